This is an optimization exercise on Yosys and OpenROAD, whose aim is small area, a short achievable clock period and few clock cycles per item, not a production implementation. Where RTL was checked, it was by simulation tests only, not by an equivalence proof against the original. The runs stand in the order in which they began. Some may have run side by side, so a run need not build on the results above it, and the first need not be the original design. Not every run is shown, and edits may drop behaviour that the tests do not exercise. Function not checked in runs 3, 4, 8 to 11, 15, 16, 20, 21, 28, 35 and 36: the RTL went through the layout flow alone. Power and IR drop assume default switching activity.

$ cat flow/run.sh
#!/bin/bash
# synth_recipe.tcl (not shown) runs the flow's synth.tcl, then flattens the netlist and writes it again
# the make line also repeats each setting of config.mk as NAME=value (left out here)
make -C /OpenROAD-flow-scripts/flow DESIGN_CONFIG=/design/flow/config.mk WORK_HOME=/design/flow/orfs CLKGATE_MAP_FILE= SYNTH_SCRIPT=/design/flow/synth_recipe.tcl finish
$ cat flow/config.mk
export PLATFORM = sky130hd
export DESIGN_NAME = MyDesign
export DESIGN_NICKNAME = MyDesign
export VERILOG_FILES = /design/flow/design.v
export SDC_FILE = /design/flow/constraint.sdc
export NUM_CORES = 4
export LEC_CHECK = 0
export CAP_MARGIN = 20
export CORE_MARGIN = 2
export CORE_UTILIZATION = 40
export SLEW_MARGIN = 20
$ cat flow/constraint.sdc
create_clock -name core_clock -period 10.0 [get_ports {clk}]
set_input_delay 2.0000 -clock core_clock [delete_from_list [all_inputs] [get_ports {clk}]]
set_output_delay 2.0000 -clock core_clock [all_outputs]
set_load 0.01 [all_outputs]
$ cat flow/design.v
module MyDesign #(parameter OUTPUT_LENGTH       = 8,
                  parameter MAX_MESSAGE_LENGTH  = 55,
                  parameter NUMBER_OF_Ks        = 64,
                  parameter NUMBER_OF_Hs        = 8 ,
                  parameter SYMBOL_WIDTH        = 8  )
            (
            output reg                                      dut__xxx__finish     ,
            input  wire                                     xxx__dut__go         ,
            input  wire  [ $clog2(MAX_MESSAGE_LENGTH):0]    xxx__dut__msg_length ,
            output reg  [ $clog2(MAX_MESSAGE_LENGTH)-1:0]   dut__msg__address  ,
            output wire                                     dut__msg__enable   ,
            output wire                                     dut__msg__write    ,
            input  wire [7:0]                               msg__dut__data     ,
            output wire [ $clog2(NUMBER_OF_Ks)-1:0]         dut__kmem__address  ,
            output wire                                     dut__kmem__enable   ,
            output wire                                     dut__kmem__write    ,
            input  wire [31:0]                              kmem__dut__data     ,
            output reg  [ $clog2(NUMBER_OF_Hs)-1:0]         dut__hmem__address  ,
            output wire                                     dut__hmem__enable   ,
            output wire                                     dut__hmem__write    ,
            input  wire [31:0]                              hmem__dut__data     ,
            output reg  [ $clog2(OUTPUT_LENGTH)-1:0]        dut__dom__address  ,
            output reg  [31:0]                              dut__dom__data     ,
            output wire                                     dut__dom__enable   ,
            output wire                                     dut__dom__write    ,
            input  wire                 clk             ,
            input  wire                 reset
            );
assign dut__msg__enable  = 1'b1;
assign dut__msg__write   = 1'b0;
assign dut__kmem__enable = 1'b1;
assign dut__kmem__write  = 1'b0;
assign dut__hmem__enable = 1'b1;
assign dut__hmem__write  = 1'b0;
reg        busy;
reg  [6:0] r, p;
reg  [3:0] hcnt;
reg        dom_en;
wire [6:0] len   = xxx__dut__msg_length;
wire       start = xxx__dut__go & ~busy;
wire       act   = busy | xxx__dut__go;
wire       kwf   = p[0] ^ r[0];              
wire       hdone = hcnt[3];
wire       last  = (r == 7'd69);
assign dut__kmem__address = p[5:0];
assign dut__dom__enable   = dom_en;
assign dut__dom__write    = dom_en;
wire [5:0] maddr = dut__msg__address;
wire       mdone = ({1'b0, maddr} == len);
wire       wavail = (p[6:4] != 3'd0) | mdone | (maddr[5:2] == p[3:0] + 4'd1);
wire rstep = kwf & hdone & ~r[6];
wire pstep = busy & ~p[6] & wavail & (~kwf | rstep);
wire rd    = act & ~mdone & ((maddr[5:2] == p[3:0]) | pstep);
wire hload = act & ~hdone;
wire drain = busy & (r >= 7'd65) & (r <= 7'd67);
wire owr   = busy & (r >= 7'd61) & (r <= 7'd68);
wire [6:0] r_n    = last ? 7'd0 : ((rstep | (busy & r[6])) ? r + 7'd1 : r);
wire [3:0] hcnt_n = last ? 4'd0 : (hload ? hcnt + 4'd1 : hcnt);
wire [2:0] haddr_n = hcnt_n[3] ? (3'd0 - r_n[2:0]) : ~hcnt_n[2:0];
always @(posedge clk or posedge reset) begin
    if (reset) begin
        busy              <= 1'b0;
        r                 <= 7'd0;
        p                 <= 7'd0;
        hcnt              <= 4'd0;
        dut__msg__address <= 6'd0;
        dut__hmem__address<= 3'd7;
        dut__xxx__finish  <= 1'b0;
        dom_en            <= 1'b0;
    end else begin
        busy               <= start | (busy & ~last);
        r                  <= r_n;
        p                  <= last ? 7'd0 : (pstep ? p + 7'd1 : p);
        hcnt               <= hcnt_n;
        dut__msg__address  <= last ? 6'd0 : (rd ? maddr + 6'd1 : maddr);
        dut__hmem__address <= haddr_n;
        dut__xxx__finish   <= busy & last;
        dom_en             <= owr;
    end
end
reg  [31:0] wr [0:15];
reg  [31:0] kw;
function [31:0] rotr(input [31:0] x, input integer n);
    rotr = (x >> n) | (x << (32 - n));
endfunction
wire [3:0]  q     = start ? 4'd0 : p[3:0] + 4'd1;
wire        qlen  = (len[5:2] == q);
wire [31:0] padw  = {qlen & (len[1:0] == 2'd0), 7'd0,
                     qlen & (len[1:0] == 2'd1), 7'd0,
                     qlen & (len[1:0] == 2'd2), 7'd0,
                     qlen & (len[1:0] == 2'd3), 7'd0}
                  | ((q == 4'd15) ? {23'd0, len[5:0], 3'd0} : 32'd0);
wire        p_lt15 = (p[6:4] == 3'd0) & (p[3:0] != 4'd15);
wire [31:0] ss0 = rotr(wr[1], 7) ^ rotr(wr[1], 18) ^ (wr[1] >> 3);
wire [31:0] ss1 = rotr(wr[14], 17) ^ rotr(wr[14], 19) ^ (wr[14] >> 10);
wire [31:0] u0  = wr[0] ^ wr[9] ^ ss0;
wire [31:0] u1  = ((wr[0] & wr[9]) | (wr[0] & ss0) | (wr[9] & ss0)) << 1;
wire [31:0] v0  = u0 ^ u1 ^ ss1;
wire [31:0] v1  = ((u0 & u1) | (u0 & ss1) | (u1 & ss1)) << 1;
wire [31:0] sched = v0 + v1;
reg [31:0] w15n;
always @(*) begin
    w15n = wr[15];
    if (pstep)      w15n = p_lt15 ? padw : sched;
    else if (start) w15n = padw;
    if (rd) begin
        case (maddr[1:0])
            2'd0: w15n[31:24] = msg__dut__data;
            2'd1: w15n[23:16] = msg__dut__data;
            2'd2: w15n[15: 8] = msg__dut__data;
            2'd3: w15n[ 7: 0] = msg__dut__data;
        endcase
    end
end
integer i;
always @(posedge clk) begin
    if (pstep) begin
        for (i = 0; i < 15; i = i + 1) wr[i] <= wr[i+1];
        kw <= kmem__dut__data + wr[15];
    end
    wr[15] <= w15n;
end
reg [31:0] a, b, c, d, e, f, g, h;
wire [31:0] S0  = rotr(a, 2) ^ rotr(a, 13) ^ rotr(a, 22);
wire [31:0] S1  = rotr(e, 6) ^ rotr(e, 11) ^ rotr(e, 25);
wire [31:0] ch  = g ^ (e & (f ^ g));
wire [31:0] maj = (a & b) | (c & (a | b));
wire [31:0] x0 = h ^ kw ^ ch;
wire [31:0] x1 = ((h & kw) | (h & ch) | (kw & ch)) << 1;
wire [31:0] m0 = S0 ^ maj ^ S1;
wire [31:0] m1 = ((S0 & maj) | (S0 & S1) | (maj & S1)) << 1;
wire [31:0] n0 = x0 ^ x1 ^ m0;
wire [31:0] n1 = ((x0 & x1) | (x0 & m0) | (x1 & m0)) << 1;
wire [31:0] y0 = x0 ^ x1 ^ S1;
wire [31:0] y1 = ((x0 & x1) | (x0 & S1) | (x1 & S1)) << 1;
wire [31:0] z0 = y0 ^ y1 ^ d;
wire [31:0] z1 = ((y0 & y1) | (y0 & d) | (y1 & d)) << 1;
wire [31:0] o0 = n0 ^ n1 ^ m1;
wire [31:0] o1 = ((n0 & n1) | (n0 & m1) | (n1 & m1)) << 1;
wire [31:0] anew = o0 + o1;
wire [31:0] enew = z0 + z1;
always @(posedge clk) begin
    if (rstep) begin
        a <= anew; b <= a; c <= b; d <= c;
        e <= enew; f <= e; g <= f; h <= g;
    end else if (hload | drain) begin
        a <= hmem__dut__data; b <= a; c <= b; d <= c;
        e <= d;               f <= e; g <= f; h <= g;
    end
end
wire [31:0] tap = (r[6] & (r[2:0] != 3'd0)) ? h : a;
always @(posedge clk) begin
    if (owr) begin
        dut__dom__data    <= tap + hmem__dut__data;
        dut__dom__address <= dut__hmem__address;
    end
end
endmodule
==> reports/results.tsv, run 1 <==
metric	value	unit
cts_htree_levels	3	
die_y	337.1	µm
synth_cell_type_count	84	
die_x	337.1	µm
grt_max_degree	172	
synthArstFlopShare	3.468	%
start_util	40.20	%
hold_viol	0	
first_pass_iters	5	
final_net_count	3800	
tightest_slew	1.091	ns
dp_cells	4700	
ff_latch_area	25510	µm²
path_clk_slew	0.07	ns
cts-root-buf	clkbuf_16	
cp-end-kind	register	
wl_per_cell	21.77	µm
grt_pass1_wl	156.9	mm
port_buffers	134	
first_iter_violations	2344	
vias_per_cell	5.127	
globalRouteOverflowTotal	0	
antenna_found_initial	9	
use_met3	4.199	%
clock_sinks	865	
synth_seq_area_share	57.49	%
crit_type	register to register	
via_count	24960	
gp_congestion	0.8846	
clk-insertion-delay-late	0.67	ns
status	no timing/DRC/antenna violations	
io_pins	141	
area_delta_synth_final	13.70	%
n_fill_cell	9768	
setup_viol	0	
gr-usage-met1	27.89	%
hold_buffers	0	
final_layout_size_suffix_gt1_share	6.955	%
rows	122	
multi_input_area	17620	µm²
drc	0	
syn_area_per_cell	14.05	µm²
clockBufferDepth	3	
cts_tree	yes	
drv_slew	0	
synth_area_leader_cell	edfxtp_1	
cts.repair.resized	0	
yosys-top-cells-area	edfxtp_1 54%, fa_1 11%, xnor2_1 6.7%, ha_1 4.7%, inv_1 1.9%	
instances_no_fill	4868	
min_period	5.895	ns
syn-cell-area	44370	µm²
wirelength	106.0	mm
ys.flop_type	edfxtp_1	
rsz0062_at_grt	no	
crit_required	10.38	ns
period_share	58.95	%
worstPathArrival	6.27	ns
first_global_vias	24786	
synth_edf_count	803	
max_cap_violations	0	
tns	0	ns
track_usage	18.81	%
netlist.area_leader.share	54.34	%
slew_headroom	27.24	%
start_kind	register	
fin_skew	0.01993	ns
synth_seq_cells	865	
dp_hpwl	79.68	mm
top_usage_layer	met1	
cts_setup_buffers	0	
syn_inst	3158	
ant_nets	0	
grtUsageMet2	27.47	%
timing.fmax	169.6	MHz
numCtsBuffers	91	
hold_class	register to register	
die-area	113600	µm²
yosys_warnings	2	
crit_fanout	5	
core	110400	µm²
[final cells by class]
cell class / instances / area share [%]
flip-flops and latches: 865 / 50.56
multi-input cells: 1966 / 34.93
clock buffers: 119 / 4.923
well taps: 1488 / 3.690
repair buffers: 151 / 2.986
inverters: 230 / 1.711
clock inverters: 48 / 1.195
diodes: 1 / 0.004960
[through the flow]
stage | setup slack [ns] | util, % | area, µm² | hold WS, ns
2_1_floorplan | 0.04156 | - | 44410 | 0.4003
3_3_place_gp | 4.240 | 42.91 | 47350 | 0.4002
4_1_cts | 4.162 | 45.71 | 50440 | 0.4115
5_1_grt | 3.798 | 45.71 | 50450 | 0.4151
3_5_place_dp | 4.192 | 42.91 | 47360 | 0.4045
6_report | 4.105 | 45.71 | 50450 | 0.4112
[cells in the final DEF (no fill, tap or decap), drive strengths merged, types with 21 or more instances in the layout]
cell type,n
mux2,59
a22oi,21
nor2b,21
a21oi,154
maj3,29
o21a,24
nand3,35
o21ai,136
a21o,86
clkinv,29
clkbuf,119
nor2,130
clkdlybuf4s50,134
dfrtp,27
xor2,84
xnor2,340
ha,165
edfxtp,803
nand2b,25
fa,248
a31oi,21
nand2,168
inv,236
dfxtp,32
[cell families (layout without fill, tap and decap cells)]
| family | Yosys count | in the layout | synth area share (%) |
|---|---|---|---|
| simple gates | 469 | 469 | 4.926 |
| buf+inv | 331 | 548 | 2.952 |
| compound gates | 554 | 554 | 7.938 |
| other cells | 2 | 7 | 0.01693 |
| xor+xnor | 424 | 424 | 8.386 |
| mux | 71 | 71 | 1.796 |
| fa+ha+maj | 442 | 442 | 16.50 |
| flops | 865 | 865 | 57.49 |
[final timing paths]
kind / start / to / slack, ns / depth (start not counted)
setup / recovery: e[26] / a[30] / 4.11 / 19
hold / removal: wr[5][23] / wr[4][23] / 0.41 / 0
setup reg to reg: e[26] / a[30] / 4.11 / 19
hold reg to reg: wr[5][23] / wr[4][23] / 0.41 / 0
max in group asynchronous: reset / dut__hmem__address[2] / 7.94 / 3
min in group asynchronous: reset / dut__msg__address[5] / 1.71 / 3
[flip-flops by register name, summed over array words and instances, names as in the netlist]
register / flops
h: 32
dut__dom__data: 32
d: 32
a: 32
r: 7
b: 32
wr: 512
dom_en: 1
f: 32
g: 32
e: 32
busy: 1
dut__dom__address: 3
kw: 32
dut__xxx__finish: 1
hcnt: 4
p: 7
dut__msg__address: 6
dut__hmem__address: 3
c: 32
[cells in the mapped netlist, drive strengths merged, types with 11 or more instances]
cell type	instances
a211oi	14
a21o	86
a21oi	154
a22oi	21
a31oi	21
and3	14
buf	20
clkbuf	81
dfrtp	27
dfxtp	32
edfxtp	803
fa	248
ha	165
inv	230
maj3	29
mux2	59
mux2i	11
nand2	168
nand2b	25
nand3	35
nand4	20
nor2	130
nor2b	21
nor3	16
o211ai	11
o21a	24
o21ai	136
o21bai	18
xnor2	340
xor2	84
[critical path, stage by stage, from the launching register on]
cell,delay [ns]
edfxtp_1,0.54
xnor2_1,0.46
xnor2_1,0.24
fa_1,0.57
inv_1,0.06
fa_1,0.41
inv_1,0.08
fa_1,0.42
ha_1,0.27
fa_1,0.48
a21o_1,0.20
a21oi_1,0.28
o21ai_0,0.19
nand3_1,0.10
nand2_1,0.17
o21a_1,0.29
a41o_1,0.26
o41ai_1,0.30
xor2_1,0.18
o21ai_0,0.09
[layer usage]
metal  vias to the layer above  routed length [µm]
met4                        10                2769
met3                       139                7739
met2                       773               46230
met1                     12487               49180
met5                         -                  71
li1                      11551                   -
Testbench counts, summed over its fixed seeds: cycles 17,711, hashes 192.
Power of run 1 is not shown: default switching activity piles up to over one toggle a cycle in this logic, so the estimate is an artifact.
==> inputs of run 2 (changes only) <==
--- a/flow/config.mk
+++ b/flow/config.mk
@@ -10,2 +10,3 @@
 export CORE_UTILIZATION = 40
+export SETUP_SLACK_MARGIN = 5
 export SLEW_MARGIN = 20
==> run 2 against run 1 <==
  * Non-clock buffer count increased by 143
  * Critical path depth decreased by 1
  * Still clean
  * Wire length grew 4.2%
  * First-iteration DRC count decreased by 1.2%
  * Register-to-register slack better by 0.74 ns
  * Area after synthesis did not move
  * Sequential cell count unchanged
  * Hold slack worse by 0.0031 ns
  * Critical path type unchanged
  * Via count grew 3.6%
  * Synthesized cell count unchanged
  * Die area did not move
  * Fmax grew 14%
==> reports/results.tsv, run 2 <==
metric	value	unit	change
status	no timing/DRC/antenna violations		
wirelength	110.4	mm	+4.2%
hold_class	register to register		
drc	0		unchanged
cts-root-buf	clkbuf_16		
core	110400	µm²	unchanged
worstReg2RegEnd	a[31]		
wl_per_cell	22.02	µm	+1.1%
vias_per_cell	5.159		+0.62%
r2r-start	e[27]		
min_period	5.159	ns	-0.7364 ns
cts_tree	yes		
syn_inst	3158		unchanged
multi_input_area	18790	µm²	+6.6%
crit_chain	buf_6 -> xnor2_4 -> xnor2_2 -> fa_1 -> fa_1 -> fa_1 -> ha_4 -> buf_4 -> a211oi_4 -> o21ai_2 -> a21oi_4 -> nor3_4 -> o2111ai_4 -> a31oi_4 -> or4_4 -> a31oi_4 -> xnor2_1 -> o21ai_0		
reg2reg_depth	18		-1
synthArstFlopShare	3.468	%	unchanged
track_usage	19.24	%	+0.44 points
yosys-top-cells-area	edfxtp_1 54%, fa_1 11%, xnor2_1 6.7%, ha_1 4.7%, inv_1 1.9%		
final_layout_size_suffix_gt1_share	14.89	%	+7.9 points
path_clk_slew	0.06	ns	about the same
via_count	25868		+3.6%
numCtsBuffers	92		+1.1%
port_buffers	134		unchanged
holdWs	0.4081	ns	-0.003140 ns
synth_top_cells_by_count	803 x edfxtp_1, 339 x xnor2_1, 248 x fa_1		
hold_viol	0		unchanged
rows	122		unchanged
instances_no_fill	5014		+3.0%
crit_type	register to register		
synth_seq_area_share	57.49	%	unchanged
worstSetupStartpoint	e[27]		
largest_register_ffs	512		unchanged
first_pass_iters	6		+1
worstPathArrival	5.53	ns	-0.74 ns
yosys_warnings	2		unchanged
clock_sinks	865		unchanged
slew_headroom	31.22	%	+4.0 points
gp_congestion	0.8770		-0.86%
fin_skew	0.03640	ns	+0.01647 ns
path_common_cell	fa_1		
largest-register	wr		
die-area	113600	µm²	unchanged
reg2reg_setup_slack	4.84	ns	+0.74 ns
synth_edf_count	803		unchanged
area_delta_synth_final	18.80	%	
tightest_slew	1.032	ns	-0.05965 ns
ant_nets	0		unchanged
final_cell_mix	803 x edfxtp_1, 281 x xnor2_1, 237 x fa_1, 228 x inv_1, 166 x nand2_1		
grt_pass1_wl	160.6	mm	+2.3%
dp_cells	4698		-0.043%
cts_htree_levels	3		unchanged
die_y	337.1	µm	unchanged
preCtsSetupSlack	4.219	ns	+0.02680 ns
die_x	337.1	µm	unchanged
hold_buffers	0		unchanged
synth_seq_cells	865		unchanged
drv_slew	0		unchanged
syn-cell-area	44370	µm²	unchanged
slowest_stage	edfxtp_1		
synth_cell_type_count	84		unchanged
synth_area_leader_cell	edfxtp_1		
start_kind	register		
cp-end-kind	register		
final_common_cell	edfxtp_1		
endpoint	a[31]		
timing.fmax	193.9	MHz	+14%
final_net_count	3944		+3.8%
max_cap_violations	0		unchanged
timing.final.ws_setup	4.841	ns	+0.7364 ns
first_global_vias	25563		+3.1%
clk-insertion-delay-late	0.68	ns	about the same
syn_area_per_cell	14.05	µm²	unchanged
grt_max_degree	192		+12%
tns	0	ns	unchanged
period_share	51.59	%	-7.4 points
io_pins	141		unchanged
globalRouteOverflowTotal	0		unchanged
post-synth-top-count-cell	edfxtp_1		
ff_latch_area	25510	µm²	unchanged
setup_viol	0		unchanged
dp_hpwl	79.58	mm	-0.12%
ys.flop_type	edfxtp_1		
netlist.area_leader.share	54.34	%	unchanged
clockBufferDepth	3		unchanged
rsz0062_at_grt	yes		
crit_required	10.37	ns	about the same
antenna_found_initial	8		-1
start_util	40.20	%	unchanged
crit_fanout	3		-2
n_fill_cell	9586		-1.9%
first_iter_violations	2317		-1.2%
cpPeakStageDelay	0.54	ns	-0.03 ns
[run 2: cell types whose count changed in the layout (fill, tap and decap cells not counted), sizes merged]
cell           before  now
buf                17  157
clkinv             29   39
inv               236  234
bufinv             11    9
clkdlybuf4s50     134  133
dlygate4sd2         0    1
clkinvlp            2    5
clkbuf            119  116
[run 2: layout make-up]
class	instances	area share, %
multi-input cells	1966	35.65
repair buffers	294	5.077
diodes	1	0.004747
clock inverters	57	1.170
well taps	1488	3.532
inverters	230	1.638
clock buffers	113	4.536
flip-flops and latches	865	48.39
[run 2: metal layers]
layer | global-route usage (%) | wire length [µm]
met1 | 27.93 | 50230
met5 | 0 | 82
met2 | 28.51 | 49080
met4 | 5.452 | 2668
met3 | 4.894 | 8333
[run 2: kinds of logic after synthesis]
family,count (synthesis),synth area share (%)
AOI/OAI and AO/OA,554,7.938
xor gates and xnor gates,424,8.386
adders and majority gates,442,16.50
buffers and inverters,331,2.952
DFF,865,57.49
muxes,71,1.796
other,2,0.01693
and+or+nand+nor,469,4.926
[run 2: per-stage QoR]
stage / utilization (%) / instance area [µm²]
final: 47.76 / 52710
after global routing: 47.76 / 52710
after CTS: 46.66 / 51500
after detailed placement: 42.90 / 47340
after global placement: 42.89 / 47340
after floorplan: - / 44430
[run 2: how the worst min path moves through the flow]
stage            endpoint  startpoint  slack, ns  cells past startpoint
3_5_place_dp    wr[10][0]   wr[11][0]       0.40                      0
4_1_cts          wr[7][8]    wr[8][8]       0.41                      0
2_1_floorplan   wr[10][0]   wr[11][0]       0.40                      0
3_3_place_gp    wr[3][13]   wr[4][13]       0.40                      0
5_1_grt         wr[12][7]   wr[13][7]       0.42                      0
6_report       wr[11][21]  wr[12][21]       0.41                      0
[run 2: critical path, delay by kind of cell (launching register included)]
| kind | cells | cell delay (ns) |
|---|---|---|
| buffers and inverters | 2 | 0.34 |
| flip-flops | 1 | 0.54 |
| XOR/XNOR | 3 | 0.50 |
| AND/OR/NAND/NOR | 2 | 0.55 |
| adder cells (fa/ha/maj) | 4 | 1.65 |
| AO/OA/AOI/OAI | 7 | 1.28 |
[run 2: timing repair]
item / 4_1_cts / 5_1_grt
hold endpoints to repair: 0 / 0
pin swaps: 40 / 79
resized for setup: 89 / 124
gates cloned: 0 / 3
setup endpoints to repair: 35 / 443
buffers inserted: 80 / 62
Power of run 2 is left out for the same reason.
==> inputs of run 3 (changes only) <==
--- a/flow/design.v
+++ b/flow/design.v
@@ -129,14 +129,15 @@
 wire [31:0] x1 = ((h & kw) | (h & ch) | (kw & ch)) << 1;
-wire [31:0] m0 = S0 ^ maj ^ S1;
-wire [31:0] m1 = ((S0 & maj) | (S0 & S1) | (maj & S1)) << 1;
-wire [31:0] n0 = x0 ^ x1 ^ m0;
-wire [31:0] n1 = ((x0 & x1) | (x0 & m0) | (x1 & m0)) << 1;
-wire [31:0] y0 = x0 ^ x1 ^ S1;
-wire [31:0] y1 = ((x0 & x1) | (x0 & S1) | (x1 & S1)) << 1;
-wire [31:0] z0 = y0 ^ y1 ^ d;
-wire [31:0] z1 = ((y0 & y1) | (y0 & d) | (y1 & d)) << 1;
-wire [31:0] o0 = n0 ^ n1 ^ m1;
-wire [31:0] o1 = ((n0 & n1) | (n0 & m1) | (n1 & m1)) << 1;
-wire [31:0] anew = o0 + o1;
-wire [31:0] enew = z0 + z1;
+wire [31:0] m0 = x0 ^ x1 ^ maj;
+wire [31:0] m1 = ((x0 & x1) | (x0 & maj) | (x1 & maj)) << 1;
+wire [31:0] n0 = m0 ^ m1 ^ S0;
+wire [31:0] n1 = ((m0 & m1) | (m0 & S0) | (m1 & S0)) << 1;
+wire [31:0] o0 = n0 ^ n1 ^ S1;
+wire [31:0] o1 = ((n0 & n1) | (n0 & S1) | (n1 & S1)) << 1;
+wire [31:0] y0 = x0 ^ x1 ^ d;
+wire [31:0] y1 = ((x0 & x1) | (x0 & d) | (x1 & d)) << 1;
+wire [31:0] z0 = y0 ^ y1 ^ S1;
+wire [31:0] z1 = ((y0 & y1) | (y0 & S1) | (y1 & S1)) << 1;
+wire [31:0] anew, enew;
+ksadd32 adda (.x(o0), .y(o1), .s(anew));
+ksadd32 adde (.x(z0), .y(z1), .s(enew));
 always @(posedge clk) begin
@@ -158 +159,10 @@
 endmodule
+module ksadd32 (input wire [31:0] x, input wire [31:0] y, output wire [31:0] s);
+    wire [31:0] g0 = x & y, p0 = x ^ y;
+    wire [31:0] g1 = g0 | (p0 & {g0[30:0], 1'b0}),  p1 = p0 & {p0[30:0], 1'b0};
+    wire [31:0] g2 = g1 | (p1 & {g1[29:0], 2'b0}),  p2 = p1 & {p1[29:0], 2'b0};
+    wire [31:0] g3 = g2 | (p2 & {g2[27:0], 4'b0}),  p3 = p2 & {p2[27:0], 4'b0};
+    wire [31:0] g4 = g3 | (p3 & {g3[23:0], 8'b0}),  p4 = p3 & {p3[23:0], 8'b0};
+    wire [31:0] g5 = g4 | (p4 & {g4[15:0], 16'b0});
+    assign s = p0 ^ {g5[30:0], 1'b0};
+endmodule
==> run 3 against run 2 <==
  * Core utilization decreased by 1.2 points
  * Critical endpoint unchanged
  * Design area decreased by 2.3%
  * Sequential cell count is the same
  * Worst setup slack got worse by 0.22 ns
  * Still clean on timing, DRC and antenna
  * Critical path depth grew 4
  * Largest cell class unchanged
  * First-iteration DRC count shrank 4.7%
  * Non-clock buffer count fell by 83
  * Hold slack better by 0.0043 ns
  * Synthesized cell count rose by 0.79%
==> reports/results.tsv, run 3 <==
metric	value	unit	change
crit_type	register to register		
synth_cell_type_count	93		+11%
yosys_warnings	2		unchanged
netlist.area_leader.share	54.12	%	-0.23 points
first_iter_violations	2208		-4.7%
antenna_found_initial	12		+4
track_usage	18.85	%	-0.39 points
wl_per_cell	21.67	µm	-1.6%
timing.fmax	185.8	MHz	-4.2%
period_share	53.83	%	+2.2 points
slew_headroom	26.59	%	-4.6 points
synthArstFlopShare	3.468	%	unchanged
start_kind	register		
wirelength	107.6	mm	-2.5%
holdWs	0.4124	ns	+0.004339 ns
core	110500	µm²	+0.14%
ant_nets	0		unchanged
drv_slew	0		unchanged
crit_fanout	3		unchanged
cp-end-kind	register		
gp_congestion	0.8914		+1.6%
hold_class	register to register		
grt_max_degree	272		+42%
cts-root-buf	clkbuf_16		
tightest_slew	1.101	ns	+0.06949 ns
min_period	5.383	ns	+0.2247 ns
hold_viol	0		unchanged
cts_tree	yes		
area_delta_synth_final	15.56	%	
worstPathArrival	5.77	ns	+0.24 ns
vias_per_cell	5.126		-0.65%
path_clk_slew	0.06	ns	about the same
globalRouteOverflowTotal	0		unchanged
crit_required	10.38	ns	about the same
io_pins	141		unchanged
synth_seq_area_share	57.25	%	-0.24 points
rsz0062_at_grt	yes		
syn_area_per_cell	14.00	µm²	-0.37%
final_cell_mix	803 x edfxtp_1, 310 x xnor2_1, 278 x inv_1, 238 x fa_1, 159 x ha_1		
numCtsBuffers	90		-2.2%
final_net_count	3901		-1.1%
synth_top_cells_by_count	803 x edfxtp_1, 314 x xnor2_1, 282 x inv_1		
synth_edf_count	803		unchanged
fin_skew	0.03507	ns	-0.001330 ns
max_cap_violations	0		unchanged
start_util	40.32	%	+0.11 points
synth_area_leader_cell	edfxtp_1		
port_buffers	134		unchanged
clockBufferDepth	3		unchanged
fin_util	46.59	%	-1.2 points
setup_viol	0		unchanged
die_y	337.8	µm	+0.21%
grt_pass1_wl	156.9	mm	-2.3%
drc	0		unchanged
ys.flop_type	edfxtp_1		
preCtsSetupSlack	4.140	ns	-0.07841 ns
final_common_cell	edfxtp_1		
clock_sinks	865		unchanged
synth_seq_cells	865		unchanged
final_layout_size_suffix_gt1_share	10.98	%	-3.9 points
clk-insertion-delay-late	0.67	ns	about the same
largest_register_ffs	512		unchanged
timing.final.ws_setup	4.617	ns	-0.2247 ns
die-area	114100	µm²	+0.42%
yosys-top-cells-area	edfxtp_1 54%, fa_1 11%, xnor2_1 6.2%, ha_1 4.7%, inv_1 2.4%		
first_global_vias	24507		-4.1%
cts_htree_levels	3		unchanged
syn_inst	3183		+0.79%
largest-register	wr		
syn-cell-area	44560	µm²	+0.42%
rows	122		unchanged
post-synth-top-count-cell	edfxtp_1		
status	no timing/DRC/antenna violations		
via_count	25459		-1.6%
die_x	337.8	µm	+0.21%
first_pass_iters	6		unchanged
dp_hpwl	79.37	mm	-0.27%
## run 3: cell types whose count changed after synthesis, sizes merged, moves of 7 or more
cell / previous run / this run
nand2: 168 / 147
buf: 20 / 31
mux2: 59 / 67
nor2: 130 / 146
xor2: 84 / 109
xnor2: 340 / 315
clkbuf: 81 / 56
nand3: 35 / 28
inv: 230 / 283
## run 3: cell families after synthesis
logic type	share of synthesized area, %
flops	57.25
compound gates	8.036
other cells	0.01685
buf+inv	3.291
simple gates	4.723
mux	1.806
xor+xnor	8.393
fa+ha+maj	16.49
## run 3: metal layers
layer	share of wire, %	global-route usage (%)	vias up
met5	0.12	0	-
li1	-	-	11741
met3	7.5	4.262	160
met2	43	27.22	731
met1	46	28.02	12807
met4	2.8	6.109	20
## run 3: timing repair
action	4_1_cts	5_1_grt
hold buffers	0	0
endpoints found under the setup margin	36	118
pin swaps	43	45
gates resized for setup	48	47
buffers inserted	35	28
gates cloned	0	1
endpoints found under the hold margin	0	0
## run 3: worst max-delay path, cell delays in order, from the launching register on
cell	delay, ns
edfxtp_1	0.40
mux2_4	0.32
fa_1	0.50
inv_1	0.05
fa_1	0.45
fa_1	0.49
inv_1	0.05
fa_1	0.44
ha_2	0.20
inv_2	0.06
fa_2	0.21
nor2b_1	0.05
o21a_1	0.19
o21ai_2	0.22
a21oi_4	0.10
a311oi_4	0.31
buf_6	0.16
o41ai_4	0.06
buf_4	0.17
a211o_1	0.26
a31o_2	0.21
xnor2_1	0.15
o21ai_1	0.07
## run 3: final timing paths
kind / end / cells past startpoint / slack (ns) / startpoint
max reg2reg: a[31] / 22 / 4.62 / e[1]
min reg2reg: wr[12][27] / 0 / 0.41 / wr[13][27]
min: wr[12][27] / 0 / 0.41 / wr[13][27]
max in group asynchronous: dut__hmem__address[1] / 3 / 7.95 / reset
max: a[31] / 22 / 4.62 / e[1]
min in group asynchronous: p[1] / 3 / 1.71 / reset
## run 3: area by class of cell
cell class / count / area [µm²]
Fill cell: 9924 / 59020
Sequential cell: 865 / 25510
Multi-Input combinational cell: 1953 / 18060
Clock buffer: 107 / 2359
Timing Repair Buffer: 211 / 1982
Tap cell: 1488 / 1862
Inverter: 283 / 1089
Clock inverter: 59 / 631.9
Antenna cell: 1 / 2.502
## run 3: metrics by stage
step	setup TNS (ns)	area, µm²	instances
2_1_floorplan	-1267.61	44650	3187
4_1_cts	0	51040	4937
3_3_place_gp	0	47600	4736
6_report	0	51490	4967
3_5_place_dp	0	47600	4736
5_1_grt	0	51490	4966
Power of run 3 is left out for the same reason.
==> inputs of run 4 (changes only) <==
--- a/flow/design.v
+++ b/flow/design.v
@@ -38,3 +38,6 @@
 reg        dom_en;
-wire [6:0] len   = xxx__dut__msg_length;
+reg  [5:0] lenr;                             
+reg  [5:0] kaddr;                            
+reg  [31:0] kreg;                            
+reg  [31:0] hreg;                            
 wire       start = xxx__dut__go & ~busy;
@@ -44,3 +47,3 @@
 wire       last  = (r == 7'd69);
-assign dut__kmem__address = p[5:0];
+assign dut__kmem__address = kaddr;
 assign dut__dom__enable   = dom_en;
@@ -48,3 +51,3 @@
 wire [5:0] maddr = dut__msg__address;
-wire       mdone = ({1'b0, maddr} == len);
+wire       mdone = (maddr == lenr);
 wire       wavail = (p[6:4] != 3'd0) | mdone | (maddr[5:2] == p[3:0] + 4'd1);
@@ -52,3 +55,3 @@
 wire pstep = busy & ~p[6] & wavail & (~kwf | rstep);
-wire rd    = act & ~mdone & ((maddr[5:2] == p[3:0]) | pstep);
+wire rd    = start | (busy & ~mdone & ((maddr[5:2] == p[3:0]) | pstep));
 wire hload = act & ~hdone;
@@ -58,3 +61,3 @@
 wire [3:0] hcnt_n = last ? 4'd0 : (hload ? hcnt + 4'd1 : hcnt);
-wire [2:0] haddr_n = hcnt_n[3] ? (3'd0 - r_n[2:0]) : ~hcnt_n[2:0];
+wire [2:0] haddr_n = ~(hcnt_n[3] ? r_n[2:0] : hcnt_n[2:0]);
 always @(posedge clk or posedge reset) begin
@@ -66,2 +69,3 @@
         dut__msg__address <= 6'd0;
+        kaddr             <= 6'd0;
         dut__hmem__address<= 3'd7;
@@ -75,2 +79,3 @@
         dut__msg__address  <= last ? 6'd0 : (rd ? maddr + 6'd1 : maddr);
+        kaddr              <= last ? 6'd0 : ((start | pstep) ? kaddr + 6'd1 : kaddr);
         dut__hmem__address <= haddr_n;
@@ -85,2 +90,8 @@
 endfunction
+always @(posedge clk) begin
+    if (start) lenr <= xxx__dut__msg_length[5:0];
+    if (start | pstep) kreg <= kmem__dut__data;
+    hreg <= hmem__dut__data;
+end
+wire [5:0]  len   = start ? xxx__dut__msg_length[5:0] : lenr;
 wire [3:0]  q     = start ? 4'd0 : p[3:0] + 4'd1;
@@ -100,13 +111,12 @@
 wire [31:0] sched = v0 + v1;
-reg [31:0] w15n;
+wire selS = pstep & ~p_lt15;
+reg [31:0] wrest;
 always @(*) begin
-    w15n = wr[15];
-    if (pstep)      w15n = p_lt15 ? padw : sched;
-    else if (start) w15n = padw;
+    wrest = ((pstep & p_lt15) | start) ? padw : wr[15];
     if (rd) begin
         case (maddr[1:0])
-            2'd0: w15n[31:24] = msg__dut__data;
-            2'd1: w15n[23:16] = msg__dut__data;
-            2'd2: w15n[15: 8] = msg__dut__data;
-            2'd3: w15n[ 7: 0] = msg__dut__data;
+            2'd0: wrest[31:24] = msg__dut__data;
+            2'd1: wrest[23:16] = msg__dut__data;
+            2'd2: wrest[15: 8] = msg__dut__data;
+            2'd3: wrest[ 7: 0] = msg__dut__data;
         endcase
@@ -114,2 +124,3 @@
 end
+wire [31:0] w15n = selS ? sched : wrest;
 integer i;
@@ -118,3 +129,3 @@
         for (i = 0; i < 15; i = i + 1) wr[i] <= wr[i+1];
-        kw <= kmem__dut__data + wr[15];
+        kw <= kreg + wr[15];
     end
@@ -129,15 +140,14 @@
 wire [31:0] x1 = ((h & kw) | (h & ch) | (kw & ch)) << 1;
-wire [31:0] m0 = x0 ^ x1 ^ maj;
-wire [31:0] m1 = ((x0 & x1) | (x0 & maj) | (x1 & maj)) << 1;
-wire [31:0] n0 = m0 ^ m1 ^ S0;
-wire [31:0] n1 = ((m0 & m1) | (m0 & S0) | (m1 & S0)) << 1;
-wire [31:0] o0 = n0 ^ n1 ^ S1;
-wire [31:0] o1 = ((n0 & n1) | (n0 & S1) | (n1 & S1)) << 1;
-wire [31:0] y0 = x0 ^ x1 ^ d;
-wire [31:0] y1 = ((x0 & x1) | (x0 & d) | (x1 & d)) << 1;
-wire [31:0] z0 = y0 ^ y1 ^ S1;
-wire [31:0] z1 = ((y0 & y1) | (y0 & S1) | (y1 & S1)) << 1;
-wire [31:0] anew, enew;
-ksadd32 adda (.x(o0), .y(o1), .s(anew));
-ksadd32 adde (.x(z0), .y(z1), .s(enew));
+wire [31:0] m0 = S0 ^ maj ^ S1;
+wire [31:0] m1 = ((S0 & maj) | (S0 & S1) | (maj & S1)) << 1;
+wire [31:0] n0 = x0 ^ x1 ^ m0;
+wire [31:0] n1 = ((x0 & x1) | (x0 & m0) | (x1 & m0)) << 1;
+wire [31:0] y0 = x0 ^ x1 ^ S1;
+wire [31:0] y1 = ((x0 & x1) | (x0 & S1) | (x1 & S1)) << 1;
+wire [31:0] z0 = y0 ^ y1 ^ d;
+wire [31:0] z1 = ((y0 & y1) | (y0 & d) | (y1 & d)) << 1;
+wire [31:0] o0 = n0 ^ n1 ^ m1;
+wire [31:0] o1 = ((n0 & n1) | (n0 & m1) | (n1 & m1)) << 1;
+wire [31:0] anew = o0 + o1;
+wire [31:0] enew = z0 + z1;
 always @(posedge clk) begin
@@ -154,4 +164,4 @@
     if (owr) begin
-        dut__dom__data    <= tap + hmem__dut__data;
-        dut__dom__address <= dut__hmem__address;
+        dut__dom__data    <= tap + hreg;
+        dut__dom__address <= 3'd0 - r[2:0];
     end
@@ -159,10 +169 @@
 endmodule
-module ksadd32 (input wire [31:0] x, input wire [31:0] y, output wire [31:0] s);
-    wire [31:0] g0 = x & y, p0 = x ^ y;
-    wire [31:0] g1 = g0 | (p0 & {g0[30:0], 1'b0}),  p1 = p0 & {p0[30:0], 1'b0};
-    wire [31:0] g2 = g1 | (p1 & {g1[29:0], 2'b0}),  p2 = p1 & {p1[29:0], 2'b0};
-    wire [31:0] g3 = g2 | (p2 & {g2[27:0], 4'b0}),  p3 = p2 & {p2[27:0], 4'b0};
-    wire [31:0] g4 = g3 | (p3 & {g3[23:0], 8'b0}),  p4 = p3 & {p3[23:0], 8'b0};
-    wire [31:0] g5 = g4 | (p4 & {g4[15:0], 16'b0});
-    assign s = p0 ^ {g5[30:0], 1'b0};
-endmodule
==> run 4 against run 3 <==
  * Worst setup slack worse by 0.0026 ns
  * Global-route usage up 0.50 points
  * Largest cell class unchanged
  * Sequential share of layout area up 0.19 points
  * Synthesized cell count up 3.7%
  * Area after synthesis up 4.7%
  * Hold slack worse by 0.0081 ns
==> reports/results.tsv, run 4 <==
metric	value	unit	change
drv_slew	0		unchanged
yosys-top-cells-area	edfxtp_1 54%, fa_1 11%, xnor2_1 6.2%, ha_1 4.5%, dfxtp_1 3.0%		
yosys_warnings	2		unchanged
path_clk_slew	0.07	ns	about the same
timing.fmax	185.7	MHz	about the same
instances_no_fill	5189		+4.5%
vias_per_cell	5.173		+0.92%
cts_tree	yes		
track_usage	19.34	%	+0.50 points
dp_cells	4887		+3.2%
globalRouteOverflowTotal	0		unchanged
setup_viol	0		unchanged
wl_per_cell	22.44	µm	+3.6%
status	no timing/DRC/antenna violations		
syn_inst	3302		+3.7%
synthArstFlopShare	3.826	%	+0.36 points
crit_required	10.43	ns	+0.05 ns
tightest_slew	1.102	ns	+0.0007136 ns
dp_hpwl	85.05	mm	+7.2%
clk-insertion-delay-late	0.70	ns	+0.03 ns
cp-end-kind	register		
core	115900	µm²	+4.9%
via_count	26842		+5.4%
area_delta_synth_final	18.07	%	
die-area	119300	µm²	+4.6%
io_pins	141		unchanged
largest-register	wr		
final_common_cell	edfxtp_1		
die_x	345.5	µm	+2.3%
synth_seq_area_share	58.71	%	+1.5 points
timing.final.ws_setup	4.614	ns	-0.002590 ns
hold_viol	0		unchanged
final_net_count	4078		+4.5%
port_buffers	133		-0.75%
wirelength	116.4	mm	+8.2%
clock_sinks	941		+8.8%
max_cap_violations	0		unchanged
crit_type	register to register		
min_period	5.386	ns	+0.002590 ns
final_cell_mix	835 x edfxtp_1, 284 x xnor2_1, 238 x fa_1, 227 x inv_1, 200 x nand2_1		
final_layout_size_suffix_gt1_share	14.82	%	+3.8 points
first_global_vias	26343		+7.5%
synth_edf_count	835		+4.0%
largest_register_ffs	512		unchanged
synth_cell_type_count	79		-15%
syn-cell-area	46640	µm²	+4.7%
antenna_found_initial	11		-1
worstSetupStartpoint	a[16]		
numCtsBuffers	96		+6.7%
drc	0		unchanged
start_util	40.24	%	-0.078 points
grt_max_degree	174		-36%
fin_skew	0.02686	ns	-0.008217 ns
rows	125		+2.5%
hold_buffers	0		unchanged
grt_pass1_wl	170.3	mm	+8.6%
period_share	53.86	%	about the same
rsz0062_at_grt	yes		
n_fill_cell	10050		+1.3%
post-synth-top-count-cell	edfxtp_1		
crit_fanout	3		unchanged
holdWs	0.4043	ns	-0.008050 ns
die_y	345.5	µm	+2.3%
ant_nets	0		unchanged
ys.flop_type	edfxtp_1		
slew_headroom	26.54	%	-0.048 points
syn_area_per_cell	14.12	µm²	+0.89%
multi_input_area	18910	µm²	+4.7%
netlist.area_leader.share	53.77	%	-0.35 points
clockBufferDepth	3		unchanged
start_kind	register		
cts-root-buf	clkbuf_16		
first_iter_violations	2558		+16%
r2r-start	a[16]		
cts_htree_levels	3		unchanged
first_pass_iters	5		-1
preCtsSetupSlack	3.881	ns	-0.2594 ns
tns	0	ns	unchanged
synth_top_cells_by_count	835 x edfxtp_1, 330 x xnor2_1, 248 x fa_1		
ff_latch_area	27380	µm²	+7.3%
synth_seq_cells	941		+8.8%
hold_class	register to register		
worstPathArrival	5.81	ns	+0.04 ns
gp_congestion	0.8987		+0.82%
hp-start	wr[13][0]		
synth_area_leader_cell	edfxtp_1		
-- run 4: cell count changes after synthesis, moves of 19 or more --
cell / previous run / this run
a21o_1: 90 / 60
dfxtp_1: 32 / 70
edfxtp_1: 803 / 835
inv_1: 282 / 234
nand2_1: 146 / 203
nand3_1: 27 / 58
xor2_1: 108 / 89
-- run 4: area by class of cell --
type / count / area share [%]
Clock buffer: 125 / 4.783
Inverter: 234 / 1.595
Sequential cell: 941 / 49.73
Antenna cell: 1 / 0.004545
Timing Repair Buffer: 276 / 4.642
Clock inverter: 55 / 1.441
Tap cell: 1524 / 3.463
Multi-Input combinational cell: 2033 / 34.35
-- run 4: cells by family after synthesis --
family / after synthesis / share of synthesized area [%]
xor+xnor: 420 / 7.904
buf+inv: 332 / 2.855
simple gates: 548 / 5.500
flops: 941 / 58.71
compound gates: 537 / 7.418
fa+ha+maj: 443 / 15.72
other cells: 2 / 0.01610
mux: 79 / 1.875
-- run 4: through the flow --
stage,util [%],cell area (µm²)
finish,47.51,55060
floorplan,-,46670
global route,47.51,55060
CTS,46.83,54280
global placement,42.85,49660
detailed placement,42.85,49660
-- run 4: repair_timing --
| action | 4_1_cts | 5_1_grt |
|---|---|---|
| pin swaps | 51 | 62 |
| endpoints found under the hold margin | 0 | 0 |
| setup endpoints to repair | 42 | 36 |
| resized for setup | 110 | 82 |
| buffers inserted | 73 | 48 |
-- run 4: worst max-delay path, cell delays in order, from the launching register on --
cell and delay [ns]:
edfxtp_1 0.57, xnor2_2 0.22, xnor2_2 0.16, fa_1 0.52, fa_1 0.49, inv_1 0.05, fa_1 0.56, inv_2 0.08
fa_2 0.40, a211o_1 0.26, o211ai_1 0.19, o31ai_4 0.16, o41ai_2 0.21, buf_4 0.18, o211a_4 0.21, buf_12 0.12
o22ai_4 0.09, o41ai_4 0.26, buf_4 0.17, xor2_1 0.14, o21ai_0 0.08
-- run 4: metal layers --
metal	track usage, %	vias up	share of wire, %
met4	6.042	12	2.8
li1	-	12347	-
met3	4.405	158	7.8
met5	0	-	0.061
met2	27.45	808	42
met1	29.31	13517	47
-- run 4: final timing paths --
check                       endpoint  slack [ns]  cells after the start
setup / recovery               a[28]        4.61                     20
hold / removal             wr[12][0]        0.40                      0
setup reg to reg               a[28]        4.61                     20
hold reg to reg            wr[12][0]        0.40                      0
max in group asynchronous       r[0]        7.92                      3
min in group asynchronous     dom_en        1.72                      3
Power of run 4 is left out for the same reason.
==> inputs of run 5 (changes only) <==
--- a/flow/design.v
+++ b/flow/design.v
@@ -45,3 +45,3 @@
 wire       kwf   = p[0] ^ r[0];              
-wire       hdone = hcnt[3];
+wire       hdone = hcnt[3] | (hcnt[2:0] == 3'd7);
 wire       last  = (r == 7'd69);
@@ -57,7 +57,20 @@
 wire hload = act & ~hdone;
+wire h0ld  = rstep & (r == 7'd0);
 wire drain = busy & (r >= 7'd65) & (r <= 7'd67);
 wire owr   = busy & (r >= 7'd61) & (r <= 7'd68);
+function [2:0] wordof(input [2:0] km1);
+    case (km1)
+        3'd4: wordof = 3'd7;
+        3'd5: wordof = 3'd3;
+        3'd6: wordof = 3'd2;
+        3'd7: wordof = 3'd1;
+        3'd0: wordof = 3'd0;
+        3'd1: wordof = 3'd6;
+        3'd2: wordof = 3'd5;
+        default: wordof = 3'd4;
+    endcase
+endfunction
 wire [6:0] r_n    = last ? 7'd0 : ((rstep | (busy & r[6])) ? r + 7'd1 : r);
-wire [3:0] hcnt_n = last ? 4'd0 : (hload ? hcnt + 4'd1 : hcnt);
-wire [2:0] haddr_n = ~(hcnt_n[3] ? r_n[2:0] : hcnt_n[2:0]);
+wire [3:0] hcnt_n = last ? 4'd0 : ((hload | h0ld) ? hcnt + 4'd1 : hcnt);
+wire [2:0] haddr_n = hcnt_n[3] ? wordof(r_n[2:0]) : ~hcnt_n[2:0];
 always @(posedge clk or posedge reset) begin
@@ -133,35 +146,40 @@
 end
-reg [31:0] a, b, c, d, e, f, g, h;
-wire [31:0] S0  = rotr(a, 2) ^ rotr(a, 13) ^ rotr(a, 22);
+reg [31:0] A1, A2, A3, A4, e, f, g, h;
+wire [31:0] S0  = rotr(A1, 2) ^ rotr(A1, 13) ^ rotr(A1, 22);
 wire [31:0] S1  = rotr(e, 6) ^ rotr(e, 11) ^ rotr(e, 25);
 wire [31:0] ch  = g ^ (e & (f ^ g));
-wire [31:0] maj = (a & b) | (c & (a | b));
-wire [31:0] x0 = h ^ kw ^ ch;
-wire [31:0] x1 = ((h & kw) | (h & ch) | (kw & ch)) << 1;
-wire [31:0] m0 = S0 ^ maj ^ S1;
-wire [31:0] m1 = ((S0 & maj) | (S0 & S1) | (maj & S1)) << 1;
-wire [31:0] n0 = x0 ^ x1 ^ m0;
-wire [31:0] n1 = ((x0 & x1) | (x0 & m0) | (x1 & m0)) << 1;
-wire [31:0] y0 = x0 ^ x1 ^ S1;
-wire [31:0] y1 = ((x0 & x1) | (x0 & S1) | (x1 & S1)) << 1;
-wire [31:0] z0 = y0 ^ y1 ^ d;
-wire [31:0] z1 = ((y0 & y1) | (y0 & d) | (y1 & d)) << 1;
-wire [31:0] o0 = n0 ^ n1 ^ m1;
-wire [31:0] o1 = ((n0 & n1) | (n0 & m1) | (n1 & m1)) << 1;
-wire [31:0] anew = o0 + o1;
+wire [31:0] maj = (A1 & A2) | (A3 & (A1 | A2));
+wire [31:0] nA4 = ~A4;
+wire [31:0] x0 = A3 ^ h ^ kw;
+wire [31:0] x1 = ((A3 & h) | (A3 & kw) | (h & kw)) << 1;
+wire [31:0] y0 = x0 ^ x1 ^ ch;
+wire [31:0] y1 = ((x0 & x1) | (x0 & ch) | (x1 & ch)) << 1;
+wire [31:0] z0 = y0 ^ y1 ^ S1;
+wire [31:0] z1 = ((y0 & y1) | (y0 & S1) | (y1 & S1)) << 1;
 wire [31:0] enew = z0 + z1;
+wire [31:0] ua = e ^ nA4 ^ maj;
+wire [31:0] ub = {((e[30:0] & nA4[30:0]) | (e[30:0] & maj[30:0]) | (nA4[30:0] & maj[30:0])), 1'b1};
+wire [31:0] va = ua ^ ub ^ S0;
+wire [31:0] vb = ((ua & ub) | (ua & S0) | (ub & S0)) << 1;
+wire [31:0] anew = va + vb;
+wire r0     = (r == 7'd0);
+wire ashift = hload | rstep | (busy & (r == 7'd64));
+wire eshift = hload | rstep | drain;
 always @(posedge clk) begin
-    if (rstep) begin
-        a <= anew; b <= a; c <= b; d <= c;
-        e <= enew; f <= e; g <= f; h <= g;
-    end else if (hload | drain) begin
-        a <= hmem__dut__data; b <= a; c <= b; d <= c;
-        e <= d;               f <= e; g <= f; h <= g;
+    if (ashift) begin
+        A1 <= (hload | r0) ? hmem__dut__data : anew;
+        A2 <= A1; A3 <= A2; A4 <= A3;
+    end
+    if (eshift) begin
+        e <= hload ? A3 : enew;
+        f <= e; g <= f; h <= g;
     end
 end
-wire [31:0] tap = (r[6] & (r[2:0] != 3'd0)) ? h : a;
+reg  [1:0] tsel;                             
+wire [31:0] tap = tsel[1] ? h : (tsel[0] ? A1 : e);
 always @(posedge clk) begin
+    tsel <= (r_n == 7'd61) ? 2'd0 : ((r_n <= 7'd65) ? 2'd1 : 2'd2);
     if (owr) begin
         dut__dom__data    <= tap + hreg;
-        dut__dom__address <= 3'd0 - r[2:0];
+        dut__dom__address <= wordof(r[2:0] - 3'd1);
     end
==> run 5 against run 4 <==
  * Core utilization shrank 1.9 points
  * Worst setup slack gained 0.53 ns
  * First-iteration DRC count is 7.1% higher
  * Sequential share of layout area increased by 1.4 points
  * Wire length is 3.8% lower
  * Die area rose by 1.3%
  * Hold slack better by 0.0061 ns
  * Design area fell by 2.6%
  * Non-clock buffer count fell by 122
  * Critical path type unchanged
==> reports/results.tsv, run 5 <==
metric	value	unit	change
min_period	4.856	ns	-0.5304 ns
ant_nets	0		unchanged
yosys.area_share.simple	5.817	%	+0.32 points
vias_per_cell	5.199		+0.51%
area_delta_synth_final	13.54	%	
via_count	27519		+2.5%
status	no timing/DRC/antenna violations		
setup_viol	0		unchanged
track_usage	18.43	%	-0.91 points
timing.fmax	206.0	MHz	+11%
first_iter_violations	2739		+7.1%
holdWs	0.4105	ns	+0.006138 ns
reg2reg_setup_slack	5.14	ns	+0.53 ns
clockBufferDepth	3		unchanged
hold_viol	0		unchanged
r2r-start	A1[0]		
final_common_cell	edfxtp_1		
yosys_warnings	2		unchanged
synthXorXnorAreaFrac	7.783	%	-0.12 points
synth_seq_cells	943		+0.21%
syn-cell-area	47230	µm²	+1.3%
whs_endpoint	wr[4][10]		
die-area	120800	µm²	+1.3%
clk-insertion-delay-late	0.70	ns	about the same
numCtsBuffers	100		+4.2%
crit_fanout	6		+3
multi_input_area	18230	µm²	-3.6%
yosys-top-cells-area	edfxtp_1 53%, fa_1 9.2%, xnor2_1 6.2%, ha_1 4.5%, dfxtp_1 3.1%		
synth_top_family_by_area	adder cells		
final_net_count	4146		+1.7%
worstReg2RegEnd	A1[29]		
fin_skew	0.04231	ns	+0.01546 ns
start_kind	register		
tns	0	ns	unchanged
post-synth-top-count-cell	edfxtp_1		
gp_congestion	0.9211		+2.5%
ys.flop_type	edfxtp_1		
io_pins	141		unchanged
path_clk_slew	0.06	ns	about the same
syn_inst	3545		+7.4%
rows	126		+0.80%
grt_max_degree	193		+11%
synthAdderAreaFrac	13.83	%	-1.9 points
wirelength	112.0	mm	-3.8%
cts_htree_levels	3		unchanged
worstPathArrival	5.35	ns	-0.46 ns
hp-start	wr[5][10]		
syn_area_per_cell	13.32	µm²	-5.7%
synth_compound_area_share	9.094	%	+1.7 points
dp_hpwl	82.70	mm	-2.8%
netlist.area_leader.share	53.09	%	-0.68 points
synth_cell_type_count	85		+7.6%
core	117600	µm²	+1.5%
die_y	347.6	µm	+0.63%
crit_type	register to register		
start_util	40.16	%	-0.081 points
slew_headroom	28.07	%	+1.5 points
synthMuxAreaShare	1.770	%	-0.11 points
final_cell_mix	835 x edfxtp_1, 333 x xnor2_1, 313 x inv_1, 218 x fa_1, 202 x nand2_1		
tightest_slew	1.079	ns	-0.02293 ns
rsz0062_at_grt	yes		
crit_required	10.50	ns	+0.07 ns
hold_depth	0		unchanged
hold_class	register to register		
ff_latch_area	27420	µm²	+0.15%
synthArstFlopShare	3.818	%	-0.0081 points
cts_tree	yes		
clock_sinks	943		+0.21%
synth_seq_area_share	58.05	%	-0.66 points
largest-register	wr		
synth_top_cells_by_count	835 x edfxtp_1, 333 x xnor2_1, 313 x inv_1		
drv_slew	0		unchanged
wl_per_cell	21.16	µm	-5.7%
cp-end-kind	register		
first_pass_iters	6		+1
synth_edf_count	835		unchanged
final_layout_size_suffix_gt1_share	5.777	%	-9.0 points
period_share	48.56	%	-5.3 points
n_fill_cell	10584		+5.3%
antenna_found_initial	6		-5
synth_area_leader_cell	edfxtp_1		
grt_pass1_wl	166.4	mm	-2.3%
die_x	347.6	µm	+0.63%
cts-root-buf	clkbuf_16		
first_global_vias	26797		+1.7%
max_cap_violations	0		unchanged
reg2reg_depth	14		-30%
globalRouteOverflowTotal	0		unchanged
drc	0		unchanged
port_buffers	133		unchanged
largest_register_ffs	512		unchanged
run 5: cell count changes after synthesis, moves of 26 or more:
cell	change
clkbuf_1	+33
fa_1	-30
inv_1	+79
maj3_1	-26
mux2_2	-63
mux2i_1	+67
o21ai_0	+58
run 5: final cells by class:
cell class | instances | area share, %
timing repair buffer | 154 | 2.830
multi-input combinational | 2163 | 33.99
sequential | 943 | 51.14
inverter | 313 | 2.191
clock inverter | 57 | 1.279
antenna | 1 | 0.004666
tap | 1536 | 3.584
clock buffer | 126 | 4.984
run 5: per-layer routing:
| layer | track usage, % | part of all wire [%] | vias up |
|---|---|---|---|
| met5 | 0 | 0.057 | - |
| met4 | 5.292 | 2.2 | 10 |
| met3 | 4.280 | 8.0 | 137 |
| met2 | 27.02 | 43 | 831 |
| met1 | 27.26 | 46 | 13681 |
| li1 | - | - | 12860 |
run 5: what timing repair did:
item                       4_1_cts  5_1_grt
buffers inserted                 0        3
hold buffers                     0        0
resized for setup                2        9
setup endpoints to repair        2       22
hold endpoints to repair         0        0
pin swaps                        0        2
run 5: metrics by stage:
step	area [µm²]	utilization (%)	std cells	setup WS, ns
detailed placement	50180	42.66	5106	4.475
floorplan	47260	-	3549	5.352
CTS	53550	45.53	5289	5.093
finish	53630	45.60	5293	5.144
global route	53620	45.60	5292	4.985
global placement	50170	42.66	5106	4.548
run 5: critical path, stage by stage, from the launching register on:
cell,delay (ns)
edfxtp_1,0.57
maj3_1,0.44
fa_1,0.41
fa_1,0.52
ha_1,0.17
inv_1,0.06
fa_1,0.45
nor2b_1,0.18
o31a_1,0.21
o21bai_1,0.27
a2111oi_2,0.56
o31a_1,0.29
o211ai_1,0.16
and3_1,0.22
o31ai_1,0.18
run 5: logic make-up after synthesis:
family,after synthesis
flops,943
compound gates,674
xor+xnor,418
simple gates,590
fa+ha+maj,392
other cells,2
buf+inv,443
mux,83
run 5: worst max-delay path by stage:
stage,start,to,slack [ns]
final,A1[0],A1[29],5.14
after global routing,A3[1],e[29],4.99
after CTS,A3[1],e[29],5.09
after detailed placement,xxx__dut__go,A1[2],4.48
after global placement,xxx__dut__go,A1[2],4.55
after floorplan,dut__msg__address[4],wr[15][23],5.35
Testbench counts for the RTL of run 5, summed over its fixed seeds: cycles 17,686, hashes 192.
Power of run 5 is left out for the same reason.
==> inputs of run 6 (changes only) <==
==> flow/flow/run.sh (new file) <==
#!/bin/bash
bash standard.sh SETUP_SLACK_MARGIN=6 finish > standard.log 2>&1
==> flow/standard.sh (new file) <==
#!/bin/bash
# synth_recipe.tcl (not shown) runs the flow's synth.tcl, then flattens the netlist and writes it again
# the make line also repeats each setting of config.mk as NAME=value (left out here)
make -C /OpenROAD-flow-scripts/flow DESIGN_CONFIG=/design/flow/config.mk WORK_HOME=/design/flow/orfs CLKGATE_MAP_FILE= SYNTH_SCRIPT=/design/flow/synth_recipe.tcl "${@:-finish}"
--- a/flow/config.mk
+++ b/flow/config.mk
@@ -9,3 +9,4 @@
 export CORE_MARGIN = 2
-export CORE_UTILIZATION = 40
+export CORE_UTILIZATION = 55
+export CTS_BUF_LIST = sky130_fd_sc_hd__clkbuf_8
 export SETUP_SLACK_MARGIN = 5
removed: flow/run.sh
==> run 6 against run 5 <==
  * Non-clock buffer count up 154
  * Via count increased by 7.8%
  * Global-route usage increased by 9.2 points
  * Clock skew grew 0.00052 ns
  * Fmax grew 7.4%
==> reports/results.tsv, run 6 <==
metric	value	unit	change
yosys_warnings	2		unchanged
netlist.area_leader.share	53.09	%	unchanged
crit_fanout	4		-2
rsz0062_at_grt	yes		
tightest_slew	1.340	ns	+0.2609 ns
wl_per_cell	23.89	µm	+13%
synth_top_cells_by_count	835 x edfxtp_1, 333 x xnor2_1, 313 x inv_1		
critical_path.top_delay_family	adder cells		
reg2reg_depth	17		+3
die_y	297.0	µm	-15%
io_pins	141		unchanged
clock_sinks	943		unchanged
synth_seq_area_share	58.05	%	unchanged
yosys-top-cells-area	edfxtp_1 53%, fa_1 9.2%, xnor2_1 6.2%, ha_1 4.5%, dfxtp_1 3.1%		
final_layout_size_suffix_gt1_share	15.68	%	+9.9 points
die_x	297.0	µm	-15%
status	no timing/DRC/antenna violations		
cpPeakStageDelay	0.48	ns	-0.09 ns
die-area	88240	µm²	-27%
crit_chain	fa_2 -> inv_1 -> fa_1 -> fa_1 -> inv_1 -> ha_2 -> inv_2 -> fa_2 -> nor2b_2 -> o31a_1 -> o311ai_4 -> a31oi_4 -> a31oi_4 -> buf_12 -> o31ai_4 -> nor3b_2 -> nor3_1		
first_global_vias	29321		+9.4%
hold_depth	0		unchanged
ys.flop_type	edfxtp_1		
preCtsSetupSlack	4.466	ns	-0.009720 ns
path_clk_slew	0.06	ns	about the same
min_period	4.521	ns	-0.3343 ns
syn_area_per_cell	13.32	µm²	unchanged
slowest_stage	edfxtp_1		
cts_htree_levels	4		+1
setup_viol	0		unchanged
via_count	29659		+7.8%
worstPathArrival	5.08	ns	-0.27 ns
synth_area_leader_cell	edfxtp_1		
clk-insertion-delay-late	0.85	ns	+0.15 ns
core	85150	µm²	-28%
globalRouteOverflowTotal	0		unchanged
whs_endpoint	wr[7][0]		
max_cap_violations	0		unchanged
clockBufferDepth	3		unchanged
post-synth-top-count-cell	edfxtp_1		
drc	0		unchanged
fin_util	65.31	%	+20 points
ant_nets	0		unchanged
final_net_count	4361		+5.2%
cts_tree	yes		
hold_buffers	0		unchanged
antenna_found_initial	6		unchanged
port_buffers	133		unchanged
fin_area	55610	µm²	+3.7%
hold_class	register to register		
rows	107		-15%
numCtsBuffers	157		+57%
dp_hpwl	85.85	mm	+3.8%
fin_skew	0.04284	ns	+0.0005220 ns
track_usage	27.63	%	+9.2 points
placed_cell_area	49760	µm²	-0.83%
final_common_cell	edfxtp_1		
tns	0	ns	unchanged
gp_congestion	0.9480		+2.9%
crit_required	10.56	ns	+0.06 ns
first_iter_violations	3035		+11%
reg2reg_setup_slack	5.48	ns	+0.33 ns
worstReg2RegEnd	e[29]		
synth_edf_count	835		unchanged
period_share	45.21	%	-3.3 points
syn-cell-area	47230	µm²	unchanged
grt_pass1_wl	181.1	mm	+8.9%
area_delta_synth_final	17.75	%	
n_fill_cell	6451		-39%
start_kind	register		
synth_seq_cells	943		unchanged
syn_inst	3545		unchanged
final_cell_mix	835 x edfxtp_1, 346 x inv_1, 297 x xnor2_1, 206 x fa_1, 198 x nand2_1		
crit_type	register to register		
grt_max_degree	93		-52%
wirelength	123.4	mm	+10%
drv_slew	0		unchanged
r2r-start	kw[0]		
timing.final.ws_setup	5.479	ns	+0.3343 ns
start_util	55.47	%	+15 points
timing.fmax	221.2	MHz	+7.4%
largest-register	wr		
cp-end-kind	register		
hold_viol	0		unchanged
largest_register_ffs	512		unchanged
first_pass_iters	5		-1
slew_headroom	10.29	%	-18 points
vias_per_cell	5.741		+10%
hp-start	wr[8][0]		
cts-root-buf	clkbuf_8		
synth_cell_type_count	85		unchanged
worst-path-buf-inv	4		+3
synthArstFlopShare	3.818	%	unchanged
run 6: cell counts after synthesis:
No cell type changed its count.
run 6: worst max path at each step:
stage	from	end	slack (ns)	cells after the start
2_1_floorplan	xxx__dut__go	A1[0]	5.44	4
3_3_place_gp	xxx__dut__go	A2[6]	4.60	7
3_5_place_dp	xxx__dut__go	A4[6]	4.47	7
4_1_cts	A3[1]	e[29]	5.58	17
5_1_grt	kw[0]	e[29]	5.31	17
6_report	kw[0]	e[29]	5.48	17
run 6: through the flow:
| stage | cells | hold slack, ns |
|---|---|---|
| 4_1_cts | 5102 | 0.3853 |
| 3_5_place_dp | 4719 | 0.4045 |
| 3_3_place_gp | 4719 | 0.4002 |
| 2_1_floorplan | 3549 | 0.4003 |
| 6_report | 5166 | 0.3965 |
| 5_1_grt | 5164 | 0.3931 |
run 6: cells by family after synthesis:
kind of cell	after synthesis	synth area share, %
mux	83	1.770
fa+ha+maj	392	13.83
simple gates	590	5.817
compound gates	674	9.094
buf+inv	443	3.632
other cells	2	0.01590
flops	943	58.05
xor+xnor	418	7.783
run 6: metal layers:
| layer | vias to the layer above | track usage (%) | share of wire, % |
|---|---|---|---|
| met5 | - | 0 | 0.011 |
| met4 | 2 | 6.914 | 1.9 |
| met3 | 163 | 6.683 | 9.3 |
| met2 | 1200 | 38.59 | 42 |
| met1 | 14951 | 43.42 | 47 |
| li1 | 13343 | - | - |
run 6: repair_timing:
action / 4_1_cts / 5_1_grt
gates resized for setup: 185 / 148
pin swaps: 107 / 91
setup buffers: 92 / 59
setup endpoints to repair: 605 / 352
cloned: 3 / 2
hold endpoints to repair: 0 / 0
run 6: area by class of cell:
| cell class | instances | area (µm²) | share of cell area [%] |
|---|---|---|---|
| Antenna cell | 3 | 7.507 | 0.01350 |
| Multi-Input combinational cell | 2167 | 19640 | 35.31 |
| Clock buffer | 165 | 2271 | 4.083 |
| Clock inverter | 123 | 753.2 | 1.354 |
| Timing Repair Buffer | 308 | 2909 | 5.231 |
| Inverter | 313 | 1175 | 2.113 |
| Tap cell | 1144 | 1431 | 2.574 |
| Sequential cell | 943 | 27430 | 49.32 |
run 6: worst register-to-register path: stages, from the launching register on:
cell	delay [ns]
edfxtp_1	0.48
fa_2	0.43
inv_1	0.10
fa_1	0.44
fa_1	0.44
inv_1	0.07
ha_2	0.19
inv_2	0.05
fa_2	0.38
nor2b_2	0.15
o31a_1	0.25
o311ai_4	0.14
a31oi_4	0.33
a31oi_4	0.15
buf_12	0.17
o31ai_4	0.22
nor3b_2	0.21
nor3_1	0.08
Power of run 6 is left out for the same reason.
==> inputs of run 7 (changes only) <==
==> flow/flow/run.sh (replaced) <==
#!/bin/bash
bash standard.sh SETUP_SLACK_MARGIN=7 finish > standard.log 2>&1
--- a/flow/config.mk
+++ b/flow/config.mk
@@ -9,4 +9,3 @@
 export CORE_MARGIN = 2
-export CORE_UTILIZATION = 55
-export CTS_BUF_LIST = sky130_fd_sc_hd__clkbuf_8
+export CORE_UTILIZATION = 40
 export SETUP_SLACK_MARGIN = 5
==> run 7 against run 6 <==
  * Still clean on timing, DRC and antenna
  * Area after synthesis unchanged
  * Non-clock buffer count rose by 132
  * Via count grew 0.24%
  * Hold slack lost 0.0065 ns
  * Register-to-register slack better by 0.09 ns
  * Synthesized cell count stayed put
  * Core utilization is 15 points lower
  * Sequential cell count stayed put
  * Global-route usage is 7.1 points lower
  * Fmax grew 2.1%
  * Highest routed layer is now met4
==> reports/results.tsv, run 7 <==
metric	value	unit	change
cts-root-buf	clkbuf_16		
max_cap_violations	0		unchanged
final_layout_size_suffix_gt1_share	22.15	%	+6.5 points
clockBufferDepth	3		unchanged
hold_viol	0		unchanged
die-area	120800	µm²	+37%
start_kind	register		
synth_cell_type_count	85		unchanged
slew_headroom	38.79	%	+29 points
gp_congestion	0.8926		-5.8%
final_common_cell	edfxtp_1		
hold_buffers	0		unchanged
synth_top_cells_by_count	835 x edfxtp_1, 333 x xnor2_1, 313 x inv_1		
io_pins	141		unchanged
clock_sinks	943		unchanged
use_met3	3.388	%	-3.3 points
hold_class	register to register		
min_period	4.429	ns	-0.09260 ns
largest-register	wr		
fin_skew	0.04500	ns	+0.002163 ns
synth_seq_cells	943		unchanged
final_net_count	4442		+1.9%
netlist.area_leader.share	53.09	%	unchanged
first_global_vias	28376		-3.2%
wl_per_cell	22.65	µm	-5.2%
crit_fanout	4		unchanged
dp_hpwl	83.83	mm	-2.4%
synth_area_leader_cell	edfxtp_1		
first_pass_iters	5		unchanged
syn_area_per_cell	13.32	µm²	unchanged
gr-usage-met1	31.61	%	-12 points
via_count	29730		+0.24%
status	no timing/DRC/antenna violations		
syn-cell-area	47230	µm²	unchanged
path_clk_slew	0.06	ns	about the same
syn_inst	3545		unchanged
setup_viol	0		unchanged
drv_slew	0		unchanged
tightest_slew	0.9153	ns	-0.4246 ns
grtUsageMet2	30.05	%	-8.5 points
crit_required	10.45	ns	-0.11 ns
worstPathArrival	4.88	ns	-0.20 ns
synth_edf_count	835		unchanged
start_util	40.16	%	-15 points
clk-insertion-delay-late	0.71	ns	-0.14 ns
yosys-top-cells-area	edfxtp_1 53%, fa_1 9.2%, xnor2_1 6.2%, ha_1 4.5%, dfxtp_1 3.1%		
cts_tree	yes		
die_y	347.6	µm	+17%
largest_register_ffs	512		unchanged
synth_seq_area_share	58.05	%	unchanged
cts_htree_levels	3		-1
post-synth-top-count-cell	edfxtp_1		
drc	0		unchanged
grt_pass1_wl	183.4	mm	+1.3%
grt_max_degree	101		+8.6%
preCtsSetupSlack	4.598	ns	+0.1318 ns
timing.final.ws_setup	5.571	ns	+0.09260 ns
rsz0062_at_grt	yes		
final_cell_mix	835 x edfxtp_1, 305 x xnor2_1, 299 x inv_1, 207 x fa_1, 198 x buf_4		
first_iter_violations	2951		-2.8%
port_buffers	133		unchanged
crit_type	register to register		
period_share	44.29	%	-0.93 points
top_usage_layer	met1		
ys.flop_type	edfxtp_1		
globalRouteOverflowTotal	0		unchanged
synthArstFlopShare	3.818	%	unchanged
vias_per_cell	5.317		-7.4%
ant_nets	0		unchanged
tns	0	ns	unchanged
timing.fmax	225.8	MHz	+2.1%
numCtsBuffers	99		-37%
cp-end-kind	register		
rows	126		+18%
antenna_found_initial	5		-1
area_delta_synth_final	24.94	%	
yosys_warnings	2		unchanged
track_usage	20.50	%	-7.1 points
wirelength	126.6	mm	+2.6%
die_x	347.6	µm	+17%
core	117600	µm²	+38%
run 7: cell counts after synthesis:
No cell type changed its count.
run 7: final timing paths:
path,cells past startpoint,endpoint,slack (ns),from
worst min register to register,0,wr[12][29],0.39,wr[13][29]
worst min-delay path,0,wr[12][29],0.39,wr[13][29]
worst max-delay path,16,e[21],5.57,A3[2]
worst max register to register,16,e[21],5.57,A3[2]
max in group asynchronous,3,dut__hmem__address[1],7.90,reset
min in group asynchronous,3,p[1],1.71,reset
run 7: logic make-up after synthesis:
| logic type | share of synthesized area (%) |
|---|---|
| AOI/OAI and AO/OA | 9.094 |
| xor gates and xnor gates | 7.783 |
| adders and majority gates | 13.83 |
| buffers and inverters | 3.632 |
| DFF | 58.05 |
| muxes | 1.770 |
| other | 0.01590 |
| and+or+nand+nor | 5.817 |
run 7: final cells by class:
class | instances | area (µm²)
Fill cell | 10054 | 58600
Sequential cell | 943 | 27450
Multi-Input combinational cell | 2174 | 20570
Timing Repair Buffer | 440 | 4479
Clock buffer | 121 | 2580
Tap cell | 1536 | 1922
Inverter | 313 | 1175
Clock inverter | 63 | 825.8
Antenna cell | 1 | 2.502
run 7: repair_timing:
action / CTS / global route
pin swaps: 139 / 119
setup buffers: 191 / 80
gates resized for setup: 550 / 167
cloned: 28 / 4
setup endpoints to repair: 989 / 723
run 7: critical path, cell delays in order, from the launching register on:
cell      delay (ns)
edfxtp_1        0.40
inv_1           0.08
fa_1            0.44
fa_1            0.52
inv_1           0.05
fa_1            0.43
ha_1            0.36
nor2b_2         0.17
o31a_1          0.29
o311ai_4        0.38
a31oi_4         0.21
buf_4           0.19
buf_6           0.12
nand3_2         0.06
nand2_2         0.05
xor2_1          0.16
mux2_4          0.27
run 7: layer usage:
metal  vias to the layer above  part of all wire [%]
met5                         -                     0
met4                         0                   2.1
met3                       165                   7.6
met2                      1005                    44
met1                     15101                    47
li1                      13459                     -
run 7: through the flow:
| stage | area, µm² | util (%) | hold slack, ns | std cells |
|---|---|---|---|---|
| 3_3_place_gp | 50740 | 43.14 | 0.4001 | 5103 |
| 5_1_grt | 59010 | 50.17 | 0.3877 | 5590 |
| 6_report | 59010 | 50.17 | 0.3900 | 5591 |
| 3_5_place_dp | 50740 | 43.14 | 0.4045 | 5103 |
| 4_1_cts | 57490 | 48.88 | 0.3829 | 5506 |
| 2_1_floorplan | 48160 | - | 0.4003 | 3549 |
Power of run 7 is left out for the same reason.
==> inputs of run 8 (changes only) <==
--- a/flow/design.v
+++ b/flow/design.v
@@ -53,4 +53,6 @@
 wire       wavail = (p[6:4] != 3'd0) | mdone | (maddr[5:2] == p[3:0] + 4'd1);
-wire rstep = kwf & hdone & ~r[6];
-wire pstep = busy & ~p[6] & wavail & (~kwf | rstep);
+wire pr    = busy & kwf & hdone & ~p[6] & wavail;
+wire p0    = busy & (p == 7'd0) & wavail;
+wire rstep = pr | (kwf & p[6]);
+wire pstep = pr | p0;
 wire rd    = start | (busy & ~mdone & ((maddr[5:2] == p[3:0]) | pstep));
@@ -99,3 +101,3 @@
 reg  [31:0] wr [0:15];
-reg  [31:0] kw;
+reg  [31:0] kx;                              
 function [31:0] rotr(input [31:0] x, input integer n);
@@ -142,3 +144,2 @@
         for (i = 0; i < 15; i = i + 1) wr[i] <= wr[i+1];
-        kw <= kreg + wr[15];
     end
@@ -152,8 +153,4 @@
 wire [31:0] nA4 = ~A4;
-wire [31:0] x0 = A3 ^ h ^ kw;
-wire [31:0] x1 = ((A3 & h) | (A3 & kw) | (h & kw)) << 1;
-wire [31:0] y0 = x0 ^ x1 ^ ch;
-wire [31:0] y1 = ((x0 & x1) | (x0 & ch) | (x1 & ch)) << 1;
-wire [31:0] z0 = y0 ^ y1 ^ S1;
-wire [31:0] z1 = ((y0 & y1) | (y0 & S1) | (y1 & S1)) << 1;
+wire [31:0] z0 = kx ^ ch ^ S1;
+wire [31:0] z1 = ((kx & ch) | (kx & S1) | (ch & S1)) << 1;
 wire [31:0] enew = z0 + z1;
@@ -167,2 +164,16 @@
 wire eshift = hload | rstep | drain;
+wire        xfix = hload & (hcnt[2:0] == 3'd6);
+wire        xz   = (p == 7'd0) & ~xfix;
+wire [31:0] q1 = xfix ? kx : kreg;
+wire [31:0] q2 = xfix ? 32'd0 : wr[15];
+wire [31:0] q3 = xz ? 32'd0 : g;
+wire [31:0] q4 = xz ? 32'd0 : A2;
+wire [31:0] c0 = q1 ^ q2 ^ q3;
+wire [31:0] c1 = ((q1 & q2) | (q1 & q3) | (q2 & q3)) << 1;
+wire [31:0] d0 = c0 ^ c1 ^ q4;
+wire [31:0] d1 = ((c0 & c1) | (c0 & q4) | (c1 & q4)) << 1;
+wire [31:0] xnew = d0 + d1;
+always @(posedge clk) begin
+    if (pstep | xfix) kx <= xnew;
+end
 always @(posedge clk) begin
==> flow/flow/run.sh (replaced) <==
#!/bin/bash
bash standard.sh SETUP_SLACK_MARGIN=6 finish > standard.log 2>&1
--- a/flow/config.mk
+++ b/flow/config.mk
@@ -9,3 +9,4 @@
 export CORE_MARGIN = 2
-export CORE_UTILIZATION = 40
+export CORE_UTILIZATION = 50
+export CTS_BUF_LIST = sky130_fd_sc_hd__clkbuf_8
 export SETUP_SLACK_MARGIN = 5
==> run 8 against run 7 <==
  * Register-to-register slack got worse by 1.0 ns
  * Core utilization grew 12 points
  * Via count increased by 4.2%
  * Fmax fell by 23%
  * First-iteration DRC count fell by 4.8%
  * Hold slack better by 0.016 ns
  * Wire length up 8.6%
  * Highest routed layer is now met5
  * Critical path type is now primary input to register
  * Sequential share of layout area about the same
  * Synthesized cell count grew 2.0%
  * Sequential cell count unchanged
==> reports/results.tsv, run 8 <==
metric	value	unit	change
path_clk_slew	0.06	ns	about the same
synth_area_leader_cell	edfxtp_1		
clock_sinks	943		unchanged
port_buffers	133		unchanged
n_fill_cell	7381		-27%
syn_area_per_cell	13.17	µm²	-1.1%
synth_seq_area_share	57.58	%	-0.48 points
netlist.area_leader.share	52.65	%	-0.44 points
largest-register	wr		
setup_viol	0		unchanged
drv_slew	0		unchanged
wl_per_cell	25.00	µm	+10%
cts-root-buf	clkbuf_8		
cts_htree_levels	4		+1
globalRouteOverflowTotal	0		unchanged
first_pass_iters	5		unchanged
cp-end-kind	register		
final_layout_size_suffix_gt1_share	22.56	%	+0.41 points
cpPeakStageDelay	0.52	ns	about the same
first_global_vias	30779		+8.5%
wirelength	137.5	mm	+8.6%
post-synth-top-count-cell	edfxtp_1		
synth_edf_count	835		unchanged
area_delta_synth_final	23.77	%	
slowest_stage	fa_1		
grt_max_degree	173		+71%
track_usage	27.63	%	+7.1 points
antenna_found_initial	7		+2
synth_top_cells_by_count	835 x edfxtp_1, 333 x xnor2_1, 312 x inv_1		
fin_util	62.22	%	+12 points
largest_register_ffs	512		unchanged
tightest_slew	1.125	ns	+0.2094 ns
cts_tree	yes		
synth_seq_cells	943		unchanged
hold_class	register to register		
first_iter_violations	2809		-4.8%
synthArstFlopShare	3.818	%	unchanged
crit_chain	buf_8 -> nor2_4 -> nor3_4 -> buf_12 -> nand3_4 -> nand2b_4 -> buf_12 -> buf_4 -> nand2_4 -> fa_1 -> inv_1 -> fa_1 -> ha_4 -> a21o_1 -> a21o_1 -> a221oi_4 -> o31ai_4 -> a221oi_4 -> o21ai_2 -> or2_4 -> a41oi_4 -> xnor2_1		
die_y	312.6	µm	-10%
max_cap_violations	0		unchanged
vias_per_cell	5.629		+5.9%
rsz0062_at_grt	yes		
gp_congestion	0.9186		+2.9%
syn-cell-area	47620	µm²	+0.83%
instances_no_fill	5502		-1.6%
worst-path-buf-inv	5		+1
core	94730	µm²	-19%
status	no timing/DRC/antenna violations		
rows	113		-10%
dp_cells	4894		-4.1%
ant_nets	0		unchanged
crit_type	primary input to register		
via_count	30971		+4.2%
worstSetupStartpoint	xxx__dut__go		
synth_cell_type_count	92		+8.2%
tns	0	ns	unchanged
die_x	312.6	µm	-10%
ys.flop_type	edfxtp_1		
period_share	57.26	%	+13 points
yosys_warnings	2		unchanged
final_common_cell	edfxtp_1		
final_cell_mix	835 x edfxtp_1, 338 x inv_1, 269 x xnor2_1, 258 x buf_4, 230 x nand2_1		
clockBufferDepth	3		unchanged
drc	0		unchanged
hold_viol	0		unchanged
syn_inst	3615		+2.0%
clk-insertion-delay-late	0.89	ns	+0.18 ns
io_pins	141		unchanged
r2r-start	hcnt[0]		
fin_skew	0.03657	ns	-0.008425 ns
numCtsBuffers	160		+62%
start_util	50.27	%	+10 points
final_net_count	4580		+3.1%
grt_pass1_wl	198.1	mm	+8.0%
timing.fmax	174.6	MHz	-23%
die-area	97730	µm²	-19%
min_period	5.726	ns	+1.298 ns
start_kind	primary input		
crit_required	10.63	ns	+0.18 ns
worstPathArrival	6.35	ns	+1.47 ns
dp_hpwl	93.12	mm	+11%
hp-start	wr[4][26]		
yosys-top-cells-area	edfxtp_1 53%, fa_1 9.2%, xnor2_1 6.1%, ha_1 4.7%, dfxtp_1 3.0%		
crit_fanout	5		+1
slew_headroom	25.02	%	-14 points
critical_path.top_delay_family	compound AO/OA/AOI/OAI gates		
[run 8: cell types whose count changed after synthesis, sizes merged, moves of 12 or more]
cell    delta
and2      +32
a31oi     +12
nand2     +35
o21a      -17
clkbuf    +16
or3       -12
nor2      +28
a21o      +19
nor3      -19
[run 8: kinds of logic (layout without fill, tap and decap cells)]
| group | Yosys count | in the layout | synth area share (%) |
|---|---|---|---|
| other | 2 | 15 | 0.01577 |
| flip-flops | 943 | 943 | 57.58 |
| multiplexers | 85 | 85 | 1.818 |
| buffers and inverters | 457 | 1061 | 3.749 |
| adder cells (fa/ha/maj) | 400 | 400 | 13.95 |
| AND/OR/NAND/NOR | 645 | 649 | 6.256 |
| AO/OA/AOI/OAI | 656 | 657 | 8.715 |
| XOR/XNOR | 427 | 427 | 7.924 |
[run 8: through the flow]
stage	hold slack (ns)	setup WS, ns	instance area, µm²
final	0.4056	4.274	58940
after global routing	0.3997	4.152	58940
after CTS	0.3980	4.406	57150
after detailed placement	0.4045	1.810	50490
after global placement	0.4003	1.865	50490
after floorplan	0.4003	3.887	48050
[run 8: timing repair]
item                                    CTS  global route
endpoints found under the hold margin     0             0
resized for setup                       306           204
endpoints found under the setup margin  444            97
cloned                                   11             3
pin swaps                               156           185
buffers inserted                        201            95
hold buffers                              0             0
[run 8: worst paths after layout]
kind                                        endpoint  slack (ns)  cells past startpoint
worst max-delay path                          kx[30]        4.27                     22
worst min-delay path                       wr[3][26]        0.41                      0
worst max register to register                kx[30]        4.54                     22
worst min register to register             wr[3][26]        0.41                      0
max in group asynchronous       dut__msg__address[3]        8.09                      3
min in group asynchronous           dut__xxx__finish        1.54                      3
[run 8: area by class of cell]
type	instances	area [µm²]	share of cell area [%]
timing repair buffer	460	4373	7.419
multi-input combinational	2224	21160	35.90
sequential	943	27430	46.54
tap	1265	1583	2.685
antenna	9	22.52	0.03821
inverter	312	1182	2.006
clock buffer	171	2354	3.993
clock inverter	118	839.6	1.424
[run 8: per-layer routing]
| metal | track usage (%) | vias to the layer above | routed length, µm |
|---|---|---|---|
| li1 | - | 13713 | - |
| met1 | 42.15 | 15889 | 62810 |
| met2 | 39.79 | 1147 | 59660 |
| met3 | 6.213 | 220 | 11800 |
| met4 | 7.764 | 2 | 3260 |
| met5 | 0 | - | 13 |
Power of run 8 is left out for the same reason.
==> inputs of run 9 (changes only) <==
--- a/flow/config.mk
+++ b/flow/config.mk
@@ -9,4 +9,3 @@
 export CORE_MARGIN = 2
-export CORE_UTILIZATION = 50
-export CTS_BUF_LIST = sky130_fd_sc_hd__clkbuf_8
+export CORE_UTILIZATION = 40
 export SETUP_SLACK_MARGIN = 5
==> run 9 against run 8 <==
  * Fmax hardly changed
  * Highest routed layer unchanged
  * Critical endpoint is now kx[29]
  * Sequential cell count stayed put
  * First-iteration DRC count is 5.0% lower
  * Core utilization is 13 points lower
  * Synthesized cell count stayed put
  * Worst setup slack better by 0.00088 ns
  * Critical path type unchanged
  * Global-route usage is 6.5 points lower
  * Via count is 4.5% lower
  * Design area is 0.93% lower
  * Wire length is 5.0% lower
==> reports/results.tsv, run 9 <==
metric	value	unit	change
rsz0062_at_grt	yes		
period_share	57.26	%	about the same
yosys_warnings	2		unchanged
hold_buffers	0		unchanged
largest_register_ffs	512		unchanged
setup_viol	0		unchanged
timing.fmax	174.7	MHz	about the same
post-synth-top-count-cell	edfxtp_1		
final_layout_size_suffix_gt1_share	19.66	%	-2.9 points
slew_headroom	26.29	%	+1.3 points
placed_cell_area	50810	µm²	+0.63%
crit_fanout	5		unchanged
final_common_cell	edfxtp_1		
cts-root-buf	clkbuf_16		
core	118100	µm²	+25%
yosys-top-cells-area	edfxtp_1 53%, fa_1 9.2%, xnor2_1 6.1%, ha_1 4.7%, dfxtp_1 3.0%		
cts_tree	yes		
largest-register	wr		
status	no timing/DRC/antenna violations		
min_period	5.726	ns	-0.0008800 ns
synth_top_cells_by_count	835 x edfxtp_1, 333 x xnor2_1, 312 x inv_1		
wl_per_cell	23.29	µm	-6.8%
die_x	349.0	µm	+12%
globalRouteOverflowTotal	0		unchanged
clockBufferDepth	3		unchanged
wirelength	130.7	mm	-5.0%
die-area	121800	µm²	+25%
synthArstFlopShare	3.818	%	unchanged
grt_max_degree	97		-44%
worstPathArrival	6.22	ns	-0.13 ns
crit_type	primary input to register		
multi_input_area	20770	µm²	-1.8%
track_usage	21.12	%	-6.5 points
synth_seq_cells	943		unchanged
tns	0	ns	unchanged
numCtsBuffers	102		-36%
cp-end-kind	register		
clock_sinks	943		unchanged
die_y	349.0	µm	+12%
netlist.area_leader.share	52.65	%	unchanged
start_util	40.33	%	-9.9 points
synth_area_leader_cell	edfxtp_1		
reg2reg_setup_slack	4.72	ns	+0.18 ns
start_kind	primary input		
rows	126		+12%
crit_required	10.50	ns	-0.13 ns
ys.flop_type	edfxtp_1		
io_pins	141		unchanged
timing.final.ws_setup	4.274	ns	+0.0008800 ns
gp_congestion	0.9017		-1.8%
path_clk_slew	0.06	ns	about the same
holdWs	0.3806	ns	-0.02495 ns
syn-cell-area	47620	µm²	unchanged
final_cell_mix	835 x edfxtp_1, 292 x inv_1, 278 x xnor2_1, 228 x nand2_1, 215 x buf_4		
fin_skew	0.08047	ns	+0.04390 ns
n_fill_cell	10045		+36%
drv_slew	0		unchanged
tightest_slew	1.103	ns	-0.02128 ns
synth_edf_count	835		unchanged
clk-insertion-delay-late	0.75	ns	-0.14 ns
final_net_count	4470		-2.4%
drc	0		unchanged
grt_pass1_wl	189.2	mm	-4.5%
max_cap_violations	0		unchanged
preCtsSetupSlack	1.798	ns	-0.01227 ns
cts_htree_levels	3		-1
hold_class	register to register		
first_iter_violations	2668		-5.0%
first_global_vias	29173		-5.2%
dp_hpwl	90.15	mm	-3.2%
ant_nets	0		unchanged
syn_inst	3615		unchanged
first_pass_iters	8		+3
synth_seq_area_share	57.58	%	unchanged
synth_cell_type_count	92		unchanged
hold_viol	0		unchanged
area_delta_synth_final	22.61	%	
port_buffers	133		unchanged
vias_per_cell	5.276		-6.3%
antenna_found_initial	8		+1
syn_area_per_cell	13.17	µm²	unchanged
fin_area	58390	µm²	-0.93%
via_count	29592		-4.5%
ff_latch_area	27430	µm²	about the same
-- run 9: changes by cell type in the layout (fill, tap and decap cells not counted), moves of 16 or more --
cell	change
a21oi_2	-16
buf_4	-43
clkbuf_1	+23
clkbuf_16	+101
clkbuf_8	-163
clkinv_1	-19
inv_1	-46
-- run 9: critical path, cell delays in order --
cell	delay, ns
buf_8	0.09
nor2_4	0.04
nor3_4	0.17
nand3_4	0.17
buf_6	0.18
nand2b_4	0.13
nand2_4	0.06
fa_1	0.53
inv_2	0.04
fa_1	0.45
ha_2	0.21
fa_2	0.37
a21oi_2	0.22
nand4b_1	0.22
a31oi_4	0.11
nand4_1	0.10
buf_6	0.13
a41oi_4	0.16
o41ai_4	0.30
nor2b_1	0.10
o21ai_2	0.16
a21oi_2	0.09
xor2_1	0.16
-- run 9: cell type report --
cell class              instances  share of cell area (%)
diodes                          4                 0.01714
clock buffers                 134                   4.750
clock inverters                48                  0.8571
inverters                     312                   2.025
multi-input cells            2225                   35.57
flip-flops and latches        943                   46.97
well taps                    1536                   3.291
repair buffers                407                   6.514
-- run 9: what timing repair did --
item / in CTS / in global routing
endpoints found under the setup margin: 367 / 111
resized for setup: 256 / 206
setup buffers: 166 / 80
pin swaps: 135 / 124
gates cloned: 10 / 1
-- run 9: cell families (layout without fill, tap and decap cells) --
kind of cell / Yosys count / after routing / synth area share, %
flops: 943 / 943 / 57.58
compound gates: 656 / 658 / 8.715
simple gates: 645 / 649 / 6.256
buf+inv: 457 / 901 / 3.749
xor+xnor: 427 / 427 / 7.924
fa+ha+maj: 400 / 400 / 13.95
mux: 85 / 85 / 1.818
other cells: 2 / 10 / 0.01577
-- run 9: final timing paths --
path / endpoint / from / cells past startpoint
max in group asynchronous: dut__msg__address[0] / reset / 3
max: kx[29] / xxx__dut__go / 23
min in group asynchronous: kaddr[5] / reset / 3
min: g[15] / f[15] / 0
max reg2reg: kx[29] / hcnt[0] / 23
min reg2reg: g[15] / f[15] / 0
-- run 9: stage by stage --
stage               std cells  utilization, %
finish                   5609           49.45
global route             5608           49.45
CTS                      5524           48.04
detailed placement       5166           43.03
global placement         5166           43.03
floorplan                3619               -
-- run 9: per-layer routing --
metal  track usage, %  wire length (µm)  vias up  share of wire [%]
met1            30.08             57960    14844                 44
met5                0                 8        -             0.0061
met2            32.36             58730     1053                 45
met4            7.416              4958        2                3.8
li1                 -                 -    13457                  -
met3            3.933              8994      236                6.9
Power of run 9 is left out for the same reason.
==> inputs of run 10 (changes only) <==
--- a/flow/design.v
+++ b/flow/design.v
@@ -119,9 +119,9 @@
 wire        p_lt15 = (p[6:4] == 3'd0) & (p[3:0] != 4'd15);
-wire [31:0] ss0 = rotr(wr[1], 7) ^ rotr(wr[1], 18) ^ (wr[1] >> 3);
+reg  [31:0] sreg;
+wire [31:0] ss0 = rotr(wr[2], 7) ^ rotr(wr[2], 18) ^ (wr[2] >> 3);
 wire [31:0] ss1 = rotr(wr[14], 17) ^ rotr(wr[14], 19) ^ (wr[14] >> 10);
-wire [31:0] u0  = wr[0] ^ wr[9] ^ ss0;
-wire [31:0] u1  = ((wr[0] & wr[9]) | (wr[0] & ss0) | (wr[9] & ss0)) << 1;
-wire [31:0] v0  = u0 ^ u1 ^ ss1;
-wire [31:0] v1  = ((u0 & u1) | (u0 & ss1) | (u1 & ss1)) << 1;
-wire [31:0] sched = v0 + v1;
+wire [31:0] u0  = wr[1] ^ wr[10] ^ ss0;
+wire [31:0] u1  = ((wr[1] & wr[10]) | (wr[1] & ss0) | (wr[10] & ss0)) << 1;
+wire [31:0] snew  = u0 + u1;
+wire [31:0] sched = ss1 + sreg;
 wire selS = pstep & ~p_lt15;
@@ -144,2 +144,3 @@
         for (i = 0; i < 15; i = i + 1) wr[i] <= wr[i+1];
+        sreg <= snew;
     end
@@ -164,3 +165,3 @@
 wire eshift = hload | rstep | drain;
-wire        xfix = hload & (hcnt[2:0] == 3'd6);
+wire        xfix = busy & ~hcnt[3] & (hcnt[2:0] == 3'd6);
 wire        xz   = (p == 7'd0) & ~xfix;
==> run 10 against run 9 <==
  * Design area rose by 1.5%
  * Area after synthesis is 2.2% higher
  * Global-route usage down 0.35 points
  * Register-to-register slack better by 0.21 ns
  * Worst setup slack better by 0.66 ns
  * Core utilization shrank 0.16 points
  * Cell count is 6.0% higher
  * Critical path type is now register to register
==> reports/results.tsv, run 10 <==
metric	value	unit	change
crit_chain	or3_4 -> nor4b_4 -> buf_4 -> nand2_4 -> buf_12 -> buf_16 -> nand2_2 -> fa_1 -> fa_1 -> inv_2 -> fa_2 -> a211oi_2 -> o21ai_2 -> nand2_2 -> a31oi_4 -> o311a_1 -> a21oi_2 -> o21ai_2 -> buf_4 -> nand3_2 -> nand2_2 -> xor2_1		
synthArstFlopShare	3.818	%	unchanged
r2r-start	p[6]		
slowest_stage	fa_1		
track_usage	20.77	%	-0.35 points
vias_per_cell	5.189		-1.7%
dp_hpwl	90.64	mm	+0.54%
multi_input_area	21090	µm²	+1.5%
cpPeakStageDelay	0.53	ns	about the same
syn-cell-area	48680	µm²	+2.2%
path_clk_slew	0.06	ns	about the same
status	no timing/DRC/antenna violations		
synth_area_leader_cell	edfxtp_1		
via_count	30852		+4.3%
n_fill_cell	10396		+3.5%
largest-register	wr		
cts_tree	yes		
worstPathArrival	5.54	ns	-0.68 ns
io_pins	141		unchanged
first_iter_violations	2753		+3.2%
timing.final.ws_setup	4.931	ns	+0.6563 ns
critical_path.top_delay_family	adder cells		
hold_class	register to register		
grt_max_degree	162		+67%
preCtsSetupSlack	3.871	ns	+2.073 ns
wirelength	132.0	mm	+1.0%
cp-end-kind	register		
final_net_count	4716		+5.5%
netlist.area_leader.share	51.51	%	-1.1 points
clockBufferDepth	3		unchanged
area_delta_synth_final	21.79	%	
crit_type	register to register		
final_cell_mix	835 x edfxtp_1, 389 x inv_1, 290 x xnor2_1, 273 x nand2_1, 206 x buf_4		
worst-path-buf-inv	5		+1
rsz0062_at_grt	yes		
crit_fanout	4		-1
setup_viol	0		unchanged
clock_sinks	943		unchanged
hold_viol	0		unchanged
crit_required	10.47	ns	-0.03 ns
drc	0		unchanged
first_global_vias	30474		+4.5%
first_pass_iters	6		-2
start_kind	register		
timing.fmax	197.3	MHz	+13%
gp_congestion	0.8944		-0.81%
numCtsBuffers	99		-2.9%
clk-insertion-delay-late	0.74	ns	about the same
fin_skew	0.03947	ns	-0.04100 ns
synth_edf_count	835		unchanged
yosys_warnings	2		unchanged
globalRouteOverflowTotal	0		unchanged
antenna_found_initial	9		+1
placed_cell_area	52040	µm²	+2.4%
ant_nets	0		unchanged
grt_pass1_wl	193.1	mm	+2.1%
cts-root-buf	clkbuf_16		
synth_cell_type_count	89		-3.3%
die_x	352.9	µm	+1.1%
rows	127		+0.79%
post-synth-top-count-cell	edfxtp_1		
core	120300	µm²	+1.9%
ff_latch_area	27430	µm²	about the same
synth_top_cells_by_count	835 x edfxtp_1, 408 x inv_1, 334 x xnor2_1		
synth_seq_cells	943		unchanged
tightest_slew	1.022	ns	-0.08133 ns
max_cap_violations	0		unchanged
synth_seq_area_share	56.33	%	-1.3 points
die_y	352.9	µm	+1.1%
path_common_cell	nand2_2		
cts_htree_levels	3		unchanged
final_common_cell	edfxtp_1		
fin_area	59290	µm²	+1.5%
hp-start	wr[3][14]		
wl_per_cell	22.19	µm	-4.7%
syn_inst	3884		+7.4%
worstSetupStartpoint	p[6]		
final_layout_size_suffix_gt1_share	17.09	%	-2.6 points
port_buffers	133		unchanged
min_period	5.069	ns	-0.6563 ns
slew_headroom	31.86	%	+5.6 points
drv_slew	0		unchanged
die-area	124500	µm²	+2.2%
syn_area_per_cell	12.53	µm²	-4.9%
period_share	50.69	%	-6.6 points
start_util	40.47	%	+0.14 points
ys.flop_type	edfxtp_1		
yosys-top-cells-area	edfxtp_1 52%, fa_1 7.8%, xnor2_1 6.0%, ha_1 5.1%, inv_1 3.1%		
largest_register_ffs	480		-6.3%
## run 10: changes by cell type in the layout (fill, tap and decap cells not counted), sizes merged, moves of 21 or more
cell / previous run / this run
ha: 178 / 200
a211oi: 24 / 45
o21ai: 193 / 227
a21oi: 161 / 213
nor2b: 10 / 31
inv: 314 / 408
xor2: 92 / 123
fa: 219 / 190
nand2: 239 / 287
## run 10: cells by family (layout without fill, tap and decap cells)
family                   Yosys count  after routing  synth area share [%]
AO/OA/AOI/OAI                    745            745                 9.484
adder cells (fa/ha/maj)          393            393                 13.02
flip-flops                       943            943                 56.33
AND/OR/NAND/NOR                  699            700                 6.610
multiplexers                      91             91                 1.917
XOR/XNOR                         457            457                 8.261
other                              2             11               0.01543
buffers and inverters            554            994                 4.372
## run 10: worst paths after layout
path	end	slack (ns)	cells after the start
min in group asynchronous	kaddr[5]	1.67	3
min	wr[2][14]	0.41	0
min reg2reg	wr[2][14]	0.41	0
max	kx[27]	4.93	22
max in group asynchronous	r[1]	7.94	3
max reg2reg	kx[27]	4.93	22
## run 10: through the flow
stage                     hold WS (ns)  util (%)  TNS [ns]  cells
after floorplan                 0.4003         -    -68.61   3888
after global placement          0.4002     43.26         0   5517
after detailed placement        0.4045     43.26         0   5517
after CTS                       0.4112     48.62         0   5899
after global routing            0.4165     49.28         0   5941
final                           0.4088     49.29         0   5946
## run 10: timing repair
| action | CTS | global route |
|---|---|---|
| resized for setup | 287 | 114 |
| endpoints found under the setup margin | 377 | 224 |
| hold buffers | 0 | 0 |
| pin swaps | 148 | 117 |
| gates cloned | 8 | 2 |
| setup buffers | 188 | 40 |
## run 10: area by class of cell
type,count,share of cell area (%)
antenna,5,0.02110
clock inverter,52,1.047
multi-input combinational,2392,35.58
sequential,943,46.27
inverter,409,2.606
clock buffer,134,4.569
tap,1612,3.402
timing repair buffer,399,6.514
## run 10: metal layers
metal,part of all wire [%],up-vias,track usage (%)
met5,0,-,0
met2,46,1052,33.10
li1,-,14269,-
met3,6.3,276,3.344
met1,43,15255,27.91
met4,4.9,0,9.521
Power of run 10 is left out for the same reason.
==> inputs of run 11 (changes only) <==
--- a/flow/design.v
+++ b/flow/design.v
@@ -119,9 +119,9 @@
 wire        p_lt15 = (p[6:4] == 3'd0) & (p[3:0] != 4'd15);
-reg  [31:0] sreg;
-wire [31:0] ss0 = rotr(wr[2], 7) ^ rotr(wr[2], 18) ^ (wr[2] >> 3);
+wire [31:0] ss0 = rotr(wr[1], 7) ^ rotr(wr[1], 18) ^ (wr[1] >> 3);
 wire [31:0] ss1 = rotr(wr[14], 17) ^ rotr(wr[14], 19) ^ (wr[14] >> 10);
-wire [31:0] u0  = wr[1] ^ wr[10] ^ ss0;
-wire [31:0] u1  = ((wr[1] & wr[10]) | (wr[1] & ss0) | (wr[10] & ss0)) << 1;
-wire [31:0] snew  = u0 + u1;
-wire [31:0] sched = ss1 + sreg;
+wire [31:0] u0  = wr[0] ^ wr[9] ^ ss0;
+wire [31:0] u1  = ((wr[0] & wr[9]) | (wr[0] & ss0) | (wr[9] & ss0)) << 1;
+wire [31:0] v0  = u0 ^ u1 ^ ss1;
+wire [31:0] v1  = ((u0 & u1) | (u0 & ss1) | (u1 & ss1)) << 1;
+wire [31:0] sched = v0 + v1;
 wire selS = pstep & ~p_lt15;
@@ -144,3 +144,2 @@
         for (i = 0; i < 15; i = i + 1) wr[i] <= wr[i+1];
-        sreg <= snew;
     end
==> run 11 against run 10 <==
  * Wire length fell by 2.6%
  * Count of clock-buffer cells in the layout fell by 4
  * Die area fell by 2.3%
  * Critical path depth stayed put
  * Non-clock buffer count rose by 49
  * Area after synthesis is 2.4% lower
  * Clock skew is 0.0028 ns lower
  * Critical path type unchanged
  * Critical endpoint is now kx[31]
==> reports/results.tsv, run 11 <==
metric	value	unit	change
track_usage	20.69	%	-0.077 points
globalRouteOverflowTotal	0		unchanged
cts-root-buf	clkbuf_16		
drc	0		unchanged
synth_top_cells_by_count	835 x edfxtp_1, 332 x xnor2_1, 314 x inv_1		
first_pass_iters	5		-1
dp_hpwl	87.41	mm	-3.6%
die_y	348.7	µm	-1.2%
area_delta_synth_final	23.30	%	
timing.fmax	212.7	MHz	+7.8%
largest-register	wr		
worstPathArrival	5.16	ns	-0.38 ns
instances_no_fill	5656		-4.9%
min_period	4.702	ns	-0.3674 ns
start_util	40.31	%	-0.17 points
placed_cell_area	50540	µm²	-2.9%
clk-insertion-delay-late	0.71	ns	-0.03 ns
yosys_warnings	2		unchanged
synth_edf_count	835		unchanged
wirelength	128.5	mm	-2.6%
syn_area_per_cell	13.12	µm²	+4.7%
rows	126		-0.79%
yosys-top-cells-area	edfxtp_1 53%, fa_1 9.2%, xnor2_1 6.1%, ha_1 4.7%, dfxtp_1 3.0%		
final_net_count	4524		-4.1%
cts_htree_levels	3		unchanged
first_global_vias	29098		-4.5%
fin_area	58610	µm²	-1.2%
status	no timing/DRC/antenna violations		
syn-cell-area	47530	µm²	-2.4%
cts_tree	yes		
port_buffers	133		unchanged
core	117900	µm²	-2.0%
synthArstFlopShare	3.818	%	unchanged
syn_inst	3623		-6.7%
final_common_cell	edfxtp_1		
rsz0062_at_grt	yes		
grt_pass1_wl	187.2	mm	-3.1%
gp_congestion	0.9241		+3.3%
ff_latch_area	27430	µm²	unchanged
largest_register_ffs	512		+6.7%
post-synth-top-count-cell	edfxtp_1		
first_iter_violations	2778		+0.91%
numCtsBuffers	100		+1.0%
slew_headroom	30.53	%	-1.3 points
tightest_slew	1.042	ns	+0.02003 ns
crit_required	10.46	ns	about the same
clockBufferDepth	3		unchanged
die-area	121600	µm²	-2.3%
ys.flop_type	edfxtp_1		
path_clk_slew	0.06	ns	about the same
drv_slew	0		unchanged
hold_buffers	0		unchanged
hold_class	register to register		
via_count	29810		-3.4%
hold_viol	0		unchanged
netlist.area_leader.share	52.75	%	+1.2 points
n_fill_cell	10076		-3.1%
fin_skew	0.03667	ns	-0.002801 ns
synth_seq_area_share	57.69	%	+1.4 points
crit_type	register to register		
synth_area_leader_cell	edfxtp_1		
synth_cell_type_count	88		-1.1%
final_layout_size_suffix_gt1_share	19.83	%	+2.7 points
n_antenna_cell	0		-5
start_kind	register		
synth_seq_cells	943		unchanged
vias_per_cell	5.271		+1.6%
tns	0	ns	unchanged
clock_sinks	943		unchanged
wl_per_cell	22.73	µm	+2.4%
die_x	348.7	µm	-1.2%
final_cell_mix	835 x edfxtp_1, 296 x inv_1, 288 x xnor2_1, 250 x nand2_1, 237 x buf_4		
antenna_found_initial	4		-5
grt_max_degree	140		-14%
period_share	47.02	%	-3.7 points
multi_input_area	20580	µm²	-2.4%
cp-end-kind	register		
io_pins	141		unchanged
dp_cells	5183		-6.1%
ant_nets	0		unchanged
max_cap_violations	0		unchanged
setup_viol	0		unchanged
crit_fanout	6		+2
run 11: cell count changes after synthesis, sizes merged, moves of 22 or more:
cell / change
xor2: -40
fa: +29
inv: -95
nand2: -22
a211oi: -24
ha: -22
o21ai: -34
a21oi: -45
run 11: cell type report:
type,count,area share [%]
clock buffer,130,4.584
sequential,943,46.81
multi-input combinational,2237,35.12
inverter,314,2.041
timing repair buffer,448,7.370
tap,1536,3.279
clock inverter,47,0.7878
timing repair inverter,1,0.008540
run 11: timing repair:
item | in CTS | in global routing
pin swaps | 182 | 154
endpoints found under the hold margin | 0 | 0
cloned | 10 | 3
setup endpoints to repair | 699 | 321
gates resized for setup | 319 | 219
buffers inserted | 207 | 76
run 11: per-layer routing:
layer | up-vias | part of all wire (%) | wire (µm) | GRT usage [%]
met5 | - | 0 | 0 | 0
met1 | 14975 | 45 | 57880 | 29.90
li1 | 13546 | - | - | -
met2 | 1070 | 46 | 58530 | 32.26
met4 | 0 | 3.7 | 4713 | 6.879
met3 | 219 | 5.8 | 7427 | 2.730
run 11: critical path, cell delays in order, from the launching register on:
cell and delay (ns):
dfrtp_1 0.39, inv_1 0.06, ha_1 0.14, nand4b_1 0.19, buf_6 0.20, nand2_8 0.07
buf_12 0.13, nand2_2 0.06, fa_1 0.50, inv_1 0.05, fa_1 0.49, ha_4 0.19
fa_2 0.36, a21o_1 0.20, a21oi_2 0.13, nand2b_4 0.16, a21oi_4 0.07, a21o_4 0.25
a21boi_4 0.21, o31ai_4 0.10, a21oi_2 0.21, nor2_1 0.06, a211o_1 0.22
run 11: worst paths after layout:
path	startpoint	endpoint	slack (ns)	depth (start not counted)
setup / recovery	hcnt[0]	kx[31]	5.30	22
setup reg to reg	hcnt[0]	kx[31]	5.30	22
max in group asynchronous	reset	p[3]	7.89	3
min in group asynchronous	reset	dom_en	1.71	3
hold reg to reg	wr[12][4]	wr[11][4]	0.41	0
hold / removal	wr[12][4]	wr[11][4]	0.41	0
run 11: cells by family (layout without fill, tap and decap cells):
group	count (synthesis)	count (layout)	synth area share [%]
fa+ha+maj	400	400	13.97
flops	943	943	57.69
simple gates	679	680	6.642
buf+inv	448	940	3.620
compound gates	656	656	8.661
mux	79	79	1.693
xor+xnor	416	416	7.705
other cells	2	6	0.01580
run 11: through the flow:
step | setup WS [ns] | hold WS (ns) | utilization [%]
floorplan | 1.046 | 0.4003 | -
global placement | 3.827 | 0.4003 | 42.86
detailed placement | 3.833 | 0.4045 | 42.86
CTS | 5.354 | 0.4159 | 48.32
global route | 5.080 | 0.4207 | 49.70
finish | 5.298 | 0.4132 | 49.70
Power of run 11 is left out for the same reason.
==> inputs of run 12 (changes only) <==
--- a/flow/design.v
+++ b/flow/design.v
@@ -53,6 +53,4 @@
 wire       wavail = (p[6:4] != 3'd0) | mdone | (maddr[5:2] == p[3:0] + 4'd1);
-wire pr    = busy & kwf & hdone & ~p[6] & wavail;
-wire p0    = busy & (p == 7'd0) & wavail;
-wire rstep = pr | (kwf & p[6]);
-wire pstep = pr | p0;
+wire rstep = kwf & hdone & ~r[6];
+wire pstep = busy & ~p[6] & wavail & (~kwf | rstep);
 wire rd    = start | (busy & ~mdone & ((maddr[5:2] == p[3:0]) | pstep));
@@ -101,3 +99,3 @@
 reg  [31:0] wr [0:15];
-reg  [31:0] kx;                              
+reg  [31:0] kw;
 function [31:0] rotr(input [31:0] x, input integer n);
@@ -144,2 +142,3 @@
         for (i = 0; i < 15; i = i + 1) wr[i] <= wr[i+1];
+        kw <= kreg + wr[15];
     end
@@ -153,4 +152,8 @@
 wire [31:0] nA4 = ~A4;
-wire [31:0] z0 = kx ^ ch ^ S1;
-wire [31:0] z1 = ((kx & ch) | (kx & S1) | (ch & S1)) << 1;
+wire [31:0] x0 = A3 ^ h ^ kw;
+wire [31:0] x1 = ((A3 & h) | (A3 & kw) | (h & kw)) << 1;
+wire [31:0] y0 = x0 ^ x1 ^ ch;
+wire [31:0] y1 = ((x0 & x1) | (x0 & ch) | (x1 & ch)) << 1;
+wire [31:0] z0 = y0 ^ y1 ^ S1;
+wire [31:0] z1 = ((y0 & y1) | (y0 & S1) | (y1 & S1)) << 1;
 wire [31:0] enew = z0 + z1;
@@ -164,16 +167,2 @@
 wire eshift = hload | rstep | drain;
-wire        xfix = busy & ~hcnt[3] & (hcnt[2:0] == 3'd6);
-wire        xz   = (p == 7'd0) & ~xfix;
-wire [31:0] q1 = xfix ? kx : kreg;
-wire [31:0] q2 = xfix ? 32'd0 : wr[15];
-wire [31:0] q3 = xz ? 32'd0 : g;
-wire [31:0] q4 = xz ? 32'd0 : A2;
-wire [31:0] c0 = q1 ^ q2 ^ q3;
-wire [31:0] c1 = ((q1 & q2) | (q1 & q3) | (q2 & q3)) << 1;
-wire [31:0] d0 = c0 ^ c1 ^ q4;
-wire [31:0] d1 = ((c0 & c1) | (c0 & q4) | (c1 & q4)) << 1;
-wire [31:0] xnew = d0 + d1;
-always @(posedge clk) begin
-    if (pstep | xfix) kx <= xnew;
-end
 always @(posedge clk) begin
==> run 12 against run 11 <==
  * Fmax rose by 6.8%
  * Cell count fell by 3.6%
  * Register-to-register slack improved by 0.30 ns
  * Sequential cell count did not move
  * Sequential share of layout area rose by 1.8 points
  * Core utilization fell by 1.7 points
  * Synthesized cell count fell by 2.2%
  * Largest cell class unchanged
  * Highest routed layer is now met5
==> reports/results.tsv, run 12 <==
metric	value	unit	change
reg2reg_setup_slack	5.60	ns	+0.30 ns
cts_tree	yes		
slowest_stage	fa_1		
area_delta_synth_final	19.52	%	
instances_no_fill	5455		-3.6%
crit_chain	buf_4 -> inv_1 -> fa_1 -> fa_1 -> inv_1 -> fa_1 -> ha_4 -> a21oi_1 -> o211ai_1 -> a221oi_1 -> nand2_1 -> a31oi_4 -> o31ai_2 -> xnor2_1 -> a21oi_1		
fin_skew	0.05031	ns	+0.01364 ns
timing.fmax	227.2	MHz	+6.8%
numCtsBuffers	100		unchanged
yosys.area_share.simple	5.817	%	-0.82 points
min_period	4.401	ns	-0.3011 ns
synth_seq_area_share	58.05	%	+0.36 points
rsz0062_at_grt	yes		
synth_top_family_by_area	adder cells		
synthMuxAreaShare	1.770	%	+0.077 points
path_clk_slew	0.06	ns	about the same
slew_headroom	29.94	%	-0.59 points
fin_util	48.00	%	-1.7 points
die-area	120800	µm²	-0.62%
globalRouteOverflowTotal	0		unchanged
netlist.area_leader.share	53.09	%	+0.33 points
syn_area_per_cell	13.32	µm²	+1.6%
start_util	40.16	%	-0.15 points
period_share	44.01	%	-3.0 points
synth_top_cells_by_count	835 x edfxtp_1, 333 x xnor2_1, 313 x inv_1		
cpPeakStageDelay	0.50	ns	about the same
grt_max_degree	101		-28%
yosys-top-cells-area	edfxtp_1 53%, fa_1 9.2%, xnor2_1 6.2%, ha_1 4.5%, dfxtp_1 3.1%		
drc	0		unchanged
fin_area	56450	µm²	-3.7%
first_iter_violations	2596		-6.6%
status	no timing/DRC/antenna violations		
largest_register_ffs	512		unchanged
cts-root-buf	clkbuf_16		
grt_pass1_wl	175.4	mm	-6.3%
max_cap_violations	0		unchanged
setup_viol	0		unchanged
tightest_slew	1.051	ns	+0.008862 ns
synth_area_leader_cell	edfxtp_1		
die_x	347.6	µm	-0.31%
ant_nets	0		unchanged
syn_inst	3545		-2.2%
crit_required	10.44	ns	-0.02 ns
first_pass_iters	6		+1
start_kind	register		
tns	0	ns	unchanged
final_cell_mix	835 x edfxtp_1, 308 x xnor2_1, 298 x inv_1, 209 x fa_1, 199 x nand2_1		
critical_path.top_delay_family	adder cells		
cts_htree_levels	3		unchanged
io_pins	141		unchanged
synthAdderAreaFrac	13.83	%	-0.14 points
clk-insertion-delay-late	0.71	ns	about the same
track_usage	19.57	%	-1.1 points
path_common_cell	fa_1		
dp_hpwl	82.94	mm	-5.1%
placed_cell_area	50230	µm²	-0.61%
ys.flop_type	edfxtp_1		
synthXorXnorAreaFrac	7.783	%	+0.078 points
final_net_count	4308		-4.8%
post-synth-top-count-cell	edfxtp_1		
worstPathArrival	4.84	ns	-0.32 ns
rows	126		unchanged
final_layout_size_suffix_gt1_share	14.35	%	-5.5 points
wl_per_cell	22.00	µm	-3.2%
syn-cell-area	47230	µm²	-0.63%
synthArstFlopShare	3.818	%	unchanged
vias_per_cell	5.289		+0.34%
clock_sinks	943		unchanged
synth_seq_cells	943		unchanged
wirelength	120.0	mm	-6.6%
cp-end-kind	register		
crit_type	register to register		
synth_compound_area_share	9.094	%	+0.43 points
hold_buffers	0		unchanged
port_buffers	133		unchanged
crit_fanout	5		-1
clockBufferDepth	3		unchanged
hold_viol	0		unchanged
gp_congestion	0.9067		-1.9%
dp_cells	5105		-1.5%
synth_cell_type_count	85		-3.4%
via_count	28849		-3.2%
worst-path-buf-inv	3		-1
die_y	347.6	µm	-0.31%
first_global_vias	27863		-4.2%
core	117600	µm²	-0.27%
yosys_warnings	2		unchanged
synth_edf_count	835		unchanged
largest-register	wr		
final_common_cell	edfxtp_1		
antenna_found_initial	7		+3
hold_class	register to register		
drv_slew	0		unchanged
==> run 12: cell count changes after synthesis, sizes merged, moves of 10 or more <==
cell / delta
o21a: +15
o31ai: +11
o31a: +10
nor2b: -10
or3: +11
clkbuf: -15
nor2: -19
a21o: -23
nand2: -60
nor3: +18
and2: -34
buf: +11
==> run 12: kinds of logic after synthesis <==
family | Yosys count
AOI/OAI and AO/OA | 674
muxes | 83
other | 2
xor gates and xnor gates | 418
and+or+nand+nor | 590
DFF | 943
buffers and inverters | 443
adders and majority gates | 392
==> run 12: metal layers <==
| metal | part of all wire, % | GRT usage, % | wire length [µm] |
|---|---|---|---|
| met4 | 2.9 | 6.396 | 3431 |
| met3 | 8.3 | 4.349 | 9930 |
| met2 | 44 | 29.17 | 52840 |
| met1 | 45 | 28.33 | 53750 |
| met5 | 0.050 | 0 | 60 |
==> run 12: timing repair <==
action / 4_1_cts / 5_1_grt
cloned: 6 / 2
resized for setup: 175 / 132
setup endpoints to repair: 498 / 500
setup buffers: 113 / 45
pin swaps: 71 / 99
==> run 12: path summary, 6_finish.rpt <==
kind | start | to | cells past startpoint
max in group asynchronous | reset | dut__hmem__address[0] | 3
setup reg to reg | A3[16] | e[25] | 15
min in group asynchronous | reset | dut__xxx__finish | 3
hold / removal | wr[11][5] | wr[10][5] | 0
hold reg to reg | wr[11][5] | wr[10][5] | 0
setup / recovery | A3[16] | e[25] | 15
==> run 12: worst reg2reg max path, cell delays in order, from the launching register on <==
cell,delay [ns]
edfxtp_1,0.41
buf_4,0.17
inv_1,0.06
fa_1,0.50
fa_1,0.50
inv_1,0.06
fa_1,0.48
ha_4,0.28
a21oi_1,0.21
o211ai_1,0.17
a221oi_1,0.38
nand2_1,0.17
a31oi_4,0.35
o31ai_2,0.14
xnor2_1,0.21
a21oi_1,0.10
==> run 12: per-stage QoR <==
step           worst slack (ns)  hold slack (ns)
4_1_cts                   5.652           0.4098
3_3_place_gp              4.531           0.4003
3_5_place_dp              4.465           0.4045
2_1_floorplan             5.441           0.4003
6_report                  5.599           0.4109
5_1_grt                   5.462           0.4073
==> run 12: cell type report <==
cell class,instances,area [µm²]
sequential,943,27420
fill,10372,61160
inverter,313,1175
clock buffer,119,2605
tap,1536,1922
clock inverter,63,845.8
multi-input combinational,2167,19500
timing repair buffer,312,2975
antenna,2,5.005
Testbench counts for the RTL of run 12, summed over its fixed seeds: cycles 17,686, hashes 192.
Power of run 12 is left out for the same reason.
==> inputs of run 13 (changes only) <==
--- a/flow/design.v
+++ b/flow/design.v
@@ -41,3 +41,2 @@
 reg  [31:0] kreg;                            
-reg  [31:0] hreg;                            
 wire       start = xxx__dut__go & ~busy;
@@ -74,3 +73,3 @@
 wire [3:0] hcnt_n = last ? 4'd0 : ((hload | h0ld) ? hcnt + 4'd1 : hcnt);
-wire [2:0] haddr_n = hcnt_n[3] ? wordof(r_n[2:0]) : ~hcnt_n[2:0];
+wire [2:0] haddr_n = hcnt_n[3] ? wordof(r_n[2:0] - 3'd1) : ~hcnt_n[2:0];
 always @(posedge clk or posedge reset) begin
@@ -106,3 +105,2 @@
     if (start | pstep) kreg <= kmem__dut__data;
-    hreg <= hmem__dut__data;
 end
@@ -181,6 +179,4 @@
     tsel <= (r_n == 7'd61) ? 2'd0 : ((r_n <= 7'd65) ? 2'd1 : 2'd2);
-    if (owr) begin
-        dut__dom__data    <= tap + hreg;
-        dut__dom__address <= wordof(r[2:0] - 3'd1);
-    end
+    dut__dom__data    <= tap + hmem__dut__data;
+    dut__dom__address <= dut__hmem__address;
 end
==> run 13 against run 12 <==
  * Clock skew is 0.0031 ns higher
  * First-iteration DRC count is 7.5% lower
  * Critical path depth increased by 2
  * Hold slack got worse by 0.0074 ns
  * Area after synthesis down 2.8%
  * Design area is 1.5% lower
  * Synthesized cell count down 2.8%
  * Sequential cell count shrank 32
  * Via count shrank 3.6%
  * Core utilization is 0.75 points higher
  * Die area down 2.8%
  * Critical path type unchanged
  * Highest routed layer unchanged
==> reports/results.tsv, run 13 <==
metric	value	unit	change
fin_skew	0.05340	ns	+0.003088 ns
crit_chain	xnor2_2 -> xnor2_2 -> fa_1 -> fa_1 -> ha_2 -> inv_2 -> fa_2 -> nor2b_2 -> o31a_1 -> o311a_4 -> o21a_1 -> o31ai_4 -> buf_6 -> o2111ai_2 -> a31o_2 -> xnor2_4 -> o21ai_1		
hold_viol	0		unchanged
core	114000	µm²	-3.0%
netlist.area_leader.share	52.33	%	-0.76 points
port_buffers	133		unchanged
globalRouteOverflowTotal	0		unchanged
clockBufferDepth	3		unchanged
n_antenna_cell	0		-2
wl_met3	8.930	mm	-10%
first_global_vias	27108		-2.7%
synth_seq_cells	911		-3.4%
first_pass_iters	5		-1
synth_area_leader_cell	edfxtp_1		
synthArstFlopShare	3.952	%	+0.13 points
io_pins	141		unchanged
tns	0	ns	unchanged
hold_class	register to register		
slew_headroom	43.34	%	+13 points
tightest_slew	0.8499	ns	-0.2011 ns
vias_per_cell	5.184		-2.0%
final_layout_size_suffix_gt1_share	17.83	%	+3.5 points
synth_seq_area_share	57.57	%	-0.49 points
clk-insertion-delay-late	0.69	ns	-0.02 ns
crit_required	10.55	ns	+0.11 ns
synth_top_cells_by_count	800 x edfxtp_1, 343 x xnor2_1, 314 x inv_1		
rows	124		-1.6%
cts_htree_levels	3		unchanged
clock_sinks	911		-3.4%
yosys_warnings	2		unchanged
rsz0062_at_grt	yes		
period_share	44.72	%	+0.72 points
path_clk_slew	0.06	ns	about the same
synth_edf_count	800		-4.2%
final_common_cell	edfxtp_1		
first_iter_violations	2401		-7.5%
track_usage	19.33	%	-0.24 points
via_count	27809		-3.6%
highest_layer	met5		
post-synth-top-count-cell	edfxtp_1		
slowest_stage	fa_1		
max_cap_violations	0		unchanged
die_x	342.8	µm	-1.4%
crit_fanout	3		-2
ant_nets	0		unchanged
status	no timing/DRC/antenna violations		
syn_inst	3447		-2.8%
cts-root-buf	clkbuf_16		
start_kind	register		
min_period	4.472	ns	+0.07173 ns
largest-register	wr		
crit_type	register to register		
setup_viol	0		unchanged
fin_util	48.75	%	+0.75 points
synth_cell_type_count	90		+5.9%
syn_area_per_cell	13.32	µm²	about the same
wl_per_cell	21.40	µm	-2.7%
syn-cell-area	45910	µm²	-2.8%
cpPeakStageDelay	0.59	ns	+0.09 ns
cts_tree	yes		
largest_register_ffs	512		unchanged
critical_path.top_delay_family	compound AO/OA/AOI/OAI gates		
gp_congestion	0.8970		-1.1%
final_cell_mix	800 x edfxtp_1, 317 x xnor2_1, 296 x inv_1, 205 x fa_1, 196 x nand2_1		
antenna_found_initial	5		-2
grt_pass1_wl	168.6	mm	-3.8%
yosys-top-cells-area	edfxtp_1 52%, fa_1 9.5%, xnor2_1 6.5%, ha_1 4.6%, dfxtp_1 3.3%		
final_net_count	4239		-1.6%
dp_hpwl	80.49	mm	-3.0%
timing.fmax	223.6	MHz	-1.6%
die-area	117500	µm²	-2.8%
holdWs	0.4035	ns	-0.007443 ns
worst-path-buf-inv	2		-1
wl_met1	51.91	mm	-3.4%
drc	0		unchanged
ys.flop_type	edfxtp_1		
dr_wl_met2	50.70	mm	-4.1%
dp_cells	4979		-2.5%
instances_no_fill	5364		-1.7%
start_util	40.26	%	+0.099 points
numCtsBuffers	96		-4.0%
grt_max_degree	85		-16%
drv_slew	0		unchanged
cp-end-kind	register		
die_y	342.8	µm	-1.4%
wirelength	114.8	mm	-4.4%
area_delta_synth_final	21.09	%	
worstPathArrival	5.03	ns	+0.19 ns
[run 13: repair_timing]
action	CTS	global route
resized for setup	266	168
pin swaps	132	143
gates cloned	1	0
buffers inserted	142	64
hold buffers	0	0
setup endpoints to repair	308	385
[run 13: cell type report]
cell class                 count  area [µm²]
fill                        9908       58440
sequential                   911       26430
tap                         1512        1892
clock inverter                57       606.8
inverter                     315        1182
clock buffer                 121        2586
timing repair buffer         357        3271
multi-input combinational   2091       19620
[run 13: final timing paths]
path                                          to  slack, ns  cells past startpoint       from
max                                   wr[15][31]       5.53                     17  wr[1][19]
max in group asynchronous  dut__hmem__address[2]       7.87                      3      reset
min                                    wr[4][17]       0.40                      0  wr[5][17]
max reg2reg                           wr[15][31]       5.53                     17  wr[1][19]
min in group asynchronous   dut__msg__address[4]       1.74                      3      reset
min reg2reg                            wr[4][17]       0.40                      0  wr[5][17]
[run 13: worst reg2reg max path: cells and delay by family (launching register included)]
kind                     cells  cell delay [ns]
AO/OA/AOI/OAI                7             1.50
adder cells (fa/ha/maj)      4             1.45
XOR/XNOR                     3             0.59
flip-flops                   1             0.54
buffers and inverters        2             0.22
AND/OR/NAND/NOR              1             0.05
[run 13: through the flow]
stage / setup WS [ns] / area, µm²
after detailed placement: 4.618 / 48860
final: 5.528 / 55590
after floorplan: -1.366 / 46100
after global routing: 5.395 / 55590
after global placement: 4.697 / 48850
after CTS: 5.548 / 54360
[run 13: logic make-up (layout without fill, tap and decap cells)]
family / Yosys count / in the layout / share of synthesized area, %
compound gates: 653 / 653 / 9.081
xor+xnor: 434 / 434 / 8.329
fa+ha+maj: 388 / 388 / 14.12
buf+inv: 449 / 850 / 3.837
flops: 911 / 911 / 57.57
mux: 75 / 75 / 1.643
other cells: 2 / 6 / 0.01636
simple gates: 535 / 535 / 5.402
[run 13: routing by layer]
metal	GRT usage (%)	up-vias
met2	28.52	889
met1	28.15	13953
met4	6.177	8
met5	0	-
met3	4.505	167
li1	-	12792
Testbench counts for the RTL of run 13, summed over its fixed seeds: cycles 17,686, hashes 192.
Power of run 13 is left out for the same reason.
==> inputs of run 14 (changes only) <==
--- a/flow/config.mk
+++ b/flow/config.mk
@@ -10,2 +10,4 @@
 export CORE_UTILIZATION = 40
+export CTS_CLUSTER_DIAMETER = 100
+export CTS_CLUSTER_SIZE = 24
 export SETUP_SLACK_MARGIN = 5
==> run 14 against run 13 <==
  * Still clean on timing, DRC and antenna
  * Register-to-register slack got worse by 0.04 ns
  * Area after synthesis did not move
  * Hold slack improved by 0.011 ns
  * Count of clock-buffer cells in the layout fell by 61
  * Highest routed layer unchanged
==> reports/results.tsv, run 14 <==
metric	value	unit	change
yosys_warnings	2		unchanged
synthMuxAreaShare	1.643	%	unchanged
via_count	27419		-1.4%
r2r-start	wr[1][19]		
netlist.area_leader.share	52.33	%	unchanged
area_delta_synth_final	16.85	%	
instances_no_fill	5236		-2.4%
reg2reg_depth	17		unchanged
slowest_stage	fa_1		
timing.final.ws_setup	5.489	ns	-0.03872 ns
cts_tree	yes		
worst-path-buf-inv	2		unchanged
wirelength	113.1	mm	-1.4%
largest_register_ffs	512		unchanged
synth_top_family_by_area	adder cells		
preCtsSetupSlack	4.618	ns	unchanged
core	114000	µm²	unchanged
fin_skew	0.04041	ns	-0.01299 ns
worstReg2RegEnd	wr[15][31]		
grt_max_degree	85		unchanged
globalRouteOverflowTotal	0		unchanged
clockBufferDepth	3		unchanged
ff_latch_area	26430	µm²	unchanged
synth_cell_type_count	90		unchanged
port_buffers	133		unchanged
synthAdderAreaFrac	14.12	%	unchanged
setup_viol	0		unchanged
cpPeakStageDelay	0.58	ns	about the same
numCtsBuffers	45		-53%
worstPathArrival	5.03	ns	about the same
n_fill_cell	10081		+1.7%
start_kind	register		
rsz0062_at_grt	yes		
synth_seq_area_share	57.57	%	unchanged
final_layout_size_suffix_gt1_share	15.47	%	-2.4 points
grt_pass1_wl	166.4	mm	-1.3%
crit_fanout	4		+1
drv_slew	0		unchanged
status	no timing/DRC/antenna violations		
post-synth-top-count-cell	edfxtp_1		
syn-cell-area	45910	µm²	unchanged
period_share	45.11	%	+0.39 points
synth_area_leader_cell	edfxtp_1		
vias_per_cell	5.237		+1.0%
cts_htree_levels	2		-1
path_clk_slew	0.10	ns	+0.04 ns
synth_edf_count	800		unchanged
rows	124		unchanged
synthXorXnorAreaFrac	8.329	%	unchanged
ant_nets	0		unchanged
yosys.area_share.simple	5.402	%	unchanged
first_global_vias	26367		-2.7%
antenna_found_initial	3		-2
crit_chain	xnor2_2 -> xnor2_2 -> fa_1 -> fa_1 -> ha_2 -> inv_2 -> fa_2 -> nor2b_2 -> o31a_1 -> o311a_4 -> o21a_1 -> o31ai_4 -> buf_6 -> o2111ai_2 -> a31o_2 -> xnor2_4 -> o21ai_1		
multi_input_area	19710	µm²	+0.44%
synthArstFlopShare	3.952	%	unchanged
synth_top_cells_by_count	800 x edfxtp_1, 343 x xnor2_1, 314 x inv_1		
min_period	4.511	ns	+0.03872 ns
dp_hpwl	80.49	mm	unchanged
tightest_slew	0.8535	ns	+0.003628 ns
largest-register	wr		
worstSetupStartpoint	wr[1][19]		
start_util	40.26	%	unchanged
die-area	117500	µm²	unchanged
cts-root-buf	clkbuf_16		
cp-end-kind	register		
wl_per_cell	21.61	µm	+0.98%
gp_congestion	0.8970		unchanged
die_x	342.8	µm	unchanged
synth_seq_cells	911		unchanged
clock_sinks	911		unchanged
crit_required	10.52	ns	-0.03 ns
critical_path.top_delay_family	compound AO/OA/AOI/OAI gates		
io_pins	141		unchanged
ys.flop_type	edfxtp_1		
final_common_cell	edfxtp_1		
final_net_count	4168		-1.7%
timing.fmax	221.7	MHz	-0.86%
first_iter_violations	2425		+1.0%
syn_area_per_cell	13.32	µm²	unchanged
hold_class	register to register		
hold_viol	0		unchanged
max_cap_violations	0		unchanged
slew_headroom	43.10	%	-0.24 points
dp_cells	4979		unchanged
die_y	342.8	µm	unchanged
n_antenna_cell	0		unchanged
drc	0		unchanged
cp_num_cells	17		unchanged
clk-insertion-delay-late	0.67	ns	-0.02 ns
endpoint	wr[15][31]		
reg2reg_setup_slack	5.49	ns	-0.04 ns
yosys-top-cells-area	edfxtp_1 52%, fa_1 9.5%, xnor2_1 6.5%, ha_1 4.6%, dfxtp_1 3.3%		
crit_type	register to register		
holdWs	0.4146	ns	+0.01114 ns
synth_compound_area_share	9.081	%	unchanged
fin_util	47.04	%	-1.7 points
final_cell_mix	800 x edfxtp_1, 319 x xnor2_1, 293 x inv_1, 202 x fa_1, 194 x nand2_1		
track_usage	18.93	%	-0.39 points
first_pass_iters	5		unchanged
syn_inst	3447		unchanged
==> run 14: cell counts after synthesis <==
Identical to the previous run, type by type.
==> run 14: worst register-to-register path, stage by stage (launching register included) <==
cell       delay (ns)
edfxtp_1         0.56
xnor2_2          0.21
xnor2_2          0.18
fa_1             0.59
fa_1             0.44
ha_2             0.21
inv_2            0.06
fa_2             0.22
nor2b_2          0.05
o31a_1           0.28
o311a_4          0.34
o21a_1           0.21
o31ai_4          0.18
buf_6            0.17
o2111ai_2        0.14
a31o_2           0.27
xnor2_4          0.20
o21ai_1          0.09
==> run 14: cell type report <==
cell class / count / area share, %
clock inverters: 10 / 0.2636
flip-flops and latches: 911 / 49.27
clock buffers: 60 / 2.204
inverters: 315 / 2.204
well taps: 1512 / 3.527
repair buffers: 336 / 5.794
multi-input cells: 2092 / 36.74
==> run 14: routing by layer <==
layer  part of all wire, %  global-route usage [%]  vias to the layer above  wire length [µm]
met5                 0.037                       0                        -                42
met3                   6.7                   2.737                      115              7593
met2                    45                   28.79                      805             50900
li1                      -                       -                    12568                 -
met4                   1.9                   3.673                        6              2204
met1                    46                   28.90                    13925             52400
==> run 14: worst min-delay path by stage <==
stage	cells after the start	start	slack [ns]	endpoint
after global placement	0	wr[8][14]	0.40	wr[7][14]
after detailed placement	0	dut__hmem__address[2]	0.40	dut__dom__address[2]
after CTS	0	wr[8][27]	0.40	wr[7][27]
after global routing	0	wr[8][27]	0.40	wr[7][27]
after floorplan	0	wr[11][0]	0.40	wr[10][0]
final	0	wr[4][10]	0.41	wr[3][10]
==> run 14: what timing repair did <==
action / CTS / global route
setup buffers: 128 / 57
resized for setup: 270 / 181
hold buffers: 0 / 0
endpoints found under the setup margin: 307 / 385
endpoints found under the hold margin: 0 / 0
pin swaps: 126 / 152
gates cloned: 1 / 1
==> run 14: per-stage QoR <==
| stage | cell area [µm²] | setup TNS, ns |
|---|---|---|
| 6_report | 53640 | 0 |
| 5_1_grt | 53640 | 0 |
| 4_1_cts | 52380 | 0 |
| 3_5_place_dp | 48860 | 0 |
| 3_3_place_gp | 48850 | 0 |
| 2_1_floorplan | 46100 | -399.81 |
==> run 14: cells by family (layout without fill, tap and decap cells) <==
| family | after synthesis | in the layout |
|---|---|---|
| DFF | 911 | 911 |
| AOI/OAI and AO/OA | 653 | 653 |
| and+or+nand+nor | 535 | 536 |
| buffers and inverters | 449 | 721 |
| xor gates and xnor gates | 434 | 434 |
| adders and majority gates | 388 | 388 |
| muxes | 75 | 75 |
| other | 2 | 6 |
Power of run 14 is left out for the same reason.
==> inputs of run 15 (changes only) <==
--- a/flow/design.v
+++ b/flow/design.v
@@ -144,3 +144,4 @@
 end
-reg [31:0] A1, A2, A3, A4, e, f, g, h;
+reg [31:0] A1, A2, A3, e, f, g, h;
+reg [31:0] t1, dh;
 wire [31:0] S0  = rotr(A1, 2) ^ rotr(A1, 13) ^ rotr(A1, 22);
@@ -149,15 +150,15 @@
 wire [31:0] maj = (A1 & A2) | (A3 & (A1 | A2));
-wire [31:0] nA4 = ~A4;
-wire [31:0] x0 = A3 ^ h ^ kw;
-wire [31:0] x1 = ((A3 & h) | (A3 & kw) | (h & kw)) << 1;
-wire [31:0] y0 = x0 ^ x1 ^ ch;
-wire [31:0] y1 = ((x0 & x1) | (x0 & ch) | (x1 & ch)) << 1;
-wire [31:0] z0 = y0 ^ y1 ^ S1;
-wire [31:0] z1 = ((y0 & y1) | (y0 & S1) | (y1 & S1)) << 1;
+wire [31:0] x0 = dh ^ kw ^ ch;
+wire [31:0] x1 = ((dh & kw) | (dh & ch) | (kw & ch)) << 1;
+wire [31:0] z0 = x0 ^ x1 ^ S1;
+wire [31:0] z1 = ((x0 & x1) | (x0 & S1) | (x1 & S1)) << 1;
 wire [31:0] enew = z0 + z1;
-wire [31:0] ua = e ^ nA4 ^ maj;
-wire [31:0] ub = {((e[30:0] & nA4[30:0]) | (e[30:0] & maj[30:0]) | (nA4[30:0] & maj[30:0])), 1'b1};
-wire [31:0] va = ua ^ ub ^ S0;
-wire [31:0] vb = ((ua & ub) | (ua & S0) | (ub & S0)) << 1;
-wire [31:0] anew = va + vb;
+wire [31:0] y0 = h ^ kw ^ ch;
+wire [31:0] y1 = ((h & kw) | (h & ch) | (kw & ch)) << 1;
+wire [31:0] w0 = y0 ^ y1 ^ S1;
+wire [31:0] w1 = ((y0 & y1) | (y0 & S1) | (y1 & S1)) << 1;
+wire [31:0] t1new = w0 + w1;
+wire [31:0] ua = t1 ^ maj ^ S0;
+wire [31:0] ub = ((t1 & maj) | (t1 & S0) | (maj & S0)) << 1;
+wire [31:0] anew = ua + ub;
 wire r0     = (r == 7'd0);
@@ -168,3 +169,3 @@
         A1 <= (hload | r0) ? hmem__dut__data : anew;
-        A2 <= A1; A3 <= A2; A4 <= A3;
+        A2 <= A1; A3 <= A2;
     end
@@ -174,2 +175,4 @@
     end
+    if (rstep) t1 <= t1new;
+    if (hload | rstep) dh <= A2 + g;
 end
==> run 15 against run 14 <==
  * Area after synthesis rose by 9.4%
  * Count of clock-buffer cells in the layout is 16 higher
  * Sequential share of layout area decreased by 3.0 points
  * Global-route usage increased by 1.8 points
  * Sequential cell count is 32 higher
  * Wire length grew 20%
  * Synthesized cell count grew 15%
  * Core utilization increased by 0.29 points
  * Hold slack worse by 0.0030 ns
  * Critical endpoint is now t1[30]
  * Highest routed layer unchanged
==> reports/results.tsv, run 15 <==
metric	value	unit	change
crit_chain	mux2_4 -> fa_1 -> inv_1 -> fa_1 -> inv_2 -> ha_4 -> a211oi_4 -> o211ai_1 -> a311oi_4 -> a211oi_4 -> o41ai_2 -> o21ai_1 -> or4_4 -> nand4_1 -> or3b_1		
synthMuxAreaShare	1.559	%	-0.084 points
max_cap_violations	0		unchanged
tightest_slew	1.088	ns	+0.2347 ns
largest_register_ffs	512		unchanged
first_pass_iters	5		unchanged
syn_inst	3975		+15%
synthAdderAreaFrac	14.70	%	+0.58 points
n_fill_cell	10984		+9.0%
first_global_vias	30706		+16%
synth_edf_count	832		+4.0%
rsz0062_at_grt	yes		
period_share	47.01	%	+1.9 points
yosys.area_share.simple	6.919	%	+1.5 points
setup_viol	0		unchanged
globalRouteOverflowTotal	0		unchanged
n_antenna_cell	0		unchanged
tns	0	ns	unchanged
clk-insertion-delay-late	0.68	ns	about the same
post-synth-top-count-cell	edfxtp_1		
port_buffers	133		unchanged
worst-path-buf-inv	2		unchanged
cts_htree_levels	2		unchanged
cp-end-kind	register		
final_common_cell	edfxtp_1		
grt_pass1_wl	197.7	mm	+19%
ant_nets	0		unchanged
clockBufferDepth	3		unchanged
timing.fmax	212.7	MHz	-4.0%
rows	130		+4.8%
synth_top_cells_by_count	832 x edfxtp_1, 334 x inv_1, 324 x xnor2_1		
synth_top_family_by_area	adder cells		
track_usage	20.73	%	+1.8 points
synth_cell_type_count	88		-2.2%
die-area	128400	µm²	+9.3%
dp_hpwl	96.53	mm	+20%
cts-root-buf	clkbuf_16		
synth_area_leader_cell	edfxtp_1		
drv_slew	0		unchanged
wl_per_cell	22.89	µm	+5.9%
worstPathArrival	5.11	ns	+0.08 ns
synth_seq_area_share	54.52	%	-3.0 points
slew_headroom	26.97	%	-16 points
slowest_stage	fa_1		
wirelength	135.9	mm	+20%
synthXorXnorAreaFrac	8.197	%	-0.13 points
vias_per_cell	5.390		+2.9%
netlist.area_leader.share	49.73	%	-2.6 points
largest-register	wr		
cpPeakStageDelay	0.49	ns	-0.09 ns
antenna_found_initial	1		-2
synthArstFlopShare	3.818	%	-0.13 points
syn_area_per_cell	12.64	µm²	-5.1%
crit_required	10.41	ns	-0.11 ns
crit_type	register to register		
die_x	358.4	µm	+4.6%
synth_seq_cells	943		+3.5%
crit_fanout	3		-1
hold_class	register to register		
via_count	32009		+17%
final_cell_mix	832 x edfxtp_1, 319 x inv_1, 265 x xnor2_1, 226 x nand2_1, 204 x fa_1		
path_clk_slew	0.11	ns	about the same
final_layout_size_suffix_gt1_share	16.34	%	+0.88 points
core	125100	µm²	+9.7%
area_delta_synth_final	17.86	%	
min_period	4.701	ns	+0.1899 ns
status	no timing/DRC/antenna violations		
grt_max_degree	182		+110%
drc	0		unchanged
synth_compound_area_share	10.40	%	+1.3 points
syn-cell-area	50240	µm²	+9.4%
start_kind	register		
gp_congestion	0.9229		+2.9%
io_pins	141		unchanged
final_net_count	4783		+15%
clock_sinks	943		+3.5%
yosys-top-cells-area	edfxtp_1 50%, fa_1 8.8%, ha_1 5.8%, xnor2_1 5.6%, dfxtp_1 3.0%		
die_y	358.4	µm	+4.6%
yosys_warnings	2		unchanged
start_util	40.16	%	-0.096 points
ys.flop_type	edfxtp_1		
numCtsBuffers	48		+6.7%
hold_viol	0		unchanged
critical_path.top_delay_family	compound AO/OA/AOI/OAI gates		
cts_tree	yes		
fin_skew	0.04542	ns	+0.005016 ns
first_iter_violations	3217		+33%
==> run 15: metrics by stage <==
| stage | hold WS, ns | worst slack, ns | util (%) | cell area, µm² | std cells |
|---|---|---|---|---|---|
| after floorplan | 0.4003 | 5.700 | - | 50730 | 3979 |
| after global placement | 0.4006 | 3.903 | 42.86 | 53610 | 5638 |
| after detailed placement | 0.4022 | 3.787 | 42.86 | 53610 | 5639 |
| after CTS | 0.4067 | 5.350 | 46.15 | 57720 | 5881 |
| after global routing | 0.4270 | 5.241 | 47.34 | 59210 | 5939 |
| final | 0.4117 | 5.299 | 47.34 | 59210 | 5939 |
==> run 15: metal layers <==
layer	vias to the layer above	part of all wire [%]	global-route usage, %
met5	-	0.012	0
met3	152	6.9	3.122
met2	999	45	31.59
met4	2	2.4	4.912
li1	14661	-	-
met1	16195	46	31.12
==> run 15: cell type report <==
type	count	area (µm²)	area share, %
clock inverters	14	175.2	0.2959
flip-flops and latches	943	27390	46.27
repair buffers	359	3269	5.522
repair inverters	1	7.507	0.01268
well taps	1650	2064	3.487
inverters	334	1257	2.124
multi-input cells	2562	23670	39.98
clock buffers	76	1369	2.312
==> run 15: kinds of logic (layout without fill, tap and decap cells) <==
group,after synthesis,count (layout)
buf+inv,478,784
xor+xnor,468,468
mux,75,75
simple gates,741,741
other cells,2,6
compound gates,809,813
fa+ha+maj,459,459
flops,943,943
==> run 15: final timing paths <==
| check | from | endpoint | slack (ns) | cells past startpoint |
|---|---|---|---|---|
| hold reg to reg | wr[11][31] | wr[10][31] | 0.41 | 0 |
| min in group asynchronous | reset | kaddr[0] | 1.74 | 3 |
| hold / removal | wr[11][31] | wr[10][31] | 0.41 | 0 |
| setup / recovery | e[11] | t1[30] | 5.30 | 15 |
| max in group asynchronous | reset | dut__msg__address[3] | 7.90 | 3 |
| setup reg to reg | e[11] | t1[30] | 5.30 | 15 |
==> run 15: timing repair <==
action | 4_1_cts | 5_1_grt
resized for setup | 270 | 227
hold buffers | 0 | 0
buffers inserted | 147 | 57
setup endpoints to repair | 456 | 250
endpoints found under the hold margin | 0 | 0
cloned | 5 | 1
pin swaps | 143 | 142
Power of run 15 is left out for the same reason.
==> inputs of run 16 (changes only) <==
--- a/flow/design.v
+++ b/flow/design.v
@@ -115,9 +115,9 @@
 wire        p_lt15 = (p[6:4] == 3'd0) & (p[3:0] != 4'd15);
-wire [31:0] ss0 = rotr(wr[1], 7) ^ rotr(wr[1], 18) ^ (wr[1] >> 3);
+reg  [31:0] sreg;
+wire [31:0] ss0 = rotr(wr[2], 7) ^ rotr(wr[2], 18) ^ (wr[2] >> 3);
 wire [31:0] ss1 = rotr(wr[14], 17) ^ rotr(wr[14], 19) ^ (wr[14] >> 10);
-wire [31:0] u0  = wr[0] ^ wr[9] ^ ss0;
-wire [31:0] u1  = ((wr[0] & wr[9]) | (wr[0] & ss0) | (wr[9] & ss0)) << 1;
-wire [31:0] v0  = u0 ^ u1 ^ ss1;
-wire [31:0] v1  = ((u0 & u1) | (u0 & ss1) | (u1 & ss1)) << 1;
-wire [31:0] sched = v0 + v1;
+wire [31:0] u0  = wr[1] ^ wr[10] ^ ss0;
+wire [31:0] u1  = ((wr[1] & wr[10]) | (wr[1] & ss0) | (wr[10] & ss0)) << 1;
+wire [31:0] snew  = u0 + u1;
+wire [31:0] sched = ss1 + sreg;
 wire selS = pstep & ~p_lt15;
@@ -140,2 +140,3 @@
         for (i = 0; i < 15; i = i + 1) wr[i] <= wr[i+1];
+        sreg <= snew;
         kw <= kreg + wr[15];
==> run 16 against run 15 <==
  * Still clean
  * Area after synthesis increased by 2.0%
  * Wire length increased by 3.4%
  * Sequential share of layout area decreased by 0.061 points
  * Hold slack got worse by 0.045 ns
  * Count of clock-buffer cells in the layout decreased by 21
  * Fmax increased by 9.2%
  * Die area increased by 2.0%
  * First-iteration DRC count decreased by 9.4%
  * Cell count increased by 3.9%
  * Worst setup slack improved by 0.40 ns
  * Critical path depth increased by 2
  * Non-clock buffer count decreased by 26
==> reports/results.tsv, run 16 <==
metric	value	unit	change
status	no timing/DRC/antenna violations		
cp-end-kind	register		
gp_congestion	0.9228		about the same
hold_class	register to register		
wirelength	140.6	mm	+3.4%
dp_hpwl	98.25	mm	+1.8%
drc	0		unchanged
ys.flop_type	edfxtp_1		
numCtsBuffers	51		+6.3%
globalRouteOverflowTotal	0		unchanged
min_period	4.303	ns	-0.3979 ns
start_kind	register		
synth_area_leader_cell	edfxtp_1		
synth_seq_area_share	53.43	%	-1.1 points
grt_pass1_wl	205.0	mm	+3.7%
synth_seq_cells	943		unchanged
tns	0	ns	unchanged
fin_area	59280	µm²	+0.13%
largest-register	wr		
antenna_found_initial	1		unchanged
grt_max_degree	189		+3.8%
fin_util	46.55	%	-0.79 points
die_x	362.0	µm	+1.0%
die-area	131000	µm²	+2.0%
syn-cell-area	51260	µm²	+2.0%
yosys-top-cells-area	edfxtp_1 49%, fa_1 7.5%, ha_1 6.3%, xnor2_1 5.6%, inv_1 3.7%		
ant_nets	0		unchanged
rsz0062_at_grt	yes		
synth_top_cells_by_count	832 x edfxtp_1, 503 x inv_1, 326 x xnor2_1		
dp_cells	5907		+4.8%
worst-path-buf-inv	5		+3
hold_viol	0		unchanged
critical_path.top_delay_family	adder cells		
via_count	33013		+3.1%
path_common_cell	buf_4		
slowest_stage	edfxtp_1		
tightest_slew	0.9514	ns	-0.1367 ns
first_global_vias	31778		+3.5%
synth_edf_count	832		unchanged
fin_skew	0.07845	ns	+0.03303 ns
rows	131		+0.77%
final_layout_size_suffix_gt1_share	12.34	%	-4.0 points
final_common_cell	edfxtp_1		
syn_area_per_cell	12.16	µm²	-3.7%
syn_inst	4214		+6.0%
vias_per_cell	5.352		-0.69%
instances_no_fill	6168		+3.9%
area_delta_synth_final	15.65	%	
io_pins	141		unchanged
path_clk_slew	0.10	ns	about the same
slew_headroom	36.57	%	+9.6 points
crit_type	register to register		
setup_viol	0		unchanged
cts_tree	yes		
placed_cell_area	54600	µm²	+1.8%
synth_cell_type_count	82		-6.8%
crit_required	10.45	ns	+0.04 ns
cts_htree_levels	2		unchanged
worstPathArrival	4.75	ns	-0.36 ns
clk-insertion-delay-late	0.72	ns	+0.04 ns
start_util	40.25	%	+0.089 points
max_cap_violations	0		unchanged
clockBufferDepth	3		unchanged
crit_chain	xnor2_2 -> fa_1 -> inv_1 -> ha_2 -> inv_2 -> fa_2 -> nor2b_4 -> o31ai_4 -> a21oi_2 -> a311oi_2 -> buf_4 -> o21a_4 -> a31o_4 -> buf_4 -> buf_6 -> xor2_4 -> a21oi_1		
clock_sinks	943		unchanged
cpPeakStageDelay	0.68	ns	+0.19 ns
final_cell_mix	832 x edfxtp_1, 492 x inv_1, 295 x xnor2_1, 224 x ha_1, 206 x nand2_1		
first_pass_iters	5		unchanged
cts-root-buf	clkbuf_16		
n_fill_cell	11447		+4.2%
crit_fanout	6		+3
netlist.area_leader.share	48.74	%	-1.0 points
die_y	362.0	µm	+1.0%
final_net_count	5012		+4.8%
first_iter_violations	2914		-9.4%
synthArstFlopShare	3.818	%	unchanged
post-synth-top-count-cell	edfxtp_1		
drv_slew	0		unchanged
port_buffers	133		unchanged
wl_per_cell	22.79	µm	-0.41%
hold_buffers	0		unchanged
period_share	43.03	%	-4.0 points
yosys_warnings	2		unchanged
core	127400	µm²	+1.8%
timing.fmax	232.4	MHz	+9.2%
track_usage	21.09	%	+0.36 points
largest_register_ffs	480		-6.3%
run 16: through the flow:
| step | worst slack, ns | hold slack (ns) |
|---|---|---|
| after detailed placement | 4.050 | 0.4039 |
| after CTS | 5.736 | 0.3524 |
| after global routing | 5.592 | 0.3651 |
| final | 5.697 | 0.3662 |
| after floorplan | -2.303 | 0.4003 |
| after global placement | 4.079 | 0.4003 |
run 16: layout make-up:
type	count	area (µm²)	area share (%)
clock buffer	55	1291	2.178
inverter	503	1888	3.185
antenna	1	2.502	0.004221
tap	1662	2079	3.508
clock inverter	22	324.1	0.5466
multi-input combinational	2649	23120	38.99
sequential	943	27390	46.21
timing repair buffer	333	3188	5.378
run 16: final timing paths:
path,from,end,slack [ns],cells past startpoint
max,e[26],e[23],5.70,17
max in group asynchronous,reset,dut__hmem__address[1],7.92,3
min reg2reg,wr[9][7],wr[8][7],0.37,0
min in group asynchronous,reset,r[3],1.71,3
max reg2reg,e[26],e[23],5.70,17
min,wr[9][7],wr[8][7],0.37,0
run 16: worst reg2reg max path: stages, from the launching register on:
cell and delay (ns):
edfxtp_1 0.68, xnor2_2 0.49, fa_1 0.49, inv_1 0.07
ha_2 0.19, inv_2 0.04, fa_2 0.38, nor2b_4 0.16
o31ai_4 0.10, a21oi_2 0.19, a311oi_2 0.12, buf_4 0.17
o21a_4 0.22, a31o_4 0.25, buf_4 0.14, buf_6 0.12
xor2_4 0.15, a21oi_1 0.08
run 16: metal layers:
layer	share of wire, %	wire, µm	up-vias	global-route usage, %
met5	0	0	-	0
met4	3.2	4481	0	6.103
met3	5.6	7900	193	2.863
met2	46	65140	885	33.86
met1	45	63080	16573	29.86
li1	-	-	15362	-
run 16: kinds of logic after synthesis:
kind of cell	count (synthesis)	share of synthesized area [%]
multiplexers	83	1.687
AND/OR/NAND/NOR	704	6.519
flip-flops	943	53.43
XOR/XNOR	509	8.696
other	2	0.01465
adder cells (fa/ha/maj)	452	13.83
buffers and inverters	632	4.733
AO/OA/AOI/OAI	889	11.09
run 16: timing repair:
item	in CTS	in global routing
setup endpoints to repair	419	162
pin swaps	80	71
cloned	10	1
buffers inserted	120	51
resized for setup	175	144
Power of run 16 is left out for the same reason.
==> inputs of run 17 (changes only) <==
==> flow/design.v: back to that of run 13 <==
--- a/flow/config.mk
+++ b/flow/config.mk
@@ -12,2 +12,3 @@
 export CTS_CLUSTER_SIZE = 24
+export PLACE_DENSITY = 0.75
 export SETUP_SLACK_MARGIN = 5
==> run 17 against run 16 <==
  * Wire length down 22%
  * Largest cell class unchanged
  * Register-to-register slack worse by 0.34 ns
  * Via count down 16%
  * First-iteration DRC count down 8.3%
  * Sequential share of layout area up 2.9 points
  * Non-clock buffer count up 16
  * Critical endpoint is now wr[15][31]
  * Hold slack better by 0.050 ns
  * Cell count down 15%
  * Count of clock-buffer cells in the layout up 22
  * Area after synthesis down 10%
  * Die area down 10%
==> reports/results.tsv, run 17 <==
metric	value	unit	change
crit_fanout	4		-2
via_count	27842		-16%
vias_per_cell	5.290		-1.2%
multi_input_area	19700	µm²	-15%
crit_required	10.52	ns	+0.07 ns
yosys_warnings	2		unchanged
hold_buffers	0		unchanged
antenna_found_initial	6		+5
port_buffers	133		unchanged
critical_path.top_delay_family	compound AO/OA/AOI/OAI gates		
holdWs	0.4164	ns	+0.05013 ns
reg2reg_setup_slack	5.35	ns	-0.34 ns
wirelength	110.0	mm	-22%
post-synth-top-count-cell	edfxtp_1		
n_fill_cell	9696		-15%
dp_cells	4979		-16%
ff_latch_area	26430	µm²	-3.5%
ant_nets	0		unchanged
setup_viol	0		unchanged
status	no timing/DRC/antenna violations		
synthArstFlopShare	3.952	%	+0.13 points
r2r-start	wr[1][18]		
area_delta_synth_final	17.28	%	
syn-cell-area	45910	µm²	-10%
whs_endpoint	dut__dom__address[1]		
crit_type	register to register		
die-area	117500	µm²	-10%
final_layout_size_suffix_gt1_share	15.44	%	+3.1 points
max_cap_violations	0		unchanged
cp-end-kind	register		
worst-path-buf-inv	2		-3
hold_viol	0		unchanged
tightest_slew	0.8386	ns	-0.1129 ns
cts-root-buf	clkbuf_16		
clock_sinks	911		-3.4%
instances_no_fill	5263		-15%
cpPeakStageDelay	0.56	ns	-0.12 ns
period_share	46.45	%	+3.4 points
hold_class	register to register		
fin_skew	0.03711	ns	-0.04134 ns
drc	0		unchanged
synth_seq_area_share	57.57	%	+4.1 points
final_net_count	4180		-17%
die_y	342.8	µm	-5.3%
synth_edf_count	800		-3.8%
numCtsBuffers	45		-12%
wl_per_cell	20.91	µm	-8.3%
rows	124		-5.3%
syn_area_per_cell	13.32	µm²	+9.5%
clockBufferDepth	3		unchanged
first_iter_violations	2672		-8.3%
min_period	4.645	ns	+0.3420 ns
globalRouteOverflowTotal	0		unchanged
start_util	40.26	%	about the same
synth_cell_type_count	90		+9.8%
synth_seq_cells	911		-3.4%
timing.fmax	215.3	MHz	-7.4%
gp_congestion	0.9336		+1.2%
largest_register_ffs	512		+6.7%
rsz0062_at_grt	yes		
die_x	342.8	µm	-5.3%
clk-insertion-delay-late	0.66	ns	-0.06 ns
largest-register	wr		
worstPathArrival	5.16	ns	+0.41 ns
synth_top_cells_by_count	800 x edfxtp_1, 343 x xnor2_1, 314 x inv_1		
final_common_cell	edfxtp_1		
slowest_stage	edfxtp_1		
drv_slew	0		unchanged
yosys-top-cells-area	edfxtp_1 52%, fa_1 9.5%, xnor2_1 6.5%, ha_1 4.6%, dfxtp_1 3.3%		
path_common_cell	fa_1		
track_usage	18.07	%	-3.0 points
crit_chain	xor2_1 -> xnor2_1 -> fa_1 -> inv_1 -> fa_1 -> ha_2 -> inv_2 -> fa_2 -> nor2b_2 -> o31a_1 -> o311a_1 -> o21a_1 -> o31ai_4 -> o2111ai_1 -> a31o_2 -> xnor2_4 -> o21ai_1		
hp-start	dut__hmem__address[1]		
netlist.area_leader.share	52.33	%	+3.6 points
dp_hpwl	76.56	mm	-22%
core	114000	µm²	-10%
first_global_vias	26807		-16%
synth_area_leader_cell	edfxtp_1		
path_clk_slew	0.09	ns	about the same
ys.flop_type	edfxtp_1		
cts_htree_levels	2		unchanged
syn_inst	3447		-18%
reg2reg_depth	17		unchanged
grt_max_degree	190		+0.53%
hold_depth	0		unchanged
final_cell_mix	800 x edfxtp_1, 312 x xnor2_1, 296 x inv_1, 204 x fa_1, 195 x nand2_1		
worstReg2RegEnd	wr[15][31]		
grt_pass1_wl	160.6	mm	-22%
cts_tree	yes		
start_kind	register		
io_pins	141		unchanged
first_pass_iters	6		+1
slew_headroom	44.10	%	+7.5 points
run 17: how the worst max path moves through the flow:
stage | start | endpoint | slack, ns | cells past startpoint
final | wr[1][18] | wr[15][31] | 5.35 | 17
after global placement | xxx__dut__go | A1[1] | 4.82 | 7
after detailed placement | xxx__dut__go | A4[0] | 4.74 | 7
after global routing | wr[1][18] | wr[15][31] | 5.29 | 17
after floorplan | dut__msg__address[3] | kaddr[5] | -1.37 | 11
after CTS | wr[1][19] | wr[15][31] | 5.53 | 16
run 17: metal layers:
metal | global-route usage (%) | vias up | routed length (µm)
li1 | - | 12628 | -
met1 | 25.37 | 13925 | 46440
met2 | 28.07 | 1096 | 50410
met3 | 4.156 | 185 | 9966
met4 | 5.181 | 8 | 3162
met5 | 0 | - | 58
run 17: cell type report:
| class | instances | share of cell area [%] |
|---|---|---|
| Inverter | 315 | 2.196 |
| Timing Repair Buffer | 349 | 5.995 |
| Multi-Input combinational cell | 2091 | 36.60 |
| Clock inverter | 7 | 0.2324 |
| Antenna cell | 1 | 0.004648 |
| Clock buffer | 77 | 2.373 |
| Sequential cell | 911 | 49.09 |
| Tap cell | 1512 | 3.514 |
run 17: metrics by stage:
step	instance area, µm²	TNS, ns	utilization (%)	setup slack, ns
final	53840	0	47.22	5.355
after CTS	52400	0	45.95	5.527
after global placement	48850	0	42.84	4.817
after floorplan	46100	-399.81	-	-1.366
after global routing	53840	0	47.21	5.286
after detailed placement	48850	0	42.84	4.737
run 17: worst reg2reg max path, cell delays in order (launching register included):
cell	delay [ns]
edfxtp_1	0.56
xor2_1	0.23
xnor2_1	0.21
fa_1	0.40
inv_1	0.10
fa_1	0.46
ha_2	0.24
inv_2	0.07
fa_2	0.21
nor2b_2	0.05
o31a_1	0.26
o311a_1	0.35
o21a_1	0.22
o31ai_4	0.33
o2111ai_1	0.21
a31o_2	0.31
xnor2_4	0.24
o21ai_1	0.08
run 17: cell families (layout without fill, tap and decap cells):
family                   count (synthesis)  count (layout)  synth area share [%]
XOR/XNOR                               434             434                 8.329
other                                    2               7               0.01636
flip-flops                             911             911                 57.57
multiplexers                            75              75                 1.643
AO/OA/AOI/OAI                          653             653                 9.081
buffers and inverters                  449             748                 3.837
adder cells (fa/ha/maj)                388             388                 14.12
AND/OR/NAND/NOR                        535             535                 5.402
run 17: what timing repair did:
action | in CTS | in global routing
buffers inserted | 131 | 67
pin swaps | 133 | 140
cloned | 0 | 1
resized for setup | 264 | 194
setup endpoints to repair | 383 | 384
Testbench counts for the RTL of run 17, summed over its fixed seeds: cycles 17,686, hashes 192.
Power of run 17 is left out for the same reason.
==> inputs of run 18 (changes only) <==
==> flow/flow/run.sh (replaced) <==
#!/bin/bash
bash standard.sh SETUP_SLACK_MARGIN=5.5 "BUFFER_PORTS_ARGS=-buffer_cell sky130_fd_sc_hd__buf_1" finish > standard.log 2>&1
--- a/flow/config.mk
+++ b/flow/config.mk
@@ -12,3 +12,2 @@
 export CTS_CLUSTER_SIZE = 24
-export PLACE_DENSITY = 0.75
 export SETUP_SLACK_MARGIN = 5
==> run 18 against run 17 <==
  * Design area is 6.6% lower
  * Clock skew is 0.0013 ns lower
  * First-iteration DRC count fell by 6.5%
  * Global-route usage down 0.075 points
  * Register-to-register slack gained 0.06 ns
  * Sequential cell count did not move
  * Count of clock-buffer cells in the layout shrank 14
  * Hold slack worse by 0.00057 ns
  * Critical path depth unchanged
  * Largest cell class unchanged
  * Via count fell by 4.5%
  * Still clean
  * Critical path type unchanged
  * Non-clock buffer count down 119
==> reports/results.tsv, run 18 <==
metric	value	unit	change
wl_per_cell	20.95	µm	+0.19%
cts_tree	yes		
yosys_warnings	2		unchanged
crit_fanout	4		unchanged
first_global_vias	25412		-5.2%
hold_viol	0		unchanged
r2r-start	wr[1][19]		
final_layout_size_suffix_gt1_share	7.350	%	-8.1 points
final_net_count	4061		-2.8%
crit_required	10.55	ns	+0.03 ns
post-synth-top-count-cell	edfxtp_1		
rsz0062_at_grt	yes		
dp_hpwl	79.71	mm	+4.1%
drv_slew	0		unchanged
instances_no_fill	5131		-2.5%
fin_area	50310	µm²	-6.6%
drc	0		unchanged
final_common_cell	edfxtp_1		
grt_max_degree	181		-4.7%
clockBufferDepth	3		unchanged
yosys-top-cells-area	edfxtp_1 52%, fa_1 9.5%, xnor2_1 6.5%, ha_1 4.6%, dfxtp_1 3.3%		
worstSetupStartpoint	wr[1][19]		
rows	124		unchanged
syn_inst	3447		unchanged
synth_top_cells_by_count	800 x edfxtp_1, 343 x xnor2_1, 314 x inv_1		
synth_seq_area_share	57.57	%	unchanged
crit_type	register to register		
fin_skew	0.03583	ns	-0.001277 ns
timing.fmax	218.2	MHz	+1.4%
syn_area_per_cell	13.32	µm²	unchanged
die_x	342.8	µm	unchanged
synth_seq_cells	911		unchanged
hold_class	register to register		
area_delta_synth_final	9.582	%	
setup_viol	0		unchanged
first_pass_iters	5		-1
wirelength	107.5	mm	-2.3%
ys.flop_type	edfxtp_1		
n_antenna_cell	0		-1
track_usage	17.99	%	-0.075 points
syn-cell-area	45910	µm²	unchanged
die_y	342.8	µm	unchanged
synth_edf_count	800		unchanged
cp-end-kind	register		
gp_congestion	0.8951		-4.1%
worstPathArrival	5.14	ns	-0.02 ns
largest_register_ffs	512		unchanged
final_cell_mix	800 x edfxtp_1, 335 x xnor2_1, 310 x inv_1, 216 x fa_1, 199 x nand2_1		
cts_htree_levels	2		unchanged
clock_sinks	911		unchanged
start_util	40.26	%	unchanged
start_kind	register		
path_clk_slew	0.11	ns	+0.02 ns
grt_pass1_wl	158.1	mm	-1.6%
numCtsBuffers	45		unchanged
ant_nets	0		unchanged
vias_per_cell	5.183		-2.0%
port_buffers	133		unchanged
max_cap_violations	0		unchanged
cts-root-buf	clkbuf_16		
synth_cell_type_count	90		unchanged
status	no timing/DRC/antenna violations		
globalRouteOverflowTotal	0		unchanged
dp_cells	4980		+0.020%
via_count	26592		-4.5%
synth_area_leader_cell	edfxtp_1		
placed_cell_area	47920	µm²	-1.9%
tightest_slew	1.042	ns	+0.2034 ns
die-area	117500	µm²	unchanged
first_iter_violations	2499		-6.5%
min_period	4.582	ns	-0.06277 ns
antenna_found_initial	11		+5
core	114000	µm²	unchanged
preCtsSetupSlack	4.805	ns	+0.06723 ns
period_share	45.82	%	-0.63 points
netlist.area_leader.share	52.33	%	unchanged
slew_headroom	30.54	%	-14 points
clk-insertion-delay-late	0.67	ns	about the same
synthArstFlopShare	3.952	%	unchanged
hp-start	wr[3][23]		
largest-register	wr		
timing.final.ws_setup	5.418	ns	+0.06277 ns
io_pins	141		unchanged
## run 18: path summary, 6_finish.rpt
kind	to	slack, ns	cells after the start
worst min register to register	wr[2][23]	0.42	0
worst min-delay path	wr[2][23]	0.42	0
worst max-delay path	wr[15][29]	5.42	17
min in group asynchronous	kaddr[5]	1.42	3
max in group asynchronous	dut__hmem__address[1]	8.19	3
worst max register to register	wr[15][29]	5.42	17
## run 18: timing repair
item | in CTS | in global routing
hold buffers | 0 | 0
pin swaps | 7 | 21
setup buffers | 19 | 60
resized for setup | 32 | 74
endpoints found under the setup margin | 31 | 236
## run 18: logic make-up (layout without fill, tap and decap cells)
family,count (synthesis),in the layout,share of synthesized area (%)
and+or+nand+nor,535,535,5.402
muxes,75,75,1.643
DFF,911,911,57.57
xor gates and xnor gates,434,434,8.329
other,2,6,0.01636
AOI/OAI and AO/OA,653,653,9.081
buffers and inverters,449,617,3.837
adders and majority gates,388,388,14.12
## run 18: layout make-up
class / count / area, µm²
multi-input combinational: 2091 / 18240
clock inverter: 9 / 117.6
timing repair buffer: 230 / 1255
fill: 10442 / 63730
inverter: 315 / 1182
tap: 1512 / 1892
sequential: 911 / 26430
clock buffer: 63 / 1194
## run 18: metal layers
layer  wire length, µm  up-vias  GRT usage, %
li1                  -    12393             -
met1             49930    13379         26.88
met2             47790      682         26.97
met3              7461      120         3.685
met4              2198       18         4.020
met5               113        -             0
## run 18: critical path, stage by stage, from the launching register on
cell and delay [ns]:
edfxtp_1 0.54, xnor2_2 0.21, xnor2_2 0.23, fa_1 0.48, fa_1 0.48, ha_2 0.23
inv_2 0.06, fa_2 0.22, nor2b_2 0.05, o31a_1 0.26, o311a_1 0.35, o21a_1 0.22
o31ai_4 0.32, buf_4 0.18, o21ai_2 0.07, a21boi_2 0.17, xnor2_2 0.12, mux2_4 0.28
## run 18: stage by stage
step,hold WS (ns),utilization (%),TNS [ns]
after floorplan,0.4003,-,-399.81
after global placement,0.4005,42.02,0
after detailed placement,0.4023,42.02,0
after CTS,0.4226,43.43,0
after global routing,0.4160,44.12,0
final,0.4158,44.12,0
Power of run 18 is left out for the same reason.
==> inputs of run 19 (changes only) <==
==> flow/flow/run.sh (replaced) <==
#!/bin/bash
bash standard.sh SETUP_SLACK_MARGIN=5.5 finish > standard.log 2>&1
==> run 19 against run 18 <==
  * Count of clock-buffer cells in the layout increased by 2
  * Via count grew 0.27%
  * Hold slack lost 0.0043 ns
  * Cell count increased by 0.33%
  * Worst setup slack got worse by 0.075 ns
  * Non-clock buffer count up 14
  * Critical endpoint is now wr[15][31]
  * Synthesized cell count is the same
  * Clock skew grew 0.015 ns
  * Core utilization rose by 1.1 points
  * Critical path type unchanged
  * Critical path depth is 3 lower
  * Die area is the same
==> reports/results.tsv, run 19 <==
metric	value	unit	change
status	no timing/DRC/antenna violations		
synth_edf_count	800		unchanged
wl_per_cell	21.22	µm	+1.3%
synthAdderAreaFrac	14.12	%	unchanged
rsz0062_at_grt	yes		
post-synth-top-count-cell	edfxtp_1		
syn_area_per_cell	13.32	µm²	unchanged
ant_nets	0		unchanged
first_pass_iters	5		unchanged
cts-root-buf	clkbuf_16		
start_kind	register		
largest_register_ffs	512		unchanged
clk-insertion-delay-late	0.68	ns	about the same
first_global_vias	25538		+0.50%
gp_congestion	0.8908		-0.48%
cts_tree	yes		
fin_util	45.19	%	+1.1 points
io_pins	141		unchanged
synth_compound_area_share	9.081	%	unchanged
reg2reg_setup_slack	5.34	ns	-0.08 ns
area_delta_synth_final	12.25	%	
tightest_slew	1.138	ns	+0.09658 ns
die_y	342.8	µm	unchanged
min_period	4.658	ns	+0.07528 ns
fin_skew	0.05043	ns	+0.01460 ns
cts_htree_levels	2		unchanged
grt_pass1_wl	160.4	mm	+1.5%
synth_seq_area_share	57.57	%	unchanged
drv_slew	0		unchanged
via_count	26663		+0.27%
ys.flop_type	edfxtp_1		
core	114000	µm²	unchanged
synthMuxAreaShare	1.643	%	unchanged
globalRouteOverflowTotal	0		unchanged
final_cell_mix	800 x edfxtp_1, 330 x xnor2_1, 309 x inv_1, 214 x fa_1, 198 x nand2_1		
yosys.area_share.simple	5.402	%	unchanged
n_antenna_cell	0		unchanged
r2r-start	wr[1][6]		
vias_per_cell	5.179		about the same
wirelength	109.2	mm	+1.6%
timing.final.ws_setup	5.342	ns	-0.07528 ns
port_buffers	133		unchanged
crit_required	10.53	ns	-0.02 ns
drc	0		unchanged
start_util	40.26	%	unchanged
synth_seq_cells	911		unchanged
path_clk_slew	0.11	ns	about the same
syn-cell-area	45910	µm²	unchanged
worstSetupStartpoint	wr[1][6]		
synth_area_leader_cell	edfxtp_1		
final_common_cell	edfxtp_1		
crit_fanout	4		unchanged
yosys_warnings	2		unchanged
largest-register	wr		
final_layout_size_suffix_gt1_share	8.333	%	+0.98 points
clock_sinks	911		unchanged
preCtsSetupSlack	4.392	ns	-0.4122 ns
rows	124		unchanged
setup_viol	0		unchanged
numCtsBuffers	46		+2.2%
final_net_count	4076		+0.37%
hold_class	register to register		
yosys-top-cells-area	edfxtp_1 52%, fa_1 9.5%, xnor2_1 6.5%, ha_1 4.6%, dfxtp_1 3.3%		
slew_headroom	24.10	%	-6.4 points
crit_type	register to register		
reg2reg_depth	14		-3
worstReg2RegEnd	wr[15][31]		
endpoint	wr[15][31]		
hold_viol	0		unchanged
die_x	342.8	µm	unchanged
netlist.area_leader.share	52.33	%	unchanged
synthArstFlopShare	3.952	%	unchanged
grt_max_degree	196		+8.3%
antenna_found_initial	5		-6
dp_hpwl	80.69	mm	+1.2%
syn_inst	3447		unchanged
synth_top_cells_by_count	800 x edfxtp_1, 343 x xnor2_1, 314 x inv_1		
worstPathArrival	5.19	ns	+0.05 ns
synth_top_family_by_area	adder cells		
track_usage	18.30	%	+0.31 points
period_share	46.58	%	+0.75 points
first_iter_violations	2394		-4.2%
timing.fmax	214.7	MHz	-1.6%
die-area	117500	µm²	unchanged
synth_cell_type_count	90		unchanged
n_fill_cell	10230		-2.0%
max_cap_violations	0		unchanged
clockBufferDepth	3		unchanged
synthXorXnorAreaFrac	8.329	%	unchanged
cp-end-kind	register		
-- run 19: kinds of logic (layout without fill, tap and decap cells) --
family          after synthesis  after routing
compound gates              653            653
xor+xnor                    434            434
fa+ha+maj                   388            388
buf+inv                     449            634
flops                       911            911
mux                          75             75
other cells                   2              6
simple gates                535            535
-- run 19: worst min-delay path by stage --
stage	startpoint	end	slack, ns	depth (start not counted)
after CTS	wr[11][17]	wr[10][17]	0.41	0
after floorplan	wr[11][0]	wr[10][0]	0.40	0
after global routing	wr[11][17]	wr[10][17]	0.42	0
after detailed placement	dut__hmem__address[2]	dut__dom__address[2]	0.40	0
final	wr[7][18]	wr[6][18]	0.41	0
after global placement	wr[7][2]	wr[6][2]	0.40	0
-- run 19: worst max-delay path, cell delays in order, from the launching register on --
cell       delay [ns]
edfxtp_1         0.53
xnor2_1          0.19
xnor2_1          0.30
fa_1             0.48
fa_1             0.57
ha_4             0.23
nor2b_2          0.16
o31a_1           0.26
o311a_4          0.38
o21a_1           0.21
o31ai_4          0.37
o2111ai_2        0.15
a31o_2           0.31
xnor2_4          0.27
o21ai_1          0.09
-- run 19: cell type report --
cell class	instances	area, µm²	area share [%]
clock buffers	65	1254	2.433
clock inverters	10	160.2	0.3108
inverters	315	1182	2.294
multi-input cells	2091	18410	35.71
flip-flops and latches	911	26430	51.29
well taps	1512	1892	3.671
repair buffers	244	2210	4.288
-- run 19: per-stage QoR --
stage               TNS [ns]  instances  cell area, µm²  hold slack (ns)
floorplan            -399.81       3451           45960           0.4003
global placement           0       4978           48740           0.4002
detailed placement         0       4978           48750           0.4038
CTS                        0       5072           50530           0.4140
global route               0       5148           51530           0.4187
finish                     0       5148           51530           0.4115
-- run 19: repair_timing --
item                                   in CTS  in global routing
setup endpoints to repair                 157                548
hold buffers                                0                  0
resized for setup                          43                 89
pin swaps                                   8                 50
buffers inserted                           19                 75
endpoints found under the hold margin       0                  0
-- run 19: layer usage --
| metal | GRT usage [%] | vias to the layer above | wire length (µm) |
|---|---|---|---|
| li1 | - | 12369 | - |
| met1 | 27.80 | 13404 | 51510 |
| met2 | 27.18 | 770 | 48110 |
| met3 | 3.286 | 114 | 7217 |
| met4 | 4.267 | 6 | 2347 |
| met5 | 0 | - | 40 |
Power of run 19 is left out for the same reason.
==> inputs of run 20 (changes only) <==
--- a/flow/design.v
+++ b/flow/design.v
@@ -39,4 +39,2 @@
 reg  [5:0] lenr;                             
-reg  [5:0] kaddr;                            
-reg  [31:0] kreg;                            
 wire       start = xxx__dut__go & ~busy;
@@ -46,3 +44,3 @@
 wire       last  = (r == 7'd69);
-assign dut__kmem__address = kaddr;
+assign dut__kmem__address = p[5:0];
 assign dut__dom__enable   = dom_en;
@@ -81,3 +79,2 @@
         dut__msg__address <= 6'd0;
-        kaddr             <= 6'd0;
         dut__hmem__address<= 3'd7;
@@ -91,3 +88,2 @@
         dut__msg__address  <= last ? 6'd0 : (rd ? maddr + 6'd1 : maddr);
-        kaddr              <= last ? 6'd0 : ((start | pstep) ? kaddr + 6'd1 : kaddr);
         dut__hmem__address <= haddr_n;
@@ -104,3 +100,2 @@
     if (start) lenr <= xxx__dut__msg_length[5:0];
-    if (start | pstep) kreg <= kmem__dut__data;
 end
@@ -140,3 +135,3 @@
         for (i = 0; i < 15; i = i + 1) wr[i] <= wr[i+1];
-        kw <= kreg + wr[15];
+        kw <= kmem__dut__data + wr[15];
     end
==> flow/flow/run.sh (replaced) <==
#!/bin/bash
bash standard.sh SETUP_SLACK_MARGIN=5.5 "BUFFER_PORTS_ARGS=-buffer_cell sky130_fd_sc_hd__buf_1" finish > standard.log 2>&1
==> run 20 against run 19 <==
  * Still clean on timing, DRC and antenna
  * Fmax increased by 1.3%
  * Via count decreased by 0.21%
  * Clock skew decreased by 0.019 ns
  * Register-to-register slack improved by 0.06 ns
  * Synthesized cell count decreased by 0.93%
  * Sequential share of layout area decreased by 0.33 points
  * Cell count decreased by 1.2%
  * Design area decreased by 3.6%
  * Critical endpoint is now wr[15][30]
  * Largest cell class unchanged
==> reports/results.tsv, run 20 <==
metric	value	unit	change
globalRouteOverflowTotal	0		unchanged
reg2reg_depth	16		+2
core	111000	µm²	-2.7%
synth_area_leader_cell	edfxtp_1		
port_buffers	133		unchanged
io_pins	141		unchanged
final_cell_mix	768 x edfxtp_1, 329 x xnor2_1, 304 x inv_1, 210 x fa_1, 199 x nand2_1		
wirelength	107.5	mm	-1.6%
start_kind	register		
syn_inst	3415		-0.93%
start_util	40.42	%	+0.16 points
synth_edf_count	768		-4.0%
wl_per_cell	21.12	µm	-0.44%
antenna_found_initial	8		+3
hold_viol	0		unchanged
synthMuxAreaShare	1.869	%	+0.23 points
cp-end-kind	register		
cpPeakStageDelay	0.57	ns	about the same
die_y	338.9	µm	-1.1%
clk-insertion-delay-late	0.66	ns	-0.02 ns
synth_seq_cells	873		-4.2%
status	no timing/DRC/antenna violations		
post-synth-top-count-cell	edfxtp_1		
synth_cell_type_count	90		unchanged
final_layout_size_suffix_gt1_share	9.091	%	+0.76 points
worstSetupStartpoint	wr[1][19]		
cts-root-buf	clkbuf_16		
syn_area_per_cell	13.13	µm²	-1.4%
vias_per_cell	5.230		+0.99%
crit_required	10.58	ns	+0.05 ns
slowest_stage	fa_1		
rsz0062_at_grt	yes		
largest-register	wr		
first_iter_violations	2384		-0.42%
period_share	46.00	%	-0.58 points
clock_sinks	873		-4.2%
hold_class	register to register		
die-area	114800	µm²	-2.3%
synthArstFlopShare	3.436	%	-0.52 points
setup_viol	0		unchanged
cp_num_cells	16		+2
grt_pass1_wl	158.5	mm	-1.2%
yosys.area_share.simple	5.719	%	+0.32 points
synthAdderAreaFrac	14.43	%	+0.31 points
endpoint	wr[15][30]		
crit_type	register to register		
synth_top_cells_by_count	768 x edfxtp_1, 344 x xnor2_1, 312 x inv_1		
largest_register_ffs	512		unchanged
path_clk_slew	0.10	ns	about the same
synth_seq_area_share	56.45	%	-1.1 points
cts_htree_levels	2		unchanged
ys.flop_type	edfxtp_1		
worstPathArrival	5.18	ns	about the same
final_net_count	4040		-0.88%
final_common_cell	edfxtp_1		
netlist.area_leader.share	51.42	%	-0.91 points
syn-cell-area	44850	µm²	-2.3%
crit_fanout	7		+3
max_cap_violations	0		unchanged
first_pass_iters	6		+1
synthXorXnorAreaFrac	8.347	%	+0.018 points
ant_nets	0		unchanged
n_fill_cell	10158		-0.70%
die_x	338.9	µm	-1.1%
drv_slew	0		unchanged
dp_hpwl	78.48	mm	-2.7%
gp_congestion	0.9185		+3.1%
track_usage	18.25	%	-0.051 points
yosys-top-cells-area	edfxtp_1 51%, fa_1 9.7%, xnor2_1 6.7%, ha_1 4.6%, dfxtp_1 3.3%		
via_count	26607		-0.21%
synth_compound_area_share	9.142	%	+0.061 points
slew_headroom	32.77	%	+8.7 points
critical_path.top_delay_family	adder cells		
tightest_slew	1.009	ns	-0.1300 ns
crit_chain	buf_4 -> xnor2_4 -> xnor2_2 -> fa_1 -> fa_1 -> ha_4 -> and4_4 -> and3_4 -> a221o_1 -> a221o_1 -> o311ai_4 -> buf_4 -> a31oi_1 -> xor2_1 -> nand2_1 -> o21ai_0		
grt_max_degree	208		+6.1%
worst-path-buf-inv	2		+2
min_period	4.600	ns	-0.05771 ns
r2r-start	wr[1][19]		
yosys_warnings	2		unchanged
fin_skew	0.03117	ns	-0.01927 ns
first_global_vias	25409		-0.51%
drc	0		unchanged
timing.fmax	217.4	MHz	+1.3%
cts_tree	yes		
tns	0	ns	unchanged
rows	122		-1.6%
worstReg2RegEnd	wr[15][30]		
clockBufferDepth	3		unchanged
synth_top_family_by_area	adder cells		
area_delta_synth_final	10.78	%	
reg2reg_setup_slack	5.40	ns	+0.06 ns
numCtsBuffers	44		-4.3%
run 20: area by class of cell:
class                      instances  area (µm²)  share of cell area [%]
inverter                         312        1171                   2.357
clock buffer                      58        1174                   2.362
tap                             1488        1862                   3.747
antenna                            2       5.005                 0.01007
clock inverter                    11       147.6                  0.2972
timing repair buffer             253        1465                   2.949
sequential                       873       25320                   50.96
multi-input combinational       2090       18540                   37.32
run 20: worst register-to-register path: stages (launching register included):
cell      delay (ns)
edfxtp_1        0.52
buf_4           0.22
xnor2_4         0.14
xnor2_2         0.15
fa_1            0.57
fa_1            0.47
ha_4            0.29
and4_4          0.21
and3_4          0.20
a221o_1         0.30
a221o_1         0.40
o311ai_4        0.28
buf_4           0.17
a31oi_1         0.09
xor2_1          0.33
nand2_1         0.09
o21ai_0         0.10
run 20: worst min-delay path by stage:
stage / startpoint / end / slack [ns] / cells past startpoint
finish: wr[10][29] / wr[9][29] / 0.41 / 0
global route: wr[10][4] / wr[9][4] / 0.41 / 0
CTS: wr[10][4] / wr[9][4] / 0.42 / 0
detailed placement: dut__hmem__address[2] / dut__dom__address[2] / 0.40 / 0
global placement: wr[8][1] / wr[7][1] / 0.40 / 0
floorplan: wr[11][0] / wr[10][0] / 0.40 / 0
run 20: routing by layer:
layer | GRT usage, % | vias to the layer above | wire length [µm]
met5 | 0 | - | 74
met1 | 27.86 | 13467 | 50600
met4 | 3.787 | 10 | 2016
li1 | - | 12280 | -
met2 | 27.34 | 741 | 47210
met3 | 3.039 | 109 | 7552
run 20: stage by stage:
step / hold WS, ns / cell area (µm²) / setup WS [ns] / cells / util [%]
3_3_place_gp: 0.4001 / 46780 / 4.516 / 4911 / 42.16
4_1_cts: 0.4154 / 48800 / 5.411 / 5029 / 43.97
5_1_grt: 0.4107 / 49680 / 5.256 / 5085 / 44.77
3_5_place_dp: 0.3992 / 46780 / 4.415 / 4911 / 42.16
2_1_floorplan: 0.4003 / 44890 / 4.965 / 3419 / -
6_report: 0.4093 / 49690 / 5.400 / 5087 / 44.77
run 20: logic make-up (layout without fill, tap and decap cells):
logic type,after synthesis,count (layout)
mux,83,83
compound gates,646,646
flops,873,873
xor+xnor,425,425
simple gates,543,543
other cells,2,8
buf+inv,456,634
fa+ha+maj,387,387
run 20: repair_timing:
| item | CTS | global route |
|---|---|---|
| setup endpoints to repair | 245 | 332 |
| pin swaps | 35 | 62 |
| gates cloned | 0 | 1 |
| hold buffers | 0 | 0 |
| gates resized for setup | 63 | 93 |
| buffers inserted | 49 | 55 |
Power of run 20 is left out for the same reason.
==> inputs of run 21 (changes only) <==
--- a/flow/design.v
+++ b/flow/design.v
@@ -39,2 +39,4 @@
 reg  [5:0] lenr;                             
+reg  [5:0] kaddr;                            
+reg  [31:0] kreg;                            
 wire       start = xxx__dut__go & ~busy;
@@ -44,3 +46,3 @@
 wire       last  = (r == 7'd69);
-assign dut__kmem__address = p[5:0];
+assign dut__kmem__address = kaddr;
 assign dut__dom__enable   = dom_en;
@@ -79,2 +81,3 @@
         dut__msg__address <= 6'd0;
+        kaddr             <= 6'd0;
         dut__hmem__address<= 3'd7;
@@ -88,2 +91,3 @@
         dut__msg__address  <= last ? 6'd0 : (rd ? maddr + 6'd1 : maddr);
+        kaddr              <= last ? 6'd0 : ((start | pstep) ? kaddr + 6'd1 : kaddr);
         dut__hmem__address <= haddr_n;
@@ -100,2 +104,3 @@
     if (start) lenr <= xxx__dut__msg_length[5:0];
+    if (start | pstep) kreg <= kmem__dut__data;
 end
@@ -110,9 +115,9 @@
 wire        p_lt15 = (p[6:4] == 3'd0) & (p[3:0] != 4'd15);
-wire [31:0] ss0 = rotr(wr[1], 7) ^ rotr(wr[1], 18) ^ (wr[1] >> 3);
+reg  [31:0] sreg;
+wire [31:0] ss0 = rotr(wr[2], 7) ^ rotr(wr[2], 18) ^ (wr[2] >> 3);
 wire [31:0] ss1 = rotr(wr[14], 17) ^ rotr(wr[14], 19) ^ (wr[14] >> 10);
-wire [31:0] u0  = wr[0] ^ wr[9] ^ ss0;
-wire [31:0] u1  = ((wr[0] & wr[9]) | (wr[0] & ss0) | (wr[9] & ss0)) << 1;
-wire [31:0] v0  = u0 ^ u1 ^ ss1;
-wire [31:0] v1  = ((u0 & u1) | (u0 & ss1) | (u1 & ss1)) << 1;
-wire [31:0] sched = v0 + v1;
+wire [31:0] u0  = wr[1] ^ wr[10] ^ ss0;
+wire [31:0] u1  = ((wr[1] & wr[10]) | (wr[1] & ss0) | (wr[10] & ss0)) << 1;
+wire [31:0] snew  = u0 + u1;
+wire [31:0] sched = ss1 + sreg;
 wire selS = pstep & ~p_lt15;
@@ -135,3 +140,4 @@
         for (i = 0; i < 15; i = i + 1) wr[i] <= wr[i+1];
-        kw <= kmem__dut__data + wr[15];
+        sreg <= snew;
+        kw <= kreg + wr[15];
     end
==> run 21 against run 20 <==
  * Critical endpoint is now A1[29]
  * Wire length grew 5.2%
  * Hold slack lost 0.017 ns
  * Critical path depth grew 2
  * Die area grew 5.4%
  * Synthesized cell count grew 11%
  * Highest routed layer unchanged
  * Non-clock buffer count shrank 26
==> reports/results.tsv, run 21 <==
metric	value	unit	change
dp_hpwl	81.96	mm	+4.4%
vias_per_cell	5.217		-0.25%
period_share	45.44	%	-0.56 points
n_antenna_cell	0		-2
n_fill_cell	10844		+6.8%
tns	0	ns	unchanged
status	no timing/DRC/antenna violations		
setup_viol	0		unchanged
die_y	347.9	µm	+2.7%
wirelength	113.0	mm	+5.2%
synth_seq_area_share	55.87	%	-0.58 points
fin_skew	0.03792	ns	+0.006749 ns
first_iter_violations	2523		+5.8%
timing.fmax	220.1	MHz	+1.2%
cts_htree_levels	2		unchanged
final_net_count	4390		+8.7%
final_cell_mix	800 x edfxtp_1, 419 x inv_1, 325 x xnor2_1, 208 x nand2_1, 186 x ha_1		
syn-cell-area	47310	µm²	+5.5%
synthArstFlopShare	3.952	%	+0.52 points
synth_cell_type_count	81		-10%
start_kind	register		
largest_register_ffs	480		-6.3%
instances_no_fill	5485		+7.8%
final_layout_size_suffix_gt1_share	7.268	%	-1.8 points
grt_pass1_wl	168.4	mm	+6.2%
slew_headroom	20.00	%	-13 points
ant_nets	0		unchanged
crit_required	10.41	ns	-0.17 ns
yosys_warnings	2		unchanged
worstPathArrival	4.95	ns	-0.23 ns
via_count	28617		+7.6%
crit_fanout	5		-2
area_delta_synth_final	9.992	%	
cp-end-kind	register		
syn_area_per_cell	12.53	µm²	-4.6%
first_pass_iters	6		unchanged
path_clk_slew	0.10	ns	about the same
clockBufferDepth	3		unchanged
die_x	347.9	µm	+2.7%
numCtsBuffers	48		+9.1%
synth_top_cells_by_count	800 x edfxtp_1, 430 x inv_1, 327 x xnor2_1		
globalRouteOverflowTotal	0		unchanged
first_global_vias	27169		+6.9%
ys.flop_type	edfxtp_1		
tightest_slew	1.200	ns	+0.1915 ns
min_period	4.544	ns	-0.05599 ns
cts-root-buf	clkbuf_16		
antenna_found_initial	3		-5
synth_seq_cells	911		+4.4%
drv_slew	0		unchanged
port_buffers	133		unchanged
syn_inst	3775		+11%
hold_class	register to register		
max_cap_violations	0		unchanged
io_pins	141		unchanged
largest-register	wr		
clock_sinks	911		+4.4%
rsz0062_at_grt	yes		
fin_util	44.24	%	-0.53 points
track_usage	18.33	%	+0.081 points
yosys-top-cells-area	edfxtp_1 51%, fa_1 8.0%, xnor2_1 6.1%, ha_1 5.2%, inv_1 3.4%		
post-synth-top-count-cell	edfxtp_1		
crit_type	register to register		
core	117600	µm²	+6.0%
netlist.area_leader.share	50.78	%	-0.64 points
synth_edf_count	800		+4.2%
rows	126		+3.3%
hold_viol	0		unchanged
clk-insertion-delay-late	0.68	ns	+0.02 ns
synth_area_leader_cell	edfxtp_1		
use_met3	2.388	%	-0.65 points
drc	0		unchanged
ff_latch_area	26430	µm²	+4.4%
grtUsageMet2	28.37	%	+1.0 points
die-area	121000	µm²	+5.4%
gr-usage-met1	27.65	%	-0.20 points
multi_input_area	19280	µm²	+4.0%
wl_per_cell	20.61	µm	-2.4%
cts_tree	yes		
start_util	40.22	%	-0.19 points
final_common_cell	edfxtp_1		
grt_max_degree	200		-3.8%
dp_cells	5329		+8.5%
gp_congestion	0.9262		+0.84%
top_usage_layer	met2		
## run 21: timing repair
action	CTS	global route
hold buffers	0	0
pin swaps	16	58
buffers inserted	32	47
gates resized for setup	28	90
endpoints found under the setup margin	33	37
## run 21: cell families (layout without fill, tap and decap cells)
group | count (synthesis) | in the layout | synth area share [%]
compound gates | 722 | 722 | 9.619
xor+xnor | 446 | 446 | 8.289
fa+ha+maj | 389 | 389 | 13.27
buf+inv | 564 | 734 | 4.594
flops | 911 | 911 | 55.87
mux | 89 | 89 | 1.910
other cells | 2 | 6 | 0.01588
simple gates | 652 | 652 | 6.432
## run 21: metal layers
layer / part of all wire (%) / vias up
met4: 2.0 / 6
met2: 45 / 699
met1: 47 / 14356
li1: - / 13432
met5: 0.037 / -
met3: 5.3 / 124
## run 21: cell type report
cell class | count | share of cell area, %
repair buffers | 227 | 2.414
flip-flops and latches | 911 | 50.80
inverters | 430 | 3.116
multi-input cells | 2304 | 37.06
clock buffers | 61 | 2.503
well taps | 1536 | 3.693
clock inverters | 16 | 0.4136
## run 21: worst paths after layout
path                            from               endpoint  slack (ns)  depth (start not counted)
setup / recovery               A3[2]                 A1[29]        5.46                         18
hold / removal             wr[5][29]              wr[4][29]        0.39                          0
setup reg to reg               A3[2]                 A1[29]        5.46                         18
hold reg to reg            wr[5][29]              wr[4][29]        0.39                          0
max in group asynchronous      reset  dut__hmem__address[0]        8.27                          3
min in group asynchronous      reset                hcnt[2]        1.39                          3
## run 21: critical path: stages, from the launching register on
cell      delay (ns)
edfxtp_1        0.44
buf_4           0.16
buf_6           0.11
a21o_1          0.18
o21ai_2         0.06
fa_1            0.46
inv_2           0.08
fa_2            0.48
inv_2           0.08
fa_2            0.23
nor2b_4         0.06
o31ai_4         0.31
a21oi_2         0.12
a221o_2         0.49
a22oi_2         0.30
a31oi_4         0.17
o211ai_1        0.26
nor3b_2         0.20
o31ai_1         0.08
## run 21: through the flow
stage          instance area (µm²)  setup WS [ns]  hold slack, ns
3_3_place_gp                 49410          4.491          0.4005
5_1_grt                      52030          5.332          0.3946
6_report                     52030          5.456          0.3920
4_1_cts                      51310          5.477          0.3892
2_1_floorplan                47400        0.07786          0.4003
3_5_place_dp                 49410          4.480          0.3978
Power of run 21 is left out for the same reason.
==> inputs of run 22 (changes only) <==
--- a/flow/design.v
+++ b/flow/design.v
@@ -38,5 +38,2 @@
 reg        dom_en;
-reg  [5:0] lenr;                             
-reg  [5:0] kaddr;                            
-reg  [31:0] kreg;                            
 wire       start = xxx__dut__go & ~busy;
@@ -46,3 +43,3 @@
 wire       last  = (r == 7'd69);
-assign dut__kmem__address = kaddr;
+assign dut__kmem__address = p[5:0];
 assign dut__dom__enable   = dom_en;
@@ -50,3 +47,3 @@
 wire [5:0] maddr = dut__msg__address;
-wire       mdone = (maddr == lenr);
+wire       mdone = (maddr == xxx__dut__msg_length[5:0]);    
 wire       wavail = (p[6:4] != 3'd0) | mdone | (maddr[5:2] == p[3:0] + 4'd1);
@@ -81,3 +78,2 @@
         dut__msg__address <= 6'd0;
-        kaddr             <= 6'd0;
         dut__hmem__address<= 3'd7;
@@ -91,3 +87,2 @@
         dut__msg__address  <= last ? 6'd0 : (rd ? maddr + 6'd1 : maddr);
-        kaddr              <= last ? 6'd0 : ((start | pstep) ? kaddr + 6'd1 : kaddr);
         dut__hmem__address <= haddr_n;
@@ -102,7 +97,3 @@
 endfunction
-always @(posedge clk) begin
-    if (start) lenr <= xxx__dut__msg_length[5:0];
-    if (start | pstep) kreg <= kmem__dut__data;
-end
-wire [5:0]  len   = start ? xxx__dut__msg_length[5:0] : lenr;
+wire [5:0]  len   = xxx__dut__msg_length[5:0];
 wire [3:0]  q     = start ? 4'd0 : p[3:0] + 4'd1;
@@ -115,9 +106,9 @@
 wire        p_lt15 = (p[6:4] == 3'd0) & (p[3:0] != 4'd15);
-reg  [31:0] sreg;
-wire [31:0] ss0 = rotr(wr[2], 7) ^ rotr(wr[2], 18) ^ (wr[2] >> 3);
+wire [31:0] ss0 = rotr(wr[1], 7) ^ rotr(wr[1], 18) ^ (wr[1] >> 3);
 wire [31:0] ss1 = rotr(wr[14], 17) ^ rotr(wr[14], 19) ^ (wr[14] >> 10);
-wire [31:0] u0  = wr[1] ^ wr[10] ^ ss0;
-wire [31:0] u1  = ((wr[1] & wr[10]) | (wr[1] & ss0) | (wr[10] & ss0)) << 1;
-wire [31:0] snew  = u0 + u1;
-wire [31:0] sched = ss1 + sreg;
+wire [31:0] u0  = wr[0] ^ wr[9] ^ ss0;
+wire [31:0] u1  = ((wr[0] & wr[9]) | (wr[0] & ss0) | (wr[9] & ss0)) << 1;
+wire [31:0] v0  = u0 ^ u1 ^ ss1;
+wire [31:0] v1  = ((u0 & u1) | (u0 & ss1) | (u1 & ss1)) << 1;
+wire [31:0] sched = v0 + v1;
 wire selS = pstep & ~p_lt15;
@@ -140,4 +131,3 @@
         for (i = 0; i < 15; i = i + 1) wr[i] <= wr[i+1];
-        sreg <= snew;
-        kw <= kreg + wr[15];
+        kw <= kmem__dut__data + wr[15];
     end
==> run 22 against run 21 <==
  * Sequential share of layout area rose by 0.66 points
  * Wire length decreased by 6.2%
  * Synthesized cell count shrank 11%
  * Critical path depth increased by 1
  * Design area decreased by 5.9%
  * Largest cell class unchanged
  * Worst setup slack improved by 0.045 ns
  * Sequential cell count decreased by 44
  * Critical path type unchanged
  * Hold slack improved by 0.020 ns
==> reports/results.tsv, run 22 <==
metric	value	unit	change
synth_cell_type_count	98		+21%
first_pass_iters	5		-1
fin_area	48980	µm²	-5.9%
cts_htree_levels	2		unchanged
crit_type	register to register		
post-synth-top-count-cell	edfxtp_1		
ys.flop_type	edfxtp_1		
slew_headroom	31.28	%	+11 points
drv_slew	0		unchanged
placed_cell_area	46590	µm²	-5.7%
globalRouteOverflowTotal	0		unchanged
cts-root-buf	clkbuf_16		
slowest_stage	fa_1		
clk-insertion-delay-late	0.67	ns	about the same
clockBufferDepth	3		unchanged
crit_fanout	6		+1
final_layout_size_suffix_gt1_share	7.760	%	+0.49 points
path_clk_slew	0.10	ns	about the same
hold_viol	0		unchanged
rows	122		-3.2%
tightest_slew	1.028	ns	-0.1716 ns
final_common_cell	edfxtp_1		
track_usage	18.28	%	-0.049 points
port_buffers	133		unchanged
tns	0	ns	unchanged
gp_congestion	0.8857		-4.4%
wl_per_cell	21.17	µm	+2.7%
synth_seq_cells	867		-4.8%
hold_class	register to register		
clock_sinks	867		-4.8%
timing.fmax	222.3	MHz	+0.99%
final_net_count	3962		-9.7%
cts_tree	yes		
cpPeakStageDelay	0.55	ns	+0.06 ns
synthArstFlopShare	3.460	%	-0.49 points
synth_area_leader_cell	edfxtp_1		
synth_edf_count	768		-4.0%
crit_chain	inv_1 -> fa_1 -> fa_1 -> fa_1 -> inv_2 -> ha_4 -> inv_2 -> fa_2 -> nor2b_2 -> o31a_1 -> o211ai_1 -> buf_4 -> a2111oi_4 -> buf_6 -> o211ai_1 -> nand2_1 -> a21oi_2 -> xor2_1 -> o21ai_1		
path_common_cell	fa_1		
yosys_warnings	2		unchanged
first_global_vias	24833		-8.6%
vias_per_cell	5.181		-0.70%
syn-cell-area	44640	µm²	-5.6%
dp_hpwl	77.92	mm	-4.9%
drc	0		unchanged
holdWs	0.4122	ns	+0.02013 ns
core	110700	µm²	-5.9%
worstPathArrival	4.90	ns	-0.05 ns
worst-path-buf-inv	5		+1
syn_area_per_cell	13.31	µm²	+6.2%
wirelength	106.0	mm	-6.2%
critical_path.top_delay_family	adder cells		
largest-register	wr		
largest_register_ffs	512		+6.7%
setup_viol	0		unchanged
fin_skew	0.05759	ns	+0.01967 ns
netlist.area_leader.share	51.66	%	+0.88 points
io_pins	141		unchanged
final_cell_mix	768 x edfxtp_1, 330 x xnor2_1, 307 x inv_1, 213 x fa_1, 178 x nand2_1		
antenna_found_initial	10		+7
min_period	4.499	ns	-0.04450 ns
via_count	25939		-9.4%
start_kind	register		
die-area	114300	µm²	-5.6%
period_share	44.99	%	-0.45 points
numCtsBuffers	44		-8.3%
area_delta_synth_final	9.718	%	
die_y	338.1	µm	-2.8%
synth_seq_area_share	56.45	%	+0.58 points
max_cap_violations	0		unchanged
crit_required	10.40	ns	about the same
yosys-top-cells-area	edfxtp_1 52%, fa_1 9.8%, xnor2_1 6.7%, ha_1 4.7%, dfxtp_1 3.1%		
first_iter_violations	2070		-18%
syn_inst	3353		-11%
start_util	40.34	%	+0.11 points
synth_top_cells_by_count	768 x edfxtp_1, 340 x xnor2_1, 311 x inv_1		
grt_pass1_wl	154.9	mm	-8.0%
cp-end-kind	register		
status	no timing/DRC/antenna violations		
die_x	338.1	µm	-2.8%
grt_max_degree	176		-12%
rsz0062_at_grt	yes		
ant_nets	0		unchanged
[run 22: cell count changes in the layout (fill, tap and decap cells not counted), sizes merged, moves of 10 or more]
cell / previous run / this run
inv: 435 / 316
nor2: 171 / 117
a21oi: 193 / 152
edfxtp: 800 / 768
xor2: 119 / 87
ha: 197 / 166
fa: 189 / 218
nand2: 212 / 184
nand3: 58 / 30
nor3: 48 / 25
xnor2: 327 / 341
a211oi: 37 / 26
o31ai: 18 / 8
[run 22: cell type report]
type | count | area [µm²]
sequential | 867 | 25200
clock buffer | 58 | 1175
fill | 10058 | 61690
multi-input combinational | 2047 | 18170
inverter | 311 | 1167
tap | 1488 | 1862
timing repair buffer | 225 | 1250
antenna | 1 | 2.502
clock inverter | 10 | 148.9
[run 22: worst paths after layout]
path / from / endpoint / slack [ns] / depth (start not counted)
setup / recovery: A3[1] / e[29] / 5.50 / 19
max in group asynchronous: reset / dut__hmem__address[2] / 8.28 / 3
setup reg to reg: A3[1] / e[29] / 5.50 / 19
min in group asynchronous: reset / dut__msg__address[4] / 1.38 / 3
hold / removal: dut__hmem__address[2] / dut__dom__address[2] / 0.41 / 0
hold reg to reg: dut__hmem__address[2] / dut__dom__address[2] / 0.41 / 0
[run 22: cell families (layout without fill, tap and decap cells)]
logic type               after synthesis  in the layout  share of synthesized area, %
flip-flops                           867            867                         56.45
AO/OA/AOI/OAI                        645            645                         9.387
AND/OR/NAND/NOR                      498            498                         5.342
buffers and inverters                443            604                         3.972
XOR/XNOR                             429            429                         8.482
adder cells (fa/ha/maj)              387            387                         14.50
multiplexers                          82             82                         1.856
other                                  2              7                       0.01682
[run 22: metrics by stage]
step                util [%]  instances  worst slack, ns
global route           44.25       5006            5.244
global placement       42.10       4862            4.632
floorplan                  -       3357           -2.061
detailed placement     42.10       4862            4.582
CTS                    43.62       4952            5.420
finish                 44.26       5007            5.501
[run 22: layer usage]
metal	wire length [µm]	GRT usage, %	share of wire, %
met1	50030	27.67	47
met2	46620	27.32	44
met3	7175	3.301	6.8
met4	2090	4.076	2.0
met5	112	0	0.11
[run 22: worst register-to-register path: stages, from the launching register on]
cell	delay, ns
edfxtp_1	0.44
inv_1	0.10
fa_1	0.43
fa_1	0.55
fa_1	0.44
inv_2	0.08
ha_4	0.13
inv_2	0.04
fa_2	0.40
nor2b_2	0.13
o31a_1	0.17
o211ai_1	0.10
buf_4	0.17
a2111oi_4	0.30
buf_6	0.18
o211ai_1	0.16
nand2_1	0.13
a21oi_2	0.06
xor2_1	0.17
o21ai_1	0.07
[run 22: repair_timing]
item,in CTS,in global routing
hold buffers,0,0
endpoints found under the setup margin,255,283
resized for setup,36,68
pin swaps,24,47
gates cloned,0,2
buffers inserted,22,52
Testbench counts for the RTL of run 22, summed over its fixed seeds: cycles 17,686, hashes 192.
Power of run 22 is left out for the same reason.
==> inputs of run 23 (changes only) <==
--- a/flow/config.mk
+++ b/flow/config.mk
@@ -7,2 +7,3 @@
 export LEC_CHECK = 0
+export ABC_AREA = 1
 export CAP_MARGIN = 20
==> run 23 against run 22 <==
  * Register-to-register slack better by 0.20 ns
  * Design area up 2.5%
  * Via count up 14%
  * Synthesized cell count up 25%
  * Core utilization down 0.48 points
  * Critical path depth down 4
  * Critical endpoint is now e[25]
  * Die area up 3.9%
==> reports/results.tsv, run 23 <==
metric	value	unit	change
hold_class	register to register		
ys.flop_type	edfxtp_1		
yosys-top-cells-area	edfxtp_1 50%, fa_1 9.4%, nand2_1 5.8%, inv_1 5.3%, ha_1 4.5%		
vias_per_cell	5.067		-2.2%
hold_depth	0		unchanged
slew_headroom	29.18	%	-2.1 points
tns	0	ns	unchanged
dp_hpwl	95.01	mm	+22%
tightest_slew	1.061	ns	+0.03270 ns
wirelength	122.2	mm	+15%
dp_cells	5762		+19%
synth_seq_cells	867		unchanged
rows	124		+1.6%
r2r-start	A3[8]		
worstPathArrival	4.72	ns	-0.18 ns
core	114700	µm²	+3.6%
start_util	40.46	%	+0.12 points
yosys_warnings	2		unchanged
hp-start	dut__hmem__address[2]		
fin_area	50190	µm²	+2.5%
final_cell_mix	768 x edfxtp_1, 711 x nand2_1, 650 x inv_1, 238 x a21oi_1, 218 x fa_1		
clk-insertion-delay-late	0.69	ns	+0.02 ns
wl_per_cell	20.89	µm	-1.3%
cts_htree_levels	2		unchanged
drv_slew	0		unchanged
final_layout_size_suffix_gt1_share	3.297	%	-4.5 points
syn_area_per_cell	11.06	µm²	-17%
instances_no_fill	5850		+17%
crit_chain	inv_1 -> fa_1 -> fa_1 -> inv_1 -> fa_1 -> ha_1 -> a21oi_1 -> o21ai_0 -> a21oi_1 -> inv_1 -> nand4_1 -> nand3_1 -> or2_2 -> nand3_1 -> o21ai_0		
largest_register_ffs	512		unchanged
gp_congestion	0.9100		+2.7%
hold_viol	0		unchanged
antenna_found_initial	6		-4
die-area	118700	µm²	+3.9%
synth_top_cells_by_count	768 x edfxtp_1, 713 x nand2_1, 651 x inv_1		
syn-cell-area	46390	µm²	+3.9%
first_global_vias	27570		+11%
timing.fmax	232.5	MHz	+4.6%
syn_inst	4194		+25%
synth_area_leader_cell	edfxtp_1		
reg2reg_depth	15		-4
largest-register	wr		
crit_type	register to register		
worstReg2RegEnd	e[25]		
final_net_count	4780		+21%
port_buffers	133		unchanged
placed_cell_area	48550	µm²	+4.2%
post-synth-top-count-cell	edfxtp_1		
final_common_cell	edfxtp_1		
worst-path-buf-inv	3		-2
numCtsBuffers	47		+6.8%
via_count	29644		+14%
clockBufferDepth	3		unchanged
min_period	4.300	ns	-0.1992 ns
drc	0		unchanged
whs_endpoint	dut__dom__address[2]		
period_share	43.00	%	-2.0 points
area_delta_synth_final	8.191	%	
globalRouteOverflowTotal	0		unchanged
cpPeakStageDelay	0.49	ns	-0.06 ns
max_cap_violations	0		unchanged
hold_buffers	0		unchanged
crit_fanout	5		-1
track_usage	20.45	%	+2.2 points
reg2reg_setup_slack	5.70	ns	+0.20 ns
die_x	344.6	µm	+1.9%
synth_cell_type_count	57		-42%
synthArstFlopShare	3.460	%	unchanged
slowest_stage	fa_1		
crit_required	10.42	ns	+0.02 ns
cp-end-kind	register		
clock_sinks	867		unchanged
fin_skew	0.03612	ns	-0.02146 ns
grt_max_degree	200		+14%
n_fill_cell	10737		+6.8%
io_pins	141		unchanged
status	no timing/DRC/antenna violations		
ant_nets	0		unchanged
grt_pass1_wl	178.5	mm	+15%
die_y	344.6	µm	+1.9%
holdWs	0.4124	ns	+0.0002800 ns
rsz0062_at_grt	no		
setup_viol	0		unchanged
cts-root-buf	clkbuf_16		
synth_edf_count	768		unchanged
critical_path.top_delay_family	adder cells		
path_clk_slew	0.10	ns	about the same
cts_tree	yes		
start_kind	register		
netlist.area_leader.share	49.71	%	-1.9 points
synth_seq_area_share	54.32	%	-2.1 points
first_iter_violations	3046		+47%
first_pass_iters	7		+2
run 23: cell count changes in the layout (fill, tap and decap cells not counted), moves of 80 or more:
cell | before | now
nand2_1 | 178 | 711
xor2_1 | 85 | 217
a21oi_1 | 138 | 238
a21o_1 | 106 | 26
xnor2_1 | 330 | 160
nor2_1 | 113 | 209
nand3_1 | 30 | 184
inv_1 | 307 | 650
run 23: logic make-up (layout without fill, tap and decap cells):
group	Yosys count	in the layout	synth area share [%]
AOI/OAI and AO/OA	569	569	6.821
buffers and inverters	753	892	6.236
and+or+nand+nor	1205	1205	10.80
DFF	867	867	54.32
muxes	32	32	0.6932
xor gates and xnor gates	380	380	7.191
other	2	7	0.01619
adders and majority gates	386	386	13.93
run 23: metrics by stage:
| step | worst slack [ns] | util, % |
|---|---|---|
| after floorplan | -0.6162 | - |
| after global placement | 4.800 | 42.34 |
| after detailed placement | 4.791 | 42.34 |
| after CTS | 5.512 | 43.62 |
| after global routing | 5.495 | 43.77 |
| final | 5.700 | 43.77 |
run 23: cell type report:
class                           instances  area (µm²)  area share (%)
Timing Repair inverter                  1       5.005        0.009972
Multi-Input combinational cell       2578       18390           36.63
Clock inverter                         18       257.7          0.5135
Tap cell                             1512        1892           3.769
Inverter                              654        2459           4.899
Antenna cell                            1       2.502        0.004986
Sequential cell                       867       25200           50.21
Clock buffer                           54        1202           2.396
Timing Repair Buffer                  165       787.0           1.568
run 23: worst max path at each step:
stage	startpoint	end	slack, ns	depth (start not counted)
floorplan	xxx__dut__msg_length[0]	kw[0]	-0.62	6
global placement	xxx__dut__msg_length[3]	wr[1][26]	4.80	11
detailed placement	xxx__dut__msg_length[3]	wr[1][0]	4.79	11
CTS	A3[1]	e[21]	5.51	15
global route	A3[0]	e[27]	5.50	18
finish	A3[8]	e[25]	5.70	15
run 23: worst register-to-register path, delay by kind of cell (launching register included):
kind	cells	cell delay [ns]
and+or+nand+nor	4	0.70
DFF	1	0.45
AOI/OAI and AO/OA	4	0.76
adders and majority gates	4	1.72
buffers and inverters	3	0.44
run 23: layer usage:
metal / global-route usage [%] / vias to the layer above / wire [µm] / part of all wire (%)
li1: - / 14099 / - / -
met4: 4.447 / 10 / 2380 / 1.9
met1: 31.91 / 14549 / 58710 / 48
met5: 0 / - / 69 / 0.056
met2: 29.59 / 877 / 51980 / 43
met3: 3.522 / 109 / 9061 / 7.4
run 23: timing repair:
| action | CTS | global route |
|---|---|---|
| pin swaps | 0 | 2 |
| gates resized for setup | 9 | 13 |
| gates cloned | 0 | 1 |
| endpoints found under the hold margin | 0 | 0 |
| endpoints found under the setup margin | 16 | 226 |
| buffers inserted | 0 | 12 |
Power of run 23 is not shown: the default activity estimate is doubtful for this run.
==> inputs of run 24 (changes only) <==
==> flow/flow/run.sh (replaced) <==
#!/bin/bash
bash standard.sh SETUP_SLACK_MARGIN=5 "BUFFER_PORTS_ARGS=-buffer_cell sky130_fd_sc_hd__buf_1" finish > standard.log 2>&1
==> run 24 against run 23 <==
  * Still clean
  * Critical path type unchanged
  * Critical endpoint is now wr[15][15]
  * Cell count fell by 0.22%
  * Register-to-register slack got worse by 0.38 ns
  * Clock skew decreased by 0.0020 ns
==> reports/results.tsv, run 24 <==
metric	value	unit	change
worstSetupStartpoint	wr[1][19]		
start_util	40.46	%	unchanged
first_global_vias	27570		unchanged
die_x	344.6	µm	unchanged
track_usage	20.45	%	unchanged
synth_top_cells_by_count	768 x edfxtp_1, 713 x nand2_1, 651 x inv_1		
clock_sinks	867		unchanged
fin_area	50040	µm²	-0.29%
cp-end-kind	register		
tightest_slew	1.076	ns	+0.01477 ns
hold_buffers	0		unchanged
io_pins	141		unchanged
globalRouteOverflowTotal	0		unchanged
wirelength	121.7	mm	-0.41%
drc	0		unchanged
hold_viol	0		unchanged
path_clk_slew	0.10	ns	about the same
largest-register	wr		
cpPeakStageDelay	0.54	ns	+0.05 ns
core	114700	µm²	unchanged
path_common_cell	nand2_1		
fin_skew	0.03415	ns	-0.001976 ns
synth_seq_area_share	54.32	%	unchanged
clockBufferDepth	3		unchanged
grt_pass1_wl	178.5	mm	unchanged
numCtsBuffers	47		unchanged
ys.flop_type	edfxtp_1		
final_common_cell	edfxtp_1		
final_cell_mix	768 x edfxtp_1, 711 x nand2_1, 650 x inv_1, 238 x a21oi_1		
crit_type	register to register		
syn_inst	4194		unchanged
synthArstFlopShare	3.460	%	unchanged
vias_per_cell	5.062		-0.11%
rows	124		unchanged
clk-insertion-delay-late	0.69	ns	about the same
crit_required	10.63	ns	+0.21 ns
timing.fmax	213.7	MHz	-8.1%
grt_max_degree	200		unchanged
slowest_stage	fa_1		
hold_class	register to register		
gp_congestion	0.9100		unchanged
reg2reg_setup_slack	5.32	ns	-0.38 ns
cts_htree_levels	2		unchanged
first_pass_iters	6		-1
synth_edf_count	768		unchanged
syn-cell-area	46390	µm²	unchanged
die_y	344.6	µm	unchanged
final_net_count	4767		-0.27%
wl_per_cell	20.85	µm	-0.19%
yosys_warnings	2		unchanged
final_layout_size_suffix_gt1_share	2.798	%	-0.50 points
cts_tree	yes		
syn_area_per_cell	11.06	µm²	unchanged
r2r-start	wr[1][19]		
port_buffers	133		unchanged
start_kind	register		
post-synth-top-count-cell	edfxtp_1		
rsz0062_at_grt	no		
dp_hpwl	95.01	mm	unchanged
yosys-top-cells-area	edfxtp_1 50%, fa_1 9.4%, nand2_1 5.8%, inv_1 5.3%, ha_1 4.5%		
placed_cell_area	48550	µm²	unchanged
ant_nets	0		unchanged
drv_slew	0		unchanged
antenna_found_initial	6		unchanged
hp-start	wr[7][18]		
cts-root-buf	clkbuf_16		
synth_cell_type_count	57		unchanged
die-area	118700	µm²	unchanged
via_count	29545		-0.33%
min_period	4.680	ns	+0.3799 ns
fin_util	43.65	%	-0.13 points
period_share	46.80	%	+3.8 points
synth_area_leader_cell	edfxtp_1		
status	no timing/DRC/antenna violations		
worstPathArrival	5.31	ns	+0.59 ns
synth_seq_cells	867		unchanged
netlist.area_leader.share	49.71	%	unchanged
largest_register_ffs	512		unchanged
slew_headroom	28.27	%	-0.91 points
crit_fanout	4		-1
setup_viol	0		unchanged
area_delta_synth_final	7.876	%	
crit_chain	xnor2_1 -> xor2_1 -> inv_1 -> fa_1 -> fa_1 -> ha_1 -> inv_1 -> fa_1 -> o21ai_0 -> nand2_1 -> nand2_1 -> inv_1 -> o21ai_0 -> nand2_1 -> nand2_1 -> xor2_1 -> nand2_1 -> nand2_1		
first_iter_violations	3192		+4.8%
max_cap_violations	0		unchanged
-- run 24: cell counts after synthesis --
Identical to the previous run, type by type.
-- run 24: cell type report --
| class | instances | area (µm²) |
|---|---|---|
| Tap cell | 1512 | 1892 |
| Sequential cell | 867 | 25200 |
| Fill cell | 10738 | 64610 |
| Clock buffer | 54 | 1202 |
| Antenna cell | 1 | 2.502 |
| Multi-Input combinational cell | 2578 | 18340 |
| Inverter | 654 | 2459 |
| Clock inverter | 18 | 257.7 |
| Timing Repair Buffer | 153 | 689.4 |
-- run 24: worst paths after layout --
path	to	cells after the start
min reg2reg	wr[6][18]	0
max reg2reg	wr[15][15]	18
max in group asynchronous	dut__hmem__address[2]	3
min	wr[6][18]	0
max	wr[15][15]	18
min in group asynchronous	r[4]	3
-- run 24: routing by layer --
layer	track usage, %	part of all wire, %	vias up
met5	0	0.057	-
met4	4.447	2.0	10
met3	3.522	7.2	111
met2	29.59	43	859
met1	31.91	48	14492
li1	-	-	14073
-- run 24: cell families (layout without fill, tap and decap cells) --
kind of cell             count (synthesis)  after routing  share of synthesized area [%]
adder cells (fa/ha/maj)                386            386                          13.93
XOR/XNOR                               380            380                          7.191
other                                    2              7                        0.01619
AND/OR/NAND/NOR                       1205           1205                          10.80
multiplexers                            32             32                         0.6932
buffers and inverters                  753            879                          6.236
AO/OA/AOI/OAI                          569            569                          6.821
flip-flops                             867            867                          54.32
-- run 24: critical path, delay by kind of cell, from the launching register on --
family	cells	cell delay (ns)
AO/OA/AOI/OAI	2	0.72
XOR/XNOR	3	0.73
AND/OR/NAND/NOR	6	0.67
adder cells (fa/ha/maj)	4	1.75
flip-flops	1	0.53
buffers and inverters	3	0.21
-- run 24: what timing repair did --
item	CTS	global route
gates resized for setup	0	5
setup buffers	0	0
endpoints found under the setup margin	0	8
-- run 24: metrics by stage --
| stage | hold WS (ns) | worst slack (ns) | setup TNS [ns] | instances |
|---|---|---|---|---|
| after floorplan | 0.4003 | -0.6162 | -315.49 | 4198 |
| after global placement | 0.4004 | 4.800 | 0 | 5762 |
| after detailed placement | 0.3977 | 4.791 | 0 | 5762 |
| after CTS | 0.4146 | 5.079 | 0 | 5834 |
| after global routing | 0.4100 | 5.009 | 0 | 5836 |
| final | 0.4104 | 5.320 | 0 | 5837 |
Power of run 24 is not shown: the default activity estimate is doubtful for this run.
==> inputs of run 25 (changes only) <==
==> flow/flow/run.sh (replaced) <==
#!/bin/bash
bash standard.sh SETUP_SLACK_MARGIN=6.5 "BUFFER_PORTS_ARGS=-buffer_cell sky130_fd_sc_hd__buf_1" finish > standard.log 2>&1
==> run 25 against run 24 <==
  * Still clean on timing, DRC and antenna
  * Core utilization up 4.5 points
  * Clock skew up 0.0054 ns
  * Area after synthesis unchanged
  * First-iteration DRC count down 1.2%
  * Sequential share of layout area down 4.7 points
  * Wire length up 8.8%
  * Hold slack about the same
  * Critical path depth down 4
  * Global-route usage up 1.1 points
  * Sequential cell count unchanged
  * Die area unchanged
  * Design area up 10%
  * Critical path type unchanged
  * Critical endpoint is now e[21]
==> reports/results.tsv, run 25 <==
metric	value	unit	change
syn_inst	4194		unchanged
hp-start	wr[5][24]		
largest_register_ffs	512		unchanged
antenna_found_initial	7		+1
top_usage_layer	met1		
gp_congestion	0.9309		+2.3%
timing.fmax	251.0	MHz	+17%
status	no timing/DRC/antenna violations		
final_cell_mix	768 x edfxtp_1, 651 x nand2_1, 602 x inv_1, 200 x xor2_1, 200 x fa_1		
synth_edf_count	768		unchanged
crit_type	register to register		
hold_class	register to register		
synth_seq_cells	867		unchanged
slowest_stage	fa_1		
final_common_cell	edfxtp_1		
crit_required	10.43	ns	-0.20 ns
drv_slew	0		unchanged
yosys-top-cells-area	edfxtp_1 50%, fa_1 9.4%, nand2_1 5.8%, inv_1 5.3%, ha_1 4.5%		
grt_max_degree	129		-36%
clock_sinks	867		unchanged
syn-cell-area	46390	µm²	unchanged
synth_top_cells_by_count	768 x edfxtp_1, 713 x nand2_1, 651 x inv_1		
port_buffers	133		unchanged
cp-end-kind	register		
first_iter_violations	3154		-1.2%
dp_hpwl	94.87	mm	-0.15%
tightest_slew	0.8237	ns	-0.2522 ns
synthArstFlopShare	3.460	%	unchanged
cts_htree_levels	2		unchanged
core	114700	µm²	unchanged
cpPeakStageDelay	0.49	ns	-0.05 ns
syn_area_per_cell	11.06	µm²	unchanged
numCtsBuffers	48		+2.1%
area_delta_synth_final	19.04	%	
crit_fanout	5		+1
max_cap_violations	0		unchanged
n_fill_cell	10283		-4.2%
via_count	31482		+6.6%
rows	124		unchanged
clk-insertion-delay-late	0.69	ns	about the same
period_share	39.84	%	-7.0 points
fin_skew	0.03956	ns	+0.005410 ns
netlist.area_leader.share	49.71	%	unchanged
die-area	118700	µm²	unchanged
final_layout_size_suffix_gt1_share	18.21	%	+15 points
worstSetupStartpoint	A3[12]		
wl_per_cell	21.75	µm	+4.3%
synth_seq_area_share	54.32	%	unchanged
drc	0		unchanged
synth_cell_type_count	57		unchanged
slew_headroom	44.93	%	+17 points
crit_chain	inv_2 -> fa_2 -> fa_1 -> inv_1 -> fa_1 -> ha_4 -> nand2_1 -> nor2_1 -> inv_1 -> o21ai_4 -> a21oi_2 -> or2_4 -> nand3_2 -> o21ai_1		
hold_viol	0		unchanged
reg2reg_setup_slack	6.02	ns	+0.70 ns
use_met3	4.244	%	+0.72 points
start_kind	register		
fin_area	55220	µm²	+10%
first_pass_iters	5		-1
hold_buffers	0		unchanged
ant_nets	0		unchanged
rsz0062_at_grt	yes		
path_clk_slew	0.10	ns	about the same
clockBufferDepth	3		unchanged
min_period	3.984	ns	-0.6964 ns
wirelength	132.4	mm	+8.8%
placed_cell_area	48780	µm²	+0.47%
globalRouteOverflowTotal	0		unchanged
worstPathArrival	4.42	ns	-0.89 ns
gr-usage-met1	32.30	%	+0.39 points
final_net_count	5012		+5.1%
io_pins	141		unchanged
synth_area_leader_cell	edfxtp_1		
die_x	344.6	µm	unchanged
r2r-start	A3[12]		
vias_per_cell	5.170		+2.1%
grt_pass1_wl	188.2	mm	+5.4%
grtUsageMet2	31.94	%	+2.4 points
track_usage	21.59	%	+1.1 points
start_util	40.46	%	unchanged
die_y	344.6	µm	unchanged
setup_viol	0		unchanged
largest-register	wr		
first_global_vias	29404		+6.7%
yosys_warnings	2		unchanged
cts-root-buf	clkbuf_16		
post-synth-top-count-cell	edfxtp_1		
cts_tree	yes		
ys.flop_type	edfxtp_1		
==> run 25: cell types whose count changed in the layout (fill, tap and decap cells not counted), moves of 36 or more <==
cell and delta:
buf_4 +177, buf_6 +45, ha_4 +59, inv_1 -48, inv_2 +44, a21oi_1 -85
nand2_1 -60, o21ai_0 -67, nand3_1 -36, ha_1 -70, a21oi_2 +67, nand2_2 +43
==> run 25: layout make-up <==
type | count | area, µm² | share of cell area [%]
sequential | 867 | 25200 | 45.64
multi-input combinational | 2582 | 21230 | 38.44
timing repair buffer | 389 | 2850 | 5.161
inverter | 654 | 2474 | 4.479
tap | 1512 | 1892 | 3.426
clock buffer | 61 | 1250 | 2.264
clock inverter | 18 | 294.0 | 0.5325
timing repair inverter | 4 | 27.53 | 0.04985
antenna | 2 | 5.005 | 0.009063
==> run 25: stage by stage <==
stage / cells / utilization, % / hold WS (ns) / setup TNS, ns / setup WS [ns]
after floorplan: 4198 / - / 0.4003 / -315.49 / -0.6162
after global placement: 5760 / 42.54 / 0.4006 / 0 / 4.863
after detailed placement: 5760 / 42.54 / 0.4045 / 0 / 4.855
after CTS: 6001 / 46.31 / 0.4004 / 0 / 6.070
after global routing: 6087 / 48.16 / 0.4132 / 0 / 5.940
final: 6089 / 48.16 / 0.4102 / 0 / 6.016
==> run 25: final timing paths <==
| path | end | cells after the start |
|---|---|---|
| min reg2reg | wr[4][24] | 0 |
| max reg2reg | e[21] | 14 |
| max | e[21] | 14 |
| min | wr[4][24] | 0 |
| max in group asynchronous | dut__hmem__address[2] | 3 |
| min in group asynchronous | r[6] | 3 |
==> run 25: layer usage <==
| metal | routed length, µm | vias to the layer above |
|---|---|---|
| met4 | 3662 | 10 |
| met1 | 60450 | 15625 |
| met5 | 64 | - |
| met2 | 57870 | 1080 |
| li1 | - | 14588 |
| met3 | 10380 | 179 |
==> run 25: worst max-delay path: cells and delay by family, from the launching register on <==
family,cells,cell delay (ns)
simple gates,4,0.75
buf+inv,3,0.33
compound gates,3,0.45
flops,1,0.45
fa+ha+maj,4,1.75
==> run 25: kinds of logic (layout without fill, tap and decap cells) <==
family | Yosys count | count (layout) | share of synthesized area [%]
xor gates and xnor gates | 380 | 380 | 7.191
AOI/OAI and AO/OA | 569 | 569 | 6.821
muxes | 32 | 32 | 0.6932
adders and majority gates | 386 | 386 | 13.93
buffers and inverters | 753 | 1126 | 6.236
other | 2 | 8 | 0.01619
and+or+nand+nor | 1205 | 1209 | 10.80
DFF | 867 | 867 | 54.32
==> run 25: what timing repair did <==
action / in CTS / in global routing
cloned: 7 / 7
buffers inserted: 155 / 79
pin swaps: 107 / 141
endpoints found under the setup margin: 781 / 634
endpoints found under the hold margin: 0 / 0
gates resized for setup: 357 / 319
Power of run 25 is not shown: the default activity estimate is doubtful for this run.
==> inputs of run 26 (changes only) <==
==> flow/flow/run.sh (replaced) <==
#!/bin/bash
bash standard.sh SETUP_SLACK_MARGIN=7 "BUFFER_PORTS_ARGS=-buffer_cell sky130_fd_sc_hd__buf_1" finish > standard.log 2>&1
==> run 26 against run 25 <==
  * Still clean
  * Worst setup slack improved by 0.10 ns
  * Core utilization increased by 5.7 points
  * Register-to-register slack improved by 0.10 ns
  * Critical path depth increased by 6
  * Wire length increased by 9.7%
  * Via count increased by 4.8%
==> reports/results.tsv, run 26 <==
metric	value	unit	change
status	no timing/DRC/antenna violations		
setup_viol	0		unchanged
n_fill_cell	9484		-7.8%
slew_headroom	36.91	%	-8.0 points
fin_util	53.86	%	+5.7 points
crit_type	register to register		
io_pins	141		unchanged
path_clk_slew	0.10	ns	about the same
placed_cell_area	49380	µm²	+1.2%
n_antenna_cell	0		-2
syn-cell-area	46390	µm²	unchanged
start_kind	register		
first_iter_violations	3094		-1.9%
rows	124		unchanged
grt_pass1_wl	206.6	mm	+9.8%
grt_max_degree	60		-53%
cp-end-kind	register		
fin_area	61750	µm²	+12%
globalRouteOverflowTotal	0		unchanged
first_global_vias	31867		+8.4%
wirelength	145.3	mm	+9.7%
netlist.area_leader.share	49.71	%	unchanged
die-area	118700	µm²	unchanged
clock_sinks	867		unchanged
largest_register_ffs	512		unchanged
drv_slew	0		unchanged
yosys_warnings	2		unchanged
final_layout_size_suffix_gt1_share	31.18	%	+13 points
holdWs	0.3927	ns	-0.01745 ns
dp_cells	5753		-0.12%
crit_required	10.55	ns	+0.12 ns
die_y	344.6	µm	unchanged
synth_cell_type_count	57		unchanged
synth_top_cells_by_count	768 x edfxtp_1, 713 x nand2_1, 651 x inv_1		
hold_class	register to register		
largest-register	wr		
start_util	40.46	%	unchanged
clockBufferDepth	3		unchanged
yosys-top-cells-area	edfxtp_1 50%, fa_1 9.4%, nand2_1 5.8%, inv_1 5.3%, ha_1 4.5%		
worstPathArrival	4.43	ns	about the same
final_cell_mix	768 x edfxtp_1, 606 x nand2_1, 565 x inv_1, 305 x buf_4, 197 x xor2_1		
area_delta_synth_final	33.12	%	
crit_fanout	3		-2
hold_depth	0		unchanged
min_period	3.879	ns	-0.1046 ns
hold_viol	0		unchanged
ys.flop_type	edfxtp_1		
dp_hpwl	96.18	mm	+1.4%
core	114700	µm²	unchanged
final_common_cell	edfxtp_1		
synth_seq_area_share	54.32	%	unchanged
rsz0062_at_grt	yes		
numCtsBuffers	47		-2.1%
post-synth-top-count-cell	edfxtp_1		
fin_skew	0.05311	ns	+0.01355 ns
final_net_count	5289		+5.5%
vias_per_cell	5.187		+0.31%
synthArstFlopShare	3.460	%	unchanged
via_count	33007		+4.8%
ant_nets	0		unchanged
max_cap_violations	0		unchanged
synth_area_leader_cell	edfxtp_1		
timing.fmax	257.8	MHz	+2.7%
port_buffers	133		unchanged
wl_per_cell	22.83	µm	+5.0%
reg2reg_depth	20		+6
reg2reg_setup_slack	6.12	ns	+0.10 ns
synth_seq_cells	867		unchanged
hold_buffers	0		unchanged
cts_htree_levels	2		unchanged
synth_edf_count	768		unchanged
track_usage	23.59	%	+2.0 points
period_share	38.79	%	-1.0 points
syn_area_per_cell	11.06	µm²	unchanged
antenna_found_initial	2		-5
die_x	344.6	µm	unchanged
gp_congestion	0.9566		+2.8%
cts_tree	yes		
syn_inst	4194		unchanged
first_pass_iters	7		+2
drc	0		unchanged
instances_no_fill	6364		+4.5%
clk-insertion-delay-late	0.69	ns	about the same
tightest_slew	0.9436	ns	+0.1199 ns
cts-root-buf	clkbuf_16		
-- run 26: cell count changes in the layout (fill, tap and decap cells not counted), sizes merged --
| cell | delta |
|---|---|
| nand3 | +1 |
| buf | +228 |
| clkinvlp | -2 |
| inv | -1 |
| nand2 | +6 |
| clkbuf | +41 |
| nor2 | +1 |
| diode | -2 |
| bufinv | +1 |
| clkinv | +2 |
-- run 26: path summary, 6_finish.rpt --
path	start	end
max in group asynchronous	reset	p[0]
min in group asynchronous	reset	dom_en
worst max-delay path	wr[1][19]	wr[15][31]
worst max register to register	wr[1][19]	wr[15][31]
worst min register to register	wr[10][23]	wr[9][23]
worst min-delay path	wr[10][23]	wr[9][23]
-- run 26: worst max-delay path: stages, from the launching register on --
cell,delay (ns)
edfxtp_1,0.50
xnor2_2,0.21
xor2_1,0.16
inv_1,0.09
fa_2,0.52
fa_1,0.54
ha_2,0.20
inv_2,0.04
fa_2,0.36
o21ai_4,0.20
nand2_2,0.07
nand2_2,0.08
inv_2,0.05
o21ai_4,0.15
nand2_2,0.09
nand2_4,0.12
nand2_2,0.07
nand2_1,0.07
nand2_1,0.06
nand3_2,0.11
nand2_1,0.06
-- run 26: metrics by stage --
stage	setup TNS, ns	worst slack, ns
3_3_place_gp	0	4.825
6_report	0	6.121
2_1_floorplan	-315.49	-0.6162
5_1_grt	0	5.998
4_1_cts	0	6.138
3_5_place_dp	0	4.795
-- run 26: cell families after synthesis --
family / Yosys count / share of synthesized area (%)
AOI/OAI and AO/OA: 569 / 6.821
xor gates and xnor gates: 380 / 7.191
adders and majority gates: 386 / 13.93
buffers and inverters: 753 / 6.236
DFF: 867 / 54.32
muxes: 32 / 0.6932
other: 2 / 0.01619
and+or+nand+nor: 1205 / 10.80
-- run 26: cell type report --
cell class	instances	area, µm²	share of cell area [%]
Clock buffer	60	1225	1.984
Clock inverter	18	265.3	0.4295
Inverter	654	2496	4.042
Multi-Input combinational cell	2590	23300	37.74
Sequential cell	867	25230	40.86
Tap cell	1512	1892	3.064
Timing Repair Buffer	659	7311	11.84
Timing Repair inverter	4	30.03	0.04863
-- run 26: timing repair --
item	4_1_cts	5_1_grt
endpoints found under the hold margin	0	0
resized for setup	805	461
pin swaps	210	247
buffers inserted	309	121
gates cloned	64	39
endpoints found under the setup margin	972	832
-- run 26: routing by layer --
layer  up-vias  track usage, %  part of all wire [%]
li1      15161               -                     -
met1     16490           34.73                    45
met2      1146           36.73                    46
met4         2           6.567                   3.2
met3       208           2.932                   6.4
met5         -               0                0.0089
Power of run 26 is not shown: the default activity estimate is doubtful for this run.
==> inputs of run 27 (changes only) <==
==> flow/flow/run.sh (replaced) <==
#!/bin/bash
bash standard.sh SETUP_SLACK_MARGIN=6 "BUFFER_PORTS_ARGS=-buffer_cell sky130_fd_sc_hd__buf_1" finish > standard.log 2>&1
==> run 27 against run 26 <==
  * Cell count is 6.4% lower
  * Sequential cell count unchanged
  * Global-route usage fell by 2.8 points
  * Critical endpoint is now e[25]
  * Count of clock-buffer cells in the layout decreased by 7
  * Synthesized cell count did not move
  * Fmax decreased by 2.1%
  * Still clean
  * Design area shrank 16%
  * Critical path depth down 4
  * Worst setup slack got worse by 0.085 ns
  * Critical path type unchanged
==> reports/results.tsv, run 27 <==
metric	value	unit	change
vias_per_cell	5.068		-2.3%
numCtsBuffers	48		+2.1%
antenna_found_initial	3		+1
ant_nets	0		unchanged
final_net_count	4885		-7.6%
grt_pass1_wl	182.6	mm	-12%
drv_slew	0		unchanged
crit_fanout	5		+2
wirelength	125.2	mm	-14%
cpPeakStageDelay	0.50	ns	-0.04 ns
globalRouteOverflowTotal	0		unchanged
status	no timing/DRC/antenna violations		
clockBufferDepth	3		unchanged
synth_seq_cells	867		unchanged
track_usage	20.83	%	-2.8 points
timing.final.ws_setup	6.036	ns	-0.08472 ns
syn_area_per_cell	11.06	µm²	unchanged
slew_headroom	26.78	%	-10 points
synth_edf_count	768		unchanged
synthArstFlopShare	3.460	%	unchanged
synthMuxAreaShare	0.6932	%	unchanged
path_clk_slew	0.10	ns	about the same
clock_sinks	867		unchanged
dp_hpwl	96.12	mm	about the same
synth_top_family_by_area	adder cells		
first_pass_iters	5		-2
rows	124		unchanged
final_layout_size_suffix_gt1_share	8.440	%	-23 points
preCtsSetupSlack	4.963	ns	+0.1683 ns
rsz0062_at_grt	yes		
gp_congestion	0.9229		-3.5%
synth_area_leader_cell	edfxtp_1		
start_util	40.46	%	unchanged
fin_skew	0.05397	ns	+0.0008559 ns
synthXorXnorAreaFrac	7.191	%	unchanged
largest_register_ffs	512		unchanged
largest-register	wr		
io_pins	141		unchanged
area_delta_synth_final	11.49	%	
start_kind	register		
timing.fmax	252.3	MHz	-2.1%
final_common_cell	edfxtp_1		
period_share	39.64	%	+0.85 points
worstPathArrival	4.40	ns	-0.03 ns
final_cell_mix	768 x edfxtp_1, 698 x nand2_1, 638 x inv_1, 214 x xor2_1, 211 x fa_1		
die-area	118700	µm²	unchanged
cts-root-buf	clkbuf_16		
tightest_slew	1.098	ns	+0.1547 ns
max_cap_violations	0		unchanged
yosys_warnings	2		unchanged
crit_chain	inv_1 -> fa_1 -> fa_1 -> inv_1 -> fa_1 -> ha_2 -> a21oi_2 -> o21ai_4 -> a21oi_4 -> inv_2 -> nand4_1 -> nand3_2 -> buf_4 -> or2_4 -> nand3_2 -> o21ai_1		
cts_tree	yes		
yosys-top-cells-area	edfxtp_1 50%, fa_1 9.4%, nand2_1 5.8%, inv_1 5.3%, ha_1 4.5%		
path_common_cell	fa_1		
yosys.area_share.simple	10.80	%	unchanged
synth_cell_type_count	57		unchanged
slowest_stage	fa_1		
min_period	3.964	ns	+0.08472 ns
ys.flop_type	edfxtp_1		
netlist.area_leader.share	49.71	%	unchanged
synth_compound_area_share	6.821	%	unchanged
hold_buffers	0		unchanged
wl_per_cell	21.01	µm	-8.0%
n_fill_cell	10703		+13%
hold_viol	0		unchanged
cp-end-kind	register		
via_count	30185		-8.5%
drc	0		unchanged
clk-insertion-delay-late	0.69	ns	about the same
holdWs	0.3905	ns	-0.002257 ns
first_global_vias	28182		-12%
tns	0	ns	unchanged
die_x	344.6	µm	unchanged
crit_required	10.44	ns	-0.11 ns
syn_inst	4194		unchanged
crit_type	register to register		
setup_viol	0		unchanged
synth_seq_area_share	54.32	%	unchanged
hold_class	register to register		
port_buffers	133		unchanged
syn-cell-area	46390	µm²	unchanged
first_iter_violations	2978		-3.7%
core	114700	µm²	unchanged
cts_htree_levels	2		unchanged
synthAdderAreaFrac	13.93	%	unchanged
die_y	344.6	µm	unchanged
post-synth-top-count-cell	edfxtp_1		
synth_top_cells_by_count	768 x edfxtp_1, 713 x nand2_1, 651 x inv_1		
grt_max_degree	193		+220%
run 27: cell count changes in the layout (fill, tap and decap cells not counted), moves of 63 or more:
| cell | delta |
|---|---|
| ha_4 | -106 |
| inv_1 | +73 |
| inv_2 | -66 |
| buf_4 | -180 |
| ha_1 | +115 |
| buf_6 | -112 |
| nand2_2 | -67 |
| a21oi_2 | -80 |
| buf_1 | +95 |
| a21oi_1 | +107 |
| o21ai_0 | +63 |
| nand2_1 | +92 |
run 27: repair_timing:
item                                    4_1_cts  5_1_grt
buffers inserted                             19       95
gates cloned                                  2        2
endpoints found under the setup margin      296      535
pin swaps                                     7       31
resized for setup                            61      144
run 27: through the flow:
step                      util [%]  cells  cell area (µm²)
after floorplan                  -   4198            46430
after global placement       42.36   5762            48570
after detailed placement     42.36   5762            48570
after CTS                    44.01   5857            50460
after global routing         45.11   5955            51720
final                        45.11   5956            51720
run 27: kinds of logic (layout without fill, tap and decap cells):
kind of cell	count (synthesis)	count (layout)
muxes	32	32
AOI/OAI and AO/OA	569	569
adders and majority gates	386	386
and+or+nand+nor	1205	1205
DFF	867	867
xor gates and xnor gates	380	380
other	2	7
buffers and inverters	753	998
run 27: per-layer routing:
layer	global-route usage (%)	up-vias	routed length, µm
met5	0	-	34
met4	3.424	6	1965
met3	3.037	96	8572
met2	30.21	909	53180
met1	33.25	14855	61400
li1	-	14319	-
run 27: worst max-delay path, delay by kind of cell (launching register included):
kind                       cells  cell delay [ns]
AOI/OAI and AO/OA              4             0.62
adders and majority gates      4             1.76
and+or+nand+nor                4             0.51
DFF                            1             0.38
buffers and inverters          4             0.49
run 27: final cells by class:
cell class	count	area, µm²	area share (%)
clock inverter	21	299.0	0.5782
antenna	1	2.502	0.004838
multi-input combinational	2578	19000	36.73
tap	1512	1892	3.658
sequential	867	25200	48.72
clock buffer	53	1220	2.359
timing repair buffer	268	1634	3.159
inverter	654	2462	4.761
timing repair inverter	2	12.51	0.02419
run 27: final timing paths:
check	start	endpoint	slack, ns	cells past startpoint
hold reg to reg	wr[10][27]	wr[9][27]	0.39	0
hold / removal	wr[10][27]	wr[9][27]	0.39	0
setup reg to reg	h[4]	e[25]	6.04	16
min in group asynchronous	reset	hcnt[1]	1.35	3
setup / recovery	h[4]	e[25]	6.04	16
max in group asynchronous	reset	dut__hmem__address[2]	8.32	3
Power of run 27 is not shown: the default activity estimate is doubtful for this run.
==> inputs of run 28 (changes only) <==
--- a/flow/design.v
+++ b/flow/design.v
@@ -38,2 +38,5 @@
 reg        dom_en;
+reg  [5:0] lenr;                             
+reg  [5:0] kaddr;                            
+reg  [31:0] kreg;                            
 wire       start = xxx__dut__go & ~busy;
@@ -43,3 +46,3 @@
 wire       last  = (r == 7'd69);
-assign dut__kmem__address = p[5:0];
+assign dut__kmem__address = kaddr;
 assign dut__dom__enable   = dom_en;
@@ -47,3 +50,3 @@
 wire [5:0] maddr = dut__msg__address;
-wire       mdone = (maddr == xxx__dut__msg_length[5:0]);    
+wire       mdone = (maddr == lenr);
 wire       wavail = (p[6:4] != 3'd0) | mdone | (maddr[5:2] == p[3:0] + 4'd1);
@@ -78,2 +81,3 @@
         dut__msg__address <= 6'd0;
+        kaddr             <= 6'd0;
         dut__hmem__address<= 3'd7;
@@ -87,2 +91,3 @@
         dut__msg__address  <= last ? 6'd0 : (rd ? maddr + 6'd1 : maddr);
+        kaddr              <= last ? 6'd0 : ((start | pstep) ? kaddr + 6'd1 : kaddr);
         dut__hmem__address <= haddr_n;
@@ -97,3 +102,7 @@
 endfunction
-wire [5:0]  len   = xxx__dut__msg_length[5:0];
+always @(posedge clk) begin
+    if (start) lenr <= xxx__dut__msg_length[5:0];
+    if (start | pstep) kreg <= kmem__dut__data;
+end
+wire [5:0]  len   = start ? xxx__dut__msg_length[5:0] : lenr;
 wire [3:0]  q     = start ? 4'd0 : p[3:0] + 4'd1;
@@ -106,9 +115,9 @@
 wire        p_lt15 = (p[6:4] == 3'd0) & (p[3:0] != 4'd15);
-wire [31:0] ss0 = rotr(wr[1], 7) ^ rotr(wr[1], 18) ^ (wr[1] >> 3);
+reg  [31:0] sreg;
+wire [31:0] ss0 = rotr(wr[2], 7) ^ rotr(wr[2], 18) ^ (wr[2] >> 3);
 wire [31:0] ss1 = rotr(wr[14], 17) ^ rotr(wr[14], 19) ^ (wr[14] >> 10);
-wire [31:0] u0  = wr[0] ^ wr[9] ^ ss0;
-wire [31:0] u1  = ((wr[0] & wr[9]) | (wr[0] & ss0) | (wr[9] & ss0)) << 1;
-wire [31:0] v0  = u0 ^ u1 ^ ss1;
-wire [31:0] v1  = ((u0 & u1) | (u0 & ss1) | (u1 & ss1)) << 1;
-wire [31:0] sched = v0 + v1;
+wire [31:0] u0  = wr[1] ^ wr[10] ^ ss0;
+wire [31:0] u1  = ((wr[1] & wr[10]) | (wr[1] & ss0) | (wr[10] & ss0)) << 1;
+wire [31:0] snew  = u0 + u1;
+wire [31:0] sched = ss1 + sreg;
 wire selS = pstep & ~p_lt15;
@@ -131,3 +140,4 @@
         for (i = 0; i < 15; i = i + 1) wr[i] <= wr[i+1];
-        kw <= kmem__dut__data + wr[15];
+        sreg <= snew;
+        kw <= kreg + wr[15];
     end
==> run 28 against run 27 <==
  * Fmax is 3.4% lower
  * Highest routed layer unchanged
  * Critical endpoint is now e[9]
  * Cell count increased by 8.7%
  * Still clean
  * Wire length grew 5.8%
==> reports/results.tsv, run 28 <==
metric	value	unit	change
cts_tree	yes		
synth_cell_type_count	56		-1.8%
whs_endpoint	wr[11][22]		
grt_pass1_wl	196.4	mm	+7.6%
first_global_vias	31375		+11%
gp_congestion	0.9420		+2.1%
numCtsBuffers	51		+6.3%
hold_depth	0		unchanged
hold_class	register to register		
syn-cell-area	49430	µm²	+6.6%
slew_headroom	30.24	%	+3.5 points
synth_seq_area_share	53.46	%	-0.86 points
rows	128		+3.2%
clock_sinks	911		+5.1%
reg2reg_setup_slack	5.99	ns	-0.05 ns
cp-end-kind	register		
ys.flop_type	edfxtp_1		
die_y	355.6	µm	+3.2%
synth_top_cells_by_count	800 x edfxtp_1, 757 x inv_1, 755 x nand2_1		
wirelength	132.4	mm	+5.8%
max_cap_violations	0		unchanged
drv_slew	0		unchanged
reg2reg_depth	13		-3
clockBufferDepth	3		unchanged
die_x	355.6	µm	+3.2%
r2r-start	A3[12]		
setup_viol	0		unchanged
worstPathArrival	4.62	ns	+0.22 ns
fin_util	44.64	%	-0.47 points
period_share	41.03	%	+1.4 points
grt_max_degree	172		-11%
via_count	32962		+9.2%
final_cell_mix	800 x edfxtp_1, 746 x nand2_1, 746 x inv_1, 270 x a21oi_1, 253 x nor2_1		
first_iter_violations	3342		+12%
clk-insertion-delay-late	0.69	ns	about the same
vias_per_cell	5.089		+0.42%
instances_no_fill	6477		+8.7%
dp_hpwl	101.8	mm	+5.9%
hold_buffers	0		unchanged
globalRouteOverflowTotal	0		unchanged
track_usage	20.69	%	-0.15 points
area_delta_synth_final	10.34	%	
netlist.area_leader.share	48.60	%	-1.1 points
antenna_found_initial	3		unchanged
synth_compound_area_share	7.692	%	+0.87 points
io_pins	141		unchanged
final_net_count	5291		+8.3%
yosys-top-cells-area	edfxtp_1 49%, fa_1 7.7%, inv_1 5.7%, nand2_1 5.7%, ha_1 5.0%		
crit_type	primary input to register		
synth_area_leader_cell	edfxtp_1		
synth_top_family_by_area	adder cells		
tightest_slew	1.040	ns	-0.05827 ns
final_layout_size_suffix_gt1_share	6.430	%	-2.0 points
start_kind	primary input		
synth_seq_cells	911		+5.1%
core	122200	µm²	+6.6%
cts_htree_levels	2		unchanged
syn_area_per_cell	10.66	µm²	-3.6%
hold_viol	0		unchanged
syn_inst	4637		+11%
cp_num_cells	7		-9
rsz0062_at_grt	yes		
synth_edf_count	800		+4.2%
path_common_cell	o21ai_0		
worstReg2RegEnd	e[19]		
dp_cells	6323		+9.7%
tns	0	ns	unchanged
crit_fanout	39		+34
crit_chain	buf_1 -> o21ai_4 -> buf_4 -> clkinv_1 -> a21oi_1 -> o21ai_0 -> o21ai_0		
crit_required	10.52	ns	+0.08 ns
yosys.area_share.simple	11.64	%	+0.85 points
min_period	4.103	ns	+0.1396 ns
port_buffers	133		unchanged
synthArstFlopShare	3.952	%	+0.49 points
post-synth-top-count-cell	edfxtp_1		
holdWs	0.4012	ns	+0.01076 ns
path_clk_slew	0.09	ns	about the same
largest-register	wr		
final_common_cell	edfxtp_1		
critical_path.top_delay_family	buffers and inverters		
die-area	126400	µm²	+6.5%
first_pass_iters	5		unchanged
cts-root-buf	clkbuf_16		
cpPeakStageDelay	1.00	ns	+0.50 ns
fin_skew	0.05256	ns	-0.001407 ns
hp-start	wr[12][22]		
status	no timing/DRC/antenna violations		
yosys_warnings	2		unchanged
slowest_stage	clkinv_1		
synthXorXnorAreaFrac	7.175	%	-0.015 points
largest_register_ffs	480		-6.3%
start_util	40.46	%	about the same
ant_nets	0		unchanged
timing.fmax	243.7	MHz	-3.4%
drc	0		unchanged
synthMuxAreaShare	0.6302	%	-0.063 points
n_antenna_cell	0		-1
worst-path-buf-inv	3		-1
wl_per_cell	20.44	µm	-2.7%
synthAdderAreaFrac	12.68	%	-1.2 points
run 28: cell count changes after synthesis, moves of 15 or more:
cell / before / now
ha_1: 166 / 197
edfxtp_1: 768 / 800
xnor2_1: 161 / 176
o21ai_1: 1 / 25
o21ai_0: 198 / 218
a21oi_1: 238 / 292
nand4_1: 24 / 73
nor2_1: 209 / 262
fa_1: 218 / 189
inv_1: 651 / 757
nand2_1: 713 / 755
run 28: final cells by class:
cell class	instances	area [µm²]
fillers	11481	67650
flip-flops and latches	911	26430
multi-input cells	2865	20230
inverters	770	2920
well taps	1625	2033
clock buffers	59	1328
repair buffers	223	1230
clock inverters	23	369.1
repair inverters	1	7.507
run 28: per-layer routing:
metal,global-route usage [%],share of wire (%),vias up
li1,-,-,15749
met1,31.00,47,16045
met2,30.96,43,1009
met3,3.303,6.8,155
met4,5.754,2.9,4
met5,0,0.014,-
run 28: worst max path at each step:
stage	from	endpoint	slack [ns]
5_1_grt	xxx__dut__go	e[9]	5.80
6_report	xxx__dut__go	e[9]	5.90
3_5_place_dp	xxx__dut__go	h[1]	5.05
4_1_cts	A1[3]	A1[26]	5.97
3_3_place_gp	xxx__dut__go	e[1]	5.11
2_1_floorplan	p[0]	p[1]	6.17
run 28: kinds of logic (layout without fill, tap and decap cells):
logic type | count (synthesis) | count (layout)
AOI/OAI and AO/OA | 685 | 685
xor gates and xnor gates | 405 | 405
adders and majority gates | 388 | 388
buffers and inverters | 865 | 1076
DFF | 911 | 911
muxes | 31 | 31
other | 2 | 6
and+or+nand+nor | 1350 | 1350
run 28: repair_timing:
action | 4_1_cts | 5_1_grt
buffers inserted | 14 | 57
endpoints found under the setup margin | 166 | 244
resized for setup | 47 | 92
pin swaps | 14 | 25
cloned | 1 | 0
run 28: stage by stage:
| stage | instance area [µm²] | worst slack (ns) |
|---|---|---|
| after floorplan | 49480 | 6.172 |
| after global routing | 54550 | 5.804 |
| final | 54550 | 5.897 |
| after global placement | 51780 | 5.113 |
| after CTS | 53730 | 5.969 |
| after detailed placement | 51780 | 5.052 |
Power of run 28 is not shown: default switching activity piles up to over one toggle a cycle in this logic, so the estimate is an artifact.
==> inputs of run 29 (changes only) <==
--- a/flow/design.v
+++ b/flow/design.v
@@ -38,5 +38,2 @@
 reg        dom_en;
-reg  [5:0] lenr;                             
-reg  [5:0] kaddr;                            
-reg  [31:0] kreg;                            
 wire       start = xxx__dut__go & ~busy;
@@ -46,3 +43,3 @@
 wire       last  = (r == 7'd69);
-assign dut__kmem__address = kaddr;
+assign dut__kmem__address = p[5:0];
 assign dut__dom__enable   = dom_en;
@@ -50,3 +47,3 @@
 wire [5:0] maddr = dut__msg__address;
-wire       mdone = (maddr == lenr);
+wire       mdone = (maddr == xxx__dut__msg_length[5:0]);    
 wire       wavail = (p[6:4] != 3'd0) | mdone | (maddr[5:2] == p[3:0] + 4'd1);
@@ -81,3 +78,2 @@
         dut__msg__address <= 6'd0;
-        kaddr             <= 6'd0;
         dut__hmem__address<= 3'd7;
@@ -91,3 +87,2 @@
         dut__msg__address  <= last ? 6'd0 : (rd ? maddr + 6'd1 : maddr);
-        kaddr              <= last ? 6'd0 : ((start | pstep) ? kaddr + 6'd1 : kaddr);
         dut__hmem__address <= haddr_n;
@@ -102,7 +97,3 @@
 endfunction
-always @(posedge clk) begin
-    if (start) lenr <= xxx__dut__msg_length[5:0];
-    if (start | pstep) kreg <= kmem__dut__data;
-end
-wire [5:0]  len   = start ? xxx__dut__msg_length[5:0] : lenr;
+wire [5:0]  len   = xxx__dut__msg_length[5:0];
 wire [3:0]  q     = start ? 4'd0 : p[3:0] + 4'd1;
@@ -115,9 +106,9 @@
 wire        p_lt15 = (p[6:4] == 3'd0) & (p[3:0] != 4'd15);
-reg  [31:0] sreg;
-wire [31:0] ss0 = rotr(wr[2], 7) ^ rotr(wr[2], 18) ^ (wr[2] >> 3);
+wire [31:0] ss0 = rotr(wr[1], 7) ^ rotr(wr[1], 18) ^ (wr[1] >> 3);
 wire [31:0] ss1 = rotr(wr[14], 17) ^ rotr(wr[14], 19) ^ (wr[14] >> 10);
-wire [31:0] u0  = wr[1] ^ wr[10] ^ ss0;
-wire [31:0] u1  = ((wr[1] & wr[10]) | (wr[1] & ss0) | (wr[10] & ss0)) << 1;
-wire [31:0] snew  = u0 + u1;
-wire [31:0] sched = ss1 + sreg;
+wire [31:0] u0  = wr[0] ^ wr[9] ^ ss0;
+wire [31:0] u1  = ((wr[0] & wr[9]) | (wr[0] & ss0) | (wr[9] & ss0)) << 1;
+wire [31:0] v0  = u0 ^ u1 ^ ss1;
+wire [31:0] v1  = ((u0 & u1) | (u0 & ss1) | (u1 & ss1)) << 1;
+wire [31:0] sched = v0 + v1;
 wire selS = pstep & ~p_lt15;
@@ -140,4 +131,3 @@
         for (i = 0; i < 15; i = i + 1) wr[i] <= wr[i+1];
-        sreg <= snew;
-        kw <= kreg + wr[15];
+        kw <= kmem__dut__data + wr[15];
     end
==> flow/flow/run.sh (replaced) <==
#!/bin/bash
bash standard.sh SETUP_SLACK_MARGIN=6.25 "BUFFER_PORTS_ARGS=-buffer_cell sky130_fd_sc_hd__buf_1" finish > standard.log 2>&1
==> run 29 against run 28 <==
  * Still clean
  * Critical path depth grew 8
  * Register-to-register slack gained 0.06 ns
  * Hold slack gained 0.0067 ns
  * Fmax grew 3.8%
  * Sequential cell count shrank 44
  * Critical path type is now register to register
==> reports/results.tsv, run 29 <==
metric	value	unit	change
vias_per_cell	5.094		about the same
setup_viol	0		unchanged
yosys_warnings	2		unchanged
synth_top_cells_by_count	768 x edfxtp_1, 713 x nand2_1, 651 x inv_1		
final_cell_mix	768 x edfxtp_1, 664 x nand2_1, 605 x inv_1, 211 x buf_4, 206 x xor2_1		
via_count	30896		-6.3%
die-area	118700	µm²	-6.1%
cts_tree	yes		
track_usage	21.33	%	+0.64 points
n_antenna_cell	0		unchanged
first_global_vias	29242		-6.8%
crit_type	register to register		
fin_util	47.17	%	+2.5 points
antenna_found_initial	6		+3
timing.final.ws_setup	6.047	ns	+0.1504 ns
grt_pass1_wl	187.3	mm	-4.6%
n_fill_cell	10484		-8.7%
syn-cell-area	46390	µm²	-6.2%
max_cap_violations	0		unchanged
yosys-top-cells-area	edfxtp_1 50%, fa_1 9.4%, nand2_1 5.8%, inv_1 5.3%, ha_1 4.5%		
cts-root-buf	clkbuf_16		
io_pins	141		unchanged
syn_area_per_cell	11.06	µm²	+3.8%
fin_skew	0.03929	ns	-0.01327 ns
area_delta_synth_final	16.58	%	
largest-register	wr		
synth_edf_count	768		-4.0%
core	114700	µm²	-6.2%
ys.flop_type	edfxtp_1		
worstPathArrival	4.37	ns	-0.25 ns
crit_fanout	3		-92%
globalRouteOverflowTotal	0		unchanged
first_pass_iters	5		unchanged
min_period	3.953	ns	-0.1504 ns
synth_area_leader_cell	edfxtp_1		
wl_per_cell	21.27	µm	+4.1%
synth_cell_type_count	57		+1.8%
wirelength	129.0	mm	-2.6%
cts_htree_levels	2		unchanged
die_y	344.6	µm	-3.1%
port_buffers	133		unchanged
first_iter_violations	2776		-17%
preCtsSetupSlack	4.795	ns	-0.2575 ns
drv_slew	0		unchanged
ff_latch_area	25200	µm²	-4.7%
holdWs	0.4079	ns	+0.006657 ns
synthArstFlopShare	3.460	%	-0.49 points
clk-insertion-delay-late	0.68	ns	about the same
synth_seq_area_share	54.32	%	+0.86 points
start_kind	register		
dp_hpwl	96.05	mm	-5.7%
hold_buffers	0		unchanged
rows	124		-3.1%
synth_seq_cells	867		-4.8%
timing.fmax	253.0	MHz	+3.8%
multi_input_area	20450	µm²	+1.1%
placed_cell_area	48530	µm²	-6.3%
numCtsBuffers	47		-7.8%
final_common_cell	edfxtp_1		
slew_headroom	49.56	%	+19 points
ant_nets	0		unchanged
crit_required	10.42	ns	-0.10 ns
clock_sinks	867		-4.8%
gp_congestion	0.9072		-3.7%
syn_inst	4194		-9.6%
status	no timing/DRC/antenna violations		
netlist.area_leader.share	49.71	%	+1.1 points
start_util	40.46	%	about the same
die_x	344.6	µm	-3.1%
final_net_count	4995		-5.6%
fin_area	54080	µm²	-0.86%
drc	0		unchanged
tightest_slew	0.7566	ns	-0.2834 ns
rsz0062_at_grt	yes		
hold_class	register to register		
cp-end-kind	register		
grt_max_degree	94		-45%
post-synth-top-count-cell	edfxtp_1		
path_clk_slew	0.10	ns	about the same
hold_viol	0		unchanged
largest_register_ffs	512		+6.7%
final_layout_size_suffix_gt1_share	15.88	%	+9.4 points
period_share	39.53	%	-1.5 points
clockBufferDepth	3		unchanged
==> run 29: critical path: stages, from the launching register on <==
cell and delay (ns):
edfxtp_1 0.39, inv_2 0.07, fa_1 0.55, fa_1 0.45, fa_1 0.44, inv_1 0.06
ha_2 0.18, inv_2 0.04, fa_2 0.42, o21ai_4 0.27, a21oi_4 0.13, o21ai_4 0.23
a21oi_2 0.10, or2_4 0.25, nand3_2 0.06, o21ai_1 0.06
==> run 29: kinds of logic after synthesis <==
family                     count (synthesis)  share of synthesized area [%]
buffers and inverters                    753                          6.236
adders and majority gates                386                          13.93
other                                      2                        0.01619
xor gates and xnor gates                 380                          7.191
and+or+nand+nor                         1205                          10.80
DFF                                      867                          54.32
muxes                                     32                         0.6932
AOI/OAI and AO/OA                        569                          6.821
==> run 29: metrics by stage <==
step                      cells  setup TNS, ns
after floorplan            4198        -315.49
after global placement     5761              0
after detailed placement   5761              0
after CTS                  5933              0
after global routing       6065              0
final                      6065              0
==> run 29: cell type report <==
cell class              instances  share of cell area [%]
clock buffers                  54                   2.223
clock inverters                19                  0.5553
inverters                     654                   4.565
multi-input cells            2578                   37.81
flip-flops and latches        867                   46.60
well taps                    1512                   3.498
repair buffers                378                   4.715
repair inverters                3                 0.03702
==> run 29: final timing paths <==
kind                                             from                     to  slack [ns]  depth (start not counted)
min in group asynchronous                       reset                   r[4]        1.37                          3
max in group asynchronous                       reset  dut__hmem__address[0]        8.28                          3
worst min-delay path            dut__hmem__address[0]   dut__dom__address[0]        0.41                          0
worst min register to register  dut__hmem__address[0]   dut__dom__address[0]        0.41                          0
worst max register to register                  A3[1]                  e[21]        6.05                         15
worst max-delay path                            A3[1]                  e[21]        6.05                         15
==> run 29: repair_timing <==
item,CTS,global route
setup buffers,96,130
gates cloned,3,1
gates resized for setup,186,376
pin swaps,46,140
endpoints found under the setup margin,413,441
==> run 29: routing by layer <==
layer	routed length (µm)	vias up	global-route usage, %
li1	-	14519	-
met1	60610	15292	32.63
met2	56000	943	31.45
met3	9701	132	3.996
met4	2610	10	4.438
met5	66	-	0
Testbench counts for the RTL of run 29, summed over its fixed seeds: cycles 17,686, hashes 192.
Power of run 29 is not shown: the default activity estimate is doubtful for this run.
==> inputs of run 30 (changes only) <==
==> flow/flow/run.sh (replaced) <==
#!/bin/bash
bash standard.sh SETUP_SLACK_MARGIN=5.75 "BUFFER_PORTS_ARGS=-buffer_cell sky130_fd_sc_hd__buf_1" finish > standard.log 2>&1
==> run 30 against run 29 <==
  * Still clean
  * Sequential cell count is the same
  * Hold slack lost 0.011 ns
  * Cell count shrank 3.4%
  * First-iteration DRC count grew 7.3%
  * Critical path depth shrank 1
  * Wire length shrank 4.2%
  * Register-to-register slack lost 0.21 ns
  * Sequential share of layout area grew 3.3 points
  * Fmax shrank 5.0%
==> reports/results.tsv, run 30 <==
metric	value	unit	change
synth_cell_type_count	57		unchanged
first_iter_violations	2978		+7.3%
core	114700	µm²	unchanged
timing.final.ws_setup	5.837	ns	-0.2096 ns
clock_sinks	867		unchanged
numCtsBuffers	48		+2.1%
port_buffers	133		unchanged
gr-usage-met1	33.04	%	+0.41 points
die_y	344.6	µm	unchanged
use_met3	2.954	%	-1.0 points
first_global_vias	28029		-4.1%
syn_area_per_cell	11.06	µm²	unchanged
clockBufferDepth	3		unchanged
grt_max_degree	193		+110%
reg2reg_setup_slack	5.84	ns	-0.21 ns
vias_per_cell	5.071		-0.45%
timing.fmax	240.2	MHz	-5.0%
status	no timing/DRC/antenna violations		
tns	0	ns	unchanged
final_layout_size_suffix_gt1_share	4.210	%	-12 points
wirelength	123.6	mm	-4.2%
synth_area_leader_cell	edfxtp_1		
cts_htree_levels	2		unchanged
ys.flop_type	edfxtp_1		
slew_headroom	20.56	%	-29 points
dp_cells	5762		+0.017%
largest-register	wr		
grt_pass1_wl	181.4	mm	-3.2%
fin_util	44.03	%	-3.1 points
r2r-start	wr[1][18]		
cp-end-kind	register		
start_util	40.46	%	unchanged
dp_hpwl	96.12	mm	about the same
rsz0062_at_grt	yes		
drc	0		unchanged
worstPathArrival	4.74	ns	+0.37 ns
min_period	4.163	ns	+0.2096 ns
drv_slew	0		unchanged
rows	124		unchanged
die_x	344.6	µm	unchanged
synthArstFlopShare	3.460	%	unchanged
syn_inst	4194		unchanged
hold_viol	0		unchanged
whs_endpoint	wr[9][27]		
crit_type	register to register		
synth_edf_count	768		unchanged
first_pass_iters	6		+1
tightest_slew	1.192	ns	+0.4350 ns
start_kind	register		
instances_no_fill	5860		-3.4%
largest_register_ffs	512		unchanged
hold_depth	0		unchanged
ant_nets	0		unchanged
preCtsSetupSlack	4.963	ns	+0.1680 ns
via_count	29717		-3.8%
synth_top_cells_by_count	768 x edfxtp_1, 713 x nand2_1, 651 x inv_1		
track_usage	20.69	%	-0.63 points
final_net_count	4789		-4.1%
cts-root-buf	clkbuf_16		
crit_fanout	4		+1
globalRouteOverflowTotal	0		unchanged
syn-cell-area	46390	µm²	unchanged
clk-insertion-delay-late	0.69	ns	about the same
final_common_cell	edfxtp_1		
antenna_found_initial	3		-3
die-area	118700	µm²	unchanged
period_share	41.63	%	+2.1 points
crit_required	10.58	ns	+0.16 ns
gp_congestion	0.9229		+1.7%
final_cell_mix	768 x edfxtp_1, 709 x nand2_1, 646 x inv_1, 231 x a21oi_1		
hold_class	register to register		
post-synth-top-count-cell	edfxtp_1		
wl_per_cell	21.09	µm	-0.82%
top_usage_layer	met1		
synth_seq_cells	867		unchanged
reg2reg_depth	14		-1
area_delta_synth_final	8.822	%	
cts_tree	yes		
max_cap_violations	0		unchanged
io_pins	141		unchanged
grtUsageMet2	30.11	%	-1.3 points
synth_seq_area_share	54.32	%	unchanged
fin_skew	0.05375	ns	+0.01446 ns
yosys_warnings	2		unchanged
path_clk_slew	0.09	ns	about the same
worstReg2RegEnd	wr[15][24]		
hp-start	wr[10][27]		
netlist.area_leader.share	49.71	%	unchanged
yosys-top-cells-area	edfxtp_1 50%, fa_1 9.4%, nand2_1 5.8%, inv_1 5.3%, ha_1 4.5%		
setup_viol	0		unchanged
==> run 30: cell counts after synthesis <==
No cell type changed its count.
==> run 30: cells by family (layout without fill, tap and decap cells) <==
family	count (synthesis)	count (layout)	synth area share, %
other	2	7	0.01619
buffers and inverters	753	902	6.236
DFF	867	867	54.32
AOI/OAI and AO/OA	569	569	6.821
xor gates and xnor gates	380	380	7.191
and+or+nand+nor	1205	1205	10.80
muxes	32	32	0.6932
adders and majority gates	386	386	13.93
==> run 30: area by class of cell <==
class	instances	area [µm²]
clock inverter	21	299.0
timing repair inverter	1	7.507
inverter	654	2462
multi-input combinational	2578	18520
tap	1512	1892
clock buffer	53	1220
timing repair buffer	173	877.1
fill	10771	64170
sequential	867	25200
antenna	1	2.502
==> run 30: layer usage <==
layer,share of wire [%],vias to the layer above
li1,-,14116
met1,50,14660
met2,42,854
met3,6.4,81
met4,1.3,6
met5,0.028,-
==> run 30: repair_timing <==
| action | 4_1_cts | 5_1_grt |
|---|---|---|
| hold buffers | 0 | 0 |
| endpoints found under the setup margin | 116 | 290 |
| resized for setup | 22 | 41 |
| setup buffers | 4 | 16 |
| pin swaps | 1 | 4 |
| cloned | 0 | 2 |
==> run 30: critical path, stage by stage, from the launching register on <==
cell	delay [ns]
edfxtp_1	0.57
xnor2_1	0.24
xor2_1	0.17
inv_1	0.07
fa_1	0.55
fa_1	0.45
ha_1	0.42
a21oi_1	0.34
a21boi_0	0.36
o21ai_0	0.18
nand2_1	0.10
nand4_1	0.18
xor2_1	0.21
nand2_1	0.14
nand2_1	0.07
==> run 30: stage by stage <==
step | area (µm²) | hold WS (ns)
floorplan | 46430 | 0.4003
global placement | 48570 | 0.4000
detailed placement | 48570 | 0.3991
CTS | 50160 | 0.3919
global route | 50480 | 0.3876
finish | 50480 | 0.3970
==> run 30: worst max-delay path by stage <==
stage                             from          to  slack, ns  cells past startpoint
2_1_floorplan  xxx__dut__msg_length[0]       kw[0]      -0.62                      6
3_3_place_gp   xxx__dut__msg_length[3]   wr[1][16]       4.99                     11
3_5_place_dp   xxx__dut__msg_length[3]    wr[1][8]       4.96                     11
4_1_cts                          A3[1]       e[31]       5.75                     17
5_1_grt                          A3[0]      A1[29]       5.70                     15
6_report                     wr[1][18]  wr[15][24]       5.84                     14
Power of run 30 is not shown: the default activity estimate is doubtful for this run.
==> inputs of run 31 (changes only) <==
==> flow/flow/run.sh (replaced) <==
#!/bin/bash
bash standard.sh SETUP_SLACK_MARGIN=6 "BUFFER_PORTS_ARGS=-buffer_cell sky130_fd_sc_hd__buf_1" finish > standard.log 2>&1
--- a/flow/config.mk
+++ b/flow/config.mk
@@ -12,3 +12,3 @@
 export CTS_CLUSTER_DIAMETER = 100
-export CTS_CLUSTER_SIZE = 24
+export CTS_CLUSTER_SIZE = 28
 export SETUP_SLACK_MARGIN = 5
==> run 31 against run 30 <==
  * First-iteration DRC count is 1.9% higher
  * Wire length is 2.1% higher
  * Non-clock buffer count is 105 higher
  * Critical path depth is 1 higher
  * Area after synthesis stayed put
  * Count of clock-buffer cells in the layout is 4 lower
  * Global-route usage is 0.17 points higher
  * Critical path type unchanged
==> reports/results.tsv, run 31 <==
metric	value	unit	change
synth_area_leader_cell	edfxtp_1		
max_cap_violations	0		unchanged
largest_register_ffs	512		unchanged
area_delta_synth_final	11.82	%	
clock_sinks	867		unchanged
start_util	40.46	%	unchanged
yosys-top-cells-area	edfxtp_1 50%, fa_1 9.4%, nand2_1 5.8%, inv_1 5.3%, ha_1 4.5%		
synth_seq_cells	867		unchanged
post-synth-top-count-cell	edfxtp_1		
first_global_vias	28147		+0.42%
status	no timing/DRC/antenna violations		
dp_hpwl	96.12	mm	unchanged
reg2reg_depth	15		+1
reg2reg_setup_slack	6.02	ns	+0.18 ns
synth_seq_area_share	54.32	%	unchanged
largest-register	wr		
globalRouteOverflowTotal	0		unchanged
rows	124		unchanged
rsz0062_at_grt	yes		
slew_headroom	26.98	%	+6.4 points
worstReg2RegEnd	e[21]		
ys.flop_type	edfxtp_1		
final_layout_size_suffix_gt1_share	9.173	%	+5.0 points
crit_fanout	3		-1
cp-end-kind	register		
io_pins	141		unchanged
worstPathArrival	4.40	ns	-0.34 ns
synth_cell_type_count	57		unchanged
setup_viol	0		unchanged
holdWs	0.4122	ns	+0.01526 ns
ant_nets	0		unchanged
cts-root-buf	clkbuf_16		
synth_top_cells_by_count	768 x edfxtp_1, 713 x nand2_1, 651 x inv_1		
cts_tree	yes		
synthArstFlopShare	3.460	%	unchanged
syn-cell-area	46390	µm²	unchanged
wl_per_cell	21.16	µm	+0.33%
clk-insertion-delay-late	0.68	ns	about the same
dp_cells	5762		unchanged
tns	0	ns	unchanged
hold_class	register to register		
gp_congestion	0.9229		unchanged
hp-start	wr[10][28]		
instances_no_fill	5961		+1.7%
grt_max_degree	193		unchanged
drc	0		unchanged
die-area	118700	µm²	unchanged
syn_inst	4194		unchanged
cts_htree_levels	2		unchanged
via_count	30335		+2.1%
grt_pass1_wl	182.5	mm	+0.59%
period_share	39.81	%	-1.8 points
drv_slew	0		unchanged
path_clk_slew	0.11	ns	+0.02 ns
tightest_slew	1.095	ns	-0.09639 ns
track_usage	20.86	%	+0.17 points
core	114700	µm²	unchanged
yosys_warnings	2		unchanged
hold_buffers	0		unchanged
start_kind	register		
worstSetupStartpoint	A3[1]		
numCtsBuffers	44		-8.3%
die_y	344.6	µm	unchanged
crit_required	10.42	ns	-0.16 ns
syn_area_per_cell	11.06	µm²	unchanged
first_pass_iters	6		unchanged
r2r-start	A3[1]		
crit_type	register to register		
vias_per_cell	5.089		+0.35%
hold_depth	0		unchanged
clockBufferDepth	3		unchanged
final_cell_mix	768 x edfxtp_1, 690 x nand2_1, 631 x inv_1, 214 x xor2_1, 209 x fa_1		
port_buffers	133		unchanged
fin_skew	0.03550	ns	-0.01824 ns
die_x	344.6	µm	unchanged
wirelength	126.1	mm	+2.1%
synth_edf_count	768		unchanged
first_iter_violations	3036		+1.9%
whs_endpoint	wr[9][28]		
netlist.area_leader.share	49.71	%	unchanged
min_period	3.981	ns	-0.1820 ns
placed_cell_area	48570	µm²	unchanged
final_common_cell	edfxtp_1		
fin_area	51870	µm²	+2.8%
hold_viol	0		unchanged
final_net_count	4891		+2.1%
timing.fmax	251.2	MHz	+4.6%
antenna_found_initial	4		+1
## run 31: how the worst max path moves through the flow
stage	endpoint	slack, ns	cells after the start
floorplan	kw[0]	-0.62	6
global placement	wr[1][16]	4.99	11
detailed placement	wr[1][8]	4.96	11
CTS	e[21]	5.91	15
global route	e[21]	5.88	15
finish	e[21]	6.02	15
## run 31: cell families (layout without fill, tap and decap cells)
logic type	Yosys count	count (layout)	synth area share (%)
AND/OR/NAND/NOR	1205	1205	10.80
flip-flops	867	867	54.32
buffers and inverters	753	1003	6.236
AO/OA/AOI/OAI	569	569	6.821
adder cells (fa/ha/maj)	386	386	13.93
XOR/XNOR	380	380	7.191
multiplexers	32	32	0.6932
other	2	7	0.01619
## run 31: layer usage
metal / GRT usage [%] / vias to the layer above / wire, µm
met3: 2.855 / 116 / 8415
met5: 0 / - / 34
met2: 30.39 / 919 / 53710
li1: - / 14303 / -
met4: 3.614 / 6 / 2188
met1: 33.24 / 14991 / 61800
## run 31: final cells by class
| class | count | area [µm²] |
|---|---|---|
| Timing Repair inverter | 2 | 12.51 |
| Clock inverter | 20 | 365.4 |
| Antenna cell | 1 | 2.502 |
| Fill cell | 10667 | 62780 |
| Clock buffer | 49 | 1120 |
| Tap cell | 1512 | 1892 |
| Inverter | 654 | 2462 |
| Multi-Input combinational cell | 2578 | 19100 |
| Timing Repair Buffer | 278 | 1718 |
| Sequential cell | 867 | 25200 |
## run 31: critical path, cell delays in order, from the launching register on
cell and delay [ns]:
edfxtp_1 0.42, inv_2 0.11, fa_1 0.43, fa_1 0.53, fa_1 0.43, inv_2 0.08, ha_4 0.13, inv_2 0.04
fa_2 0.41, o21ai_4 0.24, a21oi_4 0.12, o21ai_4 0.26, a21oi_2 0.10, or2_2 0.28, nand3_1 0.07, o21ai_0 0.08
## run 31: repair_timing
item | in CTS | in global routing
gates resized for setup | 72 | 159
buffers inserted | 22 | 102
endpoints found under the setup margin | 300 | 520
gates cloned | 2 | 2
pin swaps | 18 | 45
## run 31: through the flow
stage	setup slack, ns	util, %
5_1_grt	5.878	45.24
6_report	6.019	45.24
2_1_floorplan	-0.6162	-
3_3_place_gp	4.987	42.36
3_5_place_dp	4.963	42.36
4_1_cts	5.906	44.01
Power of run 31 is not shown: the default activity estimate is doubtful for this run.
==> inputs of run 32 (changes only) <==
--- a/flow/config.mk
+++ b/flow/config.mk
@@ -10,5 +10,5 @@
 export CORE_MARGIN = 2
-export CORE_UTILIZATION = 40
+export CORE_UTILIZATION = 50
 export CTS_CLUSTER_DIAMETER = 100
-export CTS_CLUSTER_SIZE = 28
+export CTS_CLUSTER_SIZE = 24
 export SETUP_SLACK_MARGIN = 5
==> run 32 against run 31 <==
  * Still clean
  * Clock skew shrank 0.0057 ns
  * Critical endpoint unchanged
  * Non-clock buffer count shrank 3
  * Synthesized cell count is the same
  * First-iteration DRC count grew 11%
  * Critical path depth is the same
  * Die area shrank 20%
  * Cell count shrank 4.4%
  * Wire length shrank 1.4%
  * Design area shrank 0.68%
==> reports/results.tsv, run 32 <==
metric	value	unit	change
crit_required	10.39	ns	-0.03 ns
hold_viol	0		unchanged
min_period	4.119	ns	+0.1385 ns
final_layout_size_suffix_gt1_share	8.915	%	-0.26 points
netlist.area_leader.share	49.71	%	unchanged
fin_util	56.13	%	+11 points
wirelength	124.4	mm	-1.4%
die-area	95230	µm²	-20%
worstPathArrival	4.51	ns	+0.11 ns
start_util	50.53	%	+10 points
wl_per_cell	21.84	µm	+3.2%
vias_per_cell	5.335		+4.8%
max_cap_violations	0		unchanged
dp_hpwl	94.89	mm	-1.3%
synth_top_cells_by_count	768 x edfxtp_1, 713 x nand2_1, 651 x inv_1		
clk-insertion-delay-late	0.67	ns	about the same
slew_headroom	32.50	%	+5.5 points
start_kind	register		
ys.flop_type	edfxtp_1		
clockBufferDepth	3		unchanged
synthArstFlopShare	3.460	%	unchanged
tightest_slew	1.005	ns	-0.09048 ns
synth_cell_type_count	57		unchanged
timing.fmax	242.8	MHz	-3.4%
grt_max_degree	93		-52%
cts_tree	yes		
die_x	308.6	µm	-10%
yosys-top-cells-area	edfxtp_1 50%, fa_1 9.4%, nand2_1 5.8%, inv_1 5.3%, ha_1 4.5%		
final_cell_mix	768 x edfxtp_1, 702 x nand2_1, 631 x inv_1, 208 x fa_1, 206 x xor2_1		
first_pass_iters	5		-1
path_clk_slew	0.10	ns	about the same
area_delta_synth_final	11.07	%	
io_pins	141		unchanged
grt_pass1_wl	180.1	mm	-1.3%
crit_chain	inv_2 -> fa_1 -> fa_1 -> fa_1 -> inv_1 -> ha_2 -> inv_2 -> fa_2 -> o21ai_4 -> a21oi_4 -> o21ai_4 -> a21oi_2 -> or2_4 -> nand3_1 -> o21ai_0		
yosys_warnings	2		unchanged
first_iter_violations	3384		+11%
rows	111		-10%
first_global_vias	27878		-0.96%
die_y	308.6	µm	-10%
drc	0		unchanged
syn-cell-area	46390	µm²	unchanged
synth_seq_area_share	54.32	%	unchanged
hold_class	register to register		
slowest_stage	fa_1		
cp-end-kind	register		
syn_area_per_cell	11.06	µm²	unchanged
gp_congestion	0.9543		+3.4%
cts_htree_levels	2		unchanged
largest-register	wr		
track_usage	26.00	%	+5.1 points
post-synth-top-count-cell	edfxtp_1		
cpPeakStageDelay	0.55	ns	+0.02 ns
crit_type	register to register		
ant_nets	0		unchanged
synth_seq_cells	867		unchanged
final_net_count	4891		unchanged
hold_buffers	0		unchanged
via_count	30392		+0.19%
rsz0062_at_grt	yes		
clock_sinks	867		unchanged
largest_register_ffs	512		unchanged
status	no timing/DRC/antenna violations		
final_common_cell	edfxtp_1		
crit_fanout	4		+1
cts-root-buf	clkbuf_16		
core	91800	µm²	-20%
synth_edf_count	768		unchanged
antenna_found_initial	3		-1
synth_area_leader_cell	edfxtp_1		
drv_slew	0		unchanged
path_common_cell	fa_1		
port_buffers	133		unchanged
period_share	41.19	%	+1.4 points
numCtsBuffers	46		+4.5%
syn_inst	4194		unchanged
setup_viol	0		unchanged
globalRouteOverflowTotal	0		unchanged
fin_skew	0.02985	ns	-0.005652 ns
-- run 32: cell counts after synthesis --
Identical to the previous run, type by type.
-- run 32: kinds of logic (layout without fill, tap and decap cells) --
kind of cell	after synthesis	count (layout)	synth area share (%)
muxes	32	32	0.6932
other	2	7	0.01619
xor gates and xnor gates	380	380	7.191
adders and majority gates	386	386	13.93
and+or+nand+nor	1205	1205	10.80
AOI/OAI and AO/OA	569	569	6.821
buffers and inverters	753	1008	6.236
DFF	867	867	54.32
-- run 32: area by class of cell --
cell class | count | area (µm²)
Timing Repair inverter | 3 | 20.02
Timing Repair Buffer | 275 | 1722
Clock buffer | 61 | 1229
Tap cell | 1243 | 1555
Inverter | 654 | 2466
Fill cell | 7995 | 40280
Clock inverter | 15 | 198.9
Multi-Input combinational cell | 2578 | 19130
Antenna cell | 1 | 2.502
Sequential cell | 867 | 25200
-- run 32: repair_timing --
item	CTS	global route
buffers inserted	33	83
setup endpoints to repair	344	354
gates cloned	4	1
pin swaps	11	31
gates resized for setup	85	141
-- run 32: worst max-delay path, delay by kind of cell, from the launching register on --
| kind | cells | cell delay, ns |
|---|---|---|
| AO/OA/AOI/OAI | 5 | 0.85 |
| adder cells (fa/ha/maj) | 5 | 2.02 |
| buffers and inverters | 3 | 0.23 |
| flip-flops | 1 | 0.42 |
| AND/OR/NAND/NOR | 2 | 0.31 |
-- run 32: stage by stage --
step | instances | hold slack, ns | setup TNS (ns) | setup slack, ns | area (µm²)
4_1_cts | 5611 | 0.3985 | 0 | 5.931 | 50280
3_3_place_gp | 5498 | 0.4004 | 0 | 4.796 | 48260
3_5_place_dp | 5498 | 0.4010 | 0 | 4.783 | 48260
5_1_grt | 5697 | 0.4169 | 0 | 5.743 | 51520
2_1_floorplan | 4198 | 0.4003 | -315.49 | -0.6162 | 46430
6_report | 5697 | 0.4072 | 0 | 5.881 | 51520
-- run 32: per-layer routing --
layer | GRT usage [%] | share of wire (%)
met5 | 0 | 0
met4 | 5.740 | 2.0
met3 | 6.008 | 9.5
met2 | 34.90 | 40
met1 | 42.27 | 48
-- run 32: path summary, 6_finish.rpt --
kind	cells after the start	end	slack (ns)	from
hold reg to reg	0	wr[6][28]	0.41	wr[7][28]
max in group asynchronous	3	dut__hmem__address[0]	8.28	reset
setup reg to reg	15	e[21]	5.88	A3[1]
setup / recovery	15	e[21]	5.88	A3[1]
min in group asynchronous	3	dut__xxx__finish	1.40	reset
hold / removal	0	wr[6][28]	0.41	wr[7][28]
Power of run 32 is not shown: the default activity estimate is doubtful for this run.
==> inputs of run 33 (changes only) <==
--- a/flow/config.mk
+++ b/flow/config.mk
@@ -8,5 +8,5 @@
 export ABC_AREA = 1
-export CAP_MARGIN = 20
+export CAP_MARGIN = 0
 export CORE_MARGIN = 2
-export CORE_UTILIZATION = 50
+export CORE_UTILIZATION = 40
 export CTS_CLUSTER_DIAMETER = 100
@@ -14,2 +14,2 @@
 export SETUP_SLACK_MARGIN = 5
-export SLEW_MARGIN = 20
+export SLEW_MARGIN = 0
==> run 33 against run 32 <==
  * Still clean
  * Clock skew is 0.023 ns higher
  * Hold slack worse by 0.010 ns
  * Sequential share of layout area is 0.17 points lower
  * Design area is 0.35% higher
  * Global-route usage is 5.2 points lower
  * Die area is 25% higher
  * Area after synthesis stayed put
  * Via count is 0.46% lower
  * Largest cell class unchanged
==> reports/results.tsv, run 33 <==
metric	value	unit	change
first_pass_iters	6		+1
max_cap_violations	0		unchanged
clock_sinks	867		unchanged
grt_pass1_wl	182.6	mm	+1.4%
reg2reg_setup_slack	6.01	ns	+0.13 ns
cts-root-buf	clkbuf_16		
final_layout_size_suffix_gt1_share	8.330	%	-0.59 points
clk-insertion-delay-late	0.69	ns	+0.02 ns
cp-end-kind	register		
netlist.area_leader.share	49.71	%	unchanged
drv_slew	0		unchanged
ys.flop_type	edfxtp_1		
n_fill_cell	10702		+34%
ff_latch_area	25200	µm²	unchanged
first_iter_violations	3068		-9.3%
status	no timing/DRC/antenna violations		
path_common_cell	fa_1		
whs_endpoint	wr[9][27]		
via_count	30253		-0.46%
hold_viol	0		unchanged
final_net_count	4884		-0.14%
synth_top_cells_by_count	768 x edfxtp_1, 713 x nand2_1, 651 x inv_1		
final_common_cell	edfxtp_1		
rsz0062_at_grt	yes		
gp_congestion	0.9229		-3.3%
grt_max_degree	193		+110%
hold_class	register to register		
vias_per_cell	5.079		-4.8%
first_global_vias	28182		+1.1%
area_delta_synth_final	11.45	%	
wl_per_cell	21.05	µm	-3.6%
port_buffers	133		unchanged
syn-cell-area	46390	µm²	unchanged
dp_hpwl	96.12	mm	+1.3%
setup_viol	0		unchanged
tightest_slew	1.107	ns	+0.1025 ns
yosys_warnings	2		unchanged
syn_area_per_cell	11.06	µm²	unchanged
holdWs	0.3973	ns	-0.009950 ns
globalRouteOverflowTotal	0		unchanged
crit_fanout	5		+1
synth_area_leader_cell	edfxtp_1		
hp-start	wr[10][27]		
start_util	40.46	%	-10 points
die_x	344.6	µm	+12%
rows	124		+12%
ant_nets	0		unchanged
crit_type	register to register		
clockBufferDepth	3		unchanged
reg2reg_depth	16		+1
r2r-start	h[4]		
core	114700	µm²	+25%
slew_headroom	25.73	%	-6.8 points
tns	0	ns	unchanged
slowest_stage	fa_1		
hold_depth	0		unchanged
cts_tree	yes		
wirelength	125.4	mm	+0.76%
fin_skew	0.05290	ns	+0.02305 ns
post-synth-top-count-cell	edfxtp_1		
worstPathArrival	4.43	ns	-0.08 ns
multi_input_area	18990	µm²	-0.72%
crit_chain	inv_1 -> fa_1 -> fa_1 -> inv_1 -> fa_1 -> ha_2 -> a21oi_2 -> o21ai_4 -> a21oi_4 -> inv_2 -> nand4_1 -> nand3_2 -> buf_4 -> or2_4 -> nand3_2 -> o21ai_1		
yosys-top-cells-area	edfxtp_1 50%, fa_1 9.4%, nand2_1 5.8%, inv_1 5.3%, ha_1 4.5%		
worstReg2RegEnd	e[25]		
numCtsBuffers	48		+4.3%
largest_register_ffs	512		unchanged
drc	0		unchanged
cpPeakStageDelay	0.50	ns	-0.05 ns
final_cell_mix	768 x edfxtp_1, 700 x nand2_1, 638 x inv_1, 214 x xor2_1, 211 x fa_1		
cts_htree_levels	2		unchanged
timing.fmax	250.6	MHz	+3.2%
synth_edf_count	768		unchanged
min_period	3.990	ns	-0.1289 ns
synth_cell_type_count	57		unchanged
io_pins	141		unchanged
synth_seq_area_share	54.32	%	unchanged
period_share	39.90	%	-1.3 points
synthArstFlopShare	3.460	%	unchanged
track_usage	20.83	%	-5.2 points
synth_seq_cells	867		unchanged
antenna_found_initial	3		unchanged
die-area	118700	µm²	+25%
largest-register	wr		
syn_inst	4194		unchanged
start_kind	register		
crit_required	10.44	ns	+0.05 ns
die_y	344.6	µm	+12%
path_clk_slew	0.10	ns	about the same
## run 33: cell types whose count changed in the layout (fill, tap and decap cells not counted), moves of 5 or more
| cell | delta |
|---|---|
| inv_1 | +7 |
| xor2_2 | -9 |
| ha_1 | +5 |
| clkbuf_1 | -9 |
| xor2_1 | +8 |
| inv_2 | -7 |
## run 33: worst max path at each step
stage               depth (start not counted)                     from        end  slack [ns]
floorplan                                   6  xxx__dut__msg_length[0]      kw[0]       -0.62
global placement                           11  xxx__dut__msg_length[3]  wr[1][16]        4.99
detailed placement                         11  xxx__dut__msg_length[3]   wr[1][8]        4.96
CTS                                        17                    A3[9]      e[31]        5.97
global route                               15                    A3[1]      e[21]        5.89
finish                                     16                     h[4]      e[25]        6.01
## run 33: critical path, delay by kind of cell, from the launching register on
| kind | cells | cell delay [ns] |
|---|---|---|
| adders and majority gates | 4 | 1.77 |
| AOI/OAI and AO/OA | 4 | 0.62 |
| and+or+nand+nor | 4 | 0.52 |
| buffers and inverters | 4 | 0.50 |
| DFF | 1 | 0.38 |
## run 33: through the flow
| step | util, % | cells | setup WS [ns] | area [µm²] |
|---|---|---|---|---|
| 2_1_floorplan | - | 4198 | -0.6162 | 46430 |
| 3_3_place_gp | 42.36 | 5762 | 4.987 | 48570 |
| 3_5_place_dp | 42.36 | 5762 | 4.963 | 48570 |
| 4_1_cts | 44.01 | 5857 | 5.969 | 50460 |
| 5_1_grt | 45.09 | 5954 | 5.893 | 51700 |
| 6_report | 45.09 | 5956 | 6.010 | 51700 |
## run 33: metal layers
| layer | vias up | wire length (µm) | track usage [%] |
|---|---|---|---|
| met5 | - | 34 | 0 |
| met4 | 6 | 1903 | 3.424 |
| met3 | 90 | 8405 | 3.037 |
| met2 | 894 | 53400 | 30.21 |
| met1 | 14952 | 61610 | 33.25 |
| li1 | 14311 | - | - |
## run 33: cell families after synthesis
family | Yosys count | share of synthesized area [%]
AOI/OAI and AO/OA | 569 | 6.821
xor gates and xnor gates | 380 | 7.191
adders and majority gates | 386 | 13.93
buffers and inverters | 753 | 6.236
DFF | 867 | 54.32
muxes | 32 | 0.6932
other | 2 | 0.01619
and+or+nand+nor | 1205 | 10.80
## run 33: what timing repair did
item	in CTS	in global routing
setup endpoints to repair	296	535
hold buffers	0	0
gates cloned	2	2
setup buffers	19	95
gates resized for setup	61	139
pin swaps	7	30
## run 33: layout make-up
class,count,area share (%)
Tap cell,1512,3.659
Clock buffer,53,2.359
Antenna cell,2,0.009680
Multi-Input combinational cell,2578,36.74
Timing Repair inverter,2,0.02420
Clock inverter,21,0.5784
Timing Repair Buffer,267,3.131
Inverter,654,4.762
Sequential cell,867,48.74
Power of run 33 is not shown: the default activity estimate is doubtful for this run.
==> inputs of run 34 (changes only) <==
--- a/flow/config.mk
+++ b/flow/config.mk
@@ -8,3 +8,3 @@
 export ABC_AREA = 1
-export CAP_MARGIN = 0
+export CAP_MARGIN = 10
 export CORE_MARGIN = 2
@@ -14,2 +14,2 @@
 export SETUP_SLACK_MARGIN = 5
-export SLEW_MARGIN = 0
+export SLEW_MARGIN = 10
==> run 34 against run 33 <==
  * Clock skew unchanged
  * Worst setup slack unchanged
  * Via count unchanged
  * Critical endpoint unchanged
  * First-iteration DRC count unchanged
  * Global-route usage unchanged
==> reports/results.tsv, run 34 <==
metric	value	unit	change
status	no timing/DRC/antenna violations		
placed_cell_area	48570	µm²	unchanged
tns	0	ns	unchanged
largest-register	wr		
hold_class	register to register		
n_fill_cell	10702		unchanged
yosys_warnings	2		unchanged
cpPeakStageDelay	0.50	ns	about the same
final_common_cell	edfxtp_1		
final_net_count	4884		unchanged
core	114700	µm²	unchanged
drv_slew	0		unchanged
synthArstFlopShare	3.460	%	unchanged
synth_seq_area_share	54.32	%	unchanged
largest_register_ffs	512		unchanged
first_global_vias	28182		unchanged
io_pins	141		unchanged
hold_depth	0		unchanged
rsz0062_at_grt	yes		
fin_skew	0.05290	ns	unchanged
worstPathArrival	4.43	ns	about the same
synth_edf_count	768		unchanged
cts_tree	yes		
area_delta_synth_final	11.45	%	unchanged
clock_sinks	867		unchanged
die_y	344.6	µm	unchanged
cp-end-kind	register		
holdWs	0.3973	ns	unchanged
period_share	39.90	%	unchanged
timing.fmax	250.6	MHz	unchanged
setup_viol	0		unchanged
tightest_slew	1.107	ns	unchanged
syn_area_per_cell	11.06	µm²	unchanged
first_iter_violations	3068		unchanged
synth_top_cells_by_count	768 x edfxtp_1, 713 x nand2_1, 651 x inv_1		
via_count	30253		unchanged
start_util	40.46	%	unchanged
hold_viol	0		unchanged
reg2reg_depth	16		unchanged
synth_seq_cells	867		unchanged
clk-insertion-delay-late	0.69	ns	about the same
final_cell_mix	768 x edfxtp_1, 700 x nand2_1, 638 x inv_1, 214 x xor2_1, 211 x fa_1		
netlist.area_leader.share	49.71	%	unchanged
fin_util	45.09	%	unchanged
antenna_found_initial	3		unchanged
drc	0		unchanged
cts-root-buf	clkbuf_16		
path_common_cell	fa_1		
crit_type	register to register		
syn_inst	4194		unchanged
port_buffers	133		unchanged
fin_area	51700	µm²	unchanged
grt_pass1_wl	182.6	mm	unchanged
gp_congestion	0.9229		unchanged
crit_chain	inv_1 -> fa_1 -> fa_1 -> inv_1 -> fa_1 -> ha_2 -> a21oi_2 -> o21ai_4 -> a21oi_4 -> inv_2 -> nand4_1 -> nand3_2 -> buf_4 -> or2_4 -> nand3_2 -> o21ai_1		
ant_nets	0		unchanged
globalRouteOverflowTotal	0		unchanged
start_kind	register		
wirelength	125.4	mm	unchanged
post-synth-top-count-cell	edfxtp_1		
slowest_stage	fa_1		
die_x	344.6	µm	unchanged
wl_per_cell	21.05	µm	unchanged
ys.flop_type	edfxtp_1		
vias_per_cell	5.079		unchanged
synth_cell_type_count	57		unchanged
synth_area_leader_cell	edfxtp_1		
grt_max_degree	193		unchanged
yosys-top-cells-area	edfxtp_1 50%, fa_1 9.4%, nand2_1 5.8%, inv_1 5.3%, ha_1 4.5%		
cts_htree_levels	2		unchanged
max_cap_violations	0		unchanged
path_clk_slew	0.10	ns	about the same
numCtsBuffers	48		unchanged
final_layout_size_suffix_gt1_share	8.330	%	unchanged
crit_fanout	5		unchanged
clockBufferDepth	3		unchanged
crit_required	10.44	ns	about the same
min_period	3.990	ns	unchanged
rows	124		unchanged
slew_headroom	25.73	%	unchanged
dp_hpwl	96.12	mm	unchanged
syn-cell-area	46390	µm²	unchanged
track_usage	20.83	%	unchanged
hold_buffers	0		unchanged
first_pass_iters	6		unchanged
die-area	118700	µm²	unchanged
## run 34: cell counts after synthesis
Identical to the previous run, type by type.
## run 34: metrics by stage
step	std cells	setup WS (ns)
after floorplan	4198	-0.6162
after global placement	5762	4.987
after detailed placement	5762	4.963
after CTS	5857	5.969
after global routing	5954	5.893
final	5956	6.010
## run 34: what timing repair did
action,4_1_cts,5_1_grt
gates cloned,2,2
gates resized for setup,61,139
endpoints found under the setup margin,296,535
pin swaps,7,30
hold endpoints to repair,0,0
buffers inserted,19,95
## run 34: metal layers
layer | track usage (%) | vias up | wire length (µm)
met3 | 3.037 | 90 | 8405
li1 | - | 14311 | -
met1 | 33.25 | 14952 | 61610
met2 | 30.21 | 894 | 53400
met5 | 0 | - | 34
met4 | 3.424 | 6 | 1903
## run 34: final timing paths
kind	start	to	slack, ns
hold reg to reg	wr[10][27]	wr[9][27]	0.40
max in group asynchronous	reset	dut__hmem__address[2]	8.32
hold / removal	wr[10][27]	wr[9][27]	0.40
setup / recovery	h[4]	e[25]	6.01
setup reg to reg	h[4]	e[25]	6.01
min in group asynchronous	reset	hcnt[1]	1.36
## run 34: final cells by class
| class | instances | area (µm²) | area share, % |
|---|---|---|---|
| timing repair buffer | 267 | 1619 | 3.131 |
| clock inverter | 21 | 299.0 | 0.5784 |
| timing repair inverter | 2 | 12.51 | 0.02420 |
| antenna | 2 | 5.005 | 0.009680 |
| multi-input combinational | 2578 | 18990 | 36.74 |
| tap | 1512 | 1892 | 3.659 |
| inverter | 654 | 2462 | 4.762 |
| clock buffer | 53 | 1220 | 2.359 |
| sequential | 867 | 25200 | 48.74 |
## run 34: cells by family after synthesis
group / count (synthesis) / synth area share [%]
and+or+nand+nor: 1205 / 10.80
DFF: 867 / 54.32
buffers and inverters: 753 / 6.236
AOI/OAI and AO/OA: 569 / 6.821
adders and majority gates: 386 / 13.93
xor gates and xnor gates: 380 / 7.191
muxes: 32 / 0.6932
other: 2 / 0.01619
## run 34: critical path: cells and delay by family, from the launching register on
| family | cells | cell delay (ns) |
|---|---|---|
| buffers and inverters | 4 | 0.50 |
| flip-flops | 1 | 0.38 |
| AND/OR/NAND/NOR | 4 | 0.52 |
| adder cells (fa/ha/maj) | 4 | 1.77 |
| AO/OA/AOI/OAI | 4 | 0.62 |
Power of run 34 is not shown: the default activity estimate is doubtful for this run.
==> inputs of run 35 (changes only) <==
--- a/flow/design.v
+++ b/flow/design.v
@@ -106,9 +106,9 @@
 wire        p_lt15 = (p[6:4] == 3'd0) & (p[3:0] != 4'd15);
-wire [31:0] ss0 = rotr(wr[1], 7) ^ rotr(wr[1], 18) ^ (wr[1] >> 3);
+reg  [31:0] sreg;
+wire [31:0] ss0 = rotr(wr[2], 7) ^ rotr(wr[2], 18) ^ (wr[2] >> 3);
 wire [31:0] ss1 = rotr(wr[14], 17) ^ rotr(wr[14], 19) ^ (wr[14] >> 10);
-wire [31:0] u0  = wr[0] ^ wr[9] ^ ss0;
-wire [31:0] u1  = ((wr[0] & wr[9]) | (wr[0] & ss0) | (wr[9] & ss0)) << 1;
-wire [31:0] v0  = u0 ^ u1 ^ ss1;
-wire [31:0] v1  = ((u0 & u1) | (u0 & ss1) | (u1 & ss1)) << 1;
-wire [31:0] sched = v0 + v1;
+wire [31:0] u0  = wr[1] ^ wr[10] ^ ss0;
+wire [31:0] u1  = ((wr[1] & wr[10]) | (wr[1] & ss0) | (wr[10] & ss0)) << 1;
+wire [31:0] snew  = u0 + u1;
+wire [31:0] sched = ss1 + sreg;
 wire selS = pstep & ~p_lt15;
@@ -131,2 +131,3 @@
         for (i = 0; i < 15; i = i + 1) wr[i] <= wr[i+1];
+        sreg <= snew;
         kw <= kmem__dut__data + wr[15];
--- a/flow/config.mk
+++ b/flow/config.mk
@@ -8,3 +8,3 @@
 export ABC_AREA = 1
-export CAP_MARGIN = 10
+export CAP_MARGIN = 20
 export CORE_MARGIN = 2
@@ -14,2 +14,2 @@
 export SETUP_SLACK_MARGIN = 5
-export SLEW_MARGIN = 10
+export SLEW_MARGIN = 20
==> run 35 against run 34 <==
  * First-iteration DRC count down 3.1%
  * Core utilization decreased by 0.74 points
  * Via count up 5.2%
  * Sequential share of layout area down 0.69 points
  * Critical path depth unchanged
  * Die area rose by 3.0%
==> reports/results.tsv, run 35 <==
metric	value	unit	change
cts_htree_levels	2		unchanged
start_util	40.43	%	about the same
n_fill_cell	11224		+4.9%
crit_required	10.41	ns	-0.03 ns
rows	126		+1.6%
p_per_area	141.8	nW/µm²	
drv_slew	0		unchanged
die_y	349.7	µm	+1.5%
yosys-top-cells-area	edfxtp_1 48%, fa_1 7.9%, nand2_1 6.0%, inv_1 6.0%, ha_1 5.1%		
final_layout_size_suffix_gt1_share	5.968	%	-2.4 points
slew_headroom	34.11	%	+8.4 points
wirelength	126.7	mm	+1.0%
min_period	4.015	ns	+0.02478 ns
post-synth-top-count-cell	edfxtp_1		
preCtsSetupSlack	4.704	ns	-0.2588 ns
status	no timing/DRC/antenna violations		
drc	0		unchanged
die-area	122300	µm²	+3.0%
fin_util	44.36	%	-0.74 points
yosys_warnings	2		unchanged
first_pass_iters	5		-1
max_cap_violations	0		unchanged
cts-root-buf	clkbuf_16		
hold_class	register to register		
largest_register_ffs	480		-6.3%
cts_tree	yes		
crit_fanout	4		-1
first_iter_violations	2973		-3.1%
ys.flop_type	edfxtp_1		
path_common_cell	fa_1		
power	7.437	mW	
synth_top_cells_by_count	768 x edfxtp_1, 763 x nand2_1, 759 x inv_1		
numCtsBuffers	46		-4.2%
die_x	349.7	µm	+1.5%
vias_per_cell	5.082		about the same
worst-path-buf-inv	4		unchanged
io_pins	141		unchanged
netlist.area_leader.share	48.25	%	-1.5 points
fin_skew	0.04285	ns	-0.01005 ns
first_global_vias	29851		+5.9%
ant_nets	0		unchanged
track_usage	20.46	%	-0.37 points
worstPathArrival	4.42	ns	about the same
crit_chain	inv_2 -> fa_1 -> fa_1 -> fa_1 -> inv_1 -> ha_2 -> inv_2 -> fa_2 -> o21ai_4 -> a21oi_4 -> o21ai_2 -> buf_6 -> a21oi_4 -> or2_4 -> nand3_2 -> o21ai_1		
final_common_cell	edfxtp_1		
holdWs	0.4103	ns	+0.01306 ns
port_buffers	133		unchanged
timing.fmax	249.1	MHz	-0.62%
grt_max_degree	196		+1.6%
wl_per_cell	20.23	µm	-3.9%
setup_viol	0		unchanged
ir_drop	0.1282	mV	
synth_area_leader_cell	edfxtp_1		
synth_seq_area_share	52.71	%	-1.6 points
slowest_stage	fa_1		
globalRouteOverflowTotal	0		unchanged
start_kind	register		
antenna_found_initial	2		-1
period_share	40.15	%	+0.25 points
rsz0062_at_grt	yes		
clockBufferDepth	3		unchanged
clk-insertion-delay-late	0.67	ns	-0.02 ns
hold_viol	0		unchanged
cpPeakStageDelay	0.56	ns	+0.06 ns
gp_congestion	0.9616		+4.2%
path_clk_slew	0.10	ns	about the same
tightest_slew	0.9884	ns	-0.1189 ns
syn_inst	4523		+7.8%
syn-cell-area	47800	µm²	+3.0%
timing.final.ws_setup	5.985	ns	-0.02478 ns
crit_type	register to register		
area_delta_synth_final	9.724	%	
synthArstFlopShare	3.460	%	unchanged
core	118200	µm²	+3.1%
clock_sinks	867		unchanged
critical_path.top_delay_family	adder cells		
synth_edf_count	768		unchanged
via_count	31826		+5.2%
leakage	21.50	nW	
largest-register	wr		
final_net_count	5167		+5.8%
syn_area_per_cell	10.57	µm²	-4.5%
final_cell_mix	768 x edfxtp_1, 759 x nand2_1, 741 x inv_1, 257 x a21oi_1, 246 x nor2_1		
synth_cell_type_count	57		unchanged
dp_hpwl	97.93	mm	+1.9%
cp-end-kind	register		
synth_seq_cells	867		unchanged
grt_pass1_wl	187.5	mm	+2.7%
## run 35: changes by cell type after synthesis, moves of 8 or more
cell	delta
o21ai_0	+17
nand2_1	+50
fa_1	-29
nand4_1	+8
a21oi_1	+42
a21o_1	+10
inv_1	+108
nor2_1	+45
xor2_1	+13
clkbuf_1	-11
ha_1	+30
xnor2_1	+8
## run 35: area by class of cell
cell class	instances	area [µm²]	share of cell area, %
diodes	1	2.502	0.004771
clock buffers	56	1199	2.285
clock inverters	17	236.5	0.4509
inverters	762	2869	5.470
multi-input cells	2806	19770	37.68
flip-flops and latches	867	25200	48.05
well taps	1536	1922	3.664
repair buffers	215	1244	2.371
repair inverters	2	12.51	0.02386
## run 35: report_power, final
group	switching [mW]	internal (mW)	total [mW]	leakage [nW]
clock	1.23	0.937	2.16	0.698
combinational	0.690	0.383	1.07	13.0
sequential	0.158	4.04	4.20	7.85
## run 35: through the flow
stage	cell area, µm²	setup TNS (ns)	instances
after floorplan	47850	-314.53	4527
after global placement	50010	0	6121
after detailed placement	50020	0	6122
after CTS	51720	0	6210
after global routing	52450	0	6261
final	52450	0	6262
## run 35: what timing repair did
item / in CTS / in global routing
gates resized for setup: 52 / 85
buffers inserted: 13 / 50
gates cloned: 2 / 1
setup endpoints to repair: 422 / 394
pin swaps: 5 / 20
hold buffers: 0 / 0
## run 35: worst reg2reg max path, cell delays in order, from the launching register on
cell and delay [ns]:
edfxtp_1 0.43, inv_2 0.10, fa_1 0.44, fa_1 0.56
fa_1 0.43, inv_1 0.08, ha_2 0.19, inv_2 0.05
fa_2 0.46, o21ai_4 0.23, a21oi_4 0.09, o21ai_2 0.16
buf_6 0.14, a21oi_4 0.06, or2_4 0.25, nand3_2 0.06
o21ai_1 0.06
## run 35: worst paths after layout
check / cells after the start / slack (ns) / endpoint / from
setup / recovery: 16 / 5.99 / e[21] / kw[1]
hold / removal: 0 / 0.41 / wr[11][18] / wr[12][18]
setup reg to reg: 16 / 5.99 / e[21] / kw[1]
hold reg to reg: 0 / 0.41 / wr[11][18] / wr[12][18]
max in group asynchronous: 3 / 8.29 / dut__hmem__address[2] / reset
min in group asynchronous: 3 / 1.37 / p[2] / reset
## run 35: kinds of logic (layout without fill, tap and decap cells)
| family | Yosys count | after routing | synth area share [%] |
|---|---|---|---|
| AND/OR/NAND/NOR | 1321 | 1321 | 11.56 |
| flip-flops | 867 | 867 | 52.71 |
| buffers and inverters | 854 | 1052 | 6.879 |
| other | 2 | 7 | 0.01571 |
| XOR/XNOR | 401 | 401 | 7.363 |
| multiplexers | 31 | 31 | 0.6518 |
| AO/OA/AOI/OAI | 660 | 660 | 7.727 |
| adder cells (fa/ha/maj) | 387 | 387 | 13.09 |
## run 35: layer usage
layer	up-vias	GRT usage (%)	wire, µm
li1	15286	-	-
met1	15510	32.04	62090
met2	914	30.33	54600
met3	116	2.482	7654
met4	0	4.152	2325
met5	-	0	0
==> inputs of run 36 (changes only) <==
==> flow/flow/run.sh (replaced) <==
#!/bin/bash
bash standard.sh SETUP_SLACK_MARGIN=6.25 "BUFFER_PORTS_ARGS=-buffer_cell sky130_fd_sc_hd__buf_1" finish > standard.log 2>&1
==> run 36 against run 35 <==
  * Global-route usage up 0.12 points
  * Still clean
  * Cell count up 1.7%
  * Sequential share of layout area down 1.6 points
==> reports/results.tsv, run 36 <==
metric	value	unit	change
status	no timing/DRC/antenna violations		
largest-register	wr		
syn-cell-area	47800	µm²	unchanged
gp_congestion	0.9424		-2.0%
crit_type	register to register		
period_share	39.41	%	-0.74 points
synthArstFlopShare	3.460	%	unchanged
post-synth-top-count-cell	edfxtp_1		
die_y	349.7	µm	unchanged
ir_drop	0.1233	mV	-3.8%
first_iter_violations	3183		+7.1%
ant_nets	0		unchanged
synth_top_cells_by_count	768 x edfxtp_1, 763 x nand2_1, 759 x inv_1		
crit_required	10.41	ns	about the same
start_kind	register		
synth_seq_area_share	52.71	%	unchanged
io_pins	141		unchanged
n_antenna_cell	0		-1
grt_max_degree	196		unchanged
cts_tree	yes		
globalRouteOverflowTotal	0		unchanged
via_count	32556		+2.3%
n_fill_cell	11051		-1.5%
vias_per_cell	5.110		+0.54%
yosys-top-cells-area	edfxtp_1 48%, fa_1 7.9%, nand2_1 6.0%, inv_1 6.0%, ha_1 5.1%		
drv_slew	0		unchanged
final_layout_size_suffix_gt1_share	11.19	%	+5.2 points
setup_viol	0		unchanged
wirelength	129.7	mm	+2.4%
start_util	40.43	%	unchanged
crit_fanout	3		-1
cts-root-buf	clkbuf_16		
port_buffers	133		unchanged
placed_cell_area	50010	µm²	about the same
syn_area_per_cell	10.57	µm²	unchanged
netlist.area_leader.share	48.25	%	unchanged
tightest_slew	1.046	ns	+0.05726 ns
area_delta_synth_final	13.54	%	
timing.final.ws_setup	6.060	ns	+0.07442 ns
hold_viol	0		unchanged
path_clk_slew	0.10	ns	about the same
first_pass_iters	6		+1
rsz0062_at_grt	yes		
largest_register_ffs	480		unchanged
fin_skew	0.03368	ns	-0.009166 ns
cp-end-kind	register		
antenna_found_initial	2		unchanged
yosys_warnings	2		unchanged
fin_area	54270	µm²	+3.5%
synth_area_leader_cell	edfxtp_1		
final_common_cell	edfxtp_1		
syn_inst	4523		unchanged
clockBufferDepth	3		unchanged
leakage	22.20	nW	+3.3%
core	118200	µm²	unchanged
synth_seq_cells	867		unchanged
ys.flop_type	edfxtp_1		
worstPathArrival	4.35	ns	-0.07 ns
track_usage	20.58	%	+0.12 points
first_global_vias	30369		+1.7%
clk-insertion-delay-late	0.68	ns	about the same
wl_per_cell	20.35	µm	+0.62%
hold_class	register to register		
p_per_area	137.1	nW/µm²	-3.3%
die-area	122300	µm²	unchanged
numCtsBuffers	47		+2.2%
power	7.443	mW	about the same
ff_latch_area	25200	µm²	unchanged
clock_sinks	867		unchanged
multi_input_area	20640	µm²	+4.4%
synth_edf_count	768		unchanged
min_period	3.941	ns	-0.07442 ns
preCtsSetupSlack	4.980	ns	+0.2764 ns
final_net_count	5280		+2.2%
die_x	349.7	µm	unchanged
dp_hpwl	96.65	mm	-1.3%
drc	0		unchanged
instances_no_fill	6371		+1.7%
grt_pass1_wl	189.2	mm	+0.90%
cts_htree_levels	2		unchanged
dp_cells	6119		-0.049%
rows	126		unchanged
slew_headroom	30.22	%	-3.9 points
final_cell_mix	768 x edfxtp_1, 739 x nand2_1, 721 x inv_1, 239 x nor2_1, 228 x a21oi_1		
hold_buffers	0		unchanged
synth_cell_type_count	57		unchanged
timing.fmax	253.8	MHz	+1.9%
max_cap_violations	0		unchanged
==> run 36: cell types whose count changed in the layout (fill, tap and decap cells not counted), moves of 17 or more <==
cell     previous run  this run
buf_4              70       167
a21oi_1           257       228
o21ai_0           189       163
ha_1              188       166
a21oi_2            21        41
inv_1             741       721
nand2_1           759       739
inv_2              17        34
==> run 36: area by class of cell <==
type	count	area share [%]
Clock buffer	53	2.209
Clock inverter	18	0.4634
Inverter	762	5.312
Multi-Input combinational cell	2806	38.02
Sequential cell	867	46.43
Tap cell	1536	3.541
Timing Repair Buffer	328	4.005
Timing Repair inverter	1	0.01383
==> run 36: per-stage QoR <==
stage          hold slack [ns]  util, %  setup TNS (ns)
6_report                0.3992    45.90               0
5_1_grt                 0.3970    45.90               0
2_1_floorplan           0.4003        -         -314.53
4_1_cts                 0.3962    44.52               0
3_3_place_gp            0.4000    42.28               0
3_5_place_dp            0.4000    42.29               0
==> run 36: kinds of logic after synthesis <==
family          after synthesis  synth area share [%]
other cells                   2               0.01571
simple gates               1321                 11.56
xor+xnor                    401                 7.363
fa+ha+maj                   387                 13.09
compound gates              660                 7.727
buf+inv                     854                 6.879
mux                          31                0.6518
flops                       867                 52.71
==> run 36: final timing paths <==
kind / startpoint / end / slack (ns) / cells past startpoint
setup reg to reg: A3[1] / e[21] / 6.06 / 16
hold / removal: wr[3][27] / wr[2][27] / 0.40 / 0
max in group asynchronous: reset / dut__hmem__address[1] / 8.29 / 3
min in group asynchronous: reset / p[2] / 1.36 / 3
setup / recovery: A3[1] / e[21] / 6.06 / 16
hold reg to reg: wr[3][27] / wr[2][27] / 0.40 / 0
==> run 36: metal layers <==
metal / routed length [µm] / vias up / track usage, % / part of all wire [%]
met4: 3007 / 2 / 4.821 / 2.3
li1: - / 15508 / - / -
met5: 13 / - / 0 / 0.010
met3: 8372 / 145 / 2.886 / 6.5
met2: 56410 / 979 / 30.57 / 44
met1: 61870 / 15922 / 31.68 / 48
==> run 36: report_power, final <==
group	leakage, nW	internal (mW)	switching, mW
Clock	0.694	0.903	1.26
Sequential	7.85	4.04	0.162
Combinational	13.7	0.386	0.691
==> run 36: critical path: stages, from the launching register on <==
cell and delay (ns):
edfxtp_1 0.42, inv_2 0.11, fa_1 0.45, fa_1 0.52, fa_1 0.41, inv_1 0.07
ha_2 0.18, inv_2 0.04, fa_2 0.39, o21ai_4 0.18, a21oi_4 0.09, buf_6 0.13
o21ai_4 0.23, a21oi_2 0.10, or2_4 0.23, nand3_2 0.05, o21ai_1 0.07
==> run 36: what timing repair did <==
action	CTS	global route
resized for setup	176	201
pin swaps	37	80
gates cloned	2	2
endpoints found under the hold margin	0	0
buffers inserted	68	109
endpoints found under the setup margin	693	647

[what the ideal ports hide]
No port has a modelled driver above. Below, the same layouts with a new extraction and two added sets of constraints.
Step 1, drivers: a clkbuf_16 drives clk and a buf_2 each remaining input, both assumed.
Step 2 times the ports against the registers' clock, not the clock port: input delays grow and output delays shrink by t, the midpoint of the rising clock arrivals with the driver on.
Slacks: ideal ports / drivers / drivers and shift; pairs: ideal ports / drivers.
| run | t, ns | slack for setup (ns) | latest minus earliest clock arrival (ns) | worst register clock-pin slew, ns |
|---|---|---|---|---|
| run 1 | 0.732 | 4.105 / 4.105 / 4.105 | 0.023 / 0.023 | 0.07 / 0.07 |
| run 2 | 0.734 | 4.841 / 4.841 / 4.388 | 0.036 / 0.037 | 0.07 / 0.07 |
| run 3 | 0.720 | 4.617 / 4.617 / 4.489 | 0.036 / 0.036 | 0.07 / 0.07 |
| run 4 | 0.754 | 4.614 / 4.614 / 4.614 | 0.027 / 0.027 | 0.07 / 0.07 |
| run 5 | 0.752 | 5.144 / 5.144 / 4.543 | 0.043 / 0.044 | 0.06 / 0.06 |
| run 6 | 0.895 | 5.479 / 5.479 / 5.125 | 0.045 / 0.045 | 0.07 / 0.07 |
| run 7 | 0.764 | 5.571 / 5.571 / 5.571 | 0.049 / 0.049 | 0.07 / 0.07 |
| run 8 | 0.937 | 4.274 / 4.275 / 3.338 | 0.049 / 0.048 | 0.07 / 0.07 |
| run 9 | 0.783 | 4.274 / 4.272 / 3.489 | 0.081 / 0.081 | 0.07 / 0.07 |
| run 10 | 0.797 | 4.931 / 4.931 / 4.931 | 0.040 / 0.040 | 0.07 / 0.07 |
| run 11 | 0.760 | 5.298 / 5.298 / 5.245 | 0.039 / 0.039 | 0.07 / 0.07 |
| run 12 | 0.756 | 5.599 / 5.599 / 5.432 | 0.051 / 0.051 | 0.07 / 0.07 |
| run 13 | 0.736 | 5.528 / 5.528 / 5.360 | 0.058 / 0.058 | 0.07 / 0.07 |
| run 14 | 0.710 | 5.489 / 5.489 / 5.409 | 0.041 / 0.042 | 0.11 / 0.11 |
| run 15 | 0.726 | 5.299 / 5.299 / 5.248 | 0.047 / 0.047 | 0.11 / 0.11 |
| run 16 | 0.756 | 5.697 / 5.697 / 5.337 | 0.079 / 0.079 | 0.11 / 0.11 |
| run 17 | 0.704 | 5.355 / 5.355 / 5.355 | 0.037 / 0.038 | 0.11 / 0.11 |
| run 18 | 0.713 | 5.418 / 5.418 / 5.061 | 0.039 / 0.038 | 0.11 / 0.11 |
| run 19 | 0.716 | 5.342 / 5.342 / 4.903 | 0.051 / 0.051 | 0.11 / 0.11 |
| run 20 | 0.710 | 5.400 / 5.400 / 4.956 | 0.033 / 0.033 | 0.11 / 0.11 |
| run 21 | 0.728 | 5.456 / 5.456 / 4.937 | 0.039 / 0.039 | 0.10 / 0.10 |
| run 22 | 0.709 | 5.501 / 5.501 / 5.048 | 0.058 / 0.058 | 0.11 / 0.11 |
| run 23 | 0.734 | 5.700 / 5.700 / 5.004 | 0.037 / 0.038 | 0.11 / 0.11 |
| run 24 | 0.735 | 5.320 / 5.320 / 4.750 | 0.036 / 0.036 | 0.10 / 0.10 |
| run 25 | 0.745 | 6.016 / 6.016 / 5.822 | 0.040 / 0.040 | 0.11 / 0.11 |
| run 26 | 0.732 | 6.121 / 6.121 / 5.791 | 0.059 / 0.059 | 0.11 / 0.11 |
| run 27 | 0.730 | 6.036 / 6.036 / 5.443 | 0.054 / 0.054 | 0.10 / 0.10 |
| run 28 | 0.741 | 5.897 / 5.923 / 5.182 | 0.053 / 0.054 | 0.10 / 0.10 |
| run 29 | 0.734 | 6.047 / 6.047 / 5.679 | 0.040 / 0.041 | 0.10 / 0.10 |
| run 30 | 0.734 | 5.837 / 5.837 / 5.219 | 0.057 / 0.056 | 0.10 / 0.10 |
| run 31 | 0.732 | 6.019 / 6.019 / 5.404 | 0.036 / 0.036 | 0.12 / 0.12 |
| run 32 | 0.722 | 5.881 / 5.881 / 5.512 | 0.036 / 0.035 | 0.11 / 0.11 |
| run 33 | 0.732 | 6.010 / 6.010 / 5.442 | 0.053 / 0.053 | 0.10 / 0.10 |
| run 34 | 0.732 | 6.010 / 6.010 / 5.442 | 0.053 / 0.053 | 0.10 / 0.10 |
| run 35 | 0.717 | 5.985 / 5.985 / 5.525 | 0.046 / 0.046 | 0.10 / 0.10 |
| run 36 | 0.740 | 6.059 / 6.059 / 5.611 | 0.035 / 0.035 | 0.11 / 0.11 |
After both steps setup and hold are still met in every run listed. For run 8, which loses most, drivers alone change the setup slack by +0.001 ns; drivers and shift together by -0.936 ns.
